Context: an optimization exercise on an open-source flow, tuned for small area. The choices shown serve that exercise and are no tape-out recipe. At most, simulation tests tie the RTL to the original design; equivalence was not proved. The runs stand in the order in which they began. Some may have run side by side, so a run need not build on the results above it, and the first need not be the original design. The series may have gaps, and a smaller design here may also do less where the tests do not look. For runs 3, 4 and 7, only the layout was checked, not whether the RTL still works. Power is estimated from default activity; no workload was simulated.

$ cat flow/config.mk
export PLATFORM = sky130hd
export DESIGN_NAME = usb3_link
export DESIGN_NICKNAME = usb3_link
export VERILOG_FILES = /design/flow/design.v
export SDC_FILE = /design/flow/constraint.sdc
export NUM_CORES = 4
export LEC_CHECK = 0
export CAP_MARGIN = 20
export CORE_MARGIN = 2
export CORE_UTILIZATION = 40
export SLEW_MARGIN = 20
$ cat flow/design.v
module usb3_crc_cw(
input 	wire	[10:0] 	di,
output 	wire	[4:0] 	crc_out
);
wire	[10:0]	d = { 	di[0], di[1], di[2], di[3], di[4], 
						di[5], di[6], di[7], di[8], di[9], 
						di[10] };
wire	[4:0]	c = 5'h1F;						
wire	[4:0]	q = {	^d[10:9] ^ ^d[6:5] ^ d[3] ^ d[0] ^ c[0] ^ ^c[4:3],
						d[10] ^ ^d[7:6] ^ d[4] ^ d[1] ^ ^c[1:0] ^ c[4],
						^d[10:7] ^ d[6] ^ ^d[3:2] ^ d[0] ^ ^c[4:0],
						^d[10:7] ^^ d[4:3] ^ d[1] ^ ^c[4:1],
						^d[10:8] ^ ^d[5:4] ^ d[2] ^ ^c[4:2]	};
assign	crc_out = ~q;
endmodule
module usb3_crc_hp(
input	wire	[31:0] 	di,
input	wire			crc_en,
output	wire	[15:0] 	crc_out,
input	wire			rst,
input	wire			clk
);
reg [15:0]	q;
wire [15:0]	c;
wire [31:0] d = {	di[0 ],di[1 ],di[2 ],di[3 ],di[4 ],di[5 ],di[6 ],di[7],
					di[8 ],di[9 ],di[10],di[11],di[12],di[13],di[14],di[15],
					di[16],di[17],di[18],di[19],di[20],di[21],di[22],di[23],
					di[24],di[25],di[26],di[27],di[28],di[29],di[30],di[31]};
assign crc_out = ~{	q[0], q[1], q[2], q[3], q[4], q[5], q[6], q[7], 
					q[8], q[9], q[10],q[11],q[12],q[13],q[14],q[15]};
assign	c[0] = q[4] ^ q[5] ^ q[7] ^ q[10] ^ q[12] ^ q[13] ^ q[15] ^ d[0] ^ d[4] ^ d[8] ^ d[12] ^ d[13] ^ d[15] ^ d[20] ^ d[21] ^ d[23] ^ d[26] ^ d[28] ^ d[29] ^ d[31];
assign	c[1] = q[0] ^ q[4] ^ q[6] ^ q[7] ^ q[8] ^ q[10] ^ q[11] ^ q[12] ^ q[14] ^ q[15] ^ d[0] ^ d[1] ^ d[4] ^ d[5] ^ d[8] ^ d[9] ^ d[12] ^ d[14] ^ d[15] ^ d[16] ^ d[20] ^ d[22] ^ d[23] ^ d[24] ^ d[26] ^ d[27] ^ d[28] ^ d[30] ^ d[31];
assign	c[2] = q[0] ^ q[1] ^ q[5] ^ q[7] ^ q[8] ^ q[9] ^ q[11] ^ q[12] ^ q[13] ^ q[15] ^ d[1] ^ d[2] ^ d[5] ^ d[6] ^ d[9] ^ d[10] ^ d[13] ^ d[15] ^ d[16] ^ d[17] ^ d[21] ^ d[23] ^ d[24] ^ d[25] ^ d[27] ^ d[28] ^ d[29] ^ d[31];
assign	c[3] = q[0] ^ q[1] ^ q[2] ^ q[4] ^ q[5] ^ q[6] ^ q[7] ^ q[8] ^ q[9] ^ q[14] ^ q[15] ^ d[0] ^ d[2] ^ d[3] ^ d[4] ^ d[6] ^ d[7] ^ d[8] ^ d[10] ^ d[11] ^ d[12] ^ d[13] ^ d[14] ^ d[15] ^ d[16] ^ d[17] ^ d[18] ^ d[20] ^ d[21] ^ d[22] ^ d[23] ^ d[24] ^ d[25] ^ d[30] ^ d[31];
assign	c[4] = q[0] ^ q[1] ^ q[2] ^ q[3] ^ q[5] ^ q[6] ^ q[7] ^ q[8] ^ q[9] ^ q[10] ^ q[15] ^ d[1] ^ d[3] ^ d[4] ^ d[5] ^ d[7] ^ d[8] ^ d[9] ^ d[11] ^ d[12] ^ d[13] ^ d[14] ^ d[15] ^ d[16] ^ d[17] ^ d[18] ^ d[19] ^ d[21] ^ d[22] ^ d[23] ^ d[24] ^ d[25] ^ d[26] ^ d[31];
assign	c[5] = q[0] ^ q[1] ^ q[2] ^ q[3] ^ q[4] ^ q[6] ^ q[7] ^ q[8] ^ q[9] ^ q[10] ^ q[11] ^ d[2] ^ d[4] ^ d[5] ^ d[6] ^ d[8] ^ d[9] ^ d[10] ^ d[12] ^ d[13] ^ d[14] ^ d[15] ^ d[16] ^ d[17] ^ d[18] ^ d[19] ^ d[20] ^ d[22] ^ d[23] ^ d[24] ^ d[25] ^ d[26] ^ d[27];
assign	c[6] = q[0] ^ q[1] ^ q[2] ^ q[3] ^ q[4] ^ q[5] ^ q[7] ^ q[8] ^ q[9] ^ q[10] ^ q[11] ^ q[12] ^ d[3] ^ d[5] ^ d[6] ^ d[7] ^ d[9] ^ d[10] ^ d[11] ^ d[13] ^ d[14] ^ d[15] ^ d[16] ^ d[17] ^ d[18] ^ d[19] ^ d[20] ^ d[21] ^ d[23] ^ d[24] ^ d[25] ^ d[26] ^ d[27] ^ d[28];
assign	c[7] = q[0] ^ q[1] ^ q[2] ^ q[3] ^ q[4] ^ q[5] ^ q[6] ^ q[8] ^ q[9] ^ q[10] ^ q[11] ^ q[12] ^ q[13] ^ d[4] ^ d[6] ^ d[7] ^ d[8] ^ d[10] ^ d[11] ^ d[12] ^ d[14] ^ d[15] ^ d[16] ^ d[17] ^ d[18] ^ d[19] ^ d[20] ^ d[21] ^ d[22] ^ d[24] ^ d[25] ^ d[26] ^ d[27] ^ d[28] ^ d[29];
assign	c[8] = q[0] ^ q[1] ^ q[2] ^ q[3] ^ q[4] ^ q[5] ^ q[6] ^ q[7] ^ q[9] ^ q[10] ^ q[11] ^ q[12] ^ q[13] ^ q[14] ^ d[5] ^ d[7] ^ d[8] ^ d[9] ^ d[11] ^ d[12] ^ d[13] ^ d[15] ^ d[16] ^ d[17] ^ d[18] ^ d[19] ^ d[20] ^ d[21] ^ d[22] ^ d[23] ^ d[25] ^ d[26] ^ d[27] ^ d[28] ^ d[29] ^ d[30];
assign	c[9] = q[0] ^ q[1] ^ q[2] ^ q[3] ^ q[4] ^ q[5] ^ q[6] ^ q[7] ^ q[8] ^ q[10] ^ q[11] ^ q[12] ^ q[13] ^ q[14] ^ q[15] ^ d[6] ^ d[8] ^ d[9] ^ d[10] ^ d[12] ^ d[13] ^ d[14] ^ d[16] ^ d[17] ^ d[18] ^ d[19] ^ d[20] ^ d[21] ^ d[22] ^ d[23] ^ d[24] ^ d[26] ^ d[27] ^ d[28] ^ d[29] ^ d[30] ^ d[31];
assign	c[10] = q[1] ^ q[2] ^ q[3] ^ q[4] ^ q[5] ^ q[6] ^ q[7] ^ q[8] ^ q[9] ^ q[11] ^ q[12] ^ q[13] ^ q[14] ^ q[15] ^ d[7] ^ d[9] ^ d[10] ^ d[11] ^ d[13] ^ d[14] ^ d[15] ^ d[17] ^ d[18] ^ d[19] ^ d[20] ^ d[21] ^ d[22] ^ d[23] ^ d[24] ^ d[25] ^ d[27] ^ d[28] ^ d[29] ^ d[30] ^ d[31]; 
assign  c[11] = q[0] ^ q[2] ^ q[3] ^ q[4] ^ q[5] ^ q[6] ^ q[7] ^ q[8] ^ q[9] ^ q[10] ^ q[12] ^ q[13] ^ q[14] ^ q[15] ^ d[8] ^ d[10] ^ d[11] ^ d[12] ^ d[14] ^ d[15] ^ d[16] ^ d[18] ^ d[19] ^ d[20] ^ d[21] ^ d[22] ^ d[23] ^ d[24] ^ d[25] ^ d[26] ^ d[28] ^ d[29] ^ d[30] ^ d[31];
assign	c[12] = q[0] ^ q[1] ^ q[3] ^ q[6] ^ q[8] ^ q[9] ^ q[11] ^ q[12] ^ q[14] ^ d[0] ^ d[4] ^ d[8] ^ d[9] ^ d[11] ^ d[16] ^ d[17] ^ d[19] ^ d[22] ^ d[24] ^ d[25] ^ d[27] ^ d[28] ^ d[30];
assign	c[13] = q[1] ^ q[2] ^ q[4] ^ q[7] ^ q[9] ^ q[10] ^ q[12] ^ q[13] ^ q[15] ^ d[1] ^ d[5] ^ d[9] ^ d[10] ^ d[12] ^ d[17] ^ d[18] ^ d[20] ^ d[23] ^ d[25] ^ d[26] ^ d[28] ^ d[29] ^ d[31];
assign	c[14] = q[2] ^ q[3] ^ q[5] ^ q[8] ^ q[10] ^ q[11] ^ q[13] ^ q[14] ^ d[2] ^ d[6] ^ d[10] ^ d[11] ^ d[13] ^ d[18] ^ d[19] ^ d[21] ^ d[24] ^ d[26] ^ d[27] ^ d[29] ^ d[30];
assign	c[15] = q[3] ^ q[4] ^ q[6] ^ q[9] ^ q[11] ^ q[12] ^ q[14] ^ q[15] ^ d[3] ^ d[7] ^ d[11] ^ d[12] ^ d[14] ^ d[19] ^ d[20] ^ d[22] ^ d[25] ^ d[27] ^ d[28] ^ d[30] ^ d[31];
always @(posedge clk, posedge rst) begin
	if(rst) begin
		q <= {16{1'b1}};
	end
	else begin
		q <= crc_en ? c : q;
	end
end
endmodule
module usb3_crc_dpp32(
input 	wire	[31:0]	di,
output	wire	[31:0]	lfsr_q,
input 	wire			crc_en,
output	wire	[31:0]	crc_out,
input	wire			rst,
input	wire			clk
);
reg [31:0] q;
wire [31:0]	c;
wire [31:0] d = {	di[0 ],di[1 ],di[2 ],di[3 ],di[4 ],di[5 ],di[6 ],di[7],
					di[8 ],di[9 ],di[10],di[11],di[12],di[13],di[14],di[15],
					di[16],di[17],di[18],di[19],di[20],di[21],di[22],di[23],
					di[24],di[25],di[26],di[27],di[28],di[29],di[30],di[31]};
assign lfsr_q = q;
assign crc_out = ~{	q[0],  q[1],  q[2],  q[3],  q[4],  q[5],  q[6],  q[7], 
					q[8],  q[9],  q[10], q[11], q[12], q[13], q[14], q[15],
					q[16], q[17], q[18], q[19], q[20], q[21], q[22], q[23], 
					q[24], q[25], q[26], q[27], q[28], q[29], q[30], q[31]};
assign	c[0] = q[0] ^ q[6] ^ q[9] ^ q[10] ^ q[12] ^ q[16] ^ q[24] ^ q[25] ^ q[26] ^ q[28] ^ q[29] ^ q[30] ^ q[31] ^ d[0] ^ d[6] ^ d[9] ^ d[10] ^ d[12] ^ d[16] ^ d[24] ^ d[25] ^ d[26] ^ d[28] ^ d[29] ^ d[30] ^ d[31];
assign	c[1] = q[0] ^ q[1] ^ q[6] ^ q[7] ^ q[9] ^ q[11] ^ q[12] ^ q[13] ^ q[16] ^ q[17] ^ q[24] ^ q[27] ^ q[28] ^ d[0] ^ d[1] ^ d[6] ^ d[7] ^ d[9] ^ d[11] ^ d[12] ^ d[13] ^ d[16] ^ d[17] ^ d[24] ^ d[27] ^ d[28];
assign	c[2] = q[0] ^ q[1] ^ q[2] ^ q[6] ^ q[7] ^ q[8] ^ q[9] ^ q[13] ^ q[14] ^ q[16] ^ q[17] ^ q[18] ^ q[24] ^ q[26] ^ q[30] ^ q[31] ^ d[0] ^ d[1] ^ d[2] ^ d[6] ^ d[7] ^ d[8] ^ d[9] ^ d[13] ^ d[14] ^ d[16] ^ d[17] ^ d[18] ^ d[24] ^ d[26] ^ d[30] ^ d[31];
assign	c[3] = q[1] ^ q[2] ^ q[3] ^ q[7] ^ q[8] ^ q[9] ^ q[10] ^ q[14] ^ q[15] ^ q[17] ^ q[18] ^ q[19] ^ q[25] ^ q[27] ^ q[31] ^ d[1] ^ d[2] ^ d[3] ^ d[7] ^ d[8] ^ d[9] ^ d[10] ^ d[14] ^ d[15] ^ d[17] ^ d[18] ^ d[19] ^ d[25] ^ d[27] ^ d[31];
assign	c[4] = q[0] ^ q[2] ^ q[3] ^ q[4] ^ q[6] ^ q[8] ^ q[11] ^ q[12] ^ q[15] ^ q[18] ^ q[19] ^ q[20] ^ q[24] ^ q[25] ^ q[29] ^ q[30] ^ q[31] ^ d[0] ^ d[2] ^ d[3] ^ d[4] ^ d[6] ^ d[8] ^ d[11] ^ d[12] ^ d[15] ^ d[18] ^ d[19] ^ d[20] ^ d[24] ^ d[25] ^ d[29] ^ d[30] ^ d[31];
assign	c[5] = q[0] ^ q[1] ^ q[3] ^ q[4] ^ q[5] ^ q[6] ^ q[7] ^ q[10] ^ q[13] ^ q[19] ^ q[20] ^ q[21] ^ q[24] ^ q[28] ^ q[29] ^ d[0] ^ d[1] ^ d[3] ^ d[4] ^ d[5] ^ d[6] ^ d[7] ^ d[10] ^ d[13] ^ d[19] ^ d[20] ^ d[21] ^ d[24] ^ d[28] ^ d[29];
assign	c[6] = q[1] ^ q[2] ^ q[4] ^ q[5] ^ q[6] ^ q[7] ^ q[8] ^ q[11] ^ q[14] ^ q[20] ^ q[21] ^ q[22] ^ q[25] ^ q[29] ^ q[30] ^ d[1] ^ d[2] ^ d[4] ^ d[5] ^ d[6] ^ d[7] ^ d[8] ^ d[11] ^ d[14] ^ d[20] ^ d[21] ^ d[22] ^ d[25] ^ d[29] ^ d[30];
assign	c[7] = q[0] ^ q[2] ^ q[3] ^ q[5] ^ q[7] ^ q[8] ^ q[10] ^ q[15] ^ q[16] ^ q[21] ^ q[22] ^ q[23] ^ q[24] ^ q[25] ^ q[28] ^ q[29] ^ d[0] ^ d[2] ^ d[3] ^ d[5] ^ d[7] ^ d[8] ^ d[10] ^ d[15] ^ d[16] ^ d[21] ^ d[22] ^ d[23] ^ d[24] ^ d[25] ^ d[28] ^ d[29];
assign	c[8] = q[0] ^ q[1] ^ q[3] ^ q[4] ^ q[8] ^ q[10] ^ q[11] ^ q[12] ^ q[17] ^ q[22] ^ q[23] ^ q[28] ^ q[31] ^ d[0] ^ d[1] ^ d[3] ^ d[4] ^ d[8] ^ d[10] ^ d[11] ^ d[12] ^ d[17] ^ d[22] ^ d[23] ^ d[28] ^ d[31];
assign	c[9] = q[1] ^ q[2] ^ q[4] ^ q[5] ^ q[9] ^ q[11] ^ q[12] ^ q[13] ^ q[18] ^ q[23] ^ q[24] ^ q[29] ^ d[1] ^ d[2] ^ d[4] ^ d[5] ^ d[9] ^ d[11] ^ d[12] ^ d[13] ^ d[18] ^ d[23] ^ d[24] ^ d[29];
assign	c[10] = q[0] ^ q[2] ^ q[3] ^ q[5] ^ q[9] ^ q[13] ^ q[14] ^ q[16] ^ q[19] ^ q[26] ^ q[28] ^ q[29] ^ q[31] ^ d[0] ^ d[2] ^ d[3] ^ d[5] ^ d[9] ^ d[13] ^ d[14] ^ d[16] ^ d[19] ^ d[26] ^ d[28] ^ d[29] ^ d[31];
assign	c[11] = q[0] ^ q[1] ^ q[3] ^ q[4] ^ q[9] ^ q[12] ^ q[14] ^ q[15] ^ q[16] ^ q[17] ^ q[20] ^ q[24] ^ q[25] ^ q[26] ^ q[27] ^ q[28] ^ q[31] ^ d[0] ^ d[1] ^ d[3] ^ d[4] ^ d[9] ^ d[12] ^ d[14] ^ d[15] ^ d[16] ^ d[17] ^ d[20] ^ d[24] ^ d[25] ^ d[26] ^ d[27] ^ d[28] ^ d[31];
assign	c[12] = q[0] ^ q[1] ^ q[2] ^ q[4] ^ q[5] ^ q[6] ^ q[9] ^ q[12] ^ q[13] ^ q[15] ^ q[17] ^ q[18] ^ q[21] ^ q[24] ^ q[27] ^ q[30] ^ q[31] ^ d[0] ^ d[1] ^ d[2] ^ d[4] ^ d[5] ^ d[6] ^ d[9] ^ d[12] ^ d[13] ^ d[15] ^ d[17] ^ d[18] ^ d[21] ^ d[24] ^ d[27] ^ d[30] ^ d[31];
assign	c[13] = q[1] ^ q[2] ^ q[3] ^ q[5] ^ q[6] ^ q[7] ^ q[10] ^ q[13] ^ q[14] ^ q[16] ^ q[18] ^ q[19] ^ q[22] ^ q[25] ^ q[28] ^ q[31] ^ d[1] ^ d[2] ^ d[3] ^ d[5] ^ d[6] ^ d[7] ^ d[10] ^ d[13] ^ d[14] ^ d[16] ^ d[18] ^ d[19] ^ d[22] ^ d[25] ^ d[28] ^ d[31];
assign	c[14] = q[2] ^ q[3] ^ q[4] ^ q[6] ^ q[7] ^ q[8] ^ q[11] ^ q[14] ^ q[15] ^ q[17] ^ q[19] ^ q[20] ^ q[23] ^ q[26] ^ q[29] ^ d[2] ^ d[3] ^ d[4] ^ d[6] ^ d[7] ^ d[8] ^ d[11] ^ d[14] ^ d[15] ^ d[17] ^ d[19] ^ d[20] ^ d[23] ^ d[26] ^ d[29];
assign	c[15] = q[3] ^ q[4] ^ q[5] ^ q[7] ^ q[8] ^ q[9] ^ q[12] ^ q[15] ^ q[16] ^ q[18] ^ q[20] ^ q[21] ^ q[24] ^ q[27] ^ q[30] ^ d[3] ^ d[4] ^ d[5] ^ d[7] ^ d[8] ^ d[9] ^ d[12] ^ d[15] ^ d[16] ^ d[18] ^ d[20] ^ d[21] ^ d[24] ^ d[27] ^ d[30];
assign	c[16] = q[0] ^ q[4] ^ q[5] ^ q[8] ^ q[12] ^ q[13] ^ q[17] ^ q[19] ^ q[21] ^ q[22] ^ q[24] ^ q[26] ^ q[29] ^ q[30] ^ d[0] ^ d[4] ^ d[5] ^ d[8] ^ d[12] ^ d[13] ^ d[17] ^ d[19] ^ d[21] ^ d[22] ^ d[24] ^ d[26] ^ d[29] ^ d[30];
assign	c[17] = q[1] ^ q[5] ^ q[6] ^ q[9] ^ q[13] ^ q[14] ^ q[18] ^ q[20] ^ q[22] ^ q[23] ^ q[25] ^ q[27] ^ q[30] ^ q[31] ^ d[1] ^ d[5] ^ d[6] ^ d[9] ^ d[13] ^ d[14] ^ d[18] ^ d[20] ^ d[22] ^ d[23] ^ d[25] ^ d[27] ^ d[30] ^ d[31];
assign	c[18] = q[2] ^ q[6] ^ q[7] ^ q[10] ^ q[14] ^ q[15] ^ q[19] ^ q[21] ^ q[23] ^ q[24] ^ q[26] ^ q[28] ^ q[31] ^ d[2] ^ d[6] ^ d[7] ^ d[10] ^ d[14] ^ d[15] ^ d[19] ^ d[21] ^ d[23] ^ d[24] ^ d[26] ^ d[28] ^ d[31];
assign	c[19] = q[3] ^ q[7] ^ q[8] ^ q[11] ^ q[15] ^ q[16] ^ q[20] ^ q[22] ^ q[24] ^ q[25] ^ q[27] ^ q[29] ^ d[3] ^ d[7] ^ d[8] ^ d[11] ^ d[15] ^ d[16] ^ d[20] ^ d[22] ^ d[24] ^ d[25] ^ d[27] ^ d[29];
assign	c[20] = q[4] ^ q[8] ^ q[9] ^ q[12] ^ q[16] ^ q[17] ^ q[21] ^ q[23] ^ q[25] ^ q[26] ^ q[28] ^ q[30] ^ d[4] ^ d[8] ^ d[9] ^ d[12] ^ d[16] ^ d[17] ^ d[21] ^ d[23] ^ d[25] ^ d[26] ^ d[28] ^ d[30];
assign	c[21] = q[5] ^ q[9] ^ q[10] ^ q[13] ^ q[17] ^ q[18] ^ q[22] ^ q[24] ^ q[26] ^ q[27] ^ q[29] ^ q[31] ^ d[5] ^ d[9] ^ d[10] ^ d[13] ^ d[17] ^ d[18] ^ d[22] ^ d[24] ^ d[26] ^ d[27] ^ d[29] ^ d[31];
assign	c[22] = q[0] ^ q[9] ^ q[11] ^ q[12] ^ q[14] ^ q[16] ^ q[18] ^ q[19] ^ q[23] ^ q[24] ^ q[26] ^ q[27] ^ q[29] ^ q[31] ^ d[0] ^ d[9] ^ d[11] ^ d[12] ^ d[14] ^ d[16] ^ d[18] ^ d[19] ^ d[23] ^ d[24] ^ d[26] ^ d[27] ^ d[29] ^ d[31];
assign	c[23] = q[0] ^ q[1] ^ q[6] ^ q[9] ^ q[13] ^ q[15] ^ q[16] ^ q[17] ^ q[19] ^ q[20] ^ q[26] ^ q[27] ^ q[29] ^ q[31] ^ d[0] ^ d[1] ^ d[6] ^ d[9] ^ d[13] ^ d[15] ^ d[16] ^ d[17] ^ d[19] ^ d[20] ^ d[26] ^ d[27] ^ d[29] ^ d[31];
assign	c[24] = q[1] ^ q[2] ^ q[7] ^ q[10] ^ q[14] ^ q[16] ^ q[17] ^ q[18] ^ q[20] ^ q[21] ^ q[27] ^ q[28] ^ q[30] ^ d[1] ^ d[2] ^ d[7] ^ d[10] ^ d[14] ^ d[16] ^ d[17] ^ d[18] ^ d[20] ^ d[21] ^ d[27] ^ d[28] ^ d[30];
assign	c[25] = q[2] ^ q[3] ^ q[8] ^ q[11] ^ q[15] ^ q[17] ^ q[18] ^ q[19] ^ q[21] ^ q[22] ^ q[28] ^ q[29] ^ q[31] ^ d[2] ^ d[3] ^ d[8] ^ d[11] ^ d[15] ^ d[17] ^ d[18] ^ d[19] ^ d[21] ^ d[22] ^ d[28] ^ d[29] ^ d[31];
assign	c[26] = q[0] ^ q[3] ^ q[4] ^ q[6] ^ q[10] ^ q[18] ^ q[19] ^ q[20] ^ q[22] ^ q[23] ^ q[24] ^ q[25] ^ q[26] ^ q[28] ^ q[31] ^ d[0] ^ d[3] ^ d[4] ^ d[6] ^ d[10] ^ d[18] ^ d[19] ^ d[20] ^ d[22] ^ d[23] ^ d[24] ^ d[25] ^ d[26] ^ d[28] ^ d[31];
assign	c[27] = q[1] ^ q[4] ^ q[5] ^ q[7] ^ q[11] ^ q[19] ^ q[20] ^ q[21] ^ q[23] ^ q[24] ^ q[25] ^ q[26] ^ q[27] ^ q[29] ^ d[1] ^ d[4] ^ d[5] ^ d[7] ^ d[11] ^ d[19] ^ d[20] ^ d[21] ^ d[23] ^ d[24] ^ d[25] ^ d[26] ^ d[27] ^ d[29];
assign	c[28] = q[2] ^ q[5] ^ q[6] ^ q[8] ^ q[12] ^ q[20] ^ q[21] ^ q[22] ^ q[24] ^ q[25] ^ q[26] ^ q[27] ^ q[28] ^ q[30] ^ d[2] ^ d[5] ^ d[6] ^ d[8] ^ d[12] ^ d[20] ^ d[21] ^ d[22] ^ d[24] ^ d[25] ^ d[26] ^ d[27] ^ d[28] ^ d[30];
assign	c[29] = q[3] ^ q[6] ^ q[7] ^ q[9] ^ q[13] ^ q[21] ^ q[22] ^ q[23] ^ q[25] ^ q[26] ^ q[27] ^ q[28] ^ q[29] ^ q[31] ^ d[3] ^ d[6] ^ d[7] ^ d[9] ^ d[13] ^ d[21] ^ d[22] ^ d[23] ^ d[25] ^ d[26] ^ d[27] ^ d[28] ^ d[29] ^ d[31];
assign	c[30] = q[4] ^ q[7] ^ q[8] ^ q[10] ^ q[14] ^ q[22] ^ q[23] ^ q[24] ^ q[26] ^ q[27] ^ q[28] ^ q[29] ^ q[30] ^ d[4] ^ d[7] ^ d[8] ^ d[10] ^ d[14] ^ d[22] ^ d[23] ^ d[24] ^ d[26] ^ d[27] ^ d[28] ^ d[29] ^ d[30];
assign	c[31] = q[5] ^ q[8] ^ q[9] ^ q[11] ^ q[15] ^ q[23] ^ q[24] ^ q[25] ^ q[27] ^ q[28] ^ q[29] ^ q[30] ^ q[31] ^ d[5] ^ d[8] ^ d[9] ^ d[11] ^ d[15] ^ d[23] ^ d[24] ^ d[25] ^ d[27] ^ d[28] ^ d[29] ^ d[30] ^ d[31];
always @(posedge clk, posedge rst) begin
	if(rst) begin
		q <= {32{1'b1}};
	end
	else begin
		q <= crc_en ? c : q;
	end
end
endmodule
module usb3_crc_dpp24 (
input 	wire	[23:0]	di,
input	wire	[31:0]	q,
output	wire	[31:0]	crc_out,
input	wire			rst,
input	wire			clk
);
wire [31:0]	c;
wire [23:0] d = {	di[0 ],di[1 ],di[2 ],di[3 ],di[4 ],di[5 ],di[6 ],di[7],
					di[8 ],di[9 ],di[10],di[11],di[12],di[13],di[14],di[15],
					di[16],di[17],di[18],di[19],di[20],di[21],di[22],di[23]};
assign crc_out = ~{	c[0],  c[1],  c[2],  c[3],  c[4],  c[5],  c[6],  c[7], 
					c[8],  c[9],  c[10], c[11], c[12], c[13], c[14], c[15],
					c[16], c[17], c[18], c[19], c[20], c[21], c[22], c[23], 
					c[24], c[25], c[26], c[27], c[28], c[29], c[30], c[31]};
assign	c[0] = q[8] ^ q[14] ^ q[17] ^ q[18] ^ q[20] ^ q[24] ^ d[0] ^ d[6] ^ d[9] ^ d[10] ^ d[12] ^ d[16];
assign	c[1] = q[8] ^ q[9] ^ q[14] ^ q[15] ^ q[17] ^ q[19] ^ q[20] ^ q[21] ^ q[24] ^ q[25] ^ d[0] ^ d[1] ^ d[6] ^ d[7] ^ d[9] ^ d[11] ^ d[12] ^ d[13] ^ d[16] ^ d[17];
assign	c[2] = q[8] ^ q[9] ^ q[10] ^ q[14] ^ q[15] ^ q[16] ^ q[17] ^ q[21] ^ q[22] ^ q[24] ^ q[25] ^ q[26] ^ d[0] ^ d[1] ^ d[2] ^ d[6] ^ d[7] ^ d[8] ^ d[9] ^ d[13] ^ d[14] ^ d[16] ^ d[17] ^ d[18];
assign	c[3] = q[9] ^ q[10] ^ q[11] ^ q[15] ^ q[16] ^ q[17] ^ q[18] ^ q[22] ^ q[23] ^ q[25] ^ q[26] ^ q[27] ^ d[1] ^ d[2] ^ d[3] ^ d[7] ^ d[8] ^ d[9] ^ d[10] ^ d[14] ^ d[15] ^ d[17] ^ d[18] ^ d[19];
assign	c[4] = q[8] ^ q[10] ^ q[11] ^ q[12] ^ q[14] ^ q[16] ^ q[19] ^ q[20] ^ q[23] ^ q[26] ^ q[27] ^ q[28] ^ d[0] ^ d[2] ^ d[3] ^ d[4] ^ d[6] ^ d[8] ^ d[11] ^ d[12] ^ d[15] ^ d[18] ^ d[19] ^ d[20];
assign	c[5] = q[8] ^ q[9] ^ q[11] ^ q[12] ^ q[13] ^ q[14] ^ q[15] ^ q[18] ^ q[21] ^ q[27] ^ q[28] ^ q[29] ^ d[0] ^ d[1] ^ d[3] ^ d[4] ^ d[5] ^ d[6] ^ d[7] ^ d[10] ^ d[13] ^ d[19] ^ d[20] ^ d[21];
assign	c[6] = q[9] ^ q[10] ^ q[12] ^ q[13] ^ q[14] ^ q[15] ^ q[16] ^ q[19] ^ q[22] ^ q[28] ^ q[29] ^ q[30] ^ d[1] ^ d[2] ^ d[4] ^ d[5] ^ d[6] ^ d[7] ^ d[8] ^ d[11] ^ d[14] ^ d[20] ^ d[21] ^ d[22];
assign	c[7] = q[8] ^ q[10] ^ q[11] ^ q[13] ^ q[15] ^ q[16] ^ q[18] ^ q[23] ^ q[24] ^ q[29] ^ q[30] ^ q[31] ^ d[0] ^ d[2] ^ d[3] ^ d[5] ^ d[7] ^ d[8] ^ d[10] ^ d[15] ^ d[16] ^ d[21] ^ d[22] ^ d[23];
assign	c[8] = q[8] ^ q[9] ^ q[11] ^ q[12] ^ q[16] ^ q[18] ^ q[19] ^ q[20] ^ q[25] ^ q[30] ^ q[31] ^ d[0] ^ d[1] ^ d[3] ^ d[4] ^ d[8] ^ d[10] ^ d[11] ^ d[12] ^ d[17] ^ d[22] ^ d[23];
assign	c[9] = q[9] ^ q[10] ^ q[12] ^ q[13] ^ q[17] ^ q[19] ^ q[20] ^ q[21] ^ q[26] ^ q[31] ^ d[1] ^ d[2] ^ d[4] ^ d[5] ^ d[9] ^ d[11] ^ d[12] ^ d[13] ^ d[18] ^ d[23];
assign	c[10] = q[8] ^ q[10] ^ q[11] ^ q[13] ^ q[17] ^ q[21] ^ q[22] ^ q[24] ^ q[27] ^ d[0] ^ d[2] ^ d[3] ^ d[5] ^ d[9] ^ d[13] ^ d[14] ^ d[16] ^ d[19];
assign	c[11] = q[8] ^ q[9] ^ q[11] ^ q[12] ^ q[17] ^ q[20] ^ q[22] ^ q[23] ^ q[24] ^ q[25] ^ q[28] ^ d[0] ^ d[1] ^ d[3] ^ d[4] ^ d[9] ^ d[12] ^ d[14] ^ d[15] ^ d[16] ^ d[17] ^ d[20];
assign	c[12] = q[8] ^ q[9] ^ q[10] ^ q[12] ^ q[13] ^ q[14] ^ q[17] ^ q[20] ^ q[21] ^ q[23] ^ q[25] ^ q[26] ^ q[29] ^ d[0] ^ d[1] ^ d[2] ^ d[4] ^ d[5] ^ d[6] ^ d[9] ^ d[12] ^ d[13] ^ d[15] ^ d[17] ^ d[18] ^ d[21];
assign	c[13] = q[9] ^ q[10] ^ q[11] ^ q[13] ^ q[14] ^ q[15] ^ q[18] ^ q[21] ^ q[22] ^ q[24] ^ q[26] ^ q[27] ^ q[30] ^ d[1] ^ d[2] ^ d[3] ^ d[5] ^ d[6] ^ d[7] ^ d[10] ^ d[13] ^ d[14] ^ d[16] ^ d[18] ^ d[19] ^ d[22];
assign	c[14] = q[10] ^ q[11] ^ q[12] ^ q[14] ^ q[15] ^ q[16] ^ q[19] ^ q[22] ^ q[23] ^ q[25] ^ q[27] ^ q[28] ^ q[31] ^ d[2] ^ d[3] ^ d[4] ^ d[6] ^ d[7] ^ d[8] ^ d[11] ^ d[14] ^ d[15] ^ d[17] ^ d[19] ^ d[20] ^ d[23];
assign	c[15] = q[11] ^ q[12] ^ q[13] ^ q[15] ^ q[16] ^ q[17] ^ q[20] ^ q[23] ^ q[24] ^ q[26] ^ q[28] ^ q[29] ^ d[3] ^ d[4] ^ d[5] ^ d[7] ^ d[8] ^ d[9] ^ d[12] ^ d[15] ^ d[16] ^ d[18] ^ d[20] ^ d[21];
assign	c[16] = q[8] ^ q[12] ^ q[13] ^ q[16] ^ q[20] ^ q[21] ^ q[25] ^ q[27] ^ q[29] ^ q[30] ^ d[0] ^ d[4] ^ d[5] ^ d[8] ^ d[12] ^ d[13] ^ d[17] ^ d[19] ^ d[21] ^ d[22];
assign	c[17] = q[9] ^ q[13] ^ q[14] ^ q[17] ^ q[21] ^ q[22] ^ q[26] ^ q[28] ^ q[30] ^ q[31] ^ d[1] ^ d[5] ^ d[6] ^ d[9] ^ d[13] ^ d[14] ^ d[18] ^ d[20] ^ d[22] ^ d[23];
assign	c[18] = q[10] ^ q[14] ^ q[15] ^ q[18] ^ q[22] ^ q[23] ^ q[27] ^ q[29] ^ q[31] ^ d[2] ^ d[6] ^ d[7] ^ d[10] ^ d[14] ^ d[15] ^ d[19] ^ d[21] ^ d[23];
assign	c[19] = q[11] ^ q[15] ^ q[16] ^ q[19] ^ q[23] ^ q[24] ^ q[28] ^ q[30] ^ d[3] ^ d[7] ^ d[8] ^ d[11] ^ d[15] ^ d[16] ^ d[20] ^ d[22];
assign	c[20] = q[12] ^ q[16] ^ q[17] ^ q[20] ^ q[24] ^ q[25] ^ q[29] ^ q[31] ^ d[4] ^ d[8] ^ d[9] ^ d[12] ^ d[16] ^ d[17] ^ d[21] ^ d[23];
assign	c[21] = q[13] ^ q[17] ^ q[18] ^ q[21] ^ q[25] ^ q[26] ^ q[30] ^ d[5] ^ d[9] ^ d[10] ^ d[13] ^ d[17] ^ d[18] ^ d[22];
assign	c[22] = q[8] ^ q[17] ^ q[19] ^ q[20] ^ q[22] ^ q[24] ^ q[26] ^ q[27] ^ q[31] ^ d[0] ^ d[9] ^ d[11] ^ d[12] ^ d[14] ^ d[16] ^ d[18] ^ d[19] ^ d[23];
assign	c[23] = q[8] ^ q[9] ^ q[14] ^ q[17] ^ q[21] ^ q[23] ^ q[24] ^ q[25] ^ q[27] ^ q[28] ^ d[0] ^ d[1] ^ d[6] ^ d[9] ^ d[13] ^ d[15] ^ d[16] ^ d[17] ^ d[19] ^ d[20];
assign	c[24] = q[0] ^ q[9] ^ q[10] ^ q[15] ^ q[18] ^ q[22] ^ q[24] ^ q[25] ^ q[26] ^ q[28] ^ q[29] ^ d[1] ^ d[2] ^ d[7] ^ d[10] ^ d[14] ^ d[16] ^ d[17] ^ d[18] ^ d[20] ^ d[21];
assign	c[25] = q[1] ^ q[10] ^ q[11] ^ q[16] ^ q[19] ^ q[23] ^ q[25] ^ q[26] ^ q[27] ^ q[29] ^ q[30] ^ d[2] ^ d[3] ^ d[8] ^ d[11] ^ d[15] ^ d[17] ^ d[18] ^ d[19] ^ d[21] ^ d[22];
assign	c[26] = q[2] ^ q[8] ^ q[11] ^ q[12] ^ q[14] ^ q[18] ^ q[26] ^ q[27] ^ q[28] ^ q[30] ^ q[31] ^ d[0] ^ d[3] ^ d[4] ^ d[6] ^ d[10] ^ d[18] ^ d[19] ^ d[20] ^ d[22] ^ d[23];
assign	c[27] = q[3] ^ q[9] ^ q[12] ^ q[13] ^ q[15] ^ q[19] ^ q[27] ^ q[28] ^ q[29] ^ q[31] ^ d[1] ^ d[4] ^ d[5] ^ d[7] ^ d[11] ^ d[19] ^ d[20] ^ d[21] ^ d[23];
assign	c[28] = q[4] ^ q[10] ^ q[13] ^ q[14] ^ q[16] ^ q[20] ^ q[28] ^ q[29] ^ q[30] ^ d[2] ^ d[5] ^ d[6] ^ d[8] ^ d[12] ^ d[20] ^ d[21] ^ d[22];
assign	c[29] = q[5] ^ q[11] ^ q[14] ^ q[15] ^ q[17] ^ q[21] ^ q[29] ^ q[30] ^ q[31] ^ d[3] ^ d[6] ^ d[7] ^ d[9] ^ d[13] ^ d[21] ^ d[22] ^ d[23];
assign	c[30] = q[6] ^ q[12] ^ q[15] ^ q[16] ^ q[18] ^ q[22] ^ q[30] ^ q[31] ^ d[4] ^ d[7] ^ d[8] ^ d[10] ^ d[14] ^ d[22] ^ d[23];
assign	c[31] = q[7] ^ q[13] ^ q[16] ^ q[17] ^ q[19] ^ q[23] ^ q[31] ^ d[5] ^ d[8] ^ d[9] ^ d[11] ^ d[15] ^ d[23];
endmodule
module usb3_crc_dpp16 (
input 	wire	[15:0]	di,
input	wire	[31:0]	q,
output	wire	[31:0]	crc_out,
input	wire			rst,
input	wire			clk
);
wire [31:0]	c;
wire [15:0] d = {	di[0 ],di[1 ],di[2 ],di[3 ],di[4 ],di[5 ],di[6 ],di[7],
					di[8 ],di[9 ],di[10],di[11],di[12],di[13],di[14],di[15]};
assign crc_out = ~{	c[0],  c[1],  c[2],  c[3],  c[4],  c[5],  c[6],  c[7], 
					c[8],  c[9],  c[10], c[11], c[12], c[13], c[14], c[15],
					c[16], c[17], c[18], c[19], c[20], c[21], c[22], c[23], 
					c[24], c[25], c[26], c[27], c[28], c[29], c[30], c[31]};
assign	c[0] = q[16] ^ q[22] ^ q[25] ^ q[26] ^ q[28] ^ d[0] ^ d[6] ^ d[9] ^ d[10] ^ d[12];
assign	c[1] = q[16] ^ q[17] ^ q[22] ^ q[23] ^ q[25] ^ q[27] ^ q[28] ^ q[29] ^ d[0] ^ d[1] ^ d[6] ^ d[7] ^ d[9] ^ d[11] ^ d[12] ^ d[13];
assign	c[2] = q[16] ^ q[17] ^ q[18] ^ q[22] ^ q[23] ^ q[24] ^ q[25] ^ q[29] ^ q[30] ^ d[0] ^ d[1] ^ d[2] ^ d[6] ^ d[7] ^ d[8] ^ d[9] ^ d[13] ^ d[14];
assign	c[3] = q[17] ^ q[18] ^ q[19] ^ q[23] ^ q[24] ^ q[25] ^ q[26] ^ q[30] ^ q[31] ^ d[1] ^ d[2] ^ d[3] ^ d[7] ^ d[8] ^ d[9] ^ d[10] ^ d[14] ^ d[15];
assign	c[4] = q[16] ^ q[18] ^ q[19] ^ q[20] ^ q[22] ^ q[24] ^ q[27] ^ q[28] ^ q[31] ^ d[0] ^ d[2] ^ d[3] ^ d[4] ^ d[6] ^ d[8] ^ d[11] ^ d[12] ^ d[15];
assign	c[5] = q[16] ^ q[17] ^ q[19] ^ q[20] ^ q[21] ^ q[22] ^ q[23] ^ q[26] ^ q[29] ^ d[0] ^ d[1] ^ d[3] ^ d[4] ^ d[5] ^ d[6] ^ d[7] ^ d[10] ^ d[13];
assign	c[6] = q[17] ^ q[18] ^ q[20] ^ q[21] ^ q[22] ^ q[23] ^ q[24] ^ q[27] ^ q[30] ^ d[1] ^ d[2] ^ d[4] ^ d[5] ^ d[6] ^ d[7] ^ d[8] ^ d[11] ^ d[14];
assign	c[7] = q[16] ^ q[18] ^ q[19] ^ q[21] ^ q[23] ^ q[24] ^ q[26] ^ q[31] ^ d[0] ^ d[2] ^ d[3] ^ d[5] ^ d[7] ^ d[8] ^ d[10] ^ d[15];
assign	c[8] = q[16] ^ q[17] ^ q[19] ^ q[20] ^ q[24] ^ q[26] ^ q[27] ^ q[28] ^ d[0] ^ d[1] ^ d[3] ^ d[4] ^ d[8] ^ d[10] ^ d[11] ^ d[12];
assign	c[9] = q[17] ^ q[18] ^ q[20] ^ q[21] ^ q[25] ^ q[27] ^ q[28] ^ q[29] ^ d[1] ^ d[2] ^ d[4] ^ d[5] ^ d[9] ^ d[11] ^ d[12] ^ d[13];
assign	c[10] = q[16] ^ q[18] ^ q[19] ^ q[21] ^ q[25] ^ q[29] ^ q[30] ^ d[0] ^ d[2] ^ d[3] ^ d[5] ^ d[9] ^ d[13] ^ d[14];
assign	c[11] = q[16] ^ q[17] ^ q[19] ^ q[20] ^ q[25] ^ q[28] ^ q[30] ^ q[31] ^ d[0] ^ d[1] ^ d[3] ^ d[4] ^ d[9] ^ d[12] ^ d[14] ^ d[15];
assign	c[12] = q[16] ^ q[17] ^ q[18] ^ q[20] ^ q[21] ^ q[22] ^ q[25] ^ q[28] ^ q[29] ^ q[31] ^ d[0] ^ d[1] ^ d[2] ^ d[4] ^ d[5] ^ d[6] ^ d[9] ^ d[12] ^ d[13] ^ d[15];
assign	c[13] = q[17] ^ q[18] ^ q[19] ^ q[21] ^ q[22] ^ q[23] ^ q[26] ^ q[29] ^ q[30] ^ d[1] ^ d[2] ^ d[3] ^ d[5] ^ d[6] ^ d[7] ^ d[10] ^ d[13] ^ d[14];
assign	c[14] = q[18] ^ q[19] ^ q[20] ^ q[22] ^ q[23] ^ q[24] ^ q[27] ^ q[30] ^ q[31] ^ d[2] ^ d[3] ^ d[4] ^ d[6] ^ d[7] ^ d[8] ^ d[11] ^ d[14] ^ d[15];
assign	c[15] = q[19] ^ q[20] ^ q[21] ^ q[23] ^ q[24] ^ q[25] ^ q[28] ^ q[31] ^ d[3] ^ d[4] ^ d[5] ^ d[7] ^ d[8] ^ d[9] ^ d[12] ^ d[15];
assign	c[16] = q[0] ^ q[16] ^ q[20] ^ q[21] ^ q[24] ^ q[28] ^ q[29] ^ d[0] ^ d[4] ^ d[5] ^ d[8] ^ d[12] ^ d[13];
assign	c[17] = q[1] ^ q[17] ^ q[21] ^ q[22] ^ q[25] ^ q[29] ^ q[30] ^ d[1] ^ d[5] ^ d[6] ^ d[9] ^ d[13] ^ d[14];
assign	c[18] = q[2] ^ q[18] ^ q[22] ^ q[23] ^ q[26] ^ q[30] ^ q[31] ^ d[2] ^ d[6] ^ d[7] ^ d[10] ^ d[14] ^ d[15];
assign	c[19] = q[3] ^ q[19] ^ q[23] ^ q[24] ^ q[27] ^ q[31] ^ d[3] ^ d[7] ^ d[8] ^ d[11] ^ d[15];
assign	c[20] = q[4] ^ q[20] ^ q[24] ^ q[25] ^ q[28] ^ d[4] ^ d[8] ^ d[9] ^ d[12];
assign	c[21] = q[5] ^ q[21] ^ q[25] ^ q[26] ^ q[29] ^ d[5] ^ d[9] ^ d[10] ^ d[13];
assign	c[22] = q[6] ^ q[16] ^ q[25] ^ q[27] ^ q[28] ^ q[30] ^ d[0] ^ d[9] ^ d[11] ^ d[12] ^ d[14];
assign	c[23] = q[7] ^ q[16] ^ q[17] ^ q[22] ^ q[25] ^ q[29] ^ q[31] ^ d[0] ^ d[1] ^ d[6] ^ d[9] ^ d[13] ^ d[15];
assign	c[24] = q[8] ^ q[17] ^ q[18] ^ q[23] ^ q[26] ^ q[30] ^ d[1] ^ d[2] ^ d[7] ^ d[10] ^ d[14];
assign	c[25] = q[9] ^ q[18] ^ q[19] ^ q[24] ^ q[27] ^ q[31] ^ d[2] ^ d[3] ^ d[8] ^ d[11] ^ d[15];
assign	c[26] = q[10] ^ q[16] ^ q[19] ^ q[20] ^ q[22] ^ q[26] ^ d[0] ^ d[3] ^ d[4] ^ d[6] ^ d[10];
assign	c[27] = q[11] ^ q[17] ^ q[20] ^ q[21] ^ q[23] ^ q[27] ^ d[1] ^ d[4] ^ d[5] ^ d[7] ^ d[11];
assign	c[28] = q[12] ^ q[18] ^ q[21] ^ q[22] ^ q[24] ^ q[28] ^ d[2] ^ d[5] ^ d[6] ^ d[8] ^ d[12];
assign	c[29] = q[13] ^ q[19] ^ q[22] ^ q[23] ^ q[25] ^ q[29] ^ d[3] ^ d[6] ^ d[7] ^ d[9] ^ d[13];
assign	c[30] = q[14] ^ q[20] ^ q[23] ^ q[24] ^ q[26] ^ q[30] ^ d[4] ^ d[7] ^ d[8] ^ d[10] ^ d[14];
assign	c[31] = q[15] ^ q[21] ^ q[24] ^ q[25] ^ q[27] ^ q[31] ^ d[5] ^ d[8] ^ d[9] ^ d[11] ^ d[15];
endmodule
module usb3_crc_dpp8 (
input 	wire	[7:0]	di,
input	wire	[31:0]	q,
output	wire	[31:0]	crc_out,
input	wire			rst,
input	wire			clk
);
wire [31:0]	c;
wire [7:0] d = {	di[0 ],di[1 ],di[2 ],di[3 ],di[4 ],di[5 ],di[6 ],di[7]};
assign crc_out = ~{	c[0],  c[1],  c[2],  c[3],  c[4],  c[5],  c[6],  c[7], 
					c[8],  c[9],  c[10], c[11], c[12], c[13], c[14], c[15],
					c[16], c[17], c[18], c[19], c[20], c[21], c[22], c[23], 
					c[24], c[25], c[26], c[27], c[28], c[29], c[30], c[31]};
assign	c[0] = q[24] ^ q[30] ^ d[0] ^ d[6];
assign	c[1] = q[24] ^ q[25] ^ q[30] ^ q[31] ^ d[0] ^ d[1] ^ d[6] ^ d[7];
assign	c[2] = q[24] ^ q[25] ^ q[26] ^ q[30] ^ q[31] ^ d[0] ^ d[1] ^ d[2] ^ d[6] ^ d[7];
assign	c[3] = q[25] ^ q[26] ^ q[27] ^ q[31] ^ d[1] ^ d[2] ^ d[3] ^ d[7];
assign	c[4] = q[24] ^ q[26] ^ q[27] ^ q[28] ^ q[30] ^ d[0] ^ d[2] ^ d[3] ^ d[4] ^ d[6];
assign	c[5] = q[24] ^ q[25] ^ q[27] ^ q[28] ^ q[29] ^ q[30] ^ q[31] ^ d[0] ^ d[1] ^ d[3] ^ d[4] ^ d[5] ^ d[6] ^ d[7];
assign	c[6] = q[25] ^ q[26] ^ q[28] ^ q[29] ^ q[30] ^ q[31] ^ d[1] ^ d[2] ^ d[4] ^ d[5] ^ d[6] ^ d[7];
assign	c[7] = q[24] ^ q[26] ^ q[27] ^ q[29] ^ q[31] ^ d[0] ^ d[2] ^ d[3] ^ d[5] ^ d[7];
assign	c[8] = q[0] ^ q[24] ^ q[25] ^ q[27] ^ q[28] ^ d[0] ^ d[1] ^ d[3] ^ d[4];
assign	c[9] = q[1] ^ q[25] ^ q[26] ^ q[28] ^ q[29] ^ d[1] ^ d[2] ^ d[4] ^ d[5];
assign	c[10] = q[2] ^ q[24] ^ q[26] ^ q[27] ^ q[29] ^ d[0] ^ d[2] ^ d[3] ^ d[5];
assign	c[11] = q[3] ^ q[24] ^ q[25] ^ q[27] ^ q[28] ^ d[0] ^ d[1] ^ d[3] ^ d[4];
assign	c[12] = q[4] ^ q[24] ^ q[25] ^ q[26] ^ q[28] ^ q[29] ^ q[30] ^ d[0] ^ d[1] ^ d[2] ^ d[4] ^ d[5] ^ d[6];
assign	c[13] = q[5] ^ q[25] ^ q[26] ^ q[27] ^ q[29] ^ q[30] ^ q[31] ^ d[1] ^ d[2] ^ d[3] ^ d[5] ^ d[6] ^ d[7];
assign	c[14] = q[6] ^ q[26] ^ q[27] ^ q[28] ^ q[30] ^ q[31] ^ d[2] ^ d[3] ^ d[4] ^ d[6] ^ d[7];
assign	c[15] = q[7] ^ q[27] ^ q[28] ^ q[29] ^ q[31] ^ d[3] ^ d[4] ^ d[5] ^ d[7];
assign	c[16] = q[8] ^ q[24] ^ q[28] ^ q[29] ^ d[0] ^ d[4] ^ d[5];
assign	c[17] = q[9] ^ q[25] ^ q[29] ^ q[30] ^ d[1] ^ d[5] ^ d[6];
assign	c[18] = q[10] ^ q[26] ^ q[30] ^ q[31] ^ d[2] ^ d[6] ^ d[7];
assign	c[19] = q[11] ^ q[27] ^ q[31] ^ d[3] ^ d[7];
assign	c[20] = q[12] ^ q[28] ^ d[4];
assign	c[21] = q[13] ^ q[29] ^ d[5];
assign	c[22] = q[14] ^ q[24] ^ d[0];
assign	c[23] = q[15] ^ q[24] ^ q[25] ^ q[30] ^ d[0] ^ d[1] ^ d[6];
assign	c[24] = q[16] ^ q[25] ^ q[26] ^ q[31] ^ d[1] ^ d[2] ^ d[7];
assign	c[25] = q[17] ^ q[26] ^ q[27] ^ d[2] ^ d[3];
assign	c[26] = q[18] ^ q[24] ^ q[27] ^ q[28] ^ q[30] ^ d[0] ^ d[3] ^ d[4] ^ d[6];
assign	c[27] = q[19] ^ q[25] ^ q[28] ^ q[29] ^ q[31] ^ d[1] ^ d[4] ^ d[5] ^ d[7];
assign	c[28] = q[20] ^ q[26] ^ q[29] ^ q[30] ^ d[2] ^ d[5] ^ d[6];
assign	c[29] = q[21] ^ q[27] ^ q[30] ^ q[31] ^ d[3] ^ d[6] ^ d[7];
assign	c[30] = q[22] ^ q[28] ^ q[31] ^ d[4] ^ d[7];
assign	c[31] = q[23] ^ q[29] ^ d[5];
endmodule
module usb3_link (
input	wire			local_clk,
input	wire			reset_n,
input	wire	[4:0]	ltssm_state,
input	wire			ltssm_hot_reset,
output	reg				ltssm_go_disabled,
output	reg		[2:0]	ltssm_go_u,
output	reg				ltssm_go_recovery,
input	wire	[31:0]	in_data,
input	wire	[3:0]	in_datak,
input	wire			in_active,
output	reg		[31:0]	outp_data,
output	reg		[3:0]	outp_datak,
output	reg				outp_active,
input	wire			out_stall,
input	wire	[1:0]	endp_mode_rx,
input	wire	[1:0]	endp_mode_tx,
input	wire	[6:0]	dev_addr,
output	reg				prot_rx_tp,
output	reg				prot_rx_tp_hosterr,
output	reg				prot_rx_tp_retry,
output	reg				prot_rx_tp_pktpend,
output	reg		[3:0]	prot_rx_tp_subtype,
output	reg		[3:0]	prot_rx_tp_endp,
output	reg		[4:0]	prot_rx_tp_nump,
output	reg		[4:0]	prot_rx_tp_seq,
output	reg		[15:0]	prot_rx_tp_stream,
output	reg				prot_rx_dph,
output	reg				prot_rx_dph_eob,
output	reg				prot_rx_dph_setup,
output	reg				prot_rx_dph_pktpend,
output	reg		[3:0]	prot_rx_dph_endp,
output	reg		[4:0]	prot_rx_dph_seq,
output	reg		[15:0]	prot_rx_dph_len,
output	reg				prot_rx_dpp_start,
output	reg				prot_rx_dpp_done,
output	reg				prot_rx_dpp_crcgood,
input	wire			prot_tx_tp_a,
input	wire			prot_tx_tp_a_retry,
input	wire			prot_tx_tp_a_dir,
input	wire	[3:0]	prot_tx_tp_a_subtype,
input	wire	[3:0]	prot_tx_tp_a_endp,
input	wire	[4:0]	prot_tx_tp_a_nump,
input	wire	[4:0]	prot_tx_tp_a_seq,
input	wire	[15:0]	prot_tx_tp_a_stream,
output	reg				prot_tx_tp_a_ack,
input	wire			prot_tx_tp_b,
input	wire			prot_tx_tp_b_retry,
input	wire			prot_tx_tp_b_dir,
input	wire	[3:0]	prot_tx_tp_b_subtype,
input	wire	[3:0]	prot_tx_tp_b_endp,
input	wire	[4:0]	prot_tx_tp_b_nump,
input	wire	[4:0]	prot_tx_tp_b_seq,
input	wire	[15:0]	prot_tx_tp_b_stream,
output	reg				prot_tx_tp_b_ack,
input	wire			prot_tx_tp_c,
input	wire			prot_tx_tp_c_retry,
input	wire			prot_tx_tp_c_dir,
input	wire	[3:0]	prot_tx_tp_c_subtype,
input	wire	[3:0]	prot_tx_tp_c_endp,
input	wire	[4:0]	prot_tx_tp_c_nump,
input	wire	[4:0]	prot_tx_tp_c_seq,
input	wire	[15:0]	prot_tx_tp_c_stream,
output	reg				prot_tx_tp_c_ack,
input	wire			prot_tx_dph,
input	wire			prot_tx_dph_eob,
input	wire			prot_tx_dph_dir,
input	wire	[3:0]	prot_tx_dph_endp,
input	wire	[4:0]	prot_tx_dph_seq,
input	wire	[15:0]	prot_tx_dph_len,
output	reg				prot_tx_dpp_ack,
output	reg				prot_tx_dpp_done,
output	reg		[8:0]	buf_in_addr,
output	reg		[31:0]	buf_in_data,
output	reg				buf_in_wren,
input	wire			buf_in_ready,
output	reg				buf_in_commit,
output	reg		[10:0]	buf_in_commit_len,
input	wire			buf_in_commit_ack,
output	reg		[9:0]	buf_out_addr,
input	wire	[31:0]	buf_out_q,
input	wire	[10:0]	buf_out_len,
input	wire			buf_out_hasdata,
output	reg				buf_out_arm,
input	wire			buf_out_arm_ack,
output	reg				err_lbad,
output	reg				err_lbad_recv,
output	reg				err_stuck_hpseq,
output	reg				err_lcmd_undefined,
output	reg				err_lcrd_mismatch,
output	reg				err_lgood_order,
output	reg				err_lgood_missed,
output	reg				err_pending_hp,
output	reg				err_credit_hp,
output	reg				err_hp_crc,
output	reg				err_hp_seq,
output	reg				err_hp_type,
output	reg				err_dpp_len_mismatch
);
parameter	[4:0]	LT_SS_DISABLED			= 'd01,
					LT_SS_INACTIVE			= 'd02,
					LT_SS_INACTIVE_QUIET 	= 'd03,
					LT_SS_INACTIVE_DETECT_0	= 'd04,
					LT_SS_INACTIVE_DETECT_1	= 'd05,
					LT_RX_DETECT_RESET		= 'd06,
					LT_RX_DETECT_ACTIVE_0	= 'd07,
					LT_RX_DETECT_ACTIVE_1	= 'd08,
					LT_RX_DETECT_QUIET		= 'd09,
					LT_POLLING_LFPS			= 'd10,
					LT_POLLING_RXEQ_0		= 'd11,
					LT_POLLING_RXEQ_1		= 'd12,
					LT_POLLING_ACTIVE		= 'd13,
					LT_POLLING_CONFIG		= 'd14,
					LT_POLLING_IDLE			= 'd15,
					LT_U0					= 'd16,
					LT_U1					= 'd17,
					LT_U2					= 'd18,
					LT_U3					= 'd19,
					LT_COMPLIANCE			= 'd20,
					LT_LOOPBACK				= 'd21,
					LT_HOTRESET				= 'd22,
					LT_HOTRESET_ACTIVE		= 'd23,
					LT_HOTRESET_EXIT		= 'd24,
					LT_RECOVERY				= 'd25,
					LT_RECOVERY_WAIT		= 'd26,
					LT_RECOVERY_ACTIVE		= 'd27,
					LT_RECOVERY_CONFIG		= 'd28,
					LT_RECOVERY_IDLE		= 'd29,
					LT_RESET				= 'd30,
					LT_LAST					= 'b11111;
parameter	[4:0]	LFPS_RESET			= 'h00,
					LFPS_IDLE			= 'h01,
					LFPS_RECV_1			= 'h02,
					LFPS_RECV_2			= 'h03,
					LFPS_RECV_3			= 'h04,
					LFPS_SEND_1			= 'h05,
					LFPS_SEND_2			= 'h06,
					LFPS_SEND_3			= 'h07,
					LFPS_0				= 'h08,
					LFPS_LAST			= 'b11111;
parameter	[23:0]	LFPS_POLLING_MIN	= 'd37;			 
parameter	[23:0]	LFPS_POLLING_NOM	= 'd62;			 
parameter	[23:0]	LFPS_POLLING_MAX	= 'd87;			 
parameter	[23:0]	LFPS_PING_MIN		= 'd2;			 
parameter	[23:0]	LFPS_PING_NOM		= 'd6;			 
parameter	[23:0]	LFPS_PING_MAX		= 'd12;			 
parameter	[23:0]	LFPS_RESET_MIN		= 'd5000000;	 
parameter	[23:0]	LFPS_RESET_DELAY	= 'd1875000;	 
parameter	[23:0]	LFPS_RESET_MAX		= 'd7500000;	 
parameter	[23:0]	LFPS_U1EXIT_MIN		= 'd36;			 
parameter	[23:0]	LFPS_U1EXIT_NOM		= 'd42;			 
parameter	[23:0]	LFPS_U1EXIT_MAX		= 'd125000;		 
parameter	[23:0]	LFPS_U2LBEXIT_MIN	= 'd5100;		 
parameter	[23:0]	LFPS_U2LBEXIT_NOM	= 'd6250;		 
parameter	[23:0]	LFPS_U2LBEXIT_MAX	= 'd125000+62500;		 
parameter	[23:0]	LFPS_U3WAKEUP_MIN	= 'd5000;		 
parameter	[23:0]	LFPS_U3WAKEUP_NOM	= 'd62500;		 
parameter	[23:0]	LFPS_U3WAKEUP_MAX	= 'd625000;		 
parameter	[23:0]	LFPS_BURST_POLL_MIN	= 'd375;		 
parameter	[23:0]	LFPS_BURST_POLL_NOM	= 'd625;		 
parameter	[23:0]	LFPS_BURST_POLL_MAX	= 'd875;		 
parameter	[23:0]	LFPS_BURST_PING_MIN	= 'd10000000;	 
parameter	[23:0]	LFPS_BURST_PING_NOM	= 'd12500000;	 
parameter	[23:0]	LFPS_BURST_PING_MAX	= 'd15000000;	 
parameter	[24:0]	T_SS_INACTIVE_QUIET	= 'd750000;		 
parameter	[24:0]	T_RX_DETECT_QUIET	= 'd7500000;	 
parameter	[24:0]	T_POLLING_LFPS		= 'd22500000;	 
parameter	[24:0]	T_POLLING_ACTIVE	= 'd750000;		 
parameter	[24:0]	T_POLLING_CONFIG	= 'd750000;		 
parameter	[24:0]	T_POLLING_IDLE		= 'd125000;		 
parameter	[24:0]	T_U0_RECOVERY		= 'd125000;		 
parameter	[24:0]	T_U0L_TIMEOUT		= 'd1250;		 
parameter	[24:0]	T_PENDING_HP		= 'd376;		 
parameter	[24:0]	T_CREDIT_HP			= 'd625000;		 
parameter	[24:0]	T_NOLFPS_U1			= 'd125000;		 
parameter	[24:0]	T_U1_PING			= 'd18750000;	 
parameter	[24:0]	T_NOLFPS_U2			= 'd125000;		 
parameter	[24:0]	T_NOLFPS_U3			= 'd625000;		 
parameter	[24:0]	T_RECOV_ACTIVE		= 'd750000;		 
parameter	[24:0]	T_RECOV_CONFIG		= 'd375000;		 
parameter	[24:0]	T_RECOV_IDLE		= 'd125000;		 
parameter	[24:0]	T_LOOPBACK_EXIT		= 'd125000;		 
parameter	[24:0]	T_PM_LC				= 'd376;		 
parameter	[24:0]	T_PM_ENTRY			= 'd752;		 
parameter	[24:0]	T_UX_EXIT			= 'd750000;		 
parameter	[24:0]	T_PORT_CONFIG		= 'd2550;		 
parameter	[1:0]	POWERDOWN_0			= 2'd0,		 
					POWERDOWN_1			= 2'd1,		 
					POWERDOWN_2			= 2'd2,		 
					POWERDOWN_3			= 2'd3;		 
parameter			SWING_FULL			= 1'b0,		 
					SWING_HALF			= 1'b1;
parameter			ELASBUF_HALF		= 1'b0,		 
					ELASBUF_EMPTY		= 1'b1;
parameter	[2:0]	MARGIN_A			= 3'b000,	 
					MARGIN_B			= 3'b001,	 
					MARGIN_C			= 3'b010,	 
					MARGIN_D			= 3'b011,
					MARGIN_E			= 3'b100;			
parameter	[1:0]	DEEMPH_6_0_DB		= 2'b00,	 
					DEEMPH_3_5_DB		= 2'b01,	 
					DEEMPH_NONE			= 2'b10,	 
					DEEMPH_RESVD		= 2'b11;	
parameter	[10:0]	LCMD_LGOOD			= 'b00_00_000_0_xxx,
					LCMD_LGOOD_0		= 'b00_00_000_0_000,
					LCMD_LGOOD_1		= 'b00_00_000_0_001,
					LCMD_LGOOD_2		= 'b00_00_000_0_010,
					LCMD_LGOOD_3		= 'b00_00_000_0_011,
					LCMD_LGOOD_4		= 'b00_00_000_0_100,
					LCMD_LGOOD_5		= 'b00_00_000_0_101,
					LCMD_LGOOD_6		= 'b00_00_000_0_110,
					LCMD_LGOOD_7		= 'b00_00_000_0_111;
parameter	[10:0]	LCMD_LCRD			= 'b00_01_000_00_xx,
					LCMD_LCRD_A			= 'b00_01_000_00_00,
					LCMD_LCRD_B			= 'b00_01_000_00_01,
					LCMD_LCRD_C			= 'b00_01_000_00_10,
					LCMD_LCRD_D			= 'b00_01_000_00_11;
parameter	[10:0]	LCMD_LRTY			= 'b00_10_000_0000,
					LCMD_LBAD			= 'b00_11_000_0000;
parameter	[10:0]	LCMD_LGO			= 'b01_00_000_00xx,
					LCMD_LGO_U1			= 'b01_00_000_0001,
					LCMD_LGO_U2			= 'b01_00_000_0010,
					LCMD_LGO_U3			= 'b01_00_000_0011;
parameter	[10:0]	LCMD_LAU			= 'b01_01_000_0000,
					LCMD_LXU			= 'b01_10_000_0000,
					LCMD_LPMA			= 'b01_11_000_0000;
parameter	[10:0]	LCMD_LDN			= 'b10_11_000_0000,
					LCMD_LUP			= 'b10_00_000_0000;
parameter	[4:0]	LP_TYPE_LMP			= 'b00000,				
					LP_TYPE_TP			= 'b00100,
					LP_TYPE_DP			= 'b01000,
					LP_TYPE_ITP			= 'b01100;
parameter	[3:0]	LP_LMP_SUB_RSVD			= 'b0000,
					LP_LMP_SUB_SETLINK		= 'b0001,
					LP_LMP_SUB_U2INACT		= 'b0010,
					LP_LMP_SUB_VENDTEST		= 'b0011,
					LP_LMP_SUB_PORTCAP		= 'b0100,
					LP_LMP_SUB_PORTCFG		= 'b0101,
					LP_LMP_SUB_PORTCFGRSP	= 'b0110;
parameter	[6:0]	LP_LMP_SPEED_5GBPS		= 'b000000_1;
parameter	[6:0]	LP_LMP_SPEED_DECLINE	= 'b000000_0;
parameter	[6:0]	LP_LMP_SPEED_ACCEPT		= 'b000000_1;
parameter	[7:0]	LP_LMP_NUM_HP_4			= 'd4;
parameter	[1:0]	LP_LMP_DIR_DOWN			= 'b01;
parameter	[1:0]	LP_LMP_DIR_UP			= 'b10;
parameter	[0:0]	LP_LMP_OTG_INCAPABLE	= 'b0;
parameter	[0:0]	LP_LMP_OTG_CAPABLE		= 'b1;
parameter	[3:0]	LP_LMP_TIEBREAK			= 'b0000;
parameter	[3:0]	LP_TP_SUB_RSVD			= 'b0000,
					LP_TP_SUB_ACK			= 'b0001,
					LP_TP_SUB_NRDY			= 'b0010,
					LP_TP_SUB_ERDY			= 'b0011,
					LP_TP_SUB_STATUS		= 'b0100,
					LP_TP_SUB_STALL			= 'b0101,
					LP_TP_SUB_DEVNOTIFY		= 'b0110,
					LP_TP_SUB_PING			= 'b0111,
					LP_TP_SUB_PINGRSP		= 'b1000;
parameter	[19:0]	LP_TP_ROUTE0			= 'b0;
parameter	[0:0]	LP_TP_NORETRY			= 'b0,
					LP_TP_RETRY				= 'b1;
parameter	[0:0]	LP_TP_HOSTTODEVICE		= 'b0,
					LP_TP_DEVICETOHOST		= 'b1;
parameter	[15:0]	LP_TP_STREAMID			= 'h0;
parameter	[0:0]	LP_TP_SSI_NO			= 'b0,	 
					LP_TP_SSI_YES			= 'b1;
parameter	[0:0]	LP_TP_WPA_NO			= 'b0,	 
					LP_TP_WPA_YES			= 'b1;
parameter	[0:0]	LP_TP_DBI_NO			= 'b0,	 
					LP_TP_DBI_YES			= 'b1;
parameter	[0:0]	LP_TP_PPEND_NO			= 'b0,	 
					LP_TP_PPEND_YES			= 'b1;
parameter	[3:0]	LP_TP_NBI_0				= 'b0;	 
parameter	[3:0]	LP_TP_DN_FUNC_AWAKE		= 'b0001,
					LP_TP_DN_LAT_TOL_MSG	= 'b0010,
					LP_TP_DN_BUS_INTER_ADJ	= 'b0011,
					LP_TP_DN_HOST_ROLE_REQ	= 'b0100;
parameter	[0:0]	LP_DP_EOB_LPF_NO		= 1'b0,
					LP_DP_EOB_LPF_YES		= 1'b1;
function	[15:0]	swap16;
	input	[15:0]	i;
	swap16 = {i[7:0], i[15:8]};
endfunction
function	[31:0]	swap32;
	input	[31:0]	i;
	swap32 = {i[7:0], i[15:8], i[23:16], i[31:24]};
endfunction
	reg		[5:0]	send_state;
parameter	[5:0]	LINK_SEND_RESET		= 'd0,
					LINK_SEND_IDLE		= 'd2,
					LINK_SEND_0			= 'd4,
					LINK_SEND_1			= 'd6,
					LINK_SEND_2			= 'd8,
					LINK_SEND_3			= 'd10,
					LINK_SEND_4			= 'd12,
					LINK_SEND_CMDW_0	= 'd14,
					LINK_SEND_CMDW_1	= 'd16,
					LINK_SEND_HP_RTY	= 'd17,
					LINK_SEND_HP_0		= 'd18,
					LINK_SEND_HP_1		= 'd20,
					LINK_SEND_HP_2		= 'd22;
	reg		[5:0]	recv_state;
parameter	[5:0]	LINK_RECV_RESET		= 'd0,
					LINK_RECV_IDLE		= 'd2,
					LINK_RECV_HP_0		= 'd4,
					LINK_RECV_HP_1		= 'd5,
					LINK_RECV_DP_0		= 'd7,
					LINK_RECV_DP_1		= 'd8,
					LINK_RECV_DP_2		= 'd9,
					LINK_RECV_DP_3		= 'd10,
					LINK_RECV_CMDW_0		= 'd15,
					LINK_RECV_CMDW_1		= 'd16,
					LINK_RECV_CMDW_2		= 'd17,
					LINK_RECV_CMDW_3		= 'd18,
					LINK_RECV_CMDW_4		= 'd19;
	reg		[5:0]	read_dpp_state;
parameter	[5:0]	READ_DPP_RESET		= 'd0,
					READ_DPP_IDLE		= 'd1,
					READ_DPP_0			= 'd2,
					READ_DPP_1			= 'd3,
					READ_DPP_2			= 'd4,
					READ_DPP_3			= 'd5,
					READ_DPP_4			= 'd6,
					READ_DPP_5			= 'd7,
					READ_DPP_6			= 'd8;
	reg		[5:0]	write_dpp_state;
parameter	[5:0]	WRITE_DPP_RESET		= 'd0,
					WRITE_DPP_IDLE		= 'd1,
					WRITE_DPP_0			= 'd2,
					WRITE_DPP_1			= 'd3,
					WRITE_DPP_2			= 'd4,
					WRITE_DPP_3			= 'd5,
					WRITE_DPP_4			= 'd6,
					WRITE_DPP_5			= 'd7,
					WRITE_DPP_6			= 'd8,
					WRITE_DPP_7			= 'd9,
					WRITE_DPP_8			= 'd10,
					WRITE_DPP_9			= 'd11,
					WRITE_DPP_10		= 'd12,
					WRITE_DPP_11		= 'd13,
					WRITE_DPP_12		= 'd14,
					WRITE_DPP_13		= 'd15;
	reg		[5:0]	check_hp_state;
parameter	[5:0]	CHECK_HP_RESET		= 'd0,
					CHECK_HP_IDLE		= 'd1,
					CHECK_HP_0			= 'd2,
					CHECK_HP_1			= 'd3,
					CHECK_HP_2			= 'd4,
					CHECK_HP_3			= 'd5;
	reg		[5:0]	expect_state;
parameter	[5:0]	LINK_EXPECT_RESET		= 'd0,
					LINK_EXPECT_IDLE		= 'd2,
					LINK_EXPECT_HDR_SEQ_AD	= 'd4,
					LINK_EXPECT_HP_1		= 'd6,
					LINK_EXPECT_HP_2		= 'd8,
					LINK_EXPECT_HP_3		= 'd10;
	reg		[5:0]	queue_state;
parameter	[5:0]	LINK_QUEUE_RESET		= 'd0,
					LINK_QUEUE_IDLE			= 'd2,
					LINK_QUEUE_HDR_SEQ_AD	= 'd4,
					LINK_QUEUE_PORTCAP		= 'd6,
					LINK_QUEUE_PORTCFGRSP	= 'd8,
					LINK_QUEUE_RTY_HP		= 'd9,
					LINK_QUEUE_TP_A			= 'd10,
					LINK_QUEUE_TP_B			= 'd11,
					LINK_QUEUE_TP_C			= 'd13,
					LINK_QUEUE_DP			= 'd12;
	reg		[4:0]	rd_hp_state;
parameter	[4:0]	RD_HP_RESET			= 'd0,
					RD_HP_IDLE			= 'd1,
					RD_HP_LMP_0			= 'd4,
					RD_HP_LMP_1			= 'd5,
					RD_HP_TP_0			= 'd10,
					RD_HP_TP_1			= 'd11,
					RD_HP_TP_2			= 'd12,
					RD_HP_DP_0			= 'd16,
					RD_HP_DP_1			= 'd17,
					RD_HP_DP_2			= 'd18,
					RD_HP_0				= 'd20,
					RD_HP_1				= 'd21,
					RD_HP_2				= 'd22,
					RD_HP_3				= 'd22;
	reg		[3:0]	rd_lcmd_state;
parameter	[3:0]	RD_LCMD_RESET		= 'd0,
					RD_LCMD_IDLE		= 'd1,
					RD_LCMD_0			= 'd2;
	reg		[3:0]	wr_lcmd_state;
parameter	[3:0]	WR_LCMD_RESET		= 'd0,
					WR_LCMD_IDLE		= 'd1,
					WR_LCMD_0			= 'd2,
					WR_LCMD_1			= 'd3;
	reg		[3:0]	wr_hp_state;
parameter	[3:0]	WR_HP_RESET		= 'd0,
					WR_HP_IDLE		= 'd1,
					WR_HP_0			= 'd2,
					WR_HP_1			= 'd3,
					WR_HP_2			= 'd4,
					WR_HP_3			= 'd5,
					WR_HP_4			= 'd6,
					WR_HP_5			= 'd7,
					WR_HP_6			= 'd8,
					WR_HP_7			= 'd9;
	reg		[4:0]	ltssm_last;
	reg		[4:0]	ltssm_stored  ;
	reg				ltssm_changed  ;
	reg				ltssm_go_recovery_1;
	reg		[2:0]	ltssm_go_u_1;
	reg		[24:0]	dc;
	reg		[24:0]	u0l_timeout;
	reg		[24:0]	u0_recovery_timeout;
	reg		[24:0]	u2_timeout;
	reg		[24:0]	pending_hp_timer;
	reg		[24:0]	credit_hp_timer;
	reg		[7:0]	link_error_count;
	reg				force_linkpm_accept;
	reg		[24:0]	pm_lc_timer;									 
	reg		[24:0]	pm_entry_timer;		 
	reg		[24:0]	ux_exit_timer;		 
	reg				pm_waiting_for_ack;
	reg		[24:0]	port_config_timeout;
	reg		[24:0]	T_PORT_U2_TIMEOUT;
	reg		[2:0]	tx_hdr_seq_num  ;			 
	reg		[2:0]	last_hdr_seq_num  ;
	reg		[2:0]	ack_tx_hdr_seq_num  ;		 
	reg		[2:0]	rty_tx_hdr_seq_num  ;		 
	reg		[2:0]	rx_hdr_seq_num  ;			 
	wire	[2:0]	rx_hdr_seq_num_dec = rx_hdr_seq_num - 3'h1;
	reg				rx_hdr_seq_ignore;								 
	reg		[2:0]	local_rx_cred_count  ;	 
	reg		[2:0]	remote_rx_cred_count  ;	 
	reg				remote_rx_cred_count_inc;
	reg				remote_rx_cred_count_dec;
	reg		[1:0]	tx_cred_idx  ;	
	reg		[1:0]	rx_cred_idx  ;
	reg		[1:0]	rx_cred_idx_cache;
	reg		[26:0]	itp_value;
	wire	[13:0]	bus_interval_count = itp_value[13:0];
	reg		[3:0]	in_header_pkt_queued;
	reg		[1:0]	in_header_pkt_pick;
	wire	[95:0]	in_header_pkt_mux = (	in_header_pkt_pick == 3 ? in_header_pkt_a :
											in_header_pkt_pick == 2 ? in_header_pkt_b :
											in_header_pkt_pick == 1 ? in_header_pkt_c : 
											in_header_pkt_d );
	reg		[95:0]	in_header_pkt_a;
	reg		[95:0]	in_header_pkt_b;
	reg		[95:0]	in_header_pkt_c;
	reg		[95:0]	in_header_pkt_d;
	reg		[1:0]	out_header_pkt_pick;
	wire	[95:0]	out_header_pkt_mux = (	out_header_pkt_pick == 0 ? out_header_pkt_a :
											out_header_pkt_pick == 1 ? out_header_pkt_b :
											out_header_pkt_pick == 2 ? out_header_pkt_c : 
											out_header_pkt_d );
	reg		[95:0]	out_header_pkt_a;
	reg		[95:0]	out_header_pkt_b;
	reg		[95:0]	out_header_pkt_c;
	reg		[95:0]	out_header_pkt_d;
	reg		[31:0]	out_data;
	reg		[3:0]	out_datak;
	reg				out_active;
	reg		[31:0]	out_data_1, out_data_2;
	reg		[3:0]	out_datak_1, out_datak_2;
	reg				out_active_1, out_active_2;
	reg		[10:0]	out_header_cw;
	reg		[15:0]	in_header_cw_a;
	reg		[15:0]	in_header_cw_b;
	reg		[15:0]	in_header_cw_c;
	reg		[15:0]	in_header_cw_d;
	reg		[15:0]	in_header_cw;
	wire	[2:0]	in_header_seq = in_header_cw[2:0];
	reg		[15:0]	in_header_crc;
	reg		[1:0]	in_header_err_count;
	reg				out_header_first_since_entry;
	reg		[31:0]	in_link_command  ;
	reg		[31:0]	in_link_command_1  ;
	reg				in_link_command_act  ;
	wire	[31:0]	in_data_swap16 = {in_data[23:16], in_data[31:24], in_data[7:0], in_data[15:8]};
	wire	[31:0]	in_data_swap32 = {in_data[7:0], in_data[15:8], in_data[23:16], in_data[31:24]};
	reg		[31:0]	in_data_1, in_data_2, in_data_3;
	reg		[31:0]	in_data_4, in_data_5, in_data_6;
	reg		[3:0]	in_datak_1, in_datak_2, in_datak_3;
	reg		[3:0]	in_datak_4, in_datak_5, in_datak_6;
	reg				in_active_1, in_active_2, in_active_3;
	reg				in_active_4, in_active_5, in_active_6;
	reg		[15:0]	in_dpp_length  ;
	reg		[15:0]	in_dpp_length_expect  ;
	reg				in_dpp_wasready;
	reg		[31:0]	in_dpp_crc32  ;
	reg		[15:0]	out_dpp_length  ;
	reg		[15:0]	out_dpp_length_remain  ;
	reg		[15:0]	out_dpp_length_remain_1  ;
	reg		[95:0]	out_dpp_end;
	reg		[11:0]	out_dpp_endk;
	reg				buf_in_ready_1;
	reg		[10:0]	rx_lcmd   ;
	reg				rx_lcmd_act   ;
	reg		[10:0]	tx_lcmd   ;
	reg				tx_lcmd_act   ;
	reg				tx_lcmd_act_1;
	reg				tx_lcmd_queue;
	wire			tx_lcmd_do = (tx_lcmd_act & ~tx_lcmd_act_1) | tx_lcmd_queue;
	reg		[10:0]	tx_lcmd_latch;
	reg		[10:0]	tx_lcmd_out;
	reg				tx_lcmd_done   ;
	reg		[6:0]	local_dev_addr;
	reg		[31:0]	tx_hp_word_0;
	reg		[31:0]	tx_hp_word_1;
	reg		[31:0]	tx_hp_word_2;	
	reg				tx_hp_act   ;
	reg				tx_hp_act_1;
	reg				tx_hp_queue;
	wire			tx_hp_do = (tx_hp_act & ~tx_hp_act_1) | tx_hp_queue;
	reg		[10:0]	tx_hp_latch;
	reg				tx_hp_done   ;
	reg				tx_hp_dph;
	reg				tx_hp_retry;
	reg				queue_hp_retry;
	reg				tx_queue_open;
	reg				tx_queue_lup;
	reg		[2:0]	tx_queue_lcred;	 
	reg		[3:0]	tx_queue_lgood;	 
	reg				send_port_cfg_resp;
	reg		[1:0]	recv_port_cmdcfg;
	reg		[9:0]	qc;		 
	reg				queue_send_u0_adv;
	reg				sent_u0_adv;
	reg				queue_send_u0_portcap;
	reg				sent_u0_portcap;
	reg				recv_u0_adv;
	reg		[9:0]	rc;		 
	reg		[9:0]	sc;		 
always @(posedge local_clk) begin
	ltssm_last <= ltssm_state;
	ltssm_changed <= 0;
	ltssm_go_recovery_1 <= ltssm_go_recovery;
	ltssm_go_u_1 <= ltssm_go_u_1;
	outp_data <= out_data;
	outp_datak <= out_datak;
	outp_active <= out_active;
	out_data <= 32'h0;
	out_data_1 <= 32'h0;
	out_data_2 <= 32'h0;
	out_datak <= 4'b0000;
	out_datak_1 <= 4'b0000;
	out_datak_2 <= 4'b0000;
	out_active <= 1'b0;
	out_active_1 <= 1'b0;
	out_active_2 <= 1'b0;
	{in_data_6, in_data_5,  in_data_4,  in_data_3,  in_data_2,  in_data_1}  <= 
		{in_data_5, in_data_4,  in_data_3,  in_data_2,  in_data_1,  in_data};
	{in_datak_6, in_datak_5, in_datak_4, in_datak_3, in_datak_2, in_datak_1} <= 
		{in_datak_5, in_datak_4, in_datak_3, in_datak_2, in_datak_1, in_datak};
	{in_active_6, in_active_5,  in_active_4,  in_active_3,  in_active_2,  in_active_1}  <= 
		{in_active_5, in_active_4,  in_active_3,  in_active_2,  in_active_1,  in_active};
	tx_lcmd_act <= 0;
	tx_lcmd_act_1 <= tx_lcmd_act;
	tx_lcmd_done <= 0;
	if(tx_lcmd_do) tx_lcmd_queue <= 1;
	tx_hp_act <= 0;
	tx_hp_act_1 <= tx_hp_act;
	tx_hp_done <= 0;
	if(tx_hp_do) tx_hp_queue <= 1;
	rx_lcmd_act <= 0;
	crc_hprx_rst <= 0;
	crc_hptx_rst <= 0;
	crc_dpprx_rst <= 0;
	crc_dpptx_rst <= 0;
	buf_in_wren <= 0;
	buf_in_commit <= 0;
	buf_out_arm <= 0;
	buf_in_ready_1 <= buf_in_ready;
	prot_rx_tp <= 0;
	prot_rx_dph <= 0;
	prot_tx_tp_a_ack <= 0;
	prot_tx_tp_b_ack <= 0;
	prot_tx_tp_c_ack <= 0;
	prot_tx_dpp_ack <= 0;
	if(in_data == 32'h0) dc<=dc+1'b1;
	rc<=rc+1'b1;
	sc<=sc+1'b1;
	remote_rx_cred_count_inc <= 0;
	remote_rx_cred_count_dec <= 0;
	remote_rx_cred_count <= remote_rx_cred_count + 
							(remote_rx_cred_count_inc ? 1 : 0) - 
							(remote_rx_cred_count_dec ? 1 : 0);
	if(ltssm_last != ltssm_state) begin
		ltssm_changed <= 1;
		ltssm_stored <= ltssm_last;
	end	
	if(ltssm_go_recovery & ~ltssm_go_recovery_1) begin
		link_error_count<=link_error_count+1'b1;
	end
	case(ltssm_state)
	LT_U0: begin
		pending_hp_timer<=pending_hp_timer+1'b1;
		credit_hp_timer<=credit_hp_timer+1'b1;
		pm_entry_timer<=pm_entry_timer+1'b1;
		ux_exit_timer<=ux_exit_timer+1'b1;
		port_config_timeout<=port_config_timeout+1'b1;
		if(u0l_timeout < T_U0L_TIMEOUT) 
			u0l_timeout<=u0l_timeout+1'b1;
		if(u0_recovery_timeout < T_U0_RECOVERY)
			u0_recovery_timeout<=u0_recovery_timeout+1'b1;
		if(u0l_timeout == T_U0L_TIMEOUT) begin
			tx_queue_lup <= 1;
			u0l_timeout <= 0;
		end
		if(u0_recovery_timeout == T_U0_RECOVERY) begin
			ltssm_go_recovery <= 1;
		end
		u2_timeout <= 0;
		if(remote_rx_cred_count == 4) credit_hp_timer <= 0;
		if(credit_hp_timer == T_CREDIT_HP) begin
			credit_hp_timer <= T_CREDIT_HP;
			if(wr_hp_state == WR_HP_IDLE) begin
				err_credit_hp <= 1;
				ltssm_go_recovery <= 1;
			end
		end
		if(remote_rx_cred_count == 4 && recv_u0_adv) pending_hp_timer <= 0;
		if(pending_hp_timer == T_PENDING_HP) begin
			pending_hp_timer <= T_PENDING_HP;
			if(wr_hp_state == WR_HP_IDLE) begin
				err_pending_hp <= 1;
				ltssm_go_recovery <= 1;
			end
		end
		if(!pm_waiting_for_ack) pm_entry_timer <= 0;
		if(pm_entry_timer == T_PM_ENTRY) begin
			pm_entry_timer <= T_PM_ENTRY;
			if(pm_waiting_for_ack) begin
				ltssm_go_u[2] <= 1'b1;
				pm_waiting_for_ack <= 0;
			end
		end
		if(recv_port_cmdcfg == 2'b11) port_config_timeout <= 0;
		if(port_config_timeout == T_PORT_CONFIG) begin
			port_config_timeout <= T_PORT_CONFIG;
			if(recv_port_cmdcfg != 2'b11) begin
				ltssm_go_disabled <= 1;
			end
		end
	end
	LT_U1: begin
		if(u2_timeout < T_PORT_U2_TIMEOUT)
			u2_timeout<=u2_timeout+1'b1;
		if(u2_timeout == T_PORT_U2_TIMEOUT)
			ltssm_go_u[2:0] <= {1'b1, 2'd2};
	end
	default: begin  
		u0l_timeout <= 0;
		u0_recovery_timeout <= 0;
		pending_hp_timer <= 0;
		credit_hp_timer <= 0;
		pm_lc_timer <= 0;
		pm_entry_timer <= 0;
		ux_exit_timer <= 0;
		port_config_timeout <= 0;
		ltssm_go_disabled <= 0;
	end
	endcase
	if(ltssm_state != LT_U0) begin
		recv_u0_adv <= 0;
		sent_u0_adv <= 0;
		sent_u0_portcap <= 0;
	end
	if(ltssm_changed) begin
		ltssm_go_u <= 0;
		case(ltssm_state) 
		LT_U0: begin
			if(ltssm_stored == LT_POLLING_IDLE || ltssm_stored == LT_HOTRESET_EXIT) begin
				tx_hdr_seq_num <= 0;
				rx_hdr_seq_num <= 0;
				rx_hdr_seq_ignore <= 0;
				queue_hp_retry <= 0;
				rty_tx_hdr_seq_num <= 0;
				last_hdr_seq_num <= 7;
				local_rx_cred_count <= 4;
				in_header_pkt_queued <= 4'b0000;
				in_header_pkt_a <= 'h0;
				in_header_pkt_b <= 'h0;
				in_header_pkt_c <= 'h0;
				in_header_pkt_d <= 'h0;
				link_error_count <= 0;
			end
			if(ltssm_stored == LT_POLLING_IDLE || ltssm_stored == LT_HOTRESET_EXIT) begin
				queue_send_u0_portcap <= 1;
				recv_port_cmdcfg <= 2'h0;
			end else begin
			end
			queue_send_u0_adv <= 1;
			tx_cred_idx <= 0;  
			rx_cred_idx <= 0;  
			remote_rx_cred_count <= 0;
			dc <= 0;
			force_linkpm_accept <= 0;
			pm_waiting_for_ack <= 0;
			tx_queue_lup <= 0;
			tx_queue_lcred <= 0;
			tx_queue_lgood <= 0;
			tx_queue_open <= 1;
			tx_lcmd_act <= 0;
			tx_lcmd_queue <= 0;  
			send_port_cfg_resp <= 0;
			out_header_first_since_entry <= 1;
			in_header_err_count <= 0;
			queue_state <= LINK_QUEUE_RESET;
			read_dpp_state <= READ_DPP_RESET;
			rd_hp_state <= RD_HP_RESET;
			check_hp_state <= CHECK_HP_RESET;
		end
		LT_RECOVERY_IDLE: begin
			ltssm_go_recovery <= 0;
			rx_hdr_seq_ignore <= 0;
		end
		default: begin
			ltssm_go_recovery <= 0;
		end
		endcase	
	end
	in_link_command_act <= 0;
	in_link_command_1 <= in_link_command;
	case(recv_state)
	LINK_RECV_RESET: begin
		recv_state <= LINK_RECV_IDLE;
	end
	LINK_RECV_IDLE: begin
		if(ltssm_state == LT_U0 && in_active) begin
			if({in_data, in_datak} == {32'hFEFEFEF7, 4'b1111}) begin
				u0_recovery_timeout <= 0;
				recv_state <= LINK_RECV_CMDW_0;
			end
			if({in_data, in_datak} == {32'hFBFBFBF7, 4'b1111}) begin
				rc <= 0;
				crc_hprx_rst <= 1;
				recv_state <= LINK_RECV_HP_0;
			end
		end
	end
	LINK_RECV_HP_0: begin
		if(in_active) begin
			case(rx_cred_idx)
			0: in_header_pkt_a <= {swap32(in_data), in_header_pkt_a[95:32]};
			1: in_header_pkt_b <= {swap32(in_data), in_header_pkt_b[95:32]};
			2: in_header_pkt_c <= {swap32(in_data), in_header_pkt_c[95:32]};
			3: in_header_pkt_d <= {swap32(in_data), in_header_pkt_d[95:32]};
			endcase
			crc_hprx_in <= swap32(in_data);
			if(rc == 2) recv_state <= LINK_RECV_HP_1;
		end else rc <= rc;
		if(~in_active && rc == 0) crc_hprx_rst <= 1;
	end
	LINK_RECV_HP_1: begin
		if(in_active) begin
			in_header_crc <= in_data_swap16[31:16];
			in_header_cw <= in_data_swap16[15:0];
			recv_state <= LINK_RECV_IDLE;
			if(!rx_hdr_seq_ignore) begin
				check_hp_state <= CHECK_HP_0;
			end
		end
	end
	LINK_RECV_CMDW_0: begin
		if(in_active) begin
			in_link_command <= in_data_swap16;
			in_link_command_act <= 1;
			recv_state <= LINK_RECV_IDLE;
		end
	end
	endcase
	case(expect_state)
	LINK_EXPECT_RESET: expect_state <= LINK_EXPECT_IDLE;
	LINK_EXPECT_IDLE: begin
		if(ltssm_state == LT_POLLING_IDLE || ltssm_state == LT_RECOVERY_IDLE) begin
			expect_state <= LINK_EXPECT_HDR_SEQ_AD;
		end
	end
	LINK_EXPECT_HDR_SEQ_AD: begin
		if(ltssm_state == LT_U0) begin
			case({rx_lcmd, rx_lcmd_act})
			{LCMD_LGOOD_0, 1'b1}: ack_tx_hdr_seq_num <= 1;
			{LCMD_LGOOD_1, 1'b1}: ack_tx_hdr_seq_num <= 2;
			{LCMD_LGOOD_2, 1'b1}: ack_tx_hdr_seq_num <= 3;
			{LCMD_LGOOD_3, 1'b1}: ack_tx_hdr_seq_num <= 4;
			{LCMD_LGOOD_4, 1'b1}: ack_tx_hdr_seq_num <= 5;
			{LCMD_LGOOD_5, 1'b1}: ack_tx_hdr_seq_num <= 6;
			{LCMD_LGOOD_6, 1'b1}: ack_tx_hdr_seq_num <= 7;
			{LCMD_LGOOD_7, 1'b1}: ack_tx_hdr_seq_num <= 0;
			{LCMD_LCRD_A, 1'b1}: begin 
				remote_rx_cred_count_inc <= 1;
				rx_cred_idx<=rx_cred_idx+1'b1;
			end
			{LCMD_LCRD_B, 1'b1}: begin 
				remote_rx_cred_count_inc <= 1;
				rx_cred_idx<=rx_cred_idx+1'b1;
			end
			{LCMD_LCRD_C, 1'b1}: begin 
				remote_rx_cred_count_inc <= 1;
				rx_cred_idx<=rx_cred_idx+1'b1;
			end
			{LCMD_LCRD_D, 1'b1}: begin 
				remote_rx_cred_count_inc <= 1;
				rx_cred_idx<=rx_cred_idx+1'b1;
				pending_hp_timer <= 0;
				credit_hp_timer <= 0;
				recv_u0_adv <= 1;
				expect_state <= LINK_EXPECT_IDLE;
			end
			endcase 
		end
	end
	endcase
	case(read_dpp_state)
	READ_DPP_RESET: read_dpp_state <= READ_DPP_IDLE;
	READ_DPP_IDLE: begin
		if(ltssm_state == LT_U0 && in_active_6) begin
			read_dpp_state <= READ_DPP_0;
			buf_in_wren <= 0;
		end
	end
	READ_DPP_0: begin
		buf_in_addr <= -1;
		buf_in_wren <= 0;
		in_dpp_length <= 0;
		in_dpp_wasready <= 0;
		buf_in_commit_len <= in_dpp_length_expect;
		crc_dpprx_rst <= 1;
		if({in_data_6, in_datak_6, in_active_6} == {32'h5C5C5CF7, 4'b1111, 1'b1}) begin
			read_dpp_state <= READ_DPP_1;
			prot_rx_dpp_start <= 1;
			in_dpp_wasready <= buf_in_ready;
		end
		if(ltssm_state != LT_U0) read_dpp_state <= READ_DPP_RESET;
	end
	READ_DPP_1: begin
		if(in_active_6) begin
			if(	{in_data_6, in_datak_6} == {32'hFDFDFDF7, 4'b1111}) begin
				read_dpp_state <= READ_DPP_IDLE;
				err_dpp_len_mismatch <= 1;
			end else begin
				in_dpp_length <= in_dpp_length + 3'h4;
				buf_in_addr<=buf_in_addr+1'b1;
				buf_in_data <= in_data_6;
				crc_dpprx_in <= swap32(in_data_6);
				buf_in_wren <= in_dpp_wasready;
				if((in_dpp_length + 3'h4) >= in_dpp_length_expect) begin
					read_dpp_state <= READ_DPP_2;
				end
			end
		end else begin
			if(in_dpp_length == 0) crc_dpprx_rst <= 1;
		end
	end
	READ_DPP_2: begin
		if(in_active_6) begin
			in_dpp_crc32 <= swap32(in_data_6);
			read_dpp_state <= READ_DPP_3;
		end
	end
	READ_DPP_3: begin
		prot_rx_dpp_done <= 1;
		if(in_dpp_crc32 == crc_dpprx32_out) begin
			prot_rx_dpp_crcgood <= 1;
			buf_in_commit <= 1;  
		end else begin
			prot_rx_dpp_crcgood <= 1;
			buf_in_commit <= 1;
		end
		read_dpp_state <= READ_DPP_IDLE;
	end
	endcase
	case(check_hp_state)
	CHECK_HP_RESET: check_hp_state <= CHECK_HP_IDLE;
	CHECK_HP_IDLE: begin
	end
	CHECK_HP_0: begin
		if(crc_hprx_out == in_header_crc && crc_cw3_out == in_header_cw[15:11]) begin
			if(in_header_seq == rx_hdr_seq_num && local_rx_cred_count > 0) begin
				check_hp_state <= CHECK_HP_1;
			end else begin
				err_hp_seq <= 1;
				check_hp_state <= CHECK_HP_IDLE;
				ltssm_go_recovery <= 1;
			end
		end else begin
			err_lbad <= 1;
			tx_lcmd <= LCMD_LBAD;
			tx_lcmd_act <= 1;
			err_hp_crc <= 1;
			in_header_err_count<=in_header_err_count+1'b1;
			rx_hdr_seq_ignore <= 1;
			check_hp_state <= CHECK_HP_IDLE;
			if(in_header_err_count >= 2) begin
				tx_lcmd_act <= 0;
				ltssm_go_recovery <= 1;
			end
		end
	end
	CHECK_HP_1: begin
		in_header_err_count <= 0;
		local_rx_cred_count<=local_rx_cred_count-1'b1;
		rx_hdr_seq_num<=rx_hdr_seq_num+1'b1;
		in_header_pkt_queued[3-rx_cred_idx] <= 1;
		rx_cred_idx_cache <= rx_cred_idx;
		rx_cred_idx<=rx_cred_idx+1'b1;  
		tx_queue_lgood <= {1'b1, rx_hdr_seq_num[2:0]};
		check_hp_state <= CHECK_HP_IDLE;
	end
	endcase
	case(rd_hp_state)
	RD_HP_RESET: rd_hp_state <= RD_HP_IDLE;
	RD_HP_IDLE: begin
		case(rx_cred_idx_cache)
		0: begin
			if(in_header_pkt_queued[3]) in_header_pkt_pick <= 3; else
			if(in_header_pkt_queued[2]) in_header_pkt_pick <= 2; else
			if(in_header_pkt_queued[1]) in_header_pkt_pick <= 1; else
			if(in_header_pkt_queued[0]) in_header_pkt_pick <= 0; end
		1: begin
			if(in_header_pkt_queued[2]) in_header_pkt_pick <= 2; else
			if(in_header_pkt_queued[1]) in_header_pkt_pick <= 1; else
			if(in_header_pkt_queued[0]) in_header_pkt_pick <= 0; else
			if(in_header_pkt_queued[3]) in_header_pkt_pick <= 3; end
		2: begin
			if(in_header_pkt_queued[1]) in_header_pkt_pick <= 1; else
			if(in_header_pkt_queued[0]) in_header_pkt_pick <= 0; else
			if(in_header_pkt_queued[3]) in_header_pkt_pick <= 3; else
			if(in_header_pkt_queued[2]) in_header_pkt_pick <= 2; end
		3: begin
			if(in_header_pkt_queued[0]) in_header_pkt_pick <= 0; else
			if(in_header_pkt_queued[3]) in_header_pkt_pick <= 3; else
			if(in_header_pkt_queued[2]) in_header_pkt_pick <= 2; else
			if(in_header_pkt_queued[1]) in_header_pkt_pick <= 1; end
		endcase
		if(|in_header_pkt_queued) rd_hp_state <= RD_HP_0;
	end
	RD_HP_0: begin
		case(in_header_pkt_mux[4:0])
		LP_TYPE_LMP: begin
			case(in_header_pkt_mux[8:5])
			LP_LMP_SUB_SETLINK: force_linkpm_accept <= in_header_pkt_mux[10];
			LP_LMP_SUB_U2INACT: T_PORT_U2_TIMEOUT <= in_header_pkt_mux[16:9] * 32000;  
			LP_LMP_SUB_VENDTEST: begin end
			LP_LMP_SUB_PORTCAP: begin 
				recv_port_cmdcfg[1] <= 1'b1;
			end
			LP_LMP_SUB_PORTCFG: begin
				send_port_cfg_resp <= 1;
				recv_port_cmdcfg[0] <= 1'b1;
			end
			LP_LMP_SUB_PORTCFGRSP: begin 
			end
			endcase		
		end
		LP_TYPE_TP: begin
			prot_rx_tp <= 1;
			prot_rx_tp_hosterr	<= in_header_pkt_mux[(15+32)];
			prot_rx_tp_retry	<= in_header_pkt_mux[( 6+32)];
			prot_rx_tp_pktpend	<= in_header_pkt_mux[(27+64)];
			prot_rx_tp_subtype	<= in_header_pkt_mux[( 3+32):( 0+32)];
			prot_rx_tp_endp		<= in_header_pkt_mux[(11+32):( 8+32)];
			prot_rx_tp_nump		<= in_header_pkt_mux[(20+32):(16+32)];
			prot_rx_tp_seq		<= in_header_pkt_mux[(25+32):(21+32)];
			prot_rx_tp_stream	<= in_header_pkt_mux[79:64];
		end		
		LP_TYPE_DP: begin
			in_dpp_length_expect	<= in_header_pkt_mux[(31+32):(16+32)];
			prot_rx_dph <= 1;
			prot_rx_dph_eob		<= in_header_pkt_mux[( 6+32)];
			prot_rx_dph_setup	<= in_header_pkt_mux[(15+32)];
			prot_rx_dph_pktpend	<= in_header_pkt_mux[(27+64)];
			prot_rx_dph_endp	<= in_header_pkt_mux[(11+32):( 8+32)];
			prot_rx_dph_seq		<= in_header_pkt_mux[( 4+32):( 0+32)];
			prot_rx_dph_len		<= in_header_pkt_mux[(31+32):(16+32)];
			prot_rx_dpp_start	<= 0;
			prot_rx_dpp_done	<= 0;
		end
		LP_TYPE_ITP: begin
			itp_value <= in_header_pkt_mux[31:5];
		end
		default: err_hp_type <= 1;
		endcase
		in_header_pkt_queued[in_header_pkt_pick] <= 0;
		tx_queue_lcred[2:0] <= {1'b1, rx_cred_idx_cache[1:0]};
		local_rx_cred_count<=local_rx_cred_count+1'b1;
		rd_hp_state <= RD_HP_IDLE;
	end
	endcase
	case(rd_lcmd_state) 
	RD_LCMD_RESET: rd_lcmd_state <= RD_LCMD_IDLE;
	RD_LCMD_IDLE: begin
		if(in_link_command_act) begin
			if(	in_link_command[10:0] == in_link_command[26:16] &&
				crc_cw1_out == in_link_command[31:27] &&
				crc_cw2_out == in_link_command[15:11] ) begin
				rd_lcmd_state <= RD_LCMD_0;
			end
		end
	end 
	RD_LCMD_0: begin
		rd_lcmd_state <= RD_LCMD_IDLE;
		rx_lcmd <= in_link_command_1[10:0];
		rx_lcmd_act <= 1;
	end
	endcase
	if(rx_lcmd_act) begin
		if(rx_lcmd[10:3] == LCMD_LGOOD_0[10:3] && sent_u0_adv && recv_u0_adv) begin
			if(ack_tx_hdr_seq_num != rx_lcmd[2:0]) begin
				err_lgood_order <= 1;
				ltssm_go_recovery <= 1;
			end else begin
				ack_tx_hdr_seq_num<=ack_tx_hdr_seq_num+1'b1;
				pending_hp_timer <= 0;
			end
		end else
		if(rx_lcmd[10:2] == LCMD_LCRD_A[10:2] && sent_u0_adv && recv_u0_adv) begin
			if(remote_rx_cred_count > 3) begin
				err_lcrd_mismatch <= 1;
				ltssm_go_recovery <= 1;
			end else if(tx_cred_idx != rx_lcmd[1:0]) begin
				err_lcrd_mismatch <= 1;
				ltssm_go_recovery <= 1;
			end else if (0) begin  
				err_lgood_missed <= 1;
				ltssm_go_recovery <= 1;
			end else begin
				tx_cred_idx<=tx_cred_idx+1'b1;
				remote_rx_cred_count_inc <= 1;
				credit_hp_timer <= 0;
			end
		end else
		if(rx_lcmd[10:2] == LCMD_LGO_U1[10:2]) begin
			ltssm_go_u[1:0] <= rx_lcmd[1:0];
			if(local_rx_cred_count < 4 && !force_linkpm_accept) begin  
				tx_lcmd <= LCMD_LXU;
			end else begin
				tx_lcmd <= LCMD_LAU;	 
				pm_waiting_for_ack <= 1;
			end
			tx_lcmd_act <= 1;
		end else
		if(rx_lcmd == LCMD_LPMA) begin
			ltssm_go_u[2] <= 1'b1;
			pm_waiting_for_ack <= 0;
		end else
		if(rx_lcmd == LCMD_LRTY) begin
			rx_hdr_seq_ignore <= 0;
		end else
		if(rx_lcmd == LCMD_LBAD) begin
			queue_hp_retry <= 1;
			rty_tx_hdr_seq_num <= ack_tx_hdr_seq_num;
			err_lbad_recv <= 1;
		end
	end
	case(queue_state)
	LINK_QUEUE_RESET: queue_state <= LINK_QUEUE_IDLE;
	LINK_QUEUE_IDLE: begin
		qc <= 0;
		if(queue_send_u0_adv && (recv_u0_adv||1) && dc > 1) begin
			queue_state <= LINK_QUEUE_HDR_SEQ_AD;
			queue_send_u0_adv <= 0;
		end else if( send_state == LINK_SEND_IDLE && !tx_hp_do) begin 
			if(queue_send_u0_portcap && sent_u0_adv) begin
				queue_state <= LINK_QUEUE_PORTCAP;
				queue_send_u0_portcap <= 0;
			end else
			if(!sent_u0_adv || !recv_u0_adv) begin
			end else
			if(send_port_cfg_resp) begin
				queue_state <= LINK_QUEUE_PORTCFGRSP;
				send_port_cfg_resp <= 0;
			end else
			if(queue_hp_retry) begin
				queue_state <= LINK_QUEUE_RTY_HP;
			end else
			if(prot_tx_tp_c) begin
				queue_state <= LINK_QUEUE_TP_C;
			end else
			if(prot_tx_tp_b) begin
				queue_state <= LINK_QUEUE_TP_B;
			end else
			if(prot_tx_tp_a) begin
				queue_state <= LINK_QUEUE_TP_A;
			end else
			if(prot_tx_dph) begin
				queue_state <= LINK_QUEUE_DP;
			end
		end
	end
	LINK_QUEUE_HDR_SEQ_AD: begin
		if(tx_lcmd_done) qc<=qc+1'b1;
		else
		case(qc)
		0: begin
			tx_lcmd <= {LCMD_LGOOD_0[10:3], rx_hdr_seq_num_dec[2:0]};
			tx_lcmd_act <= 1;
		end
		1: begin
			{tx_lcmd, tx_lcmd_act} <= {LCMD_LCRD_A, 1'b1};
			if(local_rx_cred_count == 1) qc <= 5; 	 
		end
		2: begin
			{tx_lcmd, tx_lcmd_act} <= {LCMD_LCRD_B, 1'b1};
			if(local_rx_cred_count == 2) qc <= 5;	 
		end
		3: begin
			{tx_lcmd, tx_lcmd_act} <= {LCMD_LCRD_C, 1'b1};
			if(local_rx_cred_count == 3) qc <= 5;	 
		end
		4: begin
			{tx_lcmd, tx_lcmd_act} <= {LCMD_LCRD_D, 1'b1};
		end
		5: begin 
			sent_u0_adv <= 1; 
			queue_state <= LINK_QUEUE_IDLE; 
		end
		default: queue_state <= LINK_QUEUE_IDLE;
		endcase
	end
	LINK_QUEUE_PORTCAP: begin
		case(qc)
		0: begin
			tx_hp_word_0 <= {16'h0, LP_LMP_SPEED_5GBPS, LP_LMP_SUB_PORTCAP, LP_TYPE_LMP};
			tx_hp_word_1 <= {8'h0, LP_LMP_TIEBREAK, 1'b0, LP_LMP_OTG_INCAPABLE, LP_LMP_DIR_UP, 8'b0, LP_LMP_NUM_HP_4};
			tx_hp_word_2 <= {32'h0};
			tx_hp_act <= 1;
			qc <= 1;
		end
		1: begin
			sent_u0_portcap <= 1;
			queue_state <= LINK_QUEUE_IDLE;
		end		
		endcase
	end
	LINK_QUEUE_PORTCFGRSP: begin
		case(qc)
		0: begin
			tx_hp_word_0 <= {16'h0, LP_LMP_SPEED_ACCEPT, LP_LMP_SUB_PORTCFGRSP, LP_TYPE_LMP};
			tx_hp_word_1 <= {32'h0};
			tx_hp_word_2 <= {32'h0};
			tx_hp_act <= 1;
			qc <= 1;
		end
		1: queue_state <= LINK_QUEUE_IDLE;
		endcase
	end
	LINK_QUEUE_RTY_HP: begin
		tx_hp_retry <= 1;
		if(tx_lcmd_done) qc<=qc+1'b1;
		else
		case(qc)
		0: begin
			tx_lcmd <= LCMD_LRTY;
			tx_lcmd_act <= 1;
		end
		1: begin
			if(tx_hp_done) begin
				queue_state <= LINK_QUEUE_IDLE;
				queue_hp_retry <= 0;
			end
		end		
		default: queue_state <= LINK_QUEUE_IDLE;
		endcase
	end
	LINK_QUEUE_TP_A: begin
		tx_hp_word_0 <= {	local_dev_addr, LP_TP_ROUTE0, LP_TYPE_TP};
		tx_hp_word_1 <= {	6'h0, prot_tx_tp_a_seq, prot_tx_tp_a_nump, 
							1'b0, 3'h0, prot_tx_tp_a_endp, prot_tx_tp_a_dir, prot_tx_tp_a_retry, 2'h0, prot_tx_tp_a_subtype};
		tx_hp_word_2 <= {	LP_TP_NBI_0, LP_TP_PPEND_NO, LP_TP_DBI_NO, LP_TP_WPA_NO, LP_TP_SSI_NO, 8'h0, prot_tx_tp_a_stream};
		tx_hp_act <= 1;
		prot_tx_tp_a_ack <= 1;
		queue_state <= LINK_QUEUE_IDLE;
	end
	LINK_QUEUE_TP_B: begin
		tx_hp_word_0 <= {	local_dev_addr, LP_TP_ROUTE0, LP_TYPE_TP};
		tx_hp_word_1 <= {	6'h0, prot_tx_tp_b_seq, prot_tx_tp_b_nump, 
							1'b0, 3'h0, prot_tx_tp_b_endp, prot_tx_tp_b_dir, prot_tx_tp_b_retry, 2'h0, prot_tx_tp_b_subtype};
		tx_hp_word_2 <= {	LP_TP_NBI_0, LP_TP_PPEND_NO, LP_TP_DBI_NO, LP_TP_WPA_NO, LP_TP_SSI_NO, 8'h0, prot_tx_tp_b_stream};
		tx_hp_act <= 1;
		local_dev_addr <= dev_addr;
		prot_tx_tp_b_ack <= 1;
		queue_state <= LINK_QUEUE_IDLE;
	end
	LINK_QUEUE_TP_C: begin
		tx_hp_word_0 <= {	local_dev_addr, LP_TP_ROUTE0, LP_TYPE_TP};
		tx_hp_word_1 <= {	6'h0, prot_tx_tp_c_seq, prot_tx_tp_c_nump, 
							1'b0, 3'h0, prot_tx_tp_c_endp, prot_tx_tp_c_dir, prot_tx_tp_c_retry, 2'h0, prot_tx_tp_c_subtype};
		tx_hp_word_2 <= {	LP_TP_NBI_0, LP_TP_PPEND_NO, LP_TP_DBI_NO, LP_TP_WPA_NO, LP_TP_SSI_NO, 8'h0, prot_tx_tp_c_stream};
		tx_hp_act <= 1;
		local_dev_addr <= dev_addr;
		prot_tx_tp_c_ack <= 1;
		queue_state <= LINK_QUEUE_IDLE;
	end
	LINK_QUEUE_DP: begin
		case(qc)
		0: begin
			if(send_state == LINK_SEND_IDLE) begin
			tx_hp_word_0 <= {	local_dev_addr, LP_TP_ROUTE0, LP_TYPE_DP};
			tx_hp_word_1 <= {	prot_tx_dph_len, 1'b0, 3'b0, prot_tx_dph_endp, prot_tx_dph_dir, prot_tx_dph_eob, 1'b0, prot_tx_dph_seq};
			tx_hp_word_2 <= {	32'h0};
			tx_hp_act <= 1;
			tx_hp_dph <= 1;
			out_dpp_length <= prot_tx_dph_len;
			prot_tx_dpp_ack <= 1;
			prot_tx_dpp_done <= 0;
			qc <= 1;
			end
		end
		1: begin
			queue_state <= LINK_QUEUE_IDLE;
		end
		endcase
	end
	endcase
	case(send_state)
	LINK_SEND_RESET: begin
		send_state <= LINK_SEND_IDLE;
	end
	LINK_SEND_IDLE: begin
		tx_queue_open <= 1;
		if(sent_u0_adv == 0) begin
			tx_queue_open <= 0;
		end
		if(ltssm_state != LT_U0 || (pm_waiting_for_ack && tx_lcmd != LCMD_LAU)) begin
			tx_queue_open <= 0;
		end else
		if(tx_lcmd_do) begin
			tx_lcmd_queue <= 0;
			tx_queue_open <= 0;
			send_state <= LINK_SEND_CMDW_0;
		end else 
		if(|tx_queue_lgood) begin
			tx_queue_lgood <= 0;
			tx_queue_open <= 0;
			tx_lcmd <= {LCMD_LGOOD_0[10:3], tx_queue_lgood[2:0]};
			send_state <= LINK_SEND_CMDW_0;
		end else
		if(|tx_queue_lcred) begin
			tx_queue_lcred <= 0;
			tx_queue_open <= 0;
			tx_lcmd <= {LCMD_LCRD_A[10:2], tx_queue_lcred[1:0]};
			send_state <= LINK_SEND_CMDW_0;
		end else 
		if(tx_hp_do && remote_rx_cred_count > 0) begin
			tx_queue_open <= 0;
			tx_hp_queue <= 0;
			send_state <= LINK_SEND_HP_0;
		end else
		if(tx_hp_retry && remote_rx_cred_count > 0 && qc > 0) begin
			tx_queue_open <= 0;
			send_state <= LINK_SEND_HP_RTY;
		end else
		if(tx_queue_lup) begin
			tx_queue_lup <= 0;
			tx_queue_open <= 0;
			tx_lcmd <= LCMD_LUP;
			send_state <= LINK_SEND_CMDW_0;
		end
	end
	LINK_SEND_CMDW_0: begin
		if(wr_lcmd_state != WR_LCMD_0) begin
			tx_lcmd_latch <= tx_lcmd;
			wr_lcmd_state <= WR_LCMD_0;
			u0l_timeout <= 0;
			send_state <= LINK_SEND_IDLE;
		end
	end
	LINK_SEND_HP_RTY: begin
		out_header_pkt_pick <= tx_cred_idx;
		send_state <= LINK_SEND_HP_1;
	end
	LINK_SEND_HP_0: begin
		case(tx_cred_idx)
		0: out_header_pkt_a <= {tx_hp_word_0, tx_hp_word_1, tx_hp_word_2};
		1: out_header_pkt_b <= {tx_hp_word_0, tx_hp_word_1, tx_hp_word_2};
		2: out_header_pkt_c <= {tx_hp_word_0, tx_hp_word_1, tx_hp_word_2};
		3: out_header_pkt_d <= {tx_hp_word_0, tx_hp_word_1, tx_hp_word_2};
		endcase	
		out_header_pkt_pick <= tx_cred_idx;
		send_state <= LINK_SEND_HP_1;
	end
	LINK_SEND_HP_1: begin
		if(wr_hp_state == WR_HP_IDLE) begin
			wr_hp_state <= WR_HP_0;
			send_state <= LINK_SEND_HP_2;
		end
	end
	LINK_SEND_HP_2: begin
		if(wr_hp_state == WR_HP_IDLE) begin
			tx_hp_retry <= 0;
			send_state <= LINK_SEND_IDLE;
		end
	end
	endcase	
	if(ltssm_state != LT_U0) send_state <= LINK_SEND_RESET;
	case(wr_lcmd_state) 
	WR_LCMD_RESET: wr_lcmd_state <= WR_LCMD_IDLE;
	WR_LCMD_IDLE: begin
	end
	WR_LCMD_0: begin
		{out_data, out_datak} <= {32'hFEFEFEF7, 4'b1111};
		out_active <= 1;
		crc_lcmd_in <= tx_lcmd_latch;
		tx_lcmd_out <= tx_lcmd_latch;	 
		wr_lcmd_state <= WR_LCMD_1;
	end
	WR_LCMD_1: begin
		{out_data, out_datak} <= {{2{tx_lcmd_out[7:0], crc_lcmd_out[4:0], tx_lcmd_out[10:8]}}, 4'b00};
		out_active <= 1;
		if(send_state == LINK_SEND_CMDW_0) 	 
			wr_lcmd_state <= WR_LCMD_0;		 
		else	
			wr_lcmd_state <= WR_LCMD_IDLE;	 
		tx_lcmd_done <= 1;
	end
	endcase
	if(wr_hp_state != WR_HP_IDLE) begin
		{out_data, out_data_1} <= {out_data_1, out_data_2} ; 
		{out_datak, out_datak_1} <= {out_datak_1, out_datak_2} ; 
		{out_active, out_active_1} <= {out_active_1, out_active_2} ; 
	end	
	case(wr_hp_state) 
	WR_HP_RESET: wr_hp_state <= WR_HP_IDLE;
	WR_HP_IDLE: begin
	end
	WR_HP_0: begin
		crc_hptx_rst <= 1;
		if(!tx_hp_retry) remote_rx_cred_count_dec <= 1;
		{out_data_2, out_datak_2} <= {32'hFBFBFBF7, 4'b1111};	 
		out_active_2 <= 1;
		sc <= 0;
		wr_hp_state <= WR_HP_1;
	end
	WR_HP_1: begin
		case(sc)
		0: out_data_2 <= swap32(out_header_pkt_mux[95:64]);
		1: out_data_2 <= swap32(out_header_pkt_mux[63:32]);
		2: out_data_2 <= swap32(out_header_pkt_mux[31:0]);
		endcase		
		if(sc == 0) begin
			last_hdr_seq_num <= tx_hdr_seq_num;
			if(tx_hdr_seq_num == last_hdr_seq_num && !tx_hp_retry) err_stuck_hpseq <= 1;
		end
		out_header_cw <= {1'b0, tx_hp_retry, 6'b0, tx_hdr_seq_num};
		out_active_2 <= 1;
		if(sc == 2) wr_hp_state <= WR_HP_2;
	end
	WR_HP_2: begin
		wr_hp_state <= WR_HP_3;
		if(tx_hp_dph) begin
			write_dpp_state <= WRITE_DPP_0;
		end
	end
	WR_HP_3: begin
		out_data_1 <= swap32({crc_cw4_out, out_header_cw, crc_hptx_out});
		out_active_1 <= 1;
		wr_hp_state <= WR_HP_4;
	end
	WR_HP_4: begin
		if(!tx_hp_retry) tx_hdr_seq_num<=tx_hdr_seq_num+1'b1;
		if(out_header_first_since_entry) begin
			out_header_first_since_entry <= 0;
		end
		if(tx_hp_dph) begin
			wr_hp_state <= WR_HP_5;
		end else begin
			tx_hp_done <= 1;
			wr_hp_state <= WR_HP_IDLE;
		end
	end
	WR_HP_5: begin
		if(write_dpp_state == WRITE_DPP_IDLE) begin
			buf_out_arm <= 1;
			tx_hp_done <= 1;
			prot_tx_dpp_done <= 1;
			wr_hp_state <= WR_HP_IDLE;
		end
	end
	endcase
	case(write_dpp_state)
	WRITE_DPP_RESET: write_dpp_state <= WRITE_DPP_IDLE;
	WRITE_DPP_IDLE: begin
		buf_out_addr <= 0;
	end
	WRITE_DPP_0: begin
		buf_out_addr<=buf_out_addr+1'b1;
		write_dpp_state <= WRITE_DPP_1;
	end
	WRITE_DPP_1: begin
		buf_out_addr<=buf_out_addr+1'b1;
		{out_data_1, out_datak_1} <= {32'h5C5C5CF7, 4'b1111};	 
		out_active_1 <= 1;
		out_dpp_length_remain <= out_dpp_length;
		out_dpp_length_remain_1 <= out_dpp_length;
		crc_dpptx_rst <= 1;
		write_dpp_state <= WRITE_DPP_2;
	end
	WRITE_DPP_2: begin
		case(out_dpp_length_remain_1)
		3: begin
			{out_data, out_datak} <= {out_data_1[31:8], crc_dpptx_out[31:24], 4'b0000};
			write_dpp_state <= WRITE_DPP_6;
		end
		2: begin
			{out_data, out_datak} <= {out_data_1[31:16], crc_dpptx_out[31:16], 4'b0000};
			write_dpp_state <= WRITE_DPP_7;
		end
		1: begin
			{out_data, out_datak} <= {out_data_1[31:24], crc_dpptx_out[31:8], 4'b0000};
			write_dpp_state <= WRITE_DPP_8;
		end
		0: begin
			{out_data, out_datak} <= {out_data_1, 4'b0000};
			write_dpp_state <= WRITE_DPP_5;
		end
		default: begin
			{out_data_1, out_datak_1} <= {buf_out_q, 4'b0000};
		end
		endcase
		if(out_dpp_length_remain_1 == 4 )
		if(out_dpp_length == 4) write_dpp_state <= WRITE_DPP_4; else begin
			{out_data_1, out_datak_1} <= {buf_out_q, 4'b0000};
			write_dpp_state <= WRITE_DPP_9;
		end
		if(out_dpp_length_remain > 4)
			out_dpp_length_remain <= out_dpp_length_remain - 16'h4;
		else
			out_dpp_length_remain <= 0;
		out_dpp_length_remain_1 <= out_dpp_length_remain;
		buf_out_addr<=buf_out_addr+1'b1;
		crc_dpptx_out_1 <= crc_dpptx_out;
		crc_dpptx_in <= swap32(buf_out_q);
		out_active_1 <= 1;
	end
	WRITE_DPP_3: begin
		tx_hp_dph <= 0;
		write_dpp_state <= WRITE_DPP_IDLE;
	end
	WRITE_DPP_4: begin
		 write_dpp_state <= WRITE_DPP_9;
	end
	WRITE_DPP_5: begin
		{out_data, out_datak, out_active} <= {crc_dpptx_out_1, 4'b0000, 1'b1}; write_dpp_state <= WRITE_DPP_10;
	end
	WRITE_DPP_6: begin
		{out_data, out_datak, out_active} <= {crc_dpptx_out_1[23:0], 8'hFD, 4'b0001, 1'b1}; write_dpp_state <= WRITE_DPP_11;
	end
	WRITE_DPP_7: begin 
		{out_data, out_datak, out_active} <= {crc_dpptx_out_1[15:0], 16'hFDFD, 4'b0011, 1'b1}; write_dpp_state <= WRITE_DPP_12;
	end
	WRITE_DPP_8: begin
		{out_data, out_datak, out_active} <= {crc_dpptx_out_1[7:0], 24'hFDFDFD, 4'b0111, 1'b1}; write_dpp_state <= WRITE_DPP_13;
	end
	WRITE_DPP_9: begin
		{out_data, out_datak, out_active} <= {crc_dpptx_out, 4'b0000, 1'b1};
		{out_data_1, out_datak_1, out_active_1} <= {32'hFDFDFDF7, 4'b1111, 1'b1}; write_dpp_state <= WRITE_DPP_3;
	end
	WRITE_DPP_10: begin
		{out_data, out_datak, out_active} <= {32'hFDFDFDF7, 4'b1111, 1'b1}; write_dpp_state <= WRITE_DPP_3;
	end
	WRITE_DPP_11: begin
		{out_data, out_datak, out_active} <= {32'hFDFDF700, 4'b1110, 1'b1}; write_dpp_state <= WRITE_DPP_3;
	end
	WRITE_DPP_12: begin 
		{out_data, out_datak, out_active} <= {32'hFDF70000, 4'b1100, 1'b1}; write_dpp_state <= WRITE_DPP_3;
	end
	WRITE_DPP_13: begin
		{out_data, out_datak, out_active} <= {32'hF7000000, 4'b1000, 1'b1}; write_dpp_state <= WRITE_DPP_3;
	end
	endcase
	if(~reset_n) begin
		ltssm_go_disabled <= 0;
		ltssm_go_u <= 0;
		ltssm_go_recovery <= 0;
		outp_data <= 0;
		outp_datak <= 0;
		outp_active <= 0;
		prot_rx_tp <= 0;
		prot_rx_tp_hosterr <= 0;
		prot_rx_tp_retry <= 0;
		prot_rx_tp_pktpend <= 0;
		prot_rx_tp_subtype <= 0;
		prot_rx_tp_endp <= 0;
		prot_rx_tp_nump <= 0;
		prot_rx_tp_seq <= 0;
		prot_rx_tp_stream <= 0;
		prot_rx_dph <= 0;
		prot_rx_dph_eob <= 0;
		prot_rx_dph_setup <= 0;
		prot_rx_dph_pktpend <= 0;
		prot_rx_dph_endp <= 0;
		prot_rx_dph_seq <= 0;
		prot_rx_dph_len <= 0;
		prot_rx_dpp_start <= 0;
		prot_rx_dpp_done <= 0;
		prot_rx_dpp_crcgood <= 0;
		prot_tx_tp_a_ack <= 0;
		prot_tx_tp_b_ack <= 0;
		prot_tx_tp_c_ack <= 0;
		prot_tx_dpp_ack <= 0;
		prot_tx_dpp_done <= 0;
		buf_in_addr <= 0;
		buf_in_data <= 0;
		buf_in_wren <= 0;
		buf_in_commit <= 0;
		buf_in_commit_len <= 0;
		buf_out_addr <= 0;
		buf_out_arm <= 0;
		err_lbad <= 0;
		err_lbad_recv <= 0;
		err_stuck_hpseq <= 0;
		err_lcmd_undefined <= 0;
		err_lcrd_mismatch <= 0;
		err_lgood_order <= 0;
		err_lgood_missed <= 0;
		err_pending_hp <= 0;
		err_credit_hp <= 0;
		err_hp_crc <= 0;
		err_hp_seq <= 0;
		err_hp_type <= 0;
		send_state <= 0;
		recv_state <= 0;
		read_dpp_state <= 0;
		write_dpp_state <= 0;
		check_hp_state <= 0;
		expect_state <= 0;
		queue_state <= 0;
		rd_hp_state <= 0;
		rd_lcmd_state <= 0;
		wr_lcmd_state <= 0;
		wr_hp_state <= 0;
		ltssm_last <= 0;
		ltssm_stored <= 0;
		ltssm_changed <= 0;
		ltssm_go_recovery_1 <= 0;
		ltssm_go_u_1 <= 0;
		dc <= 0;
		u0l_timeout <= 0;
		u0_recovery_timeout <= 0;
		u2_timeout <= 0;
		pending_hp_timer <= 0;
		credit_hp_timer <= 0;
		link_error_count <= 0;
		force_linkpm_accept <= 0;
		pm_lc_timer <= 0;
		pm_entry_timer <= 0;
		ux_exit_timer <= 0;
		pm_waiting_for_ack <= 0;
		port_config_timeout <= 0;
		T_PORT_U2_TIMEOUT <= 0;
		tx_hdr_seq_num <= 0;
		last_hdr_seq_num <= 0;
		ack_tx_hdr_seq_num <= 0;
		rty_tx_hdr_seq_num <= 0;
		rx_hdr_seq_num <= 0;
		rx_hdr_seq_ignore <= 0;
		local_rx_cred_count <= 0;
		remote_rx_cred_count <= 0;
		remote_rx_cred_count_inc <= 0;
		remote_rx_cred_count_dec <= 0;
		tx_cred_idx <= 0;
		rx_cred_idx <= 0;
		rx_cred_idx_cache <= 0;
		itp_value <= 0;
		in_header_pkt_queued <= 0;
		in_header_pkt_pick <= 0;
		in_header_pkt_a <= 0;
		in_header_pkt_b <= 0;
		in_header_pkt_c <= 0;
		in_header_pkt_d <= 0;
		out_header_pkt_pick <= 0;
		out_header_pkt_a <= 0;
		out_header_pkt_b <= 0;
		out_header_pkt_c <= 0;
		out_header_pkt_d <= 0;
		out_data <= 0;
		out_datak <= 0;
		out_active <= 0;
		out_data_1 <= 0;
		out_data_2 <= 0;
		out_datak_1 <= 0;
		out_datak_2 <= 0;
		out_active_1 <= 0;
		out_active_2 <= 0;
		out_header_cw <= 0;
		in_header_cw_a <= 0;
		in_header_cw_b <= 0;
		in_header_cw_c <= 0;
		in_header_cw_d <= 0;
		in_header_cw <= 0;
		in_header_crc <= 0;
		in_header_err_count <= 0;
		out_header_first_since_entry <= 0;
		in_link_command <= 0;
		in_link_command_1 <= 0;
		in_link_command_act <= 0;
		in_data_1 <= 0;
		in_data_2 <= 0;
		in_data_3 <= 0;
		in_data_4 <= 0;
		in_data_5 <= 0;
		in_data_6 <= 0;
		in_datak_1 <= 0;
		in_datak_2 <= 0;
		in_datak_3 <= 0;
		in_datak_4 <= 0;
		in_datak_5 <= 0;
		in_datak_6 <= 0;
		in_active_1 <= 0;
		in_active_2 <= 0;
		in_active_3 <= 0;
		in_active_4 <= 0;
		in_active_5 <= 0;
		in_active_6 <= 0;
		in_dpp_length <= 0;
		in_dpp_length_expect <= 0;
		in_dpp_wasready <= 0;
		in_dpp_crc32 <= 0;
		out_dpp_length <= 0;
		out_dpp_length_remain <= 0;
		out_dpp_length_remain_1 <= 0;
		out_dpp_end <= 0;
		out_dpp_endk <= 0;
		buf_in_ready_1 <= 0;
		rx_lcmd <= 0;
		rx_lcmd_act <= 0;
		tx_lcmd <= 0;
		tx_lcmd_act <= 0;
		tx_lcmd_act_1 <= 0;
		tx_lcmd_queue <= 0;
		tx_lcmd_latch <= 0;
		tx_lcmd_out <= 0;
		tx_lcmd_done <= 0;
		local_dev_addr <= 0;
		tx_hp_word_0 <= 0;
		tx_hp_word_1 <= 0;
		tx_hp_word_2 <= 0;
		tx_hp_act <= 0;
		tx_hp_act_1 <= 0;
		tx_hp_queue <= 0;
		tx_hp_latch <= 0;
		tx_hp_done <= 0;
		tx_hp_dph <= 0;
		tx_hp_retry <= 0;
		queue_hp_retry <= 0;
		tx_queue_open <= 0;
		tx_queue_lup <= 0;
		tx_queue_lcred <= 0;
		tx_queue_lgood <= 0;
		send_port_cfg_resp <= 0;
		recv_port_cmdcfg <= 0;
		qc <= 0;
		queue_send_u0_adv <= 0;
		sent_u0_adv <= 0;
		queue_send_u0_portcap <= 0;
		sent_u0_portcap <= 0;
		recv_u0_adv <= 0;
		rc <= 0;
		sc <= 0;
		crc_dpprx_rst <= 0;
		crc_dpprx_in <= 0;
		crc_dpptx_out_1 <= 0;
		crc_dpptx_rst <= 0;
		crc_dpptx_in <= 0;
		crc_hprx_rst <= 0;
		crc_hprx_in <= 0;
		crc_hptx_rst <= 0;
		crc_lcmd_in <= 0;
		send_state <= LINK_SEND_RESET;
		recv_state <= LINK_RECV_RESET;
		expect_state <= LINK_EXPECT_RESET;
		queue_state <= LINK_QUEUE_RESET;
		rd_lcmd_state <= RD_LCMD_RESET;
		rd_hp_state <= RD_HP_RESET;
		wr_lcmd_state <= WR_LCMD_RESET;
		wr_hp_state <= WR_HP_RESET;
		check_hp_state <= CHECK_HP_RESET;
		err_lcmd_undefined <= 0;
		err_lcrd_mismatch <= 0;
		err_lgood_order <= 0;
		err_lgood_missed <= 0;
		err_pending_hp <= 0;
		err_credit_hp <= 0;
		err_hp_crc <= 0;
		err_hp_seq <= 0;
		err_hp_type <= 0;
		err_dpp_len_mismatch <= 0;
		err_lbad <= 0;
		err_lbad_recv <= 0;
		err_stuck_hpseq <= 0;
		link_error_count <= 0;
		ltssm_go_recovery <= 0;
		ltssm_go_u <= 0;
		queue_send_u0_adv <= 0;
		local_dev_addr <= 0;
		tx_hp_dph <= 0;
		tx_hp_retry <= 0;
		prot_rx_dpp_done <= 0;
		prot_tx_dpp_done <= 0;
	end
end
	wire	[31:0]	crc_dpprx_q;
	reg				crc_dpprx_rst;
	reg		[31:0]	crc_dpprx_in;
	wire	[31:0]	crc_dpprx32_out;
	wire	[31:0]	crc_dpprx24_out;
	wire	[31:0]	crc_dpprx16_out;
	wire	[31:0]	crc_dpprx8_out;
usb3_crc_dpp32 iu3cdprx32 (
	.clk		( local_clk ),
	.rst		( crc_dpprx_rst ),
	.crc_en		( in_active_6 ),
	.di			( crc_dpprx_in ),
	.lfsr_q		( crc_dpprx_q ),
	.crc_out	( crc_dpprx32_out )
);
usb3_crc_dpp24 iu3cdprx24 (
	.di			( crc_dpprx_in[31:8] ),
	.q			( crc_dpprx_q ),
	.crc_out	( crc_dpprx24_out )
);
usb3_crc_dpp16 iu3cdprx16 (
	.di			( crc_dpprx_in[31:16] ),
	.q			( crc_dpprx_q ),
	.crc_out	( crc_dpprx16_out )
);
usb3_crc_dpp8 iu3cdprx8 (
	.di			( crc_dpprx_in[31:24] ),
	.q			( crc_dpprx_q ),
	.crc_out	( crc_dpprx8_out )
);
	wire	[31:0]	crc_dpptx_out = (out_dpp_length_remain_1 == 4) ? (swap32(crc_dpptx32_out)) :
									(out_dpp_length_remain_1 == 3) ? (swap32(crc_dpptx24_out)) :
									(out_dpp_length_remain_1 == 2) ? (swap32(crc_dpptx16_out)) :
									(out_dpp_length_remain_1 == 1) ? (swap32(crc_dpptx8_out)) : (swap32(crc_dpptx32_out));
	reg		[31:0]	crc_dpptx_out_1;
	wire	[31:0]	crc_dpptx_q;
	reg				crc_dpptx_rst;
	reg		[31:0]	crc_dpptx_in;
	wire	[31:0]	crc_dpptx32_out;
	wire	[31:0]	crc_dpptx24_out;
	wire	[31:0]	crc_dpptx16_out;
	wire	[31:0]	crc_dpptx8_out;
usb3_crc_dpp32 iu3cdptx32 (
	.clk		( local_clk ),
	.rst		( crc_dpptx_rst ),
	.crc_en		( 1'b1 ),
	.di			( crc_dpptx_in ),
	.lfsr_q		( crc_dpptx_q ),
	.crc_out	( crc_dpptx32_out )
);
usb3_crc_dpp24 iu3cdptx24 (
	.di			( crc_dpptx_in[23:0] ),
	.q			( crc_dpptx_q ),
	.crc_out	( crc_dpptx24_out )
);
usb3_crc_dpp16 iu3cdptx16 (
	.di			( crc_dpptx_in[15:0] ),
	.q			( crc_dpptx_q ),
	.crc_out	( crc_dpptx16_out )
);
usb3_crc_dpp8 iu3cdptx8 (
	.di			( crc_dpptx_in[7:0] ),
	.q			( crc_dpptx_q ),
	.crc_out	( crc_dpptx8_out )
);
	reg				crc_hprx_rst;
	reg		[31:0]	crc_hprx_in;
	wire	[15:0]	crc_hprx_out;
usb3_crc_hp iu3chprx (
	.clk		( local_clk ),
	.rst		( crc_hprx_rst ),
	.crc_en		( in_active ),
	.di			( crc_hprx_in ),
	.crc_out	( crc_hprx_out )
);
	reg				crc_hptx_rst;
	wire	[31:0]	crc_hptx_in = swap32(out_data_2);
	wire	[15:0]	crc_hptx_out;
usb3_crc_hp iu3chptx (
	.clk		( local_clk ),
	.rst		( crc_hptx_rst ),
	.crc_en		( 1'b1 ),
	.di			( crc_hptx_in ),
	.crc_out	( crc_hptx_out )
);
	wire	[10:0]	crc_cw1_in = in_link_command[26:16];
	wire	[4:0]	crc_cw1_out;
usb3_crc_cw iu3ccw1 (
	.di			( crc_cw1_in ),
	.crc_out	( crc_cw1_out )
);
	wire	[10:0]	crc_cw2_in = in_link_command[10:0];
	wire	[4:0]	crc_cw2_out;
usb3_crc_cw iu3ccw2 (
	.di			( crc_cw2_in ),
	.crc_out	( crc_cw2_out )
);
	wire	[10:0]	crc_cw3_in = in_header_cw[10:0];
	wire	[4:0]	crc_cw3_out;
usb3_crc_cw iu3ccw3 (
	.di			( crc_cw3_in ),
	.crc_out	( crc_cw3_out )
);
	wire	[10:0]	crc_cw4_in = out_header_cw[10:0];
	wire	[4:0]	crc_cw4_out;
usb3_crc_cw iu3ccw5 (
	.di			( crc_cw4_in ),
	.crc_out	( crc_cw4_out )
);
	reg		[10:0]	crc_lcmd_in;
	wire	[4:0]	crc_lcmd_out;
usb3_crc_cw iu3ccw4 (
	.di			( crc_lcmd_in ),
	.crc_out	( crc_lcmd_out )
);
endmodule
$ cat flow/run.sh
#!/bin/bash
# synth_recipe.tcl (not shown) runs the flow's synth.tcl, then flattens the netlist and writes it again
# the make line also repeats each setting of config.mk as NAME=value (left out here)
make -C /OpenROAD-flow-scripts/flow DESIGN_CONFIG=/design/flow/config.mk WORK_HOME=/design/flow/orfs CLKGATE_MAP_FILE= SYNTH_SCRIPT=/design/flow/synth_recipe.tcl finish
$ cat flow/constraint.sdc
create_clock -name core_clock -period 8.0 [get_ports {local_clk}]
set_input_delay 1.6000 -clock core_clock [delete_from_list [all_inputs] [get_ports {local_clk}]]
set_output_delay 1.6000 -clock core_clock [all_outputs]
set_load 0.01 [all_outputs]
==> impl_metrics.toml, run 1 <==
[global_routing]
first_global_vias = 68800
antenna_violations_before_repair = 16
grtUsageTotal_pct = 26.1
wire_length_of_the_first_global_routing_pass_mm = 445
globalRouteOverflowTotal = 0
pin_count_of_the_biggest_net_entering_global_routing = 223

[worst_setup_path]
worstSetupStartpointType = "flop"
worst-endpoint-required_ns = 8.73
cp_max_fo = 24
timing.critical_path.arrival_ns = 6.45
critical_path_class = "flop to flop"
timing.critical_path.to_type = "flop"

[power_and_ir_drop]
power.leakage_uw = 0.0355
p_per_area_nw_per_um2 = 441
power.share.sequential_pct = 24.8
netSwitchingFraction_pct = 41.1
internal_power_summed_over_all_cells_uw = 26200
power.switching_uw = 18300
power_frac_clock_pct = 21.9
power.share.combinational_pct = 53.2
peakVddDrop_mv = 0.387

[floorplan]
starting_density_pct = 40.2
die_w_um = 471
pin_count = 438
fp-row-count = 171
design.die.area_um2 = 222000
die-height_um = 471
core_um2 = 217000

[timing]
skew_ns = 0.0919
finalSetupTns_ns = 0
slew-limit-headroom_pct = 16.2
setup_viol = 0
worst-slew-pin-transition_ns = 1.26
finalMaxSlewViolations = 0
timing_hold_violations_final = 0
timing.hold.ws_ns = 0.412
unrepaired_setup_endpoints_after_global_routing = "false"
period_minus_slack_ns = 5.72
final_min_period_over_clock_period_pct = 71.4
maxClockFrequency_mhz = 175

[cells_and_area]
layout-area-overhead-vs-synth_pct = 15.8
multiInputGateArea_um2 = 47100
fill_cells = 20800
most_frequent_cells_in_the_layout = "1771 x sky130_fd_sc_hd__dfxtp_1, 1527 x sky130_fd_sc_hd__nand2_1, 1000 x sky130_fd_sc_hd__a21oi_1"
final_common_cell = "sky130_fd_sc_hd__dfxtp_1"
final-seq-area_um2 = 37200
share_of_post_route_cells_with_drive_strength_above_1_pct = 8.04
finalNetCount = 10300

[route]
drc = 0
wl_per_cell_um = 23.2
via_count = 72700
routed_wirelength_mm = 301
route.antenna.remaining_nets = 0
drt-vias-per-instance = 5.61
detailedRoute.firstPassIterationCount = 8
drt_iter0_drc = 6521

[synth]
netlist.top_cell.by_area = "sky130_fd_sc_hd__dfxtp_1"
postSynth.topFlopCell = "sky130_fd_sc_hd__dfxtp_1"
ffs_latches_synth = 1839
synth_cells = 9838
synth-edff-count = 0
synth_top_family_by_area = "simple AND/OR/NAND/NOR gates"
synth_area_um2 = 87200
synthTopCellsByArea = "sky130_fd_sc_hd__dfxtp_1 41%, sky130_fd_sc_hd__xnor2_1 9.3%, sky130_fd_sc_hd__nand2_1 6.6%"
synth_mux_area_share_pct = 4.04
netlist-cell-type-count = 91
avgSynthCellArea_um2 = 8.87
synth_largest_type_area_fraction_pct = 40.7
synthAdderAreaFrac_pct = 2.29
synth_compound_area_share_pct = 15.1
synthXorXnorAreaFrac_pct = 14.2
synthArstFlopShare_pct = 3.48
yosysSeqAreaShare_pct = 42.7
yosys.area_share.simple_pct = 17.9
yosysWarnings = 3

[clock_tree]
h-tree-depth = 4
register_clock_pin_slew_on_the_reported_worst_setup_and_hold_paths_ns = 0.06
tritoncts = "done"
clock_path_buffers = 3
cts_hold_repair.buffers = 0
cts_made_buffers = 195
numClockSinks = 1839
clk_root_buffer_cell = "sky130_fd_sc_hd__clkbuf_16"
post_cts_setup_repair_bufs = 0
cts_resized = 0
insertion_delay_ns = 0.91

[status]
status = "complete, no violations"

[placed_design]
io_buffer_count = 415
finalWeightedCongestion = 0.983
dpl.hpwl_mm = 214

[min_path]
hold_path.class = "flop to flop"

[run]
max-cap-violations = 0
metrics by stage:
| stage | cell area [µm²] | setup WS (ns) | instances | util (%) | total power [µW] |
|---|---|---|---|---|---|
| 3_5_place_dp | 93900 | 2.16 | 12600 | 43.3 | 34500 |
| 3_3_place_gp | 93800 | 2.27 | 12600 | 43.3 | 34600 |
| 5_1_grt | 101000 | 1.98 | 13000 | 46.6 | 46200 |
| 2_1_floorplan | 87200 | 2.26 | 9839 | - | 27700 |
| 6_report | 101000 | 2.28 | 13000 | 46.6 | 44600 |
| 4_1_cts | 101000 | 2.25 | 12900 | 46.5 | 44500 |
logic make-up (layout without fill, tap and decap cells):
kind of cell    after synthesis  count (layout)
compound gates             2122            2122
mux                         208             208
other cells                   1              15
flops                      1839            1839
buf+inv                     851            1105
simple gates               3379            3379
fa+ha+maj                   146             146
xor+xnor                   1292            1292
registers in the layout (all words and copies together), names as in the netlist, 54 cells and up:
name              count
in_header_pkt_b      81
out_header_pkt_c     54
in_header_pkt_c      81
in_header_pkt_a      81
out_header_pkt_d     54
out_header_pkt_a     54
out_header_pkt_b     54
in_header_pkt_d      81
power groups by stage:
stage,clock (µW),sequential [µW],combinational [µW]
final,9780,11100,23700
after global placement,0,11200,23400
after global routing,10300,11100,24800
after CTS,9950,11000,23500
after floorplan,0,10600,17100
after detailed placement,0,11200,23300
synth_stat cells (173+ instances only):
library cell and count:
sky130_fd_sc_hd__nand2_1 1533, sky130_fd_sc_hd__xor2_1 280, sky130_fd_sc_hd__o21ai_0 304, sky130_fd_sc_hd__a22o_1 260
sky130_fd_sc_hd__xnor2_1 926, sky130_fd_sc_hd__a21oi_1 1001, sky130_fd_sc_hd__nor2_1 610, sky130_fd_sc_hd__nand3_1 260
sky130_fd_sc_hd__inv_1 173, sky130_fd_sc_hd__clkbuf_1 581, sky130_fd_sc_hd__dfxtp_1 1775, sky130_fd_sc_hd__and2_1 336
final cells by class:
cell class | count | share of cell area, %
tap | 2854 | 3.53
timing repair buffer | 568 | 5.29
sequential | 1839 | 36.8
clock buffer | 264 | 5.50
inverter | 175 | 0.658
multi-input combinational | 7149 | 46.6
antenna | 13 | 0.0322
clock inverter | 98 | 1.49
metal layers:
metal	vias up	share of wire, %	global-route usage, %
met5	-	0.0090	0
met4	4	4.2	10.5
met3	537	6.5	3.86
met2	2598	46	41.8
met1	35400	43	35.2
li1	34100	-	-
path summary, 6_finish.rpt:
check / startpoint / depth (start not counted) / endpoint / slack, ns
min in group asynchronous: crc_hprx_rst$_SDFF_PN0_ / 1 / iu3chprx.q[15]$_DFFE_PP1P_ / 0.63
worst max-delay path: in_header_pkt_pick[0]$_SDFFE_PN0P_ / 15 / T_PORT_U2_TIMEOUT[22]$_SDFFE_PN0P_ / 2.28
worst min register to register: out_data[11]$_SDFF_PN0_ / 1 / outp_data[11]$_SDFF_PN0_ / 0.41
max in group asynchronous: crc_dpptx_rst$_SDFF_PN0_ / 1 / iu3cdptx32.q[16]$_DFF_PP1_ / 7.07
worst min-delay path: out_data[11]$_SDFF_PN0_ / 1 / outp_data[11]$_SDFF_PN0_ / 0.41
worst max register to register: in_header_pkt_pick[0]$_SDFFE_PN0P_ / 15 / T_PORT_U2_TIMEOUT[22]$_SDFFE_PN0P_ / 2.28
worst max-delay path: stages (launching register included):
cell	delay [ns]
sky130_fd_sc_hd__dfxtp_4	0.65
sky130_fd_sc_hd__buf_4	0.55
sky130_fd_sc_hd__mux4_2	0.80
sky130_fd_sc_hd__ha_1	0.38
sky130_fd_sc_hd__inv_1	0.06
sky130_fd_sc_hd__fa_1	0.54
sky130_fd_sc_hd__inv_1	0.05
sky130_fd_sc_hd__fa_1	0.44
sky130_fd_sc_hd__ha_1	0.29
sky130_fd_sc_hd__ha_1	0.33
sky130_fd_sc_hd__a21o_1	0.17
sky130_fd_sc_hd__a31oi_1	0.20
sky130_fd_sc_hd__o22ai_1	0.14
sky130_fd_sc_hd__o41ai_1	0.34
sky130_fd_sc_hd__or4b_1	0.48
sky130_fd_sc_hd__o311ai_1	0.10
==> run 2: changes to the inputs <==
--- a/flow/design.v
+++ b/flow/design.v
@@ -27,22 +27,141 @@
 					di[16],di[17],di[18],di[19],di[20],di[21],di[22],di[23],
 					di[24],di[25],di[26],di[27],di[28],di[29],di[30],di[31]};
+wire [31:0] x = d ^ {q, 16'h0};
 assign crc_out = ~{	q[0], q[1], q[2], q[3], q[4], q[5], q[6], q[7], 
 					q[8], q[9], q[10],q[11],q[12],q[13],q[14],q[15]};
-assign	c[0] = q[4] ^ q[5] ^ q[7] ^ q[10] ^ q[12] ^ q[13] ^ q[15] ^ d[0] ^ d[4] ^ d[8] ^ d[12] ^ d[13] ^ d[15] ^ d[20] ^ d[21] ^ d[23] ^ d[26] ^ d[28] ^ d[29] ^ d[31];
-assign	c[1] = q[0] ^ q[4] ^ q[6] ^ q[7] ^ q[8] ^ q[10] ^ q[11] ^ q[12] ^ q[14] ^ q[15] ^ d[0] ^ d[1] ^ d[4] ^ d[5] ^ d[8] ^ d[9] ^ d[12] ^ d[14] ^ d[15] ^ d[16] ^ d[20] ^ d[22] ^ d[23] ^ d[24] ^ d[26] ^ d[27] ^ d[28] ^ d[30] ^ d[31];
-assign	c[2] = q[0] ^ q[1] ^ q[5] ^ q[7] ^ q[8] ^ q[9] ^ q[11] ^ q[12] ^ q[13] ^ q[15] ^ d[1] ^ d[2] ^ d[5] ^ d[6] ^ d[9] ^ d[10] ^ d[13] ^ d[15] ^ d[16] ^ d[17] ^ d[21] ^ d[23] ^ d[24] ^ d[25] ^ d[27] ^ d[28] ^ d[29] ^ d[31];
-assign	c[3] = q[0] ^ q[1] ^ q[2] ^ q[4] ^ q[5] ^ q[6] ^ q[7] ^ q[8] ^ q[9] ^ q[14] ^ q[15] ^ d[0] ^ d[2] ^ d[3] ^ d[4] ^ d[6] ^ d[7] ^ d[8] ^ d[10] ^ d[11] ^ d[12] ^ d[13] ^ d[14] ^ d[15] ^ d[16] ^ d[17] ^ d[18] ^ d[20] ^ d[21] ^ d[22] ^ d[23] ^ d[24] ^ d[25] ^ d[30] ^ d[31];
-assign	c[4] = q[0] ^ q[1] ^ q[2] ^ q[3] ^ q[5] ^ q[6] ^ q[7] ^ q[8] ^ q[9] ^ q[10] ^ q[15] ^ d[1] ^ d[3] ^ d[4] ^ d[5] ^ d[7] ^ d[8] ^ d[9] ^ d[11] ^ d[12] ^ d[13] ^ d[14] ^ d[15] ^ d[16] ^ d[17] ^ d[18] ^ d[19] ^ d[21] ^ d[22] ^ d[23] ^ d[24] ^ d[25] ^ d[26] ^ d[31];
-assign	c[5] = q[0] ^ q[1] ^ q[2] ^ q[3] ^ q[4] ^ q[6] ^ q[7] ^ q[8] ^ q[9] ^ q[10] ^ q[11] ^ d[2] ^ d[4] ^ d[5] ^ d[6] ^ d[8] ^ d[9] ^ d[10] ^ d[12] ^ d[13] ^ d[14] ^ d[15] ^ d[16] ^ d[17] ^ d[18] ^ d[19] ^ d[20] ^ d[22] ^ d[23] ^ d[24] ^ d[25] ^ d[26] ^ d[27];
-assign	c[6] = q[0] ^ q[1] ^ q[2] ^ q[3] ^ q[4] ^ q[5] ^ q[7] ^ q[8] ^ q[9] ^ q[10] ^ q[11] ^ q[12] ^ d[3] ^ d[5] ^ d[6] ^ d[7] ^ d[9] ^ d[10] ^ d[11] ^ d[13] ^ d[14] ^ d[15] ^ d[16] ^ d[17] ^ d[18] ^ d[19] ^ d[20] ^ d[21] ^ d[23] ^ d[24] ^ d[25] ^ d[26] ^ d[27] ^ d[28];
-assign	c[7] = q[0] ^ q[1] ^ q[2] ^ q[3] ^ q[4] ^ q[5] ^ q[6] ^ q[8] ^ q[9] ^ q[10] ^ q[11] ^ q[12] ^ q[13] ^ d[4] ^ d[6] ^ d[7] ^ d[8] ^ d[10] ^ d[11] ^ d[12] ^ d[14] ^ d[15] ^ d[16] ^ d[17] ^ d[18] ^ d[19] ^ d[20] ^ d[21] ^ d[22] ^ d[24] ^ d[25] ^ d[26] ^ d[27] ^ d[28] ^ d[29];
-assign	c[8] = q[0] ^ q[1] ^ q[2] ^ q[3] ^ q[4] ^ q[5] ^ q[6] ^ q[7] ^ q[9] ^ q[10] ^ q[11] ^ q[12] ^ q[13] ^ q[14] ^ d[5] ^ d[7] ^ d[8] ^ d[9] ^ d[11] ^ d[12] ^ d[13] ^ d[15] ^ d[16] ^ d[17] ^ d[18] ^ d[19] ^ d[20] ^ d[21] ^ d[22] ^ d[23] ^ d[25] ^ d[26] ^ d[27] ^ d[28] ^ d[29] ^ d[30];
-assign	c[9] = q[0] ^ q[1] ^ q[2] ^ q[3] ^ q[4] ^ q[5] ^ q[6] ^ q[7] ^ q[8] ^ q[10] ^ q[11] ^ q[12] ^ q[13] ^ q[14] ^ q[15] ^ d[6] ^ d[8] ^ d[9] ^ d[10] ^ d[12] ^ d[13] ^ d[14] ^ d[16] ^ d[17] ^ d[18] ^ d[19] ^ d[20] ^ d[21] ^ d[22] ^ d[23] ^ d[24] ^ d[26] ^ d[27] ^ d[28] ^ d[29] ^ d[30] ^ d[31];
-assign	c[10] = q[1] ^ q[2] ^ q[3] ^ q[4] ^ q[5] ^ q[6] ^ q[7] ^ q[8] ^ q[9] ^ q[11] ^ q[12] ^ q[13] ^ q[14] ^ q[15] ^ d[7] ^ d[9] ^ d[10] ^ d[11] ^ d[13] ^ d[14] ^ d[15] ^ d[17] ^ d[18] ^ d[19] ^ d[20] ^ d[21] ^ d[22] ^ d[23] ^ d[24] ^ d[25] ^ d[27] ^ d[28] ^ d[29] ^ d[30] ^ d[31]; 
-assign  c[11] = q[0] ^ q[2] ^ q[3] ^ q[4] ^ q[5] ^ q[6] ^ q[7] ^ q[8] ^ q[9] ^ q[10] ^ q[12] ^ q[13] ^ q[14] ^ q[15] ^ d[8] ^ d[10] ^ d[11] ^ d[12] ^ d[14] ^ d[15] ^ d[16] ^ d[18] ^ d[19] ^ d[20] ^ d[21] ^ d[22] ^ d[23] ^ d[24] ^ d[25] ^ d[26] ^ d[28] ^ d[29] ^ d[30] ^ d[31];
-assign	c[12] = q[0] ^ q[1] ^ q[3] ^ q[6] ^ q[8] ^ q[9] ^ q[11] ^ q[12] ^ q[14] ^ d[0] ^ d[4] ^ d[8] ^ d[9] ^ d[11] ^ d[16] ^ d[17] ^ d[19] ^ d[22] ^ d[24] ^ d[25] ^ d[27] ^ d[28] ^ d[30];
-assign	c[13] = q[1] ^ q[2] ^ q[4] ^ q[7] ^ q[9] ^ q[10] ^ q[12] ^ q[13] ^ q[15] ^ d[1] ^ d[5] ^ d[9] ^ d[10] ^ d[12] ^ d[17] ^ d[18] ^ d[20] ^ d[23] ^ d[25] ^ d[26] ^ d[28] ^ d[29] ^ d[31];
-assign	c[14] = q[2] ^ q[3] ^ q[5] ^ q[8] ^ q[10] ^ q[11] ^ q[13] ^ q[14] ^ d[2] ^ d[6] ^ d[10] ^ d[11] ^ d[13] ^ d[18] ^ d[19] ^ d[21] ^ d[24] ^ d[26] ^ d[27] ^ d[29] ^ d[30];
-assign	c[15] = q[3] ^ q[4] ^ q[6] ^ q[9] ^ q[11] ^ q[12] ^ q[14] ^ q[15] ^ d[3] ^ d[7] ^ d[11] ^ d[12] ^ d[14] ^ d[19] ^ d[20] ^ d[22] ^ d[25] ^ d[27] ^ d[28] ^ d[30] ^ d[31];
+wire hx_0 = x[12] ^ x[20];
+wire hx_1 = x[15] ^ x[23];
+wire hx_2 = x[17] ^ x[25];
+wire hx_3 = x[16] ^ x[24];
+wire hx_4 = x[18] ^ x[19];
+wire hx_5 = x[27] ^ x[28];
+wire hx_6 = x[8] ^ x[22];
+wire hx_7 = x[13] ^ x[21];
+wire hx_8 = x[9] ^ hx_2;
+wire hx_9 = x[26] ^ hx_4;
+wire hx_10 = x[14] ^ hx_3;
+wire hx_11 = hx_0 ^ hx_6;
+wire hx_12 = x[6] ^ x[10];
+wire hx_13 = x[11] ^ x[30];
+wire hx_14 = x[31] ^ hx_1;
+wire hx_15 = hx_10 ^ hx_11;
+wire hx_16 = x[5] ^ hx_8;
+wire hx_17 = x[29] ^ hx_7;
+wire hx_18 = x[7] ^ hx_5;
+wire hx_19 = hx_9 ^ hx_12;
+wire hx_20 = x[4] ^ hx_15;
+wire hx_21 = hx_14 ^ hx_17;
+wire hx_22 = hx_13 ^ hx_18;
+wire hx_23 = hx_1 ^ hx_16;
+wire hx_24 = x[1] ^ hx_16;
+wire hx_25 = x[3] ^ hx_7;
+wire hx_26 = x[9] ^ x[30];
+wire hx_27 = hx_5 ^ hx_26;
+wire hx_28 = x[0] ^ x[26];
+wire hx_29 = hx_3 ^ hx_5;
+wire hx_30 = x[27] ^ hx_19;
+wire hx_31 = x[31] ^ hx_0;
+wire hx_32 = hx_9 ^ hx_14;
+wire hx_33 = x[14] ^ x[22];
+wire hx_34 = x[2] ^ hx_12;
+wire hx_35 = x[11] ^ hx_25;
+wire hx_36 = x[4] ^ hx_6;
+wire hx_37 = x[10] ^ x[29];
+wire hx_38 = x[0] ^ hx_13;
+wire hx_39 = hx_2 ^ hx_20;
+wire hx_40 = x[2] ^ hx_30;
+wire hx_41 = x[28] ^ hx_37;
+wire hx_42 = hx_18 ^ hx_19;
+wire hx_43 = hx_22 ^ hx_33;
+wire hx_44 = hx_10 ^ hx_35;
+wire hx_45 = x[4] ^ x[8];
+wire hx_46 = x[28] ^ hx_0;
+wire hx_47 = hx_21 ^ hx_28;
+wire hx_48 = hx_45 ^ hx_46;
+wire hx_49 = hx_47 ^ hx_48;
+wire hx_50 = x[1] ^ x[5];
+wire hx_51 = hx_14 ^ hx_20;
+wire hx_52 = hx_27 ^ hx_28;
+wire hx_53 = hx_50 ^ hx_51;
+wire hx_54 = hx_52 ^ hx_53;
+wire hx_55 = hx_21 ^ hx_24;
+wire hx_56 = hx_29 ^ hx_34;
+wire hx_57 = hx_55 ^ hx_56;
+wire hx_58 = x[7] ^ x[18];
+wire hx_59 = hx_14 ^ hx_25;
+wire hx_60 = hx_34 ^ hx_38;
+wire hx_61 = hx_39 ^ hx_58;
+wire hx_62 = hx_59 ^ hx_60;
+wire hx_63 = hx_61 ^ hx_62;
+wire hx_64 = x[7] ^ x[12];
+wire hx_65 = hx_24 ^ hx_32;
+wire hx_66 = hx_36 ^ hx_44;
+wire hx_67 = hx_64 ^ hx_65;
+wire hx_68 = hx_66 ^ hx_67;
+wire hx_69 = x[13] ^ hx_20;
+wire hx_70 = hx_23 ^ hx_40;
+wire hx_71 = hx_69 ^ hx_70;
+wire hx_72 = x[20] ^ hx_23;
+wire hx_73 = hx_42 ^ hx_44;
+wire hx_74 = hx_72 ^ hx_73;
+wire hx_75 = x[11] ^ x[15];
+wire hx_76 = x[21] ^ x[29];
+wire hx_77 = hx_39 ^ hx_42;
+wire hx_78 = hx_75 ^ hx_76;
+wire hx_79 = hx_77 ^ hx_78;
+wire hx_80 = x[16] ^ hx_9;
+wire hx_81 = hx_11 ^ hx_17;
+wire hx_82 = hx_22 ^ hx_23;
+wire hx_83 = hx_80 ^ hx_81;
+wire hx_84 = hx_82 ^ hx_83;
+wire hx_85 = x[17] ^ x[23];
+wire hx_86 = x[31] ^ hx_15;
+wire hx_87 = hx_17 ^ hx_19;
+wire hx_88 = hx_27 ^ hx_85;
+wire hx_89 = hx_86 ^ hx_87;
+wire hx_90 = hx_88 ^ hx_89;
+wire hx_91 = x[10] ^ x[20];
+wire hx_92 = x[24] ^ hx_4;
+wire hx_93 = hx_8 ^ hx_21;
+wire hx_94 = hx_43 ^ hx_91;
+wire hx_95 = hx_92 ^ hx_93;
+wire hx_96 = hx_94 ^ hx_95;
+wire hx_97 = x[21] ^ x[25];
+wire hx_98 = hx_13 ^ hx_15;
+wire hx_99 = hx_32 ^ hx_41;
+wire hx_100 = hx_97 ^ hx_98;
+wire hx_101 = hx_99 ^ hx_100;
+wire hx_102 = x[19] ^ hx_8;
+wire hx_103 = hx_29 ^ hx_36;
+wire hx_104 = hx_38 ^ hx_102;
+wire hx_105 = hx_103 ^ hx_104;
+wire hx_106 = x[18] ^ x[23];
+wire hx_107 = x[26] ^ hx_24;
+wire hx_108 = hx_31 ^ hx_41;
+wire hx_109 = hx_106 ^ hx_107;
+wire hx_110 = hx_108 ^ hx_109;
+wire hx_111 = x[24] ^ hx_13;
+wire hx_112 = hx_17 ^ hx_40;
+wire hx_113 = hx_111 ^ hx_112;
+wire hx_114 = x[3] ^ x[19];
+wire hx_115 = x[25] ^ hx_31;
+wire hx_116 = hx_43 ^ hx_114;
+wire hx_117 = hx_115 ^ hx_116;
+assign c[0] = hx_49;
+assign c[1] = hx_54;
+assign c[2] = hx_57;
+assign c[3] = hx_63;
+assign c[4] = hx_68;
+assign c[5] = hx_71;
+assign c[6] = hx_74;
+assign c[7] = hx_79;
+assign c[8] = hx_84;
+assign c[9] = hx_90;
+assign c[10] = hx_96;
+assign c[11] = hx_101;
+assign c[12] = hx_105;
+assign c[13] = hx_110;
+assign c[14] = hx_113;
+assign c[15] = hx_117;
 always @(posedge clk, posedge rst) begin
 	if(rst) begin
@@ -54,8 +173,7 @@
 end
 endmodule
-module usb3_crc_dpp32(
-input 	wire	[31:0]	di,
-output	wire	[31:0]	lfsr_q,
-input 	wire			crc_en,
+module usb3_crc_dpptx(
+input	wire	[31:0]	di,
+input	wire	[1:0]	part,
 output	wire	[31:0]	crc_out,
 input	wire			rst,
@@ -63,46 +181,258 @@
 );
 reg [31:0] q;
-wire [31:0]	c;
+wire [31:0] p;
 wire [31:0] d = {	di[0 ],di[1 ],di[2 ],di[3 ],di[4 ],di[5 ],di[6 ],di[7],
 					di[8 ],di[9 ],di[10],di[11],di[12],di[13],di[14],di[15],
 					di[16],di[17],di[18],di[19],di[20],di[21],di[22],di[23],
 					di[24],di[25],di[26],di[27],di[28],di[29],di[30],di[31]};
-assign lfsr_q = q;
-assign crc_out = ~{	q[0],  q[1],  q[2],  q[3],  q[4],  q[5],  q[6],  q[7], 
-					q[8],  q[9],  q[10], q[11], q[12], q[13], q[14], q[15],
-					q[16], q[17], q[18], q[19], q[20], q[21], q[22], q[23], 
-					q[24], q[25], q[26], q[27], q[28], q[29], q[30], q[31]};
-assign	c[0] = q[0] ^ q[6] ^ q[9] ^ q[10] ^ q[12] ^ q[16] ^ q[24] ^ q[25] ^ q[26] ^ q[28] ^ q[29] ^ q[30] ^ q[31] ^ d[0] ^ d[6] ^ d[9] ^ d[10] ^ d[12] ^ d[16] ^ d[24] ^ d[25] ^ d[26] ^ d[28] ^ d[29] ^ d[30] ^ d[31];
-assign	c[1] = q[0] ^ q[1] ^ q[6] ^ q[7] ^ q[9] ^ q[11] ^ q[12] ^ q[13] ^ q[16] ^ q[17] ^ q[24] ^ q[27] ^ q[28] ^ d[0] ^ d[1] ^ d[6] ^ d[7] ^ d[9] ^ d[11] ^ d[12] ^ d[13] ^ d[16] ^ d[17] ^ d[24] ^ d[27] ^ d[28];
-assign	c[2] = q[0] ^ q[1] ^ q[2] ^ q[6] ^ q[7] ^ q[8] ^ q[9] ^ q[13] ^ q[14] ^ q[16] ^ q[17] ^ q[18] ^ q[24] ^ q[26] ^ q[30] ^ q[31] ^ d[0] ^ d[1] ^ d[2] ^ d[6] ^ d[7] ^ d[8] ^ d[9] ^ d[13] ^ d[14] ^ d[16] ^ d[17] ^ d[18] ^ d[24] ^ d[26] ^ d[30] ^ d[31];
-assign	c[3] = q[1] ^ q[2] ^ q[3] ^ q[7] ^ q[8] ^ q[9] ^ q[10] ^ q[14] ^ q[15] ^ q[17] ^ q[18] ^ q[19] ^ q[25] ^ q[27] ^ q[31] ^ d[1] ^ d[2] ^ d[3] ^ d[7] ^ d[8] ^ d[9] ^ d[10] ^ d[14] ^ d[15] ^ d[17] ^ d[18] ^ d[19] ^ d[25] ^ d[27] ^ d[31];
-assign	c[4] = q[0] ^ q[2] ^ q[3] ^ q[4] ^ q[6] ^ q[8] ^ q[11] ^ q[12] ^ q[15] ^ q[18] ^ q[19] ^ q[20] ^ q[24] ^ q[25] ^ q[29] ^ q[30] ^ q[31] ^ d[0] ^ d[2] ^ d[3] ^ d[4] ^ d[6] ^ d[8] ^ d[11] ^ d[12] ^ d[15] ^ d[18] ^ d[19] ^ d[20] ^ d[24] ^ d[25] ^ d[29] ^ d[30] ^ d[31];
-assign	c[5] = q[0] ^ q[1] ^ q[3] ^ q[4] ^ q[5] ^ q[6] ^ q[7] ^ q[10] ^ q[13] ^ q[19] ^ q[20] ^ q[21] ^ q[24] ^ q[28] ^ q[29] ^ d[0] ^ d[1] ^ d[3] ^ d[4] ^ d[5] ^ d[6] ^ d[7] ^ d[10] ^ d[13] ^ d[19] ^ d[20] ^ d[21] ^ d[24] ^ d[28] ^ d[29];
-assign	c[6] = q[1] ^ q[2] ^ q[4] ^ q[5] ^ q[6] ^ q[7] ^ q[8] ^ q[11] ^ q[14] ^ q[20] ^ q[21] ^ q[22] ^ q[25] ^ q[29] ^ q[30] ^ d[1] ^ d[2] ^ d[4] ^ d[5] ^ d[6] ^ d[7] ^ d[8] ^ d[11] ^ d[14] ^ d[20] ^ d[21] ^ d[22] ^ d[25] ^ d[29] ^ d[30];
-assign	c[7] = q[0] ^ q[2] ^ q[3] ^ q[5] ^ q[7] ^ q[8] ^ q[10] ^ q[15] ^ q[16] ^ q[21] ^ q[22] ^ q[23] ^ q[24] ^ q[25] ^ q[28] ^ q[29] ^ d[0] ^ d[2] ^ d[3] ^ d[5] ^ d[7] ^ d[8] ^ d[10] ^ d[15] ^ d[16] ^ d[21] ^ d[22] ^ d[23] ^ d[24] ^ d[25] ^ d[28] ^ d[29];
-assign	c[8] = q[0] ^ q[1] ^ q[3] ^ q[4] ^ q[8] ^ q[10] ^ q[11] ^ q[12] ^ q[17] ^ q[22] ^ q[23] ^ q[28] ^ q[31] ^ d[0] ^ d[1] ^ d[3] ^ d[4] ^ d[8] ^ d[10] ^ d[11] ^ d[12] ^ d[17] ^ d[22] ^ d[23] ^ d[28] ^ d[31];
-assign	c[9] = q[1] ^ q[2] ^ q[4] ^ q[5] ^ q[9] ^ q[11] ^ q[12] ^ q[13] ^ q[18] ^ q[23] ^ q[24] ^ q[29] ^ d[1] ^ d[2] ^ d[4] ^ d[5] ^ d[9] ^ d[11] ^ d[12] ^ d[13] ^ d[18] ^ d[23] ^ d[24] ^ d[29];
-assign	c[10] = q[0] ^ q[2] ^ q[3] ^ q[5] ^ q[9] ^ q[13] ^ q[14] ^ q[16] ^ q[19] ^ q[26] ^ q[28] ^ q[29] ^ q[31] ^ d[0] ^ d[2] ^ d[3] ^ d[5] ^ d[9] ^ d[13] ^ d[14] ^ d[16] ^ d[19] ^ d[26] ^ d[28] ^ d[29] ^ d[31];
-assign	c[11] = q[0] ^ q[1] ^ q[3] ^ q[4] ^ q[9] ^ q[12] ^ q[14] ^ q[15] ^ q[16] ^ q[17] ^ q[20] ^ q[24] ^ q[25] ^ q[26] ^ q[27] ^ q[28] ^ q[31] ^ d[0] ^ d[1] ^ d[3] ^ d[4] ^ d[9] ^ d[12] ^ d[14] ^ d[15] ^ d[16] ^ d[17] ^ d[20] ^ d[24] ^ d[25] ^ d[26] ^ d[27] ^ d[28] ^ d[31];
-assign	c[12] = q[0] ^ q[1] ^ q[2] ^ q[4] ^ q[5] ^ q[6] ^ q[9] ^ q[12] ^ q[13] ^ q[15] ^ q[17] ^ q[18] ^ q[21] ^ q[24] ^ q[27] ^ q[30] ^ q[31] ^ d[0] ^ d[1] ^ d[2] ^ d[4] ^ d[5] ^ d[6] ^ d[9] ^ d[12] ^ d[13] ^ d[15] ^ d[17] ^ d[18] ^ d[21] ^ d[24] ^ d[27] ^ d[30] ^ d[31];
-assign	c[13] = q[1] ^ q[2] ^ q[3] ^ q[5] ^ q[6] ^ q[7] ^ q[10] ^ q[13] ^ q[14] ^ q[16] ^ q[18] ^ q[19] ^ q[22] ^ q[25] ^ q[28] ^ q[31] ^ d[1] ^ d[2] ^ d[3] ^ d[5] ^ d[6] ^ d[7] ^ d[10] ^ d[13] ^ d[14] ^ d[16] ^ d[18] ^ d[19] ^ d[22] ^ d[25] ^ d[28] ^ d[31];
-assign	c[14] = q[2] ^ q[3] ^ q[4] ^ q[6] ^ q[7] ^ q[8] ^ q[11] ^ q[14] ^ q[15] ^ q[17] ^ q[19] ^ q[20] ^ q[23] ^ q[26] ^ q[29] ^ d[2] ^ d[3] ^ d[4] ^ d[6] ^ d[7] ^ d[8] ^ d[11] ^ d[14] ^ d[15] ^ d[17] ^ d[19] ^ d[20] ^ d[23] ^ d[26] ^ d[29];
-assign	c[15] = q[3] ^ q[4] ^ q[5] ^ q[7] ^ q[8] ^ q[9] ^ q[12] ^ q[15] ^ q[16] ^ q[18] ^ q[20] ^ q[21] ^ q[24] ^ q[27] ^ q[30] ^ d[3] ^ d[4] ^ d[5] ^ d[7] ^ d[8] ^ d[9] ^ d[12] ^ d[15] ^ d[16] ^ d[18] ^ d[20] ^ d[21] ^ d[24] ^ d[27] ^ d[30];
-assign	c[16] = q[0] ^ q[4] ^ q[5] ^ q[8] ^ q[12] ^ q[13] ^ q[17] ^ q[19] ^ q[21] ^ q[22] ^ q[24] ^ q[26] ^ q[29] ^ q[30] ^ d[0] ^ d[4] ^ d[5] ^ d[8] ^ d[12] ^ d[13] ^ d[17] ^ d[19] ^ d[21] ^ d[22] ^ d[24] ^ d[26] ^ d[29] ^ d[30];
-assign	c[17] = q[1] ^ q[5] ^ q[6] ^ q[9] ^ q[13] ^ q[14] ^ q[18] ^ q[20] ^ q[22] ^ q[23] ^ q[25] ^ q[27] ^ q[30] ^ q[31] ^ d[1] ^ d[5] ^ d[6] ^ d[9] ^ d[13] ^ d[14] ^ d[18] ^ d[20] ^ d[22] ^ d[23] ^ d[25] ^ d[27] ^ d[30] ^ d[31];
-assign	c[18] = q[2] ^ q[6] ^ q[7] ^ q[10] ^ q[14] ^ q[15] ^ q[19] ^ q[21] ^ q[23] ^ q[24] ^ q[26] ^ q[28] ^ q[31] ^ d[2] ^ d[6] ^ d[7] ^ d[10] ^ d[14] ^ d[15] ^ d[19] ^ d[21] ^ d[23] ^ d[24] ^ d[26] ^ d[28] ^ d[31];
-assign	c[19] = q[3] ^ q[7] ^ q[8] ^ q[11] ^ q[15] ^ q[16] ^ q[20] ^ q[22] ^ q[24] ^ q[25] ^ q[27] ^ q[29] ^ d[3] ^ d[7] ^ d[8] ^ d[11] ^ d[15] ^ d[16] ^ d[20] ^ d[22] ^ d[24] ^ d[25] ^ d[27] ^ d[29];
-assign	c[20] = q[4] ^ q[8] ^ q[9] ^ q[12] ^ q[16] ^ q[17] ^ q[21] ^ q[23] ^ q[25] ^ q[26] ^ q[28] ^ q[30] ^ d[4] ^ d[8] ^ d[9] ^ d[12] ^ d[16] ^ d[17] ^ d[21] ^ d[23] ^ d[25] ^ d[26] ^ d[28] ^ d[30];
-assign	c[21] = q[5] ^ q[9] ^ q[10] ^ q[13] ^ q[17] ^ q[18] ^ q[22] ^ q[24] ^ q[26] ^ q[27] ^ q[29] ^ q[31] ^ d[5] ^ d[9] ^ d[10] ^ d[13] ^ d[17] ^ d[18] ^ d[22] ^ d[24] ^ d[26] ^ d[27] ^ d[29] ^ d[31];
-assign	c[22] = q[0] ^ q[9] ^ q[11] ^ q[12] ^ q[14] ^ q[16] ^ q[18] ^ q[19] ^ q[23] ^ q[24] ^ q[26] ^ q[27] ^ q[29] ^ q[31] ^ d[0] ^ d[9] ^ d[11] ^ d[12] ^ d[14] ^ d[16] ^ d[18] ^ d[19] ^ d[23] ^ d[24] ^ d[26] ^ d[27] ^ d[29] ^ d[31];
-assign	c[23] = q[0] ^ q[1] ^ q[6] ^ q[9] ^ q[13] ^ q[15] ^ q[16] ^ q[17] ^ q[19] ^ q[20] ^ q[26] ^ q[27] ^ q[29] ^ q[31] ^ d[0] ^ d[1] ^ d[6] ^ d[9] ^ d[13] ^ d[15] ^ d[16] ^ d[17] ^ d[19] ^ d[20] ^ d[26] ^ d[27] ^ d[29] ^ d[31];
-assign	c[24] = q[1] ^ q[2] ^ q[7] ^ q[10] ^ q[14] ^ q[16] ^ q[17] ^ q[18] ^ q[20] ^ q[21] ^ q[27] ^ q[28] ^ q[30] ^ d[1] ^ d[2] ^ d[7] ^ d[10] ^ d[14] ^ d[16] ^ d[17] ^ d[18] ^ d[20] ^ d[21] ^ d[27] ^ d[28] ^ d[30];
-assign	c[25] = q[2] ^ q[3] ^ q[8] ^ q[11] ^ q[15] ^ q[17] ^ q[18] ^ q[19] ^ q[21] ^ q[22] ^ q[28] ^ q[29] ^ q[31] ^ d[2] ^ d[3] ^ d[8] ^ d[11] ^ d[15] ^ d[17] ^ d[18] ^ d[19] ^ d[21] ^ d[22] ^ d[28] ^ d[29] ^ d[31];
-assign	c[26] = q[0] ^ q[3] ^ q[4] ^ q[6] ^ q[10] ^ q[18] ^ q[19] ^ q[20] ^ q[22] ^ q[23] ^ q[24] ^ q[25] ^ q[26] ^ q[28] ^ q[31] ^ d[0] ^ d[3] ^ d[4] ^ d[6] ^ d[10] ^ d[18] ^ d[19] ^ d[20] ^ d[22] ^ d[23] ^ d[24] ^ d[25] ^ d[26] ^ d[28] ^ d[31];
-assign	c[27] = q[1] ^ q[4] ^ q[5] ^ q[7] ^ q[11] ^ q[19] ^ q[20] ^ q[21] ^ q[23] ^ q[24] ^ q[25] ^ q[26] ^ q[27] ^ q[29] ^ d[1] ^ d[4] ^ d[5] ^ d[7] ^ d[11] ^ d[19] ^ d[20] ^ d[21] ^ d[23] ^ d[24] ^ d[25] ^ d[26] ^ d[27] ^ d[29];
-assign	c[28] = q[2] ^ q[5] ^ q[6] ^ q[8] ^ q[12] ^ q[20] ^ q[21] ^ q[22] ^ q[24] ^ q[25] ^ q[26] ^ q[27] ^ q[28] ^ q[30] ^ d[2] ^ d[5] ^ d[6] ^ d[8] ^ d[12] ^ d[20] ^ d[21] ^ d[22] ^ d[24] ^ d[25] ^ d[26] ^ d[27] ^ d[28] ^ d[30];
-assign	c[29] = q[3] ^ q[6] ^ q[7] ^ q[9] ^ q[13] ^ q[21] ^ q[22] ^ q[23] ^ q[25] ^ q[26] ^ q[27] ^ q[28] ^ q[29] ^ q[31] ^ d[3] ^ d[6] ^ d[7] ^ d[9] ^ d[13] ^ d[21] ^ d[22] ^ d[23] ^ d[25] ^ d[26] ^ d[27] ^ d[28] ^ d[29] ^ d[31];
-assign	c[30] = q[4] ^ q[7] ^ q[8] ^ q[10] ^ q[14] ^ q[22] ^ q[23] ^ q[24] ^ q[26] ^ q[27] ^ q[28] ^ q[29] ^ q[30] ^ d[4] ^ d[7] ^ d[8] ^ d[10] ^ d[14] ^ d[22] ^ d[23] ^ d[24] ^ d[26] ^ d[27] ^ d[28] ^ d[29] ^ d[30];
-assign	c[31] = q[5] ^ q[8] ^ q[9] ^ q[11] ^ q[15] ^ q[23] ^ q[24] ^ q[25] ^ q[27] ^ q[28] ^ q[29] ^ q[30] ^ q[31] ^ d[5] ^ d[8] ^ d[9] ^ d[11] ^ d[15] ^ d[23] ^ d[24] ^ d[25] ^ d[27] ^ d[28] ^ d[29] ^ d[30] ^ d[31];
+wire [31:0] xs = q ^ d;
+wire [31:0] y = xs >> {part, 3'b000};
+wire [31:0] qs = (part == 2'd1) ? {q[7:0], 24'h0} :
+				 (part == 2'd2) ? {q[15:0], 16'h0} :
+				 (part == 2'd3) ? {q[23:0], 8'h0} : 32'h0;
+wire [31:0] r = (part == 2'd0) ? q : (p ^ qs);
+assign crc_out = ~{	r[0],  r[1],  r[2],  r[3],  r[4],  r[5],  r[6],  r[7], 
+					r[8],  r[9],  r[10], r[11], r[12], r[13], r[14], r[15],
+					r[16], r[17], r[18], r[19], r[20], r[21], r[22], r[23], 
+					r[24], r[25], r[26], r[27], r[28], r[29], r[30], r[31]};
+wire mx_0 = y[24] ^ y[29];
+wire mx_1 = y[9] ^ y[31];
+wire mx_2 = y[25] ^ y[28];
+wire mx_3 = y[27] ^ mx_1;
+wire mx_4 = y[8] ^ y[30];
+wire mx_5 = y[6] ^ y[7];
+wire mx_6 = y[4] ^ y[20];
+wire mx_7 = y[0] ^ y[16];
+wire mx_8 = y[2] ^ y[18];
+wire mx_9 = y[1] ^ y[17];
+wire mx_10 = y[5] ^ y[21];
+wire mx_11 = y[19] ^ y[26];
+wire mx_12 = y[3] ^ y[15];
+wire mx_13 = y[11] ^ mx_0;
+wire mx_14 = y[22] ^ y[23];
+wire mx_15 = y[10] ^ mx_0;
+wire mx_16 = y[13] ^ mx_5;
+wire mx_17 = y[8] ^ mx_12;
+wire mx_18 = y[12] ^ y[24];
+wire mx_19 = y[26] ^ mx_2;
+wire mx_20 = y[7] ^ y[27];
+wire mx_21 = mx_3 ^ mx_9;
+wire mx_22 = y[14] ^ mx_11;
+wire mx_23 = y[4] ^ y[12];
+wire mx_24 = y[14] ^ mx_8;
+wire mx_25 = y[10] ^ y[31];
+wire mx_26 = mx_4 ^ mx_10;
+wire mx_27 = y[5] ^ y[13];
+wire mx_28 = y[23] ^ mx_13;
+wire mx_29 = y[18] ^ mx_3;
+wire mx_30 = y[1] ^ mx_6;
+wire mx_31 = y[28] ^ mx_9;
+wire mx_32 = y[2] ^ mx_22;
+wire mx_33 = y[3] ^ mx_14;
+wire mx_34 = mx_1 ^ mx_7;
+wire mx_35 = y[6] ^ y[30];
+wire mx_36 = y[16] ^ mx_20;
+wire mx_37 = y[17] ^ y[22];
+wire mx_38 = y[11] ^ y[29];
+wire mx_39 = mx_6 ^ mx_12;
+wire mx_40 = y[19] ^ y[25];
+wire mx_41 = y[27] ^ mx_18;
+wire mx_42 = y[25] ^ mx_30;
+wire mx_43 = y[11] ^ mx_31;
+wire mx_44 = y[2] ^ mx_26;
+wire mx_45 = y[10] ^ mx_24;
+wire mx_46 = y[21] ^ mx_19;
+wire mx_47 = y[13] ^ mx_21;
+wire mx_48 = y[0] ^ mx_23;
+wire mx_49 = y[28] ^ mx_15;
+wire mx_50 = y[7] ^ mx_17;
+wire mx_51 = y[26] ^ mx_4;
+wire mx_52 = mx_17 ^ mx_38;
+wire mx_53 = mx_27 ^ mx_29;
+wire mx_54 = y[3] ^ y[19];
+wire mx_55 = y[6] ^ y[20];
+wire mx_56 = mx_18 ^ mx_39;
+wire mx_57 = y[21] ^ y[28];
+wire mx_58 = y[0] ^ mx_10;
+wire mx_59 = y[17] ^ y[23];
+wire mx_60 = y[22] ^ mx_44;
+wire mx_61 = y[31] ^ mx_8;
+wire mx_62 = y[0] ^ y[6];
+wire mx_63 = y[5] ^ mx_2;
+wire mx_64 = y[20] ^ y[25];
+wire mx_65 = mx_16 ^ mx_24;
+wire mx_66 = mx_25 ^ mx_33;
+wire mx_67 = y[15] ^ mx_47;
+wire mx_68 = mx_5 ^ mx_32;
+wire mx_69 = y[14] ^ mx_14;
+wire mx_70 = y[9] ^ mx_23;
+wire mx_71 = y[12] ^ mx_15;
+wire mx_72 = mx_19 ^ mx_34;
+wire mx_73 = mx_35 ^ mx_71;
+wire mx_74 = mx_72 ^ mx_73;
+wire mx_75 = y[9] ^ mx_7;
+wire mx_76 = mx_16 ^ mx_41;
+wire mx_77 = mx_43 ^ mx_75;
+wire mx_78 = mx_76 ^ mx_77;
+wire mx_79 = y[24] ^ mx_9;
+wire mx_80 = mx_34 ^ mx_51;
+wire mx_81 = mx_65 ^ mx_79;
+wire mx_82 = mx_80 ^ mx_81;
+wire mx_83 = mx_21 ^ mx_40;
+wire mx_84 = mx_45 ^ mx_50;
+wire mx_85 = mx_83 ^ mx_84;
+wire mx_86 = y[12] ^ mx_4;
+wire mx_87 = mx_13 ^ mx_39;
+wire mx_88 = mx_40 ^ mx_61;
+wire mx_89 = mx_62 ^ mx_86;
+wire mx_90 = mx_87 ^ mx_88;
+wire mx_91 = mx_89 ^ mx_90;
+wire mx_92 = mx_16 ^ mx_30;
+wire mx_93 = mx_49 ^ mx_54;
+wire mx_94 = mx_58 ^ mx_92;
+wire mx_95 = mx_93 ^ mx_94;
+wire mx_96 = y[14] ^ mx_5;
+wire mx_97 = mx_38 ^ mx_42;
+wire mx_98 = mx_60 ^ mx_96;
+wire mx_99 = mx_97 ^ mx_98;
+wire mx_100 = y[2] ^ mx_2;
+wire mx_101 = mx_7 ^ mx_10;
+wire mx_102 = mx_14 ^ mx_15;
+wire mx_103 = mx_50 ^ mx_100;
+wire mx_104 = mx_101 ^ mx_102;
+wire mx_105 = mx_103 ^ mx_104;
+wire mx_106 = y[8] ^ mx_43;
+wire mx_107 = mx_48 ^ mx_66;
+wire mx_108 = mx_106 ^ mx_107;
+wire mx_109 = y[1] ^ mx_8;
+wire mx_110 = mx_27 ^ mx_28;
+wire mx_111 = mx_70 ^ mx_109;
+wire mx_112 = mx_110 ^ mx_111;
+wire mx_113 = y[3] ^ y[28];
+wire mx_114 = y[29] ^ mx_27;
+wire mx_115 = mx_32 ^ mx_34;
+wire mx_116 = mx_113 ^ mx_114;
+wire mx_117 = mx_115 ^ mx_116;
+wire mx_118 = y[14] ^ mx_7;
+wire mx_119 = mx_19 ^ mx_21;
+wire mx_120 = mx_56 ^ mx_118;
+wire mx_121 = mx_119 ^ mx_120;
+wire mx_122 = y[4] ^ mx_8;
+wire mx_123 = mx_18 ^ mx_35;
+wire mx_124 = mx_58 ^ mx_67;
+wire mx_125 = mx_122 ^ mx_123;
+wire mx_126 = mx_124 ^ mx_125;
+wire mx_127 = y[1] ^ y[16];
+wire mx_128 = y[22] ^ mx_25;
+wire mx_129 = mx_54 ^ mx_63;
+wire mx_130 = mx_65 ^ mx_127;
+wire mx_131 = mx_128 ^ mx_129;
+wire mx_132 = mx_130 ^ mx_131;
+wire mx_133 = mx_6 ^ mx_52;
+wire mx_134 = mx_59 ^ mx_68;
+wire mx_135 = mx_133 ^ mx_134;
+wire mx_136 = y[9] ^ y[18];
+wire mx_137 = mx_26 ^ mx_36;
+wire mx_138 = mx_56 ^ mx_136;
+wire mx_139 = mx_137 ^ mx_138;
+wire mx_140 = y[13] ^ mx_0;
+wire mx_141 = mx_11 ^ mx_26;
+wire mx_142 = mx_37 ^ mx_48;
+wire mx_143 = mx_140 ^ mx_141;
+wire mx_144 = mx_142 ^ mx_143;
+wire mx_145 = y[1] ^ mx_35;
+wire mx_146 = mx_53 ^ mx_64;
+wire mx_147 = mx_69 ^ mx_145;
+wire mx_148 = mx_146 ^ mx_147;
+wire mx_149 = y[15] ^ y[23];
+wire mx_150 = y[24] ^ mx_25;
+wire mx_151 = mx_57 ^ mx_68;
+wire mx_152 = mx_149 ^ mx_150;
+wire mx_153 = mx_151 ^ mx_152;
+wire mx_154 = y[22] ^ mx_13;
+wire mx_155 = mx_17 ^ mx_36;
+wire mx_156 = mx_64 ^ mx_154;
+wire mx_157 = mx_155 ^ mx_156;
+wire mx_158 = y[16] ^ mx_4;
+wire mx_159 = mx_46 ^ mx_59;
+wire mx_160 = mx_70 ^ mx_158;
+wire mx_161 = mx_159 ^ mx_160;
+wire mx_162 = y[26] ^ mx_15;
+wire mx_163 = mx_37 ^ mx_53;
+wire mx_164 = mx_162 ^ mx_163;
+wire mx_165 = y[12] ^ mx_7;
+wire mx_166 = mx_22 ^ mx_28;
+wire mx_167 = mx_29 ^ mx_165;
+wire mx_168 = mx_166 ^ mx_167;
+wire mx_169 = y[29] ^ mx_7;
+wire mx_170 = mx_11 ^ mx_55;
+wire mx_171 = mx_67 ^ mx_169;
+wire mx_172 = mx_170 ^ mx_171;
+wire mx_173 = y[20] ^ y[21];
+wire mx_174 = y[30] ^ mx_31;
+wire mx_175 = mx_36 ^ mx_45;
+wire mx_176 = mx_173 ^ mx_174;
+wire mx_177 = mx_175 ^ mx_176;
+wire mx_178 = y[19] ^ mx_37;
+wire mx_179 = mx_52 ^ mx_57;
+wire mx_180 = mx_61 ^ mx_178;
+wire mx_181 = mx_179 ^ mx_180;
+wire mx_182 = y[18] ^ y[24];
+wire mx_183 = mx_2 ^ mx_6;
+wire mx_184 = mx_11 ^ mx_62;
+wire mx_185 = mx_66 ^ mx_182;
+wire mx_186 = mx_183 ^ mx_184;
+wire mx_187 = mx_185 ^ mx_186;
+wire mx_188 = mx_10 ^ mx_11;
+wire mx_189 = mx_20 ^ mx_28;
+wire mx_190 = mx_42 ^ mx_188;
+wire mx_191 = mx_189 ^ mx_190;
+wire mx_192 = mx_19 ^ mx_41;
+wire mx_193 = mx_55 ^ mx_60;
+wire mx_194 = mx_192 ^ mx_193;
+wire mx_195 = y[29] ^ mx_3;
+wire mx_196 = mx_16 ^ mx_33;
+wire mx_197 = mx_46 ^ mx_195;
+wire mx_198 = mx_196 ^ mx_197;
+wire mx_199 = y[4] ^ mx_20;
+wire mx_200 = mx_49 ^ mx_51;
+wire mx_201 = mx_69 ^ mx_199;
+wire mx_202 = mx_200 ^ mx_201;
+wire mx_203 = y[15] ^ mx_3;
+wire mx_204 = mx_4 ^ mx_28;
+wire mx_205 = mx_63 ^ mx_203;
+wire mx_206 = mx_204 ^ mx_205;
+assign p[0] = mx_74;
+assign p[1] = mx_78;
+assign p[2] = mx_82;
+assign p[3] = mx_85;
+assign p[4] = mx_91;
+assign p[5] = mx_95;
+assign p[6] = mx_99;
+assign p[7] = mx_105;
+assign p[8] = mx_108;
+assign p[9] = mx_112;
+assign p[10] = mx_117;
+assign p[11] = mx_121;
+assign p[12] = mx_126;
+assign p[13] = mx_132;
+assign p[14] = mx_135;
+assign p[15] = mx_139;
+assign p[16] = mx_144;
+assign p[17] = mx_148;
+assign p[18] = mx_153;
+assign p[19] = mx_157;
+assign p[20] = mx_161;
+assign p[21] = mx_164;
+assign p[22] = mx_168;
+assign p[23] = mx_172;
+assign p[24] = mx_177;
+assign p[25] = mx_181;
+assign p[26] = mx_187;
+assign p[27] = mx_191;
+assign p[28] = mx_194;
+assign p[29] = mx_198;
+assign p[30] = mx_202;
+assign p[31] = mx_206;
 always @(posedge clk, posedge rst) begin
 	if(rst) begin
@@ -110,149 +440,8 @@
 	end
 	else begin
-		q <= crc_en ? c : q;
+		q <= p;
 	end
 end
 endmodule
-module usb3_crc_dpp24 (
-input 	wire	[23:0]	di,
-input	wire	[31:0]	q,
-output	wire	[31:0]	crc_out,
-input	wire			rst,
-input	wire			clk
-);
-wire [31:0]	c;
-wire [23:0] d = {	di[0 ],di[1 ],di[2 ],di[3 ],di[4 ],di[5 ],di[6 ],di[7],
-					di[8 ],di[9 ],di[10],di[11],di[12],di[13],di[14],di[15],
-					di[16],di[17],di[18],di[19],di[20],di[21],di[22],di[23]};
-assign crc_out = ~{	c[0],  c[1],  c[2],  c[3],  c[4],  c[5],  c[6],  c[7], 
-					c[8],  c[9],  c[10], c[11], c[12], c[13], c[14], c[15],
-					c[16], c[17], c[18], c[19], c[20], c[21], c[22], c[23], 
-					c[24], c[25], c[26], c[27], c[28], c[29], c[30], c[31]};
-assign	c[0] = q[8] ^ q[14] ^ q[17] ^ q[18] ^ q[20] ^ q[24] ^ d[0] ^ d[6] ^ d[9] ^ d[10] ^ d[12] ^ d[16];
-assign	c[1] = q[8] ^ q[9] ^ q[14] ^ q[15] ^ q[17] ^ q[19] ^ q[20] ^ q[21] ^ q[24] ^ q[25] ^ d[0] ^ d[1] ^ d[6] ^ d[7] ^ d[9] ^ d[11] ^ d[12] ^ d[13] ^ d[16] ^ d[17];
-assign	c[2] = q[8] ^ q[9] ^ q[10] ^ q[14] ^ q[15] ^ q[16] ^ q[17] ^ q[21] ^ q[22] ^ q[24] ^ q[25] ^ q[26] ^ d[0] ^ d[1] ^ d[2] ^ d[6] ^ d[7] ^ d[8] ^ d[9] ^ d[13] ^ d[14] ^ d[16] ^ d[17] ^ d[18];
-assign	c[3] = q[9] ^ q[10] ^ q[11] ^ q[15] ^ q[16] ^ q[17] ^ q[18] ^ q[22] ^ q[23] ^ q[25] ^ q[26] ^ q[27] ^ d[1] ^ d[2] ^ d[3] ^ d[7] ^ d[8] ^ d[9] ^ d[10] ^ d[14] ^ d[15] ^ d[17] ^ d[18] ^ d[19];
-assign	c[4] = q[8] ^ q[10] ^ q[11] ^ q[12] ^ q[14] ^ q[16] ^ q[19] ^ q[20] ^ q[23] ^ q[26] ^ q[27] ^ q[28] ^ d[0] ^ d[2] ^ d[3] ^ d[4] ^ d[6] ^ d[8] ^ d[11] ^ d[12] ^ d[15] ^ d[18] ^ d[19] ^ d[20];
-assign	c[5] = q[8] ^ q[9] ^ q[11] ^ q[12] ^ q[13] ^ q[14] ^ q[15] ^ q[18] ^ q[21] ^ q[27] ^ q[28] ^ q[29] ^ d[0] ^ d[1] ^ d[3] ^ d[4] ^ d[5] ^ d[6] ^ d[7] ^ d[10] ^ d[13] ^ d[19] ^ d[20] ^ d[21];
-assign	c[6] = q[9] ^ q[10] ^ q[12] ^ q[13] ^ q[14] ^ q[15] ^ q[16] ^ q[19] ^ q[22] ^ q[28] ^ q[29] ^ q[30] ^ d[1] ^ d[2] ^ d[4] ^ d[5] ^ d[6] ^ d[7] ^ d[8] ^ d[11] ^ d[14] ^ d[20] ^ d[21] ^ d[22];
-assign	c[7] = q[8] ^ q[10] ^ q[11] ^ q[13] ^ q[15] ^ q[16] ^ q[18] ^ q[23] ^ q[24] ^ q[29] ^ q[30] ^ q[31] ^ d[0] ^ d[2] ^ d[3] ^ d[5] ^ d[7] ^ d[8] ^ d[10] ^ d[15] ^ d[16] ^ d[21] ^ d[22] ^ d[23];
-assign	c[8] = q[8] ^ q[9] ^ q[11] ^ q[12] ^ q[16] ^ q[18] ^ q[19] ^ q[20] ^ q[25] ^ q[30] ^ q[31] ^ d[0] ^ d[1] ^ d[3] ^ d[4] ^ d[8] ^ d[10] ^ d[11] ^ d[12] ^ d[17] ^ d[22] ^ d[23];
-assign	c[9] = q[9] ^ q[10] ^ q[12] ^ q[13] ^ q[17] ^ q[19] ^ q[20] ^ q[21] ^ q[26] ^ q[31] ^ d[1] ^ d[2] ^ d[4] ^ d[5] ^ d[9] ^ d[11] ^ d[12] ^ d[13] ^ d[18] ^ d[23];
-assign	c[10] = q[8] ^ q[10] ^ q[11] ^ q[13] ^ q[17] ^ q[21] ^ q[22] ^ q[24] ^ q[27] ^ d[0] ^ d[2] ^ d[3] ^ d[5] ^ d[9] ^ d[13] ^ d[14] ^ d[16] ^ d[19];
-assign	c[11] = q[8] ^ q[9] ^ q[11] ^ q[12] ^ q[17] ^ q[20] ^ q[22] ^ q[23] ^ q[24] ^ q[25] ^ q[28] ^ d[0] ^ d[1] ^ d[3] ^ d[4] ^ d[9] ^ d[12] ^ d[14] ^ d[15] ^ d[16] ^ d[17] ^ d[20];
-assign	c[12] = q[8] ^ q[9] ^ q[10] ^ q[12] ^ q[13] ^ q[14] ^ q[17] ^ q[20] ^ q[21] ^ q[23] ^ q[25] ^ q[26] ^ q[29] ^ d[0] ^ d[1] ^ d[2] ^ d[4] ^ d[5] ^ d[6] ^ d[9] ^ d[12] ^ d[13] ^ d[15] ^ d[17] ^ d[18] ^ d[21];
-assign	c[13] = q[9] ^ q[10] ^ q[11] ^ q[13] ^ q[14] ^ q[15] ^ q[18] ^ q[21] ^ q[22] ^ q[24] ^ q[26] ^ q[27] ^ q[30] ^ d[1] ^ d[2] ^ d[3] ^ d[5] ^ d[6] ^ d[7] ^ d[10] ^ d[13] ^ d[14] ^ d[16] ^ d[18] ^ d[19] ^ d[22];
-assign	c[14] = q[10] ^ q[11] ^ q[12] ^ q[14] ^ q[15] ^ q[16] ^ q[19] ^ q[22] ^ q[23] ^ q[25] ^ q[27] ^ q[28] ^ q[31] ^ d[2] ^ d[3] ^ d[4] ^ d[6] ^ d[7] ^ d[8] ^ d[11] ^ d[14] ^ d[15] ^ d[17] ^ d[19] ^ d[20] ^ d[23];
-assign	c[15] = q[11] ^ q[12] ^ q[13] ^ q[15] ^ q[16] ^ q[17] ^ q[20] ^ q[23] ^ q[24] ^ q[26] ^ q[28] ^ q[29] ^ d[3] ^ d[4] ^ d[5] ^ d[7] ^ d[8] ^ d[9] ^ d[12] ^ d[15] ^ d[16] ^ d[18] ^ d[20] ^ d[21];
-assign	c[16] = q[8] ^ q[12] ^ q[13] ^ q[16] ^ q[20] ^ q[21] ^ q[25] ^ q[27] ^ q[29] ^ q[30] ^ d[0] ^ d[4] ^ d[5] ^ d[8] ^ d[12] ^ d[13] ^ d[17] ^ d[19] ^ d[21] ^ d[22];
-assign	c[17] = q[9] ^ q[13] ^ q[14] ^ q[17] ^ q[21] ^ q[22] ^ q[26] ^ q[28] ^ q[30] ^ q[31] ^ d[1] ^ d[5] ^ d[6] ^ d[9] ^ d[13] ^ d[14] ^ d[18] ^ d[20] ^ d[22] ^ d[23];
-assign	c[18] = q[10] ^ q[14] ^ q[15] ^ q[18] ^ q[22] ^ q[23] ^ q[27] ^ q[29] ^ q[31] ^ d[2] ^ d[6] ^ d[7] ^ d[10] ^ d[14] ^ d[15] ^ d[19] ^ d[21] ^ d[23];
-assign	c[19] = q[11] ^ q[15] ^ q[16] ^ q[19] ^ q[23] ^ q[24] ^ q[28] ^ q[30] ^ d[3] ^ d[7] ^ d[8] ^ d[11] ^ d[15] ^ d[16] ^ d[20] ^ d[22];
-assign	c[20] = q[12] ^ q[16] ^ q[17] ^ q[20] ^ q[24] ^ q[25] ^ q[29] ^ q[31] ^ d[4] ^ d[8] ^ d[9] ^ d[12] ^ d[16] ^ d[17] ^ d[21] ^ d[23];
-assign	c[21] = q[13] ^ q[17] ^ q[18] ^ q[21] ^ q[25] ^ q[26] ^ q[30] ^ d[5] ^ d[9] ^ d[10] ^ d[13] ^ d[17] ^ d[18] ^ d[22];
-assign	c[22] = q[8] ^ q[17] ^ q[19] ^ q[20] ^ q[22] ^ q[24] ^ q[26] ^ q[27] ^ q[31] ^ d[0] ^ d[9] ^ d[11] ^ d[12] ^ d[14] ^ d[16] ^ d[18] ^ d[19] ^ d[23];
-assign	c[23] = q[8] ^ q[9] ^ q[14] ^ q[17] ^ q[21] ^ q[23] ^ q[24] ^ q[25] ^ q[27] ^ q[28] ^ d[0] ^ d[1] ^ d[6] ^ d[9] ^ d[13] ^ d[15] ^ d[16] ^ d[17] ^ d[19] ^ d[20];
-assign	c[24] = q[0] ^ q[9] ^ q[10] ^ q[15] ^ q[18] ^ q[22] ^ q[24] ^ q[25] ^ q[26] ^ q[28] ^ q[29] ^ d[1] ^ d[2] ^ d[7] ^ d[10] ^ d[14] ^ d[16] ^ d[17] ^ d[18] ^ d[20] ^ d[21];
-assign	c[25] = q[1] ^ q[10] ^ q[11] ^ q[16] ^ q[19] ^ q[23] ^ q[25] ^ q[26] ^ q[27] ^ q[29] ^ q[30] ^ d[2] ^ d[3] ^ d[8] ^ d[11] ^ d[15] ^ d[17] ^ d[18] ^ d[19] ^ d[21] ^ d[22];
-assign	c[26] = q[2] ^ q[8] ^ q[11] ^ q[12] ^ q[14] ^ q[18] ^ q[26] ^ q[27] ^ q[28] ^ q[30] ^ q[31] ^ d[0] ^ d[3] ^ d[4] ^ d[6] ^ d[10] ^ d[18] ^ d[19] ^ d[20] ^ d[22] ^ d[23];
-assign	c[27] = q[3] ^ q[9] ^ q[12] ^ q[13] ^ q[15] ^ q[19] ^ q[27] ^ q[28] ^ q[29] ^ q[31] ^ d[1] ^ d[4] ^ d[5] ^ d[7] ^ d[11] ^ d[19] ^ d[20] ^ d[21] ^ d[23];
-assign	c[28] = q[4] ^ q[10] ^ q[13] ^ q[14] ^ q[16] ^ q[20] ^ q[28] ^ q[29] ^ q[30] ^ d[2] ^ d[5] ^ d[6] ^ d[8] ^ d[12] ^ d[20] ^ d[21] ^ d[22];
-assign	c[29] = q[5] ^ q[11] ^ q[14] ^ q[15] ^ q[17] ^ q[21] ^ q[29] ^ q[30] ^ q[31] ^ d[3] ^ d[6] ^ d[7] ^ d[9] ^ d[13] ^ d[21] ^ d[22] ^ d[23];
-assign	c[30] = q[6] ^ q[12] ^ q[15] ^ q[16] ^ q[18] ^ q[22] ^ q[30] ^ q[31] ^ d[4] ^ d[7] ^ d[8] ^ d[10] ^ d[14] ^ d[22] ^ d[23];
-assign	c[31] = q[7] ^ q[13] ^ q[16] ^ q[17] ^ q[19] ^ q[23] ^ q[31] ^ d[5] ^ d[8] ^ d[9] ^ d[11] ^ d[15] ^ d[23];
-endmodule
-module usb3_crc_dpp16 (
-input 	wire	[15:0]	di,
-input	wire	[31:0]	q,
-output	wire	[31:0]	crc_out,
-input	wire			rst,
-input	wire			clk
-);
-wire [31:0]	c;
-wire [15:0] d = {	di[0 ],di[1 ],di[2 ],di[3 ],di[4 ],di[5 ],di[6 ],di[7],
-					di[8 ],di[9 ],di[10],di[11],di[12],di[13],di[14],di[15]};
-assign crc_out = ~{	c[0],  c[1],  c[2],  c[3],  c[4],  c[5],  c[6],  c[7], 
-					c[8],  c[9],  c[10], c[11], c[12], c[13], c[14], c[15],
-					c[16], c[17], c[18], c[19], c[20], c[21], c[22], c[23], 
-					c[24], c[25], c[26], c[27], c[28], c[29], c[30], c[31]};
-assign	c[0] = q[16] ^ q[22] ^ q[25] ^ q[26] ^ q[28] ^ d[0] ^ d[6] ^ d[9] ^ d[10] ^ d[12];
-assign	c[1] = q[16] ^ q[17] ^ q[22] ^ q[23] ^ q[25] ^ q[27] ^ q[28] ^ q[29] ^ d[0] ^ d[1] ^ d[6] ^ d[7] ^ d[9] ^ d[11] ^ d[12] ^ d[13];
-assign	c[2] = q[16] ^ q[17] ^ q[18] ^ q[22] ^ q[23] ^ q[24] ^ q[25] ^ q[29] ^ q[30] ^ d[0] ^ d[1] ^ d[2] ^ d[6] ^ d[7] ^ d[8] ^ d[9] ^ d[13] ^ d[14];
-assign	c[3] = q[17] ^ q[18] ^ q[19] ^ q[23] ^ q[24] ^ q[25] ^ q[26] ^ q[30] ^ q[31] ^ d[1] ^ d[2] ^ d[3] ^ d[7] ^ d[8] ^ d[9] ^ d[10] ^ d[14] ^ d[15];
-assign	c[4] = q[16] ^ q[18] ^ q[19] ^ q[20] ^ q[22] ^ q[24] ^ q[27] ^ q[28] ^ q[31] ^ d[0] ^ d[2] ^ d[3] ^ d[4] ^ d[6] ^ d[8] ^ d[11] ^ d[12] ^ d[15];
-assign	c[5] = q[16] ^ q[17] ^ q[19] ^ q[20] ^ q[21] ^ q[22] ^ q[23] ^ q[26] ^ q[29] ^ d[0] ^ d[1] ^ d[3] ^ d[4] ^ d[5] ^ d[6] ^ d[7] ^ d[10] ^ d[13];
-assign	c[6] = q[17] ^ q[18] ^ q[20] ^ q[21] ^ q[22] ^ q[23] ^ q[24] ^ q[27] ^ q[30] ^ d[1] ^ d[2] ^ d[4] ^ d[5] ^ d[6] ^ d[7] ^ d[8] ^ d[11] ^ d[14];
-assign	c[7] = q[16] ^ q[18] ^ q[19] ^ q[21] ^ q[23] ^ q[24] ^ q[26] ^ q[31] ^ d[0] ^ d[2] ^ d[3] ^ d[5] ^ d[7] ^ d[8] ^ d[10] ^ d[15];
-assign	c[8] = q[16] ^ q[17] ^ q[19] ^ q[20] ^ q[24] ^ q[26] ^ q[27] ^ q[28] ^ d[0] ^ d[1] ^ d[3] ^ d[4] ^ d[8] ^ d[10] ^ d[11] ^ d[12];
-assign	c[9] = q[17] ^ q[18] ^ q[20] ^ q[21] ^ q[25] ^ q[27] ^ q[28] ^ q[29] ^ d[1] ^ d[2] ^ d[4] ^ d[5] ^ d[9] ^ d[11] ^ d[12] ^ d[13];
-assign	c[10] = q[16] ^ q[18] ^ q[19] ^ q[21] ^ q[25] ^ q[29] ^ q[30] ^ d[0] ^ d[2] ^ d[3] ^ d[5] ^ d[9] ^ d[13] ^ d[14];
-assign	c[11] = q[16] ^ q[17] ^ q[19] ^ q[20] ^ q[25] ^ q[28] ^ q[30] ^ q[31] ^ d[0] ^ d[1] ^ d[3] ^ d[4] ^ d[9] ^ d[12] ^ d[14] ^ d[15];
-assign	c[12] = q[16] ^ q[17] ^ q[18] ^ q[20] ^ q[21] ^ q[22] ^ q[25] ^ q[28] ^ q[29] ^ q[31] ^ d[0] ^ d[1] ^ d[2] ^ d[4] ^ d[5] ^ d[6] ^ d[9] ^ d[12] ^ d[13] ^ d[15];
-assign	c[13] = q[17] ^ q[18] ^ q[19] ^ q[21] ^ q[22] ^ q[23] ^ q[26] ^ q[29] ^ q[30] ^ d[1] ^ d[2] ^ d[3] ^ d[5] ^ d[6] ^ d[7] ^ d[10] ^ d[13] ^ d[14];
-assign	c[14] = q[18] ^ q[19] ^ q[20] ^ q[22] ^ q[23] ^ q[24] ^ q[27] ^ q[30] ^ q[31] ^ d[2] ^ d[3] ^ d[4] ^ d[6] ^ d[7] ^ d[8] ^ d[11] ^ d[14] ^ d[15];
-assign	c[15] = q[19] ^ q[20] ^ q[21] ^ q[23] ^ q[24] ^ q[25] ^ q[28] ^ q[31] ^ d[3] ^ d[4] ^ d[5] ^ d[7] ^ d[8] ^ d[9] ^ d[12] ^ d[15];
-assign	c[16] = q[0] ^ q[16] ^ q[20] ^ q[21] ^ q[24] ^ q[28] ^ q[29] ^ d[0] ^ d[4] ^ d[5] ^ d[8] ^ d[12] ^ d[13];
-assign	c[17] = q[1] ^ q[17] ^ q[21] ^ q[22] ^ q[25] ^ q[29] ^ q[30] ^ d[1] ^ d[5] ^ d[6] ^ d[9] ^ d[13] ^ d[14];
-assign	c[18] = q[2] ^ q[18] ^ q[22] ^ q[23] ^ q[26] ^ q[30] ^ q[31] ^ d[2] ^ d[6] ^ d[7] ^ d[10] ^ d[14] ^ d[15];
-assign	c[19] = q[3] ^ q[19] ^ q[23] ^ q[24] ^ q[27] ^ q[31] ^ d[3] ^ d[7] ^ d[8] ^ d[11] ^ d[15];
-assign	c[20] = q[4] ^ q[20] ^ q[24] ^ q[25] ^ q[28] ^ d[4] ^ d[8] ^ d[9] ^ d[12];
-assign	c[21] = q[5] ^ q[21] ^ q[25] ^ q[26] ^ q[29] ^ d[5] ^ d[9] ^ d[10] ^ d[13];
-assign	c[22] = q[6] ^ q[16] ^ q[25] ^ q[27] ^ q[28] ^ q[30] ^ d[0] ^ d[9] ^ d[11] ^ d[12] ^ d[14];
-assign	c[23] = q[7] ^ q[16] ^ q[17] ^ q[22] ^ q[25] ^ q[29] ^ q[31] ^ d[0] ^ d[1] ^ d[6] ^ d[9] ^ d[13] ^ d[15];
-assign	c[24] = q[8] ^ q[17] ^ q[18] ^ q[23] ^ q[26] ^ q[30] ^ d[1] ^ d[2] ^ d[7] ^ d[10] ^ d[14];
-assign	c[25] = q[9] ^ q[18] ^ q[19] ^ q[24] ^ q[27] ^ q[31] ^ d[2] ^ d[3] ^ d[8] ^ d[11] ^ d[15];
-assign	c[26] = q[10] ^ q[16] ^ q[19] ^ q[20] ^ q[22] ^ q[26] ^ d[0] ^ d[3] ^ d[4] ^ d[6] ^ d[10];
-assign	c[27] = q[11] ^ q[17] ^ q[20] ^ q[21] ^ q[23] ^ q[27] ^ d[1] ^ d[4] ^ d[5] ^ d[7] ^ d[11];
-assign	c[28] = q[12] ^ q[18] ^ q[21] ^ q[22] ^ q[24] ^ q[28] ^ d[2] ^ d[5] ^ d[6] ^ d[8] ^ d[12];
-assign	c[29] = q[13] ^ q[19] ^ q[22] ^ q[23] ^ q[25] ^ q[29] ^ d[3] ^ d[6] ^ d[7] ^ d[9] ^ d[13];
-assign	c[30] = q[14] ^ q[20] ^ q[23] ^ q[24] ^ q[26] ^ q[30] ^ d[4] ^ d[7] ^ d[8] ^ d[10] ^ d[14];
-assign	c[31] = q[15] ^ q[21] ^ q[24] ^ q[25] ^ q[27] ^ q[31] ^ d[5] ^ d[8] ^ d[9] ^ d[11] ^ d[15];
-endmodule
-module usb3_crc_dpp8 (
-input 	wire	[7:0]	di,
-input	wire	[31:0]	q,
-output	wire	[31:0]	crc_out,
-input	wire			rst,
-input	wire			clk
-);
-wire [31:0]	c;
-wire [7:0] d = {	di[0 ],di[1 ],di[2 ],di[3 ],di[4 ],di[5 ],di[6 ],di[7]};
-assign crc_out = ~{	c[0],  c[1],  c[2],  c[3],  c[4],  c[5],  c[6],  c[7], 
-					c[8],  c[9],  c[10], c[11], c[12], c[13], c[14], c[15],
-					c[16], c[17], c[18], c[19], c[20], c[21], c[22], c[23], 
-					c[24], c[25], c[26], c[27], c[28], c[29], c[30], c[31]};
-assign	c[0] = q[24] ^ q[30] ^ d[0] ^ d[6];
-assign	c[1] = q[24] ^ q[25] ^ q[30] ^ q[31] ^ d[0] ^ d[1] ^ d[6] ^ d[7];
-assign	c[2] = q[24] ^ q[25] ^ q[26] ^ q[30] ^ q[31] ^ d[0] ^ d[1] ^ d[2] ^ d[6] ^ d[7];
-assign	c[3] = q[25] ^ q[26] ^ q[27] ^ q[31] ^ d[1] ^ d[2] ^ d[3] ^ d[7];
-assign	c[4] = q[24] ^ q[26] ^ q[27] ^ q[28] ^ q[30] ^ d[0] ^ d[2] ^ d[3] ^ d[4] ^ d[6];
-assign	c[5] = q[24] ^ q[25] ^ q[27] ^ q[28] ^ q[29] ^ q[30] ^ q[31] ^ d[0] ^ d[1] ^ d[3] ^ d[4] ^ d[5] ^ d[6] ^ d[7];
-assign	c[6] = q[25] ^ q[26] ^ q[28] ^ q[29] ^ q[30] ^ q[31] ^ d[1] ^ d[2] ^ d[4] ^ d[5] ^ d[6] ^ d[7];
-assign	c[7] = q[24] ^ q[26] ^ q[27] ^ q[29] ^ q[31] ^ d[0] ^ d[2] ^ d[3] ^ d[5] ^ d[7];
-assign	c[8] = q[0] ^ q[24] ^ q[25] ^ q[27] ^ q[28] ^ d[0] ^ d[1] ^ d[3] ^ d[4];
-assign	c[9] = q[1] ^ q[25] ^ q[26] ^ q[28] ^ q[29] ^ d[1] ^ d[2] ^ d[4] ^ d[5];
-assign	c[10] = q[2] ^ q[24] ^ q[26] ^ q[27] ^ q[29] ^ d[0] ^ d[2] ^ d[3] ^ d[5];
-assign	c[11] = q[3] ^ q[24] ^ q[25] ^ q[27] ^ q[28] ^ d[0] ^ d[1] ^ d[3] ^ d[4];
-assign	c[12] = q[4] ^ q[24] ^ q[25] ^ q[26] ^ q[28] ^ q[29] ^ q[30] ^ d[0] ^ d[1] ^ d[2] ^ d[4] ^ d[5] ^ d[6];
-assign	c[13] = q[5] ^ q[25] ^ q[26] ^ q[27] ^ q[29] ^ q[30] ^ q[31] ^ d[1] ^ d[2] ^ d[3] ^ d[5] ^ d[6] ^ d[7];
-assign	c[14] = q[6] ^ q[26] ^ q[27] ^ q[28] ^ q[30] ^ q[31] ^ d[2] ^ d[3] ^ d[4] ^ d[6] ^ d[7];
-assign	c[15] = q[7] ^ q[27] ^ q[28] ^ q[29] ^ q[31] ^ d[3] ^ d[4] ^ d[5] ^ d[7];
-assign	c[16] = q[8] ^ q[24] ^ q[28] ^ q[29] ^ d[0] ^ d[4] ^ d[5];
-assign	c[17] = q[9] ^ q[25] ^ q[29] ^ q[30] ^ d[1] ^ d[5] ^ d[6];
-assign	c[18] = q[10] ^ q[26] ^ q[30] ^ q[31] ^ d[2] ^ d[6] ^ d[7];
-assign	c[19] = q[11] ^ q[27] ^ q[31] ^ d[3] ^ d[7];
-assign	c[20] = q[12] ^ q[28] ^ d[4];
-assign	c[21] = q[13] ^ q[29] ^ d[5];
-assign	c[22] = q[14] ^ q[24] ^ d[0];
-assign	c[23] = q[15] ^ q[24] ^ q[25] ^ q[30] ^ d[0] ^ d[1] ^ d[6];
-assign	c[24] = q[16] ^ q[25] ^ q[26] ^ q[31] ^ d[1] ^ d[2] ^ d[7];
-assign	c[25] = q[17] ^ q[26] ^ q[27] ^ d[2] ^ d[3];
-assign	c[26] = q[18] ^ q[24] ^ q[27] ^ q[28] ^ q[30] ^ d[0] ^ d[3] ^ d[4] ^ d[6];
-assign	c[27] = q[19] ^ q[25] ^ q[28] ^ q[29] ^ q[31] ^ d[1] ^ d[4] ^ d[5] ^ d[7];
-assign	c[28] = q[20] ^ q[26] ^ q[29] ^ q[30] ^ d[2] ^ d[5] ^ d[6];
-assign	c[29] = q[21] ^ q[27] ^ q[30] ^ q[31] ^ d[3] ^ d[6] ^ d[7];
-assign	c[30] = q[22] ^ q[28] ^ q[31] ^ d[4] ^ d[7];
-assign	c[31] = q[23] ^ q[29] ^ d[5];
-endmodule
 module usb3_link (
 input	wire			local_clk,
@@ -541,4 +730,8 @@
 	swap32 = {i[7:0], i[15:8], i[23:16], i[31:24]};
 endfunction
+function	[2:0]	len_code;
+	input	[15:0]	i;
+	len_code = (i > 16'd4) ? 3'd7 : i[2:0];
+endfunction
 	reg		[5:0]	send_state;
 parameter	[5:0]	LINK_SEND_RESET		= 'd0,
@@ -657,21 +850,21 @@
 					WR_HP_7			= 'd9;
 	reg		[4:0]	ltssm_last;
-	reg		[4:0]	ltssm_stored  ;
+	reg				ltssm_stored_init;	 
 	reg				ltssm_changed  ;
 	reg				ltssm_go_recovery_1;
 	reg		[2:0]	ltssm_go_u_1;
-	reg		[24:0]	dc;
-	reg		[24:0]	u0l_timeout;
-	reg		[24:0]	u0_recovery_timeout;
-	reg		[24:0]	u2_timeout;
-	reg		[24:0]	pending_hp_timer;
-	reg		[24:0]	credit_hp_timer;
+	reg		[1:0]	dc;		 
+	reg		[10:0]	u0l_timeout;			 
+	reg		[16:0]	u0_recovery_timeout;	 
+	reg		[22:0]	u2_timeout;				 
+	reg		[8:0]	pending_hp_timer;		 
+	reg		[19:0]	credit_hp_timer;		 
 	reg		[7:0]	link_error_count;
 	reg				force_linkpm_accept;
 	reg		[24:0]	pm_lc_timer;									 
-	reg		[24:0]	pm_entry_timer;		 
+	reg		[9:0]	pm_entry_timer;			 
 	reg		[24:0]	ux_exit_timer;		 
 	reg				pm_waiting_for_ack;
-	reg		[24:0]	port_config_timeout;
+	reg		[11:0]	port_config_timeout;	 
 	reg		[24:0]	T_PORT_U2_TIMEOUT;
 	reg		[2:0]	tx_hdr_seq_num  ;			 
@@ -689,6 +882,4 @@
 	reg		[1:0]	rx_cred_idx  ;
 	reg		[1:0]	rx_cred_idx_cache;
-	reg		[26:0]	itp_value;
-	wire	[13:0]	bus_interval_count = itp_value[13:0];
 	reg		[3:0]	in_header_pkt_queued;
 	reg		[1:0]	in_header_pkt_pick;
@@ -717,15 +908,11 @@
 	reg				out_active_1, out_active_2;
 	reg		[10:0]	out_header_cw;
-	reg		[15:0]	in_header_cw_a;
-	reg		[15:0]	in_header_cw_b;
-	reg		[15:0]	in_header_cw_c;
-	reg		[15:0]	in_header_cw_d;
-	reg		[15:0]	in_header_cw;
-	wire	[2:0]	in_header_seq = in_header_cw[2:0];
+	reg		[2:0]	in_header_seq;		 
+	reg				in_header_cw_ok;	 
 	reg		[15:0]	in_header_crc;
 	reg		[1:0]	in_header_err_count;
 	reg				out_header_first_since_entry;
-	reg		[31:0]	in_link_command  ;
-	reg		[31:0]	in_link_command_1  ;
+	reg		[10:0]	in_link_command;		 
+	reg				in_link_command_ok;		 
 	reg				in_link_command_act  ;
 	wire	[31:0]	in_data_swap16 = {in_data[23:16], in_data[31:24], in_data[7:0], in_data[15:8]};
@@ -733,6 +920,6 @@
 	reg		[31:0]	in_data_1, in_data_2, in_data_3;
 	reg		[31:0]	in_data_4, in_data_5, in_data_6;
-	reg		[3:0]	in_datak_1, in_datak_2, in_datak_3;
-	reg		[3:0]	in_datak_4, in_datak_5, in_datak_6;
+	reg				in_dpps_1, in_dpps_2, in_dpps_3, in_dpps_4, in_dpps_5, in_dpps_6;
+	reg				in_dppe_1, in_dppe_2, in_dppe_3, in_dppe_4, in_dppe_5, in_dppe_6;
 	reg				in_active_1, in_active_2, in_active_3;
 	reg				in_active_4, in_active_5, in_active_6;
@@ -740,8 +927,7 @@
 	reg		[15:0]	in_dpp_length_expect  ;
 	reg				in_dpp_wasready;
-	reg		[31:0]	in_dpp_crc32  ;
 	reg		[15:0]	out_dpp_length  ;
 	reg		[15:0]	out_dpp_length_remain  ;
-	reg		[15:0]	out_dpp_length_remain_1  ;
+	reg		[2:0]	out_dpp_length_remain_1;	 
 	reg		[95:0]	out_dpp_end;
 	reg		[11:0]	out_dpp_endk;
@@ -776,5 +962,5 @@
 	reg				send_port_cfg_resp;
 	reg		[1:0]	recv_port_cmdcfg;
-	reg		[9:0]	qc;		 
+	reg		[2:0]	qc;		 
 	reg				queue_send_u0_adv;
 	reg				sent_u0_adv;
@@ -782,6 +968,6 @@
 	reg				sent_u0_portcap;
 	reg				recv_u0_adv;
-	reg		[9:0]	rc;		 
-	reg		[9:0]	sc;		 
+	reg		[1:0]	rc;		 
+	reg		[1:0]	sc;		 
 always @(posedge local_clk) begin
 	ltssm_last <= ltssm_state;
@@ -803,6 +989,8 @@
 	{in_data_6, in_data_5,  in_data_4,  in_data_3,  in_data_2,  in_data_1}  <= 
 		{in_data_5, in_data_4,  in_data_3,  in_data_2,  in_data_1,  in_data};
-	{in_datak_6, in_datak_5, in_datak_4, in_datak_3, in_datak_2, in_datak_1} <= 
-		{in_datak_5, in_datak_4, in_datak_3, in_datak_2, in_datak_1, in_datak};
+	{in_dpps_6, in_dpps_5, in_dpps_4, in_dpps_3, in_dpps_2, in_dpps_1} <= 
+		{in_dpps_5, in_dpps_4, in_dpps_3, in_dpps_2, in_dpps_1, {in_data, in_datak} == {32'h5C5C5CF7, 4'b1111}};
+	{in_dppe_6, in_dppe_5, in_dppe_4, in_dppe_3, in_dppe_2, in_dppe_1} <= 
+		{in_dppe_5, in_dppe_4, in_dppe_3, in_dppe_2, in_dppe_1, {in_data, in_datak} == {32'hFDFDFDF7, 4'b1111}};
 	{in_active_6, in_active_5,  in_active_4,  in_active_3,  in_active_2,  in_active_1}  <= 
 		{in_active_5, in_active_4,  in_active_3,  in_active_2,  in_active_1,  in_active};
@@ -818,5 +1006,4 @@
 	crc_hprx_rst <= 0;
 	crc_hptx_rst <= 0;
-	crc_dpprx_rst <= 0;
 	crc_dpptx_rst <= 0;
 	buf_in_wren <= 0;
@@ -830,5 +1017,5 @@
 	prot_tx_tp_c_ack <= 0;
 	prot_tx_dpp_ack <= 0;
-	if(in_data == 32'h0) dc<=dc+1'b1;
+	if(in_data == 32'h0 && !dc[1]) dc<=dc+1'b1;
 	rc<=rc+1'b1;
 	sc<=sc+1'b1;
@@ -840,5 +1027,5 @@
 	if(ltssm_last != ltssm_state) begin
 		ltssm_changed <= 1;
-		ltssm_stored <= ltssm_last;
+		ltssm_stored_init <= (ltssm_last == LT_POLLING_IDLE || ltssm_last == LT_HOTRESET_EXIT);
 	end	
 	if(ltssm_go_recovery & ~ltssm_go_recovery_1) begin
@@ -923,5 +1110,5 @@
 		case(ltssm_state) 
 		LT_U0: begin
-			if(ltssm_stored == LT_POLLING_IDLE || ltssm_stored == LT_HOTRESET_EXIT) begin
+			if(ltssm_stored_init) begin
 				tx_hdr_seq_num <= 0;
 				rx_hdr_seq_num <= 0;
@@ -938,5 +1125,5 @@
 				link_error_count <= 0;
 			end
-			if(ltssm_stored == LT_POLLING_IDLE || ltssm_stored == LT_HOTRESET_EXIT) begin
+			if(ltssm_stored_init) begin
 				queue_send_u0_portcap <= 1;
 				recv_port_cmdcfg <= 2'h0;
@@ -974,5 +1161,4 @@
 	end
 	in_link_command_act <= 0;
-	in_link_command_1 <= in_link_command;
 	case(recv_state)
 	LINK_RECV_RESET: begin
@@ -995,8 +1181,8 @@
 		if(in_active) begin
 			case(rx_cred_idx)
-			0: in_header_pkt_a <= {swap32(in_data), in_header_pkt_a[95:32]};
-			1: in_header_pkt_b <= {swap32(in_data), in_header_pkt_b[95:32]};
-			2: in_header_pkt_c <= {swap32(in_data), in_header_pkt_c[95:32]};
-			3: in_header_pkt_d <= {swap32(in_data), in_header_pkt_d[95:32]};
+			0: in_header_pkt_a <= {swap32(in_data), in_header_pkt_a[95:64], 15'h0, in_header_pkt_a[48:32]};
+			1: in_header_pkt_b <= {swap32(in_data), in_header_pkt_b[95:64], 15'h0, in_header_pkt_b[48:32]};
+			2: in_header_pkt_c <= {swap32(in_data), in_header_pkt_c[95:64], 15'h0, in_header_pkt_c[48:32]};
+			3: in_header_pkt_d <= {swap32(in_data), in_header_pkt_d[95:64], 15'h0, in_header_pkt_d[48:32]};
 			endcase
 			crc_hprx_in <= swap32(in_data);
@@ -1008,5 +1194,6 @@
 		if(in_active) begin
 			in_header_crc <= in_data_swap16[31:16];
-			in_header_cw <= in_data_swap16[15:0];
+			in_header_seq <= in_data_swap16[2:0];
+			in_header_cw_ok <= (crc_in_cw_out == in_data_swap16[15:11]);
 			recv_state <= LINK_RECV_IDLE;
 			if(!rx_hdr_seq_ignore) begin
@@ -1017,5 +1204,8 @@
 	LINK_RECV_CMDW_0: begin
 		if(in_active) begin
-			in_link_command <= in_data_swap16;
+			in_link_command <= in_data_swap16[10:0];
+			in_link_command_ok <= in_data_swap16[10:0] == in_data_swap16[26:16] &&
+								crc_in_cw_out == in_data_swap16[31:27] &&
+								crc_in_cw_out == in_data_swap16[15:11];
 			in_link_command_act <= 1;
 			recv_state <= LINK_RECV_IDLE;
@@ -1079,6 +1269,5 @@
 		in_dpp_wasready <= 0;
 		buf_in_commit_len <= in_dpp_length_expect;
-		crc_dpprx_rst <= 1;
-		if({in_data_6, in_datak_6, in_active_6} == {32'h5C5C5CF7, 4'b1111, 1'b1}) begin
+		if(in_dpps_6 && in_active_6) begin
 			read_dpp_state <= READ_DPP_1;
 			prot_rx_dpp_start <= 1;
@@ -1089,5 +1278,5 @@
 	READ_DPP_1: begin
 		if(in_active_6) begin
-			if(	{in_data_6, in_datak_6} == {32'hFDFDFDF7, 4'b1111}) begin
+			if(in_dppe_6) begin
 				read_dpp_state <= READ_DPP_IDLE;
 				err_dpp_len_mismatch <= 1;
@@ -1096,5 +1285,4 @@
 				buf_in_addr<=buf_in_addr+1'b1;
 				buf_in_data <= in_data_6;
-				crc_dpprx_in <= swap32(in_data_6);
 				buf_in_wren <= in_dpp_wasready;
 				if((in_dpp_length + 3'h4) >= in_dpp_length_expect) begin
@@ -1102,11 +1290,8 @@
 				end
 			end
-		end else begin
-			if(in_dpp_length == 0) crc_dpprx_rst <= 1;
 		end
 	end
 	READ_DPP_2: begin
 		if(in_active_6) begin
-			in_dpp_crc32 <= swap32(in_data_6);
 			read_dpp_state <= READ_DPP_3;
 		end
@@ -1114,11 +1299,6 @@
 	READ_DPP_3: begin
 		prot_rx_dpp_done <= 1;
-		if(in_dpp_crc32 == crc_dpprx32_out) begin
-			prot_rx_dpp_crcgood <= 1;
-			buf_in_commit <= 1;  
-		end else begin
-			prot_rx_dpp_crcgood <= 1;
-			buf_in_commit <= 1;
-		end
+		prot_rx_dpp_crcgood <= 1;
+		buf_in_commit <= 1;
 		read_dpp_state <= READ_DPP_IDLE;
 	end
@@ -1129,5 +1309,5 @@
 	end
 	CHECK_HP_0: begin
-		if(crc_hprx_out == in_header_crc && crc_cw3_out == in_header_cw[15:11]) begin
+		if(crc_hprx_out == in_header_crc && in_header_cw_ok) begin
 			if(in_header_seq == rx_hdr_seq_num && local_rx_cred_count > 0) begin
 				check_hp_state <= CHECK_HP_1;
@@ -1231,5 +1411,4 @@
 		end
 		LP_TYPE_ITP: begin
-			itp_value <= in_header_pkt_mux[31:5];
 		end
 		default: err_hp_type <= 1;
@@ -1245,7 +1424,5 @@
 	RD_LCMD_IDLE: begin
 		if(in_link_command_act) begin
-			if(	in_link_command[10:0] == in_link_command[26:16] &&
-				crc_cw1_out == in_link_command[31:27] &&
-				crc_cw2_out == in_link_command[15:11] ) begin
+			if(in_link_command_ok) begin
 				rd_lcmd_state <= RD_LCMD_0;
 			end
@@ -1254,5 +1431,5 @@
 	RD_LCMD_0: begin
 		rd_lcmd_state <= RD_LCMD_IDLE;
-		rx_lcmd <= in_link_command_1[10:0];
+		rx_lcmd <= in_link_command;
 		rx_lcmd_act <= 1;
 	end
@@ -1646,5 +1823,5 @@
 		out_active_1 <= 1;
 		out_dpp_length_remain <= out_dpp_length;
-		out_dpp_length_remain_1 <= out_dpp_length;
+		out_dpp_length_remain_1 <= len_code(out_dpp_length);
 		crc_dpptx_rst <= 1;
 		write_dpp_state <= WRITE_DPP_2;
@@ -1652,17 +1829,17 @@
 	WRITE_DPP_2: begin
 		case(out_dpp_length_remain_1)
-		3: begin
+		3'd3: begin
 			{out_data, out_datak} <= {out_data_1[31:8], crc_dpptx_out[31:24], 4'b0000};
 			write_dpp_state <= WRITE_DPP_6;
 		end
-		2: begin
+		3'd2: begin
 			{out_data, out_datak} <= {out_data_1[31:16], crc_dpptx_out[31:16], 4'b0000};
 			write_dpp_state <= WRITE_DPP_7;
 		end
-		1: begin
+		3'd1: begin
 			{out_data, out_datak} <= {out_data_1[31:24], crc_dpptx_out[31:8], 4'b0000};
 			write_dpp_state <= WRITE_DPP_8;
 		end
-		0: begin
+		3'd0: begin
 			{out_data, out_datak} <= {out_data_1, 4'b0000};
 			write_dpp_state <= WRITE_DPP_5;
@@ -1672,5 +1849,5 @@
 		end
 		endcase
-		if(out_dpp_length_remain_1 == 4 )
+		if(out_dpp_length_remain_1 == 3'd4 )
 		if(out_dpp_length == 4) write_dpp_state <= WRITE_DPP_4; else begin
 			{out_data_1, out_datak_1} <= {buf_out_q, 4'b0000};
@@ -1681,5 +1858,5 @@
 		else
 			out_dpp_length_remain <= 0;
-		out_dpp_length_remain_1 <= out_dpp_length_remain;
+		out_dpp_length_remain_1 <= len_code(out_dpp_length_remain);
 		buf_out_addr<=buf_out_addr+1'b1;
 		crc_dpptx_out_1 <= crc_dpptx_out;
@@ -1785,5 +1962,5 @@
 		wr_hp_state <= 0;
 		ltssm_last <= 0;
-		ltssm_stored <= 0;
+		ltssm_stored_init <= 0;
 		ltssm_changed <= 0;
 		ltssm_go_recovery_1 <= 0;
@@ -1816,12 +1993,9 @@
 		rx_cred_idx <= 0;
 		rx_cred_idx_cache <= 0;
-		itp_value <= 0;
 		in_header_pkt_queued <= 0;
-		in_header_pkt_pick <= 0;
 		in_header_pkt_a <= 0;
 		in_header_pkt_b <= 0;
 		in_header_pkt_c <= 0;
 		in_header_pkt_d <= 0;
-		out_header_pkt_pick <= 0;
 		out_header_pkt_a <= 0;
 		out_header_pkt_b <= 0;
@@ -1837,28 +2011,9 @@
 		out_active_1 <= 0;
 		out_active_2 <= 0;
-		out_header_cw <= 0;
-		in_header_cw_a <= 0;
-		in_header_cw_b <= 0;
-		in_header_cw_c <= 0;
-		in_header_cw_d <= 0;
-		in_header_cw <= 0;
-		in_header_crc <= 0;
 		in_header_err_count <= 0;
 		out_header_first_since_entry <= 0;
-		in_link_command <= 0;
-		in_link_command_1 <= 0;
 		in_link_command_act <= 0;
-		in_data_1 <= 0;
-		in_data_2 <= 0;
-		in_data_3 <= 0;
-		in_data_4 <= 0;
-		in_data_5 <= 0;
-		in_data_6 <= 0;
-		in_datak_1 <= 0;
-		in_datak_2 <= 0;
-		in_datak_3 <= 0;
-		in_datak_4 <= 0;
-		in_datak_5 <= 0;
-		in_datak_6 <= 0;
+		{in_dpps_6, in_dpps_5, in_dpps_4, in_dpps_3, in_dpps_2, in_dpps_1} <= 0;
+		{in_dppe_6, in_dppe_5, in_dppe_4, in_dppe_3, in_dppe_2, in_dppe_1} <= 0;
 		in_active_1 <= 0;
 		in_active_2 <= 0;
@@ -1867,27 +2022,14 @@
 		in_active_5 <= 0;
 		in_active_6 <= 0;
-		in_dpp_length <= 0;
 		in_dpp_length_expect <= 0;
-		in_dpp_wasready <= 0;
-		in_dpp_crc32 <= 0;
-		out_dpp_length <= 0;
-		out_dpp_length_remain <= 0;
-		out_dpp_length_remain_1 <= 0;
 		out_dpp_end <= 0;
 		out_dpp_endk <= 0;
 		buf_in_ready_1 <= 0;
-		rx_lcmd <= 0;
 		rx_lcmd_act <= 0;
-		tx_lcmd <= 0;
 		tx_lcmd_act <= 0;
 		tx_lcmd_act_1 <= 0;
 		tx_lcmd_queue <= 0;
-		tx_lcmd_latch <= 0;
-		tx_lcmd_out <= 0;
 		tx_lcmd_done <= 0;
 		local_dev_addr <= 0;
-		tx_hp_word_0 <= 0;
-		tx_hp_word_1 <= 0;
-		tx_hp_word_2 <= 0;
 		tx_hp_act <= 0;
 		tx_hp_act_1 <= 0;
@@ -1912,13 +2054,8 @@
 		rc <= 0;
 		sc <= 0;
-		crc_dpprx_rst <= 0;
-		crc_dpprx_in <= 0;
-		crc_dpptx_out_1 <= 0;
 		crc_dpptx_rst <= 0;
 		crc_dpptx_in <= 0;
 		crc_hprx_rst <= 0;
-		crc_hprx_in <= 0;
 		crc_hptx_rst <= 0;
-		crc_lcmd_in <= 0;
 		send_state <= LINK_SEND_RESET;
 		recv_state <= LINK_RECV_RESET;
@@ -1954,68 +2091,16 @@
 	end
 end
-	wire	[31:0]	crc_dpprx_q;
-	reg				crc_dpprx_rst;
-	reg		[31:0]	crc_dpprx_in;
-	wire	[31:0]	crc_dpprx32_out;
-	wire	[31:0]	crc_dpprx24_out;
-	wire	[31:0]	crc_dpprx16_out;
-	wire	[31:0]	crc_dpprx8_out;
-usb3_crc_dpp32 iu3cdprx32 (
-	.clk		( local_clk ),
-	.rst		( crc_dpprx_rst ),
-	.crc_en		( in_active_6 ),
-	.di			( crc_dpprx_in ),
-	.lfsr_q		( crc_dpprx_q ),
-	.crc_out	( crc_dpprx32_out )
-);
-usb3_crc_dpp24 iu3cdprx24 (
-	.di			( crc_dpprx_in[31:8] ),
-	.q			( crc_dpprx_q ),
-	.crc_out	( crc_dpprx24_out )
-);
-usb3_crc_dpp16 iu3cdprx16 (
-	.di			( crc_dpprx_in[31:16] ),
-	.q			( crc_dpprx_q ),
-	.crc_out	( crc_dpprx16_out )
-);
-usb3_crc_dpp8 iu3cdprx8 (
-	.di			( crc_dpprx_in[31:24] ),
-	.q			( crc_dpprx_q ),
-	.crc_out	( crc_dpprx8_out )
-);
-	wire	[31:0]	crc_dpptx_out = (out_dpp_length_remain_1 == 4) ? (swap32(crc_dpptx32_out)) :
-									(out_dpp_length_remain_1 == 3) ? (swap32(crc_dpptx24_out)) :
-									(out_dpp_length_remain_1 == 2) ? (swap32(crc_dpptx16_out)) :
-									(out_dpp_length_remain_1 == 1) ? (swap32(crc_dpptx8_out)) : (swap32(crc_dpptx32_out));
+	wire	[1:0]	crc_dpptx_part = (out_dpp_length_remain_1[2] == 1'b0) ? 2'd0 - out_dpp_length_remain_1[1:0] : 2'd0;
+	wire	[31:0]	crc_dpptx_out_r;
+	wire	[31:0]	crc_dpptx_out = swap32(crc_dpptx_out_r);
 	reg		[31:0]	crc_dpptx_out_1;
-	wire	[31:0]	crc_dpptx_q;
 	reg				crc_dpptx_rst;
 	reg		[31:0]	crc_dpptx_in;
-	wire	[31:0]	crc_dpptx32_out;
-	wire	[31:0]	crc_dpptx24_out;
-	wire	[31:0]	crc_dpptx16_out;
-	wire	[31:0]	crc_dpptx8_out;
-usb3_crc_dpp32 iu3cdptx32 (
+usb3_crc_dpptx iu3cdptx (
 	.clk		( local_clk ),
 	.rst		( crc_dpptx_rst ),
-	.crc_en		( 1'b1 ),
 	.di			( crc_dpptx_in ),
-	.lfsr_q		( crc_dpptx_q ),
-	.crc_out	( crc_dpptx32_out )
-);
-usb3_crc_dpp24 iu3cdptx24 (
-	.di			( crc_dpptx_in[23:0] ),
-	.q			( crc_dpptx_q ),
-	.crc_out	( crc_dpptx24_out )
-);
-usb3_crc_dpp16 iu3cdptx16 (
-	.di			( crc_dpptx_in[15:0] ),
-	.q			( crc_dpptx_q ),
-	.crc_out	( crc_dpptx16_out )
-);
-usb3_crc_dpp8 iu3cdptx8 (
-	.di			( crc_dpptx_in[7:0] ),
-	.q			( crc_dpptx_q ),
-	.crc_out	( crc_dpptx8_out )
+	.part		( crc_dpptx_part ),
+	.crc_out	( crc_dpptx_out_r )
 );
 	reg				crc_hprx_rst;
@@ -2039,21 +2124,8 @@
 	.crc_out	( crc_hptx_out )
 );
-	wire	[10:0]	crc_cw1_in = in_link_command[26:16];
-	wire	[4:0]	crc_cw1_out;
-usb3_crc_cw iu3ccw1 (
-	.di			( crc_cw1_in ),
-	.crc_out	( crc_cw1_out )
-);
-	wire	[10:0]	crc_cw2_in = in_link_command[10:0];
-	wire	[4:0]	crc_cw2_out;
-usb3_crc_cw iu3ccw2 (
-	.di			( crc_cw2_in ),
-	.crc_out	( crc_cw2_out )
-);
-	wire	[10:0]	crc_cw3_in = in_header_cw[10:0];
-	wire	[4:0]	crc_cw3_out;
-usb3_crc_cw iu3ccw3 (
-	.di			( crc_cw3_in ),
-	.crc_out	( crc_cw3_out )
+	wire	[4:0]	crc_in_cw_out;
+usb3_crc_cw iu3ccwin (
+	.di			( in_data_swap16[10:0] ),
+	.crc_out	( crc_in_cw_out )
 );
 	wire	[10:0]	crc_cw4_in = out_header_cw[10:0];
==> run 2 against run 1 <==
Net effect: clock-buffer cell count fell by 17; clock power fell by 15%; wire length fell by 20%; global-route usage fell by 1.4 points; cell count fell by 15%; via count fell by 17%; non-clock buffer count fell by 26; register-to-register slack improved by 0.10 ns; combinational power fell by 34%; worst setup slack improved by 0.10 ns; critical path type unchanged.
==> impl_metrics.toml, run 2 <==
[global_routing]
grtUsageTotal_pct = 24.6
pin_count_of_the_biggest_net_entering_global_routing = 212
globalRouteOverflowTotal = 0
antenna_violations_before_repair = 8
wire_length_of_the_first_global_routing_pass_mm = 365
first_global_vias = 58500

[route]
drc = 0
wl_per_cell_um = 22.0
via_count = 60600
routed_wirelength_mm = 242
route.antenna.remaining_nets = 0
drt-vias-per-instance = 5.52
drt_iter0_drc = 5125
detailedRoute.firstPassIterationCount = 13

[timing]
timing_hold_violations_final = 0
setup_slack_ns = 2.39
unrepaired_setup_endpoints_after_global_routing = "false"
maxClockFrequency_mhz = 178
slew-limit-headroom_pct = 20.4
final_min_period_over_clock_period_pct = 70.1
setup_viol = 0
finalSetupTns_ns = 0
skew_ns = 0.0592
worst-slew-pin-transition_ns = 1.18
period_minus_slack_ns = 5.61
finalMaxSlewViolations = 0

[synth]
synth-edff-count = 241
synthArstFlopShare_pct = 3.88
netlist-cell-type-count = 107
ffs_latches_synth = 1648
netlist.top_cell.by_area = "sky130_fd_sc_hd__dfxtp_1"
synth_largest_type_area_fraction_pct = 36.0
yosysWarnings = 3
yosysSeqAreaShare_pct = 47.9
synth_area_um2 = 74700
synthTopCellsByArea = "sky130_fd_sc_hd__dfxtp_1 36%, sky130_fd_sc_hd__edfxtp_1 9.7%, sky130_fd_sc_hd__nand2_1 6.9%"
postSynth.topFlopCell = "sky130_fd_sc_hd__dfxtp_1"
yosysMostFrequentCell = "sky130_fd_sc_hd__nand2_1"
synth_top_cells_by_count = "1373 x sky130_fd_sc_hd__nand2_1, 1343 x sky130_fd_sc_hd__dfxtp_1, 1027 x sky130_fd_sc_hd__a21oi_1, 490 x sky130_fd_sc_hd__clkbuf_1, 477 x sky130_fd_sc_hd__xnor2_1"
synth_cells = 8170
avgSynthCellArea_um2 = 9.15

[floorplan]
pin_count = 438
fp-row-count = 158
core_um2 = 186000
design.die.area_um2 = 190000
starting_density_pct = 40.3
die_w_um = 436
die-height_um = 436

[clock_tree]
cts_resized = 0
insertion_delay_ns = 0.84
tritoncts = "done"
cts_made_buffers = 179
cts_hold_repair.buffers = 0
h-tree-depth = 4
clk_root_buffer_cell = "sky130_fd_sc_hd__clkbuf_16"
clock_path_buffers = 3
post_cts_setup_repair_bufs = 0
register_clock_pin_slew_on_the_reported_worst_setup_and_hold_paths_ns = 0.06
numClockSinks = 1648

[cells_and_area]
fill_cells = 17600
share_of_post_route_cells_with_drive_strength_above_1_pct = 8.81
most_frequent_cells_in_the_layout = "1363 x sky130_fd_sc_hd__nand2_1, 1343 x sky130_fd_sc_hd__dfxtp_1, 1027 x sky130_fd_sc_hd__a21oi_1"
final_core_utilization_pct = 46.9
final-seq-area_um2 = 35800
finalNetCount = 8743
final_common_cell = "sky130_fd_sc_hd__nand2_1"
layout-area-overhead-vs-synth_pct = 16.5
multiInputGateArea_um2 = 36200

[power_and_ir_drop]
peakVddDrop_mv = 0.485
power.leakage_uw = 0.0306
p_per_area_nw_per_um2 = 390
design_power_total_uw = 33900

[worst_setup_path]
worstSetupStartpointType = "flop"
worstPathCellList = "buf_4, mux4_2, fa_1, fa_1, inv_1, fa_1, fa_1, inv_1, ha_1, a21oi_1, o21bai_1, a21oi_1, o21bai_1, a21oi_1, o21bai_1, a21oi_1, xnor2_1, mux2i_1, nor2_1"
critical-path-top-delay-family = "adder cells"
r2r_path_start = "in_header_pkt_pick[0]$_DFFE_PP_"
slowest_delay_ns = 0.68
critical_path.n_buffers_inverters = 3
timing.critical_path.to_type = "flop"
worst-endpoint-required_ns = 8.69
timing.critical_path.arrival_ns = 6.30
worst-r2r-setup-slack_ns = 2.39
crit_path_top_delay_cell = "sky130_fd_sc_hd__mux4_2"
rr_endpoint = "T_PORT_U2_TIMEOUT[21]$_SDFFE_PN0P_"
critical_path_class = "flop to flop"
cp_max_fo = 16
number_of_cell_instances_on_the_worst_register_to_register_path = 19

[min_path]
hold_depth = 0
hold_path.class = "flop to flop"
hold_path_end = "in_data_4[7]$_DFF_P_"
holdCritStartpoint = "in_data_3[7]$_DFF_P_"

[placed_design]
dpl.hpwl_mm = 166
finalWeightedCongestion = 0.974
placement.setup.worst_slack_ns = 2.36
io_buffer_count = 415

[run]
max-cap-violations = 0

[status]
status = "complete, no violations"
[run 2: cell count changes after synthesis, sizes merged, moves of 41 or more]
| cell | delta |
|---|---|
| clkbuf | -91 |
| dfxtp | -432 |
| a22o | -225 |
| edfxtp | +241 |
| o21ai | -68 |
| xor2 | -94 |
| nand3 | +193 |
| nor4 | -41 |
| nand2 | -159 |
| and2 | -226 |
| xnor2 | -449 |
| nor2 | -160 |
[run 2: worst max-delay path by stage]
stage | from | end | cells after the start
6_report | in_header_pkt_pick[0]$_DFFE_PP_ | T_PORT_U2_TIMEOUT[21]$_SDFFE_PN0P_ | 19
5_1_grt | in_header_pkt_pick[0]$_DFFE_PP_ | T_PORT_U2_TIMEOUT[21]$_SDFFE_PN0P_ | 19
4_1_cts | in_header_pkt_pick[0]$_DFFE_PP_ | T_PORT_U2_TIMEOUT[21]$_SDFFE_PN0P_ | 19
3_5_place_dp | in_header_pkt_pick[0]$_DFFE_PP_ | T_PORT_U2_TIMEOUT[21]$_SDFFE_PN0P_ | 19
3_3_place_gp | in_header_pkt_pick[0]$_DFFE_PP_ | T_PORT_U2_TIMEOUT[21]$_SDFFE_PN0P_ | 19
2_1_floorplan | send_state[0]$_SDFFE_PP0P_ | tx_hp_word_1[0]$_SDFFCE_PN0P_ | 6
[run 2: cell families after synthesis]
kind of cell    count (synthesis)  share of synthesized area, %
xor+xnor                      714                          9.14
compound gates               1802                          14.4
mux                           243                          4.75
buf+inv                       765                          3.95
simple gates                 2838                          17.0
fa+ha+maj                     159                          2.89
other cells                     1                       0.00502
flops                        1648                          47.9
[run 2: metrics by stage]
stage / instance area (µm²) / hold WS [ns] / std cells
detailed placement: 81000 / 0.312 / 10600
global placement: 81000 / 0.310 / 10600
finish: 87100 / 0.317 / 11000
global route: 87100 / 0.321 / 11000
CTS: 87000 / 0.321 / 11000
floorplan: 74700 / 0.310 / 8171
[run 2: report_power, final]
part | switching, µW | internal [µW] | total, µW | leakage, µW
clock network | 3580 | 4770 | 8350 | 0.00295
logic | 8990 | 6750 | 15700 | 0.0140
registers | 478 | 9380 | 9860 | 0.0137
[run 2: area by class of cell]
class | instances | area share, %
Multi-Input combinational cell | 5758 | 41.5
Sequential cell | 1648 | 41.1
Clock inverter | 86 | 1.04
Tap cell | 2480 | 3.56
Timing Repair Buffer | 542 | 5.91
Antenna cell | 2 | 0.00575
Clock buffer | 247 | 5.89
Inverter | 212 | 0.923
[run 2: metal layers]
metal	share of wire [%]	up-vias	GRT usage, %
li1	-	28700	-
met4	5.4	0	12.3
met5	0	-	0
met1	41	29500	30.5
met2	48	1937	41.9
met3	5.1	509	3.33
==> run 3: changes to the inputs <==
--- a/flow/design.v
+++ b/flow/design.v
@@ -176,6 +176,9 @@
 input	wire	[31:0]	di,
 input	wire	[1:0]	part,
+input	wire			hold,
 output	wire	[31:0]	crc_out,
-input	wire			rst,
+output	wire	[31:0]	crc_q,
+input	wire			set,
+input	wire			set_next,
 input	wire			clk
 );
@@ -196,4 +199,8 @@
 					r[16], r[17], r[18], r[19], r[20], r[21], r[22], r[23], 
 					r[24], r[25], r[26], r[27], r[28], r[29], r[30], r[31]};
+assign crc_q = ~{	q[0],  q[1],  q[2],  q[3],  q[4],  q[5],  q[6],  q[7], 
+					q[8],  q[9],  q[10], q[11], q[12], q[13], q[14], q[15],
+					q[16], q[17], q[18], q[19], q[20], q[21], q[22], q[23], 
+					q[24], q[25], q[26], q[27], q[28], q[29], q[30], q[31]};
 wire mx_0 = y[24] ^ y[29];
 wire mx_1 = y[9] ^ y[31];
@@ -435,10 +442,10 @@
 assign p[30] = mx_202;
 assign p[31] = mx_206;
-always @(posedge clk, posedge rst) begin
-	if(rst) begin
+always @(posedge clk) begin
+	if(set_next || (set && !hold)) begin
 		q <= {32{1'b1}};
 	end
 	else begin
-		q <= p;
+		q <= hold ? r : p;
 	end
 end
@@ -857,5 +864,6 @@
 	reg		[10:0]	u0l_timeout;			 
 	reg		[16:0]	u0_recovery_timeout;	 
-	reg		[22:0]	u2_timeout;				 
+	reg		[7:0]	u2_timeout_hi;			 
+	reg		[14:0]	u2_timeout_lo;			 
 	reg		[8:0]	pending_hp_timer;		 
 	reg		[19:0]	credit_hp_timer;		 
@@ -867,5 +875,5 @@
 	reg				pm_waiting_for_ack;
 	reg		[11:0]	port_config_timeout;	 
-	reg		[24:0]	T_PORT_U2_TIMEOUT;
+	reg		[7:0]	T_PORT_U2_TIMEOUT;		 
 	reg		[2:0]	tx_hdr_seq_num  ;			 
 	reg		[2:0]	last_hdr_seq_num  ;
@@ -897,4 +905,10 @@
 											out_header_pkt_pick == 2 ? out_header_pkt_c : 
 											out_header_pkt_d );
+	wire			out_hp_isdp = out_header_pkt_mux[64+3];
+	wire	[31:0]	out_hp_w1 = {out_hp_isdp ? out_header_pkt_mux[5:0] : out_header_pkt_mux[63:58],
+								out_header_pkt_mux[57:37],
+								out_hp_isdp ? out_header_pkt_mux[6] : out_header_pkt_mux[36],
+								out_header_pkt_mux[35:32]};
+	wire	[31:0]	out_hp_w2 = out_hp_isdp ? 32'h0 : out_header_pkt_mux[31:0];
 	reg		[95:0]	out_header_pkt_a;
 	reg		[95:0]	out_header_pkt_b;
@@ -940,6 +954,8 @@
 	reg				tx_lcmd_queue;
 	wire			tx_lcmd_do = (tx_lcmd_act & ~tx_lcmd_act_1) | tx_lcmd_queue;
-	reg		[10:0]	tx_lcmd_latch;
-	reg		[10:0]	tx_lcmd_out;
+	reg		[6:0]	tx_lcmd_latch_v;
+	wire	[10:0]	tx_lcmd_latch = {tx_lcmd_latch_v[6:3], 4'b0000, tx_lcmd_latch_v[2:0]};
+	reg		[6:0]	tx_lcmd_out_v;
+	wire	[10:0]	tx_lcmd_out = {tx_lcmd_out_v[6:3], 4'b0000, tx_lcmd_out_v[2:0]};
 	reg				tx_lcmd_done   ;
 	reg		[6:0]	local_dev_addr;
@@ -1050,5 +1066,6 @@
 			ltssm_go_recovery <= 1;
 		end
-		u2_timeout <= 0;
+		u2_timeout_hi <= 0;
+		u2_timeout_lo <= 0;
 		if(remote_rx_cred_count == 4) credit_hp_timer <= 0;
 		if(credit_hp_timer == T_CREDIT_HP) begin
@@ -1084,7 +1101,12 @@
 	end
 	LT_U1: begin
-		if(u2_timeout < T_PORT_U2_TIMEOUT)
-			u2_timeout<=u2_timeout+1'b1;
-		if(u2_timeout == T_PORT_U2_TIMEOUT)
+		if(u2_timeout_hi < T_PORT_U2_TIMEOUT) begin
+			if(u2_timeout_lo == 15'd31999) begin
+				u2_timeout_lo <= 0;
+				u2_timeout_hi<=u2_timeout_hi+1'b1;
+			end else
+				u2_timeout_lo<=u2_timeout_lo+1'b1;
+		end
+		if(u2_timeout_hi == T_PORT_U2_TIMEOUT && u2_timeout_lo == 0)
 			ltssm_go_u[2:0] <= {1'b1, 2'd2};
 	end
@@ -1374,5 +1396,5 @@
 			case(in_header_pkt_mux[8:5])
 			LP_LMP_SUB_SETLINK: force_linkpm_accept <= in_header_pkt_mux[10];
-			LP_LMP_SUB_U2INACT: T_PORT_U2_TIMEOUT <= in_header_pkt_mux[16:9] * 32000;  
+			LP_LMP_SUB_U2INACT: T_PORT_U2_TIMEOUT <= in_header_pkt_mux[16:9];  
 			LP_LMP_SUB_VENDTEST: begin end
 			LP_LMP_SUB_PORTCAP: begin 
@@ -1628,6 +1650,6 @@
 			if(send_state == LINK_SEND_IDLE) begin
 			tx_hp_word_0 <= {	local_dev_addr, LP_TP_ROUTE0, LP_TYPE_DP};
-			tx_hp_word_1 <= {	prot_tx_dph_len, 1'b0, 3'b0, prot_tx_dph_endp, prot_tx_dph_dir, prot_tx_dph_eob, 1'b0, prot_tx_dph_seq};
-			tx_hp_word_2 <= {	32'h0};
+			tx_hp_word_1 <= {	6'h0, prot_tx_dph_len[9:0], 1'b0, 3'b0, prot_tx_dph_endp, prot_tx_dph_dir, prot_tx_dph_eob, 1'b0, 1'b0, prot_tx_dph_seq[3:0]};
+			tx_hp_word_2 <= {	25'h0, prot_tx_dph_seq[4], prot_tx_dph_len[15:10]};
 			tx_hp_act <= 1;
 			tx_hp_dph <= 1;
@@ -1691,5 +1713,5 @@
 	LINK_SEND_CMDW_0: begin
 		if(wr_lcmd_state != WR_LCMD_0) begin
-			tx_lcmd_latch <= tx_lcmd;
+			tx_lcmd_latch_v <= {tx_lcmd[10:7], tx_lcmd[2:0]};
 			wr_lcmd_state <= WR_LCMD_0;
 			u0l_timeout <= 0;
@@ -1732,6 +1754,5 @@
 		{out_data, out_datak} <= {32'hFEFEFEF7, 4'b1111};
 		out_active <= 1;
-		crc_lcmd_in <= tx_lcmd_latch;
-		tx_lcmd_out <= tx_lcmd_latch;	 
+		tx_lcmd_out_v <= tx_lcmd_latch_v;	 
 		wr_lcmd_state <= WR_LCMD_1;
 	end
@@ -1766,6 +1787,6 @@
 		case(sc)
 		0: out_data_2 <= swap32(out_header_pkt_mux[95:64]);
-		1: out_data_2 <= swap32(out_header_pkt_mux[63:32]);
-		2: out_data_2 <= swap32(out_header_pkt_mux[31:0]);
+		1: out_data_2 <= swap32(out_hp_w1);
+		2: out_data_2 <= swap32(out_hp_w2);
 		endcase		
 		if(sc == 0) begin
@@ -1860,5 +1881,4 @@
 		out_dpp_length_remain_1 <= len_code(out_dpp_length_remain);
 		buf_out_addr<=buf_out_addr+1'b1;
-		crc_dpptx_out_1 <= crc_dpptx_out;
 		crc_dpptx_in <= swap32(buf_out_q);
 		out_active_1 <= 1;
@@ -1969,5 +1989,6 @@
 		u0l_timeout <= 0;
 		u0_recovery_timeout <= 0;
-		u2_timeout <= 0;
+		u2_timeout_hi <= 0;
+		u2_timeout_lo <= 0;
 		pending_hp_timer <= 0;
 		credit_hp_timer <= 0;
@@ -2027,4 +2048,5 @@
 		buf_in_ready_1 <= 0;
 		rx_lcmd_act <= 0;
+		tx_lcmd <= 0;
 		tx_lcmd_act <= 0;
 		tx_lcmd_act_1 <= 0;
@@ -2094,13 +2116,17 @@
 	wire	[31:0]	crc_dpptx_out_r;
 	wire	[31:0]	crc_dpptx_out = swap32(crc_dpptx_out_r);
-	reg		[31:0]	crc_dpptx_out_1;
+	wire	[31:0]	crc_dpptx_q;
+	wire	[31:0]	crc_dpptx_out_1 = swap32(crc_dpptx_q);
 	reg				crc_dpptx_rst;
 	reg		[31:0]	crc_dpptx_in;
 usb3_crc_dpptx iu3cdptx (
 	.clk		( local_clk ),
-	.rst		( crc_dpptx_rst ),
+	.set		( crc_dpptx_rst ),
+	.set_next	( write_dpp_state == WRITE_DPP_1 && reset_n ),
 	.di			( crc_dpptx_in ),
 	.part		( crc_dpptx_part ),
-	.crc_out	( crc_dpptx_out_r )
+	.hold		( write_dpp_state == WRITE_DPP_2 && ~out_dpp_length_remain_1[2] ),
+	.crc_out	( crc_dpptx_out_r ),
+	.crc_q		( crc_dpptx_q )
 );
 	reg				crc_hprx_rst;
@@ -2135,5 +2161,5 @@
 	.crc_out	( crc_cw4_out )
 );
-	reg		[10:0]	crc_lcmd_in;
+	wire	[10:0]	crc_lcmd_in = tx_lcmd_out;
 	wire	[4:0]	crc_lcmd_out;
 usb3_crc_cw iu3ccw4 (
--- a/flow/config.mk
+++ b/flow/config.mk
@@ -9,3 +9,6 @@
 export CORE_MARGIN = 2
 export CORE_UTILIZATION = 40
+export CTS_BUF_LIST = sky130_fd_sc_hd__clkbuf_8
+export CTS_CLUSTER_DIAMETER = 60
+export CTS_CLUSTER_SIZE = 16
 export SLEW_MARGIN = 20
==> run 3 against run 2 <==
Net effect: synthesized cell count shrank 4.0%; fmax rose by 8.1%; final area decreased by 8.4%; non-clock buffer count decreased by 16; utilization shrank 1.6 points; via count shrank 4.8%; combinational power rose by 16%; clock skew increased by 0.0019 ns; critical endpoint is now out_data[3]$_SDFF_PN0_; first-iteration DRC count increased by 1.3%; worst hold slack gained 0.0058 ns; synthesized area down 5.3%; clock power fell by 38%.
==> impl_metrics.toml, run 3 <==
[status]
status = "complete, no violations"

[global_routing]
first_global_vias = 55400
grtUsageTotal_pct = 25.3
antenna_violations_before_repair = 5
globalRouteOverflowTotal = 0
pin_count_of_the_biggest_net_entering_global_routing = 207
wire_length_of_the_first_global_routing_pass_mm = 350

[clock_tree]
register_clock_pin_slew_on_the_reported_worst_setup_and_hold_paths_ns = 0.10
numClockSinks = 1566
clk_root_buffer_cell = "sky130_fd_sc_hd__clkbuf_8"
post_cts_setup_repair_bufs = 0
cts_hold_repair.buffers = 0
clock_path_buffers = 3
insertion_delay_ns = 0.96
tritoncts = "done"
h-tree-depth = 4
cts_resized = 0
cts_made_buffers = 141

[power_and_ir_drop]
internal_power_summed_over_all_cells_uw = 18700
power.switching_uw = 14100
power.leakage_uw = 0.0278
power.share.sequential_pct = 28.9
power_frac_clock_pct = 15.7
p_per_area_nw_per_um2 = 411
peakVddDrop_mv = 0.669
power.share.combinational_pct = 55.5
netSwitchingFraction_pct = 43.0

[placed_design]
finalWeightedCongestion = 0.946
placed_cell_area_um2 = 76700
dpl.hpwl_mm = 162
io_buffer_count = 415
placed_cells_incl_taps = 10200

[synth]
netlist-cell-type-count = 116
ffs_latches_synth = 1566
synthTopCellsByArea = "sky130_fd_sc_hd__dfxtp_1 38%, sky130_fd_sc_hd__edfxtp_1 8.2%, sky130_fd_sc_hd__nand2_1 7.2%"
synth_mux_area_share_pct = 5.76
synth_cells = 7841
synth-edff-count = 194
synth_area_um2 = 70800
synth_largest_type_area_fraction_pct = 37.9
synthAdderAreaFrac_pct = 1.67
avgSynthCellArea_um2 = 9.03
postSynth.topFlopCell = "sky130_fd_sc_hd__dfxtp_1"
netlist.top_cell.by_area = "sky130_fd_sc_hd__dfxtp_1"
synthXorXnorAreaFrac_pct = 9.30
synth_compound_area_share_pct = 14.0
yosysWarnings = 3
yosys.area_share.simple_pct = 18.1
synth_top_family_by_area = "simple AND/OR/NAND/NOR gates"
synthArstFlopShare_pct = 2.04
synth_top_cells_by_count = "1350 x sky130_fd_sc_hd__nand2_1, 1340 x sky130_fd_sc_hd__dfxtp_1, 983 x sky130_fd_sc_hd__a21oi_1, 506 x sky130_fd_sc_hd__nor2_1, 482 x sky130_fd_sc_hd__clkbuf_1"
yosysSeqAreaShare_pct = 47.3
yosysMostFrequentCell = "sky130_fd_sc_hd__nand2_1"

[route]
drt_iter0_drc = 5192
via_count = 57700
routed-wl-met2_mm = 113
drt-vias-per-instance = 5.55
met3_wirelength_mm = 13.7
wl_per_cell_um = 22.6
met1_wire_length_mm = 95.4
route.antenna.remaining_nets = 0
drc = 0
routed_wirelength_mm = 235
top_layer = "met4"
detailedRoute.firstPassIterationCount = 6

[cells_and_area]
fill_cells = 17000
finalNetCount = 8291
layout-area-overhead-vs-synth_pct = 12.7
final_core_utilization_pct = 45.3
layout.cell_area.non_filler_um2 = 79800
most_frequent_cells_in_the_layout = "1344 x sky130_fd_sc_hd__nand2_1, 1339 x sky130_fd_sc_hd__dfxtp_1, 982 x sky130_fd_sc_hd__a21oi_1"
post_layout_nonfiller_instances = 10400
share_of_post_route_cells_with_drive_strength_above_1_pct = 7.70
final_common_cell = "sky130_fd_sc_hd__nand2_1"

[worst_setup_path]
rr_endpoint = "out_data[3]$_SDFF_PN0_"
cpMostUsedCell = "sky130_fd_sc_hd__xor2_1"
worstPathCellList = "inv_1, ha_1, buf_4, or3b_4, o22a_1, a21boi_4, xor2_1, xor2_1, xnor2_2, mux2i_1, a21o_1, a221o_1, a221oi_1, o21ai_1"
worst-endpoint-required_ns = 8.79
crit_path_top_delay_cell = "sky130_fd_sc_hd__ha_1"
worst-r2r-setup-slack_ns = 2.81
slowest_delay_ns = 0.79
timing.critical_path.to_type = "flop"
cp_max_fo = 14
critical-path-top-delay-family = "compound AO/OA/AOI/OAI gates"
critical_path_class = "flop to flop"
critical_path.n_buffers_inverters = 2
r2r_path_start = "out_dpp_length_remain_1[1]$_DFFE_PP_"
number_of_cell_instances_on_the_worst_register_to_register_path = 14
timing.critical_path.arrival_ns = 5.98
worstSetupStartpointType = "flop"

[timing]
final_min_period_over_clock_period_pct = 64.9
timing_hold_violations_final = 0
worst-slew-pin-transition_ns = 1.10
timing.hold.ws_ns = 0.323
period_minus_slack_ns = 5.19
finalMaxSlewViolations = 0
maxClockFrequency_mhz = 193
unrepaired_setup_endpoints_after_global_routing = "false"
setup_viol = 0
slew-limit-headroom_pct = 26.4
skew_ns = 0.0611
finalSetupTns_ns = 0

[floorplan]
starting_density_pct = 40.2
die-height_um = 425
design.die.area_um2 = 180000
die_w_um = 425
fp-row-count = 154
core_um2 = 176000
pin_count = 438

[run]
max-cap-violations = 0

[min_path]
hold_depth = 0
holdCritStartpoint = "in_data_4[3]$_DFF_P_"
hold_path.class = "flop to flop"
hold_path_end = "in_data_5[3]$_DFF_P_"
[run 3: worst max path at each step]
| stage | startpoint | cells after the start | endpoint | slack, ns |
|---|---|---|---|---|
| after detailed placement | in_data[30] | 9 | u0_recovery_timeout[13]$_SDFF_PN0_ | 2.80 |
| after global routing | out_dpp_length_remain_1[1]$_DFFE_PP_ | 14 | out_data[3]$_SDFF_PN0_ | 2.67 |
| after floorplan | out_dpp_length_remain_1[0]$_DFFE_PP_ | 16 | out_data[14]$_SDFF_PN0_ | 3.81 |
| after global placement | in_data[30] | 9 | u0_recovery_timeout[14]$_SDFF_PN0_ | 2.82 |
| after CTS | out_dpp_length_remain_1[1]$_DFFE_PP_ | 14 | out_data[3]$_SDFF_PN0_ | 2.84 |
| final | out_dpp_length_remain_1[1]$_DFFE_PP_ | 14 | out_data[3]$_SDFF_PN0_ | 2.81 |
[run 3: layout make-up]
cell class / count / area, µm² / area share (%)
Clock buffer: 148 / 2040 / 2.55
Multi-Input combinational cell: 5590 / 34700 / 43.6
Tap cell: 2340 / 2930 / 3.67
Sequential cell: 1566 / 33500 / 42.0
Clock inverter: 97 / 1000 / 1.26
Inverter: 129 / 492 / 0.617
Timing Repair Buffer: 526 / 5050 / 6.33
Antenna cell: 2 / 5.00 / 0.00628
[run 3: cell families after synthesis]
| family | count (synthesis) |
|---|---|
| AO/OA/AOI/OAI | 1675 |
| XOR/XNOR | 675 |
| adder cells (fa/ha/maj) | 94 |
| buffers and inverters | 686 |
| flip-flops | 1566 |
| multiplexers | 262 |
| other | 1 |
| AND/OR/NAND/NOR | 2882 |
[run 3: power groups by stage]
| stage | Combinational [µW] | Sequential (µW) | Clock, µW |
|---|---|---|---|
| after global routing | 19300 | 9490 | 5590 |
| after floorplan | 13300 | 9150 | 0 |
| after global placement | 17700 | 9610 | 0 |
| after CTS | 17900 | 9440 | 5300 |
| final | 18200 | 9460 | 5140 |
| after detailed placement | 17700 | 9610 | 0 |
[run 3: layer usage]
layer	global-route usage [%]	vias to the layer above
met5	0	-
met4	12.9	0
met3	3.76	440
met2	42.8	1960
met1	31.3	28000
li1	-	27400
[run 3: worst register-to-register path, stage by stage, from the launching register on]
cell,delay [ns]
sky130_fd_sc_hd__edfxtp_1,0.53
sky130_fd_sc_hd__inv_1,0.11
sky130_fd_sc_hd__ha_1,0.79
sky130_fd_sc_hd__buf_4,0.35
sky130_fd_sc_hd__or3b_4,0.21
sky130_fd_sc_hd__o22a_1,0.14
sky130_fd_sc_hd__a21boi_4,0.38
sky130_fd_sc_hd__xor2_1,0.63
sky130_fd_sc_hd__xor2_1,0.24
sky130_fd_sc_hd__xnor2_2,0.37
sky130_fd_sc_hd__mux2i_1,0.13
sky130_fd_sc_hd__a21o_1,0.25
sky130_fd_sc_hd__a221o_1,0.31
sky130_fd_sc_hd__a221oi_1,0.44
sky130_fd_sc_hd__o21ai_1,0.14
[run 3: stage by stage]
stage	setup WS [ns]	power [µW]
global placement	2.82	27300
floorplan	3.81	22400
global route	2.67	34400
finish	2.81	32800
detailed placement	2.80	27300
CTS	2.84	32600
==> run 4: changes to the inputs <==
--- a/flow/config.mk
+++ b/flow/config.mk
@@ -9,6 +9,6 @@
 export CORE_MARGIN = 2
 export CORE_UTILIZATION = 40
-export CTS_BUF_LIST = sky130_fd_sc_hd__clkbuf_8
-export CTS_CLUSTER_DIAMETER = 60
-export CTS_CLUSTER_SIZE = 16
+export CTS_BUF_LIST = sky130_fd_sc_hd__clkbuf_16
+export CTS_CLUSTER_DIAMETER = 100
+export CTS_CLUSTER_SIZE = 25
 export SLEW_MARGIN = 20
==> run 4 against run 3 <==
Net effect: global-route usage fell by 0.22 points; synthesized area did not move; largest cell class unchanged; sequential power barely moved; sequential share of layout area rose by 0.34 points; die area did not move; largest power group unchanged; still clean on timing, DRC and antenna; clock-buffer cell count fell by 71; worst setup slack got worse by 0.059 ns; final area fell by 0.79%; combinational power barely moved; critical path depth did not move; first-iteration DRC count rose by 3.6%.
==> impl_metrics.toml, run 4 <==
[status]
status = "complete, no violations"

[clock_tree]
cts_hold_repair.buffers = 0
insertion_delay_ns = 0.76
clk_root_buffer_cell = "sky130_fd_sc_hd__clkbuf_16"
register_clock_pin_slew_on_the_reported_worst_setup_and_hold_paths_ns = 0.10
cts_made_buffers = 77
tritoncts = "done"
cts_resized = 0
clock_path_buffers = 3
h-tree-depth = 3
post_cts_setup_repair_bufs = 0
numClockSinks = 1566

[cells_and_area]
most_frequent_cells_in_the_layout = "1344 x sky130_fd_sc_hd__nand2_1, 1339 x sky130_fd_sc_hd__dfxtp_1, 982 x sky130_fd_sc_hd__a21oi_1"
diodes = 0
final_common_cell = "sky130_fd_sc_hd__nand2_1"
layout-area-overhead-vs-synth_pct = 11.8
finalNetCount = 8227
share_of_post_route_cells_with_drive_strength_above_1_pct = 6.24

[floorplan]
pin_count = 438
core_um2 = 176000
fp-row-count = 154
die_w_um = 425
design.die.area_um2 = 180000
starting_density_pct = 40.2
die-height_um = 425

[global_routing]
pin_count_of_the_biggest_net_entering_global_routing = 207
antenna_violations_before_repair = 3
grtUsageTotal_pct = 25.1
first_global_vias = 54800
globalRouteOverflowTotal = 0
wire_length_of_the_first_global_routing_pass_mm = 349

[timing]
worst-slew-pin-transition_ns = 1.12
slew-limit-headroom_pct = 25.6
setup_viol = 0
final_min_period_over_clock_period_pct = 65.6
maxClockFrequency_mhz = 190
finalMaxSlewViolations = 0
unrepaired_setup_endpoints_after_global_routing = "false"
timing.hold.ws_ns = 0.327
skew_ns = 0.0621
period_minus_slack_ns = 5.25
finalSetupTns_ns = 0
setup_slack_ns = 2.75
timing_hold_violations_final = 0

[worst_setup_path]
slowest_delay_ns = 0.78
timing.critical_path.arrival_ns = 5.83
critical-path-top-delay-family = "compound AO/OA/AOI/OAI gates"
worst-endpoint-required_ns = 8.58
timing.critical_path.to_type = "flop"
worstPathCellList = "inv_1, ha_1, buf_4, or3b_4, o22a_1, a21boi_4, xor2_1, xor2_1, xnor2_2, mux2i_1, a21o_1, a221o_1, a221oi_1, o21ai_1"
cpMostUsedCell = "sky130_fd_sc_hd__xor2_1"
worstSetupStartpointType = "flop"
critical_path.n_buffers_inverters = 2
critical_path_class = "flop to flop"
crit_path_top_delay_cell = "sky130_fd_sc_hd__ha_1"
cp_max_fo = 14

[power_and_ir_drop]
power_frac_clock_pct = 14.3
design_power_total_uw = 32200
netSwitchingFraction_pct = 42.8
power.switching_uw = 13800
peakVddDrop_mv = 0.683
power.share.combinational_pct = 56.4
internal_power_summed_over_all_cells_uw = 18400
power.share.sequential_pct = 29.4
power.leakage_uw = 0.0275
p_per_area_nw_per_um2 = 407

[synth]
yosysSeqAreaShare_pct = 47.3
yosys.area_share.simple_pct = 18.1
synth_mux_area_share_pct = 5.76
netlist-cell-type-count = 116
synth-edff-count = 194
synthXorXnorAreaFrac_pct = 9.30
ffs_latches_synth = 1566
synth_top_family_by_area = "simple AND/OR/NAND/NOR gates"
synthTopCellsByArea = "sky130_fd_sc_hd__dfxtp_1 38%, sky130_fd_sc_hd__edfxtp_1 8.2%, sky130_fd_sc_hd__nand2_1 7.2%"
yosysMostFrequentCell = "sky130_fd_sc_hd__nand2_1"
avgSynthCellArea_um2 = 9.03
synth_largest_type_area_fraction_pct = 37.9
postSynth.topFlopCell = "sky130_fd_sc_hd__dfxtp_1"
synth_area_um2 = 70800
netlist.top_cell.by_area = "sky130_fd_sc_hd__dfxtp_1"
yosysWarnings = 3
synth_top_cells_by_count = "1350 x sky130_fd_sc_hd__nand2_1, 1340 x sky130_fd_sc_hd__dfxtp_1, 983 x sky130_fd_sc_hd__a21oi_1, 506 x sky130_fd_sc_hd__nor2_1, 482 x sky130_fd_sc_hd__clkbuf_1"
synthAdderAreaFrac_pct = 1.67
synth_cells = 7841
synth_compound_area_share_pct = 14.0
synthArstFlopShare_pct = 2.04

[min_path]
hold_path.class = "flop to flop"

[route]
route.antenna.remaining_nets = 0
drt-vias-per-instance = 5.59
drt_iter0_drc = 5381
routed_wirelength_mm = 233
via_count = 57500
detailedRoute.firstPassIterationCount = 6
drc = 0
wl_per_cell_um = 22.7

[placed_design]
finalWeightedCongestion = 0.946
io_buffer_count = 415
placement.setup.worst_slack_ns = 2.80
dpl.hpwl_mm = 162

[run]
max-cap-violations = 0
[run 4: cell counts after synthesis]
Identical to the previous run, type by type.
[run 4: worst register-to-register path, delay by kind of cell, from the launching register on]
family	cells	cell delay, ns
compound gates	6	1.75
xor+xnor	3	1.27
fa+ha+maj	1	0.78
flops	1	0.52
buf+inv	2	0.46
simple gates	1	0.21
mux	1	0.13
[run 4: kinds of logic after synthesis]
logic type | after synthesis
AND/OR/NAND/NOR | 2882
AO/OA/AOI/OAI | 1675
flip-flops | 1566
buffers and inverters | 686
XOR/XNOR | 675
multiplexers | 262
adder cells (fa/ha/maj) | 94
other | 1
[run 4: worst paths after layout]
path,from,end,slack (ns),cells past startpoint
max,out_dpp_length_remain_1[1]$_DFFE_PP_,out_data[3]$_SDFF_PN0_,2.75,14
min,in_data_4[3]$_DFF_P_,in_data_5[3]$_DFF_P_,0.33,0
min in group asynchronous,crc_hprx_rst$_SDFF_PN0_,iu3chprx.q[13]$_DFFE_PP1P_,0.66,1
min reg2reg,in_data_4[3]$_DFF_P_,in_data_5[3]$_DFF_P_,0.33,0
max reg2reg,out_dpp_length_remain_1[1]$_DFFE_PP_,out_data[3]$_SDFF_PN0_,2.75,14
max in group asynchronous,out_datak_2[2]$_SDFF_PN0_,iu3chptx.q[6]$_DFF_PP1_,7.28,1
[run 4: per-stage QoR]
step	area [µm²]	util, %	cells
floorplan	70800	-	7842
global placement	76700	43.6	10200
detailed placement	76700	43.6	10200
CTS	79100	45.0	10300
global route	79100	45.0	10300
finish	79100	45.0	10300
[run 4: layout make-up]
type,instances,area (µm²)
Clock buffer,77,1930
Tap cell,2340,2930
Timing Repair Buffer,526,5050
Multi-Input combinational cell,5590,34700
Inverter,129,492
Fill cell,17000,96800
Clock inverter,50,488
Sequential cell,1566,33500
[run 4: routing by layer]
layer	vias to the layer above	part of all wire, %	GRT usage, %
met5	-	0	0
met4	0	5.4	12.3
met3	418	5.5	3.05
met2	1918	48	42.8
met1	28000	41	31.4
li1	27200	-	-
[run 4: power groups by stage]
stage / Clock [µW] / Combinational, µW / Sequential [µW]
after global routing: 5010 / 19300 / 9490
after floorplan: 0 / 13300 / 9150
final: 4590 / 18100 / 9460
after global placement: 0 / 17700 / 9610
after CTS: 4730 / 17900 / 9440
after detailed placement: 0 / 17700 / 9610
==> run 5: changes to the inputs <==
--- a/flow/design.v
+++ b/flow/design.v
@@ -18,4 +18,5 @@
 input	wire			crc_en,
 output	wire	[15:0] 	crc_out,
+output	wire	[15:0] 	crc_next_out,	 
 input	wire			rst,
 input	wire			clk
@@ -30,4 +31,6 @@
 assign crc_out = ~{	q[0], q[1], q[2], q[3], q[4], q[5], q[6], q[7], 
 					q[8], q[9], q[10],q[11],q[12],q[13],q[14],q[15]};
+assign crc_next_out = ~{	c[0], c[1], c[2], c[3], c[4], c[5], c[6], c[7], 
+					c[8], c[9], c[10],c[11],c[12],c[13],c[14],c[15]};
 wire hx_0 = x[12] ^ x[20];
 wire hx_1 = x[15] ^ x[23];
@@ -741,4 +744,30 @@
 	len_code = (i > 16'd4) ? 3'd7 : i[2:0];
 endfunction
+function	[46:0]	ohp_pack;
+	input	[95:0]	p;
+	ohp_pack = {p[95:89], p[73], p[70], p[67], p[66], p[57:48], p[43:38], p[35:32], p[15:0]};
+endfunction
+function	[95:0]	ohp_unpack;
+	input	[46:0]	p;
+	ohp_unpack = {p[46:40], 15'h0, p[39], 1'b0, p[39], p[38], 2'b0, p[37], p[36], 2'b0,
+				6'h0, p[35:26], 4'h0, p[25:20], 2'b0, p[19:16],
+				16'h0, p[15:0]};
+endfunction
+function	[6:0]	lc7;
+	input	[10:0]	i;
+	lc7 = {i[10:7], i[2:0]};
+endfunction
+localparam	[2:0]	LC_OTHER = 3'd0, LC_LGOOD = 3'd1, LC_LCRD = 3'd2, LC_LGO = 3'd3,
+					LC_LPMA = 3'd4, LC_LRTY = 3'd5, LC_LBAD = 3'd6;
+function	[5:0]	lcmd_dec;
+	input	[10:0]	i;
+	if(i[10:3] == LCMD_LGOOD_0[10:3])	lcmd_dec = {LC_LGOOD, i[2:0]};
+	else if(i[10:2] == LCMD_LCRD_A[10:2])	lcmd_dec = {LC_LCRD, 1'b0, i[1:0]};
+	else if(i[10:2] == LCMD_LGO_U1[10:2])	lcmd_dec = {LC_LGO, 1'b0, i[1:0]};
+	else if(i == LCMD_LPMA)	lcmd_dec = {LC_LPMA, 3'd0};
+	else if(i == LCMD_LRTY)	lcmd_dec = {LC_LRTY, 3'd0};
+	else if(i == LCMD_LBAD)	lcmd_dec = {LC_LBAD, 3'd0};
+	else					lcmd_dec = {LC_OTHER, 3'd0};
+endfunction
 	reg		[5:0]	send_state;
 parameter	[5:0]	LINK_SEND_RESET		= 'd0,
@@ -892,17 +921,20 @@
 	reg		[3:0]	in_header_pkt_queued;
 	reg		[1:0]	in_header_pkt_pick;
-	wire	[95:0]	in_header_pkt_mux = (	in_header_pkt_pick == 3 ? in_header_pkt_a :
-											in_header_pkt_pick == 2 ? in_header_pkt_b :
-											in_header_pkt_pick == 1 ? in_header_pkt_c : 
-											in_header_pkt_d );
-	reg		[95:0]	in_header_pkt_a;
-	reg		[95:0]	in_header_pkt_b;
-	reg		[95:0]	in_header_pkt_c;
-	reg		[95:0]	in_header_pkt_d;
+	reg		[31:0]	ihw2_a, ihw2_b, ihw2_c, ihw2_d;
+	reg		[31:0]	ihw1_a, ihw1_b, ihw1_c, ihw1_d;
+	reg		[16:0]	ihw0_a, ihw0_b, ihw0_c, ihw0_d;
+	reg		[2:0]	ihz_a, ihz_b, ihz_c, ihz_d;
+	wire	[31:0]	ih_w2 = in_header_pkt_pick == 3 ? ihw2_a : in_header_pkt_pick == 2 ? ihw2_b : in_header_pkt_pick == 1 ? ihw2_c : ihw2_d;
+	wire	[31:0]	ih_w1 = in_header_pkt_pick == 3 ? ihw1_a : in_header_pkt_pick == 2 ? ihw1_b : in_header_pkt_pick == 1 ? ihw1_c : ihw1_d;
+	wire	[16:0]	ih_w0 = in_header_pkt_pick == 3 ? ihw0_a : in_header_pkt_pick == 2 ? ihw0_b : in_header_pkt_pick == 1 ? ihw0_c : ihw0_d;
+	wire	[2:0]	ih_z  = in_header_pkt_pick == 3 ? ihz_a  : in_header_pkt_pick == 2 ? ihz_b  : in_header_pkt_pick == 1 ? ihz_c  : ihz_d;
+	wire	[95:0]	in_header_pkt_mux = {ih_w2 & {32{~ih_z[2]}}, ih_w1 & {32{~ih_z[1]}}, 15'h0, ih_w0 & {17{~ih_z[0]}}};
 	reg		[1:0]	out_header_pkt_pick;
-	wire	[95:0]	out_header_pkt_mux = (	out_header_pkt_pick == 0 ? out_header_pkt_a :
-											out_header_pkt_pick == 1 ? out_header_pkt_b :
-											out_header_pkt_pick == 2 ? out_header_pkt_c : 
-											out_header_pkt_d );
+	reg		[46:0]	ohp_a, ohp_b, ohp_c, ohp_d;
+	reg				ohz_a, ohz_b, ohz_c, ohz_d;
+	wire	[46:0]	ohp_sel = out_header_pkt_pick == 0 ? ohp_a : out_header_pkt_pick == 1 ? ohp_b : out_header_pkt_pick == 2 ? ohp_c : ohp_d;
+	wire			ohz_sel = out_header_pkt_pick == 0 ? ohz_a : out_header_pkt_pick == 1 ? ohz_b : out_header_pkt_pick == 2 ? ohz_c : ohz_d;
+	wire	[95:0]	out_header_pkt_mux = ohp_unpack(ohp_sel & {47{~ohz_sel}});
+	wire	[46:0]	tx_hp_packed = ohp_pack({tx_hp_word_0, tx_hp_word_1, tx_hp_word_2});
 	wire			out_hp_isdp = out_header_pkt_mux[64+3];
 	wire	[31:0]	out_hp_w1 = {out_hp_isdp ? out_header_pkt_mux[5:0] : out_header_pkt_mux[63:58],
@@ -911,8 +943,4 @@
 								out_header_pkt_mux[35:32]};
 	wire	[31:0]	out_hp_w2 = out_hp_isdp ? 32'h0 : out_header_pkt_mux[31:0];
-	reg		[95:0]	out_header_pkt_a;
-	reg		[95:0]	out_header_pkt_b;
-	reg		[95:0]	out_header_pkt_c;
-	reg		[95:0]	out_header_pkt_d;
 	reg		[31:0]	out_data;
 	reg		[3:0]	out_datak;
@@ -924,8 +952,8 @@
 	reg		[2:0]	in_header_seq;		 
 	reg				in_header_cw_ok;	 
-	reg		[15:0]	in_header_crc;
+	reg				in_header_crc_ok;	 
 	reg		[1:0]	in_header_err_count;
 	reg				out_header_first_since_entry;
-	reg		[10:0]	in_link_command;		 
+	reg		[5:0]	in_link_command;		 
 	reg				in_link_command_ok;		 
 	reg				in_link_command_act  ;
@@ -947,7 +975,8 @@
 	reg		[11:0]	out_dpp_endk;
 	reg				buf_in_ready_1;
-	reg		[10:0]	rx_lcmd   ;
+	reg		[5:0]	rx_lcmd;		 
 	reg				rx_lcmd_act   ;
-	reg		[10:0]	tx_lcmd   ;
+	reg		[6:0]	tx_lcmd_v;		 
+	wire	[10:0]	tx_lcmd = {tx_lcmd_v[6:3], 4'b0000, tx_lcmd_v[2:0]};
 	reg				tx_lcmd_act   ;
 	reg				tx_lcmd_act_1;
@@ -1141,8 +1170,5 @@
 				local_rx_cred_count <= 4;
 				in_header_pkt_queued <= 4'b0000;
-				in_header_pkt_a <= 'h0;
-				in_header_pkt_b <= 'h0;
-				in_header_pkt_c <= 'h0;
-				in_header_pkt_d <= 'h0;
+				{ihz_a, ihz_b, ihz_c, ihz_d} <= 12'hFFF;
 				link_error_count <= 0;
 			end
@@ -1203,8 +1229,8 @@
 		if(in_active) begin
 			case(rx_cred_idx)
-			0: in_header_pkt_a <= {swap32(in_data), in_header_pkt_a[95:64], 15'h0, in_header_pkt_a[48:32]};
-			1: in_header_pkt_b <= {swap32(in_data), in_header_pkt_b[95:64], 15'h0, in_header_pkt_b[48:32]};
-			2: in_header_pkt_c <= {swap32(in_data), in_header_pkt_c[95:64], 15'h0, in_header_pkt_c[48:32]};
-			3: in_header_pkt_d <= {swap32(in_data), in_header_pkt_d[95:64], 15'h0, in_header_pkt_d[48:32]};
+			0: begin {ihw2_a, ihw1_a, ihw0_a} <= {swap32(in_data), ihw2_a, ihw1_a[16:0]}; ihz_a <= {1'b0, ihz_a[2:1]}; end
+			1: begin {ihw2_b, ihw1_b, ihw0_b} <= {swap32(in_data), ihw2_b, ihw1_b[16:0]}; ihz_b <= {1'b0, ihz_b[2:1]}; end
+			2: begin {ihw2_c, ihw1_c, ihw0_c} <= {swap32(in_data), ihw2_c, ihw1_c[16:0]}; ihz_c <= {1'b0, ihz_c[2:1]}; end
+			3: begin {ihw2_d, ihw1_d, ihw0_d} <= {swap32(in_data), ihw2_d, ihw1_d[16:0]}; ihz_d <= {1'b0, ihz_d[2:1]}; end
 			endcase
 			crc_hprx_in <= swap32(in_data);
@@ -1215,5 +1241,5 @@
 	LINK_RECV_HP_1: begin
 		if(in_active) begin
-			in_header_crc <= in_data_swap16[31:16];
+			in_header_crc_ok <= (crc_hprx_next_out == in_data_swap16[31:16]);
 			in_header_seq <= in_data_swap16[2:0];
 			in_header_cw_ok <= (crc_in_cw_out == in_data_swap16[15:11]);
@@ -1226,5 +1252,5 @@
 	LINK_RECV_CMDW_0: begin
 		if(in_active) begin
-			in_link_command <= in_data_swap16[10:0];
+			in_link_command <= lcmd_dec(in_data_swap16[10:0]);
 			in_link_command_ok <= in_data_swap16[10:0] == in_data_swap16[26:16] &&
 								crc_in_cw_out == in_data_swap16[31:27] &&
@@ -1245,25 +1271,25 @@
 		if(ltssm_state == LT_U0) begin
 			case({rx_lcmd, rx_lcmd_act})
-			{LCMD_LGOOD_0, 1'b1}: ack_tx_hdr_seq_num <= 1;
-			{LCMD_LGOOD_1, 1'b1}: ack_tx_hdr_seq_num <= 2;
-			{LCMD_LGOOD_2, 1'b1}: ack_tx_hdr_seq_num <= 3;
-			{LCMD_LGOOD_3, 1'b1}: ack_tx_hdr_seq_num <= 4;
-			{LCMD_LGOOD_4, 1'b1}: ack_tx_hdr_seq_num <= 5;
-			{LCMD_LGOOD_5, 1'b1}: ack_tx_hdr_seq_num <= 6;
-			{LCMD_LGOOD_6, 1'b1}: ack_tx_hdr_seq_num <= 7;
-			{LCMD_LGOOD_7, 1'b1}: ack_tx_hdr_seq_num <= 0;
-			{LCMD_LCRD_A, 1'b1}: begin 
+			{LC_LGOOD, 3'd0, 1'b1}: ack_tx_hdr_seq_num <= 1;
+			{LC_LGOOD, 3'd1, 1'b1}: ack_tx_hdr_seq_num <= 2;
+			{LC_LGOOD, 3'd2, 1'b1}: ack_tx_hdr_seq_num <= 3;
+			{LC_LGOOD, 3'd3, 1'b1}: ack_tx_hdr_seq_num <= 4;
+			{LC_LGOOD, 3'd4, 1'b1}: ack_tx_hdr_seq_num <= 5;
+			{LC_LGOOD, 3'd5, 1'b1}: ack_tx_hdr_seq_num <= 6;
+			{LC_LGOOD, 3'd6, 1'b1}: ack_tx_hdr_seq_num <= 7;
+			{LC_LGOOD, 3'd7, 1'b1}: ack_tx_hdr_seq_num <= 0;
+			{LC_LCRD, 3'd0, 1'b1}: begin 
 				remote_rx_cred_count_inc <= 1;
 				rx_cred_idx<=rx_cred_idx+1'b1;
 			end
-			{LCMD_LCRD_B, 1'b1}: begin 
+			{LC_LCRD, 3'd1, 1'b1}: begin 
 				remote_rx_cred_count_inc <= 1;
 				rx_cred_idx<=rx_cred_idx+1'b1;
 			end
-			{LCMD_LCRD_C, 1'b1}: begin 
+			{LC_LCRD, 3'd2, 1'b1}: begin 
 				remote_rx_cred_count_inc <= 1;
 				rx_cred_idx<=rx_cred_idx+1'b1;
 			end
-			{LCMD_LCRD_D, 1'b1}: begin 
+			{LC_LCRD, 3'd3, 1'b1}: begin 
 				remote_rx_cred_count_inc <= 1;
 				rx_cred_idx<=rx_cred_idx+1'b1;
@@ -1331,5 +1357,5 @@
 	end
 	CHECK_HP_0: begin
-		if(crc_hprx_out == in_header_crc && in_header_cw_ok) begin
+		if(in_header_crc_ok && in_header_cw_ok) begin
 			if(in_header_seq == rx_hdr_seq_num && local_rx_cred_count > 0) begin
 				check_hp_state <= CHECK_HP_1;
@@ -1341,5 +1367,5 @@
 		end else begin
 			err_lbad <= 1;
-			tx_lcmd <= LCMD_LBAD;
+			tx_lcmd_v <= lc7(LCMD_LBAD);
 			tx_lcmd_act <= 1;
 			err_hp_crc <= 1;
@@ -1458,5 +1484,5 @@
 	endcase
 	if(rx_lcmd_act) begin
-		if(rx_lcmd[10:3] == LCMD_LGOOD_0[10:3] && sent_u0_adv && recv_u0_adv) begin
+		if(rx_lcmd[5:3] == LC_LGOOD && sent_u0_adv && recv_u0_adv) begin
 			if(ack_tx_hdr_seq_num != rx_lcmd[2:0]) begin
 				err_lgood_order <= 1;
@@ -1467,5 +1493,5 @@
 			end
 		end else
-		if(rx_lcmd[10:2] == LCMD_LCRD_A[10:2] && sent_u0_adv && recv_u0_adv) begin
+		if(rx_lcmd[5:3] == LC_LCRD && sent_u0_adv && recv_u0_adv) begin
 			if(remote_rx_cred_count > 3) begin
 				err_lcrd_mismatch <= 1;
@@ -1483,22 +1509,22 @@
 			end
 		end else
-		if(rx_lcmd[10:2] == LCMD_LGO_U1[10:2]) begin
+		if(rx_lcmd[5:3] == LC_LGO) begin
 			ltssm_go_u[1:0] <= rx_lcmd[1:0];
 			if(local_rx_cred_count < 4 && !force_linkpm_accept) begin  
-				tx_lcmd <= LCMD_LXU;
+				tx_lcmd_v <= lc7(LCMD_LXU);
 			end else begin
-				tx_lcmd <= LCMD_LAU;	 
+				tx_lcmd_v <= lc7(LCMD_LAU);	 
 				pm_waiting_for_ack <= 1;
 			end
 			tx_lcmd_act <= 1;
 		end else
-		if(rx_lcmd == LCMD_LPMA) begin
+		if(rx_lcmd[5:3] == LC_LPMA) begin
 			ltssm_go_u[2] <= 1'b1;
 			pm_waiting_for_ack <= 0;
 		end else
-		if(rx_lcmd == LCMD_LRTY) begin
+		if(rx_lcmd[5:3] == LC_LRTY) begin
 			rx_hdr_seq_ignore <= 0;
 		end else
-		if(rx_lcmd == LCMD_LBAD) begin
+		if(rx_lcmd[5:3] == LC_LBAD) begin
 			queue_hp_retry <= 1;
 			rty_tx_hdr_seq_num <= ack_tx_hdr_seq_num;
@@ -1546,21 +1572,21 @@
 		case(qc)
 		0: begin
-			tx_lcmd <= {LCMD_LGOOD_0[10:3], rx_hdr_seq_num_dec[2:0]};
+			tx_lcmd_v <= lc7({LCMD_LGOOD_0[10:3], rx_hdr_seq_num_dec[2:0]});
 			tx_lcmd_act <= 1;
 		end
 		1: begin
-			{tx_lcmd, tx_lcmd_act} <= {LCMD_LCRD_A, 1'b1};
+			begin tx_lcmd_v <= lc7(LCMD_LCRD_A); tx_lcmd_act <= 1'b1; end
 			if(local_rx_cred_count == 1) qc <= 5; 	 
 		end
 		2: begin
-			{tx_lcmd, tx_lcmd_act} <= {LCMD_LCRD_B, 1'b1};
+			begin tx_lcmd_v <= lc7(LCMD_LCRD_B); tx_lcmd_act <= 1'b1; end
 			if(local_rx_cred_count == 2) qc <= 5;	 
 		end
 		3: begin
-			{tx_lcmd, tx_lcmd_act} <= {LCMD_LCRD_C, 1'b1};
+			begin tx_lcmd_v <= lc7(LCMD_LCRD_C); tx_lcmd_act <= 1'b1; end
 			if(local_rx_cred_count == 3) qc <= 5;	 
 		end
 		4: begin
-			{tx_lcmd, tx_lcmd_act} <= {LCMD_LCRD_D, 1'b1};
+			begin tx_lcmd_v <= lc7(LCMD_LCRD_D); tx_lcmd_act <= 1'b1; end
 		end
 		5: begin 
@@ -1604,5 +1630,5 @@
 		case(qc)
 		0: begin
-			tx_lcmd <= LCMD_LRTY;
+			tx_lcmd_v <= lc7(LCMD_LRTY);
 			tx_lcmd_act <= 1;
 		end
@@ -1686,5 +1712,5 @@
 			tx_queue_lgood <= 0;
 			tx_queue_open <= 0;
-			tx_lcmd <= {LCMD_LGOOD_0[10:3], tx_queue_lgood[2:0]};
+			tx_lcmd_v <= lc7({LCMD_LGOOD_0[10:3], tx_queue_lgood[2:0]});
 			send_state <= LINK_SEND_CMDW_0;
 		end else
@@ -1692,5 +1718,5 @@
 			tx_queue_lcred <= 0;
 			tx_queue_open <= 0;
-			tx_lcmd <= {LCMD_LCRD_A[10:2], tx_queue_lcred[1:0]};
+			tx_lcmd_v <= lc7({LCMD_LCRD_A[10:2], tx_queue_lcred[1:0]});
 			send_state <= LINK_SEND_CMDW_0;
 		end else 
@@ -1707,5 +1733,5 @@
 			tx_queue_lup <= 0;
 			tx_queue_open <= 0;
-			tx_lcmd <= LCMD_LUP;
+			tx_lcmd_v <= lc7(LCMD_LUP);
 			send_state <= LINK_SEND_CMDW_0;
 		end
@@ -1713,5 +1739,5 @@
 	LINK_SEND_CMDW_0: begin
 		if(wr_lcmd_state != WR_LCMD_0) begin
-			tx_lcmd_latch_v <= {tx_lcmd[10:7], tx_lcmd[2:0]};
+			tx_lcmd_latch_v <= tx_lcmd_v;
 			wr_lcmd_state <= WR_LCMD_0;
 			u0l_timeout <= 0;
@@ -1725,8 +1751,8 @@
 	LINK_SEND_HP_0: begin
 		case(tx_cred_idx)
-		0: out_header_pkt_a <= {tx_hp_word_0, tx_hp_word_1, tx_hp_word_2};
-		1: out_header_pkt_b <= {tx_hp_word_0, tx_hp_word_1, tx_hp_word_2};
-		2: out_header_pkt_c <= {tx_hp_word_0, tx_hp_word_1, tx_hp_word_2};
-		3: out_header_pkt_d <= {tx_hp_word_0, tx_hp_word_1, tx_hp_word_2};
+		0: begin ohp_a <= tx_hp_packed; ohz_a <= 0; end
+		1: begin ohp_b <= tx_hp_packed; ohz_b <= 0; end
+		2: begin ohp_c <= tx_hp_packed; ohz_c <= 0; end
+		3: begin ohp_d <= tx_hp_packed; ohz_d <= 0; end
 		endcase	
 		out_header_pkt_pick <= tx_cred_idx;
@@ -2015,12 +2041,6 @@
 		rx_cred_idx_cache <= 0;
 		in_header_pkt_queued <= 0;
-		in_header_pkt_a <= 0;
-		in_header_pkt_b <= 0;
-		in_header_pkt_c <= 0;
-		in_header_pkt_d <= 0;
-		out_header_pkt_a <= 0;
-		out_header_pkt_b <= 0;
-		out_header_pkt_c <= 0;
-		out_header_pkt_d <= 0;
+		{ihz_a, ihz_b, ihz_c, ihz_d} <= 12'hFFF;
+		{ohz_a, ohz_b, ohz_c, ohz_d} <= 4'hF;
 		out_data <= 0;
 		out_datak <= 0;
@@ -2048,5 +2068,5 @@
 		buf_in_ready_1 <= 0;
 		rx_lcmd_act <= 0;
-		tx_lcmd <= 0;
+		tx_lcmd_v <= 0;
 		tx_lcmd_act <= 0;
 		tx_lcmd_act_1 <= 0;
@@ -2133,4 +2153,5 @@
 	reg		[31:0]	crc_hprx_in;
 	wire	[15:0]	crc_hprx_out;
+	wire	[15:0]	crc_hprx_next_out;
 usb3_crc_hp iu3chprx (
 	.clk		( local_clk ),
@@ -2138,5 +2159,6 @@
 	.crc_en		( in_active ),
 	.di			( crc_hprx_in ),
-	.crc_out	( crc_hprx_out )
+	.crc_out	( crc_hprx_out ),
+	.crc_next_out	( crc_hprx_next_out )
 );
 	reg				crc_hptx_rst;
--- a/flow/config.mk
+++ b/flow/config.mk
@@ -8,5 +8,5 @@
 export CAP_MARGIN = 20
 export CORE_MARGIN = 2
-export CORE_UTILIZATION = 40
+export CORE_UTILIZATION = 55
 export CTS_BUF_LIST = sky130_fd_sc_hd__clkbuf_16
 export CTS_CLUSTER_DIAMETER = 100
==> run 5 against run 4 <==
Net effect: still clean; sequential share of layout area grew 7.7 points; clock power is 6.8% lower; critical path depth decreased by 1; critical endpoint unchanged; largest cell class is now flip-flops and latches; largest power group unchanged.
==> impl_metrics.toml, run 5 <==
[placed_design]
dpl.hpwl_mm = 137
io_buffer_count = 415
finalWeightedCongestion = 1.02
placement.setup.worst_slack_ns = 2.54

[clock_tree]
cts_resized = 0
h-tree-depth = 3
post_cts_setup_repair_bufs = 0
cts_hold_repair.buffers = 0
clock_path_buffers = 3
cts_made_buffers = 74
tritoncts = "done"
clk_root_buffer_cell = "sky130_fd_sc_hd__clkbuf_16"
insertion_delay_ns = 0.69
register_clock_pin_slew_on_the_reported_worst_setup_and_hold_paths_ns = 0.10
numClockSinks = 1553

[timing]
finalMaxSlewViolations = 0
unrepaired_setup_endpoints_after_global_routing = "false"
slew-limit-headroom_pct = 26.3
finalSetupTns_ns = 0
period_minus_slack_ns = 5.61
final_min_period_over_clock_period_pct = 70.1
worst-slew-pin-transition_ns = 1.10
skew_ns = 0.0343
setup_viol = 0
timing.hold.ws_ns = 0.317
maxClockFrequency_mhz = 178
timing_hold_violations_final = 0
setup_slack_ns = 2.39

[synth]
ffs_latches_synth = 1553
netlist.top_cell.by_area = "sky130_fd_sc_hd__edfxtp_1"
synthArstFlopShare_pct = 2.06
synth_top_cells_by_count = "840 x sky130_fd_sc_hd__dfxtp_1, 681 x sky130_fd_sc_hd__edfxtp_1, 547 x sky130_fd_sc_hd__nand2_1, 505 x sky130_fd_sc_hd__nor2_1, 418 x sky130_fd_sc_hd__a21oi_1"
synth_largest_type_area_fraction_pct = 30.0
synth-edff-count = 681
avgSynthCellArea_um2 = 11.2
yosysSeqAreaShare_pct = 55.8
postSynth.topFlopCell = "sky130_fd_sc_hd__dfxtp_1"
yosysMostFrequentCell = "sky130_fd_sc_hd__dfxtp_1"
yosysWarnings = 3
synth_area_um2 = 68200
netlist-cell-type-count = 109
synth_cells = 6104
synthTopCellsByArea = "sky130_fd_sc_hd__edfxtp_1 30%, sky130_fd_sc_hd__dfxtp_1 25%, sky130_fd_sc_hd__xnor2_1 5.2%"

[global_routing]
first_global_vias = 45500
globalRouteMet1Util_pct = 46.1
antenna_violations_before_repair = 10
pin_count_of_the_biggest_net_entering_global_routing = 93
globalRouteOverflowTotal = 0
globalRoute.busiestLayer = "met1"
wire_length_of_the_first_global_routing_pass_mm = 289
grt.met2_usage_pct = 44.3
grtUsageTotal_pct = 30.0
grt.met3_usage_pct = 4.36

[worst_setup_path]
critical_path_class = "flop to flop"
worst-endpoint-required_ns = 8.52
worstSetupStartpointType = "flop"
timing.critical_path.to_type = "flop"
crit_path_top_delay_cell = "sky130_fd_sc_hd__and2b_1"
critical_path.n_buffers_inverters = 2
worstPathCellList = "inv_1, ha_1, buf_4, and2b_1, a221oi_2, xnor2_2, xnor3_2, xor2_2, xnor2_2, xnor2_1, o211ai_1, a41o_1, a221oi_1"
number_of_cell_instances_on_the_worst_register_to_register_path = 13
cpMostUsedCell = "sky130_fd_sc_hd__xnor2_2"
critical-path-top-delay-family = "XOR/XNOR gates"
slowest_delay_ns = 0.72
timing.critical_path.arrival_ns = 6.13
cp_max_fo = 20
timing.critical_path.depth = 13

[min_path]
hold_path.class = "flop to flop"
hold_depth = 0

[floorplan]
core_um2 = 123000
design.die.area_um2 = 127000
pin_count = 438
starting_density_pct = 55.3
die_w_um = 356
die-height_um = 356
fp-row-count = 129

[route]
wl_per_cell_um = 24.0
route.antenna.remaining_nets = 0
detailedRoute.firstPassIterationCount = 6
drt_iter0_drc = 5359
drt-vias-per-instance = 5.98
via_count = 48100
routed_wirelength_mm = 193
drc = 0

[cells_and_area]
layout-area-overhead-vs-synth_pct = 11.6
fill_cells = 10100
share_of_post_route_cells_with_drive_strength_above_1_pct = 7.43
finalNetCount = 6692
final_common_cell = "sky130_fd_sc_hd__dfxtp_1"
most_frequent_cells_in_the_layout = "839 x sky130_fd_sc_hd__dfxtp_1, 681 x sky130_fd_sc_hd__edfxtp_1, 547 x sky130_fd_sc_hd__nand2_1"

[power_and_ir_drop]
design_power_total_uw = 32000
peakVddDrop_mv = 0.911
p_per_area_nw_per_um2 = 420
power.leakage_uw = 0.0267

[run]
max-cap-violations = 0

[status]
status = "complete, no violations"
[run 5: cell count changes after synthesis, moves of 28 or more]
cell,change
sky130_fd_sc_hd__clkbuf_1,-204
sky130_fd_sc_hd__edfxtp_1,+487
sky130_fd_sc_hd__nand2_1,-803
sky130_fd_sc_hd__a21oi_1,-565
sky130_fd_sc_hd__o22ai_1,+28
sky130_fd_sc_hd__o21ai_0,+63
sky130_fd_sc_hd__nand3_1,-328
sky130_fd_sc_hd__dfxtp_1,-500
sky130_fd_sc_hd__a22oi_1,+36
[run 5: layout make-up]
class / count / area [µm²] / area share [%]
well taps: 1637 / 2050 / 2.69
clock inverters: 58 / 364 / 0.478
diodes: 1 / 2.50 / 0.00329
flip-flops and latches: 1553 / 38100 / 50.1
multi-input cells: 4076 / 28400 / 37.3
inverters: 137 / 526 / 0.690
repair buffers: 508 / 4850 / 6.38
clock buffers: 74 / 1850 / 2.43
[run 5: power breakdown]
part | internal [µW] | switching, µW
Combinational | 8050 | 9900
Clock | 1770 | 2510
Sequential | 9060 | 681
[run 5: kinds of logic (layout without fill, tap and decap cells)]
logic type / after synthesis / after routing / synth area share [%]
AOI/OAI and AO/OA: 1232 / 1232 / 11.4
xor gates and xnor gates: 667 / 667 / 9.86
adders and majority gates: 99 / 99 / 1.83
buffers and inverters: 476 / 777 / 2.73
DFF: 1553 / 1553 / 55.8
muxes: 272 / 272 / 5.82
other: 1 / 3 / 0.00550
and+or+nand+nor: 1804 / 1804 / 12.5
[run 5: metrics by stage]
| stage | std cells | util, % | instance area [µm²] |
|---|---|---|---|
| after floorplan | 6105 | - | 68200 |
| after global placement | 7909 | 59.8 | 73900 |
| after detailed placement | 7911 | 59.9 | 73900 |
| after CTS | 8043 | 61.6 | 76100 |
| after global routing | 8043 | 61.7 | 76100 |
| final | 8044 | 61.7 | 76100 |
[run 5: metal layers]
metal,vias to the layer above,routed length (µm),part of all wire [%]
li1,22400,-,-
met1,23600,89200,46
met2,1892,83800,43
met3,286,15000,7.7
met4,2,5230,2.7
met5,-,20,0.010
[run 5: path summary, 6_finish.rpt]
| check | slack [ns] | end | startpoint |
|---|---|---|---|
| max | 2.39 | out_data[3]$_SDFF_PN0_ | out_dpp_length_remain_1[0]$_DFFE_PP_ |
| min | 0.32 | in_data_5[7]$_DFF_P_ | in_data_4[7]$_DFF_P_ |
| max reg2reg | 2.39 | out_data[3]$_SDFF_PN0_ | out_dpp_length_remain_1[0]$_DFFE_PP_ |
| min reg2reg | 0.32 | in_data_5[7]$_DFF_P_ | in_data_4[7]$_DFF_P_ |
| max in group asynchronous | 7.27 | iu3chprx.q[7]$_DFFE_PP1P_ | crc_hprx_rst$_SDFF_PN0_ |
| min in group asynchronous | 0.67 | iu3chptx.q[15]$_DFF_PP1_ | out_datak_2[2]$_SDFF_PN0_ |
[run 5: worst reg2reg max path, stage by stage (launching register included)]
cell and delay (ns):
sky130_fd_sc_hd__edfxtp_1 0.43, sky130_fd_sc_hd__inv_1 0.67, sky130_fd_sc_hd__ha_1 0.61, sky130_fd_sc_hd__buf_4 0.31, sky130_fd_sc_hd__and2b_1 0.73, sky130_fd_sc_hd__a221oi_2 0.16
sky130_fd_sc_hd__xnor2_2 0.30, sky130_fd_sc_hd__xnor3_2 0.55, sky130_fd_sc_hd__xor2_2 0.21, sky130_fd_sc_hd__xnor2_2 0.26, sky130_fd_sc_hd__xnor2_1 0.15, sky130_fd_sc_hd__o211ai_1 0.18
sky130_fd_sc_hd__a41o_1 0.31, sky130_fd_sc_hd__a221oi_1 0.56
==> run 6: changes to the inputs <==
==> flow/flow/run.sh (new file) <==
#!/bin/bash
# Own layout flow: the standard layout (standard.sh) with one change to
# synthesis. The synthesis is ORFS's synth.tcl run through synth_recipe.tcl as
# the standard flow runs it, except that the ABC technology-mapping step uses
# flow/area.abc (area-recovering mapping, no speed-driven buffering) instead of
# ORFS's abc_speed.script. Flip-flops are mapped by dfflibmap before ABC runs,
# so the registers, their names and their cell types are the standard ones.
# Each tool's output goes to its own log in this folder.
set -euo pipefail
W=$(pwd)

# synth.tcl with the ABC call replaced
sed 's|^  log_cmd abc {\*}\$abc_args$|  log_cmd abc -script '"$W"'/flow/area.abc {*}$lib_args {*}$lib_dont_use_args|' \
  "$FLOW_HOME/scripts/synth.tcl" > "$W/area_synth.tcl"
grep -q 'flow/area.abc' "$W/area_synth.tcl"
# The standard flow's synthesis wrapper, sourcing that synth.tcl
sed 's|source \$::env(SCRIPTS_DIR)/synth.tcl|source '"$W"'/area_synth.tcl|' \
  "$W/synth_recipe.tcl" > "$W/area_synth_recipe.tcl"
grep -q 'area_synth.tcl' "$W/area_synth_recipe.tcl"

# synthesis into the folder standard.sh uses, then the standard flow from there
make -C "$FLOW_HOME" DESIGN_CONFIG="$W/config.mk" WORK_HOME="$W/orfs" CLKGATE_MAP_FILE= \
  SYNTH_SCRIPT="$W/area_synth_recipe.tcl" synth > "$W/synth.log" 2>&1
# clock tree: sink clusters of up to 25 flip-flops under one clkbuf_16, and no
# dummy loads (they only balance an already small skew)
export CTS_ARGS="-sink_clustering_enable -repair_clock_nets -dont_use_dummy_load -sink_clustering_size 25 -sink_clustering_max_diameter 100 -buf_list sky130_fd_sc_hd__clkbuf_16"
bash "$W/standard.sh" > "$W/layout.log" 2>&1
test -f "$W/out/final.def"
==> flow/flow/area.abc (new file) <==
strash
&get -n
&st
&dch
&nf
&put
strash
&get -n
&st
&syn2
&dch
&nf -a
&put
strash
&get -n
&st
&syn2
&dch
&nf -a
&put
==> flow/standard.sh (new file) <==
#!/bin/bash
# synth_recipe.tcl (not shown) runs the flow's synth.tcl, then flattens the netlist and writes it again
# the make line also repeats each setting of config.mk as NAME=value (left out here)
make -C /OpenROAD-flow-scripts/flow DESIGN_CONFIG=/design/flow/config.mk WORK_HOME=/design/flow/orfs CLKGATE_MAP_FILE= SYNTH_SCRIPT=/design/flow/synth_recipe.tcl "${@:-finish}"
--- a/flow/config.mk
+++ b/flow/config.mk
@@ -8,7 +8,4 @@
 export CAP_MARGIN = 20
 export CORE_MARGIN = 2
-export CORE_UTILIZATION = 55
-export CTS_BUF_LIST = sky130_fd_sc_hd__clkbuf_16
-export CTS_CLUSTER_DIAMETER = 100
-export CTS_CLUSTER_SIZE = 25
+export CORE_UTILIZATION = 40
 export SLEW_MARGIN = 20
removed: flow/run.sh
==> run 6 against run 5 <==
Net effect: still clean on timing, DRC and antenna; sequential share of layout area is 2.0 points higher; fmax is 11% lower; non-clock buffer count is 8 higher; critical path type unchanged; largest power group unchanged.
==> impl_metrics.toml, run 6 <==
[cells_and_area]
share_of_post_route_cells_with_drive_strength_above_1_pct = 5.73
most_frequent_cells_in_the_layout = "840 x sky130_fd_sc_hd__dfxtp_1, 681 x sky130_fd_sc_hd__edfxtp_1, 541 x sky130_fd_sc_hd__nor2_1"
layout-area-overhead-vs-synth_pct = 15.0
finalNetCount = 6348
final_common_cell = "sky130_fd_sc_hd__dfxtp_1"
layout.cell_area.non_filler_um2 = 73300

[route]
via_count = 44700
wl_per_cell_um = 23.4
drt_iter0_drc = 3991
drt-vias-per-instance = 5.54
detailedRoute.firstPassIterationCount = 8
drc = 0
route.antenna.remaining_nets = 0
routed_wirelength_mm = 189

[clock_tree]
cts_hold_repair.buffers = 0
cts_made_buffers = 75
register_clock_pin_slew_on_the_reported_worst_setup_and_hold_paths_ns = 0.10
clock_path_buffers = 3
clk_root_buffer_cell = "sky130_fd_sc_hd__clkbuf_16"
h-tree-depth = 3
tritoncts = "done"
post_cts_setup_repair_bufs = 0
cts_resized = 0
numClockSinks = 1553
insertion_delay_ns = 0.73

[worst_setup_path]
worst-r2r-setup-slack_ns = 1.73
worstPathCellList = "clkinv_1, ha_1, o21bai_1, nand2_1, xnor2_1, xnor2_1, xnor3_1, xor2_1, xor2_1, mux2i_1, a221oi_1, a221o_1, a221oi_1"
critical-path-top-delay-family = "XOR/XNOR gates"
cp_max_fo = 13
r2r_path_start = "out_dpp_length_remain_1[0]$_DFFE_PP_"
crit_path_top_delay_cell = "sky130_fd_sc_hd__edfxtp_1"
slowest_delay_ns = 0.85
critical_path.n_buffers_inverters = 1
number_of_cell_instances_on_the_worst_register_to_register_path = 13
worstSetupStartpointType = "flop"
rr_endpoint = "out_data[10]$_SDFF_PN0_"
worst-endpoint-required_ns = 8.56
timing.critical_path.to_type = "flop"
critical_path_class = "flop to flop"
timing.critical_path.arrival_ns = 6.83

[synth]
yosysSeqAreaShare_pct = 59.8
ffs_latches_synth = 1553
yosysMostFrequentCell = "sky130_fd_sc_hd__dfxtp_1"
netlist-cell-type-count = 76
netlist.top_cell.by_area = "sky130_fd_sc_hd__edfxtp_1"
synthTopCellsByArea = "sky130_fd_sc_hd__edfxtp_1 32%, sky130_fd_sc_hd__dfxtp_1 26%, sky130_fd_sc_hd__xnor2_1 5.5%"
avgSynthCellArea_um2 = 11.8
synth-edff-count = 681
synth_cells = 5415
postSynth.topFlopCell = "sky130_fd_sc_hd__dfxtp_1"
synth_largest_type_area_fraction_pct = 32.1
synth_area_um2 = 63700
synthArstFlopShare_pct = 2.06
yosysWarnings = 3
synth_top_cells_by_count = "840 x sky130_fd_sc_hd__dfxtp_1, 681 x sky130_fd_sc_hd__edfxtp_1, 551 x sky130_fd_sc_hd__nor2_1, 493 x sky130_fd_sc_hd__nand2_1, 403 x sky130_fd_sc_hd__xnor2_1"

[timing]
maxClockFrequency_mhz = 159
period_minus_slack_ns = 6.27
slew-limit-headroom_pct = 24.3
setup_viol = 0
worst-slew-pin-transition_ns = 1.14
final_min_period_over_clock_period_pct = 78.4
finalSetupTns_ns = 0
finalMaxSlewViolations = 0
timing_hold_violations_final = 0
skew_ns = 0.0823
unrepaired_setup_endpoints_after_global_routing = "false"

[min_path]
hold_path.class = "flop to flop"
hold_path_end = "in_data_2[19]$_DFF_P_"
hold_depth = 0
holdCritStartpoint = "in_data_1[19]$_DFF_P_"

[placed_design]
finalWeightedCongestion = 0.979
dpl.hpwl_mm = 133
placed_cell_area_um2 = 71300
io_buffer_count = 415

[floorplan]
fp-row-count = 146
die-height_um = 403
core_um2 = 158000
design.die.area_um2 = 163000
die_w_um = 403
pin_count = 438
starting_density_pct = 40.2

[global_routing]
antenna_violations_before_repair = 6
grtUsageTotal_pct = 22.7
first_global_vias = 43300
globalRouteOverflowTotal = 0
wire_length_of_the_first_global_routing_pass_mm = 280
pin_count_of_the_biggest_net_entering_global_routing = 69

[status]
status = "complete, no violations"

[power_and_ir_drop]
p_per_area_nw_per_um2 = 341
peakVddDrop_mv = 0.392
power.leakage_uw = 0.0248

[run]
max-cap-violations = 0
run 6: changes by cell type after synthesis, sizes merged, moves of 57 or more:
| cell | change |
|---|---|
| a21oi | -102 |
| buf | -57 |
| inv | -136 |
| mux2i | -95 |
| clkbuf | -279 |
| o21ai | +60 |
| clkinv | +132 |
run 6: per-layer routing:
| layer | GRT usage (%) | share of wire [%] | vias up |
|---|---|---|---|
| met1 | 29.7 | 42 | 22000 |
| met3 | 3.79 | 6.2 | 301 |
| met5 | 0 | 0.021 | - |
| met2 | 37.7 | 47 | 1492 |
| li1 | - | - | 21000 |
| met4 | 8.81 | 4.2 | 6 |
run 6: kinds of logic (layout without fill, tap and decap cells):
group | count (synthesis) | after routing | share of synthesized area, %
AND/OR/NAND/NOR | 1700 | 1700 | 12.4
flip-flops | 1553 | 1553 | 59.8
AO/OA/AOI/OAI | 1118 | 1118 | 11.0
XOR/XNOR | 650 | 650 | 9.48
multiplexers | 158 | 158 | 4.51
buffers and inverters | 136 | 724 | 0.819
adder cells (fa/ha/maj) | 99 | 99 | 1.96
other | 1 | 7 | 0.00588
run 6: through the flow:
stage	utilization (%)	setup slack (ns)	cells	hold slack (ns)	total power [µW]
detailed placement	45.0	1.96	8000	0.312	20900
finish	46.3	1.73	8081	0.268	25000
global placement	45.0	1.94	8000	0.310	21000
global route	46.2	1.54	8076	0.271	26200
CTS	46.2	1.90	8075	0.269	25100
floorplan	-	1.75	5416	0.310	17900
run 6: how the worst max path moves through the flow:
stage                                   endpoint  cells after the start                                  from
2_1_floorplan  prot_rx_tp_stream[0]$_SDFFE_PN0P_                      3                               reset_n
3_3_place_gp             out_data[12]$_SDFF_PN0_                     14  out_dpp_length_remain_1[0]$_DFFE_PP_
3_5_place_dp             out_data[12]$_SDFF_PN0_                     14  out_dpp_length_remain_1[0]$_DFFE_PP_
4_1_cts                  out_data[12]$_SDFF_PN0_                     14  out_dpp_length_remain_1[0]$_DFFE_PP_
5_1_grt                  out_data[12]$_SDFF_PN0_                     14  out_dpp_length_remain_1[0]$_DFFE_PP_
6_report                 out_data[10]$_SDFF_PN0_                     13  out_dpp_length_remain_1[0]$_DFFE_PP_
run 6: worst register-to-register path, stage by stage (launching register included):
cell and delay, ns:
sky130_fd_sc_hd__edfxtp_1 0.85, sky130_fd_sc_hd__clkinv_1 0.31, sky130_fd_sc_hd__ha_1 0.54, sky130_fd_sc_hd__o21bai_1 0.76
sky130_fd_sc_hd__nand2_1 0.48, sky130_fd_sc_hd__xnor2_1 0.31, sky130_fd_sc_hd__xnor2_1 0.63, sky130_fd_sc_hd__xnor3_1 0.45
sky130_fd_sc_hd__xor2_1 0.38, sky130_fd_sc_hd__xor2_1 0.12, sky130_fd_sc_hd__mux2i_1 0.47, sky130_fd_sc_hd__a221oi_1 0.16
sky130_fd_sc_hd__a221o_1 0.38, sky130_fd_sc_hd__a221oi_1 0.29
run 6: power by group:
part | switching (µW) | total (µW) | internal [µW]
Combinational | 6540 | 11800 | 5260
Clock | 2430 | 4120 | 1680
Sequential | 332 | 9080 | 8750
Total | 9310 | 25000 | 15700
run 6: area by class of cell:
class | instances | area, µm²
diodes | 5 | 12.5
flip-flops and latches | 1553 | 38100
well taps | 2072 | 2590
fillers | 14400 | 85100
clock buffers | 75 | 1880
repair buffers | 516 | 4930
inverters | 133 | 504
multi-input cells | 3727 | 25200
==> run 7: changes to the inputs <==
--- a/flow/design.v
+++ b/flow/design.v
@@ -176,4 +176,161 @@
 end
 endmodule
+module usb3_crc_hprx(
+input	wire	[31:0] 	di,
+input	wire			en,
+input	wire			set,
+output	wire	[15:0] 	crc_out,
+input	wire			clk
+);
+reg [15:0]	q;
+wire [15:0]	c;
+wire [31:0] d = {	di[0 ],di[1 ],di[2 ],di[3 ],di[4 ],di[5 ],di[6 ],di[7],
+					di[8 ],di[9 ],di[10],di[11],di[12],di[13],di[14],di[15],
+					di[16],di[17],di[18],di[19],di[20],di[21],di[22],di[23],
+					di[24],di[25],di[26],di[27],di[28],di[29],di[30],di[31]};
+wire [31:0] x = d ^ {q, 16'h0};
+assign crc_out = ~{	q[0], q[1], q[2], q[3], q[4], q[5], q[6], q[7], 
+					q[8], q[9], q[10],q[11],q[12],q[13],q[14],q[15]};
+wire hx_0 = x[12] ^ x[20];
+wire hx_1 = x[15] ^ x[23];
+wire hx_2 = x[17] ^ x[25];
+wire hx_3 = x[16] ^ x[24];
+wire hx_4 = x[18] ^ x[19];
+wire hx_5 = x[27] ^ x[28];
+wire hx_6 = x[8] ^ x[22];
+wire hx_7 = x[13] ^ x[21];
+wire hx_8 = x[9] ^ hx_2;
+wire hx_9 = x[26] ^ hx_4;
+wire hx_10 = x[14] ^ hx_3;
+wire hx_11 = hx_0 ^ hx_6;
+wire hx_12 = x[6] ^ x[10];
+wire hx_13 = x[11] ^ x[30];
+wire hx_14 = x[31] ^ hx_1;
+wire hx_15 = hx_10 ^ hx_11;
+wire hx_16 = x[5] ^ hx_8;
+wire hx_17 = x[29] ^ hx_7;
+wire hx_18 = x[7] ^ hx_5;
+wire hx_19 = hx_9 ^ hx_12;
+wire hx_20 = x[4] ^ hx_15;
+wire hx_21 = hx_14 ^ hx_17;
+wire hx_22 = hx_13 ^ hx_18;
+wire hx_23 = hx_1 ^ hx_16;
+wire hx_24 = x[1] ^ hx_16;
+wire hx_25 = x[3] ^ hx_7;
+wire hx_26 = x[9] ^ x[30];
+wire hx_27 = hx_5 ^ hx_26;
+wire hx_28 = x[0] ^ x[26];
+wire hx_29 = hx_3 ^ hx_5;
+wire hx_30 = x[27] ^ hx_19;
+wire hx_31 = x[31] ^ hx_0;
+wire hx_32 = hx_9 ^ hx_14;
+wire hx_33 = x[14] ^ x[22];
+wire hx_34 = x[2] ^ hx_12;
+wire hx_35 = x[11] ^ hx_25;
+wire hx_36 = x[4] ^ hx_6;
+wire hx_37 = x[10] ^ x[29];
+wire hx_38 = x[0] ^ hx_13;
+wire hx_39 = hx_2 ^ hx_20;
+wire hx_40 = x[2] ^ hx_30;
+wire hx_41 = x[28] ^ hx_37;
+wire hx_42 = hx_18 ^ hx_19;
+wire hx_43 = hx_22 ^ hx_33;
+wire hx_44 = hx_10 ^ hx_35;
+wire hx_45 = x[4] ^ x[8];
+wire hx_46 = x[28] ^ hx_0;
+wire hx_47 = hx_21 ^ hx_28;
+wire hx_48 = hx_45 ^ hx_46;
+wire hx_49 = hx_47 ^ hx_48;
+wire hx_50 = x[1] ^ x[5];
+wire hx_51 = hx_14 ^ hx_20;
+wire hx_52 = hx_27 ^ hx_28;
+wire hx_53 = hx_50 ^ hx_51;
+wire hx_54 = hx_52 ^ hx_53;
+wire hx_55 = hx_21 ^ hx_24;
+wire hx_56 = hx_29 ^ hx_34;
+wire hx_57 = hx_55 ^ hx_56;
+wire hx_58 = x[7] ^ x[18];
+wire hx_59 = hx_14 ^ hx_25;
+wire hx_60 = hx_34 ^ hx_38;
+wire hx_61 = hx_39 ^ hx_58;
+wire hx_62 = hx_59 ^ hx_60;
+wire hx_63 = hx_61 ^ hx_62;
+wire hx_64 = x[7] ^ x[12];
+wire hx_65 = hx_24 ^ hx_32;
+wire hx_66 = hx_36 ^ hx_44;
+wire hx_67 = hx_64 ^ hx_65;
+wire hx_68 = hx_66 ^ hx_67;
+wire hx_69 = x[13] ^ hx_20;
+wire hx_70 = hx_23 ^ hx_40;
+wire hx_71 = hx_69 ^ hx_70;
+wire hx_72 = x[20] ^ hx_23;
+wire hx_73 = hx_42 ^ hx_44;
+wire hx_74 = hx_72 ^ hx_73;
+wire hx_75 = x[11] ^ x[15];
+wire hx_76 = x[21] ^ x[29];
+wire hx_77 = hx_39 ^ hx_42;
+wire hx_78 = hx_75 ^ hx_76;
+wire hx_79 = hx_77 ^ hx_78;
+wire hx_80 = x[16] ^ hx_9;
+wire hx_81 = hx_11 ^ hx_17;
+wire hx_82 = hx_22 ^ hx_23;
+wire hx_83 = hx_80 ^ hx_81;
+wire hx_84 = hx_82 ^ hx_83;
+wire hx_85 = x[17] ^ x[23];
+wire hx_86 = x[31] ^ hx_15;
+wire hx_87 = hx_17 ^ hx_19;
+wire hx_88 = hx_27 ^ hx_85;
+wire hx_89 = hx_86 ^ hx_87;
+wire hx_90 = hx_88 ^ hx_89;
+wire hx_91 = x[10] ^ x[20];
+wire hx_92 = x[24] ^ hx_4;
+wire hx_93 = hx_8 ^ hx_21;
+wire hx_94 = hx_43 ^ hx_91;
+wire hx_95 = hx_92 ^ hx_93;
+wire hx_96 = hx_94 ^ hx_95;
+wire hx_97 = x[21] ^ x[25];
+wire hx_98 = hx_13 ^ hx_15;
+wire hx_99 = hx_32 ^ hx_41;
+wire hx_100 = hx_97 ^ hx_98;
+wire hx_101 = hx_99 ^ hx_100;
+wire hx_102 = x[19] ^ hx_8;
+wire hx_103 = hx_29 ^ hx_36;
+wire hx_104 = hx_38 ^ hx_102;
+wire hx_105 = hx_103 ^ hx_104;
+wire hx_106 = x[18] ^ x[23];
+wire hx_107 = x[26] ^ hx_24;
+wire hx_108 = hx_31 ^ hx_41;
+wire hx_109 = hx_106 ^ hx_107;
+wire hx_110 = hx_108 ^ hx_109;
+wire hx_111 = x[24] ^ hx_13;
+wire hx_112 = hx_17 ^ hx_40;
+wire hx_113 = hx_111 ^ hx_112;
+wire hx_114 = x[3] ^ x[19];
+wire hx_115 = x[25] ^ hx_31;
+wire hx_116 = hx_43 ^ hx_114;
+wire hx_117 = hx_115 ^ hx_116;
+assign c[0] = hx_49;
+assign c[1] = hx_54;
+assign c[2] = hx_57;
+assign c[3] = hx_63;
+assign c[4] = hx_68;
+assign c[5] = hx_71;
+assign c[6] = hx_74;
+assign c[7] = hx_79;
+assign c[8] = hx_84;
+assign c[9] = hx_90;
+assign c[10] = hx_96;
+assign c[11] = hx_101;
+assign c[12] = hx_105;
+assign c[13] = hx_110;
+assign c[14] = hx_113;
+assign c[15] = hx_117;
+always @(posedge clk) begin
+	if(set)
+		q <= {16{1'b1}};
+	else if(en)
+		q <= c;
+end
+endmodule
 module usb3_crc_dpptx(
 input	wire	[31:0]	di,
@@ -1049,5 +1206,4 @@
 	if(tx_hp_do) tx_hp_queue <= 1;
 	rx_lcmd_act <= 0;
-	crc_hprx_rst <= 0;
 	crc_hptx_rst <= 0;
 	crc_dpptx_rst <= 0;
@@ -1221,5 +1377,4 @@
 			if({in_data, in_datak} == {32'hFBFBFBF7, 4'b1111}) begin
 				rc <= 0;
-				crc_hprx_rst <= 1;
 				recv_state <= LINK_RECV_HP_0;
 			end
@@ -1234,12 +1389,10 @@
 			3: begin {ihw2_d, ihw1_d, ihw0_d} <= {swap32(in_data), ihw2_d, ihw1_d[16:0]}; ihz_d <= {1'b0, ihz_d[2:1]}; end
 			endcase
-			crc_hprx_in <= swap32(in_data);
 			if(rc == 2) recv_state <= LINK_RECV_HP_1;
 		end else rc <= rc;
-		if(~in_active && rc == 0) crc_hprx_rst <= 1;
 	end
 	LINK_RECV_HP_1: begin
 		if(in_active) begin
-			in_header_crc_ok <= (crc_hprx_next_out == in_data_swap16[31:16]);
+			in_header_crc_ok <= (crc_hprx_out == in_data_swap16[31:16]);
 			in_header_seq <= in_data_swap16[2:0];
 			in_header_cw_ok <= (crc_in_cw_out == in_data_swap16[15:11]);
@@ -2098,5 +2251,4 @@
 		crc_dpptx_rst <= 0;
 		crc_dpptx_in <= 0;
-		crc_hprx_rst <= 0;
 		crc_hptx_rst <= 0;
 		send_state <= LINK_SEND_RESET;
@@ -2150,15 +2302,12 @@
 	.crc_q		( crc_dpptx_q )
 );
-	reg				crc_hprx_rst;
-	reg		[31:0]	crc_hprx_in;
 	wire	[15:0]	crc_hprx_out;
-	wire	[15:0]	crc_hprx_next_out;
-usb3_crc_hp iu3chprx (
+usb3_crc_hprx iu3chprx (
 	.clk		( local_clk ),
-	.rst		( crc_hprx_rst ),
-	.crc_en		( in_active ),
-	.di			( crc_hprx_in ),
-	.crc_out	( crc_hprx_out ),
-	.crc_next_out	( crc_hprx_next_out )
+	.set		( recv_state == LINK_RECV_IDLE && ltssm_state == LT_U0 && in_active &&
+				  {in_data, in_datak} == {32'hFBFBFBF7, 4'b1111} ),
+	.en			( recv_state == LINK_RECV_HP_0 && in_active ),
+	.di			( swap32(in_data) ),
+	.crc_out	( crc_hprx_out )
 );
 	reg				crc_hptx_rst;
--- a/flow/flow/run.sh
+++ b/flow/flow/run.sh
@@ -25,4 +25,6 @@
 # dummy loads (they only balance an already small skew)
 export CTS_ARGS="-sink_clustering_enable -repair_clock_nets -dont_use_dummy_load -sink_clustering_size 25 -sink_clustering_max_diameter 100 -buf_list sky130_fd_sc_hd__clkbuf_16"
+# every input and output port still gets its own buffer, the smallest one
+export BUFFER_PORTS_ARGS="-buffer_cell sky130_fd_sc_hd__buf_1"
 bash "$W/standard.sh" > "$W/layout.log" 2>&1
 test -f "$W/out/final.def"
==> flow/flow/area.abc (replaced) <==
strash
dc2
&get -n
&st
&dch
&nf
&put
strash
&get -n
&st
&dc2
&syn2
&dch -f
&nf -a
&put
strash
&get -n
&st
&dc2
&syn2
&dch -f
&nf -a
&put
--- a/flow/config.mk
+++ b/flow/config.mk
@@ -6,6 +6,6 @@
 export NUM_CORES = 4
 export LEC_CHECK = 0
-export CAP_MARGIN = 20
+export CAP_MARGIN = 10
 export CORE_MARGIN = 2
-export CORE_UTILIZATION = 40
-export SLEW_MARGIN = 20
+export CORE_UTILIZATION = 55
+export SLEW_MARGIN = 10
==> run 7 against run 6 <==
Net effect: largest cell class unchanged; critical endpoint is now out_data[5]$_SDFF_PN0_; via count is 2.5% higher; register-to-register slack improved by 0.16 ns; first-iteration DRC count grew 15%; sequential power grew 3.1%.
==> impl_metrics.toml, run 7 <==
[cells_and_area]
finalNetCount = 6513
share_of_post_route_cells_with_drive_strength_above_1_pct = 3.73
most_frequent_cells_in_the_layout = "855 x sky130_fd_sc_hd__dfxtp_1, 649 x sky130_fd_sc_hd__edfxtp_1, 600 x sky130_fd_sc_hd__nor2_1"
layout-area-overhead-vs-synth_pct = 9.95
final_core_utilization_pct = 61.0
fill_cells = 9323
final-seq-area_um2 = 37000
layout.cell_area.non_filler_um2 = 67600
multiInputGateArea_um2 = 24000
final_common_cell = "sky130_fd_sc_hd__dfxtp_1"

[clock_tree]
insertion_delay_ns = 0.68
register_clock_pin_slew_on_the_reported_worst_setup_and_hold_paths_ns = 0.10
post_cts_setup_repair_bufs = 0
cts_hold_repair.buffers = 0
cts_resized = 0
numClockSinks = 1520
tritoncts = "done"
h-tree-depth = 3
clk_root_buffer_cell = "sky130_fd_sc_hd__clkbuf_16"
cts_made_buffers = 72
clock_path_buffers = 3

[synth]
yosysSeqAreaShare_pct = 60.2
avgSynthCellArea_um2 = 11.0
netlist-cell-type-count = 67
synth_top_cells_by_count = "855 x sky130_fd_sc_hd__dfxtp_1, 649 x sky130_fd_sc_hd__edfxtp_1, 610 x sky130_fd_sc_hd__nor2_1, 444 x sky130_fd_sc_hd__nand2_1, 418 x sky130_fd_sc_hd__xnor2_1"
synth_mux_area_share_pct = 0.358
synth_area_um2 = 61500
synth_compound_area_share_pct = 14.4
yosysMostFrequentCell = "sky130_fd_sc_hd__dfxtp_1"
synthTopCellsByArea = "sky130_fd_sc_hd__edfxtp_1 32%, sky130_fd_sc_hd__dfxtp_1 28%, sky130_fd_sc_hd__xnor2_1 6.0%"
synth-edff-count = 649
netlist.top_cell.by_area = "sky130_fd_sc_hd__edfxtp_1"
synthArstFlopShare_pct = 1.05
synthXorXnorAreaFrac_pct = 9.15
yosys.area_share.simple_pct = 12.9
postSynth.topFlopCell = "sky130_fd_sc_hd__dfxtp_1"
ffs_latches_synth = 1520
synthAdderAreaFrac_pct = 2.01
synth_largest_type_area_fraction_pct = 31.7
synth_cells = 5580
synth_top_family_by_area = "compound AO/OA/AOI/OAI gates"
yosysWarnings = 4

[floorplan]
design.die.area_um2 = 114000
starting_density_pct = 55.5
die-height_um = 338
die_w_um = 338
pin_count = 438
fp-row-count = 122
core_um2 = 111000

[timing]
unrepaired_setup_endpoints_after_global_routing = "false"
skew_ns = 0.0752
timing_hold_violations_final = 0
slew-limit-headroom_pct = 22.1
setup_viol = 0
maxClockFrequency_mhz = 164
worst-slew-pin-transition_ns = 1.17
final_min_period_over_clock_period_pct = 76.4
period_minus_slack_ns = 6.12
finalSetupTns_ns = 0
finalMaxSlewViolations = 0
setup_slack_ns = 1.88

[placed_design]
dpl.hpwl_mm = 127
placement.setup.worst_slack_ns = 2.10
placed_cell_area_um2 = 65800
finalWeightedCongestion = 0.967
io_buffer_count = 415

[worst_setup_path]
timing.critical_path.to_type = "flop"
cp_max_fo = 31
critical_path_class = "flop to flop"
timing.critical_path.arrival_ns = 6.59
worstSetupStartpointType = "flop"
worst-endpoint-required_ns = 8.48
worst-r2r-setup-slack_ns = 1.88

[global_routing]
pin_count_of_the_biggest_net_entering_global_routing = 76
globalRouteOverflowTotal = 0
first_global_vias = 43800
wire_length_of_the_first_global_routing_pass_mm = 270
grtUsageTotal_pct = 30.6
antenna_violations_before_repair = 6

[run]
max-cap-violations = 0

[min_path]
hold_path.class = "flop to flop"

[route]
drt-vias-per-instance = 5.98
route.antenna.remaining_nets = 0
routed-wl-met2_mm = 87.3
via_count = 45800
routed_wirelength_mm = 180
top_layer = "met5"
drc = 0
wl_per_cell_um = 23.6
met1_wire_length_mm = 73.0
detailedRoute.firstPassIterationCount = 7
met3_wirelength_mm = 11.6
drt_iter0_drc = 4588

[power_and_ir_drop]
design_power_total_uw = 28800
power.leakage_uw = 0.0231
peakVddDrop_mv = 0.752
p_per_area_nw_per_um2 = 426

[status]
status = "complete, no violations"
run 7: layout make-up:
cell class | instances | area share (%)
inverters | 142 | 0.801
clock buffers | 72 | 2.67
diodes | 2 | 0.00740
repair buffers | 520 | 3.48
flip-flops and latches | 1520 | 54.8
well taps | 1488 | 2.75
multi-input cells | 3916 | 35.5
run 7: final timing paths:
check / start / endpoint / cells past startpoint
worst min-delay path: in_data_4[1]$_DFF_P_ / in_data_5[1]$_DFF_P_ / 0
min in group asynchronous: out_datak_2[2]$_SDFF_PN0_ / iu3chptx.q[6]$_DFF_PP1_ / 1
worst max register to register: out_dpp_length_remain_1[0]$_DFFE_PP_ / out_data[5]$_SDFF_PN0_ / 19
max in group asynchronous: out_datak_2[2]$_SDFF_PN0_ / iu3chptx.q[12]$_DFF_PP1_ / 1
worst max-delay path: out_dpp_length_remain_1[0]$_DFFE_PP_ / out_data[5]$_SDFF_PN0_ / 19
worst min register to register: in_data_4[1]$_DFF_P_ / in_data_5[1]$_DFF_P_ / 0
run 7: logic make-up after synthesis:
| family | count (synthesis) |
|---|---|
| XOR/XNOR | 641 |
| multiplexers | 22 |
| flip-flops | 1520 |
| AO/OA/AOI/OAI | 1425 |
| adder cells (fa/ha/maj) | 98 |
| other | 1 |
| buffers and inverters | 145 |
| AND/OR/NAND/NOR | 1728 |
run 7: critical path, stage by stage (launching register included):
cell and delay, ns:
sky130_fd_sc_hd__edfxtp_1 0.53, sky130_fd_sc_hd__clkinv_1 0.27, sky130_fd_sc_hd__ha_1 0.76, sky130_fd_sc_hd__nand2b_1 0.10, sky130_fd_sc_hd__buf_4 0.22, sky130_fd_sc_hd__nand2_2 0.37
sky130_fd_sc_hd__buf_4 0.40, sky130_fd_sc_hd__o22ai_1 0.16, sky130_fd_sc_hd__a21oi_1 0.45, sky130_fd_sc_hd__xor2_1 0.48, sky130_fd_sc_hd__xnor2_1 0.17, sky130_fd_sc_hd__xnor2_1 0.16
sky130_fd_sc_hd__xnor2_1 0.47, sky130_fd_sc_hd__xor2_1 0.14, sky130_fd_sc_hd__a21oi_1 0.46, sky130_fd_sc_hd__nor2b_1 0.10, sky130_fd_sc_hd__a21oi_1 0.13, sky130_fd_sc_hd__a221oi_1 0.10
sky130_fd_sc_hd__a2111oi_0 0.35, sky130_fd_sc_hd__a211oi_1 0.09
run 7: per-layer routing:
metal	global-route usage (%)	vias up
met1	39.3	22200
met3	4.27	376
met4	13.3	4
met2	51.9	1688
li1	-	21600
met5	0	-
run 7: report_power, final:
part	total (µW)	leakage, µW	switching (µW)	internal [µW]
clock	3940	0.000887	2320	1620
sequential	9360	0.0129	534	8820
combinational	15500	0.00924	9110	6380
total	28800	0.0231	12000	16800
run 7: metrics by stage:
stage                     instances  hold WS [ns]
final                          7660         0.314
after global routing           7659         0.304
after CTS                      7658         0.307
after detailed placement       7586         0.312
after global placement         7586         0.310
after floorplan                5581         0.310
==> run 8: changes to the inputs <==
--- a/flow/design.v
+++ b/flow/design.v
@@ -1204,5 +1204,5 @@
 	tx_hp_act_1 <= tx_hp_act;
 	tx_hp_done <= 0;
-	if(tx_hp_do) tx_hp_queue <= 1;
+	tx_hp_queue <= tx_hp_do;	 
 	rx_lcmd_act <= 0;
 	crc_hptx_rst <= 0;
@@ -1240,7 +1240,7 @@
 		ux_exit_timer<=ux_exit_timer+1'b1;
 		port_config_timeout<=port_config_timeout+1'b1;
-		if(u0l_timeout < T_U0L_TIMEOUT) 
+		if(u0l_timeout != T_U0L_TIMEOUT) 	 
 			u0l_timeout<=u0l_timeout+1'b1;
-		if(u0_recovery_timeout < T_U0_RECOVERY)
+		if(u0_recovery_timeout != T_U0_RECOVERY)	 
 			u0_recovery_timeout<=u0_recovery_timeout+1'b1;
 		if(u0l_timeout == T_U0L_TIMEOUT) begin
@@ -2200,9 +2200,6 @@
 		out_active <= 0;
 		out_data_1 <= 0;
-		out_data_2 <= 0;
 		out_datak_1 <= 0;
-		out_datak_2 <= 0;
 		out_active_1 <= 0;
-		out_active_2 <= 0;
 		in_header_err_count <= 0;
 		out_header_first_since_entry <= 0;
--- a/flow/config.mk
+++ b/flow/config.mk
@@ -8,4 +8,4 @@
 export CAP_MARGIN = 10
 export CORE_MARGIN = 2
-export CORE_UTILIZATION = 55
+export CORE_UTILIZATION = 40
 export SLEW_MARGIN = 10
==> run 8 against run 7 <==
Net effect: final area is 1.5% higher; clock-buffer cell count up 3; still clean; register-to-register slack improved by 0.08 ns.
==> impl_metrics.toml, run 8 <==
[route]
met3_wirelength_mm = 12.1
routed-wl-met2_mm = 87.3
drc = 0
drt-vias-per-instance = 5.57
route.antenna.remaining_nets = 0
via_count = 45300
met1_wire_length_mm = 79.5
wl_per_cell_um = 22.9
drt_iter0_drc = 4099
detailedRoute.firstPassIterationCount = 9
routed_wirelength_mm = 186
top_layer = "met5"

[min_path]
hold_depth = 0
hold_path.class = "flop to flop"
hold_path_end = "in_data_4[23]$_DFF_P_"
holdCritStartpoint = "in_data_3[23]$_DFF_P_"

[power_and_ir_drop]
netSwitchingFraction_pct = 39.9
power.share.sequential_pct = 34.9
power.leakage_uw = 0.0232
internal_power_summed_over_all_cells_uw = 16200
power_frac_clock_pct = 15.1
peakVddDrop_mv = 0.713
p_per_area_nw_per_um2 = 392
power.share.combinational_pct = 50.0
design_power_total_uw = 26900
power.switching_uw = 10700

[timing]
finalMaxSlewViolations = 0
unrepaired_setup_endpoints_after_global_routing = "false"
skew_ns = 0.114
finalSetupTns_ns = 0
final_min_period_over_clock_period_pct = 75.5
setup_viol = 0
worst-slew-pin-transition_ns = 1.29
maxClockFrequency_mhz = 166
period_minus_slack_ns = 6.04
slew-limit-headroom_pct = 14.0
setup_slack_ns = 1.96
timing_hold_violations_final = 0

[clock_tree]
cts_resized = 0
clk_root_buffer_cell = "sky130_fd_sc_hd__clkbuf_16"
cts_made_buffers = 75
register_clock_pin_slew_on_the_reported_worst_setup_and_hold_paths_ns = 0.10
h-tree-depth = 3
post_cts_setup_repair_bufs = 0
numClockSinks = 1521
tritoncts = "done"
insertion_delay_ns = 0.72
clock_path_buffers = 3
cts_hold_repair.buffers = 0

[worst_setup_path]
cp_max_fo = 22
number_of_cell_instances_on_the_worst_register_to_register_path = 19
worst-endpoint-required_ns = 8.55
critical_path_class = "flop to flop"
timing.critical_path.arrival_ns = 6.58
crit_path_top_delay_cell = "sky130_fd_sc_hd__edfxtp_1"
worstPathCellList = "clkinv_1, ha_1, buf_4, o21bai_1, buf_4, nand2_1, xnor2_1, xor2_1, xnor2_1, xnor2_1, nand2_1, o211ai_1, o21ai_0, buf_4, a221o_1, a221oi_1, a211oi_1, o31ai_1, a21oi_1"
worst-r2r-setup-slack_ns = 1.96
timing.critical_path.to_type = "flop"
rr_endpoint = "out_data[1]$_SDFF_PN0_"
worstSetupStartpointType = "flop"
slowest_delay_ns = 0.68
r2r_path_start = "out_dpp_length_remain_1[0]$_DFFE_PP_"

[synth]
synth_area_um2 = 61800
avgSynthCellArea_um2 = 11.2
yosysWarnings = 4
synthArstFlopShare_pct = 1.05
synth-edff-count = 649
yosysSeqAreaShare_pct = 60.0
netlist.top_cell.by_area = "sky130_fd_sc_hd__edfxtp_1"
yosysMostFrequentCell = "sky130_fd_sc_hd__dfxtp_1"
synthTopCellsByArea = "sky130_fd_sc_hd__edfxtp_1 32%, sky130_fd_sc_hd__dfxtp_1 28%, sky130_fd_sc_hd__xnor2_1 6.2%"
synth_largest_type_area_fraction_pct = 31.6
synth_top_cells_by_count = "856 x sky130_fd_sc_hd__dfxtp_1, 649 x sky130_fd_sc_hd__edfxtp_1, 583 x sky130_fd_sc_hd__nor2_1, 478 x sky130_fd_sc_hd__nand2_1, 439 x sky130_fd_sc_hd__xnor2_1"
postSynth.topFlopCell = "sky130_fd_sc_hd__dfxtp_1"
synth_cells = 5514
ffs_latches_synth = 1521
netlist-cell-type-count = 72

[status]
status = "complete, no violations"

[floorplan]
core_um2 = 154000
starting_density_pct = 40.2
die-height_um = 397
design.die.area_um2 = 158000
pin_count = 438
die_w_um = 397
fp-row-count = 144

[cells_and_area]
most_frequent_cells_in_the_layout = "856 x sky130_fd_sc_hd__dfxtp_1, 649 x sky130_fd_sc_hd__edfxtp_1, 576 x sky130_fd_sc_hd__nor2_1"
fill_cells = 14400
share_of_post_route_cells_with_drive_strength_above_1_pct = 4.23
finalNetCount = 6443
layout-area-overhead-vs-synth_pct = 11.0
final_common_cell = "sky130_fd_sc_hd__dfxtp_1"

[global_routing]
antenna_violations_before_repair = 6
globalRouteOverflowTotal = 0
first_global_vias = 43000
pin_count_of_the_biggest_net_entering_global_routing = 73
wire_length_of_the_first_global_routing_pass_mm = 276
grtUsageTotal_pct = 23.0

[placed_design]
finalWeightedCongestion = 0.976
dpl.hpwl_mm = 132
placement.setup.worst_slack_ns = 2.13
io_buffer_count = 415

[run]
max-cap-violations = 0
## run 8: changes by cell type after synthesis, sizes merged, moves of 9 or more
cell | before | now
mux4 | 0 | 40
a22oi | 47 | 58
and3 | 71 | 61
a211oi | 56 | 47
o21ai | 404 | 366
xor2 | 222 | 204
nand3 | 110 | 119
xnor2 | 418 | 439
or3 | 54 | 37
nand2 | 444 | 478
a21o | 27 | 11
o22ai | 224 | 156
nor2 | 610 | 583
nor3 | 143 | 125
## run 8: routing by layer
metal / up-vias / global-route usage [%]
li1: 21300 / -
met1: 22100 / 30.7
met2: 1544 / 37.8
met3: 312 / 3.87
met4: 6 / 8.33
met5: - / 0
## run 8: worst max-delay path by stage
stage / from / to / cells past startpoint
2_1_floorplan: reset_n / prot_rx_tp_endp[2]$_SDFFE_PN0P_ / 3
3_3_place_gp: out_dpp_length_remain_1[0]$_DFFE_PP_ / out_data[1]$_SDFF_PN0_ / 19
3_5_place_dp: out_dpp_length_remain_1[0]$_DFFE_PP_ / out_data[1]$_SDFF_PN0_ / 19
4_1_cts: out_dpp_length_remain_1[0]$_DFFE_PP_ / out_data[1]$_SDFF_PN0_ / 19
5_1_grt: out_dpp_length_remain_1[0]$_DFFE_PP_ / out_data[4]$_SDFF_PN0_ / 16
6_report: out_dpp_length_remain_1[0]$_DFFE_PP_ / out_data[1]$_SDFF_PN0_ / 19
## run 8: final cells by class
cell class,count,area (µm²),share of cell area (%)
inverter,147,561,0.817
clock buffer,75,1880,2.74
timing repair buffer,513,2300,3.35
sequential,1521,37000,54.0
tap,2044,2560,3.73
antenna,1,2.50,0.00365
multi-input combinational,3844,24200,35.3
## run 8: metrics by stage
stage               instance area [µm²]  hold WS (ns)  std cells  utilization [%]
floorplan                         61800         0.310       5515                -
global placement                  66700         0.311       8068             43.4
detailed placement                66700         0.312       8068             43.4
CTS                               68600         0.246       8143             44.6
global route                      68600         0.269       8145             44.6
finish                            68600         0.252       8145             44.6
## run 8: logic make-up (layout without fill, tap and decap cells)
kind of cell               Yosys count  count (layout)  share of synthesized area, %
DFF                               1521            1521                          60.0
AOI/OAI and AO/OA                 1316            1316                          13.3
muxes                               64              64                          1.86
other                                1               3                       0.00607
xor gates and xnor gates           643             643                          9.12
and+or+nand+nor                   1721            1721                          12.8
adders and majority gates           98              98                          2.00
buffers and inverters              150             735                         0.930
## run 8: power by group through the flow
stage | clock network, µW | registers, µW | logic, µW
global route | 4410 | 9420 | 14600
global placement | 0 | 9530 | 13400
CTS | 4170 | 9370 | 13500
floorplan | 0 | 9270 | 10100
detailed placement | 0 | 9540 | 13400
finish | 4050 | 9390 | 13400
## run 8: worst max-delay path, delay by kind of cell (launching register included)
family,cells,cell delay (ns)
AOI/OAI and AO/OA,8,1.83
xor gates and xnor gates,4,1.55
buffers and inverters,4,1.08
DFF,1,0.68
adders and majority gates,1,0.38
and+or+nand+nor,2,0.34
==> run 9: changes to the inputs <==
--- a/flow/config.mk
+++ b/flow/config.mk
@@ -8,4 +8,4 @@
 export CAP_MARGIN = 10
 export CORE_MARGIN = 2
-export CORE_UTILIZATION = 40
+export CORE_UTILIZATION = 65
 export SLEW_MARGIN = 10
==> run 9 against run 8 <==
Net effect: combinational power is essentially flat; clock-buffer cell count fell by 4; critical path type unchanged; synthesized area did not move; worst hold slack improved by 0.050 ns; utilization grew 27 points; global-route usage up 12 points; via count increased by 3.0%; fmax rose by 1.3%; worst setup slack improved by 0.076 ns; first-iteration DRC count up 51%; wire length shrank 5.4%; total power is 0.25% higher.
==> impl_metrics.toml, run 9 <==
[status]
status = "complete, no violations"

[worst_setup_path]
crit_path_top_delay_cell = "sky130_fd_sc_hd__a211oi_1"
number_of_cell_instances_on_the_worst_register_to_register_path = 18
worstPathCellList = "clkinv_1, ha_1, nand2b_1, buf_4, o22ai_1, a211oi_1, xnor2_1, xnor2_1, xnor2_1, xnor2_1, xnor2_1, nand2_1, o21ai_0, buf_4, a221oi_1, a221oi_1, a2111oi_0, a211oi_1"
worst-endpoint-required_ns = 8.48
cp_max_fo = 22
r2r_path_start = "out_dpp_length_remain_1[0]$_DFFE_PP_"
cp-endpoint = "out_data[11]$_SDFF_PN0_"
critical_path_class = "flop to flop"
rr_endpoint = "out_data[11]$_SDFF_PN0_"
worst-r2r-setup-slack_ns = 2.04
worstSetupStartpointType = "flop"
cpMostUsedCell = "sky130_fd_sc_hd__xnor2_1"
slowest_delay_ns = 0.83
timing.critical_path.arrival_ns = 6.44
timing.critical_path.from = "out_dpp_length_remain_1[0]$_DFFE_PP_"
timing.critical_path.to_type = "flop"

[synth]
synth_cells = 5514
yosysSeqAreaShare_pct = 60.0
postSynth.topFlopCell = "sky130_fd_sc_hd__dfxtp_1"
synthArstFlopShare_pct = 1.05
synth_compound_area_share_pct = 13.3
yosys.area_share.simple_pct = 12.8
synth_top_cells_by_count = "856 x sky130_fd_sc_hd__dfxtp_1, 649 x sky130_fd_sc_hd__edfxtp_1, 583 x sky130_fd_sc_hd__nor2_1, 478 x sky130_fd_sc_hd__nand2_1, 439 x sky130_fd_sc_hd__xnor2_1"
netlist-cell-type-count = 72
synth_top_family_by_area = "compound AO/OA/AOI/OAI gates"
synth-edff-count = 649
yosysMostFrequentCell = "sky130_fd_sc_hd__dfxtp_1"
synth_area_um2 = 61800
ffs_latches_synth = 1521
synth_mux_area_share_pct = 1.86
synthAdderAreaFrac_pct = 2.00
synthXorXnorAreaFrac_pct = 9.12
netlist.top_cell.by_area = "sky130_fd_sc_hd__edfxtp_1"
avgSynthCellArea_um2 = 11.2
yosysWarnings = 4
synth_largest_type_area_fraction_pct = 31.6
synthTopCellsByArea = "sky130_fd_sc_hd__edfxtp_1 32%, sky130_fd_sc_hd__dfxtp_1 28%, sky130_fd_sc_hd__xnor2_1 6.2%"

[clock_tree]
h-tree-depth = 3
clk_root_buffer_cell = "sky130_fd_sc_hd__clkbuf_16"
numClockSinks = 1521
clock_path_buffers = 3
cts_made_buffers = 71
cts_resized = 0
cts_hold_repair.buffers = 0
tritoncts = "done"
post_cts_setup_repair_bufs = 0
insertion_delay_ns = 0.67
register_clock_pin_slew_on_the_reported_worst_setup_and_hold_paths_ns = 0.10

[min_path]
hold_path.class = "flop to flop"

[cells_and_area]
fill_cells = 6878
multiInputGateArea_um2 = 24200
layout.cell_area.non_filler_um2 = 67400
final_common_cell = "sky130_fd_sc_hd__dfxtp_1"
share_of_post_route_cells_with_drive_strength_above_1_pct = 3.93
finalNetCount = 6421
most_frequent_cells_in_the_layout = "856 x sky130_fd_sc_hd__dfxtp_1, 649 x sky130_fd_sc_hd__edfxtp_1, 573 x sky130_fd_sc_hd__nor2_1"
final_core_utilization_pct = 71.3
final-seq-area_um2 = 37000
layout-area-overhead-vs-synth_pct = 9.11

[floorplan]
die_w_um = 312
design.die.area_um2 = 97500
die-height_um = 312
fp-row-count = 113
pin_count = 438
core_um2 = 94600
starting_density_pct = 65.3

[route]
wl_per_cell_um = 24.0
detailedRoute.firstPassIterationCount = 10
drt-vias-per-instance = 6.36
route.antenna.remaining_nets = 0
drt_iter0_drc = 6184
drc = 0
via_count = 46700
routed_wirelength_mm = 176

[power_and_ir_drop]
power_frac_clock_pct = 14.4
power.switching_uw = 10900
power.share.sequential_pct = 34.8
peakVddDrop_mv = 0.746
netSwitchingFraction_pct = 40.4
power.leakage_uw = 0.0230
power.share.combinational_pct = 50.8
p_per_area_nw_per_um2 = 400
internal_power_summed_over_all_cells_uw = 16100

[timing]
timing.hold.ws_ns = 0.302
unrepaired_setup_endpoints_after_global_routing = "false"
finalSetupTns_ns = 0
worst-slew-pin-transition_ns = 1.32
skew_ns = 0.0466
maxClockFrequency_mhz = 168
setup_viol = 0
finalMaxSlewViolations = 0
timing_hold_violations_final = 0
slew-limit-headroom_pct = 12.0
period_minus_slack_ns = 5.96
final_min_period_over_clock_period_pct = 74.5

[global_routing]
wire_length_of_the_first_global_routing_pass_mm = 264
first_global_vias = 43600
globalRouteOverflowTotal = 0
grtUsageTotal_pct = 35.2
antenna_violations_before_repair = 4
pin_count_of_the_biggest_net_entering_global_routing = 126

[placed_design]
finalWeightedCongestion = 1.00
placed_cell_area_um2 = 65600
dpl.hpwl_mm = 123
io_buffer_count = 415

[run]
max-cap-violations = 0
## run 9: cell types whose count changed in the layout (fill, tap and decap cells not counted), sizes merged
cell	delta
diode	+2
clkbuf	-4
buf	-18
## run 9: critical path: cells and delay by family (launching register included)
kind	cells	cell delay, ns
compound gates	7	1.95
xor+xnor	5	1.61
fa+ha+maj	1	0.61
buf+inv	3	0.76
flops	1	0.61
simple gates	2	0.24
## run 9: per-stage QoR
step                instances  setup slack [ns]  power [µW]
floorplan                5515              1.85       19400
global placement         7272              2.31       22700
detailed placement       7272              2.22       22800
CTS                      7343              2.20       26600
global route             7343              1.61       28300
finish                   7346              2.04       27000
## run 9: layout make-up
cell class	instances	area share, %
clock buffers	71	2.64
diodes	3	0.0111
inverters	147	0.832
multi-input cells	3844	36.0
well taps	1265	2.35
flip-flops and latches	1521	55.0
repair buffers	495	3.23
## run 9: power by group through the flow
stage / Sequential, µW / Clock [µW] / Combinational (µW)
floorplan: 9270 / 0 / 10100
finish: 9380 / 3880 / 13700
global placement: 9480 / 0 / 13200
global route: 9390 / 4150 / 14700
detailed placement: 9500 / 0 / 13300
CTS: 9320 / 3910 / 13400
## run 9: per-layer routing
layer	global-route usage (%)	part of all wire, %	vias to the layer above	routed length [µm]
met5	0.532	0.048	-	85
met4	11.9	3.4	4	5930
met3	7.76	10	354	18500
met2	53.1	44	2538	78100
met1	50.7	42	22500	73700
li1	-	-	21300	-
## run 9: cells by family (layout without fill, tap and decap cells)
family | after synthesis | in the layout
xor gates and xnor gates | 643 | 643
buffers and inverters | 150 | 713
AOI/OAI and AO/OA | 1316 | 1316
DFF | 1521 | 1521
muxes | 64 | 64
adders and majority gates | 98 | 98
and+or+nand+nor | 1721 | 1721
other | 1 | 5
## run 9: worst min-delay path by stage
stage / endpoint / startpoint / cells after the start
finish: in_data_5[27]$_DFF_P_ / in_data_4[27]$_DFF_P_ / 0
global route: in_data_5[27]$_DFF_P_ / in_data_4[27]$_DFF_P_ / 0
CTS: in_data_5[27]$_DFF_P_ / in_data_4[27]$_DFF_P_ / 0
detailed placement: in_data_3[27]$_DFF_P_ / in_data_2[27]$_DFF_P_ / 0
global placement: in_data_3[18]$_DFF_P_ / in_data_2[18]$_DFF_P_ / 0
floorplan: in_data_2[0]$_DFF_P_ / in_data_1[0]$_DFF_P_ / 0
==> run 10: changes to the inputs <==
--- a/flow/design.v
+++ b/flow/design.v
@@ -927,44 +927,27 @@
 	else					lcmd_dec = {LC_OTHER, 3'd0};
 endfunction
-	reg		[5:0]	send_state;
-parameter	[5:0]	LINK_SEND_RESET		= 'd0,
-					LINK_SEND_IDLE		= 'd2,
-					LINK_SEND_0			= 'd4,
-					LINK_SEND_1			= 'd6,
-					LINK_SEND_2			= 'd8,
-					LINK_SEND_3			= 'd10,
-					LINK_SEND_4			= 'd12,
-					LINK_SEND_CMDW_0	= 'd14,
-					LINK_SEND_CMDW_1	= 'd16,
-					LINK_SEND_HP_RTY	= 'd17,
-					LINK_SEND_HP_0		= 'd18,
-					LINK_SEND_HP_1		= 'd20,
-					LINK_SEND_HP_2		= 'd22;
-	reg		[5:0]	recv_state;
-parameter	[5:0]	LINK_RECV_RESET		= 'd0,
-					LINK_RECV_IDLE		= 'd2,
-					LINK_RECV_HP_0		= 'd4,
-					LINK_RECV_HP_1		= 'd5,
-					LINK_RECV_DP_0		= 'd7,
-					LINK_RECV_DP_1		= 'd8,
-					LINK_RECV_DP_2		= 'd9,
-					LINK_RECV_DP_3		= 'd10,
-					LINK_RECV_CMDW_0		= 'd15,
-					LINK_RECV_CMDW_1		= 'd16,
-					LINK_RECV_CMDW_2		= 'd17,
-					LINK_RECV_CMDW_3		= 'd18,
-					LINK_RECV_CMDW_4		= 'd19;
-	reg		[5:0]	read_dpp_state;
-parameter	[5:0]	READ_DPP_RESET		= 'd0,
+	reg		[2:0]	send_state;
+parameter	[2:0]	LINK_SEND_RESET		= 'd0,
+					LINK_SEND_IDLE		= 'd1,
+					LINK_SEND_CMDW_0	= 'd2,
+					LINK_SEND_HP_RTY	= 'd3,
+					LINK_SEND_HP_0		= 'd4,
+					LINK_SEND_HP_1		= 'd5,
+					LINK_SEND_HP_2		= 'd6;
+	reg		[2:0]	recv_state;
+parameter	[2:0]	LINK_RECV_RESET		= 'd0,
+					LINK_RECV_IDLE		= 'd1,
+					LINK_RECV_HP_0		= 'd2,
+					LINK_RECV_HP_1		= 'd3,
+					LINK_RECV_CMDW_0	= 'd4;
+	reg		[2:0]	read_dpp_state;
+parameter	[2:0]	READ_DPP_RESET		= 'd0,
 					READ_DPP_IDLE		= 'd1,
 					READ_DPP_0			= 'd2,
 					READ_DPP_1			= 'd3,
 					READ_DPP_2			= 'd4,
-					READ_DPP_3			= 'd5,
-					READ_DPP_4			= 'd6,
-					READ_DPP_5			= 'd7,
-					READ_DPP_6			= 'd8;
-	reg		[5:0]	write_dpp_state;
-parameter	[5:0]	WRITE_DPP_RESET		= 'd0,
+					READ_DPP_3			= 'd5;
+	reg		[3:0]	write_dpp_state;
+parameter	[3:0]	WRITE_DPP_RESET		= 'd0,
 					WRITE_DPP_IDLE		= 'd1,
 					WRITE_DPP_0			= 'd2,
@@ -982,55 +965,39 @@
 					WRITE_DPP_12		= 'd14,
 					WRITE_DPP_13		= 'd15;
-	reg		[5:0]	check_hp_state;
-parameter	[5:0]	CHECK_HP_RESET		= 'd0,
+	reg		[1:0]	check_hp_state;
+parameter	[1:0]	CHECK_HP_RESET		= 'd0,
 					CHECK_HP_IDLE		= 'd1,
 					CHECK_HP_0			= 'd2,
-					CHECK_HP_1			= 'd3,
-					CHECK_HP_2			= 'd4,
-					CHECK_HP_3			= 'd5;
-	reg		[5:0]	expect_state;
-parameter	[5:0]	LINK_EXPECT_RESET		= 'd0,
-					LINK_EXPECT_IDLE		= 'd2,
-					LINK_EXPECT_HDR_SEQ_AD	= 'd4,
-					LINK_EXPECT_HP_1		= 'd6,
-					LINK_EXPECT_HP_2		= 'd8,
-					LINK_EXPECT_HP_3		= 'd10;
-	reg		[5:0]	queue_state;
-parameter	[5:0]	LINK_QUEUE_RESET		= 'd0,
-					LINK_QUEUE_IDLE			= 'd2,
-					LINK_QUEUE_HDR_SEQ_AD	= 'd4,
-					LINK_QUEUE_PORTCAP		= 'd6,
-					LINK_QUEUE_PORTCFGRSP	= 'd8,
-					LINK_QUEUE_RTY_HP		= 'd9,
-					LINK_QUEUE_TP_A			= 'd10,
-					LINK_QUEUE_TP_B			= 'd11,
-					LINK_QUEUE_TP_C			= 'd13,
-					LINK_QUEUE_DP			= 'd12;
-	reg		[4:0]	rd_hp_state;
-parameter	[4:0]	RD_HP_RESET			= 'd0,
+					CHECK_HP_1			= 'd3;
+	reg		[1:0]	expect_state;
+parameter	[1:0]	LINK_EXPECT_RESET		= 'd0,
+					LINK_EXPECT_IDLE		= 'd1,
+					LINK_EXPECT_HDR_SEQ_AD	= 'd2;
+	reg		[3:0]	queue_state;
+parameter	[3:0]	LINK_QUEUE_RESET		= 'd0,
+					LINK_QUEUE_IDLE			= 'd1,
+					LINK_QUEUE_HDR_SEQ_AD	= 'd2,
+					LINK_QUEUE_PORTCAP		= 'd3,
+					LINK_QUEUE_PORTCFGRSP	= 'd4,
+					LINK_QUEUE_RTY_HP		= 'd5,
+					LINK_QUEUE_TP_A			= 'd6,
+					LINK_QUEUE_TP_B			= 'd7,
+					LINK_QUEUE_TP_C			= 'd8,
+					LINK_QUEUE_DP			= 'd9;
+	reg		[1:0]	rd_hp_state;
+parameter	[1:0]	RD_HP_RESET			= 'd0,
 					RD_HP_IDLE			= 'd1,
-					RD_HP_LMP_0			= 'd4,
-					RD_HP_LMP_1			= 'd5,
-					RD_HP_TP_0			= 'd10,
-					RD_HP_TP_1			= 'd11,
-					RD_HP_TP_2			= 'd12,
-					RD_HP_DP_0			= 'd16,
-					RD_HP_DP_1			= 'd17,
-					RD_HP_DP_2			= 'd18,
-					RD_HP_0				= 'd20,
-					RD_HP_1				= 'd21,
-					RD_HP_2				= 'd22,
-					RD_HP_3				= 'd22;
-	reg		[3:0]	rd_lcmd_state;
-parameter	[3:0]	RD_LCMD_RESET		= 'd0,
+					RD_HP_0				= 'd2;
+	reg		[1:0]	rd_lcmd_state;
+parameter	[1:0]	RD_LCMD_RESET		= 'd0,
 					RD_LCMD_IDLE		= 'd1,
 					RD_LCMD_0			= 'd2;
-	reg		[3:0]	wr_lcmd_state;
-parameter	[3:0]	WR_LCMD_RESET		= 'd0,
+	reg		[1:0]	wr_lcmd_state;
+parameter	[1:0]	WR_LCMD_RESET		= 'd0,
 					WR_LCMD_IDLE		= 'd1,
 					WR_LCMD_0			= 'd2,
 					WR_LCMD_1			= 'd3;
-	reg		[3:0]	wr_hp_state;
-parameter	[3:0]	WR_HP_RESET		= 'd0,
+	reg		[2:0]	wr_hp_state;
+parameter	[2:0]	WR_HP_RESET		= 'd0,
 					WR_HP_IDLE		= 'd1,
 					WR_HP_0			= 'd2,
@@ -1039,7 +1006,5 @@
 					WR_HP_3			= 'd5,
 					WR_HP_4			= 'd6,
-					WR_HP_5			= 'd7,
-					WR_HP_6			= 'd8,
-					WR_HP_7			= 'd9;
+					WR_HP_5			= 'd7;
 	reg		[4:0]	ltssm_last;
 	reg				ltssm_stored_init;	 
--- a/flow/config.mk
+++ b/flow/config.mk
@@ -8,4 +8,4 @@
 export CAP_MARGIN = 10
 export CORE_MARGIN = 2
-export CORE_UTILIZATION = 65
+export CORE_UTILIZATION = 55
 export SLEW_MARGIN = 10
==> run 10 against run 9 <==
Net effect: still clean; final area barely moved; clock-buffer cell count unchanged; register-to-register slack worse by 0.15 ns; non-clock buffer count increased by 26; utilization is 10 points lower; clock skew up 0.026 ns; global-route usage shrank 4.1 points; critical endpoint is now out_data[7]$_SDFF_PN0_; largest cell class unchanged; highest routed layer unchanged.
==> impl_metrics.toml, run 10 <==
[power_and_ir_drop]
power.share.sequential_pct = 40.6
power.share.combinational_pct = 41.2
power.switching_uw = 7800
internal_power_summed_over_all_cells_uw = 13700
power_frac_clock_pct = 18.1
p_per_area_nw_per_um2 = 319
peakVddDrop_mv = 0.484
netSwitchingFraction_pct = 36.3
power.leakage_uw = 0.0228

[placed_design]
io_buffer_count = 415
dpl.hpwl_mm = 127
finalWeightedCongestion = 0.977
placed_cell_area_um2 = 65700

[min_path]
hold_path.class = "flop to flop"
hold_path_end = "in_data_2[19]$_DFF_P_"
holdCritStartpoint = "in_data_1[19]$_DFF_P_"
hold_depth = 0

[worst_setup_path]
timing.critical_path.arrival_ns = 6.68
worst-r2r-setup-slack_ns = 1.89
rr_endpoint = "out_data[7]$_SDFF_PN0_"
critical_path_class = "flop to flop"
timing.critical_path.to_type = "flop"
crit_path_top_delay_cell = "sky130_fd_sc_hd__a221oi_2"
slowest_delay_ns = 0.95
worst-endpoint-required_ns = 8.57
cp_max_fo = 22
cpMostUsedCell = "sky130_fd_sc_hd__xnor2_1"
worstPathCellList = "clkinv_1, ha_1, nand2b_1, nor2_2, buf_4, a221oi_2, xor2_1, xnor2_1, xnor2_1, xnor2_1, xor2_1, nor2_1, a21oi_1, buf_4, a21oi_1, a221oi_1, a2111oi_0, a211oi_1"
number_of_cell_instances_on_the_worst_register_to_register_path = 18
r2r_path_start = "out_dpp_length_remain_1[0]$_DFFE_PP_"
worstSetupStartpointType = "flop"

[timing]
worst-slew-pin-transition_ns = 1.19
timing_hold_violations_final = 0
maxClockFrequency_mhz = 164
slew-limit-headroom_pct = 20.5
skew_ns = 0.0731
finalSetupTns_ns = 0
unrepaired_setup_endpoints_after_global_routing = "false"
timing.hold.ws_ns = 0.313
period_minus_slack_ns = 6.11
final_min_period_over_clock_period_pct = 76.4
setup_viol = 0
finalMaxSlewViolations = 0

[global_routing]
pin_count_of_the_biggest_net_entering_global_routing = 87
grtUsageTotal_pct = 31.1
globalRouteOverflowTotal = 0
wire_length_of_the_first_global_routing_pass_mm = 266
antenna_violations_before_repair = 11
first_global_vias = 41600

[route]
drc = 0
top_layer = "met5"
wl_per_cell_um = 24.0
routed-wl-met2_mm = 80.3
route.antenna.remaining_nets = 0
met1_wire_length_mm = 79.6
routed_wirelength_mm = 180
drt_iter0_drc = 5178
detailedRoute.firstPassIterationCount = 10
met3_wirelength_mm = 15.3
via_count = 45200
drt-vias-per-instance = 6.01

[synth]
netlist.top_cell.by_area = "sky130_fd_sc_hd__edfxtp_1"
yosysSeqAreaShare_pct = 59.8
yosysWarnings = 4
synth-edff-count = 649
synth_area_um2 = 61300
avgSynthCellArea_um2 = 11.3
synthArstFlopShare_pct = 1.06
synth_cells = 5438
synthTopCellsByArea = "sky130_fd_sc_hd__edfxtp_1 32%, sky130_fd_sc_hd__dfxtp_1 27%, sky130_fd_sc_hd__xnor2_1 6.0%"
postSynth.topFlopCell = "sky130_fd_sc_hd__dfxtp_1"
netlist-cell-type-count = 75
synth_top_cells_by_count = "838 x sky130_fd_sc_hd__dfxtp_1, 649 x sky130_fd_sc_hd__edfxtp_1, 591 x sky130_fd_sc_hd__nor2_1, 457 x sky130_fd_sc_hd__nand2_1, 419 x sky130_fd_sc_hd__xnor2_1"
ffs_latches_synth = 1503
synth_largest_type_area_fraction_pct = 31.8
yosysMostFrequentCell = "sky130_fd_sc_hd__dfxtp_1"

[clock_tree]
register_clock_pin_slew_on_the_reported_worst_setup_and_hold_paths_ns = 0.09
cts_resized = 0
h-tree-depth = 3
clock_path_buffers = 3
tritoncts = "done"
cts_hold_repair.buffers = 0
numClockSinks = 1503
cts_made_buffers = 71
insertion_delay_ns = 0.71
clk_root_buffer_cell = "sky130_fd_sc_hd__clkbuf_16"
post_cts_setup_repair_bufs = 0

[cells_and_area]
final_core_utilization_pct = 61.0
multiInputGateArea_um2 = 24200
layout-area-overhead-vs-synth_pct = 9.98
layout.cell_area.non_filler_um2 = 67500
share_of_post_route_cells_with_drive_strength_above_1_pct = 4.50
final-seq-area_um2 = 36700
most_frequent_cells_in_the_layout = "838 x sky130_fd_sc_hd__dfxtp_1, 649 x sky130_fd_sc_hd__edfxtp_1, 580 x sky130_fd_sc_hd__nor2_1"
final_common_cell = "sky130_fd_sc_hd__dfxtp_1"
finalNetCount = 6372
fill_cells = 9245

[floorplan]
die-height_um = 338
design.die.area_um2 = 114000
starting_density_pct = 55.4
die_w_um = 338
pin_count = 438
fp-row-count = 122
core_um2 = 111000

[status]
status = "complete, no violations"

[run]
max-cap-violations = 0
[run 10: cell count changes after synthesis, moves of 10 or more]
| cell | before | now |
|---|---|---|
| sky130_fd_sc_hd__a21oi_1 | 337 | 301 |
| sky130_fd_sc_hd__and2_0 | 116 | 93 |
| sky130_fd_sc_hd__nand2_1 | 478 | 457 |
| sky130_fd_sc_hd__xnor2_1 | 439 | 419 |
| sky130_fd_sc_hd__dfxtp_1 | 856 | 838 |
| sky130_fd_sc_hd__xor2_1 | 204 | 220 |
| sky130_fd_sc_hd__nor4_1 | 39 | 26 |
| sky130_fd_sc_hd__o22ai_1 | 156 | 144 |
| sky130_fd_sc_hd__mux2i_1 | 20 | 31 |
| sky130_fd_sc_hd__o221ai_1 | 17 | 6 |
| sky130_fd_sc_hd__and3_1 | 61 | 51 |
[run 10: critical path: cells and delay by family (launching register included)]
kind	cells	cell delay, ns
AO/OA/AOI/OAI	6	2.18
XOR/XNOR	5	1.13
buffers and inverters	3	0.68
adder cells (fa/ha/maj)	1	0.60
flip-flops	1	0.62
AND/OR/NAND/NOR	3	0.78
[run 10: cell type report]
class,instances,area share [%]
antenna,1,0.00371
clock buffer,71,2.63
inverter,151,0.853
multi-input combinational,3782,35.9
sequential,1503,54.4
tap,1488,2.76
timing repair buffer,521,3.49
[run 10: per-layer routing]
layer | track usage [%] | up-vias
met2 | 47.8 | 1898
met5 | 0 | -
met3 | 6.05 | 301
met4 | 8.33 | 12
met1 | 45.1 | 22000
li1 | - | 21000
[run 10: stage by stage]
step           setup slack [ns]  std cells  power [µW]
2_1_floorplan              1.93       5439       15200
3_3_place_gp               2.18       7445       17500
3_5_place_dp               2.13       7445       17600
4_1_cts                    2.09       7516       21400
5_1_grt                    1.46       7516       22400
6_report                   1.89       7517       21500
[run 10: logic make-up after synthesis]
group / share of synthesized area (%)
simple gates: 12.5
flops: 59.8
compound gates: 13.1
xor+xnor: 9.39
buf+inv: 0.961
fa+ha+maj: 2.03
mux: 2.21
other cells: 0.00611
[run 10: power groups by stage]
stage / Sequential [µW] / Clock [µW] / Combinational, µW
finish: 8730 / 3890 / 8860
global route: 8740 / 4220 / 9470
CTS: 8710 / 3970 / 8740
detailed placement: 8880 / 0 / 8670
global placement: 8880 / 0 / 8620
floorplan: 8690 / 0 / 6470
[run 10: worst max path at each step]
stage | from | depth (start not counted) | end | slack, ns
finish | out_dpp_length_remain_1[0]$_DFFE_PP_ | 18 | out_data[7]$_SDFF_PN0_ | 1.89
global route | out_dpp_length_remain_1[0]$_DFFE_PP_ | 16 | out_data[6]$_SDFF_PN0_ | 1.46
CTS | out_dpp_length_remain_1[0]$_DFFE_PP_ | 17 | out_data[5]$_SDFF_PN0_ | 2.09
detailed placement | out_dpp_length_remain_1[0]$_DFFE_PP_ | 17 | out_data[5]$_SDFF_PN0_ | 2.13
global placement | out_dpp_length_remain_1[0]$_DFFE_PP_ | 16 | out_data[6]$_SDFF_PN0_ | 2.18
floorplan | reset_n | 4 | prot_rx_tp_stream[0]$_SDFFE_PN0P_ | 1.93
==> run 11: changes to the inputs <==
--- a/flow/flow/run.sh
+++ b/flow/flow/run.sh
@@ -24,5 +24,5 @@
 # clock tree: sink clusters of up to 25 flip-flops under one clkbuf_16, and no
 # dummy loads (they only balance an already small skew)
-export CTS_ARGS="-sink_clustering_enable -repair_clock_nets -dont_use_dummy_load -sink_clustering_size 25 -sink_clustering_max_diameter 100 -buf_list sky130_fd_sc_hd__clkbuf_16"
+export CTS_ARGS="-sink_clustering_enable -repair_clock_nets -dont_use_dummy_load -sink_clustering_size 30 -sink_clustering_max_diameter 80 -buf_list sky130_fd_sc_hd__clkbuf_16"
 # every input and output port still gets its own buffer, the smallest one
 export BUFFER_PORTS_ARGS="-buffer_cell sky130_fd_sc_hd__buf_1"
==> run 11 against run 10 <==
Net effect: sequential share of layout area is essentially flat; total power shrank 0.40%; register-to-register slack lost 0.03 ns; global-route usage is essentially flat; cell count is essentially flat; fmax shrank 0.46%; highest routed layer unchanged; non-clock buffer count is the same; synthesized area is the same; largest power group unchanged; final area is essentially flat.
==> impl_metrics.toml, run 11 <==
[floorplan]
die-height_um = 338
starting_density_pct = 55.4
die_w_um = 338
fp-row-count = 122
core_um2 = 111000
design.die.area_um2 = 114000
pin_count = 438

[power_and_ir_drop]
power.switching_uw = 7760
p_per_area_nw_per_um2 = 317
power.share.sequential_pct = 40.8
power_frac_clock_pct = 17.9
power.share.combinational_pct = 41.3
internal_power_summed_over_all_cells_uw = 13600
netSwitchingFraction_pct = 36.3
peakVddDrop_mv = 0.486
power.leakage_uw = 0.0228
design_power_total_uw = 21400

[worst_setup_path]
critical_path_class = "flop to flop"
timing.critical_path.arrival_ns = 6.69
timing.critical_path.to_type = "flop"
worstSetupStartpointType = "flop"
cp_max_fo = 22
worst-endpoint-required_ns = 8.55

[clock_tree]
cts_made_buffers = 69
insertion_delay_ns = 0.68
tritoncts = "done"
clock_path_buffers = 3
post_cts_setup_repair_bufs = 0
cts_hold_repair.buffers = 0
register_clock_pin_slew_on_the_reported_worst_setup_and_hold_paths_ns = 0.12
numClockSinks = 1503
h-tree-depth = 3
cts_resized = 0
clk_root_buffer_cell = "sky130_fd_sc_hd__clkbuf_16"

[run]
max-cap-violations = 0

[synth]
synth-edff-count = 649
avgSynthCellArea_um2 = 11.3
ffs_latches_synth = 1503
synthXorXnorAreaFrac_pct = 9.39
synthArstFlopShare_pct = 1.06
synth_largest_type_area_fraction_pct = 31.8
yosysWarnings = 4
yosysSeqAreaShare_pct = 59.8
synthAdderAreaFrac_pct = 2.03
yosys.area_share.simple_pct = 12.5
synthTopCellsByArea = "sky130_fd_sc_hd__edfxtp_1 32%, sky130_fd_sc_hd__dfxtp_1 27%, sky130_fd_sc_hd__xnor2_1 6.0%"
postSynth.topFlopCell = "sky130_fd_sc_hd__dfxtp_1"
synth_top_cells_by_count = "838 x sky130_fd_sc_hd__dfxtp_1, 649 x sky130_fd_sc_hd__edfxtp_1, 591 x sky130_fd_sc_hd__nor2_1, 457 x sky130_fd_sc_hd__nand2_1, 419 x sky130_fd_sc_hd__xnor2_1"
netlist-cell-type-count = 75
synth_cells = 5438
synth_top_family_by_area = "compound AO/OA/AOI/OAI gates"
netlist.top_cell.by_area = "sky130_fd_sc_hd__edfxtp_1"
yosysMostFrequentCell = "sky130_fd_sc_hd__dfxtp_1"
synth_area_um2 = 61300
synth_compound_area_share_pct = 13.1
synth_mux_area_share_pct = 2.21

[cells_and_area]
share_of_post_route_cells_with_drive_strength_above_1_pct = 4.46
layout-area-overhead-vs-synth_pct = 9.90
most_frequent_cells_in_the_layout = "838 x sky130_fd_sc_hd__dfxtp_1, 649 x sky130_fd_sc_hd__edfxtp_1, 580 x sky130_fd_sc_hd__nor2_1"
finalNetCount = 6370
layout.cell_area.non_filler_um2 = 67400
final_common_cell = "sky130_fd_sc_hd__dfxtp_1"

[global_routing]
pin_count_of_the_biggest_net_entering_global_routing = 87
grtUsageTotal_pct = 31.0
antenna_violations_before_repair = 12
globalRouteOverflowTotal = 0
first_global_vias = 41500
wire_length_of_the_first_global_routing_pass_mm = 266

[route]
routed_wirelength_mm = 180
drc = 0
wl_per_cell_um = 24.0
via_count = 45100
detailedRoute.firstPassIterationCount = 9
drt-vias-per-instance = 6.01
drt_iter0_drc = 5249
route.antenna.remaining_nets = 0

[timing]
maxClockFrequency_mhz = 163
final_min_period_over_clock_period_pct = 76.8
setup_slack_ns = 1.86
finalMaxSlewViolations = 0
worst-slew-pin-transition_ns = 1.18
unrepaired_setup_endpoints_after_global_routing = "false"
skew_ns = 0.0938
slew-limit-headroom_pct = 21.5
finalSetupTns_ns = 0
timing_hold_violations_final = 0
setup_viol = 0
period_minus_slack_ns = 6.14
timing.hold.ws_ns = 0.326

[placed_design]
io_buffer_count = 415
placed_cell_area_um2 = 65700
dpl.hpwl_mm = 127
finalWeightedCongestion = 0.977
placement.setup.worst_slack_ns = 2.13

[min_path]
hold_path.class = "flop to flop"

[status]
status = "complete, no violations"
run 11: cell counts after synthesis:
Identical to the previous run, type by type.
run 11: worst paths after layout:
kind	startpoint	end	slack, ns	cells after the start
setup reg to reg	out_dpp_length_remain_1[0]$_DFFE_PP_	out_data[7]$_SDFF_PN0_	1.86	18
min in group asynchronous	crc_hptx_rst$_SDFF_PN0_	iu3chptx.q[8]$_DFF_PP1_	0.47	1
hold reg to reg	in_data_1[19]$_DFF_P_	in_data_2[19]$_DFF_P_	0.33	0
max in group asynchronous	crc_hptx_rst$_SDFF_PN0_	iu3chptx.q[6]$_DFF_PP1_	7.47	1
setup / recovery	out_dpp_length_remain_1[0]$_DFFE_PP_	out_data[7]$_SDFF_PN0_	1.86	18
hold / removal	in_data_1[19]$_DFF_P_	in_data_2[19]$_DFF_P_	0.33	0
run 11: critical path, stage by stage (launching register included):
cell and delay [ns]:
sky130_fd_sc_hd__edfxtp_1 0.63, sky130_fd_sc_hd__clkinv_1 0.24, sky130_fd_sc_hd__ha_1 0.60, sky130_fd_sc_hd__nand2b_1 0.60, sky130_fd_sc_hd__nor2_2 0.14, sky130_fd_sc_hd__buf_4 0.26
sky130_fd_sc_hd__a221oi_2 0.96, sky130_fd_sc_hd__xor2_1 0.18, sky130_fd_sc_hd__xnor2_1 0.31, sky130_fd_sc_hd__xnor2_1 0.15, sky130_fd_sc_hd__xnor2_1 0.31, sky130_fd_sc_hd__xor2_1 0.18
sky130_fd_sc_hd__nor2_1 0.05, sky130_fd_sc_hd__a21oi_1 0.14, sky130_fd_sc_hd__buf_4 0.19, sky130_fd_sc_hd__a21oi_1 0.08, sky130_fd_sc_hd__a221oi_1 0.61, sky130_fd_sc_hd__a2111oi_0 0.14
sky130_fd_sc_hd__a211oi_1 0.23
run 11: per-layer routing:
metal  wire, µm  share of wire, %  vias up  track usage, %
met2      80500                45     1809            47.9
met1      79300                44    22000            45.0
li1           -                 -    21000               -
met5         81             0.045        -               0
met4       4960               2.8       14            8.05
met3      15200               8.5      319            6.04
run 11: power groups by stage:
stage	Clock [µW]	Combinational [µW]	Sequential, µW
after floorplan	0	6470	8690
after global placement	0	8620	8880
after detailed placement	0	8670	8880
after CTS	3910	8730	8710
after global routing	4160	9470	8740
final	3820	8840	8730
run 11: logic make-up after synthesis:
logic type,count (synthesis)
fa+ha+maj,99
simple gates,1675
flops,1503
xor+xnor,646
mux,83
compound gates,1277
buf+inv,154
other cells,1
run 11: final cells by class:
| cell class | count | area (µm²) |
|---|---|---|
| fillers | 9268 | 43300 |
| flip-flops and latches | 1503 | 36700 |
| multi-input cells | 3782 | 24200 |
| repair buffers | 521 | 2360 |
| well taps | 1488 | 1860 |
| clock buffers | 69 | 1730 |
| inverters | 151 | 576 |
| diodes | 1 | 2.50 |
run 11: metrics by stage:
step | cells | utilization, %
4_1_cts | 7514 | 60.9
2_1_floorplan | 5439 | -
5_1_grt | 7514 | 60.9
6_report | 7515 | 60.9
3_5_place_dp | 7445 | 59.3
3_3_place_gp | 7445 | 59.3
==> run 12: changes to the inputs <==
--- a/flow/design.v
+++ b/flow/design.v
@@ -354,5 +354,5 @@
 				 (part == 2'd2) ? {q[15:0], 16'h0} :
 				 (part == 2'd3) ? {q[23:0], 8'h0} : 32'h0;
-wire [31:0] r = (part == 2'd0) ? q : (p ^ qs);
+wire [31:0] r = p ^ qs;
 assign crc_out = ~{	r[0],  r[1],  r[2],  r[3],  r[4],  r[5],  r[6],  r[7], 
 					r[8],  r[9],  r[10], r[11], r[12], r[13], r[14], r[15],
@@ -606,6 +606,6 @@
 		q <= {32{1'b1}};
 	end
-	else begin
-		q <= hold ? r : p;
+	else if(!(hold && part == 2'd0)) begin
+		q <= r;
 	end
 end
@@ -1084,8 +1084,6 @@
 	reg		[31:0]	in_data_1, in_data_2, in_data_3;
 	reg		[31:0]	in_data_4, in_data_5, in_data_6;
-	reg				in_dpps_1, in_dpps_2, in_dpps_3, in_dpps_4, in_dpps_5, in_dpps_6;
-	reg				in_dppe_1, in_dppe_2, in_dppe_3, in_dppe_4, in_dppe_5, in_dppe_6;
-	reg				in_active_1, in_active_2, in_active_3;
-	reg				in_active_4, in_active_5, in_active_6;
+	reg		[1:0]	in_stat_1, in_stat_2, in_stat_3, in_stat_4, in_stat_5, in_stat_6;
+	wire			in_active_6 = |in_stat_6;
 	reg		[15:0]	in_dpp_length  ;
 	reg		[15:0]	in_dpp_length_expect  ;
@@ -1107,6 +1105,5 @@
 	reg		[6:0]	tx_lcmd_latch_v;
 	wire	[10:0]	tx_lcmd_latch = {tx_lcmd_latch_v[6:3], 4'b0000, tx_lcmd_latch_v[2:0]};
-	reg		[6:0]	tx_lcmd_out_v;
-	wire	[10:0]	tx_lcmd_out = {tx_lcmd_out_v[6:3], 4'b0000, tx_lcmd_out_v[2:0]};
+	wire	[10:0]	tx_lcmd_out = tx_lcmd_latch;
 	reg				tx_lcmd_done   ;
 	reg		[6:0]	local_dev_addr;
@@ -1156,10 +1153,9 @@
 	{in_data_6, in_data_5,  in_data_4,  in_data_3,  in_data_2,  in_data_1}  <= 
 		{in_data_5, in_data_4,  in_data_3,  in_data_2,  in_data_1,  in_data};
-	{in_dpps_6, in_dpps_5, in_dpps_4, in_dpps_3, in_dpps_2, in_dpps_1} <= 
-		{in_dpps_5, in_dpps_4, in_dpps_3, in_dpps_2, in_dpps_1, {in_data, in_datak} == {32'h5C5C5CF7, 4'b1111}};
-	{in_dppe_6, in_dppe_5, in_dppe_4, in_dppe_3, in_dppe_2, in_dppe_1} <= 
-		{in_dppe_5, in_dppe_4, in_dppe_3, in_dppe_2, in_dppe_1, {in_data, in_datak} == {32'hFDFDFDF7, 4'b1111}};
-	{in_active_6, in_active_5,  in_active_4,  in_active_3,  in_active_2,  in_active_1}  <= 
-		{in_active_5, in_active_4,  in_active_3,  in_active_2,  in_active_1,  in_active};
+	{in_stat_6, in_stat_5, in_stat_4, in_stat_3, in_stat_2, in_stat_1} <= 
+		{in_stat_5, in_stat_4, in_stat_3, in_stat_2, in_stat_1,
+		 !in_active ? 2'd0 :
+		 {in_data, in_datak} == {32'h5C5C5CF7, 4'b1111} ? 2'd2 :
+		 {in_data, in_datak} == {32'hFDFDFDF7, 4'b1111} ? 2'd3 : 2'd1};
 	tx_lcmd_act <= 0;
 	tx_lcmd_act_1 <= tx_lcmd_act;
@@ -1435,5 +1431,5 @@
 		in_dpp_wasready <= 0;
 		buf_in_commit_len <= in_dpp_length_expect;
-		if(in_dpps_6 && in_active_6) begin
+		if(in_stat_6 == 2'd2) begin
 			read_dpp_state <= READ_DPP_1;
 			prot_rx_dpp_start <= 1;
@@ -1444,5 +1440,5 @@
 	READ_DPP_1: begin
 		if(in_active_6) begin
-			if(in_dppe_6) begin
+			if(in_stat_6 == 2'd3) begin
 				read_dpp_state <= READ_DPP_IDLE;
 				err_dpp_len_mismatch <= 1;
@@ -1898,5 +1894,4 @@
 		{out_data, out_datak} <= {32'hFEFEFEF7, 4'b1111};
 		out_active <= 1;
-		tx_lcmd_out_v <= tx_lcmd_latch_v;	 
 		wr_lcmd_state <= WR_LCMD_1;
 	end
@@ -2048,5 +2043,5 @@
 	end
 	WRITE_DPP_9: begin
-		{out_data, out_datak, out_active} <= {crc_dpptx_out, 4'b0000, 1'b1};
+		{out_data, out_datak, out_active} <= {crc_dpptx_out_1, 4'b0000, 1'b1};
 		{out_data_1, out_datak_1, out_active_1} <= {32'hFDFDFDF7, 4'b1111, 1'b1}; write_dpp_state <= WRITE_DPP_3;
 	end
@@ -2170,12 +2165,5 @@
 		out_header_first_since_entry <= 0;
 		in_link_command_act <= 0;
-		{in_dpps_6, in_dpps_5, in_dpps_4, in_dpps_3, in_dpps_2, in_dpps_1} <= 0;
-		{in_dppe_6, in_dppe_5, in_dppe_4, in_dppe_3, in_dppe_2, in_dppe_1} <= 0;
-		in_active_1 <= 0;
-		in_active_2 <= 0;
-		in_active_3 <= 0;
-		in_active_4 <= 0;
-		in_active_5 <= 0;
-		in_active_6 <= 0;
+		{in_stat_6, in_stat_5, in_stat_4, in_stat_3, in_stat_2, in_stat_1} <= 0;
 		in_dpp_length_expect <= 0;
 		out_dpp_end <= 0;
--- a/flow/flow/run.sh
+++ b/flow/flow/run.sh
@@ -24,5 +24,5 @@
 # clock tree: sink clusters of up to 25 flip-flops under one clkbuf_16, and no
 # dummy loads (they only balance an already small skew)
-export CTS_ARGS="-sink_clustering_enable -repair_clock_nets -dont_use_dummy_load -sink_clustering_size 30 -sink_clustering_max_diameter 80 -buf_list sky130_fd_sc_hd__clkbuf_16"
+export CTS_ARGS="-sink_clustering_enable -repair_clock_nets -dont_use_dummy_load -sink_clustering_size 25 -sink_clustering_max_diameter 100 -buf_list sky130_fd_sc_hd__clkbuf_16"
 # every input and output port still gets its own buffer, the smallest one
 export BUFFER_PORTS_ARGS="-buffer_cell sky130_fd_sc_hd__buf_1"
==> run 12 against run 11 <==
Net effect: synthesized area shrank 1.7%; combinational power shrank 6.6%; register-to-register slack gained 0.38 ns; wire length shrank 4.1%; sequential power shrank 0.7%; via count shrank 3.2%; worst hold slack lost 0.029 ns; total power shrank 2.9%; sequential cell count shrank 13; worst setup slack gained 0.38 ns.
==> impl_metrics.toml, run 12 <==
[worst_setup_path]
crit_path_top_delay_cell = "sky130_fd_sc_hd__nor3b_1"
r2r_path_start = "out_dpp_length_remain_1[0]$_DFFE_PP_"
slowest_delay_ns = 0.85
worstPathCellList = "clkinv_1, ha_1, nor3b_1, a21oi_1, xnor2_1, xor2_1, xor2_1, xnor2_1, a221oi_1, a221oi_1, o21ai_0, a21oi_1"
timing.critical_path.arrival_ns = 6.35
rr_endpoint = "out_data[9]$_SDFF_PN0_"
critical_path.n_buffers_inverters = 1
timing.critical_path.from = "out_dpp_length_remain_1[0]$_DFFE_PP_"
cp_max_fo = 20
worstSetupStartpointType = "flop"
critical-path-top-delay-family = "XOR/XNOR gates"
timing.critical_path.to_type = "flop"
timing.critical_path.depth = 12
worst-endpoint-required_ns = 8.58
critical_path_class = "flop to flop"
number_of_cell_instances_on_the_worst_register_to_register_path = 12
cp-endpoint = "out_data[9]$_SDFF_PN0_"
worst-r2r-setup-slack_ns = 2.24

[floorplan]
die-height_um = 335
fp-row-count = 121
pin_count = 438
design.die.area_um2 = 112000
die_w_um = 335
core_um2 = 109000
starting_density_pct = 55.4

[synth]
synth_top_cells_by_count = "832 x sky130_fd_sc_hd__dfxtp_1, 642 x sky130_fd_sc_hd__edfxtp_1, 540 x sky130_fd_sc_hd__nor2_1, 473 x sky130_fd_sc_hd__nand2_1, 431 x sky130_fd_sc_hd__xnor2_1"
synth_cells = 5302
synth-edff-count = 642
avgSynthCellArea_um2 = 11.4
synthTopCellsByArea = "sky130_fd_sc_hd__edfxtp_1 32%, sky130_fd_sc_hd__dfxtp_1 28%, sky130_fd_sc_hd__xnor2_1 6.3%"
yosysSeqAreaShare_pct = 60.3
postSynth.topFlopCell = "sky130_fd_sc_hd__dfxtp_1"
netlist-cell-type-count = 71
synthArstFlopShare_pct = 1.07
netlist.top_cell.by_area = "sky130_fd_sc_hd__edfxtp_1"
synth_area_um2 = 60300
ffs_latches_synth = 1490
yosysMostFrequentCell = "sky130_fd_sc_hd__dfxtp_1"
yosysWarnings = 4
synth_largest_type_area_fraction_pct = 32.0

[route]
met1_wire_length_mm = 80.2
detailedRoute.firstPassIterationCount = 7
wl_per_cell_um = 23.6
routed-wl-met2_mm = 74.7
drt-vias-per-instance = 5.98
via_count = 43700
drc = 0
drt_iter0_drc = 4724
route.antenna.remaining_nets = 0
top_layer = "met5"
routed_wirelength_mm = 173
met3_wirelength_mm = 13.3

[placed_design]
dpl.hpwl_mm = 122
io_buffer_count = 415
finalWeightedCongestion = 0.969

[power_and_ir_drop]
p_per_area_nw_per_um2 = 314
design_power_total_uw = 20800
peakVddDrop_mv = 0.569
power.leakage_uw = 0.0228

[status]
status = "complete, no violations"

[timing]
worst-slew-pin-transition_ns = 1.21
unrepaired_setup_endpoints_after_global_routing = "false"
setup_viol = 0
finalMaxSlewViolations = 0
skew_ns = 0.0786
slew-limit-headroom_pct = 18.8
period_minus_slack_ns = 5.76
timing_hold_violations_final = 0
final_min_period_over_clock_period_pct = 72.0
maxClockFrequency_mhz = 174
finalSetupTns_ns = 0

[clock_tree]
numClockSinks = 1490
cts_made_buffers = 72
cts_resized = 0
cts_hold_repair.buffers = 0
insertion_delay_ns = 0.68
h-tree-depth = 3
tritoncts = "done"
register_clock_pin_slew_on_the_reported_worst_setup_and_hold_paths_ns = 0.10
post_cts_setup_repair_bufs = 0
clk_root_buffer_cell = "sky130_fd_sc_hd__clkbuf_16"
clock_path_buffers = 3

[run]
max-cap-violations = 0

[global_routing]
first_global_vias = 40800
pin_count_of_the_biggest_net_entering_global_routing = 166
antenna_violations_before_repair = 16
grtUsageTotal_pct = 30.2
globalRouteOverflowTotal = 0
wire_length_of_the_first_global_routing_pass_mm = 258

[min_path]
hold_path.class = "flop to flop"

[cells_and_area]
final_common_cell = "sky130_fd_sc_hd__dfxtp_1"
layout-area-overhead-vs-synth_pct = 9.99
most_frequent_cells_in_the_layout = "832 x sky130_fd_sc_hd__dfxtp_1, 642 x sky130_fd_sc_hd__edfxtp_1, 533 x sky130_fd_sc_hd__nor2_1"
finalNetCount = 6237
share_of_post_route_cells_with_drive_strength_above_1_pct = 4.45
## run 12: cell types whose count changed after synthesis, moves of 10 or more
cell	change
sky130_fd_sc_hd__mux2i_1	-10
sky130_fd_sc_hd__xnor2_1	+12
sky130_fd_sc_hd__o22ai_1	+10
sky130_fd_sc_hd__clkinv_1	-12
sky130_fd_sc_hd__o221ai_1	+11
sky130_fd_sc_hd__nor3_1	-41
sky130_fd_sc_hd__a31oi_1	+10
sky130_fd_sc_hd__a211oi_1	-10
sky130_fd_sc_hd__nor2_1	-51
sky130_fd_sc_hd__o21ai_0	-32
sky130_fd_sc_hd__nand2_1	+16
sky130_fd_sc_hd__nor4_1	+14
sky130_fd_sc_hd__xor2_1	-20
## run 12: logic make-up (layout without fill, tap and decap cells)
group           Yosys count  in the layout  share of synthesized area [%]
simple gates           1605           1605                           12.3
flops                  1490           1490                           60.3
compound gates         1261           1261                           13.1
xor+xnor                631            631                           9.17
buf+inv                 142            729                          0.903
fa+ha+maj               102            102                           2.13
mux                      70             70                           2.07
other cells               1              8                        0.00622
## run 12: worst reg2reg max path, stage by stage (launching register included)
cell and delay [ns]:
sky130_fd_sc_hd__edfxtp_1 0.76, sky130_fd_sc_hd__clkinv_1 0.32, sky130_fd_sc_hd__ha_1 0.59, sky130_fd_sc_hd__nor3b_1 0.85, sky130_fd_sc_hd__a21oi_1 0.48, sky130_fd_sc_hd__xnor2_1 0.59, sky130_fd_sc_hd__xor2_1 0.30, sky130_fd_sc_hd__xor2_1 0.16
sky130_fd_sc_hd__xnor2_1 0.80, sky130_fd_sc_hd__a221oi_1 0.23, sky130_fd_sc_hd__a221oi_1 0.34, sky130_fd_sc_hd__o21ai_0 0.13, sky130_fd_sc_hd__a21oi_1 0.16
## run 12: final cells by class
type | count | area [µm²]
Multi-Input combinational cell | 3671 | 23500
Timing Repair Buffer | 518 | 2350
Sequential cell | 1490 | 36400
Tap cell | 1414 | 1770
Inverter | 139 | 531
Clock buffer | 72 | 1800
Antenna cell | 6 | 15.0
Fill cell | 9238 | 42400
## run 12: metrics by stage
stage          worst slack [ns]  hold slack (ns)  instances  instance area [µm²]  utilization [%]
2_1_floorplan              1.96            0.310       5303                60300                -
3_3_place_gp               2.50            0.310       7231                64500             59.3
3_5_place_dp               2.44            0.312       7231                64500             59.3
4_1_cts                    2.40            0.284       7303                66300             61.0
5_1_grt                    1.99            0.289       7307                66300             61.0
6_report                   2.24            0.297       7310                66300             61.0
## run 12: worst min-delay path by stage
stage | start | end | depth (start not counted)
floorplan | in_data_1[0]$_DFF_P_ | in_data_2[0]$_DFF_P_ | 0
global placement | in_data_5[26]$_DFF_P_ | in_data_6[26]$_DFF_P_ | 0
detailed placement | in_data_1[9]$_DFF_P_ | in_data_2[9]$_DFF_P_ | 0
CTS | in_data_1[12]$_DFF_P_ | in_data_2[12]$_DFF_P_ | 0
global route | in_data_1[12]$_DFF_P_ | in_data_2[12]$_DFF_P_ | 0
finish | in_data_1[12]$_DFF_P_ | in_data_2[12]$_DFF_P_ | 0
## run 12: metal layers
metal	track usage, %	vias to the layer above
li1	-	20600
met1	46.1	21200
met2	44.9	1673
met3	5.05	226
met4	7.39	8
met5	0	-
## run 12: power by group
| group | leakage, µW | internal [µW] | switching [µW] |
|---|---|---|---|
| registers | 0.0130 | 8310 | 355 |
| logic | 0.00888 | 3260 | 5000 |
| clock network | 0.000887 | 1610 | 2240 |
==> run 13: changes to the inputs <==
--- a/flow/config.mk
+++ b/flow/config.mk
@@ -6,6 +6,6 @@
 export NUM_CORES = 4
 export LEC_CHECK = 0
-export CAP_MARGIN = 10
+export CAP_MARGIN = 0
 export CORE_MARGIN = 2
 export CORE_UTILIZATION = 55
-export SLEW_MARGIN = 10
+export SLEW_MARGIN = 0
==> run 13 against run 12 <==
Net effect: still clean; sequential share of layout area hardly changed; sequential cell count stayed put; clock power hardly changed; sequential power hardly changed; worst hold slack worse by 0.0016 ns; worst setup slack better by 0.043 ns; clock skew is 0.0018 ns higher; non-clock buffer count is 1 lower; die area stayed put; utilization hardly changed; first-iteration DRC count is 2.8% lower; critical path type unchanged.
==> impl_metrics.toml, run 13 <==
[worst_setup_path]
worstPathCellList = "clkinv_1, ha_1, nor3b_1, a21oi_1, xnor2_1, xor2_1, xor2_1, xnor2_1, a221oi_1, a221oi_1, o21ai_0, a21oi_1"
worst-endpoint-required_ns = 8.59
cp_max_fo = 20
timing.critical_path.arrival_ns = 6.31
slowest_delay_ns = 0.81
timing.critical_path.to_type = "flop"
crit_path_top_delay_cell = "sky130_fd_sc_hd__nor3b_1"
worstSetupStartpointType = "flop"
critical_path_class = "flop to flop"

[synth]
ffs_latches_synth = 1490
avgSynthCellArea_um2 = 11.4
yosysSeqAreaShare_pct = 60.3
synth_cells = 5302
postSynth.topFlopCell = "sky130_fd_sc_hd__dfxtp_1"
netlist-cell-type-count = 71
synthArstFlopShare_pct = 1.07
synth-edff-count = 642
yosysWarnings = 4
netlist.top_cell.by_area = "sky130_fd_sc_hd__edfxtp_1"
synthTopCellsByArea = "sky130_fd_sc_hd__edfxtp_1 32%, sky130_fd_sc_hd__dfxtp_1 28%, sky130_fd_sc_hd__xnor2_1 6.3%"
synth_largest_type_area_fraction_pct = 32.0
synth_top_cells_by_count = "832 x sky130_fd_sc_hd__dfxtp_1, 642 x sky130_fd_sc_hd__edfxtp_1, 540 x sky130_fd_sc_hd__nor2_1, 473 x sky130_fd_sc_hd__nand2_1, 431 x sky130_fd_sc_hd__xnor2_1"
yosysMostFrequentCell = "sky130_fd_sc_hd__dfxtp_1"
synth_area_um2 = 60300

[power_and_ir_drop]
power.leakage_uw = 0.0228
peakVddDrop_mv = 0.561
design_power_total_uw = 20800
p_per_area_nw_per_um2 = 313

[global_routing]
globalRouteOverflowTotal = 0
antenna_violations_before_repair = 16
grtUsageTotal_pct = 30.2
wire_length_of_the_first_global_routing_pass_mm = 258
pin_count_of_the_biggest_net_entering_global_routing = 166
first_global_vias = 40800

[placed_design]
dpl.hpwl_mm = 122
placement.setup.worst_slack_ns = 2.44
io_buffer_count = 415
placed_cell_area_um2 = 64500
finalWeightedCongestion = 0.969

[floorplan]
fp-row-count = 121
die_w_um = 335
design.die.area_um2 = 112000
core_um2 = 109000
pin_count = 438
die-height_um = 335
starting_density_pct = 55.4

[timing]
timing_hold_violations_final = 0
setup_viol = 0
setup_slack_ns = 2.28
finalSetupTns_ns = 0
worst-slew-pin-transition_ns = 1.25
final_min_period_over_clock_period_pct = 71.5
slew-limit-headroom_pct = 16.3
skew_ns = 0.0805
maxClockFrequency_mhz = 175
unrepaired_setup_endpoints_after_global_routing = "false"
finalMaxSlewViolations = 0
period_minus_slack_ns = 5.72

[clock_tree]
h-tree-depth = 3
post_cts_setup_repair_bufs = 0
clk_root_buffer_cell = "sky130_fd_sc_hd__clkbuf_16"
register_clock_pin_slew_on_the_reported_worst_setup_and_hold_paths_ns = 0.10
clock_path_buffers = 3
cts_hold_repair.buffers = 0
numClockSinks = 1490
cts_resized = 0
tritoncts = "done"
insertion_delay_ns = 0.68
cts_made_buffers = 72

[route]
detailedRoute.firstPassIterationCount = 8
route.antenna.remaining_nets = 0
drt_iter0_drc = 4593
drc = 0
routed_wirelength_mm = 173
via_count = 43800
wl_per_cell_um = 23.6
drt-vias-per-instance = 5.99

[cells_and_area]
layout.cell_area.non_filler_um2 = 66300
most_frequent_cells_in_the_layout = "832 x sky130_fd_sc_hd__dfxtp_1, 642 x sky130_fd_sc_hd__edfxtp_1, 533 x sky130_fd_sc_hd__nor2_1"
share_of_post_route_cells_with_drive_strength_above_1_pct = 4.43
layout-area-overhead-vs-synth_pct = 9.97
finalNetCount = 6236
final_common_cell = "sky130_fd_sc_hd__dfxtp_1"

[status]
status = "complete, no violations"

[run]
max-cap-violations = 0

[min_path]
hold_path.class = "flop to flop"
==> run 13: logic make-up after synthesis <==
logic type / count (synthesis) / share of synthesized area (%)
simple gates: 1605 / 12.3
flops: 1490 / 60.3
compound gates: 1261 / 13.1
xor+xnor: 631 / 9.17
buf+inv: 142 / 0.903
fa+ha+maj: 102 / 2.13
mux: 70 / 2.07
other cells: 1 / 0.00622
==> run 13: worst paths after layout <==
check	startpoint	endpoint	slack [ns]	cells past startpoint
setup / recovery	out_dpp_length_remain_1[0]$_DFFE_PP_	out_data[9]$_SDFF_PN0_	2.28	12
hold / removal	in_data_1[12]$_DFF_P_	in_data_2[12]$_DFF_P_	0.30	0
setup reg to reg	out_dpp_length_remain_1[0]$_DFFE_PP_	out_data[9]$_SDFF_PN0_	2.28	12
hold reg to reg	in_data_1[12]$_DFF_P_	in_data_2[12]$_DFF_P_	0.30	0
max in group asynchronous	crc_hptx_rst$_SDFF_PN0_	iu3chptx.q[6]$_DFF_PP1_	7.45	1
min in group asynchronous	crc_hptx_rst$_SDFF_PN0_	iu3chptx.q[5]$_DFF_PP1_	0.51	1
==> run 13: per-stage QoR <==
stage | instances | hold WS (ns) | utilization [%]
detailed placement | 7231 | 0.312 | 59.3
finish | 7309 | 0.295 | 61.0
floorplan | 5303 | 0.310 | -
global route | 7306 | 0.289 | 61.0
CTS | 7303 | 0.284 | 61.0
global placement | 7231 | 0.310 | 59.3
==> run 13: area by class of cell <==
class                           instances  area [µm²]
Antenna cell                            6        15.0
Clock buffer                           72        1800
Fill cell                            9238       42400
Inverter                              139         531
Multi-Input combinational cell       3671       23500
Sequential cell                      1490       36400
Tap cell                             1414        1770
Timing Repair Buffer                  517        2340
==> run 13: per-layer routing <==
metal  wire length, µm  GRT usage [%]  up-vias
met5                54              0        -
met4              4350           7.39        8
met3             13400           5.05      228
met2             74900           44.9     1721
met1             80000           46.1    21300
li1                  -              -    20600
==> run 13: power by group <==
part | total (µW) | internal, µW | switching (µW)
clock network | 3850 | 1610 | 2240
logic | 8240 | 3260 | 4980
registers | 8670 | 8310 | 353
==> run 13: critical path, delay by kind of cell, from the launching register on <==
kind                     cells  cell delay, ns
AO/OA/AOI/OAI                5            1.34
XOR/XNOR                     4            1.85
adder cells (fa/ha/maj)      1            0.59
buffers and inverters        1            0.31
flip-flops                   1            0.75
AND/OR/NAND/NOR              1            0.81
==> run 14: changes to the inputs <==
--- a/flow/design.v
+++ b/flow/design.v
@@ -927,4 +927,44 @@
 	else					lcmd_dec = {LC_OTHER, 3'd0};
 endfunction
+function	[8:0]	lfsr_pend;	 
+	input	[8:0]	s;
+	lfsr_pend = {s[7:0], s[8] ^ s[4]};
+endfunction
+localparam	[8:0]	PEND_S0 = 9'h1, PEND_SLIM = 9'h10f;	 
+function	[9:0]	lfsr_pme;	 
+	input	[9:0]	s;
+	lfsr_pme = {s[8:0], s[9] ^ s[6]};
+endfunction
+localparam	[9:0]	PME_S0 = 10'h1, PME_SLIM = 10'ha2;	 
+function	[10:0]	lfsr_u0l;	 
+	input	[10:0]	s;
+	lfsr_u0l = {s[9:0], s[10] ^ s[8]};
+endfunction
+localparam	[10:0]	U0L_S0 = 11'h1, U0L_SLIM = 11'h19a;	 
+function	[11:0]	lfsr_pcfg;	 
+	input	[11:0]	s;
+	lfsr_pcfg = {s[10:0], s[11] ^ s[5] ^ s[3] ^ s[0]};
+endfunction
+localparam	[11:0]	PCFG_S0 = 12'h1, PCFG_SLIM = 12'hd32;	 
+function	[14:0]	lfsr_u2lo;	 
+	input	[14:0]	s;
+	lfsr_u2lo = {s[13:0], s[14] ^ s[13]};
+endfunction
+localparam	[14:0]	U2LO_S0 = 15'h1, U2LO_SLIM = 15'h2e5d;	 
+function	[16:0]	lfsr_u0r;	 
+	input	[16:0]	s;
+	lfsr_u0r = {s[15:0], s[16] ^ s[13]};
+endfunction
+localparam	[16:0]	U0R_S0 = 17'h1, U0R_SLIM = 17'h12718;	 
+function	[19:0]	lfsr_cred;	 
+	input	[19:0]	s;
+	lfsr_cred = {s[18:0], s[19] ^ s[16]};
+endfunction
+localparam	[19:0]	CRED_S0 = 20'h1, CRED_SLIM = 20'h5d4af;	 
+function	[24:0]	lfsr_dc;	 
+	input	[24:0]	s;
+	lfsr_dc = {s[23:0], s[24] ^ s[21] ^ (s[23:0] == 24'h0)};
+endfunction
+localparam	[24:0]	DC_S0 = 25'h0, DC_S1 = 25'h1;	 
 	reg		[2:0]	send_state;
 parameter	[2:0]	LINK_SEND_RESET		= 'd0,
@@ -1012,5 +1052,5 @@
 	reg				ltssm_go_recovery_1;
 	reg		[2:0]	ltssm_go_u_1;
-	reg		[1:0]	dc;		 
+	reg		[24:0]	dc;
 	reg		[10:0]	u0l_timeout;			 
 	reg		[16:0]	u0_recovery_timeout;	 
@@ -1179,5 +1219,5 @@
 	prot_tx_tp_c_ack <= 0;
 	prot_tx_dpp_ack <= 0;
-	if(in_data == 32'h0 && !dc[1]) dc<=dc+1'b1;
+	if(in_data == 32'h0) dc <= lfsr_dc(dc);
 	rc<=rc+1'b1;
 	sc<=sc+1'b1;
@@ -1196,25 +1236,25 @@
 	case(ltssm_state)
 	LT_U0: begin
-		pending_hp_timer<=pending_hp_timer+1'b1;
-		credit_hp_timer<=credit_hp_timer+1'b1;
-		pm_entry_timer<=pm_entry_timer+1'b1;
+		pending_hp_timer <= lfsr_pend(pending_hp_timer);
+		credit_hp_timer <= lfsr_cred(credit_hp_timer);
+		pm_entry_timer <= lfsr_pme(pm_entry_timer);
 		ux_exit_timer<=ux_exit_timer+1'b1;
-		port_config_timeout<=port_config_timeout+1'b1;
-		if(u0l_timeout != T_U0L_TIMEOUT) 	 
-			u0l_timeout<=u0l_timeout+1'b1;
-		if(u0_recovery_timeout != T_U0_RECOVERY)	 
-			u0_recovery_timeout<=u0_recovery_timeout+1'b1;
-		if(u0l_timeout == T_U0L_TIMEOUT) begin
+		port_config_timeout <= lfsr_pcfg(port_config_timeout);
+		if(u0l_timeout != U0L_SLIM) 	 
+			u0l_timeout <= lfsr_u0l(u0l_timeout);
+		if(u0_recovery_timeout != U0R_SLIM)	 
+			u0_recovery_timeout <= lfsr_u0r(u0_recovery_timeout);
+		if(u0l_timeout == U0L_SLIM) begin
 			tx_queue_lup <= 1;
-			u0l_timeout <= 0;
+			u0l_timeout <= U0L_S0;
 		end
-		if(u0_recovery_timeout == T_U0_RECOVERY) begin
+		if(u0_recovery_timeout == U0R_SLIM) begin
 			ltssm_go_recovery <= 1;
 		end
 		u2_timeout_hi <= 0;
-		u2_timeout_lo <= 0;
-		if(remote_rx_cred_count == 4) credit_hp_timer <= 0;
-		if(credit_hp_timer == T_CREDIT_HP) begin
-			credit_hp_timer <= T_CREDIT_HP;
+		u2_timeout_lo <= U2LO_S0;
+		if(remote_rx_cred_count == 4) credit_hp_timer <= CRED_S0;
+		if(credit_hp_timer == CRED_SLIM) begin
+			credit_hp_timer <= CRED_SLIM;
 			if(wr_hp_state == WR_HP_IDLE) begin
 				err_credit_hp <= 1;
@@ -1222,7 +1262,7 @@
 			end
 		end
-		if(remote_rx_cred_count == 4 && recv_u0_adv) pending_hp_timer <= 0;
-		if(pending_hp_timer == T_PENDING_HP) begin
-			pending_hp_timer <= T_PENDING_HP;
+		if(remote_rx_cred_count == 4 && recv_u0_adv) pending_hp_timer <= PEND_S0;
+		if(pending_hp_timer == PEND_SLIM) begin
+			pending_hp_timer <= PEND_SLIM;
 			if(wr_hp_state == WR_HP_IDLE) begin
 				err_pending_hp <= 1;
@@ -1230,7 +1270,7 @@
 			end
 		end
-		if(!pm_waiting_for_ack) pm_entry_timer <= 0;
-		if(pm_entry_timer == T_PM_ENTRY) begin
-			pm_entry_timer <= T_PM_ENTRY;
+		if(!pm_waiting_for_ack) pm_entry_timer <= PME_S0;
+		if(pm_entry_timer == PME_SLIM) begin
+			pm_entry_timer <= PME_SLIM;
 			if(pm_waiting_for_ack) begin
 				ltssm_go_u[2] <= 1'b1;
@@ -1238,7 +1278,7 @@
 			end
 		end
-		if(recv_port_cmdcfg == 2'b11) port_config_timeout <= 0;
-		if(port_config_timeout == T_PORT_CONFIG) begin
-			port_config_timeout <= T_PORT_CONFIG;
+		if(recv_port_cmdcfg == 2'b11) port_config_timeout <= PCFG_S0;
+		if(port_config_timeout == PCFG_SLIM) begin
+			port_config_timeout <= PCFG_SLIM;
 			if(recv_port_cmdcfg != 2'b11) begin
 				ltssm_go_disabled <= 1;
@@ -1248,22 +1288,22 @@
 	LT_U1: begin
 		if(u2_timeout_hi < T_PORT_U2_TIMEOUT) begin
-			if(u2_timeout_lo == 15'd31999) begin
-				u2_timeout_lo <= 0;
+			if(u2_timeout_lo == U2LO_SLIM) begin
+				u2_timeout_lo <= U2LO_S0;
 				u2_timeout_hi<=u2_timeout_hi+1'b1;
 			end else
-				u2_timeout_lo<=u2_timeout_lo+1'b1;
+				u2_timeout_lo <= lfsr_u2lo(u2_timeout_lo);
 		end
-		if(u2_timeout_hi == T_PORT_U2_TIMEOUT && u2_timeout_lo == 0)
+		if(u2_timeout_hi == T_PORT_U2_TIMEOUT && u2_timeout_lo == U2LO_S0)
 			ltssm_go_u[2:0] <= {1'b1, 2'd2};
 	end
 	default: begin  
-		u0l_timeout <= 0;
-		u0_recovery_timeout <= 0;
-		pending_hp_timer <= 0;
-		credit_hp_timer <= 0;
+		u0l_timeout <= U0L_S0;
+		u0_recovery_timeout <= U0R_S0;
+		pending_hp_timer <= PEND_S0;
+		credit_hp_timer <= CRED_S0;
 		pm_lc_timer <= 0;
-		pm_entry_timer <= 0;
+		pm_entry_timer <= PME_S0;
 		ux_exit_timer <= 0;
-		port_config_timeout <= 0;
+		port_config_timeout <= PCFG_S0;
 		ltssm_go_disabled <= 0;
 	end
@@ -1299,5 +1339,5 @@
 			rx_cred_idx <= 0;  
 			remote_rx_cred_count <= 0;
-			dc <= 0;
+			dc <= DC_S0;
 			force_linkpm_accept <= 0;
 			pm_waiting_for_ack <= 0;
@@ -1333,5 +1373,5 @@
 		if(ltssm_state == LT_U0 && in_active) begin
 			if({in_data, in_datak} == {32'hFEFEFEF7, 4'b1111}) begin
-				u0_recovery_timeout <= 0;
+				u0_recovery_timeout <= U0R_S0;
 				recv_state <= LINK_RECV_CMDW_0;
 			end
@@ -1408,6 +1448,6 @@
 				remote_rx_cred_count_inc <= 1;
 				rx_cred_idx<=rx_cred_idx+1'b1;
-				pending_hp_timer <= 0;
-				credit_hp_timer <= 0;
+				pending_hp_timer <= PEND_S0;
+				credit_hp_timer <= CRED_S0;
 				recv_u0_adv <= 1;
 				expect_state <= LINK_EXPECT_IDLE;
@@ -1604,5 +1644,5 @@
 			end else begin
 				ack_tx_hdr_seq_num<=ack_tx_hdr_seq_num+1'b1;
-				pending_hp_timer <= 0;
+				pending_hp_timer <= PEND_S0;
 			end
 		end else
@@ -1620,5 +1660,5 @@
 				tx_cred_idx<=tx_cred_idx+1'b1;
 				remote_rx_cred_count_inc <= 1;
-				credit_hp_timer <= 0;
+				credit_hp_timer <= CRED_S0;
 			end
 		end else
@@ -1650,5 +1690,5 @@
 	LINK_QUEUE_IDLE: begin
 		qc <= 0;
-		if(queue_send_u0_adv && (recv_u0_adv||1) && dc > 1) begin
+		if(queue_send_u0_adv && (recv_u0_adv||1) && dc != DC_S0 && dc != DC_S1) begin
 			queue_state <= LINK_QUEUE_HDR_SEQ_AD;
 			queue_send_u0_adv <= 0;
@@ -1855,5 +1895,5 @@
 			tx_lcmd_latch_v <= tx_lcmd_v;
 			wr_lcmd_state <= WR_LCMD_0;
-			u0l_timeout <= 0;
+			u0l_timeout <= U0L_S0;
 			send_state <= LINK_SEND_IDLE;
 		end
@@ -2125,18 +2165,18 @@
 		ltssm_go_recovery_1 <= 0;
 		ltssm_go_u_1 <= 0;
-		dc <= 0;
-		u0l_timeout <= 0;
-		u0_recovery_timeout <= 0;
+		dc <= DC_S0;
+		u0l_timeout <= U0L_S0;
+		u0_recovery_timeout <= U0R_S0;
 		u2_timeout_hi <= 0;
-		u2_timeout_lo <= 0;
-		pending_hp_timer <= 0;
-		credit_hp_timer <= 0;
+		u2_timeout_lo <= U2LO_S0;
+		pending_hp_timer <= PEND_S0;
+		credit_hp_timer <= CRED_S0;
 		link_error_count <= 0;
 		force_linkpm_accept <= 0;
 		pm_lc_timer <= 0;
-		pm_entry_timer <= 0;
+		pm_entry_timer <= PME_S0;
 		ux_exit_timer <= 0;
 		pm_waiting_for_ack <= 0;
-		port_config_timeout <= 0;
+		port_config_timeout <= PCFG_S0;
 		T_PORT_U2_TIMEOUT <= 0;
 		tx_hdr_seq_num <= 0;
==> run 14 against run 13 <==
Net effect: global-route usage rose by 0.13 points; worst hold slack better by 0.030 ns; synthesized cell count shrank 1.2%; sequential power is essentially flat; largest cell class unchanged.
==> impl_metrics.toml, run 14 <==
[route]
drt-vias-per-instance = 6.02
wl_per_cell_um = 24.1
drc = 0
detailedRoute.firstPassIterationCount = 10
routed_wirelength_mm = 174
via_count = 43600
drt_iter0_drc = 4796
route.antenna.remaining_nets = 0

[synth]
synth_area_um2 = 60500
synth_top_family_by_area = "compound AO/OA/AOI/OAI gates"
yosysWarnings = 4
synth_top_cells_by_count = "855 x sky130_fd_sc_hd__dfxtp_1, 642 x sky130_fd_sc_hd__edfxtp_1, 539 x sky130_fd_sc_hd__nor2_1, 464 x sky130_fd_sc_hd__nand2_1, 403 x sky130_fd_sc_hd__xnor2_1"
synthAdderAreaFrac_pct = 1.81
postSynth.topFlopCell = "sky130_fd_sc_hd__dfxtp_1"
synth-edff-count = 642
synthArstFlopShare_pct = 1.06
avgSynthCellArea_um2 = 11.6
synthXorXnorAreaFrac_pct = 8.76
synth_compound_area_share_pct = 12.3
synth_mux_area_share_pct = 3.23
synthTopCellsByArea = "sky130_fd_sc_hd__edfxtp_1 32%, sky130_fd_sc_hd__dfxtp_1 28%, sky130_fd_sc_hd__xnor2_1 5.8%"
netlist-cell-type-count = 72
netlist.top_cell.by_area = "sky130_fd_sc_hd__edfxtp_1"
ffs_latches_synth = 1513
yosysMostFrequentCell = "sky130_fd_sc_hd__dfxtp_1"
yosysSeqAreaShare_pct = 60.8
yosys.area_share.simple_pct = 12.3
synth_largest_type_area_fraction_pct = 31.8
synth_cells = 5239

[clock_tree]
cts_resized = 0
numClockSinks = 1513
tritoncts = "done"
clk_root_buffer_cell = "sky130_fd_sc_hd__clkbuf_16"
register_clock_pin_slew_on_the_reported_worst_setup_and_hold_paths_ns = 0.10
cts_made_buffers = 72
clock_path_buffers = 3
insertion_delay_ns = 0.69
h-tree-depth = 3
post_cts_setup_repair_bufs = 0
cts_hold_repair.buffers = 0

[cells_and_area]
post_layout_nonfiller_instances = 7239
fill_cells = 9016
share_of_post_route_cells_with_drive_strength_above_1_pct = 4.70
final_core_utilization_pct = 61.0
most_frequent_cells_in_the_layout = "855 x sky130_fd_sc_hd__dfxtp_1, 642 x sky130_fd_sc_hd__edfxtp_1, 532 x sky130_fd_sc_hd__nor2_1"
final_common_cell = "sky130_fd_sc_hd__dfxtp_1"
finalNetCount = 6156
layout-area-overhead-vs-synth_pct = 9.90

[worst_setup_path]
crit_path_top_delay_cell = "sky130_fd_sc_hd__ha_1"
cpMostUsedCell = "sky130_fd_sc_hd__xnor2_1"
cp_max_fo = 18
worst-endpoint-required_ns = 8.53
timing.critical_path.from = "out_dpp_length_remain_1[0]$_DFFE_PP_"
r2r_path_start = "out_dpp_length_remain_1[0]$_DFFE_PP_"
slowest_delay_ns = 0.73
worstSetupStartpointType = "flop"
critical_path.n_buffers_inverters = 1
critical_path_class = "flop to flop"
critical-path-top-delay-family = "XOR/XNOR gates"
worstPathCellList = "clkinv_1, ha_1, nand2b_1, nand2_1, o22ai_1, a21oi_1, xnor2_1, xnor2_1, xor2_1, xnor2_1, a22oi_1, nor2_1, o41ai_1, a21oi_1"
timing.critical_path.to_type = "flop"
timing.critical_path.arrival_ns = 6.98

[floorplan]
pin_count = 438
die_w_um = 336
design.die.area_um2 = 113000
starting_density_pct = 55.5
fp-row-count = 121
core_um2 = 109000
die-height_um = 336

[min_path]
hold_path.class = "flop to flop"
holdCritStartpoint = "in_data_4[14]$_DFF_P_"

[timing]
finalSetupTns_ns = 0
timing_hold_violations_final = 0
period_minus_slack_ns = 6.45
slew-limit-headroom_pct = 10.5
skew_ns = 0.0679
setup_viol = 0
finalMaxSlewViolations = 0
worst-slew-pin-transition_ns = 1.33
unrepaired_setup_endpoints_after_global_routing = "false"
timing.hold.ws_ns = 0.325
final_min_period_over_clock_period_pct = 80.6
maxClockFrequency_mhz = 155

[global_routing]
grtUsageTotal_pct = 30.4
globalRouteOverflowTotal = 0
wire_length_of_the_first_global_routing_pass_mm = 258
pin_count_of_the_biggest_net_entering_global_routing = 107
first_global_vias = 40500
antenna_violations_before_repair = 11

[power_and_ir_drop]
p_per_area_nw_per_um2 = 297
peakVddDrop_mv = 0.562
power.leakage_uw = 0.0227

[run]
max-cap-violations = 0

[placed_design]
dpl.hpwl_mm = 123
io_buffer_count = 415
placed_cells_incl_taps = 7166
finalWeightedCongestion = 0.980

[status]
status = "complete, no violations"
[run 14: worst reg2reg max path, stage by stage, from the launching register on]
cell and delay (ns):
sky130_fd_sc_hd__edfxtp_1 0.72, sky130_fd_sc_hd__clkinv_1 0.43, sky130_fd_sc_hd__ha_1 0.73, sky130_fd_sc_hd__nand2b_1 0.54, sky130_fd_sc_hd__nand2_1 0.64, sky130_fd_sc_hd__o22ai_1 0.26, sky130_fd_sc_hd__a21oi_1 0.66, sky130_fd_sc_hd__xnor2_1 0.29
sky130_fd_sc_hd__xnor2_1 0.50, sky130_fd_sc_hd__xor2_1 0.24, sky130_fd_sc_hd__xnor2_1 0.59, sky130_fd_sc_hd__a22oi_1 0.14, sky130_fd_sc_hd__nor2_1 0.13, sky130_fd_sc_hd__o41ai_1 0.09, sky130_fd_sc_hd__a21oi_1 0.36
[run 14: path summary, 6_finish.rpt]
| kind | endpoint | slack [ns] | cells after the start |
|---|---|---|---|
| min in group asynchronous | iu3chptx.q[13]$_DFF_PP1_ | 0.49 | 1 |
| setup / recovery | out_data[22]$_SDFF_PN0_ | 1.55 | 14 |
| hold reg to reg | in_data_5[14]$_DFF_P_ | 0.33 | 0 |
| setup reg to reg | out_data[22]$_SDFF_PN0_ | 1.55 | 14 |
| hold / removal | in_data_5[14]$_DFF_P_ | 0.33 | 0 |
| max in group asynchronous | iu3chptx.q[8]$_DFF_PP1_ | 7.48 | 1 |
[run 14: final cells by class]
type                       count  area (µm²)  share of cell area, %
antenna                        1        2.50                0.00376
clock buffer                  72        1800                   2.71
inverter                     113         433                  0.651
multi-input combinational   3611       23400                   35.2
sequential                  1513       36800                   55.3
tap                         1414        1770                   2.66
timing repair buffer         515        2320                   3.49
[run 14: kinds of logic after synthesis]
group | Yosys count
other cells | 1
mux | 122
flops | 1513
xor+xnor | 602
fa+ha+maj | 87
buf+inv | 116
simple gates | 1608
compound gates | 1190
[run 14: power by group]
| part | switching [µW] | internal (µW) | total, µW |
|---|---|---|---|
| registers | 318 | 8380 | 8690 |
| logic | 4280 | 2900 | 7180 |
| clock network | 2280 | 1620 | 3900 |
| total | 6880 | 12900 | 19800 |
[run 14: per-layer routing]
layer	global-route usage, %	vias up	routed length [µm]
met4	6.85	8	4050
met2	45.4	1788	75700
li1	-	20200	-
met5	0	-	57
met1	46.4	21300	79900
met3	4.91	226	14400
[run 14: per-stage QoR]
stage	power (µW)	cell area (µm²)	setup slack [ns]
final	19800	66500	1.55
after global routing	20500	66500	1.24
after CTS	19700	66500	1.76
after detailed placement	15900	64700	1.79
after global placement	15800	64700	1.89
after floorplan	13800	60600	1.42
==> run 15: changes to the inputs <==
--- a/flow/flow/run.sh
+++ b/flow/flow/run.sh
@@ -3,5 +3,6 @@
 # synthesis. The synthesis is ORFS's synth.tcl run through synth_recipe.tcl as
 # the standard flow runs it, except that the ABC technology-mapping step uses
-# flow/area.abc (area-recovering mapping, no speed-driven buffering) instead of
+# flow/area.abc (AIG restructuring with &deepsyn for at most 60 s, then
+# area-recovering mapping, no speed-driven buffering) instead of
 # ORFS's abc_speed.script. Flip-flops are mapped by dfflibmap before ABC runs,
 # so the registers, their names and their cell types are the standard ones.
--- a/flow/flow/area.abc
+++ b/flow/flow/area.abc
@@ -3,4 +3,5 @@
 &get -n
 &st
+&deepsyn -T 60
 &dch
 &nf
==> run 15 against run 14 <==
Net effect: still clean on timing, DRC and antenna; synthesized area fell by 2.3%; die area shrank 2.3%; utilization fell by 0.084 points; total power rose by 7.0%; highest routed layer unchanged; critical path type unchanged; sequential cell count is the same.
==> impl_metrics.toml, run 15 <==
[status]
status = "complete, no violations"

[timing]
slew-limit-headroom_pct = 17.9
period_minus_slack_ns = 6.19
worst-slew-pin-transition_ns = 1.22
final_min_period_over_clock_period_pct = 77.3
skew_ns = 0.0827
timing_hold_violations_final = 0
unrepaired_setup_endpoints_after_global_routing = "false"
setup_viol = 0
finalSetupTns_ns = 0
maxClockFrequency_mhz = 162
finalMaxSlewViolations = 0

[min_path]
hold_path.class = "flop to flop"
hold_path_end = "in_data_5[2]$_DFF_P_"
holdCritStartpoint = "in_data_4[2]$_DFF_P_"
hold_depth = 0

[placed_design]
io_buffer_count = 415
placed_cell_area_um2 = 63400
finalWeightedCongestion = 1.01
dpl.hpwl_mm = 122

[worst_setup_path]
timing.critical_path.arrival_ns = 6.67
critical_path_class = "flop to flop"
worstSetupStartpointType = "flop"
worst-r2r-setup-slack_ns = 1.81
timing.critical_path.to_type = "flop"
number_of_cell_instances_on_the_worst_register_to_register_path = 15
cp_max_fo = 20
worst-endpoint-required_ns = 8.48
r2r_path_start = "out_dpp_length_remain_1[0]$_DFFE_PP_"
rr_endpoint = "out_data[1]$_SDFF_PN0_"

[cells_and_area]
layout-area-overhead-vs-synth_pct = 10.2
finalNetCount = 6005
final_common_cell = "sky130_fd_sc_hd__dfxtp_1"
final_core_utilization_pct = 61.0
layout.cell_area.non_filler_um2 = 65200
most_frequent_cells_in_the_layout = "855 x sky130_fd_sc_hd__dfxtp_1, 642 x sky130_fd_sc_hd__edfxtp_1, 488 x sky130_fd_sc_hd__nor2_1"
share_of_post_route_cells_with_drive_strength_above_1_pct = 3.95

[synth]
avgSynthCellArea_um2 = 11.6
netlist-cell-type-count = 68
yosysMostFrequentCell = "sky130_fd_sc_hd__dfxtp_1"
postSynth.topFlopCell = "sky130_fd_sc_hd__dfxtp_1"
synth_cells = 5081
synth-edff-count = 642
yosysSeqAreaShare_pct = 62.2
synthTopCellsByArea = "sky130_fd_sc_hd__edfxtp_1 33%, sky130_fd_sc_hd__dfxtp_1 29%, sky130_fd_sc_hd__xnor2_1 6.1%"
ffs_latches_synth = 1513
synth_largest_type_area_fraction_pct = 32.6
netlist.top_cell.by_area = "sky130_fd_sc_hd__edfxtp_1"
synthArstFlopShare_pct = 1.06
synth_top_cells_by_count = "855 x sky130_fd_sc_hd__dfxtp_1, 642 x sky130_fd_sc_hd__edfxtp_1, 496 x sky130_fd_sc_hd__nor2_1, 474 x sky130_fd_sc_hd__nand2_1, 414 x sky130_fd_sc_hd__xnor2_1"
synth_area_um2 = 59100
yosysWarnings = 4

[clock_tree]
h-tree-depth = 3
cts_resized = 0
cts_hold_repair.buffers = 0
register_clock_pin_slew_on_the_reported_worst_setup_and_hold_paths_ns = 0.09
numClockSinks = 1513
clk_root_buffer_cell = "sky130_fd_sc_hd__clkbuf_16"
tritoncts = "done"
post_cts_setup_repair_bufs = 0
clock_path_buffers = 3
insertion_delay_ns = 0.67
cts_made_buffers = 72

[power_and_ir_drop]
power.leakage_uw = 0.0231
p_per_area_nw_per_um2 = 325
peakVddDrop_mv = 0.381

[floorplan]
starting_density_pct = 55.3
die_w_um = 332
core_um2 = 107000
design.die.area_um2 = 110000
die-height_um = 332
fp-row-count = 120
pin_count = 438

[global_routing]
antenna_violations_before_repair = 9
first_global_vias = 40900
globalRouteOverflowTotal = 0
wire_length_of_the_first_global_routing_pass_mm = 258
pin_count_of_the_biggest_net_entering_global_routing = 65
grtUsageTotal_pct = 30.9

[route]
drt-vias-per-instance = 5.99
route.antenna.remaining_nets = 0
via_count = 42400
routed_wirelength_mm = 173
drt_iter0_drc = 3906
wl_per_cell_um = 24.5
drc = 0
detailedRoute.firstPassIterationCount = 8

[run]
max-cap-violations = 0
-- run 15: changes by cell type after synthesis, sizes merged, moves of 27 or more --
cell | before | now
o21ai | 353 | 230
a22o | 15 | 115
nor2 | 539 | 496
nor2b | 88 | 43
mux4 | 58 | 0
a211oi | 59 | 32
a22oi | 114 | 54
o22ai | 62 | 157
-- run 15: worst max-delay path by stage --
stage,start,endpoint,slack (ns),depth (start not counted)
after CTS,out_dpp_length_remain_1[0]$_DFFE_PP_,out_data[1]$_SDFF_PN0_,2.07,15
final,out_dpp_length_remain_1[0]$_DFFE_PP_,out_data[1]$_SDFF_PN0_,1.81,15
after floorplan,in_active,ihw0_d[0]$_DFFE_PP_,1.40,2
after global routing,out_dpp_length_remain_1[0]$_DFFE_PP_,out_data[1]$_SDFF_PN0_,1.51,15
after global placement,out_dpp_length_remain_1[0]$_DFFE_PP_,out_data[1]$_SDFF_PN0_,2.10,15
after detailed placement,out_dpp_length_remain_1[0]$_DFFE_PP_,out_data[1]$_SDFF_PN0_,2.12,15
-- run 15: kinds of logic after synthesis --
kind of cell	synth area share (%)
compound gates	13.3
xor+xnor	9.06
fa+ha+maj	1.85
buf+inv	0.781
flops	62.2
mux	1.34
other cells	0.00634
simple gates	11.4
-- run 15: power by group --
group / switching [µW] / internal, µW
logic: 4930 / 3490
clock network: 2290 / 1620
registers: 328 / 8490
-- run 15: per-layer routing --
layer	global-route usage [%]	vias up	share of wire [%]
li1	-	19700	-
met1	39.5	20800	40
met2	53.4	1592	49
met3	4.40	328	6.5
met4	11.6	4	3.9
met5	0	-	0.016
-- run 15: critical path, stage by stage (launching register included) --
cell and delay [ns]:
sky130_fd_sc_hd__edfxtp_1 0.62, sky130_fd_sc_hd__clkinv_1 0.35, sky130_fd_sc_hd__ha_1 0.64, sky130_fd_sc_hd__nand2b_1 0.55, sky130_fd_sc_hd__nand2_1 0.55, sky130_fd_sc_hd__o22ai_1 0.16
sky130_fd_sc_hd__a21oi_1 0.70, sky130_fd_sc_hd__xnor2_1 0.38, sky130_fd_sc_hd__xnor2_1 0.52, sky130_fd_sc_hd__xnor2_1 0.17, sky130_fd_sc_hd__xnor2_1 0.41, sky130_fd_sc_hd__o221ai_1 0.20
sky130_fd_sc_hd__a21oi_1 0.21, sky130_fd_sc_hd__a211oi_1 0.07, sky130_fd_sc_hd__a2111oi_0 0.40, sky130_fd_sc_hd__a211oi_1 0.09
-- run 15: cell type report --
type,count,area [µm²]
Fill cell,8973,41700
Inverter,117,444
Sequential cell,1513,36800
Antenna cell,3,7.51
Clock buffer,72,1800
Tap cell,1403,1760
Multi-Input combinational cell,3449,22000
Timing Repair Buffer,522,2360
-- run 15: stage by stage --
stage                     setup WS [ns]  std cells  total power [µW]  hold slack (ns)
final                              1.81       7079             21200            0.274
after global routing               1.51       7076             22000            0.282
after global placement             2.10       7004             17200            0.310
after CTS                          2.07       7076             21000            0.277
after detailed placement           2.12       7004             17100            0.312
after floorplan                    1.40       5082             14800            0.310
==> run 16: changes to the inputs <==
--- a/flow/flow/run.sh
+++ b/flow/flow/run.sh
@@ -3,6 +3,6 @@
 # synthesis. The synthesis is ORFS's synth.tcl run through synth_recipe.tcl as
 # the standard flow runs it, except that the ABC technology-mapping step uses
-# flow/area.abc (AIG restructuring with &deepsyn for at most 60 s, then
-# area-recovering mapping, no speed-driven buffering) instead of
+# flow/area.abc (AIG restructuring with &deepsyn, twice for at most 120 s,
+# and area-recovering mapping, no speed-driven buffering) instead of
 # ORFS's abc_speed.script. Flip-flops are mapped by dfflibmap before ABC runs,
 # so the registers, their names and their cell types are the standard ones.
==> flow/flow/area.abc (replaced) <==
strash
dc2
&get -n
&st
&deepsyn -T 120
&dch
&nf
&put
strash
&get -n
&st
&dc2
&syn2
&dch -f
&nf -a
&put
strash
&get -n
&st
&dc2
&syn2
&dch -f
&nf -a
&put
strash
&get -n
&st
&deepsyn -T 120
&dch -f
&nf -a
&put
==> run 16 against run 15 <==
Net effect: critical path depth is 1 lower; wire length down 1.9%; cell count shrank 4.5%; final area shrank 1.7%; sequential cell count unchanged; synthesized area fell by 1.7%; synthesized cell count decreased by 5.8%; combinational power grew 4.0%; critical path type unchanged; still clean on timing, DRC and antenna; die area shrank 1.7%; largest power group unchanged.
==> impl_metrics.toml, run 16 <==
[status]
status = "complete, no violations"

[clock_tree]
clk_root_buffer_cell = "sky130_fd_sc_hd__clkbuf_16"
numClockSinks = 1513
cts_hold_repair.buffers = 0
clock_path_buffers = 3
register_clock_pin_slew_on_the_reported_worst_setup_and_hold_paths_ns = 0.09
post_cts_setup_repair_bufs = 0
h-tree-depth = 3
tritoncts = "done"
cts_made_buffers = 71
insertion_delay_ns = 0.67
cts_resized = 0

[placed_design]
dpl.hpwl_mm = 119
finalWeightedCongestion = 0.983
io_buffer_count = 415

[timing]
maxClockFrequency_mhz = 179
unrepaired_setup_endpoints_after_global_routing = "false"
period_minus_slack_ns = 5.59
setup_viol = 0
slew-limit-headroom_pct = 10.6
skew_ns = 0.0695
worst-slew-pin-transition_ns = 1.34
timing_hold_violations_final = 0
timing.hold.ws_ns = 0.325
finalSetupTns_ns = 0
final_min_period_over_clock_period_pct = 69.9
finalMaxSlewViolations = 0

[route]
drc = 0
wl_per_cell_um = 25.2
via_count = 41200
routed_wirelength_mm = 170
drt-vias-per-instance = 6.10
route.antenna.remaining_nets = 0
drt_iter0_drc = 4120
detailedRoute.firstPassIterationCount = 9

[synth]
postSynth.topFlopCell = "sky130_fd_sc_hd__dfxtp_1"
synthArstFlopShare_pct = 1.06
netlist.top_cell.by_area = "sky130_fd_sc_hd__edfxtp_1"
synthTopCellsByArea = "sky130_fd_sc_hd__edfxtp_1 33%, sky130_fd_sc_hd__dfxtp_1 29%, sky130_fd_sc_hd__xnor2_1 5.9%"
yosysMostFrequentCell = "sky130_fd_sc_hd__dfxtp_1"
yosysWarnings = 4
synth_area_um2 = 58100
synth-edff-count = 642
ffs_latches_synth = 1513
synth_largest_type_area_fraction_pct = 33.2
yosysSeqAreaShare_pct = 63.3
netlist-cell-type-count = 71
synth_cells = 4786
avgSynthCellArea_um2 = 12.1
synth_top_cells_by_count = "855 x sky130_fd_sc_hd__dfxtp_1, 642 x sky130_fd_sc_hd__edfxtp_1, 434 x sky130_fd_sc_hd__nand2_1, 391 x sky130_fd_sc_hd__xnor2_1, 338 x sky130_fd_sc_hd__nor2_1"

[floorplan]
die_w_um = 329
fp-row-count = 119
starting_density_pct = 55.3
core_um2 = 105000
design.die.area_um2 = 108000
pin_count = 438
die-height_um = 329

[global_routing]
first_global_vias = 39000
wire_length_of_the_first_global_routing_pass_mm = 249
pin_count_of_the_biggest_net_entering_global_routing = 70
grtUsageTotal_pct = 30.7
globalRouteOverflowTotal = 0
antenna_violations_before_repair = 6

[worst_setup_path]
timing.critical_path.depth = 14
worstPathCellList = "clkinv_1, ha_1, nand2b_1, nand2_1, o22ai_1, nor2_1, xnor2_1, xnor2_1, xnor2_1, xnor2_1, a21oi_1, a221oi_1, nor2_1, a211oi_1"
cp_max_fo = 17
worstSetupStartpointType = "flop"
slowest_delay_ns = 0.70
timing.critical_path.to_type = "flop"
worst-r2r-setup-slack_ns = 2.41
r2r_path_start = "out_dpp_length_remain_1[0]$_DFFE_PP_"
rr_endpoint = "out_data[1]$_SDFF_PN0_"
cpMostUsedCell = "sky130_fd_sc_hd__xnor2_1"
critical_path.n_buffers_inverters = 1
timing.critical_path.arrival_ns = 6.12
critical-path-top-delay-family = "XOR/XNOR gates"
number_of_cell_instances_on_the_worst_register_to_register_path = 14
worst-endpoint-required_ns = 8.53
crit_path_top_delay_cell = "sky130_fd_sc_hd__xnor2_1"
critical_path_class = "flop to flop"

[cells_and_area]
layout-area-overhead-vs-synth_pct = 10.2
finalNetCount = 5698
share_of_post_route_cells_with_drive_strength_above_1_pct = 3.95
final_common_cell = "sky130_fd_sc_hd__dfxtp_1"
diodes = 0
most_frequent_cells_in_the_layout = "855 x sky130_fd_sc_hd__dfxtp_1, 642 x sky130_fd_sc_hd__edfxtp_1, 434 x sky130_fd_sc_hd__nand2_1"

[min_path]
hold_path_end = "in_data_6[14]$_DFF_P_"
holdCritStartpoint = "in_data_5[14]$_DFF_P_"
hold_depth = 0
hold_path.class = "flop to flop"

[power_and_ir_drop]
peakVddDrop_mv = 0.857
power.leakage_uw = 0.0225
p_per_area_nw_per_um2 = 339

[run]
max-cap-violations = 0
[run 16: cell count changes after synthesis, sizes merged, moves of 18 or more]
cell and change:
o31ai -18, o22ai -62, nor2 -158, o21ai -57, nand2 -40, a211oi -20
a21oi -74, xor2 -24, a222oi +68, nand3 -28, xnor2 -23, mux2i -71
a22o +131
[run 16: metal layers]
metal  global-route usage (%)  vias up  wire length [µm]
li1                         -    19000                 -
met2                     51.6     1639             82100
met3                     4.15      301             11700
met4                     10.9        2              6120
met5                        0        -                13
met1                     41.0    20300             70200
[run 16: logic make-up after synthesis]
| family | count (synthesis) | synth area share (%) |
|---|---|---|
| AND/OR/NAND/NOR | 1297 | 10.5 |
| adder cells (fa/ha/maj) | 87 | 1.89 |
| multiplexers | 6 | 0.105 |
| buffers and inverters | 135 | 0.891 |
| AO/OA/AOI/OAI | 1182 | 14.8 |
| flip-flops | 1513 | 63.3 |
| XOR/XNOR | 565 | 8.51 |
| other | 1 | 0.00645 |
[run 16: how the worst max path moves through the flow]
stage | slack (ns) | end | startpoint
finish | 2.41 | out_data[1]$_SDFF_PN0_ | out_dpp_length_remain_1[0]$_DFFE_PP_
global route | 2.08 | out_data[1]$_SDFF_PN0_ | out_dpp_length_remain_1[0]$_DFFE_PP_
CTS | 2.64 | out_data[1]$_SDFF_PN0_ | out_dpp_length_remain_1[0]$_DFFE_PP_
detailed placement | 2.66 | out_data[1]$_SDFF_PN0_ | out_dpp_length_remain_1[0]$_DFFE_PP_
global placement | 2.61 | out_data[1]$_SDFF_PN0_ | out_dpp_length_remain_1[0]$_DFFE_PP_
floorplan | 2.15 | ihz_a[0]$_SDFF_PN1_ | in_active
[run 16: stage by stage]
step	area, µm²	total power [µW]	worst slack [ns]	cells	utilization (%)
final	64100	21700	2.41	6757	60.9
after detailed placement	62300	17700	2.66	6686	59.2
after global routing	64100	22500	2.08	6757	60.9
after floorplan	58100	15200	2.15	4787	-
after global placement	62300	17700	2.61	6686	59.2
after CTS	64100	21600	2.64	6757	60.9
[run 16: cell type report]
cell class	count	area (µm²)
Clock buffer	71	1780
Sequential cell	1513	36800
Multi-Input combinational cell	3139	20900
Inverter	132	498
Tap cell	1391	1740
Fill cell	8757	41100
Timing Repair Buffer	511	2290
[run 16: worst register-to-register path, stage by stage, from the launching register on]
cell	delay, ns
sky130_fd_sc_hd__edfxtp_1	0.56
sky130_fd_sc_hd__clkinv_1	0.25
sky130_fd_sc_hd__ha_1	0.39
sky130_fd_sc_hd__nand2b_1	0.54
sky130_fd_sc_hd__nand2_1	0.49
sky130_fd_sc_hd__o22ai_1	0.36
sky130_fd_sc_hd__nor2_1	0.24
sky130_fd_sc_hd__xnor2_1	0.71
sky130_fd_sc_hd__xnor2_1	0.33
sky130_fd_sc_hd__xnor2_1	0.22
sky130_fd_sc_hd__xnor2_1	0.48
sky130_fd_sc_hd__a21oi_1	0.19
sky130_fd_sc_hd__a221oi_1	0.35
sky130_fd_sc_hd__nor2_1	0.09
sky130_fd_sc_hd__a211oi_1	0.30
[run 16: report_power, final]
part	internal (µW)	leakage [µW]	switching (µW)	total, µW
Sequential	8640	0.0130	446	9080
Combinational	3540	0.00862	5230	8770
Clock	1600	0.000875	2270	3860
Total	13800	0.0225	7940	21700
==> run 17: changes to the inputs <==
--- a/flow/flow/run.sh
+++ b/flow/flow/run.sh
@@ -3,5 +3,5 @@
 # synthesis. The synthesis is ORFS's synth.tcl run through synth_recipe.tcl as
 # the standard flow runs it, except that the ABC technology-mapping step uses
-# flow/area.abc (AIG restructuring with &deepsyn, twice for at most 120 s,
+# flow/area.abc (AIG restructuring with &deepsyn, twice for at most 240 s,
 # and area-recovering mapping, no speed-driven buffering) instead of
 # ORFS's abc_speed.script. Flip-flops are mapped by dfflibmap before ABC runs,
==> flow/flow/area.abc (replaced) <==
strash
dc2
&get -n
&st
&deepsyn -T 240
&dch
&nf
&put
strash
&get -n
&st
&dc2
&syn2
&dch -f
&nf -a
&put
strash
&get -n
&st
&dc2
&syn2
&dch -f
&nf -a
&put
strash
&get -n
&st
&deepsyn -T 240
&dch -f
&nf -a
&put
==> run 17 against run 16 <==
Net effect: fmax up 6.3%; sequential power about the same; final area up 0.15%; synthesized cell count up 0.17%; wire length up 0.98%; total power down 2.8%; sequential share of layout area down 0.089 points; utilization up 0.094 points; first-iteration DRC count up 6.4%; critical endpoint is now out_data[7]$_SDFF_PN0_; largest cell class unchanged; largest power group unchanged; highest routed layer is now met4.
==> impl_metrics.toml, run 17 <==
[status]
status = "complete, no violations"

[floorplan]
fp-row-count = 119
die-height_um = 329
starting_density_pct = 55.4
design.die.area_um2 = 108000
pin_count = 438
die_w_um = 329
core_um2 = 105000

[global_routing]
wire_length_of_the_first_global_routing_pass_mm = 252
first_global_vias = 39400
antenna_violations_before_repair = 4
grtUsageTotal_pct = 31.1
pin_count_of_the_biggest_net_entering_global_routing = 58
globalRouteOverflowTotal = 0

[cells_and_area]
layout-area-overhead-vs-synth_pct = 10.3
most_frequent_cells_in_the_layout = "855 x sky130_fd_sc_hd__dfxtp_1, 642 x sky130_fd_sc_hd__edfxtp_1, 414 x sky130_fd_sc_hd__buf_1"
final_common_cell = "sky130_fd_sc_hd__dfxtp_1"
fill_cells = 8825
finalNetCount = 5712
share_of_post_route_cells_with_drive_strength_above_1_pct = 4.01
layout.cell_area.non_filler_um2 = 64100

[timing]
timing.hold.ws_ns = 0.296
timing_hold_violations_final = 0
maxClockFrequency_mhz = 190
period_minus_slack_ns = 5.26
final_min_period_over_clock_period_pct = 65.8
unrepaired_setup_endpoints_after_global_routing = "false"
worst-slew-pin-transition_ns = 1.15
skew_ns = 0.0645
finalSetupTns_ns = 0
setup_viol = 0
finalMaxSlewViolations = 0
slew-limit-headroom_pct = 23.2

[synth]
synth_top_cells_by_count = "855 x sky130_fd_sc_hd__dfxtp_1, 642 x sky130_fd_sc_hd__edfxtp_1, 408 x sky130_fd_sc_hd__nand2_1, 391 x sky130_fd_sc_hd__xnor2_1, 330 x sky130_fd_sc_hd__nor2_1"
yosysWarnings = 4
synth_cells = 4794
synthTopCellsByArea = "sky130_fd_sc_hd__edfxtp_1 33%, sky130_fd_sc_hd__dfxtp_1 29%, sky130_fd_sc_hd__xnor2_1 5.9%"
ffs_latches_synth = 1513
netlist-cell-type-count = 70
postSynth.topFlopCell = "sky130_fd_sc_hd__dfxtp_1"
avgSynthCellArea_um2 = 12.1
synth-edff-count = 642
synthArstFlopShare_pct = 1.06
netlist.top_cell.by_area = "sky130_fd_sc_hd__edfxtp_1"
synth_area_um2 = 58200
yosysSeqAreaShare_pct = 63.3
synth_largest_type_area_fraction_pct = 33.1
yosysMostFrequentCell = "sky130_fd_sc_hd__dfxtp_1"

[worst_setup_path]
timing.critical_path.to_type = "flop"
worstPathCellList = "clkinv_1, ha_1, nand2_1, nand2_1, o22ai_1, a21oi_1, xnor2_1, xor2_1, xor2_1, xnor2_1, xnor2_1, nor2_1, nor4_1, nor2_1"
r2r_path_start = "out_dpp_length_remain_1[0]$_DFFE_PP_"
critical_path.n_buffers_inverters = 1
slowest_delay_ns = 0.64
critical_path_class = "flop to flop"
worstSetupStartpointType = "flop"
worst-r2r-setup-slack_ns = 2.74
timing.critical_path.arrival_ns = 5.80
cp_max_fo = 15
number_of_cell_instances_on_the_worst_register_to_register_path = 14
critical-path-top-delay-family = "XOR/XNOR gates"
crit_path_top_delay_cell = "sky130_fd_sc_hd__xnor2_1"
rr_endpoint = "out_data[7]$_SDFF_PN0_"
cpMostUsedCell = "sky130_fd_sc_hd__xnor2_1"
worst-endpoint-required_ns = 8.53

[run]
max-cap-violations = 0

[min_path]
hold_path.class = "flop to flop"
holdCritStartpoint = "in_data_4[6]$_DFF_P_"
hold_path_end = "in_data_5[6]$_DFF_P_"
hold_depth = 0

[route]
drt-vias-per-instance = 6.11
drt_iter0_drc = 4382
via_count = 41400
route.antenna.remaining_nets = 0
detailedRoute.firstPassIterationCount = 8
drc = 0
wl_per_cell_um = 25.4
routed_wirelength_mm = 172

[power_and_ir_drop]
peakVddDrop_mv = 0.552
p_per_area_nw_per_um2 = 329
power.leakage_uw = 0.0223

[clock_tree]
numClockSinks = 1513
clock_path_buffers = 3
tritoncts = "done"
cts_made_buffers = 72
cts_resized = 0
clk_root_buffer_cell = "sky130_fd_sc_hd__clkbuf_16"
insertion_delay_ns = 0.67
register_clock_pin_slew_on_the_reported_worst_setup_and_hold_paths_ns = 0.10
cts_hold_repair.buffers = 0
h-tree-depth = 3
post_cts_setup_repair_bufs = 0

[placed_design]
placed_cell_area_um2 = 62300
finalWeightedCongestion = 0.992
dpl.hpwl_mm = 121
io_buffer_count = 415
## run 17: cell types whose count changed in the layout (fill, tap and decap cells not counted), sizes merged, moves of 25 or more
cell	before	now
a21oi	221	190
nand2	434	408
nand3	58	92
o211ai	4	30
o22ai	95	141
o31ai	5	30
## run 17: how the worst max path moves through the flow
stage	startpoint	endpoint	slack, ns	cells past startpoint
floorplan	in_active	ihw0_d[0]$_DFFE_PP_	1.12	4
global placement	in_data[0]	u0_recovery_timeout[0]$_SDFF_PN1_	2.54	11
detailed placement	in_data[27]	u0_recovery_timeout[0]$_SDFF_PN1_	2.46	11
CTS	out_dpp_length_remain_1[0]$_DFFE_PP_	out_data[7]$_SDFF_PN0_	2.85	14
global route	out_dpp_length_remain_1[0]$_DFFE_PP_	out_data[1]$_SDFF_PN0_	2.52	17
finish	out_dpp_length_remain_1[0]$_DFFE_PP_	out_data[7]$_SDFF_PN0_	2.74	14
## run 17: area by class of cell
cell class	instances	area [µm²]	share of cell area [%]
inverter	135	509	0.794
multi-input combinational	3144	21000	32.7
antenna	3	7.51	0.0117
timing repair buffer	516	2320	3.62
sequential	1513	36800	57.4
tap	1391	1740	2.71
clock buffer	72	1800	2.81
## run 17: routing by layer
metal	vias up	wire [µm]	track usage [%]
li1	19000	-	-
met1	20400	70300	40.9
met2	1625	82900	52.5
met3	362	11200	3.60
met4	0	7460	12.4
met5	-	0	0
## run 17: power breakdown
group          leakage (µW)  switching (µW)  total, µW  internal (µW)
combinational       0.00848            4790       8080           3290
sequential           0.0129             475       9100           8630
clock              0.000887            2300       3910           1620
## run 17: worst register-to-register path: stages, from the launching register on
cell                       delay [ns]
sky130_fd_sc_hd__edfxtp_1        0.50
sky130_fd_sc_hd__clkinv_1        0.25
sky130_fd_sc_hd__ha_1            0.46
sky130_fd_sc_hd__nand2_1         0.40
sky130_fd_sc_hd__nand2_1         0.55
sky130_fd_sc_hd__o22ai_1         0.12
sky130_fd_sc_hd__a21oi_1         0.58
sky130_fd_sc_hd__xnor2_1         0.34
sky130_fd_sc_hd__xor2_1          0.32
sky130_fd_sc_hd__xor2_1          0.39
sky130_fd_sc_hd__xnor2_1         0.15
sky130_fd_sc_hd__xnor2_1         0.64
sky130_fd_sc_hd__nor2_1          0.09
sky130_fd_sc_hd__nor4_1          0.30
sky130_fd_sc_hd__nor2_1          0.07
## run 17: stage by stage
step | power, µW | instances | utilization (%) | worst slack [ns]
2_1_floorplan | 14700 | 4795 | - | 1.12
6_report | 21100 | 6774 | 61.0 | 2.74
5_1_grt | 21900 | 6771 | 61.0 | 2.52
3_5_place_dp | 17100 | 6699 | 59.3 | 2.46
3_3_place_gp | 17100 | 6699 | 59.3 | 2.54
4_1_cts | 21000 | 6771 | 61.0 | 2.85
## run 17: kinds of logic (layout without fill, tap and decap cells)
kind of cell	count (synthesis)	count (layout)	share of synthesized area (%)
multiplexers	14	14	0.245
XOR/XNOR	561	561	8.44
flip-flops	1513	1513	63.3
AND/OR/NAND/NOR	1302	1302	10.6
AO/OA/AOI/OAI	1178	1178	14.7
other	1	5	0.00645
adder cells (fa/ha/maj)	87	87	1.88
buffers and inverters	138	723	0.910

## separate check: timing with driven ports
The flow's constraints put no driver on any port. The routed layouts listed below were extracted and timed again, unchanged, in two steps. Step 1, drivers: a clkbuf_16 drives local_clk and a buf_2 each remaining input, both assumed. Step 2 moves the port delays by t, midway between the first and last clock arrival at a register: inputs arrive t later, outputs are due t later. That takes back most of the time a late clock gives input paths. Three values: no drivers, after step 1, after step 2; two values: the first two.
run | shift t [ns] | slack for setup (ns) | worst setup path after step 2 | clock arrival spread, ns | worst register clock-pin slew, ns
run 1 | 0.948 | 2.285 / 2.285 / 2.173 | input to register | 0.110 / 0.109 | 0.07 / 0.07
run 2 | 0.893 | 2.388 / 2.388 / 2.388 | register to register | 0.065 / 0.065 | 0.07 / 0.07
run 3 | 1.014 | 2.808 / 2.808 / 2.808 | register to register | 0.069 / 0.069 | 0.11 / 0.11
run 4 | 0.810 | 2.749 / 2.749 / 2.749 | register to register | 0.069 / 0.069 | 0.11 / 0.11
run 5 | 0.755 | 2.393 / 2.393 / 2.393 | register to register | 0.035 / 0.036 | 0.11 / 0.11
run 6 | 0.774 | 1.728 / 1.728 / 1.728 | register to register | 0.101 / 0.102 | 0.11 / 0.11
run 7 | 0.735 | 1.885 / 1.885 / 1.885 | register to register | 0.097 / 0.097 | 0.11 / 0.11
run 8 | 0.769 | 1.961 / 1.961 / 1.961 | register to register | 0.155 / 0.155 | 0.11 / 0.11
run 9 | 0.720 | 2.038 / 2.038 / 2.038 | register to register | 0.052 / 0.052 | 0.11 / 0.11
run 10 | 0.738 | 1.887 / 1.887 / 1.887 | register to register | 0.088 / 0.088 | 0.10 / 0.10
run 11 | 0.723 | 1.859 / 1.859 / 1.859 | register to register | 0.112 / 0.112 | 0.12 / 0.12
run 12 | 0.729 | 2.238 / 2.238 / 2.238 | register to register | 0.112 / 0.112 | 0.10 / 0.10
run 13 | 0.729 | 2.281 / 2.281 / 2.281 | register to register | 0.112 / 0.112 | 0.10 / 0.10
run 14 | 0.732 | 1.554 / 1.554 / 1.554 | register to register | 0.072 / 0.073 | 0.11 / 0.11
run 15 | 0.724 | 1.814 / 1.814 / 1.814 | register to register | 0.124 / 0.124 | 0.10 / 0.10
run 16 | 0.723 | 2.406 / 2.406 / 2.406 | register to register | 0.091 / 0.091 | 0.11 / 0.11
run 17 | 0.727 | 2.736 / 2.736 / 2.476 | input to register | 0.088 / 0.088 | 0.10 / 0.10
After both steps every run listed still meets setup and hold. For run 17, which loses most, drivers alone change the setup slack by 0.000 ns; drivers and shift together by -0.260 ns.
